Background: an optimization exercise with open tools, aiming at small area. Do not read the settings as production practice. RTL that was checked went through simulation tests only; none was proved equivalent to the original. Order is by start time. A run may have started before the one above it ended, and the first run may already hold edits. Not every run is shown, and edits may drop behaviour that the tests do not exercise. For runs 2 and 3, only the layout was checked, not whether the RTL still works. No activity file was given, so power comes from the tool's default toggle rates.

## design/flow/design.v

```verilog
module ALU(input [7:0] a, b, input [3:0] oper, input clk,
           output reg [7:0] msb, lsb);
    wire [7:0] quo = (b == 8'h00) ? 8'hFF : a / b;
    wire [7:0] rem = (b == 8'h00) ? a : a % b;
    always @(posedge clk) begin
        case(oper)
            4'h0: {msb, lsb} <= a + b;   
            4'h1: {msb, lsb} <= a - b;   
            4'h2: {msb, lsb} <= a * b;   
            4'h3: {msb, lsb} <= quo;     
            4'h4: {msb, lsb} <= rem;     
            4'h5: {msb, lsb} <= a & b;   
            4'h6: {msb, lsb} <= ~(a & b);  
            4'h7: {msb, lsb} <= a | b;   
            4'h8: {msb, lsb} <= ~(a | b);  
            4'h9: {msb, lsb} <= a ^ b;   
            4'hA: {msb, lsb} <= a ~^ b;  
            4'hB: {msb, lsb} <= ~a;      
            4'hC: {msb, lsb} <= a << 1;  
            4'hD: {msb, lsb} <= a >> 1;  
            4'hE: {msb, lsb} <= a > b;     
            4'hF: {msb, lsb} <= a < b;     
            default: {msb, lsb} <= 16'h0000;
        endcase
    end
endmodule
```

## design/flow/run.sh

```bash
#!/bin/bash
# synth_recipe.tcl (not shown) runs the flow's synth.tcl, then flattens the netlist and writes it again
# the make line also repeats each setting of config.mk as NAME=value (left out here)
make -C /OpenROAD-flow-scripts/flow DESIGN_CONFIG=/design/flow/config.mk WORK_HOME=/design/flow/orfs CLKGATE_MAP_FILE= SYNTH_SCRIPT=/design/flow/synth_recipe.tcl finish
```

## design/flow/config.mk

```make
export PLATFORM = sky130hd
export DESIGN_NAME = ALU
export DESIGN_NICKNAME = ALU
export VERILOG_FILES = /design/flow/design.v
export SDC_FILE = /design/flow/constraint.sdc
export NUM_CORES = 4
export LEC_CHECK = 0
export CAP_MARGIN = 20
export CORE_MARGIN = 2
export CORE_UTILIZATION = 40
export SLEW_MARGIN = 20
```

## design/flow/constraint.sdc

```tcl
create_clock -name core_clock -period 12.5 [get_ports {clk}]
set_input_delay 2.5000 -clock core_clock [delete_from_list [all_inputs] [get_ports {clk}]]
set_output_delay 2.5000 -clock core_clock [all_outputs]
set_load 0.01 [all_outputs]
```

==> results.yml, run 1 <==
run_status:
  run_status: "timing/DRC/antenna clean"
pwr:
  switching_share_pct: 47.1
  power_density_mw_per_mm2: 92.7
  p_leak_uw: 0.00369
  p_sw_uw: 359
  ir_worst_vdd_v: 0.0000570
  power_frac_seq_pct: 8.6
  comb_power_share_pct: 82.6
  internal_power_uw: 402
  clkPwrFrac_pct: 8.7
die:
  fp.dieW_microns: 129
  start_util_pct: 41.2
  die_height_microns: 129
  die_area_sq_mm: 0.0167
  ioPinCount: 37
  rows: 45
  core_area_sq_mm: 0.0153
yosys:
  synth_top_flop_cell: "dfxtp_1"
  synth_compound_gate_area_share_pct: 27.6
  syn_nets: 1002
  synth_seq_cells: 16
  synth-edff-count: 0
  netlist_area_sq_mm: 0.00629
  synth.largest_area_cell: "ha_1"
  ys_types: 80
  synth_top_family_by_area: "adder cells"
  synth-xor-area-share_pct: 3.76
  yosys.area.top_type_share_pct: 19.9
  synth.area.mux_share_pct: 2.21
  syn_avg_cell_area_sq_um: 7.47
  synthArstFlopShare_pct: 0
  ys_warn_count: 1
  synth_adder_area_share_pct: 32.3
  syn_inst: 842
  ys_seq_area_share_pct: 5.09
  synthSimpleGateAreaFrac_pct: 21.2
  synth_area_leaders: "ha_1 20%, fa_1 12%, inv_1 5.1%"
cts:
  cts_sinks: 16
  clkTransAtPathRegs_ns: 0.05
  cts_tree: "done"
  clockBufferDepth: 2
  cts_hold_repair.buffers: 0
  htreeDepth: 1
  cts-root-buf: "clkbuf_16"
  cts_buffers: 3
setup_path:
  crit_path_start_kind: "input pin"
  crit_required_ns: 12.64
  cpPeakStageDelay_ns: 0.52
  setup.worst_path.class: "input pin to flop"
  end_kind: "flop"
  critical-path-slowest-cell: "clkdlybuf4s50_1"
  critPathMostFrequentCell: "a21oi_2"
  crit_fanout: 6
  worstPathArrival_ns: 12.25
routing:
  top_layer_used: "met4"
  met1_length_microns: 9930
  wl_met3_microns: 1820
  wl_met2_microns: 10100
  drt.antenna.violating_nets: 0
  num_vias: 6916
  drt-pass1-iter-count: 5
  routed_via_density: 5.90
  drc: 0
  wl_microns: 22400
  drt_iter0_markers: 695
  wl_per_cell_microns: 19.1
min_path:
  holdCritPathClass: "input pin to flop"
cells_and_area:
  final_net_count: 1123
  syn_to_final_growth_pct: 30.6
  final_cell_area_sq_mm: 0.00821
  drive_above_1_share_pct: 21.4
  stdcell_count: 1172
  nFillCells: 1451
  n_antenna_cell: 0
placed_design:
  gp_congestion: 0.967
  dp_cells: 1160
  postPlaceCellArea_sq_mm: 0.00766
  port_buffers: 36
  dp_hpwl_microns: 16700
sta:
  period_minus_slack_ns: 12.12
  hold_viol: 0
  fin_crit_sh_pct: 97.0
  setup_tns_ns: 0
  worst_pin_slew_ns: 1.05
  slew_headroom_pct: 29.7
  holdWs_ns: 3.21
  fmax_ghz: 0.0825
  final_max_slew_viol_count: 0
  setup_viol: 0
grt:
  grt_util_all_layers_pct: 26.1
  overflow: 0
  grt_start_max_net_pins: 46
  antenna_found_initial: 0
  first_global_vias: 6409
  grt_pass1_wl_microns: 34400
job:
  drv_cap: 0
## area by class of cell
class                   instances  area, sq um  share of cell area, %
repair buffers                157         1310                   15.9
multi-input cells             697         5910                   72.0
flip-flops and latches         16          320                   3.90
inverters                      88          330                   4.02
well taps                     211          264                   3.21
clock buffers                   3         75.1                  0.914
## placed cells by master, fill, tap and decap left out, types with 15 or more instances in the layout
cell,instances
o21a_1,15
nor2_1,69
inv_1,85
nor3_1,31
o21ai_0,36
buf_4,117
dfxtp_1,16
nand2_1,65
fa_1,38
ha_1,89
a21oi_1,42
clkdlybuf4s50_1,30
## through the flow
step	power (uW)	worst slack, ns	util [%]
finish	761	0.381	53.8
global route	832	-0.0757	53.8
CTS	717	0.0255	50.7
detailed placement	646	-0.296	50.2
global placement	643	-0.160	50.2
floorplan	458	0.00608	-
## cells by family after synthesis
logic type | count (synthesis)
AND/OR/NAND/NOR | 269
AO/OA/AOI/OAI | 250
adder cells (fa/ha/maj) | 139
buffers and inverters | 129
XOR/XNOR | 27
flip-flops | 16
multiplexers | 12
## state kept, by name (all words and copies together), names as in the netlist
| signal | flops |
|---|---|
| msb | 8 |
| lsb | 8 |
## synth_stat cells (15+ instances only)
master / instances
dfxtp_1: 16
fa_1: 39
nor3_1: 37
o21a_1: 15
nand2_1: 66
inv_1: 86
clkbuf_1: 32
o21ai_0: 41
a21oi_1: 51
a31oi_1: 17
ha_1: 100
nor2b_1: 15
nor2_1: 70
## worst max-delay path: cells and delay by family
kind / cells / cell delay [ns]
compound gates: 26 / 4.45
fa+ha+maj: 8 / 2.26
buf+inv: 7 / 1.09
mux: 2 / 0.57
simple gates: 6 / 1.37
## path summary, 6_finish.rpt
check	startpoint	to	slack [ns]	cells past startpoint
worst max-delay path	a[7]	lsb[1]	0.38	49
worst min-delay path	oper[2]	lsb[0]	3.21	4
## power by group through the flow
stage                     combinational, uW  sequential (uW)  clock, uW
after detailed placement                579             66.9          0
after CTS                               584             65.9       66.8
after global placement                  577             66.9          0
after global routing                    697             66.2       69.4
final                                   629             65.6       66.6
after floorplan                         387             70.6          0
## metal layers
metal  up-vias  global-route usage [%]
met3        57                    3.26
met1      3277                    37.9
met5         -                       0
met4         0                    7.16
met2       316                    40.6
li1       3266                       -
## repair_timing
| action | 4_1_cts | 5_1_grt |
|---|---|---|
| cloned | 0 | 0 |
| pin swaps | 1 | 37 |
| setup buffers | 1 | 8 |
| setup endpoints to repair | 3 | 8 |
| resized for setup | 1 | 76 |
==> inputs of run 2 (changes only) <==
==> design/flow/design.v (replaced) <==
module ALU(input [7:0] a, b, input [3:0] oper, input clk,
           output reg [7:0] msb, lsb);
    wire       inv = (oper == 4'h1) | (oper == 4'hE) | (oper == 4'hF);
    wire       cin = (oper == 4'h1) | (oper == 4'hF);
    wire [8:0] sum = {1'b0, a} + {1'b0, b ^ {8{inv}}} + {8'h00, cin};
    wire       co  = sum[8];
    wire [7:0] np [0:7];
    genvar i, j;
    generate
        for (i = 0; i < 8; i = i + 1) begin : pp
            assign np[i] = ~(a & {8{b[i]}});
        end
    endgenerate
    wire [7:0] ns [0:7];    
    wire [6:0] nc [0:7];    
    wire [15:0] nprod;
    assign ns[0] = np[0];
    assign nc[0] = 7'h7F;
    generate
        for (i = 1; i < 8; i = i + 1) begin : mrow
            for (j = 0; j < 7; j = j + 1) begin : cl
                wire x, y, z;
                assign x = np[i][j];
                assign y = ns[i-1][j+1];
                assign z = nc[i-1][j];
                assign ns[i][j] = x ^ y ^ z;
                assign nc[i][j] = (x & y) | (x & z) | (y & z);
            end
            assign ns[i][7] = np[i][7];
        end
        for (i = 0; i < 8; i = i + 1) begin : lowp
            assign nprod[i] = ns[i][0];
        end
    endgenerate
    wire [7:0] fc;    
    assign fc[0] = 1'b1;
    generate
        for (j = 0; j < 7; j = j + 1) begin : fadd
            wire x, y, z;
                assign x = ns[7][j+1];
                assign y = nc[7][j];
                assign z = fc[j];
            assign nprod[8+j] = x ^ y ^ z;
            assign fc[j+1] = (x & y) | (x & z) | (y & z);
        end
    endgenerate
    assign nprod[15] = fc[7];
    wire [15:0] prod = ~nprod;
    wire [7:0] q;
    wire [7:0] nb = ~b;
    genvar k;
    generate
        for (k = 7; k >= 0; k = k - 1) begin : row
            localparam integer W = 8 - k;
            wire [W-1:0] x;
            wire [W-1:0] r;
            wire [W-1:0] d;
            wire [W:0]   c;
            wire         hz;
            if (k == 7) begin : first
                assign x = a[7];
            end else begin : next
                assign x = {row[k+1].r, a[k]};
            end
            if (W < 8) begin : hzw
                assign hz = ~|b[7:W];
            end else begin : hzf
                assign hz = 1'b1;
            end
            assign c[0] = 1'b1;
            for (j = 0; j < W; j = j + 1) begin : sub
                assign d[j] = x[j] ^ nb[j] ^ c[j];
                assign c[j+1] = (x[j] & nb[j]) | (x[j] & c[j]) | (nb[j] & c[j]);
            end
            assign q[k] = hz & c[W];
            assign r = q[k] ? d : x;
        end
    endgenerate
    wire [7:0] r0 = row[0].r;
    always @(posedge clk) begin
        case (oper)
            4'h0: {msb, lsb} <= {7'h00, co, sum[7:0]};
            4'h1: {msb, lsb} <= {{8{~co}}, sum[7:0]};
            4'h2: {msb, lsb} <= prod;
            4'h3: {msb, lsb} <= {8'h00, q};
            4'h4: {msb, lsb} <= {8'h00, r0};
            4'h5: {msb, lsb} <= {8'h00, a & b};
            4'h6: {msb, lsb} <= {8'hFF, ~(a & b)};
            4'h7: {msb, lsb} <= {8'h00, a | b};
            4'h8: {msb, lsb} <= {8'hFF, ~(a | b)};
            4'h9: {msb, lsb} <= {8'h00, a ^ b};
            4'hA: {msb, lsb} <= {8'hFF, a ~^ b};
            4'hB: {msb, lsb} <= {8'hFF, ~a};
            4'hC: {msb, lsb} <= {7'h00, a, 1'b0};
            4'hD: {msb, lsb} <= {9'h000, a[7:1]};
            4'hE: {msb, lsb} <= {15'h0000, co};
            default: {msb, lsb} <= {15'h0000, ~co};
        endcase
    end
endmodule
==> run 2 against run 1 <==
The layout now fails its checks (negative setup slack). Synthesized area is 20% lower. Global-route usage is 0.095 points higher. Flip-flop and latch count stayed put. Sequential share of layout area is 0.96 points higher. Hold slack worse by 0.099 ns. Critical path type unchanged. Largest power group unchanged.
==> results.yml, run 2 <==
routing:
  wl_per_cell_microns: 18.9
  wl_microns: 16700
  drc: 0
  routed_via_density: 5.66
  drt.antenna.violating_nets: 0
  num_vias: 4978
  drt_iter0_markers: 409
  drt-pass1-iter-count: 5
die:
  die_height_microns: 116
  fp.dieW_microns: 116
  die_area_sq_mm: 0.0135
  ioPinCount: 37
  rows: 40
  start_util_pct: 41.4
  core_area_sq_mm: 0.0121
placed_design:
  gp_congestion: 0.903
  dp_hpwl_microns: 13000
  port_buffers: 36
  dp_cells: 857
  place_ws_ns: -5.06
cells_and_area:
  drive_above_1_share_pct: 27.1
  syn_to_final_growth_pct: 31.3
  mostFrequentLayoutCells: "94 x buf_4, 68 x inv_1, 67 x nor2_1"
  n_antenna_cell: 0
  final_net_count: 859
  nFillCells: 1193
  stdcell_count: 880
  multi_input_area_sq_mm: 0.00458
  seq_area_sq_um: 320
  final_common_cell: "buf_4"
pwr:
  comb_power_share_pct: 76.9
  internal_power_uw: 310
  power_frac_seq_pct: 11.2
  power_density_mw_per_mm2: 86.2
  switching_share_pct: 45.4
  p_sw_uw: 258
  clkPwrFrac_pct: 11.9
  p_leak_uw: 0.00295
  ir_worst_vdd_v: 0.0000434
grt:
  grt_util_all_layers_pct: 26.2
  grt_pass1_wl_microns: 26700
  overflow: 0
  first_global_vias: 5012
  antenna_found_initial: 0
  grt_start_max_net_pins: 47
yosys:
  synth_top_flop_cell: "dfxtp_1"
  synth_seq_cells: 16
  yosys.area.top_type_share_pct: 29.9
  ys_types: 71
  syn_avg_cell_area_sq_um: 8.41
  synthArstFlopShare_pct: 0
  synth-edff-count: 0
  ys_warn_count: 1
  synth_commonest_cells: "75 x fa_1, 75 x nor2_1, 70 x inv_1"
  ys_seq_area_share_pct: 6.38
  syn_inst: 597
  synth_area_leaders: "fa_1 30%, ha_1 12%, dfxtp_1 6.4%"
  netlist_area_sq_mm: 0.00502
  synth.largest_area_cell: "fa_1"
  syn_nets: 742
sta:
  setup_tns_ns: -30.60
  setup_slack_ns: -4.13
  fmax_ghz: 0.0601
  fin_crit_sh_pct: 133
  hold_viol: 0
  period_minus_slack_ns: 16.63
  setup_viol: 8
  rsz0062_at_grt: "true"
  worst_pin_slew_ns: 0.841
  final_max_slew_viol_count: 0
  slew_headroom_pct: 43.8
min_path:
  holdPathStages: 5
  holdCritPathClass: "input pin to flop"
cts:
  cts_buffers: 3
  cts_tree: "done"
  cts_sinks: 16
  clockBufferDepth: 2
  htreeDepth: 1
  cts_hold_repair.buffers: 0
  cts-root-buf: "clkbuf_16"
  clkTransAtPathRegs_ns: 0.06
setup_path:
  crit_fanout: 3
  critPathMostFrequentCell: "fa_2"
  worstPathArrival_ns: 16.76
  setup.worst_path.class: "input pin to flop"
  crit_required_ns: 12.64
  crit_path_start_kind: "input pin"
  critical-path-slowest-cell: "or4_4"
  cpPeakStageDelay_ns: 0.57
  end_kind: "flop"
run_status:
  so.violations: "negative setup slack"
  run_status: "failed layout checks"
job:
  drv_cap: 0
## run 2: final timing paths
kind | endpoint | slack, ns | start
worst max-delay path | lsb[7] | -4.13 | b[6]
worst min-delay path | lsb[1] | 3.11 | b[7]
## run 2: cells by family after synthesis
group	share of synthesized area, %
flip-flops	6.38
XOR/XNOR	2.97
AO/OA/AOI/OAI	17.9
buffers and inverters	7.63
AND/OR/NAND/NOR	18.9
adder cells (fa/ha/maj)	42.1
multiplexers	4.09
## run 2: stage by stage
stage	hold slack, ns	total power [uW]	cell area (sq um)	util, %
after global placement	3.24	469	6210	51.3
after global routing	3.14	628	6590	54.4
after detailed placement	3.23	478	6210	51.3
after CTS	3.10	557	6480	53.5
final	3.11	569	6590	54.4
after floorplan	2.75	336	5170	-
## run 2: what timing repair did
action / 4_1_cts / 5_1_grt
buffers inserted: 18 / 3
setup endpoints to repair: 8 / 8
resized for setup: 35 / 21
pin swaps: 52 / 14
## run 2: per-layer routing
layer / wire, microns / global-route usage [%]
met5: 0 / 0
met4: 726 / 12.8
met3: 981 / 2.82
met2: 7890 / 42.6
met1: 7070 / 34.9
## run 2: area by class of cell
type                            count  area share, %
Clock buffer                        3           1.14
Multi-Input combinational cell    484           69.5
Tap cell                          168           3.19
Inverter                           72           4.10
Timing Repair Buffer              137           17.3
Sequential cell                    16           4.86
## run 2: power by group through the flow
stage	sequential, uW	combinational [uW]	clock, uW
floorplan	69.5	267	0
global placement	64.8	405	0
detailed placement	64.9	413	0
finish	63.7	437	67.6
global route	64.3	493	70.9
CTS	63.8	425	68.7
## run 2: worst max-delay path: cells and delay by family
family,cells,cell delay (ns)
adder cells (fa/ha/maj),27,9.36
AND/OR/NAND/NOR,14,3.02
AO/OA/AOI/OAI,14,1.62
buffers and inverters,3,0.23
==> inputs of run 3 (changes only) <==
--- a/design/flow/config.mk
+++ b/design/flow/config.mk
@@ -5,6 +5,7 @@
 export SDC_FILE = /design/flow/constraint.sdc
 export NUM_CORES = 4
 export LEC_CHECK = 0
+export ABC_AREA = 1
 export CAP_MARGIN = 20
 export CORE_MARGIN = 2
 export CORE_UTILIZATION = 40
==> run 3 against run 2 <==
The layout still fails its checks (negative setup slack). Total power down 8.0%. Via count down 8.3%. Clock power down 3%. Count of clock-buffer cells in the layout unchanged. Sequential share of layout area up 0.21 points. Setup slack better by 1.7 ns. Wire length down 14%.
==> results.yml, run 3 <==
die:
  start_util_pct: 40.8
  die_area_sq_mm: 0.0131
  core_area_sq_mm: 0.0120
  rows: 40
  ioPinCount: 37
  die_height_microns: 114
  fp.dieW_microns: 114
pwr:
  ir_worst_vdd_v: 0.0000405
  switching_share_pct: 45.7
  p_leak_uw: 0.00337
  power_frac_seq_pct: 12.2
  power_density_mw_per_mm2: 82.8
  clkPwrFrac_pct: 12.6
  comb_power_share_pct: 75.2
  internal_power_uw: 284
  p_sw_uw: 239
yosys:
  synth.largest_area_cell: "fa_1"
  synth_area_leaders: "fa_1 31%, ha_1 13%, nand2_1 11%"
  synth.most_common_cell: "nand2_1"
  syn_nets: 779
  yosys.area.top_type_share_pct: 30.8
  ys_warn_count: 1
  synthArstFlopShare_pct: 0
  netlist_area_sq_mm: 0.00488
  synth_commonest_cells: "141 x nand2_1, 130 x inv_1, 75 x fa_1"
  syn_inst: 634
  ys_seq_area_share_pct: 6.56
  synth-edff-count: 0
  synth_seq_cells: 16
  syn_avg_cell_area_sq_um: 7.70
  ys_types: 49
  synth_top_flop_cell: "dfxtp_1"
cts:
  clockBufferDepth: 2
  cts_tree: "done"
  cts-root-buf: "clkbuf_16"
  cts_sinks: 16
  clkTransAtPathRegs_ns: 0.05
  htreeDepth: 1
  cts_buffers: 3
sta:
  fmax_ghz: 0.0671
  setup_slack_ns: -2.41
  final_max_slew_viol_count: 0
  worst_pin_slew_ns: 0.669
  holdWs_ns: 2.75
  setup_tns_ns: -18.39
  period_minus_slack_ns: 14.91
  slew_headroom_pct: 54.2
  hold_viol: 0
  setup_viol: 8
  fin_crit_sh_pct: 119
  rsz0062_at_grt: "true"
job:
  drv_cap: 0
routing:
  drt_iter0_markers: 318
  wl_per_cell_microns: 16.0
  drc: 0
  drt-pass1-iter-count: 5
  num_vias: 4564
  drt.antenna.violating_nets: 0
  routed_via_density: 5.08
  wl_microns: 14400
cells_and_area:
  final_common_cell: "nand2_1"
  mostFrequentLayoutCells: "137 x nand2_1, 126 x inv_1, 91 x buf_4"
  n_antenna_cell: 0
  final_net_count: 899
  drive_above_1_share_pct: 25.8
  syn_to_final_growth_pct: 29.5
  nFillCells: 1152
setup_path:
  critical-path-slowest-cell: "fa_2"
  crit_path_start_kind: "input pin"
  critPathMostFrequentCell: "fa_2"
  end_kind: "flop"
  worstPathArrival_ns: 15.04
  cpPeakStageDelay_ns: 0.46
  crit_required_ns: 12.63
  crit_fanout: 6
  setup.worst_path.class: "input pin to flop"
placed_design:
  gp_congestion: 0.970
  port_buffers: 36
  dp_hpwl_microns: 11900
grt:
  grt_util_all_layers_pct: 22.8
  antenna_found_initial: 0
  overflow: 0
  grt_pass1_wl_microns: 23200
  grt_start_max_net_pins: 17
  first_global_vias: 4491
min_path:
  holdCritPathClass: "input pin to flop"
run_status:
  run_status: "failed layout checks"
  so.violations: "negative setup slack"
## run 3: cells by family after synthesis
kind of cell | count (synthesis) | synth area share (%)
DFF | 16 | 6.56
xor gates and xnor gates | 11 | 1.97
AOI/OAI and AO/OA | 91 | 12.5
and+or+nand+nor | 238 | 22.9
buffers and inverters | 154 | 12.8
adders and majority gates | 124 | 43.3
## run 3: cell type report
class	count	area (sq um)	share of cell area, %
clock buffer	3	75.1	1.19
inverter	138	536	8.47
multi-input combinational	464	4120	65.1
sequential	16	320	5.07
tap	147	184	2.91
timing repair buffer	131	1090	17.2
## run 3: worst paths after layout
path / start / endpoint / cells past startpoint
max: b[1] / lsb[1] / 63
min: a[7] / msb[0] / 4
## run 3: stage by stage
step           setup slack (ns)  util [%]  total power [uW]  area [sq um]  std cells
3_5_place_dp              -3.61      51.2               455          6120        885
4_1_cts                   -2.66      52.1               525          6230        892
3_3_place_gp              -3.32      51.2               448          6120        885
2_1_floorplan             -2.96         -               321          5070        634
5_1_grt                   -2.86      52.8               586          6320        899
6_report                  -2.41      52.8               523          6320        899
## run 3: repair_timing
| action | 4_1_cts | 5_1_grt |
|---|---|---|
| endpoints found under the setup margin | 8 | 8 |
| hold buffers | 0 | 0 |
| gates resized for setup | 12 | 37 |
| pin swaps | 32 | 22 |
| buffers inserted | 4 | 7 |
| gates cloned | 0 | 0 |
## run 3: power groups by stage
| stage | clock [uW] | sequential, uW | combinational, uW |
|---|---|---|---|
| 2_1_floorplan | 0 | 69.7 | 251 |
| 3_3_place_gp | 0 | 64.6 | 383 |
| 6_report | 65.9 | 63.6 | 394 |
| 4_1_cts | 67.4 | 63.8 | 394 |
| 3_5_place_dp | 0 | 64.6 | 391 |
| 5_1_grt | 67.9 | 64.6 | 454 |
## run 3: metal layers
metal | share of wire (%) | vias to the layer above | GRT usage, %
li1 | - | 2213 | -
met3 | 4.6 | 29 | 1.59
met2 | 45 | 146 | 35.9
met5 | 0 | - | 0
met1 | 48 | 2176 | 33.4
met4 | 2.4 | 0 | 7.64
## run 3: critical path: cells and delay by family
family	cells	cell delay (ns)
buf+inv	8	0.92
simple gates	18	1.80
compound gates	10	1.25
fa+ha+maj	27	8.53
==> inputs of run 4 (changes only) <==
==> design/flow/design.v (replaced) <==
module ALU(input [7:0] a, b, input [3:0] oper, input clk,
           output reg [7:0] msb, lsb);
    wire [7:0] pp [0:7];
    wire [7:0] s  [0:7];    
    wire [6:0] c  [0:7];    
    wire [15:0] prod;
    genvar i, j, k;
    generate
        for (i = 0; i < 8; i = i + 1) begin : ppg
            assign pp[i] = a & {8{b[i]}};
        end
        assign s[0] = pp[0];
        assign c[0] = 7'h00;
        for (i = 1; i < 8; i = i + 1) begin : mrow
            for (j = 0; j < 7; j = j + 1) begin : mcl
                wire x = pp[i][j];
                wire y = s[i-1][j+1];
                wire z = c[i-1][j];
                assign s[i][j] = x ^ y ^ z;
                assign c[i][j] = (x & y) | (x & z) | (y & z);
            end
            assign s[i][7] = pp[i][7];
        end
        for (i = 0; i < 8; i = i + 1) begin : plo
            assign prod[i] = s[i][0];
        end
    endgenerate
    wire [7:0] fc;
    assign fc[0] = 1'b0;
    generate
        for (j = 0; j < 7; j = j + 1) begin : fadd
            wire x = s[7][j+1];
            wire y = c[7][j];
            assign prod[8+j] = x ^ y ^ fc[j];
            assign fc[j+1] = (x & y) | (x & fc[j]) | (y & fc[j]);
        end
    endgenerate
    assign prod[15] = fc[7];
    wire isdiv = (oper == 4'h3) | (oper == 4'h4);
    wire add   = (oper == 4'h0);
    wire gt    = (oper == 4'hE);
    wire [7:0] q;
    wire co;
    generate
        for (k = 7; k >= 0; k = k - 1) begin : row
            localparam integer W = 8 - k;
            wire [W-1:0] x;
            wire [W-1:0] bb;
            wire [W:0]   cc;
            wire [W-1:0] r;
            wire         qq;
            if (k == 7) begin : first
                assign x = a[7];
            end else begin : next
                assign x = {row[k+1].r, a[k]};
            end
            if (k == 0) begin : r0
                assign bb = b ^ {8{add}};
                assign cc[0] = ~(add | gt);
                assign qq = ~isdiv | cc[W];
                assign co = cc[W];
            end else begin : rk
                assign bb = b[W-1:0];
                assign cc[0] = 1'b1;
                assign qq = isdiv & ~|b[7:W] & cc[W];
            end
            for (j = 0; j < W; j = j + 1) begin : bt
                assign cc[j+1] = (x[j] & ~bb[j]) | (x[j] & cc[j]) | (~bb[j] & cc[j]);
                assign r[j] = x[j] ^ (qq & (~bb[j] ^ cc[j]));
            end
            assign q[k] = (k == 0) ? cc[W] : qq;
        end
    endgenerate
    wire [7:0] rem = row[0].r;
    always @(posedge clk) begin
        case (oper)
            4'h0: {msb, lsb} <= {7'h00, co, rem};
            4'h1: {msb, lsb} <= {{8{~co}}, rem};
            4'h2: {msb, lsb} <= prod;
            4'h3: {msb, lsb} <= {8'h00, q};
            4'h4: {msb, lsb} <= {8'h00, rem};
            4'h5: {msb, lsb} <= {8'h00, a & b};
            4'h6: {msb, lsb} <= {8'hFF, ~(a & b)};
            4'h7: {msb, lsb} <= {8'h00, a | b};
            4'h8: {msb, lsb} <= {8'hFF, ~(a | b)};
            4'h9: {msb, lsb} <= {8'h00, a ^ b};
            4'hA: {msb, lsb} <= {8'hFF, a ~^ b};
            4'hB: {msb, lsb} <= {8'hFF, ~a};
            4'hC: {msb, lsb} <= {7'h00, a, 1'b0};
            4'hD: {msb, lsb} <= {9'h000, a[7:1]};
            4'hE: {msb, lsb} <= {15'h0000, co};
            default: {msb, lsb} <= {15'h0000, ~co};
        endcase
    end
endmodule
==> design/flow/flow/run.sh (new file) <==
#!/bin/bash
# Own flow: the standard synthesis (kept for reference), then the
# hand-built netlist in flow/net.v (same registers, same names) in its place,
# then the standard layout from floorplan to finish. Port buffers are
# buf_1 cells.
set -euo pipefail
R=orfs/results/$FLOW_PLATFORM/ALU/base
bash standard.sh synth > std_synth.log 2>&1
cp $R/1_2_yosys.v std_1_2_yosys.v
cp flow/net.v $R/1_2_yosys.v
touch $R/1_2_yosys.v
bash standard.sh finish > layout.log 2>&1
==> design/flow/flow/net.v (new file) <==
module ALU(a, b, oper, clk, msb, lsb);
input [7:0] a; input [7:0] b; input [3:0] oper; input clk;
output [7:0] msb; output [7:0] lsb;
wire n0,n2,n3,n4,n5,n6,n7,n8,n9,n10,n11,n12,n13,n14,n15,n16,n17,n18,n19,n20;
wire n21,n22,n23,n24,n25,n26,n27,n28,n29,n30,n31,n32,n33,n34,n35,n36,n37,n38,n39,n40;
wire n41,n42,n43,n44,n45,n46,n47,n48,n49,n50,n51,n52,n53,n54,n55,n56,n57,n58,n59,n60;
wire n61,n62,n63,n64,n65,n66,n67,n68,n69,n70,n71,n72,n73,n74,n75,n76,n77,n78,n79,n80;
wire n81,n82,n83,n84,n85,n86,n87,n88,n89,n90,n91,n92,n93,n94,n95,n96,n97,n98,n99,n100;
wire n101,n102,n103,n104,n105,n106,n107,n108,n109,n110,n111,n112,n113,n114,n115,n116,n117,n118,n119,n120;
wire n121,n122,n123,n124,n125,n126,n127,n128,n129,n130,n131,n132,n133,n134,n135,n136,n137,n138,n139,n140;
wire n141,n142,n143,n144,n145,n146,n147,n148,n149,n150,n151,n152,n153,n154,n155,n156,n157,n158,n159,n160;
wire n161,n162,n163,n164,n165,n166,n167,n168,n169,n170,n171,n172,n173,n174,n175,n176,n177,n178,n179,n180;
wire n181,n182,n183,n184,n185,n186,n187,n188,n189,n190,n191,n192,n193,n194,n195,n196,n197,n198,n199,n200;
wire n201,n202,n203,n204,n205,n206,n207,n208,n209,n210,n211,n212,n213,n214,n215,n216,n217,n218,n219,n220;
wire n221,n222,n223,n224,n225,n226,n227,n228,n229,n230,n231,n232,n233,n234,n235,n236,n237,n238,n239,n240;
wire n241,n242,n243,n244,n245,n246,n247,n248,n249,n250,n251,n252,n253,n254,n255,n256,n257,n258,n259,n260;
wire n261,n262,n263,n264,n265,n266,n267,n268,n269,n270,n271,n272,n273,n274,n275,n276,n277,n278,n279,n280;
wire n281,n282,n283,n284,n285,n286,n287,n288,n289,n290,n291,n292,n293,n294,n295,n296,n297,n298,n299,n300;
wire n301,n302,n303,n304,n305,n306,n307,n308,n309,n310,n311,n312,n313,n314,n315,n316,n317,n318,n319,n320;
wire n321,n322,n323,n324,n325,n326,n327,n328,n329,n330,n331,n332,n333,n334,n335,n336,n337,n338,n339,n340;
wire n341,n342,n343,n344,n345,n346,n347,n348,n349,n350,n351,n352,n353,n354,n355,n356,n357,n358,n359,n360;
wire n361,n362,n363,n364,n365,n366,n367,n368,n369,n370,n371,n372,n373,n374,n375,n376,n377,n378,n379,n380;
wire n381,n382,n383,n384,n385,n386,n387,n388,n389,n390,n391,n392,n393,n394,n395,n396,n397,n398,n399,n400;
wire n401,n402,n403,n404,n405,n406,n407,n408,n409,n410,n411,n412,n413,n414,n415,n416,n417,n418,n419,n420;
wire n421,n422,n423,n424,n425,n426,n427,n428,n429,n430,n431,n432,n433,n434,n435,n436,n437,n438,n439,n440;
wire n441,n442,n443,n444,n445,n446,n447,n448,n449,n450,n451,n452,n453,n454,n455,n456,n457,n458,n459,n460;
wire n461,n462,n463,n464,n465,n466,n467,n468,n469,n470,n471,n472,n473,n474,n475,n476,n477,n478,n479,n480;
wire n481,n482,n483,n484,n485,n486,n487,n488,n489,n490,n491,n492,n493,n494,n495,n496,n497,n498,n499,n500;
wire n501,n502,n503,n504,n505,n506,n507,n508,n509,n510,n511,n512,n513,n514,n515,n516,n517,n518,n519,n520;
wire n521,n522,n523,n524,n525,n526,n527,n528,n529,n530,n531,n532,n533,n534,n535,n536,n537,n538,n539,n540;
wire n541,n542,n543,n544,n545,n546,n547,n548,n549,n550,n551,n552,n553,n554,n555,n556,n557,n558,n559,n560;
wire n561,n562,n563,n564,n565,n566,n567,n568,n569,n570,n571,n572,n573,n574;
sky130_fd_sc_hd__clkinv_1 g0(.A(b[5]),.Y(n2));
sky130_fd_sc_hd__clkinv_1 g1(.A(b[3]),.Y(n3));
sky130_fd_sc_hd__clkinv_1 g2(.A(b[1]),.Y(n4));
sky130_fd_sc_hd__clkinv_1 g3(.A(b[0]),.Y(n0));
sky130_fd_sc_hd__nor2_1 g4(.A(n0),.B(a[1]),.Y(n5));
sky130_fd_sc_hd__nor2_1 g5(.A(n0),.B(a[2]),.Y(n6));
sky130_fd_sc_hd__nor2_1 g6(.A(n0),.B(a[3]),.Y(n7));
sky130_fd_sc_hd__nor2_1 g7(.A(n0),.B(a[4]),.Y(n8));
sky130_fd_sc_hd__nor2_1 g8(.A(n0),.B(a[5]),.Y(n9));
sky130_fd_sc_hd__nor2_1 g9(.A(n0),.B(a[6]),.Y(n10));
sky130_fd_sc_hd__nor2_1 g10(.A(n0),.B(a[7]),.Y(n11));
sky130_fd_sc_hd__nor2_1 g11(.A(oper[1]),.B(oper[0]),.Y(n12));
sky130_fd_sc_hd__and3b_1 g12(.A_N(oper[2]),.B(oper[0]),.C(oper[1]),.X(n13));
sky130_fd_sc_hd__a21oi_1 g13(.A1(oper[2]),.A2(n12),.B1(n13),.Y(n14));
sky130_fd_sc_hd__clkbuf_1 g14(.A(n14),.X(n15));
sky130_fd_sc_hd__or2_2 g15(.A(oper[3]),.B(n15),.X(n16));
sky130_fd_sc_hd__or3_1 g16(.A(oper[3]),.B(b[7]),.C(n15),.X(n17));
sky130_fd_sc_hd__or2_2 g17(.A(b[7]),.B(b[6]),.X(n18));
sky130_fd_sc_hd__nor3_1 g18(.A(oper[3]),.B(n15),.C(n18),.Y(n19));
sky130_fd_sc_hd__or4_1 g19(.A(oper[3]),.B(b[5]),.C(n14),.D(n18),.X(n20));
sky130_fd_sc_hd__or4_1 g20(.A(b[7]),.B(b[6]),.C(b[5]),.D(b[4]),.X(n21));
sky130_fd_sc_hd__buf_2 g21(.A(n21),.X(n22));
sky130_fd_sc_hd__nor3_1 g22(.A(oper[3]),.B(n15),.C(n22),.Y(n23));
sky130_fd_sc_hd__or4_1 g23(.A(oper[3]),.B(b[3]),.C(n14),.D(n22),.X(n24));
sky130_fd_sc_hd__nor4_1 g24(.A(oper[3]),.B(b[3]),.C(b[2]),.D(n22),.Y(n25));
sky130_fd_sc_hd__nor2b_1 g25(.A(n15),.B_N(n25),.Y(n26));
sky130_fd_sc_hd__nor4_1 g26(.A(oper[3]),.B(b[3]),.C(b[2]),.D(b[1]),.Y(n27));
sky130_fd_sc_hd__or3b_1 g27(.A(n14),.B(n22),.C_N(n27),.X(n28));
sky130_fd_sc_hd__clkinv_1 g28(.A(oper[1]),.Y(n29));
sky130_fd_sc_hd__nor2_1 g29(.A(oper[0]),.B(n29),.Y(n30));
sky130_fd_sc_hd__clkinv_1 g30(.A(n30),.Y(n31));
sky130_fd_sc_hd__nor2_1 g31(.A(oper[2]),.B(n31),.Y(n32));
sky130_fd_sc_hd__clkinv_1 g32(.A(n33),.Y(n34));
sky130_fd_sc_hd__clkinv_1 g33(.A(oper[2]),.Y(n35));
sky130_fd_sc_hd__nand2_1 g34(.A(n35),.B(oper[3]),.Y(n36));
sky130_fd_sc_hd__clkinv_1 g35(.A(oper[0]),.Y(n37));
sky130_fd_sc_hd__nor2_1 g36(.A(oper[1]),.B(n37),.Y(n38));
sky130_fd_sc_hd__clkinv_1 g37(.A(oper[3]),.Y(n39));
sky130_fd_sc_hd__nand2_1 g38(.A(n39),.B(oper[2]),.Y(n40));
sky130_fd_sc_hd__o22ai_1 g39(.A1(n36),.A2(n38),.B1(n40),.B2(n31),.Y(n41));
sky130_fd_sc_hd__a21oi_1 g40(.A1(n32),.A2(n34),.B1(n41),.Y(n42));
sky130_fd_sc_hd__clkinv_1 g41(.A(n43),.Y(n44));
sky130_fd_sc_hd__a21oi_1 g42(.A1(n32),.A2(n44),.B1(n41),.Y(n45));
sky130_fd_sc_hd__clkinv_1 g43(.A(n46),.Y(n47));
sky130_fd_sc_hd__a21oi_1 g44(.A1(n32),.A2(n47),.B1(n41),.Y(n48));
sky130_fd_sc_hd__nand3_1 g45(.A(n30),.B(oper[3]),.C(n35),.Y(n49));
sky130_fd_sc_hd__o21ai_0 g46(.A1(n37),.A2(n40),.B1(n49),.Y(n50));
sky130_fd_sc_hd__clkinv_1 g47(.A(n50),.Y(n51));
sky130_fd_sc_hd__nand3_1 g48(.A(n39),.B(oper[1]),.C(oper[2]),.Y(n52));
sky130_fd_sc_hd__o21ai_0 g49(.A1(n37),.A2(n36),.B1(n52),.Y(n53));
sky130_fd_sc_hd__o21ai_0 g50(.A1(a[0]),.A2(n53),.B1(b[0]),.Y(n54));
sky130_fd_sc_hd__a21oi_1 g51(.A1(n51),.A2(a[0]),.B1(n54),.Y(n55));
sky130_fd_sc_hd__nor2_1 g52(.A(oper[3]),.B(oper[2]),.Y(n56));
sky130_fd_sc_hd__nand2_1 g53(.A(n30),.B(n56),.Y(n57));
sky130_fd_sc_hd__clkinv_1 g54(.A(a[1]),.Y(n58));
sky130_fd_sc_hd__nor2_1 g55(.A(n39),.B(n35),.Y(n59));
sky130_fd_sc_hd__nand2_1 g56(.A(n59),.B(n38),.Y(n60));
sky130_fd_sc_hd__o22ai_1 g57(.A1(n61),.A2(n57),.B1(n58),.B2(n60),.Y(n62));
sky130_fd_sc_hd__clkinv_1 g58(.A(b[0]),.Y(n63));
sky130_fd_sc_hd__o21ai_0 g59(.A1(a[0]),.A2(n41),.B1(n63),.Y(n64));
sky130_fd_sc_hd__clkinv_1 g60(.A(a[0]),.Y(n65));
sky130_fd_sc_hd__nor2_1 g61(.A(n36),.B(n38),.Y(n66));
sky130_fd_sc_hd__clkinv_1 g62(.A(n53),.Y(n67));
sky130_fd_sc_hd__nor2_1 g63(.A(n66),.B(n67),.Y(n68));
sky130_fd_sc_hd__nor2_1 g64(.A(n65),.B(n68),.Y(n69));
sky130_fd_sc_hd__nor2_1 g65(.A(n64),.B(n69),.Y(n70));
sky130_fd_sc_hd__nor3_1 g66(.A(n55),.B(n62),.C(n70),.Y(n71));
sky130_fd_sc_hd__clkinv_1 g67(.A(n72),.Y(n73));
sky130_fd_sc_hd__a21oi_1 g68(.A1(n32),.A2(n73),.B1(n41),.Y(n74));
sky130_fd_sc_hd__clkinv_1 g69(.A(n75),.Y(n76));
sky130_fd_sc_hd__a21oi_1 g70(.A1(n32),.A2(n76),.B1(n41),.Y(n77));
sky130_fd_sc_hd__clkinv_1 g71(.A(n78),.Y(n79));
sky130_fd_sc_hd__a21oi_1 g72(.A1(n32),.A2(n79),.B1(n41),.Y(n80));
sky130_fd_sc_hd__clkinv_1 g73(.A(a[7]),.Y(n81));
sky130_fd_sc_hd__nor2_1 g74(.A(oper[0]),.B(oper[1]),.Y(n82));
sky130_fd_sc_hd__nand2_1 g75(.A(n59),.B(n82),.Y(n83));
sky130_fd_sc_hd__nor2_1 g76(.A(n81),.B(n83),.Y(n84));
sky130_fd_sc_hd__nor3_1 g77(.A(oper[2]),.B(n85),.C(n31),.Y(n86));
sky130_fd_sc_hd__nor3_1 g78(.A(n84),.B(n41),.C(n86),.Y(n87));
sky130_fd_sc_hd__nand2_1 g79(.A(n50),.B(a[6]),.Y(n88));
sky130_fd_sc_hd__o21ai_0 g80(.A1(a[6]),.A2(n67),.B1(n88),.Y(n89));
sky130_fd_sc_hd__nor2_1 g81(.A(n90),.B(n57),.Y(n91));
sky130_fd_sc_hd__clkinv_1 g82(.A(a[5]),.Y(n92));
sky130_fd_sc_hd__o22ai_1 g83(.A1(n81),.A2(n60),.B1(n92),.B2(n83),.Y(n93));
sky130_fd_sc_hd__clkinv_1 g84(.A(b[6]),.Y(n94));
sky130_fd_sc_hd__o21ai_0 g85(.A1(a[6]),.A2(n41),.B1(n94),.Y(n95));
sky130_fd_sc_hd__clkinv_1 g86(.A(a[6]),.Y(n96));
sky130_fd_sc_hd__nor2_1 g87(.A(n96),.B(n68),.Y(n97));
sky130_fd_sc_hd__nor2_1 g88(.A(n95),.B(n97),.Y(n98));
sky130_fd_sc_hd__a2111oi_0 g89(.A1(b[6]),.A2(n89),.B1(n91),.C1(n93),.D1(n98),.Y(n99));
sky130_fd_sc_hd__nand2_1 g90(.A(n50),.B(a[5]),.Y(n100));
sky130_fd_sc_hd__o21ai_0 g91(.A1(a[5]),.A2(n67),.B1(n100),.Y(n101));
sky130_fd_sc_hd__nor2_1 g92(.A(n102),.B(n57),.Y(n103));
sky130_fd_sc_hd__clkinv_1 g93(.A(a[4]),.Y(n104));
sky130_fd_sc_hd__o22ai_1 g94(.A1(n96),.A2(n60),.B1(n104),.B2(n83),.Y(n105));
sky130_fd_sc_hd__clkinv_1 g95(.A(b[5]),.Y(n106));
sky130_fd_sc_hd__o21ai_0 g96(.A1(a[5]),.A2(n41),.B1(n106),.Y(n107));
sky130_fd_sc_hd__nor2_1 g97(.A(n92),.B(n68),.Y(n108));
sky130_fd_sc_hd__nor2_1 g98(.A(n107),.B(n108),.Y(n109));
sky130_fd_sc_hd__a2111oi_0 g99(.A1(b[5]),.A2(n101),.B1(n103),.C1(n105),.D1(n109),.Y(n110));
sky130_fd_sc_hd__nand2_1 g100(.A(n50),.B(a[3]),.Y(n111));
sky130_fd_sc_hd__o21ai_0 g101(.A1(a[3]),.A2(n67),.B1(n111),.Y(n112));
sky130_fd_sc_hd__nor2_1 g102(.A(n113),.B(n57),.Y(n114));
sky130_fd_sc_hd__clkinv_1 g103(.A(a[2]),.Y(n115));
sky130_fd_sc_hd__o22ai_1 g104(.A1(n104),.A2(n60),.B1(n115),.B2(n83),.Y(n116));
sky130_fd_sc_hd__clkinv_1 g105(.A(b[3]),.Y(n117));
sky130_fd_sc_hd__o21ai_0 g106(.A1(a[3]),.A2(n41),.B1(n117),.Y(n118));
sky130_fd_sc_hd__clkinv_1 g107(.A(a[3]),.Y(n119));
sky130_fd_sc_hd__nor2_1 g108(.A(n119),.B(n68),.Y(n120));
sky130_fd_sc_hd__nor2_1 g109(.A(n118),.B(n120),.Y(n121));
sky130_fd_sc_hd__a2111oi_0 g110(.A1(b[3]),.A2(n112),.B1(n114),.C1(n116),.D1(n121),.Y(n122));
sky130_fd_sc_hd__nand2_1 g111(.A(n50),.B(a[4]),.Y(n123));
sky130_fd_sc_hd__o21ai_0 g112(.A1(a[4]),.A2(n67),.B1(n123),.Y(n124));
sky130_fd_sc_hd__nor2_1 g113(.A(n125),.B(n57),.Y(n126));
sky130_fd_sc_hd__o22ai_1 g114(.A1(n92),.A2(n60),.B1(n119),.B2(n83),.Y(n127));
sky130_fd_sc_hd__clkinv_1 g115(.A(b[4]),.Y(n128));
sky130_fd_sc_hd__o21ai_0 g116(.A1(a[4]),.A2(n41),.B1(n128),.Y(n129));
sky130_fd_sc_hd__nor2_1 g117(.A(n104),.B(n68),.Y(n130));
sky130_fd_sc_hd__nor2_1 g118(.A(n129),.B(n130),.Y(n131));
sky130_fd_sc_hd__a2111oi_0 g119(.A1(b[4]),.A2(n124),.B1(n126),.C1(n127),.D1(n131),.Y(n132));
sky130_fd_sc_hd__nand2_1 g120(.A(n50),.B(a[2]),.Y(n133));
sky130_fd_sc_hd__o21ai_0 g121(.A1(a[2]),.A2(n67),.B1(n133),.Y(n134));
sky130_fd_sc_hd__nor2_1 g122(.A(n135),.B(n57),.Y(n136));
sky130_fd_sc_hd__o22ai_1 g123(.A1(n58),.A2(n83),.B1(n119),.B2(n60),.Y(n137));
sky130_fd_sc_hd__clkinv_1 g124(.A(b[2]),.Y(n138));
sky130_fd_sc_hd__o21ai_0 g125(.A1(a[2]),.A2(n41),.B1(n138),.Y(n139));
sky130_fd_sc_hd__nor2_1 g126(.A(n115),.B(n68),.Y(n140));
sky130_fd_sc_hd__nor2_1 g127(.A(n139),.B(n140),.Y(n141));
sky130_fd_sc_hd__a2111oi_0 g128(.A1(b[2]),.A2(n134),.B1(n136),.C1(n137),.D1(n141),.Y(n142));
sky130_fd_sc_hd__nand2_1 g129(.A(n56),.B(n82),.Y(n143));
sky130_fd_sc_hd__clkinv_1 g130(.A(n143),.Y(n144));
sky130_fd_sc_hd__xor2_1 g131(.A(n94),.B(n143),.X(n145));
sky130_fd_sc_hd__xor2_1 g132(.A(n106),.B(n143),.X(n146));
sky130_fd_sc_hd__clkinv_1 g133(.A(n146),.Y(n147));
sky130_fd_sc_hd__xor2_1 g134(.A(n128),.B(n143),.X(n148));
sky130_fd_sc_hd__xor2_1 g135(.A(n117),.B(n143),.X(n149));
sky130_fd_sc_hd__clkinv_1 g136(.A(n149),.Y(n150));
sky130_fd_sc_hd__xor2_1 g137(.A(n138),.B(n143),.X(n151));
sky130_fd_sc_hd__clkinv_1 g138(.A(b[1]),.Y(n152));
sky130_fd_sc_hd__xor2_1 g139(.A(n152),.B(n143),.X(n153));
sky130_fd_sc_hd__clkinv_1 g140(.A(n153),.Y(n154));
sky130_fd_sc_hd__nor2_1 g141(.A(b[0]),.B(n144),.Y(n155));
sky130_fd_sc_hd__nand2_1 g142(.A(n50),.B(a[1]),.Y(n156));
sky130_fd_sc_hd__o21ai_0 g143(.A1(a[1]),.A2(n67),.B1(n156),.Y(n157));
sky130_fd_sc_hd__nor2_1 g144(.A(n158),.B(n57),.Y(n159));
sky130_fd_sc_hd__o22ai_1 g145(.A1(n65),.A2(n83),.B1(n115),.B2(n60),.Y(n160));
sky130_fd_sc_hd__o21ai_0 g146(.A1(a[1]),.A2(n41),.B1(n152),.Y(n161));
sky130_fd_sc_hd__nor2_1 g147(.A(n58),.B(n68),.Y(n162));
sky130_fd_sc_hd__nor2_1 g148(.A(n161),.B(n162),.Y(n163));
sky130_fd_sc_hd__a2111oi_0 g149(.A1(b[1]),.A2(n157),.B1(n159),.C1(n160),.D1(n163),.Y(n164));
sky130_fd_sc_hd__clkinv_1 g150(.A(n56),.Y(n165));
sky130_fd_sc_hd__nor3_1 g151(.A(n37),.B(n29),.C(n165),.Y(n166));
sky130_fd_sc_hd__clkinv_1 g152(.A(n166),.Y(n167));
sky130_fd_sc_hd__nand2_1 g153(.A(n38),.B(n56),.Y(n168));
sky130_fd_sc_hd__clkinv_1 g154(.A(n168),.Y(n169));
sky130_fd_sc_hd__clkinv_1 g155(.A(n170),.Y(n171));
sky130_fd_sc_hd__a21oi_1 g156(.A1(n32),.A2(n171),.B1(n41),.Y(n172));
sky130_fd_sc_hd__o21ai_0 g157(.A1(a[7]),.A2(n53),.B1(b[7]),.Y(n173));
sky130_fd_sc_hd__a21oi_1 g158(.A1(n51),.A2(a[7]),.B1(n173),.Y(n174));
sky130_fd_sc_hd__o22ai_1 g159(.A1(n175),.A2(n57),.B1(n96),.B2(n83),.Y(n176));
sky130_fd_sc_hd__clkinv_1 g160(.A(b[7]),.Y(n177));
sky130_fd_sc_hd__o21ai_0 g161(.A1(a[7]),.A2(n41),.B1(n177),.Y(n178));
sky130_fd_sc_hd__nor2_1 g162(.A(n81),.B(n68),.Y(n179));
sky130_fd_sc_hd__nor2_1 g163(.A(n178),.B(n179),.Y(n180));
sky130_fd_sc_hd__nor3_1 g164(.A(n174),.B(n176),.C(n180),.Y(n181));
sky130_fd_sc_hd__clkinv_1 g165(.A(n59),.Y(n182));
sky130_fd_sc_hd__nor2_1 g166(.A(n31),.B(n182),.Y(n183));
sky130_fd_sc_hd__nor2_1 g167(.A(b[0]),.B(n183),.Y(n184));
sky130_fd_sc_hd__clkinv_1 g168(.A(n183),.Y(n185));
sky130_fd_sc_hd__a21oi_1 g169(.A1(n185),.A2(b[0]),.B1(n155),.Y(n186));
sky130_fd_sc_hd__nor2_1 g170(.A(n184),.B(n186),.Y(n187));
sky130_fd_sc_hd__clkinv_1 g171(.A(n187),.Y(n188));
sky130_fd_sc_hd__o21bai_1 g172(.A1(a[0]),.A2(n184),.B1_N(n186),.Y(n189));
sky130_fd_sc_hd__xor2_1 g173(.A(n177),.B(n143),.X(n190));
sky130_fd_sc_hd__clkinv_1 g174(.A(n190),.Y(n191));
sky130_fd_sc_hd__nor3_1 g175(.A(n37),.B(n29),.C(n182),.Y(n192));
sky130_fd_sc_hd__nand2_1 g176(.A(n185),.B(n167),.Y(n193));
sky130_fd_sc_hd__nor3_1 g177(.A(oper[1]),.B(oper[3]),.C(n50),.Y(n194));
sky130_fd_sc_hd__clkinv_1 g178(.A(n194),.Y(n195));
sky130_fd_sc_hd__a21oi_1 g179(.A1(n196),.A2(n197),.B1(n198),.Y(n199));
sky130_fd_sc_hd__a21oi_1 g180(.A1(n200),.A2(n201),.B1(n202),.Y(n203));
sky130_fd_sc_hd__a21oi_1 g181(.A1(n204),.A2(n205),.B1(n206),.Y(n207));
sky130_fd_sc_hd__a21oi_1 g182(.A1(n208),.A2(n209),.B1(n210),.Y(n211));
sky130_fd_sc_hd__a21oi_1 g183(.A1(n212),.A2(n213),.B1(n214),.Y(n215));
sky130_fd_sc_hd__a21oi_1 g184(.A1(n216),.A2(n217),.B1(n218),.Y(n219));
sky130_fd_sc_hd__a21oi_1 g185(.A1(n220),.A2(n221),.B1(n222),.Y(n223));
sky130_fd_sc_hd__a21oi_1 g186(.A1(n224),.A2(n225),.B1(n226),.Y(n227));
sky130_fd_sc_hd__a21oi_1 g187(.A1(n228),.A2(n229),.B1(n230),.Y(n231));
sky130_fd_sc_hd__a21oi_1 g188(.A1(n232),.A2(n233),.B1(n234),.Y(n235));
sky130_fd_sc_hd__a21oi_1 g189(.A1(n236),.A2(n237),.B1(n238),.Y(n239));
sky130_fd_sc_hd__a21oi_1 g190(.A1(n240),.A2(n241),.B1(n242),.Y(n243));
sky130_fd_sc_hd__buf_2 g191(.A(n244),.X(n245));
sky130_fd_sc_hd__fa_1 g192(.A(n246),.B(n247),.CIN(n248),.COUT(n249),.SUM(n135));
sky130_fd_sc_hd__fa_1 g193(.A(n250),.B(n251),.CIN(n252),.COUT(n253),.SUM(n254));
sky130_fd_sc_hd__fa_1 g194(.A(n255),.B(n256),.CIN(n257),.COUT(n258),.SUM(n259));
sky130_fd_sc_hd__fa_1 g195(.A(n260),.B(n261),.CIN(n262),.COUT(n263),.SUM(n264));
sky130_fd_sc_hd__fa_1 g196(.A(n265),.B(n266),.CIN(n267),.COUT(n268),.SUM(n269));
sky130_fd_sc_hd__fa_1 g197(.A(n270),.B(n271),.CIN(n272),.COUT(n273),.SUM(n274));
sky130_fd_sc_hd__fa_1 g198(.A(n275),.B(n276),.CIN(n277),.COUT(n278),.SUM(n125));
sky130_fd_sc_hd__fa_1 g199(.A(n279),.B(n280),.CIN(n281),.COUT(n282),.SUM(n283));
sky130_fd_sc_hd__fa_1 g200(.A(n284),.B(n259),.CIN(n285),.COUT(n286),.SUM(n287));
sky130_fd_sc_hd__fa_1 g201(.A(n288),.B(n264),.CIN(n258),.COUT(n289),.SUM(n290));
sky130_fd_sc_hd__fa_1 g202(.A(n291),.B(n269),.CIN(n263),.COUT(n292),.SUM(n293));
sky130_fd_sc_hd__fa_1 g203(.A(n294),.B(n274),.CIN(n268),.COUT(n295),.SUM(n296));
sky130_fd_sc_hd__fa_1 g204(.A(n297),.B(n298),.CIN(n299),.COUT(n300),.SUM(n301));
sky130_fd_sc_hd__fa_1 g205(.A(n302),.B(n303),.CIN(n273),.COUT(n304),.SUM(n305));
sky130_fd_sc_hd__fa_1 g206(.A(n306),.B(n283),.CIN(n278),.COUT(n307),.SUM(n102));
sky130_fd_sc_hd__fa_1 g207(.A(n308),.B(n287),.CIN(n282),.COUT(n309),.SUM(n310));
sky130_fd_sc_hd__fa_1 g208(.A(n311),.B(n290),.CIN(n286),.COUT(n312),.SUM(n313));
sky130_fd_sc_hd__fa_1 g209(.A(n314),.B(n293),.CIN(n289),.COUT(n315),.SUM(n316));
sky130_fd_sc_hd__fa_1 g210(.A(n317),.B(n296),.CIN(n292),.COUT(n318),.SUM(n319));
sky130_fd_sc_hd__fa_1 g211(.A(n320),.B(n305),.CIN(n295),.COUT(n321),.SUM(n322));
sky130_fd_sc_hd__fa_1 g212(.A(n323),.B(n324),.CIN(n304),.COUT(n325),.SUM(n326));
sky130_fd_sc_hd__fa_1 g213(.A(n327),.B(n310),.CIN(n307),.COUT(n328),.SUM(n90));
sky130_fd_sc_hd__fa_1 g214(.A(n329),.B(n313),.CIN(n309),.COUT(n330),.SUM(n331));
sky130_fd_sc_hd__fa_1 g215(.A(n332),.B(n333),.CIN(n334),.COUT(n257),.SUM(n335));
sky130_fd_sc_hd__fa_1 g216(.A(n336),.B(n316),.CIN(n312),.COUT(n337),.SUM(n338));
sky130_fd_sc_hd__fa_1 g217(.A(n339),.B(n319),.CIN(n315),.COUT(n340),.SUM(n341));
sky130_fd_sc_hd__fa_1 g218(.A(n342),.B(n322),.CIN(n318),.COUT(n343),.SUM(n344));
sky130_fd_sc_hd__fa_1 g219(.A(n345),.B(n326),.CIN(n321),.COUT(n346),.SUM(n347));
sky130_fd_sc_hd__fa_1 g220(.A(n348),.B(n349),.CIN(n325),.COUT(n350),.SUM(n351));
sky130_fd_sc_hd__fa_1 g221(.A(n352),.B(n331),.CIN(n328),.COUT(n353),.SUM(n175));
sky130_fd_sc_hd__fa_1 g222(.A(n354),.B(n338),.CIN(n330),.COUT(n355),.SUM(n356));
sky130_fd_sc_hd__fa_1 g223(.A(n357),.B(n341),.CIN(n337),.COUT(n358),.SUM(n359));
sky130_fd_sc_hd__fa_1 g224(.A(n360),.B(n344),.CIN(n340),.COUT(n361),.SUM(n362));
sky130_fd_sc_hd__fa_1 g225(.A(n363),.B(n347),.CIN(n343),.COUT(n364),.SUM(n365));
sky130_fd_sc_hd__fa_1 g226(.A(n366),.B(n367),.CIN(n368),.COUT(n262),.SUM(n256));
sky130_fd_sc_hd__fa_1 g227(.A(n369),.B(n351),.CIN(n346),.COUT(n370),.SUM(n371));
sky130_fd_sc_hd__fa_1 g228(.A(n372),.B(n373),.CIN(n350),.COUT(n374),.SUM(n375));
sky130_fd_sc_hd__fa_1 g229(.A(n359),.B(n355),.CIN(n376),.COUT(n377),.SUM(n78));
sky130_fd_sc_hd__fa_1 g230(.A(n362),.B(n358),.CIN(n377),.COUT(n378),.SUM(n75));
sky130_fd_sc_hd__fa_1 g231(.A(n365),.B(n361),.CIN(n378),.COUT(n379),.SUM(n72));
sky130_fd_sc_hd__fa_1 g232(.A(n371),.B(n364),.CIN(n379),.COUT(n380),.SUM(n43));
sky130_fd_sc_hd__fa_1 g233(.A(n375),.B(n370),.CIN(n380),.COUT(n381),.SUM(n33));
sky130_fd_sc_hd__fa_1 g234(.A(n382),.B(n374),.CIN(n381),.COUT(n170),.SUM(n46));
sky130_fd_sc_hd__fa_1 g235(.A(n383),.B(n384),.CIN(n385),.COUT(n267),.SUM(n261));
sky130_fd_sc_hd__fa_1 g236(.A(n386),.B(n387),.CIN(n388),.COUT(n272),.SUM(n266));
sky130_fd_sc_hd__fa_1 g237(.A(n389),.B(n254),.CIN(n249),.COUT(n277),.SUM(n113));
sky130_fd_sc_hd__fa_1 g238(.A(n390),.B(n301),.CIN(n253),.COUT(n281),.SUM(n276));
sky130_fd_sc_hd__fa_1 g239(.A(n391),.B(n335),.CIN(n300),.COUT(n285),.SUM(n280));
sky130_fd_sc_hd__mux2i_1 g240(.A0(n192),.A1(n193),.S(n245),.Y(n392));
sky130_fd_sc_hd__mux2i_1 g241(.A0(n169),.A1(n144),.S(n245),.Y(n393));
sky130_fd_sc_hd__nand2_1 g242(.A(a[0]),.B(b[0]),.Y(n61));
sky130_fd_sc_hd__nand2_1 g243(.A(a[1]),.B(b[0]),.Y(n394));
sky130_fd_sc_hd__nand2_1 g244(.A(a[2]),.B(b[1]),.Y(n395));
sky130_fd_sc_hd__nand2_1 g245(.A(n396),.B(n397),.Y(n398));
sky130_fd_sc_hd__nand2_1 g246(.A(n396),.B(n399),.Y(n400));
sky130_fd_sc_hd__nand2_1 g247(.A(n401),.B(n154),.Y(n402));
sky130_fd_sc_hd__nand2_1 g248(.A(n403),.B(n151),.Y(n240));
sky130_fd_sc_hd__nand2_1 g249(.A(n404),.B(n150),.Y(n405));
sky130_fd_sc_hd__nand2_1 g250(.A(n406),.B(n148),.Y(n204));
sky130_fd_sc_hd__nand2_1 g251(.A(n407),.B(n147),.Y(n408));
sky130_fd_sc_hd__nand2_1 g252(.A(n409),.B(n145),.Y(n208));
sky130_fd_sc_hd__nand2_1 g253(.A(n410),.B(n191),.Y(n411));
sky130_fd_sc_hd__nand2_1 g254(.A(n166),.B(n396),.Y(n412));
sky130_fd_sc_hd__nand2_1 g255(.A(a[3]),.B(b[1]),.Y(n413));
sky130_fd_sc_hd__nand2_1 g256(.A(n194),.B(n414),.Y(n415));
sky130_fd_sc_hd__nand2_1 g257(.A(n166),.B(n416),.Y(n417));
sky130_fd_sc_hd__nand2_1 g258(.A(n194),.B(n418),.Y(n419));
sky130_fd_sc_hd__nand2_1 g259(.A(n166),.B(n420),.Y(n421));
sky130_fd_sc_hd__nand2_1 g260(.A(n194),.B(n422),.Y(n423));
sky130_fd_sc_hd__nand2_1 g261(.A(n166),.B(n424),.Y(n425));
sky130_fd_sc_hd__nand2_1 g262(.A(n194),.B(n426),.Y(n427));
sky130_fd_sc_hd__nand2_1 g263(.A(n393),.B(n87),.Y(n428));
sky130_fd_sc_hd__nand2_1 g264(.A(a[4]),.B(b[1]),.Y(n429));
sky130_fd_sc_hd__nand2_1 g265(.A(a[5]),.B(b[1]),.Y(n430));
sky130_fd_sc_hd__nand2_1 g266(.A(a[6]),.B(b[1]),.Y(n431));
sky130_fd_sc_hd__nand2_1 g267(.A(a[7]),.B(b[1]),.Y(n387));
sky130_fd_sc_hd__nand2_1 g268(.A(a[0]),.B(b[2]),.Y(n246));
sky130_fd_sc_hd__nand2_1 g269(.A(a[1]),.B(b[2]),.Y(n250));
sky130_fd_sc_hd__nand2_1 g270(.A(a[2]),.B(b[2]),.Y(n297));
sky130_fd_sc_hd__nand2_1 g271(.A(a[3]),.B(b[2]),.Y(n332));
sky130_fd_sc_hd__nand2_1 g272(.A(a[2]),.B(b[0]),.Y(n432));
sky130_fd_sc_hd__nand2_1 g273(.A(a[4]),.B(b[2]),.Y(n366));
sky130_fd_sc_hd__nand2_1 g274(.A(a[5]),.B(b[2]),.Y(n383));
sky130_fd_sc_hd__nand2_1 g275(.A(a[6]),.B(b[2]),.Y(n386));
sky130_fd_sc_hd__nand2_1 g276(.A(a[7]),.B(b[2]),.Y(n271));
sky130_fd_sc_hd__nand2_1 g277(.A(a[0]),.B(b[3]),.Y(n389));
sky130_fd_sc_hd__nand2_1 g278(.A(a[1]),.B(b[3]),.Y(n390));
sky130_fd_sc_hd__nand2_1 g279(.A(a[2]),.B(b[3]),.Y(n391));
sky130_fd_sc_hd__nand2_1 g280(.A(a[3]),.B(b[3]),.Y(n255));
sky130_fd_sc_hd__nand2_1 g281(.A(a[4]),.B(b[3]),.Y(n260));
sky130_fd_sc_hd__nand2_1 g282(.A(a[5]),.B(b[3]),.Y(n265));
sky130_fd_sc_hd__nand2_1 g283(.A(a[3]),.B(b[0]),.Y(n433));
sky130_fd_sc_hd__nand2_1 g284(.A(a[6]),.B(b[3]),.Y(n270));
sky130_fd_sc_hd__nand2_1 g285(.A(a[7]),.B(b[3]),.Y(n303));
sky130_fd_sc_hd__nand2_1 g286(.A(a[0]),.B(b[4]),.Y(n275));
sky130_fd_sc_hd__nand2_1 g287(.A(a[1]),.B(b[4]),.Y(n279));
sky130_fd_sc_hd__nand2_1 g288(.A(a[2]),.B(b[4]),.Y(n284));
sky130_fd_sc_hd__nand2_1 g289(.A(a[3]),.B(b[4]),.Y(n288));
sky130_fd_sc_hd__nand2_1 g290(.A(a[4]),.B(b[4]),.Y(n291));
sky130_fd_sc_hd__nand2_1 g291(.A(a[5]),.B(b[4]),.Y(n294));
sky130_fd_sc_hd__nand2_1 g292(.A(a[6]),.B(b[4]),.Y(n302));
sky130_fd_sc_hd__nand2_1 g293(.A(a[7]),.B(b[4]),.Y(n324));
sky130_fd_sc_hd__nand2_1 g294(.A(a[4]),.B(b[0]),.Y(n434));
sky130_fd_sc_hd__nand2_1 g295(.A(a[0]),.B(b[5]),.Y(n306));
sky130_fd_sc_hd__nand2_1 g296(.A(a[1]),.B(b[5]),.Y(n308));
sky130_fd_sc_hd__nand2_1 g297(.A(a[2]),.B(b[5]),.Y(n311));
sky130_fd_sc_hd__nand2_1 g298(.A(a[3]),.B(b[5]),.Y(n314));
sky130_fd_sc_hd__nand2_1 g299(.A(a[4]),.B(b[5]),.Y(n317));
sky130_fd_sc_hd__nand2_1 g300(.A(a[5]),.B(b[5]),.Y(n320));
sky130_fd_sc_hd__nand2_1 g301(.A(a[6]),.B(b[5]),.Y(n323));
sky130_fd_sc_hd__nand2_1 g302(.A(a[7]),.B(b[5]),.Y(n349));
sky130_fd_sc_hd__nand2_1 g303(.A(a[0]),.B(b[6]),.Y(n327));
sky130_fd_sc_hd__nand2_1 g304(.A(a[1]),.B(b[6]),.Y(n329));
sky130_fd_sc_hd__nand2_1 g305(.A(a[5]),.B(b[0]),.Y(n435));
sky130_fd_sc_hd__nand2_1 g306(.A(a[2]),.B(b[6]),.Y(n336));
sky130_fd_sc_hd__nand2_1 g307(.A(a[3]),.B(b[6]),.Y(n339));
sky130_fd_sc_hd__nand2_1 g308(.A(a[4]),.B(b[6]),.Y(n342));
sky130_fd_sc_hd__nand2_1 g309(.A(a[5]),.B(b[6]),.Y(n345));
sky130_fd_sc_hd__nand2_1 g310(.A(a[6]),.B(b[6]),.Y(n348));
sky130_fd_sc_hd__nand2_1 g311(.A(a[7]),.B(b[6]),.Y(n373));
sky130_fd_sc_hd__nand2_1 g312(.A(a[0]),.B(b[7]),.Y(n352));
sky130_fd_sc_hd__nand2_1 g313(.A(a[1]),.B(b[7]),.Y(n354));
sky130_fd_sc_hd__nand2_1 g314(.A(a[2]),.B(b[7]),.Y(n357));
sky130_fd_sc_hd__nand2_1 g315(.A(a[3]),.B(b[7]),.Y(n360));
sky130_fd_sc_hd__nand2_1 g316(.A(a[6]),.B(b[0]),.Y(n436));
sky130_fd_sc_hd__nand2_1 g317(.A(a[4]),.B(b[7]),.Y(n363));
sky130_fd_sc_hd__nand2_1 g318(.A(a[5]),.B(b[7]),.Y(n369));
sky130_fd_sc_hd__nand2_1 g319(.A(a[6]),.B(b[7]),.Y(n372));
sky130_fd_sc_hd__nand2_1 g320(.A(a[7]),.B(b[7]),.Y(n382));
sky130_fd_sc_hd__nand2_1 g321(.A(n424),.B(b[0]),.Y(n437));
sky130_fd_sc_hd__nand2_1 g322(.A(n438),.B(n4),.Y(n439));
sky130_fd_sc_hd__nand2_1 g323(.A(n26),.B(n440),.Y(n441));
sky130_fd_sc_hd__nand2_1 g324(.A(n442),.B(n4),.Y(n443));
sky130_fd_sc_hd__nand2_1 g325(.A(n444),.B(b[2]),.Y(n196));
sky130_fd_sc_hd__nand2_1 g326(.A(n420),.B(b[0]),.Y(n445));
sky130_fd_sc_hd__nand2_1 g327(.A(a[7]),.B(b[0]),.Y(n446));
sky130_fd_sc_hd__nand2_1 g328(.A(n420),.B(n447),.Y(n448));
sky130_fd_sc_hd__nand2_1 g329(.A(n420),.B(n449),.Y(n450));
sky130_fd_sc_hd__nand2_1 g330(.A(n451),.B(n4),.Y(n452));
sky130_fd_sc_hd__nand2_1 g331(.A(n453),.B(b[2]),.Y(n200));
sky130_fd_sc_hd__nand2_1 g332(.A(n454),.B(n3),.Y(n455));
sky130_fd_sc_hd__nand2_1 g333(.A(n456),.B(n4),.Y(n457));
sky130_fd_sc_hd__nand2_1 g334(.A(n458),.B(b[2]),.Y(n212));
sky130_fd_sc_hd__nand2_1 g335(.A(n459),.B(n3),.Y(n460));
sky130_fd_sc_hd__nand2_1 g336(.A(n461),.B(b[4]),.Y(n216));
sky130_fd_sc_hd__nand2_1 g337(.A(n416),.B(b[0]),.Y(n462));
sky130_fd_sc_hd__nand2_1 g338(.A(a[0]),.B(b[1]),.Y(n463));
sky130_fd_sc_hd__nand2_1 g339(.A(n416),.B(n464),.Y(n465));
sky130_fd_sc_hd__nand2_1 g340(.A(n416),.B(n466),.Y(n467));
sky130_fd_sc_hd__nand2_1 g341(.A(n416),.B(n468),.Y(n469));
sky130_fd_sc_hd__nand2_1 g342(.A(n416),.B(n470),.Y(n471));
sky130_fd_sc_hd__nand2_1 g343(.A(n472),.B(n4),.Y(n473));
sky130_fd_sc_hd__nand2_1 g344(.A(n474),.B(b[2]),.Y(n220));
sky130_fd_sc_hd__nand2_1 g345(.A(n475),.B(n3),.Y(n476));
sky130_fd_sc_hd__nand2_1 g346(.A(n477),.B(b[4]),.Y(n224));
sky130_fd_sc_hd__nand2_1 g347(.A(n478),.B(n2),.Y(n479));
sky130_fd_sc_hd__nand2_1 g348(.A(n480),.B(n4),.Y(n481));
sky130_fd_sc_hd__nand2_1 g349(.A(a[1]),.B(b[1]),.Y(n482));
sky130_fd_sc_hd__nand2_1 g350(.A(n483),.B(b[2]),.Y(n228));
sky130_fd_sc_hd__nand2_1 g351(.A(n484),.B(n3),.Y(n485));
sky130_fd_sc_hd__nand2_1 g352(.A(n486),.B(b[4]),.Y(n232));
sky130_fd_sc_hd__nand2_1 g353(.A(n487),.B(n2),.Y(n488));
sky130_fd_sc_hd__nand2_1 g354(.A(n489),.B(b[6]),.Y(n236));
sky130_fd_sc_hd__nand2_1 g355(.A(n396),.B(b[0]),.Y(n490));
sky130_fd_sc_hd__nand2_1 g356(.A(n396),.B(n491),.Y(n492));
sky130_fd_sc_hd__nand2_1 g357(.A(n396),.B(n493),.Y(n494));
sky130_fd_sc_hd__nand2_1 g358(.A(n396),.B(n495),.Y(n496));
sky130_fd_sc_hd__nand2_1 g359(.A(n396),.B(n497),.Y(n498));
sky130_fd_sc_hd__nand2_2 g360(.A(n23),.B(n499),.Y(n500));
sky130_fd_sc_hd__nand2_2 g361(.A(n19),.B(n501),.Y(n502));
sky130_fd_sc_hd__nand3_1 g362(.A(n427),.B(n392),.C(n71),.Y(n503));
sky130_fd_sc_hd__nor2_1 g363(.A(n28),.B(n11),.Y(n424));
sky130_fd_sc_hd__nor2_1 g364(.A(n438),.B(n4),.Y(n504));
sky130_fd_sc_hd__nor2_1 g365(.A(n500),.B(n0),.Y(n505));
sky130_fd_sc_hd__nor2_1 g366(.A(n500),.B(n506),.Y(n507));
sky130_fd_sc_hd__nor2_1 g367(.A(n500),.B(n508),.Y(n509));
sky130_fd_sc_hd__nor2_1 g368(.A(n500),.B(n510),.Y(n511));
sky130_fd_sc_hd__nor2_1 g369(.A(n456),.B(n4),.Y(n512));
sky130_fd_sc_hd__nor2_1 g370(.A(n458),.B(b[2]),.Y(n214));
sky130_fd_sc_hd__nor2_1 g371(.A(n459),.B(n3),.Y(n513));
sky130_fd_sc_hd__nor2_1 g372(.A(n461),.B(b[4]),.Y(n218));
sky130_fd_sc_hd__nor2_1 g373(.A(n472),.B(n4),.Y(n514));
sky130_fd_sc_hd__nor2_1 g374(.A(n474),.B(b[2]),.Y(n222));
sky130_fd_sc_hd__nor2_1 g375(.A(n441),.B(n0),.Y(n515));
sky130_fd_sc_hd__nor2_1 g376(.A(n475),.B(n3),.Y(n516));
sky130_fd_sc_hd__nor2_1 g377(.A(n477),.B(b[4]),.Y(n226));
sky130_fd_sc_hd__nor2_1 g378(.A(n478),.B(n2),.Y(n517));
sky130_fd_sc_hd__nor2_1 g379(.A(n502),.B(n0),.Y(n518));
sky130_fd_sc_hd__nor2_1 g380(.A(n502),.B(n519),.Y(n520));
sky130_fd_sc_hd__nor2_1 g381(.A(n502),.B(n521),.Y(n522));
sky130_fd_sc_hd__nor2_1 g382(.A(n502),.B(n523),.Y(n524));
sky130_fd_sc_hd__nor2_1 g383(.A(n502),.B(n525),.Y(n526));
sky130_fd_sc_hd__nor2_1 g384(.A(n502),.B(n527),.Y(n528));
sky130_fd_sc_hd__nor2_1 g385(.A(n480),.B(n4),.Y(n529));
sky130_fd_sc_hd__nor2_1 g386(.A(n441),.B(n530),.Y(n531));
sky130_fd_sc_hd__nor2_1 g387(.A(n483),.B(b[2]),.Y(n230));
sky130_fd_sc_hd__nor2_1 g388(.A(n484),.B(n3),.Y(n532));
sky130_fd_sc_hd__nor2_1 g389(.A(n486),.B(b[4]),.Y(n234));
sky130_fd_sc_hd__nor2_1 g390(.A(n487),.B(n2),.Y(n533));
sky130_fd_sc_hd__nor2_1 g391(.A(n489),.B(b[6]),.Y(n238));
sky130_fd_sc_hd__nor2_1 g392(.A(n401),.B(n154),.Y(n534));
sky130_fd_sc_hd__nor2_1 g393(.A(n403),.B(n151),.Y(n242));
sky130_fd_sc_hd__nor2_1 g394(.A(n404),.B(n150),.Y(n535));
sky130_fd_sc_hd__nor2_1 g395(.A(n406),.B(n148),.Y(n206));
sky130_fd_sc_hd__nor2_1 g396(.A(n407),.B(n147),.Y(n536));
sky130_fd_sc_hd__nor2_1 g397(.A(n442),.B(n4),.Y(n537));
sky130_fd_sc_hd__nor2_1 g398(.A(n409),.B(n145),.Y(n210));
sky130_fd_sc_hd__nor2_1 g399(.A(n410),.B(n191),.Y(n538));
sky130_fd_sc_hd__nor2_1 g400(.A(n539),.B(n188),.Y(n540));
sky130_fd_sc_hd__nor2_1 g401(.A(n539),.B(n541),.Y(n542));
sky130_fd_sc_hd__nor2_1 g402(.A(n539),.B(n543),.Y(n544));
sky130_fd_sc_hd__nor2_1 g403(.A(n539),.B(n545),.Y(n546));
sky130_fd_sc_hd__nor2_1 g404(.A(n539),.B(n547),.Y(n548));
sky130_fd_sc_hd__nor2_1 g405(.A(n539),.B(n549),.Y(n550));
sky130_fd_sc_hd__nor2_1 g406(.A(n539),.B(n551),.Y(n552));
sky130_fd_sc_hd__nor2_1 g407(.A(n539),.B(n553),.Y(n554));
sky130_fd_sc_hd__nor2_1 g408(.A(n444),.B(b[2]),.Y(n198));
sky130_fd_sc_hd__nor2_1 g409(.A(n24),.B(n199),.Y(n420));
sky130_fd_sc_hd__nor2_1 g410(.A(n451),.B(n4),.Y(n555));
sky130_fd_sc_hd__nor2_1 g411(.A(n453),.B(b[2]),.Y(n202));
sky130_fd_sc_hd__nor2_1 g412(.A(n454),.B(n3),.Y(n556));
sky130_fd_sc_hd__nor2_2 g413(.A(n20),.B(n219),.Y(n416));
sky130_fd_sc_hd__nor2_2 g414(.A(n17),.B(n239),.Y(n396));
sky130_fd_sc_hd__nor2_2 g415(.A(n16),.B(n244),.Y(n539));
sky130_fd_sc_hd__o211ai_1 g416(.A1(n195),.A2(n557),.B1(n412),.C1(n164),.Y(n558));
sky130_fd_sc_hd__o211ai_1 g417(.A1(n167),.A2(n502),.B1(n415),.C1(n142),.Y(n559));
sky130_fd_sc_hd__o211ai_1 g418(.A1(n195),.A2(n560),.B1(n417),.C1(n122),.Y(n561));
sky130_fd_sc_hd__o211ai_1 g419(.A1(n167),.A2(n500),.B1(n419),.C1(n132),.Y(n562));
sky130_fd_sc_hd__o211ai_1 g420(.A1(n195),.A2(n563),.B1(n421),.C1(n110),.Y(n564));
sky130_fd_sc_hd__o211ai_1 g421(.A1(n167),.A2(n441),.B1(n423),.C1(n99),.Y(n565));
sky130_fd_sc_hd__o211ai_1 g422(.A1(n195),.A2(n566),.B1(n425),.C1(n181),.Y(n567));
sky130_fd_sc_hd__o21ai_1 g423(.A1(n504),.A2(n10),.B1(n439),.Y(n440));
sky130_fd_sc_hd__o21ai_1 g424(.A1(n537),.A2(n9),.B1(n443),.Y(n197));
sky130_fd_sc_hd__o21ai_1 g425(.A1(n532),.A2(n231),.B1(n485),.Y(n233));
sky130_fd_sc_hd__o21ai_1 g426(.A1(n533),.A2(n235),.B1(n488),.Y(n237));
sky130_fd_sc_hd__o21ai_1 g427(.A1(n534),.A2(n189),.B1(n402),.Y(n241));
sky130_fd_sc_hd__o21ai_1 g428(.A1(n535),.A2(n243),.B1(n405),.Y(n205));
sky130_fd_sc_hd__o21ai_1 g429(.A1(n536),.A2(n207),.B1(n408),.Y(n209));
sky130_fd_sc_hd__o21ai_1 g430(.A1(n538),.A2(n211),.B1(n411),.Y(n244));
sky130_fd_sc_hd__o21ai_1 g431(.A1(n168),.A2(n245),.B1(n80),.Y(n568));
sky130_fd_sc_hd__o21ai_1 g432(.A1(n168),.A2(n245),.B1(n77),.Y(n569));
sky130_fd_sc_hd__o21ai_1 g433(.A1(n168),.A2(n245),.B1(n74),.Y(n570));
sky130_fd_sc_hd__o21ai_1 g434(.A1(n168),.A2(n245),.B1(n45),.Y(n571));
sky130_fd_sc_hd__o21ai_1 g435(.A1(n555),.A2(n8),.B1(n452),.Y(n201));
sky130_fd_sc_hd__o21ai_1 g436(.A1(n168),.A2(n245),.B1(n42),.Y(n572));
sky130_fd_sc_hd__o21ai_1 g437(.A1(n168),.A2(n245),.B1(n48),.Y(n573));
sky130_fd_sc_hd__o21ai_1 g438(.A1(n168),.A2(n245),.B1(n172),.Y(n574));
sky130_fd_sc_hd__o21ai_1 g439(.A1(n556),.A2(n203),.B1(n455),.Y(n499));
sky130_fd_sc_hd__o21ai_1 g440(.A1(n512),.A2(n7),.B1(n457),.Y(n213));
sky130_fd_sc_hd__o21ai_1 g441(.A1(n513),.A2(n215),.B1(n460),.Y(n217));
sky130_fd_sc_hd__o21ai_1 g442(.A1(n514),.A2(n6),.B1(n473),.Y(n221));
sky130_fd_sc_hd__o21ai_1 g443(.A1(n516),.A2(n223),.B1(n476),.Y(n225));
sky130_fd_sc_hd__o21ai_1 g444(.A1(n517),.A2(n227),.B1(n479),.Y(n501));
sky130_fd_sc_hd__o21ai_1 g445(.A1(n529),.A2(n5),.B1(n481),.Y(n229));
sky130_fd_sc_hd__or2_1 g446(.A(n463),.B(n394),.X(n248));
sky130_fd_sc_hd__or2_1 g447(.A(n482),.B(n432),.X(n252));
sky130_fd_sc_hd__or2_1 g448(.A(n395),.B(n433),.X(n299));
sky130_fd_sc_hd__or2_1 g449(.A(n413),.B(n434),.X(n334));
sky130_fd_sc_hd__or2_1 g450(.A(n429),.B(n435),.X(n368));
sky130_fd_sc_hd__or2_1 g451(.A(n430),.B(n436),.X(n385));
sky130_fd_sc_hd__or2_1 g452(.A(n431),.B(n446),.X(n388));
sky130_fd_sc_hd__or2_1 g453(.A(n356),.B(n353),.X(n376));
sky130_fd_sc_hd__xnor2_1 g454(.A(n463),.B(n394),.Y(n158));
sky130_fd_sc_hd__xnor2_1 g455(.A(n482),.B(n432),.Y(n247));
sky130_fd_sc_hd__xnor2_1 g456(.A(n438),.B(n531),.Y(n444));
sky130_fd_sc_hd__xnor2_1 g457(.A(a[5]),.B(n445),.Y(n451));
sky130_fd_sc_hd__xnor2_1 g458(.A(b[2]),.B(n197),.Y(n449));
sky130_fd_sc_hd__xnor2_1 g459(.A(b[1]),.B(n8),.Y(n506));
sky130_fd_sc_hd__xnor2_1 g460(.A(n451),.B(n507),.Y(n458));
sky130_fd_sc_hd__xnor2_1 g461(.A(n453),.B(n509),.Y(n459));
sky130_fd_sc_hd__xnor2_1 g462(.A(b[3]),.B(n203),.Y(n510));
sky130_fd_sc_hd__xnor2_1 g463(.A(n454),.B(n511),.Y(n461));
sky130_fd_sc_hd__xnor2_1 g464(.A(a[3]),.B(n462),.Y(n472));
sky130_fd_sc_hd__xnor2_1 g465(.A(b[2]),.B(n213),.Y(n466));
sky130_fd_sc_hd__xnor2_1 g466(.A(n395),.B(n433),.Y(n251));
sky130_fd_sc_hd__xnor2_1 g467(.A(b[4]),.B(n217),.Y(n470));
sky130_fd_sc_hd__xnor2_1 g468(.A(b[1]),.B(n6),.Y(n519));
sky130_fd_sc_hd__xnor2_1 g469(.A(n472),.B(n520),.Y(n483));
sky130_fd_sc_hd__xnor2_1 g470(.A(n474),.B(n522),.Y(n484));
sky130_fd_sc_hd__xnor2_1 g471(.A(b[3]),.B(n223),.Y(n523));
sky130_fd_sc_hd__xnor2_1 g472(.A(n475),.B(n524),.Y(n486));
sky130_fd_sc_hd__xnor2_1 g473(.A(n477),.B(n526),.Y(n487));
sky130_fd_sc_hd__xnor2_1 g474(.A(b[5]),.B(n227),.Y(n527));
sky130_fd_sc_hd__xnor2_1 g475(.A(n478),.B(n528),.Y(n489));
sky130_fd_sc_hd__xnor2_1 g476(.A(a[1]),.B(n490),.Y(n401));
sky130_fd_sc_hd__xnor2_1 g477(.A(n413),.B(n434),.Y(n298));
sky130_fd_sc_hd__xnor2_1 g478(.A(b[2]),.B(n229),.Y(n493));
sky130_fd_sc_hd__xnor2_1 g479(.A(b[4]),.B(n233),.Y(n497));
sky130_fd_sc_hd__xnor2_1 g480(.A(b[6]),.B(n237),.Y(n399));
sky130_fd_sc_hd__xnor2_1 g481(.A(n153),.B(n189),.Y(n541));
sky130_fd_sc_hd__xnor2_1 g482(.A(n401),.B(n542),.Y(n557));
sky130_fd_sc_hd__xnor2_1 g483(.A(n403),.B(n544),.Y(n414));
sky130_fd_sc_hd__xnor2_1 g484(.A(n149),.B(n243),.Y(n545));
sky130_fd_sc_hd__xnor2_1 g485(.A(n404),.B(n546),.Y(n560));
sky130_fd_sc_hd__xnor2_1 g486(.A(n406),.B(n548),.Y(n418));
sky130_fd_sc_hd__xnor2_1 g487(.A(n146),.B(n207),.Y(n549));
sky130_fd_sc_hd__xnor2_1 g488(.A(n429),.B(n435),.Y(n333));
sky130_fd_sc_hd__xnor2_1 g489(.A(n407),.B(n550),.Y(n563));
sky130_fd_sc_hd__xnor2_1 g490(.A(n409),.B(n552),.Y(n422));
sky130_fd_sc_hd__xnor2_1 g491(.A(n190),.B(n211),.Y(n553));
sky130_fd_sc_hd__xnor2_1 g492(.A(n410),.B(n554),.Y(n566));
sky130_fd_sc_hd__xnor2_1 g493(.A(n430),.B(n436),.Y(n367));
sky130_fd_sc_hd__xnor2_1 g494(.A(n431),.B(n446),.Y(n384));
sky130_fd_sc_hd__xnor2_1 g495(.A(n356),.B(n353),.Y(n85));
sky130_fd_sc_hd__xnor2_1 g496(.A(a[7]),.B(n437),.Y(n438));
sky130_fd_sc_hd__xnor2_1 g497(.A(b[1]),.B(n10),.Y(n530));
sky130_fd_sc_hd__xor2_1 g498(.A(a[6]),.B(n515),.X(n442));
sky130_fd_sc_hd__xor2_1 g499(.A(b[1]),.B(n9),.X(n447));
sky130_fd_sc_hd__xor2_1 g500(.A(n459),.B(n469),.X(n477));
sky130_fd_sc_hd__xor2_1 g501(.A(n461),.B(n471),.X(n478));
sky130_fd_sc_hd__xor2_1 g502(.A(a[2]),.B(n518),.X(n480));
sky130_fd_sc_hd__xor2_1 g503(.A(b[2]),.B(n221),.X(n521));
sky130_fd_sc_hd__xor2_1 g504(.A(b[4]),.B(n225),.X(n525));
sky130_fd_sc_hd__xor2_1 g505(.A(b[1]),.B(n5),.X(n491));
sky130_fd_sc_hd__xor2_1 g506(.A(n480),.B(n492),.X(n403));
sky130_fd_sc_hd__xor2_1 g507(.A(n483),.B(n494),.X(n404));
sky130_fd_sc_hd__xor2_1 g508(.A(b[3]),.B(n231),.X(n495));
sky130_fd_sc_hd__xor2_1 g509(.A(n484),.B(n496),.X(n406));
sky130_fd_sc_hd__xor2_1 g510(.A(n442),.B(n448),.X(n453));
sky130_fd_sc_hd__xor2_1 g511(.A(n486),.B(n498),.X(n407));
sky130_fd_sc_hd__xor2_1 g512(.A(b[5]),.B(n235),.X(n397));
sky130_fd_sc_hd__xor2_1 g513(.A(n487),.B(n398),.X(n409));
sky130_fd_sc_hd__xor2_1 g514(.A(n489),.B(n400),.X(n410));
sky130_fd_sc_hd__xor2_1 g515(.A(a[0]),.B(n540),.X(n426));
sky130_fd_sc_hd__xor2_1 g516(.A(n151),.B(n241),.X(n543));
sky130_fd_sc_hd__xor2_1 g517(.A(n148),.B(n205),.X(n547));
sky130_fd_sc_hd__xor2_1 g518(.A(n145),.B(n209),.X(n551));
sky130_fd_sc_hd__xor2_1 g519(.A(n444),.B(n450),.X(n454));
sky130_fd_sc_hd__xor2_1 g520(.A(a[4]),.B(n505),.X(n456));
sky130_fd_sc_hd__xor2_1 g521(.A(b[2]),.B(n201),.X(n508));
sky130_fd_sc_hd__xor2_1 g522(.A(b[1]),.B(n7),.X(n464));
sky130_fd_sc_hd__xor2_1 g523(.A(n456),.B(n465),.X(n474));
sky130_fd_sc_hd__xor2_1 g524(.A(n458),.B(n467),.X(n475));
sky130_fd_sc_hd__xor2_1 g525(.A(b[3]),.B(n215),.X(n468));
sky130_fd_sc_hd__dfxtp_1 \lsb[0]$_DFF_P_ (.CLK(clk),.D(n503),.Q(lsb[0]));
sky130_fd_sc_hd__dfxtp_1 \lsb[1]$_DFF_P_ (.CLK(clk),.D(n558),.Q(lsb[1]));
sky130_fd_sc_hd__dfxtp_1 \lsb[2]$_DFF_P_ (.CLK(clk),.D(n559),.Q(lsb[2]));
sky130_fd_sc_hd__dfxtp_1 \lsb[3]$_DFF_P_ (.CLK(clk),.D(n561),.Q(lsb[3]));
sky130_fd_sc_hd__dfxtp_1 \lsb[4]$_DFF_P_ (.CLK(clk),.D(n562),.Q(lsb[4]));
sky130_fd_sc_hd__dfxtp_1 \lsb[5]$_DFF_P_ (.CLK(clk),.D(n564),.Q(lsb[5]));
sky130_fd_sc_hd__dfxtp_1 \lsb[6]$_DFF_P_ (.CLK(clk),.D(n565),.Q(lsb[6]));
sky130_fd_sc_hd__dfxtp_1 \lsb[7]$_DFF_P_ (.CLK(clk),.D(n567),.Q(lsb[7]));
sky130_fd_sc_hd__dfxtp_1 \msb[0]$_DFF_P_ (.CLK(clk),.D(n428),.Q(msb[0]));
sky130_fd_sc_hd__dfxtp_1 \msb[1]$_DFF_P_ (.CLK(clk),.D(n568),.Q(msb[1]));
sky130_fd_sc_hd__dfxtp_1 \msb[2]$_DFF_P_ (.CLK(clk),.D(n569),.Q(msb[2]));
sky130_fd_sc_hd__dfxtp_1 \msb[3]$_DFF_P_ (.CLK(clk),.D(n570),.Q(msb[3]));
sky130_fd_sc_hd__dfxtp_1 \msb[4]$_DFF_P_ (.CLK(clk),.D(n571),.Q(msb[4]));
sky130_fd_sc_hd__dfxtp_1 \msb[5]$_DFF_P_ (.CLK(clk),.D(n572),.Q(msb[5]));
sky130_fd_sc_hd__dfxtp_1 \msb[6]$_DFF_P_ (.CLK(clk),.D(n573),.Q(msb[6]));
sky130_fd_sc_hd__dfxtp_1 \msb[7]$_DFF_P_ (.CLK(clk),.D(n574),.Q(msb[7]));
endmodule
==> design/flow/standard.sh (new file) <==
#!/bin/bash
# synth_recipe.tcl (not shown) runs the flow's synth.tcl, then flattens the netlist and writes it again
# the make line also repeats each setting of config.mk as NAME=value (left out here)
make -C /OpenROAD-flow-scripts/flow DESIGN_CONFIG=/design/flow/config.mk WORK_HOME=/design/flow/orfs CLKGATE_MAP_FILE= SYNTH_SCRIPT=/design/flow/synth_recipe.tcl "${@:-finish}"
--- a/design/flow/config.mk
+++ b/design/flow/config.mk
@@ -5,7 +5,6 @@
 export SDC_FILE = /design/flow/constraint.sdc
 export NUM_CORES = 4
 export LEC_CHECK = 0
-export ABC_AREA = 1
 export CAP_MARGIN = 20
 export CORE_MARGIN = 2
 export CORE_UTILIZATION = 40
removed: design/flow/run.sh
==> run 4 against run 3 <==
Now clean on timing, DRC and antenna. Maximum frequency is 24% higher. Wire length fell by 20%. Critical path depth up 1. Via count down 14%. Non-clock buffer count is 48 lower. Clock power is 46% lower. Utilization grew 0.18 points. Flip-flop and latch count is the same. Total power shrank 18%. Global-route usage up 0.25 points. Setup slack gained 2.9 ns. Cell count shrank 18%. Highest routed layer unchanged.
==> results.yml, run 4 <==
placed_design:
  dp_hpwl_microns: 8890
  port_buffers: 36
  dp_cells: 719
  postPlaceCellArea_sq_mm: 0.00447
  place_ws_ns: -0.495
  gp_congestion: 0.857
routing:
  routed_via_density: 5.31
  num_vias: 3910
  wl_per_cell_microns: 15.7
  drt-pass1-iter-count: 4
  drt.antenna.violating_nets: 0
  drt_iter0_markers: 196
  drc: 0
  wl_microns: 11600
pwr:
  ir_worst_vdd_v: 0.0000534
  power_density_mw_per_mm2: 88.1
  p_sw_uw: 191
  internal_power_uw: 237
  p_leak_uw: 0.00174
  power_frac_seq_pct: 15.1
  switching_share_pct: 44.6
  clkPwrFrac_pct: 8.4
  comb_power_share_pct: 76.5
die:
  core_area_sq_mm: 0.00915
  die_height_microns: 101
  fp.dieW_microns: 101
  start_util_pct: 40.8
  ioPinCount: 37
  die_area_sq_mm: 0.0101
  rows: 35
cells_and_area:
  mostFrequentLayoutCells: "130 x nand2_1, 85 x nor2_1, 48 x fa_1"
  final_net_count: 696
  syn_to_final_growth_pct: 30.0
  seq_area_sq_um: 320
  nFillCells: 875
  n_antenna_cell: 0
  drive_above_1_share_pct: 16.6
  stdcell_count: 736
  multi_input_area_sq_mm: 0.00346
  final_cell_area_sq_mm: 0.00485
  final_util_pct: 53.0
  final_common_cell: "nand2_1"
setup_path:
  critPathMostFrequentCell: "o21ai_2"
  crit_fanout: 8
  setup.worst_path.class: "input pin to flop"
  cpPeakStageDelay_ns: 0.52
  crit_path_start_kind: "input pin"
  worstPathArrival_ns: 12.20
  critical-path-slowest-cell: "clkdlybuf4s50_1"
  crit_required_ns: 12.64
  end_kind: "flop"
grt:
  overflow: 0
  met1_usage_pct: 30.6
  busiest_layer: "met2"
  grt_start_max_net_pins: 27
  grt_util_met3_pct: 1.25
  antenna_found_initial: 0
  grt_util_all_layers_pct: 23.1
  grtUsageMet2_pct: 41.4
  grt_pass1_wl_microns: 18300
  first_global_vias: 3707
sta:
  holdWs_ns: 3.01
  worst_pin_slew_ns: 1.01
  setup_slack_ns: 0.440
  final_max_slew_viol_count: 0
  fin_crit_sh_pct: 96.5
  setup_viol: 0
  hold_viol: 0
  slew_headroom_pct: 31.9
  period_minus_slack_ns: 12.06
  fmax_ghz: 0.0829
yosys:
  syn_avg_cell_area_sq_um: 6.89
  syn_inst: 542
  netlist_area_sq_mm: 0.00373
  syn_nets: 611
  ys_warn_count: 1
cts:
  cts_sinks: 16
  cts_hold_repair.buffers: 0
  htreeDepth: 1
  cts_buffers: 3
  clockBufferDepth: 2
  cts_tree: "done"
  clkTransAtPathRegs_ns: 0.05
  cts-root-buf: "clkbuf_8"
job:
  drv_cap: 0
min_path:
  holdPathStages: 4
  holdCritPathClass: "input pin to flop"
run_status:
  run_status: "timing/DRC/antenna clean"
==> run 4: cell count changes in the layout (fill, tap and decap cells not counted), sizes merged, moves of 18 or more <==
cell / change
nand3: -21
xor2: +24
nor2: +52
buf: -52
nand2: -18
ha: -49
inv: -136
fa: -27
xnor2: +44
clkinv: +44
==> run 4: area by class of cell <==
cell class | instances | share of cell area, %
Multi-Input combinational cell | 477 | 71.3
Sequential cell | 16 | 6.60
Inverter | 46 | 3.56
Clock buffer | 3 | 0.851
Tap cell | 111 | 2.86
Timing Repair Buffer | 83 | 14.8
==> run 4: critical path, delay by kind of cell <==
family	cells	cell delay, ns
buf+inv	2	0.69
simple gates	26	3.63
compound gates	28	3.76
xor+xnor	8	1.59
==> run 4: timing repair <==
item / CTS / global route
pin swaps: 0 / 34
cloned: 0 / 0
setup endpoints to repair: 9 / 16
buffers inserted: 1 / 13
gates resized for setup: 8 / 43
==> run 4: path summary, 6_finish.rpt <==
kind,startpoint,to,slack [ns]
worst max-delay path,oper[3],lsb[4],0.44
worst min-delay path,b[6],lsb[6],3.01
==> run 4: stage by stage <==
stage / setup TNS, ns / power [uW]
2_1_floorplan: 0 / 279
3_3_place_gp: -0.416 / 372
3_5_place_dp: -4.05 / 380
4_1_cts: 0 / 419
5_1_grt: -1.35 / 473
6_report: 0 / 428
==> run 4: per-layer routing <==
metal / wire length, microns / vias up
li1: - / 1896
met1: 5030 / 1886
met2: 5880 / 113
met3: 495 / 15
met4: 171 / 0
met5: 0 / -
==> run 4: power groups by stage <==
| stage | logic [uW] | registers [uW] | clock network, uW |
|---|---|---|---|
| after floorplan | 206 | 72.2 | 0 |
| after global placement | 307 | 65.6 | 0 |
| after detailed placement | 314 | 66.0 | 0 |
| after CTS | 318 | 64.9 | 36.9 |
| after global routing | 370 | 65.4 | 37.7 |
| final | 327 | 64.7 | 35.7 |
==> inputs of run 5 (changes only) <==
--- a/design/flow/flow/run.sh
+++ b/design/flow/flow/run.sh
@@ -9,4 +9,4 @@
 cp $R/1_2_yosys.v std_1_2_yosys.v
 cp flow/net.v $R/1_2_yosys.v
 touch $R/1_2_yosys.v
-bash standard.sh finish > layout.log 2>&1
+bash standard.sh "BUFFER_PORTS_ARGS=-buffer_cell sky130_fd_sc_hd__buf_1" finish > layout.log 2>&1
==> run 5 against run 4 <==
Sequential power about the same. Flip-flop and latch count stayed put. Count of clock-buffer cells in the layout stayed put. Synthesized area stayed put. Synthesized cell count is the same. Maximum frequency is 1.9% higher. Die area unchanged. Critical path type unchanged. Highest routed layer unchanged.
==> results.yml, run 5 <==
sta:
  worst_pin_slew_ns: 0.996
  setup_viol: 0
  fin_crit_sh_pct: 94.7
  final_max_slew_viol_count: 0
  fmax_ghz: 0.0845
  period_minus_slack_ns: 11.83
  setup_slack_ns: 0.668
  setup_tns_ns: 0
  slew_headroom_pct: 32.9
  hold_viol: 0
job:
  drv_cap: 0
placed_design:
  port_buffers: 36
  gp_congestion: 0.975
  postPlaceCellArea_sq_mm: 0.00417
  dp_hpwl_microns: 8480
  dp_cells: 709
  place_ws_ns: -0.465
grt:
  busiest_layer: "met2"
  first_global_vias: 3609
  grt_util_all_layers_pct: 22.6
  met1_usage_pct: 32.0
  antenna_found_initial: 0
  grt_pass1_wl_microns: 18100
  overflow: 0
  grt_util_met3_pct: 1.04
  grtUsageMet2_pct: 37.8
  grt_start_max_net_pins: 27
cells_and_area:
  nFillCells: 934
  final_common_cell: "nand2_1"
  syn_to_final_growth_pct: 19.1
  n_antenna_cell: 0
  drive_above_1_share_pct: 12.6
  mostFrequentLayoutCells: "132 x nand2_1, 89 x nor2_1, 48 x fa_1"
  stdcell_count: 721
  final_net_count: 681
  final_cell_area_sq_mm: 0.00445
routing:
  drt.antenna.violating_nets: 0
  drt-pass1-iter-count: 5
  num_vias: 3776
  wl_microns: 11000
  drc: 0
  drt_iter0_markers: 215
  wl_per_cell_microns: 15.2
  routed_via_density: 5.24
setup_path:
  crit_fanout: 8
  cpPeakStageDelay_ns: 0.55
  critPathMostFrequentCell: "o21ai_2"
  end_kind: "flop"
  crit_path_start_kind: "input pin"
  critical-path-slowest-cell: "or4_1"
  crit_required_ns: 12.65
  worstPathArrival_ns: 11.98
  setup.worst_path.class: "input pin to flop"
cts:
  htreeDepth: 1
  cts_hold_repair.buffers: 0
  cts_tree: "done"
  cts-root-buf: "clkbuf_8"
  cts_buffers: 3
  clockBufferDepth: 2
  clkTransAtPathRegs_ns: 0.05
  cts_sinks: 16
run_status:
  run_status: "timing/DRC/antenna clean"
yosys:
  ys_warn_count: 1
  syn_nets: 611
  syn_inst: 542
  netlist_area_sq_mm: 0.00373
  syn_avg_cell_area_sq_um: 6.89
pwr:
  power_density_mw_per_mm2: 89.8
  ir_worst_vdd_v: 0.0000409
  p_leak_uw: 0.00154
  total_power_uw: 399
die:
  fp.dieW_microns: 101
  ioPinCount: 37
  die_area_sq_mm: 0.0101
  rows: 35
  core_area_sq_mm: 0.00915
  die_height_microns: 101
  start_util_pct: 40.8
min_path:
  holdCritPathClass: "input pin to flop"
-- run 5: changes by cell type in the layout (fill, tap and decap cells not counted), sizes merged --
cell           delta
buf              +21
clkdlybuf4s50    -34
dlymetal6s2s      -2
-- run 5: area by class of cell --
class                      instances  area [sq um]  area share, %
tap                              111           139           3.12
clock buffer                       3          41.3          0.929
multi-input combinational        477          3400           76.4
timing repair buffer              68           375           8.44
sequential                        16           320           7.21
inverter                          46           173           3.88
-- run 5: worst paths after layout --
| path | slack [ns] | depth (start not counted) | start | endpoint |
|---|---|---|---|---|
| setup / recovery | 0.67 | 65 | b[7] | lsb[2] |
| hold / removal | 2.80 | 4 | oper[2] | msb[0] |
-- run 5: where the power goes --
part	internal [uW]	total, uW	switching, uW
Sequential	62.3	64.5	2.21
Combinational	129	299	169
Clock	21.3	36.3	15.0
-- run 5: worst max-delay path, delay by kind of cell --
family / cells / cell delay (ns)
AOI/OAI and AO/OA: 27 / 3.81
buffers and inverters: 4 / 0.60
and+or+nand+nor: 26 / 3.48
xor gates and xnor gates: 8 / 1.56
-- run 5: what timing repair did --
item | in CTS | in global routing
buffers inserted | 3 | 6
setup endpoints to repair | 9 | 16
pin swaps | 2 | 12
gates cloned | 0 | 0
resized for setup | 2 | 33
-- run 5: per-stage QoR --
stage / hold slack, ns / utilization, %
3_5_place_dp: 2.88 / 45.5
2_1_floorplan: 2.66 / -
6_report: 2.80 / 48.6
5_1_grt: 2.85 / 48.6
3_3_place_gp: 2.89 / 45.5
4_1_cts: 2.79 / 46.4
-- run 5: per-layer routing --
metal	vias up	part of all wire (%)
met5	-	0
met4	0	2.1
met3	21	5.0
met2	121	48
met1	1761	45
li1	1873	-
==> inputs of run 6 (changes only) <==
==> design/flow/config.mk (replaced) <==
export PLATFORM = sky130hd
export DESIGN_NAME = ALU
export DESIGN_NICKNAME = ALU
export VERILOG_FILES = /design/flow/design.v
export SDC_FILE = /design/flow/constraint.sdc
export NUM_CORES = 4
export LEC_CHECK = 0
export CAP_MARGIN = 0
export CORE_MARGIN = 2
export CORE_UTILIZATION = 40
export SLEW_MARGIN = 0
==> run 6 against run 5 <==
Highest routed layer unchanged. Combinational power about the same. Global-route usage unchanged. Largest cell class unchanged. Via count increased by 0.13%. Critical endpoint unchanged. Final area down 0.14%.
==> results.yml, run 6 <==
run_status:
  run_status: "timing/DRC/antenna clean"
cells_and_area:
  mostFrequentLayoutCells: "132 x nand2_1, 89 x nor2_1, 48 x fa_1"
  final_common_cell: "nand2_1"
  final_net_count: 681
  stdcell_count: 721
  final_util_pct: 48.5
  n_antenna_cell: 0
  drive_above_1_share_pct: 12.5
  syn_to_final_growth_pct: 18.9
pwr:
  ir_worst_vdd_v: 0.0000410
  power_density_mw_per_mm2: 89.8
  p_leak_uw: 0.00154
yosys:
  syn_inst: 542
  netlist_area_sq_mm: 0.00373
  syn_avg_cell_area_sq_um: 6.89
  ys_warn_count: 1
  syn_nets: 611
routing:
  routed_via_density: 5.24
  wl_per_cell_microns: 15.3
  drc: 0
  drt-pass1-iter-count: 5
  drt_iter0_markers: 212
  drt.antenna.violating_nets: 0
  num_vias: 3781
  wl_microns: 11000
job:
  drv_cap: 0
grt:
  overflow: 0
  first_global_vias: 3609
  grt_start_max_net_pins: 27
  grt_pass1_wl_microns: 18100
  antenna_found_initial: 0
  grt_util_all_layers_pct: 22.6
die:
  core_area_sq_mm: 0.00915
  rows: 35
  start_util_pct: 40.8
  ioPinCount: 37
  die_area_sq_mm: 0.0101
  fp.dieW_microns: 101
  die_height_microns: 101
setup_path:
  setup.worst_path.class: "input pin to flop"
  critPathMostFrequentCell: "o21ai_2"
  crit_path_start_kind: "input pin"
  worstPathArrival_ns: 11.98
  cpPeakStageDelay_ns: 0.55
  critical-path-slowest-cell: "or4_1"
  crit_fanout: 8
  endpoint: "lsb[2]"
  end_kind: "flop"
  crit_path_start: "b[7]"
  crit_required_ns: 12.64
sta:
  worst_pin_slew_ns: 1.12
  fin_crit_sh_pct: 94.7
  slew_headroom_pct: 25.3
  setup_viol: 0
  hold_viol: 0
  fmax_ghz: 0.0845
  final_max_slew_viol_count: 0
  period_minus_slack_ns: 11.84
placed_design:
  dp_hpwl_microns: 8480
  port_buffers: 36
  dp_cells: 709
  gp_congestion: 0.975
cts:
  cts_buffers: 3
  htreeDepth: 1
  cts-root-buf: "clkbuf_8"
  clockBufferDepth: 2
  cts_hold_repair.buffers: 0
  clkTransAtPathRegs_ns: 0.05
  cts_sinks: 16
  cts_tree: "done"
min_path:
  holdCritPathClass: "input pin to flop"
run 6: report_power, final:
part | switching [uW] | internal, uW | total (uW)
Sequential | 2.21 | 62.3 | 64.5
Clock | 14.7 | 21.3 | 36.0
Combinational | 169 | 129 | 298
run 6: worst max-delay path, delay by kind of cell:
family	cells	cell delay, ns
buf+inv	4	0.60
compound gates	27	3.81
xor+xnor	8	1.56
simple gates	26	3.48
run 6: worst min-delay path by stage:
stage,from,end,slack (ns),cells after the start
after floorplan,b[1],lsb[1],2.66,2
after global placement,lsb[7],lsb[7],2.89,1
after detailed placement,lsb[4],lsb[4],2.88,1
after CTS,oper[2],msb[0],2.79,4
after global routing,oper[2],msb[0],2.85,4
final,oper[2],msb[0],2.80,4
run 6: what timing repair did:
item,in CTS,in global routing
setup buffers,3,6
gates resized for setup,2,33
hold endpoints to repair,0,0
setup endpoints to repair,9,16
pin swaps,2,12
run 6: routing by layer:
metal | vias up | wire length (microns) | global-route usage, %
met3 | 21 | 576 | 1.04
met5 | - | 0 | 0
li1 | 1873 | - | -
met4 | 0 | 227 | 5.90
met2 | 128 | 5290 | 37.8
met1 | 1759 | 4910 | 32.0
run 6: cell type report:
| class | instances | area [sq um] |
|---|---|---|
| clock buffer | 3 | 41.3 |
| fill | 933 | 4710 |
| inverter | 46 | 173 |
| multi-input combinational | 477 | 3390 |
| sequential | 16 | 320 |
| tap | 111 | 139 |
| timing repair buffer | 68 | 375 |
run 6: per-stage QoR:
stage	cell area, sq um	worst slack (ns)	setup TNS, ns	hold WS [ns]	power, uW
floorplan	3730	0.443	0	2.66	279
global route	4440	-0.174	-1.07	2.85	444
CTS	4240	0.0277	0	2.79	392
detailed placement	4170	-0.465	-4.00	2.88	354
finish	4440	0.661	0	2.80	399
global placement	4170	-0.0302	-0.0511	2.89	349
## Run 7: large edit since run 6, in outline
changed, not shown: design/flow/flow/net.v
==> run 7 against run 6 <==
Via count fell by 0.37%. Count of clock-buffer cells in the layout did not move. Setup slack improved by 0.37 ns. Critical endpoint is now lsb[4]. Highest routed layer unchanged.
==> results.yml, run 7 <==
cells_and_area:
  drive_above_1_share_pct: 5.71
  final_util_pct: 45.9
  final_common_cell: "nand2_1"
  mostFrequentLayoutCells: "130 x nand2_1, 84 x nor2_1, 48 x fa_1"
  multi_input_area_sq_mm: 0.00330
  n_antenna_cell: 0
  final_cell_area_sq_mm: 0.00424
  stdcell_count: 724
  seq_area_sq_um: 320
  syn_to_final_growth_pct: 11.3
  final_net_count: 666
  nFillCells: 992
yosys:
  syn_inst: 546
  syn_nets: 615
  ys_warn_count: 1
  netlist_area_sq_mm: 0.00381
  syn_avg_cell_area_sq_um: 6.98
routing:
  wl_per_cell_microns: 14.7
  drt-pass1-iter-count: 5
  wl_microns: 10700
  drc: 0
  drt.antenna.violating_nets: 0
  routed_via_density: 5.20
  num_vias: 3767
  drt_iter0_markers: 275
pwr:
  p_sw_uw: 185
  power_frac_seq_pct: 16.7
  p_leak_uw: 0.00147
  switching_share_pct: 47.2
  comb_power_share_pct: 73.7
  power_density_mw_per_mm2: 92.5
  clkPwrFrac_pct: 9.6
  internal_power_uw: 207
  ir_worst_vdd_v: 0.0000497
grt:
  grt_pass1_wl_microns: 18100
  first_global_vias: 3611
  grt_util_met3_pct: 1.73
  met1_usage_pct: 31.5
  antenna_found_initial: 0
  busiest_layer: "met2"
  grt_util_all_layers_pct: 22.0
  grt_start_max_net_pins: 24
  overflow: 0
  grtUsageMet2_pct: 36.5
placed_design:
  postPlaceCellArea_sq_mm: 0.00418
  gp_congestion: 0.918
  dp_cells: 721
  port_buffers: 36
  dp_hpwl_microns: 8490
cts:
  cts_tree: "done"
  htreeDepth: 1
  cts_sinks: 16
  cts_hold_repair.buffers: 0
  clkTransAtPathRegs_ns: 0.07
  clockBufferDepth: 2
  cts_setup_buffers: 0
  cts_buffers: 3
  cts-root-buf: "clkbuf_8"
die:
  core_area_sq_mm: 0.00924
  die_area_sq_mm: 0.0103
  fp.dieW_microns: 102
  rows: 35
  die_height_microns: 102
  start_util_pct: 41.2
  ioPinCount: 37
sta:
  rsz0062_at_grt: "false"
  setup_viol: 0
  worst_pin_slew_ns: 1.13
  final_max_slew_viol_count: 0
  period_minus_slack_ns: 11.47
  fmax_ghz: 0.0872
  fin_crit_sh_pct: 91.7
  hold_viol: 0
  setup_tns_ns: 0
  slew_headroom_pct: 24.4
setup_path:
  critical-path-slowest-cell: "buf_1"
  worstPathArrival_ns: 11.56
  end_kind: "flop"
  crit_path_start_kind: "input pin"
  crit_required_ns: 12.59
  crit_path_start: "oper[3]"
  cpPeakStageDelay_ns: 0.45
  critPathMostFrequentCell: "o21ai_1"
  crit_fanout: 10
  setup.worst_path.class: "input pin to flop"
  worstPathBufferInverterCount: 2
  cp_top_family: "compound AO/OA/AOI/OAI gates"
min_path:
  holdCritPathClass: "input pin to flop"
  worstHoldStart: "oper[2]"
run_status:
  run_status: "timing/DRC/antenna clean"
job:
  drv_cap: 0
## run 7: power groups by stage
stage	sequential [uW]	combinational, uW	clock (uW)
CTS	65.5	291	38.6
detailed placement	66.6	290	0
finish	65.4	289	37.8
global route	66.5	332	40.0
floorplan	72.3	207	0
global placement	66.5	285	0
## run 7: final timing paths
path	to	slack [ns]	depth (start not counted)
worst max-delay path	lsb[4]	1.03	54
worst min-delay path	msb[0]	2.81	4
## run 7: routing by layer
metal,up-vias,wire (microns)
met5,-,0
met4,0,167
met3,13,582
met2,103,4910
met1,1785,4990
li1,1866,-
## run 7: what timing repair did
item | in CTS | in global routing
hold endpoints to repair | 0 | 0
resized for setup | 0 | 8
endpoints found under the setup margin | 0 | 8
## run 7: per-stage QoR
step,setup WS (ns),hold slack [ns],total power [uW]
finish,1.03,2.81,392
global route,0.0407,2.88,438
CTS,1.01,2.85,395
detailed placement,0.772,2.89,356
global placement,1.12,2.89,352
floorplan,2.47,2.66,279
## run 7: cell type report
cell class	instances	share of cell area [%]
multi-input cells	477	77.8
flip-flops and latches	16	7.56
repair buffers	47	5.28
inverters	52	4.61
well taps	129	3.81
clock buffers	3	0.974
==> inputs of run 8 (changes only) <==
--- a/design/flow/flow/run.sh
+++ b/design/flow/flow/run.sh
@@ -9,4 +9,4 @@
 cp $R/1_2_yosys.v std_1_2_yosys.v
 cp flow/net.v $R/1_2_yosys.v
 touch $R/1_2_yosys.v
-bash standard.sh "BUFFER_PORTS_ARGS=-buffer_cell sky130_fd_sc_hd__buf_1" finish > layout.log 2>&1
+bash standard.sh "BUFFER_PORTS_ARGS=-buffer_cell sky130_fd_sc_hd__buf_2" finish > layout.log 2>&1
==> run 8 against run 7 <==
Wire length decreased by 2.6%. Largest cell class unchanged. Cell count decreased by 1.4%. Setup slack gained 0.23 ns. Largest power group unchanged. Highest routed layer unchanged. Via count shrank 1.8%. Die area unchanged. Still clean on timing, DRC and antenna. Final area decreased by 0.97%. Flip-flop and latch count stayed put. Global-route usage down 0.58 points. Utilization fell by 0.45 points. Sequential power fell by 0.8%.
==> results.yml, run 8 <==
setup_path:
  setup.worst_path.class: "input pin to flop"
  worstPathBufferInverterCount: 2
  worstPathArrival_ns: 11.32
  cpPeakStageDelay_ns: 0.40
  critPathMostFrequentCell: "o21ai_1"
  crit_path_start_kind: "input pin"
  crit_required_ns: 12.58
  critical-path-slowest-cell: "buf_2"
  cp_top_family: "compound AO/OA/AOI/OAI gates"
  end_kind: "flop"
  crit_fanout: 23
  cp.depth: 53
cts:
  cts_sinks: 16
  htreeDepth: 1
  cts-root-buf: "clkbuf_8"
  clockBufferDepth: 2
  cts_tree: "done"
  clkTransAtPathRegs_ns: 0.07
  cts_buffers: 3
yosys:
  netlist_area_sq_mm: 0.00381
  syn_inst: 546
  syn_avg_cell_area_sq_um: 6.98
  syn_nets: 615
  ys_warn_count: 1
sta:
  fin_crit_sh_pct: 89.9
  hold_viol: 0
  setup_tns_ns: 0
  slew_headroom_pct: 22.5
  setup_slack_ns: 1.26
  final_max_slew_viol_count: 0
  period_minus_slack_ns: 11.24
  rsz0062_at_grt: "false"
  setup_viol: 0
  worst_pin_slew_ns: 1.15
  holdWs_ns: 2.77
  fmax_ghz: 0.0890
placed_design:
  place_ws_ns: 0.922
  postPlaceCellArea_sq_mm: 0.00415
  dp_hpwl_microns: 8230
  gp_congestion: 0.888
  port_buffers: 36
routing:
  routed_via_density: 5.18
  num_vias: 3698
  drc: 0
  wl_microns: 10400
  drt_iter0_markers: 245
  drt-pass1-iter-count: 5
  drt.antenna.violating_nets: 0
  wl_per_cell_microns: 14.5
cells_and_area:
  final_common_cell: "nand2_1"
  syn_to_final_growth_pct: 10.2
  final_cell_area_sq_mm: 0.00420
  drive_above_1_share_pct: 9.23
  nFillCells: 955
  final_net_count: 656
  seq_area_sq_um: 320
  multi_input_area_sq_mm: 0.00329
  mostFrequentLayoutCells: "130 x nand2_1, 84 x nor2_1, 48 x fa_1"
  n_antenna_cell: 0
grt:
  grt_start_max_net_pins: 29
  antenna_found_initial: 0
  overflow: 0
  grt_util_all_layers_pct: 21.4
  grt_pass1_wl_microns: 17500
  first_global_vias: 3680
die:
  ioPinCount: 37
  rows: 35
  die_height_microns: 102
  core_area_sq_mm: 0.00924
  fp.dieW_microns: 102
  die_area_sq_mm: 0.0103
  start_util_pct: 41.2
pwr:
  total_power_uw: 393
  p_leak_uw: 0.00150
  ir_worst_vdd_v: 0.0000474
  power_density_mw_per_mm2: 93.7
min_path:
  holdPathStages: 4
  holdCritPathClass: "input pin to flop"
run_status:
  run_status: "timing/DRC/antenna clean"
job:
  drv_cap: 0
==> run 8: tightest hold or removal path: stages <==
cell     delay [ns]
buf_2          0.17
nor3_1         0.20
nor3_1         0.06
nand2_1        0.06
==> run 8: final timing paths <==
kind	from	end	slack, ns
min	oper[2]	msb[0]	2.77
max	b[1]	lsb[1]	1.26
==> run 8: through the flow <==
step                instances  util [%]
floorplan                 546         -
global placement          711      44.9
detailed placement        711      44.9
CTS                       714      45.4
global route              714      45.4
finish                    714      45.4
==> run 8: power by group <==
| group | internal (uW) | switching [uW] | total [uW] |
|---|---|---|---|
| registers | 62.3 | 2.67 | 64.9 |
| clock network | 21.3 | 16.6 | 37.9 |
| logic | 125 | 165 | 290 |
| total | 209 | 185 | 393 |
==> run 8: layout make-up <==
cell class | count | area share, %
Clock buffer | 3 | 0.984
Inverter | 52 | 4.65
Multi-Input combinational cell | 477 | 78.4
Sequential cell | 16 | 7.63
Tap cell | 129 | 3.85
Timing Repair Buffer | 37 | 4.53
==> run 8: repair_timing <==
action | 4_1_cts | 5_1_grt
gates resized for setup | 0 | 1
setup buffers | 0 | 0
endpoints found under the hold margin | 0 | 0
hold buffers | 0 | 0
endpoints found under the setup margin | 0 | 5
==> run 8: per-layer routing <==
layer | vias up | global-route usage [%] | part of all wire (%)
met2 | 114 | 37.3 | 46
met3 | 25 | 1.24 | 5.5
met1 | 1714 | 29.5 | 47
li1 | 1845 | - | -
met4 | 0 | 4.16 | 1.5
met5 | - | 0 | 0
--- run 9: outline of the changes from run 8 ---
changed, not shown: design/flow/flow/net.v
==> run 9 against run 8 <==
Combinational power about the same. Count of clock-buffer cells in the layout unchanged. Die area down 4.4%. Setup slack worse by 0.25 ns. Maximum frequency down 2.2%. Via count down 3.9%. Utilization up 1.9 points. Critical endpoint is now lsb[4]. Wire length down 2.7%. Critical path depth up 7.
==> results.yml, run 9 <==
run_status:
  run_status: "timing/DRC/antenna clean"
placed_design:
  port_buffers: 36
  gp_congestion: 0.902
  dp_hpwl_microns: 7950
  postPlaceCellArea_sq_mm: 0.00399
cells_and_area:
  n_antenna_cell: 0
  final_net_count: 646
  mostFrequentLayoutCells: "129 x nand2_1, 86 x nor2_1, 52 x clkinv_1"
  drive_above_1_share_pct: 12.0
  final_cell_area_sq_mm: 0.00415
  final_common_cell: "nand2_1"
  syn_to_final_growth_pct: 14.1
  nFillCells: 939
pwr:
  p_leak_uw: 0.00149
  total_power_uw: 389
  power_density_mw_per_mm2: 93.8
  ir_worst_vdd_v: 0.0000430
sta:
  final_max_slew_viol_count: 0
  setup_viol: 0
  fmax_ghz: 0.0871
  holdWs_ns: 2.70
  slew_headroom_pct: 30.1
  worst_pin_slew_ns: 1.05
  hold_viol: 0
  setup_tns_ns: 0
  fin_crit_sh_pct: 91.9
  period_minus_slack_ns: 11.49
yosys:
  syn_avg_cell_area_sq_um: 6.89
  syn_nets: 597
  ys_warn_count: 1
  syn_inst: 528
  netlist_area_sq_mm: 0.00364
setup_path:
  crit_required_ns: 12.64
  setup.worst_path.class: "input pin to flop"
  end_kind: "flop"
  cp_top_family: "compound AO/OA/AOI/OAI gates"
  worstPathArrival_ns: 11.63
  crit_fanout: 8
  crit_path_start_kind: "input pin"
  worstPathBufferInverterCount: 1
  critPathMostFrequentCell: "o21ai_1"
  critical-path-slowest-cell: "nor4_2"
  cpPeakStageDelay_ns: 0.34
grt:
  antenna_found_initial: 0
  first_global_vias: 3448
  overflow: 0
  grt_util_all_layers_pct: 21.0
  grt_start_max_net_pins: 29
  grt_pass1_wl_microns: 16900
die:
  core_area_sq_mm: 0.00876
  fp.dieW_microns: 99.3
  die_height_microns: 99.3
  start_util_pct: 41.5
  die_area_sq_mm: 0.00987
  ioPinCount: 37
  rows: 34
cts:
  cts_tree: "done"
  clockBufferDepth: 2
  clkTransAtPathRegs_ns: 0.06
  cts_sinks: 16
  cts-root-buf: "clkbuf_8"
  cts_buffers: 3
  htreeDepth: 1
  cts_hold_repair.buffers: 0
min_path:
  holdCritPathClass: "input pin to flop"
routing:
  wl_microns: 10100
  wl_per_cell_microns: 14.8
  drt-pass1-iter-count: 4
  drt.antenna.violating_nets: 0
  num_vias: 3555
  drt_iter0_markers: 191
  routed_via_density: 5.20
  drc: 0
job:
  drv_cap: 0
[run 9: repair_timing]
action,in CTS,in global routing
gates resized for setup,0,17
setup buffers,0,3
setup endpoints to repair,0,16
[run 9: per-layer routing]
metal,global-route usage (%),wire length [microns],vias to the layer above
met5,0,0,-
met4,4.95,44,0
met3,1.62,453,7
li1,-,-,1783
met2,34.8,4890,99
met1,30.0,4710,1666
[run 9: worst paths after layout]
check / start / endpoint / depth (start not counted)
min: oper[1] / msb[0] / 4
max: oper[2] / lsb[4] / 60
[run 9: stage by stage]
step	util (%)	setup WS (ns)	cells
after floorplan	-	1.67	528
after global placement	45.5	0.348	677
after detailed placement	45.5	-0.0326	677
after CTS	46.0	0.202	680
after global routing	47.3	-0.0666	683
final	47.3	1.01	683
[run 9: cell type report]
class	count	area, sq um	share of cell area (%)
sequential	16	320	7.72
multi-input combinational	459	3210	77.4
inverter	52	195	4.70
tap	108	135	3.26
timing repair buffer	45	248	5.97
clock buffer	3	41.3	0.995
[run 9: power by group]
group          internal [uW]  total (uW)  switching [uW]
combinational            125         288             163
sequential              62.9        65.1            2.23
clock                   21.3        36.1            14.8
==> run 10: too many edits to list; what changed since run 9 <==
changed, not shown: design/flow/flow/net.v
--- a/design/flow/config.mk
+++ b/design/flow/config.mk
@@ -8,4 +8,5 @@
 export CAP_MARGIN = 0
 export CORE_MARGIN = 2
 export CORE_UTILIZATION = 40
+export SETUP_SLACK_MARGIN = -0.5
 export SLEW_MARGIN = 0
==> run 10 against run 9 <==
Clock power decreased by 1%. Total power decreased by 5.1%. Final area decreased by 1.0%. Via count decreased by 6.8%. Maximum frequency decreased by 2.5%. Highest routed layer unchanged. Cell count decreased by 7.0%. Largest cell class unchanged. Synthesized cell count decreased by 9.1%. Still clean on timing, DRC and antenna. First-iteration DRC count increased by 3.7%. Setup slack got worse by 0.29 ns. Count of clock-buffer cells in the layout unchanged.
==> results.yml, run 10 <==
yosys:
  syn_nets: 549
  syn_inst: 480
  syn_avg_cell_area_sq_um: 7.56
  ys_warn_count: 1
  netlist_area_sq_mm: 0.00363
grt:
  antenna_found_initial: 0
  grt_pass1_wl_microns: 15400
  grt_util_all_layers_pct: 19.2
  busiest_layer: "met2"
  met1_usage_pct: 27.2
  grt_start_max_net_pins: 26
  grt_util_met3_pct: 0.843
  grtUsageMet2_pct: 31.7
  overflow: 0
  first_global_vias: 3154
cells_and_area:
  nFillCells: 873
  drive_above_1_share_pct: 11.4
  syn_to_final_growth_pct: 13.1
  n_antenna_cell: 0
  seq_area_sq_um: 320
  final_common_cell: "nand2_1"
  multi_input_area_sq_mm: 0.00324
  mostFrequentLayoutCells: "126 x nand2_1, 68 x nor2_1, 48 x fa_1"
  final_net_count: 598
  final_cell_area_sq_mm: 0.00411
pwr:
  power_density_mw_per_mm2: 89.9
  p_leak_uw: 0.00153
  ir_worst_vdd_v: 0.0000465
cts:
  cts_sinks: 16
  htreeDepth: 1
  clkTransAtPathRegs_ns: 0.05
  clockBufferDepth: 2
  cts_buffers: 3
  cts_tree: "done"
  cts_hold_repair.buffers: 0
  cts-root-buf: "clkbuf_8"
sta:
  fin_crit_sh_pct: 94.2
  setup_viol: 0
  setup_slack_ns: 0.722
  fmax_ghz: 0.0849
  worst_pin_slew_ns: 1.06
  final_max_slew_viol_count: 0
  setup_tns_ns: 0
  slew_headroom_pct: 28.4
  period_minus_slack_ns: 11.78
  hold_viol: 0
die:
  rows: 34
  start_util_pct: 41.4
  ioPinCount: 37
  die_area_sq_mm: 0.00986
  core_area_sq_mm: 0.00876
  fp.dieW_microns: 99.3
  die_height_microns: 99.3
job:
  drv_cap: 0
setup_path:
  worstPathBufferInverterCount: 1
  worstPathArrival_ns: 11.89
  crit_required_ns: 12.61
  end_kind: "flop"
  critical-path-slowest-cell: "nor4_4"
  setup.worst_path.class: "input pin to flop"
  cpPeakStageDelay_ns: 0.36
  critPathMostFrequentCell: "o21ai_1"
  crit_path_start_kind: "input pin"
  cp_top_family: "compound AO/OA/AOI/OAI gates"
  crit_fanout: 8
routing:
  wl_microns: 9080
  wl_per_cell_microns: 14.3
  num_vias: 3313
  routed_via_density: 5.22
  drt.antenna.violating_nets: 0
  drt_iter0_markers: 198
  drt-pass1-iter-count: 5
  drc: 0
placed_design:
  postPlaceCellArea_sq_mm: 0.00400
  dp_hpwl_microns: 7240
  port_buffers: 36
  place_ws_ns: -0.369
  gp_congestion: 0.847
min_path:
  min_to: "msb[0]"
  worstHoldStart: "oper[3]"
  holdPathStages: 4
  holdCritPathClass: "input pin to flop"
run_status:
  run_status: "timing/DRC/antenna clean"
## run 10: cell count changes in the layout (fill, tap and decap cells not counted), moves of 7 or more
cell and change:
clkinv_1 -18, o21a_1 +7, or2_1 +8, mux4_1 +8
o21ai_0 -12, xor2_1 +10, nor2_1 -18
## run 10: worst max-delay path by stage
stage	cells after the start	slack (ns)	end	start
after global placement	59	-0.09	lsb[5]	oper[2]
after CTS	59	-0.13	lsb[5]	oper[2]
final	59	0.72	lsb[7]	oper[2]
after floorplan	59	1.68	lsb[2]	oper[2]
after detailed placement	59	-0.37	lsb[5]	oper[2]
after global routing	59	-0.49	lsb[7]	oper[2]
## run 10: layer usage
layer | wire length (microns) | part of all wire (%)
met5 | 0 | 0
met4 | 273 | 3.0
met3 | 334 | 3.7
met2 | 4190 | 46
met1 | 4290 | 47
## run 10: tightest hold or removal path: stages
cell	delay, ns
buf_2	0.14
nor3_1	0.09
mux2i_1	0.12
nand2_1	0.06
## run 10: area by class of cell
| type | count | share of cell area [%] |
|---|---|---|
| Clock buffer | 3 | 1.01 |
| Tap cell | 108 | 3.29 |
| Multi-Input combinational cell | 429 | 78.8 |
| Sequential cell | 16 | 7.80 |
| Timing Repair Buffer | 45 | 6.03 |
| Inverter | 34 | 3.11 |
## run 10: metrics by stage
| stage | utilization [%] | cells | total power [uW] | hold slack (ns) |
|---|---|---|---|---|
| final | 46.9 | 635 | 369 | 2.71 |
| after global routing | 46.9 | 635 | 407 | 2.74 |
| after CTS | 46.1 | 634 | 371 | 2.69 |
| after detailed placement | 45.7 | 631 | 335 | 2.89 |
| after global placement | 45.7 | 631 | 329 | 2.90 |
| after floorplan | - | 480 | 264 | 2.63 |
## run 10: where the power goes
part	total (uW)	internal [uW]	switching, uW
sequential	62.5	60.9	1.64
clock	35.7	21.3	14.4
combinational	271	122	149
total	369	204	165
## run 10: what timing repair did
| item | 4_1_cts | 5_1_grt |
|---|---|---|
| setup endpoints to repair | 0 | 16 |
| buffers inserted | 0 | 1 |
| gates resized for setup | 0 | 9 |
==> inputs of run 11 (changes only) <==
--- a/design/flow/config.mk
+++ b/design/flow/config.mk
@@ -8,5 +8,6 @@
 export CAP_MARGIN = 0
 export CORE_MARGIN = 2
 export CORE_UTILIZATION = 40
-export SETUP_SLACK_MARGIN = -0.5
+export GPL_TIMING_DRIVEN = 0
+export SETUP_SLACK_MARGIN = -1.0
 export SLEW_MARGIN = 0
==> run 11 against run 10 <==
Still clean. Setup slack got worse by 0.36 ns. Synthesized area did not move. Sequential share of layout area rose by 0.12 points. Clock power fell by 2%. Non-clock buffer count fell by 6. Die area did not move.
==> results.yml, run 11 <==
cts:
  cts_sinks: 16
  clockBufferDepth: 2
  clkTransAtPathRegs_ns: 0.05
  cts_hold_repair.buffers: 0
  htreeDepth: 1
  cts_tree: "done"
  cts-root-buf: "clkbuf_8"
  cts_buffers: 3
grt:
  antenna_found_initial: 0
  grt_start_max_net_pins: 26
  overflow: 0
  grt_pass1_wl_microns: 15100
  grt_util_all_layers_pct: 18.6
  first_global_vias: 3071
routing:
  met1_length_microns: 4170
  wl_microns: 8740
  num_vias: 3245
  wl_met2_microns: 4160
  drc: 0
  drt-pass1-iter-count: 4
  wl_per_cell_microns: 13.9
  top_layer_used: "met4"
  drt.antenna.violating_nets: 0
  drt_iter0_markers: 162
  wl_met3_microns: 351
  routed_via_density: 5.16
die:
  die_area_sq_mm: 0.00986
  ioPinCount: 37
  fp.dieW_microns: 99.3
  die_height_microns: 99.3
  start_util_pct: 41.4
  rows: 34
  core_area_sq_mm: 0.00876
cells_and_area:
  n_antenna_cell: 0
  final_net_count: 592
  multi_input_area_sq_mm: 0.00322
  nFillCells: 912
  drive_above_1_share_pct: 9.79
  mostFrequentLayoutCells: "126 x nand2_1, 68 x nor2_1, 48 x fa_1"
  syn_to_final_growth_pct: 11.4
  final_common_cell: "nand2_1"
  seq_area_sq_um: 320
sta:
  setup_slack_ns: 0.359
  worst_pin_slew_ns: 1.15
  final_max_slew_viol_count: 0
  fmax_ghz: 0.0824
  setup_viol: 0
  period_minus_slack_ns: 12.14
  fin_crit_sh_pct: 97.1
  setup_tns_ns: 0
  hold_viol: 0
  slew_headroom_pct: 22.9
setup_path:
  setup.worst_path.class: "input pin to flop"
  cp_top_family: "compound AO/OA/AOI/OAI gates"
  crit_required_ns: 12.62
  end_kind: "flop"
  worstPathArrival_ns: 12.26
  crit_path_start_kind: "input pin"
  worstPathBufferInverterCount: 2
  critPathMostFrequentCell: "o21ai_1"
  cpPeakStageDelay_ns: 0.32
  crit_fanout: 9
  critical-path-slowest-cell: "nor4_4"
pwr:
  comb_power_share_pct: 73.5
  switching_share_pct: 44.8
  power_density_mw_per_mm2: 91.2
  internal_power_uw: 204
  clkPwrFrac_pct: 9.5
  ir_worst_vdd_v: 0.0000371
  power_frac_seq_pct: 17.0
  p_leak_uw: 0.00149
  p_sw_uw: 165
yosys:
  syn_avg_cell_area_sq_um: 7.56
  syn_nets: 549
  syn_inst: 480
  netlist_area_sq_mm: 0.00363
  ys_warn_count: 1
placed_design:
  gp_congestion: 0.765
  place_ws_ns: -0.319
  port_buffers: 36
  dp_hpwl_microns: 7000
min_path:
  holdCritPathClass: "input pin to flop"
run_status:
  run_status: "timing/DRC/antenna clean"
job:
  drv_cap: 0
-- run 11: per-layer routing --
layer / up-vias / GRT usage [%]
li1: 1645 / -
met1: 1511 / 26.8
met2: 83 / 31.6
met3: 6 / 0.562
met4: 0 / 3.79
met5: - / 0
-- run 11: area by class of cell --
type | count | area share (%)
Sequential cell | 16 | 7.92
Inverter | 34 | 3.15
Clock buffer | 3 | 1.02
Multi-Input combinational cell | 429 | 79.6
Buffer | 1 | 0.124
Timing Repair Buffer | 38 | 4.83
Tap cell | 108 | 3.34
-- run 11: timing repair --
| item | CTS | global route |
|---|---|---|
| endpoints found under the setup margin | 0 | 16 |
| resized for setup | 0 | 6 |
| buffers inserted | 0 | 2 |
-- run 11: path summary, 6_finish.rpt --
| path | start | endpoint | slack [ns] | cells past startpoint |
|---|---|---|---|---|
| worst min-delay path | oper[3] | msb[0] | 2.72 | 4 |
| worst max-delay path | oper[2] | lsb[0] | 0.36 | 58 |
-- run 11: through the flow --
| step | std cells | hold slack, ns | power, uW | utilization (%) | instance area (sq um) |
|---|---|---|---|---|---|
| after detailed placement | 624 | 2.89 | 336 | 45.0 | 3950 |
| after CTS | 627 | 2.69 | 373 | 45.5 | 3990 |
| after global placement | 624 | 2.90 | 329 | 45.0 | 3950 |
| after global routing | 629 | 2.77 | 412 | 46.2 | 4050 |
| final | 629 | 2.72 | 369 | 46.2 | 4050 |
| after floorplan | 480 | 2.63 | 264 | - | 3630 |
-- run 11: power groups by stage --
| stage | Clock (uW) | Combinational, uW | Sequential, uW |
|---|---|---|---|
| after floorplan | 0 | 194 | 69.9 |
| after global placement | 0 | 266 | 63.8 |
| after detailed placement | 0 | 272 | 63.8 |
| after CTS | 36.7 | 273 | 62.7 |
| after global routing | 38.1 | 310 | 63.4 |
| final | 35.1 | 271 | 62.6 |
-- run 11: tightest hold or removal path: stages --
cell and delay (ns):
buf_2 0.14, nor3_1 0.08, mux2i_1 0.12, nand2_1 0.07
--- run 12: outline of the changes from run 11 ---
changed, not shown: design/flow/flow/net.v
--- a/design/flow/config.mk
+++ b/design/flow/config.mk
@@ -8,6 +8,5 @@
 export CAP_MARGIN = 0
 export CORE_MARGIN = 2
 export CORE_UTILIZATION = 40
-export GPL_TIMING_DRIVEN = 0
-export SETUP_SLACK_MARGIN = -1.0
+export SETUP_SLACK_MARGIN = -0.5
 export SLEW_MARGIN = 0
==> run 12 against run 11 <==
Clock power up 31%. Cell count rose by 0.79%. Sequential power hardly changed. Count of clock-buffer cells in the layout up 1. Synthesized cell count fell by 1.0%. Non-clock buffer count up 9. Maximum frequency grew 1.8%. Final area grew 1.9%. Still clean. Wire length increased by 6.3%. Global-route usage rose by 1.4 points. Sequential share of layout area shrank 0.15 points.
==> results.yml, run 12 <==
grt:
  antenna_found_initial: 0
  grt_start_max_net_pins: 26
  grt_pass1_wl_microns: 15900
  first_global_vias: 3302
  overflow: 0
  grt_util_all_layers_pct: 20.0
die:
  rows: 34
  ioPinCount: 37
  die_area_sq_mm: 0.00981
  die_height_microns: 99.0
  fp.dieW_microns: 99.0
  core_area_sq_mm: 0.00872
  start_util_pct: 41.4
setup_path:
  worstPathArrival_ns: 12.05
  critical-path-slowest-cell: "o21ai_1"
  endpoint: "lsb[6]"
  cp.depth: 61
  crit_path_start_kind: "input pin"
  cpPeakStageDelay_ns: 0.25
  crit_required_ns: 12.62
  cp_top_family: "compound AO/OA/AOI/OAI gates"
  setup.worst_path.class: "input pin to flop"
  worstPathBufferInverterCount: 2
  end_kind: "flop"
  crit_fanout: 8
  crit_path_start: "oper[2]"
  critPathMostFrequentCell: "o21ai_1"
pwr:
  clkPwrFrac_pct: 12.1
  comb_power_share_pct: 71.4
  switching_share_pct: 44.0
  p_sw_uw: 167
  power_density_mw_per_mm2: 91.9
  p_leak_uw: 0.00155
  internal_power_uw: 212
  power_frac_seq_pct: 16.5
  ir_worst_vdd_v: 0.0000386
cells_and_area:
  syn_to_final_growth_pct: 14.1
  drive_above_1_share_pct: 13.3
  final_common_cell: "nand2_1"
  final_net_count: 596
  mostFrequentLayoutCells: "125 x nand2_1, 68 x nor2_1, 48 x fa_1"
  n_antenna_cell: 0
  final_cell_area_sq_mm: 0.00412
sta:
  fin_crit_sh_pct: 95.4
  setup_slack_ns: 0.572
  worst_pin_slew_ns: 0.826
  setup_viol: 0
  holdWs_ns: 2.67
  final_max_slew_viol_count: 0
  slew_headroom_pct: 44.5
  hold_viol: 0
  fmax_ghz: 0.0838
  period_minus_slack_ns: 11.93
placed_design:
  place_ws_ns: -0.0565
  dp_hpwl_microns: 7450
  port_buffers: 36
  postPlaceCellArea_sq_mm: 0.00401
  gp_congestion: 0.819
cts:
  htreeDepth: 1
  cts_tree: "done"
  clkTransAtPathRegs_ns: 0.06
  clockBufferDepth: 2
  cts_sinks: 16
  cts_buffers: 3
  cts-root-buf: "clkbuf_8"
yosys:
  netlist_area_sq_mm: 0.00361
  syn_avg_cell_area_sq_um: 7.61
  syn_inst: 475
  ys_warn_count: 1
  syn_nets: 544
routing:
  wl_microns: 9290
  drt.antenna.violating_nets: 0
  drt_iter0_markers: 195
  num_vias: 3303
  wl_per_cell_microns: 14.7
  drt-pass1-iter-count: 4
  routed_via_density: 5.21
  drc: 0
min_path:
  holdCritPathClass: "input pin to flop"
run_status:
  run_status: "timing/DRC/antenna clean"
job:
  drv_cap: 0
## run 12: tightest hold or removal path, delay by kind of cell
family                 cells  cell delay (ns)
buffers and inverters      1             0.13
and+or+nand+nor            2             0.13
muxes                      1             0.12
## run 12: worst min path at each step
stage	start	endpoint	cells past startpoint
after floorplan	a[1]	lsb[0]	2
after global placement	msb[1]	msb[1]	1
after detailed placement	msb[7]	msb[7]	1
after CTS	oper[3]	msb[0]	4
after global routing	oper[3]	msb[1]	4
final	oper[3]	msb[0]	4
## run 12: routing by layer
metal	track usage, %	part of all wire (%)	vias to the layer above
met1	26.2	45	1553
li1	-	-	1649
met2	34.8	48	80
met3	1.49	4.4	21
met5	0	0	-
met4	6.95	2.7	0
## run 12: area by class of cell
cell class              instances  area [sq um]
fillers                       871          4600
clock buffers                   4          55.1
inverters                      29           109
flip-flops and latches         16           320
well taps                     108           135
repair buffers                 48           270
multi-input cells             429          3230
## run 12: power by group through the flow
stage | registers (uW) | clock network (uW) | logic (uW)
6_report | 62.6 | 45.9 | 270
5_1_grt | 63.5 | 49.8 | 312
4_1_cts | 62.7 | 47.3 | 273
3_5_place_dp | 63.9 | 0 | 272
3_3_place_gp | 63.6 | 0 | 267
2_1_floorplan | 69.8 | 0 | 194
## run 12: what timing repair did
item	in CTS	in global routing
setup endpoints to repair	0	16
hold buffers	0	0
buffers inserted	0	0
gates resized for setup	0	10
## run 12: stage by stage
| step | cells | util, % | TNS (ns) | total power, uW |
|---|---|---|---|---|
| 5_1_grt | 634 | 47.3 | -4.95 | 425 |
| 6_report | 634 | 47.3 | 0 | 379 |
| 2_1_floorplan | 475 | - | 0 | 264 |
| 4_1_cts | 634 | 46.7 | 0 | 383 |
| 3_5_place_dp | 630 | 46.0 | -0.165 | 336 |
| 3_3_place_gp | 630 | 46.0 | 0 | 330 |
==> inputs of run 13 (changes only) <==
--- a/design/flow/config.mk
+++ b/design/flow/config.mk
@@ -8,5 +8,6 @@
 export CAP_MARGIN = 0
 export CORE_MARGIN = 2
 export CORE_UTILIZATION = 40
+export CTS_BUF_LIST = sky130_fd_sc_hd__clkbuf_4
 export SETUP_SLACK_MARGIN = -0.5
 export SLEW_MARGIN = 0
==> run 13 against run 12 <==
Combinational power is essentially flat. Total power is 4.6% lower. Largest cell class unchanged. Critical path type unchanged. Highest routed layer unchanged. Wire length is 0.38% higher. Clock power shrank 37%. First-iteration DRC count shrank 4.1%. Non-clock buffer count unchanged. Maximum frequency decreased by 0.11%. Global-route usage is 0.089 points higher. Utilization down 0.37 points. Synthesized cell count is the same.
==> results.yml, run 13 <==
grt:
  overflow: 0
  met1_usage_pct: 26.3
  grt_util_all_layers_pct: 20.1
  busiest_layer: "met2"
  antenna_found_initial: 0
  grtUsageMet2_pct: 34.9
  grt_util_met3_pct: 1.70
  grt_start_max_net_pins: 26
  grt_pass1_wl_microns: 16000
  first_global_vias: 3306
pwr:
  power_density_mw_per_mm2: 88.4
  p_leak_uw: 0.00153
  ir_worst_vdd_v: 0.0000385
  total_power_uw: 362
cts:
  cts_sinks: 16
  cts-root-buf: "clkbuf_4"
  clockBufferDepth: 2
  cts_tree: "done"
  cts_buffers: 3
  clkTransAtPathRegs_ns: 0.09
  htreeDepth: 1
die:
  ioPinCount: 37
  rows: 34
  die_height_microns: 99.0
  die_area_sq_mm: 0.00981
  start_util_pct: 41.4
  fp.dieW_microns: 99.0
  core_area_sq_mm: 0.00872
cells_and_area:
  drive_above_1_share_pct: 12.9
  mostFrequentLayoutCells: "125 x nand2_1, 68 x nor2_1, 48 x fa_1"
  final_common_cell: "nand2_1"
  final_net_count: 596
  final_util_pct: 46.9
  n_antenna_cell: 0
  syn_to_final_growth_pct: 13.2
sta:
  final_max_slew_viol_count: 0
  fmax_ghz: 0.0837
  setup_slack_ns: 0.558
  period_minus_slack_ns: 11.94
  worst_pin_slew_ns: 0.844
  setup_tns_ns: 0
  setup_viol: 0
  hold_viol: 0
  fin_crit_sh_pct: 95.5
  slew_headroom_pct: 43.3
routing:
  drt-pass1-iter-count: 4
  num_vias: 3317
  wl_per_cell_microns: 14.7
  wl_microns: 9330
  drc: 0
  drt.antenna.violating_nets: 0
  routed_via_density: 5.23
  drt_iter0_markers: 187
yosys:
  syn_avg_cell_area_sq_um: 7.61
  netlist_area_sq_mm: 0.00361
  syn_nets: 544
  syn_inst: 475
  ys_warn_count: 1
run_status:
  run_status: "timing/DRC/antenna clean"
setup_path:
  crit_required_ns: 12.67
  crit_fanout: 8
  cpPeakStageDelay_ns: 0.28
  crit_path_start: "oper[2]"
  critPathMostFrequentCell: "o21ai_1"
  end_kind: "flop"
  worstPathArrival_ns: 12.11
  setup.worst_path.class: "input pin to flop"
  crit_path_start_kind: "input pin"
  critical-path-slowest-cell: "a21oi_1"
placed_design:
  gp_congestion: 0.819
  port_buffers: 36
  dp_hpwl_microns: 7450
  place_ws_ns: -0.0565
job:
  drv_cap: 0
min_path:
  holdCritPathClass: "input pin to flop"
  worstHoldStart: "oper[3]"
run 13: metal layers:
metal | share of wire (%) | vias up | wire, microns
li1 | - | 1648 | -
met1 | 45 | 1570 | 4230
met2 | 48 | 79 | 4430
met3 | 4.4 | 20 | 409
met4 | 2.7 | 0 | 256
met5 | 0 | - | 0
run 13: worst paths after layout:
check | endpoint | slack, ns | cells past startpoint
min | msb[0] | 2.62 | 4
max | lsb[6] | 0.56 | 61
run 13: report_power, final:
| part | internal, uW | total, uW | switching (uW) |
|---|---|---|---|
| clock network | 11.7 | 28.7 | 17.1 |
| registers | 60.8 | 62.5 | 1.72 |
| logic | 123 | 270 | 147 |
| total | 196 | 362 | 166 |
run 13: layout make-up:
type | count | area [sq um]
clock buffer | 3 | 22.5
clock inverter | 1 | 3.75
fill | 879 | 4630
inverter | 29 | 109
multi-input combinational | 429 | 3230
sequential | 16 | 320
tap | 108 | 135
timing repair buffer | 48 | 270
run 13: critical path: cells and delay by family:
kind            cells  cell delay [ns]
compound gates     31             5.23
simple gates       23             3.06
xor+xnor            5             0.93
buf+inv             2             0.31
run 13: timing repair:
| action | CTS | global route |
|---|---|---|
| setup endpoints to repair | 0 | 16 |
| setup buffers | 0 | 0 |
| resized for setup | 0 | 9 |
| hold buffers | 0 | 0 |
run 13: metrics by stage:
stage / area, sq um / hold WS (ns) / std cells
after floorplan: 3610 / 2.63 / 475
after global placement: 4010 / 2.89 / 630
after detailed placement: 4010 / 2.89 / 630
after CTS: 4040 / 2.61 / 634
after global routing: 4090 / 2.67 / 634
final: 4090 / 2.62 / 634
==> inputs of run 14 (changes only) <==
--- a/design/flow/config.mk
+++ b/design/flow/config.mk
@@ -7,7 +7,8 @@
 export LEC_CHECK = 0
 export CAP_MARGIN = 0
 export CORE_MARGIN = 2
-export CORE_UTILIZATION = 40
+export CORE_UTILIZATION = 65
 export CTS_BUF_LIST = sky130_fd_sc_hd__clkbuf_4
+export GPL_TIMING_DRIVEN = 0
 export SETUP_SLACK_MARGIN = -0.5
 export SLEW_MARGIN = 0
==> run 14 against run 13 <==
Synthesized cell count stayed put. First-iteration DRC count down 22%. Maximum frequency grew 1.4%. Cell count down 7.3%. Combinational power up 3%. Sequential power about the same. Global-route usage increased by 7.9 points. Critical path depth fell by 2. Final area shrank 2.8%. Synthesized area is the same. Hold slack better by 0.036 ns. Utilization is 26 points higher. Critical path type unchanged. Critical endpoint is now lsb[7]. Largest power group unchanged. Highest routed layer unchanged.
==> results.yml, run 14 <==
pwr:
  ir_worst_vdd_v: 0.0000704
  p_leak_uw: 0.00149
  power_density_mw_per_mm2: 91.4
sta:
  period_minus_slack_ns: 11.77
  fmax_ghz: 0.0849
  holdWs_ns: 2.65
  slew_headroom_pct: 28.2
  final_max_slew_viol_count: 0
  worst_pin_slew_ns: 1.07
  setup_viol: 0
  hold_viol: 0
  fin_crit_sh_pct: 94.2
yosys:
  syn_nets: 544
  ys_warn_count: 1
  syn_avg_cell_area_sq_um: 7.61
  syn_inst: 475
  netlist_area_sq_mm: 0.00361
routing:
  routed_via_density: 5.57
  drt-pass1-iter-count: 4
  drc: 0
  wl_met3_microns: 285
  wl_met2_microns: 3960
  drt.antenna.violating_nets: 0
  top_layer_used: "met4"
  wl_microns: 8090
  num_vias: 3277
  drt_iter0_markers: 146
  met1_length_microns: 3710
  wl_per_cell_microns: 13.8
run_status:
  run_status: "timing/DRC/antenna clean"
setup_path:
  cpPeakStageDelay_ns: 0.26
  crit_path_start_kind: "input pin"
  setup.worst_path.class: "input pin to flop"
  worstPathArrival_ns: 11.91
  crit_fanout: 8
  crit_required_ns: 12.64
  end_kind: "flop"
  critical-path-slowest-cell: "xor2_1"
cts:
  cts-root-buf: "clkbuf_4"
  clockBufferDepth: 2
  htreeDepth: 1
  cts_buffers: 3
  cts_hold_repair.buffers: 0
  clkTransAtPathRegs_ns: 0.07
  cts_sinks: 16
  cts_tree: "done"
grt:
  grt_pass1_wl_microns: 13900
  first_global_vias: 3020
  overflow: 0
  grt_util_all_layers_pct: 28.0
  antenna_found_initial: 0
  grt_start_max_net_pins: 27
die:
  start_util_pct: 66.4
  rows: 27
  die_height_microns: 78.6
  fp.dieW_microns: 78.6
  ioPinCount: 37
  core_area_sq_mm: 0.00544
  die_area_sq_mm: 0.00617
cells_and_area:
  syn_to_final_growth_pct: 10.0
  drive_above_1_share_pct: 11.6
  final_common_cell: "nand2_1"
  mostFrequentLayoutCells: "125 x nand2_1, 67 x nor2_1, 48 x fa_1"
  n_antenna_cell: 0
  final_util_pct: 73.1
  final_net_count: 587
job:
  drv_cap: 0
min_path:
  holdCritPathClass: "input pin to flop"
  worstHoldStart: "oper[3]"
  min_to: "msb[0]"
  holdPathStages: 4
placed_design:
  dp_hpwl_microns: 6460
  port_buffers: 36
  gp_congestion: 0.950
==> run 14: final cells by class <==
| class | count | area [sq um] |
|---|---|---|
| Inverter | 29 | 109 |
| Multi-Input combinational cell | 429 | 3230 |
| Buffer | 1 | 5.00 |
| Sequential cell | 16 | 320 |
| Timing Repair Buffer | 38 | 195 |
| Fill cell | 456 | 1460 |
| Clock buffer | 3 | 22.5 |
| Tap cell | 72 | 90.1 |
==> run 14: worst max path at each step <==
stage	from	endpoint	slack, ns	cells after the start
3_5_place_dp	oper[2]	lsb[4]	-0.09	60
5_1_grt	oper[2]	lsb[7]	-0.50	59
4_1_cts	oper[2]	lsb[7]	0.17	59
3_3_place_gp	oper[2]	lsb[4]	0.17	60
2_1_floorplan	oper[2]	lsb[2]	1.80	59
6_report	oper[2]	lsb[7]	0.73	59
==> run 14: repair_timing <==
action | 4_1_cts | 5_1_grt
gates resized for setup | 0 | 11
setup buffers | 0 | 2
setup endpoints to repair | 0 | 16
==> run 14: metal layers <==
layer,vias to the layer above,GRT usage [%]
met2,72,47.2
met1,1560,40.2
met5,-,0
li1,1635,-
met4,0,6.84
met3,10,0.690
==> run 14: worst max-delay path: cells and delay by family <==
| family | cells | cell delay (ns) |
|---|---|---|
| buf+inv | 1 | 0.14 |
| simple gates | 21 | 2.96 |
| compound gates | 32 | 5.29 |
| xor+xnor | 5 | 1.05 |
==> run 14: report_power, final <==
| part | internal [uW] | switching [uW] | total, uW |
|---|---|---|---|
| sequential | 60.8 | 1.81 | 62.6 |
| clock | 11.1 | 12.3 | 23.5 |
| combinational | 125 | 153 | 277 |
| total | 197 | 167 | 364 |
==> run 14: stage by stage <==
step	TNS (ns)	setup slack, ns	power [uW]	cells	area (sq um)
after floorplan	0	1.80	264	475	3610
after global placement	0	0.166	329	583	3880
after detailed placement	-0.475	-0.0871	338	583	3880
after CTS	0	0.166	362	586	3910
after global routing	-5.66	-0.495	401	588	3980
final	0	0.728	364	588	3980
==> inputs of run 15 (changes only) <==
--- a/design/flow/config.mk
+++ b/design/flow/config.mk
@@ -7,7 +7,7 @@
 export LEC_CHECK = 0
 export CAP_MARGIN = 0
 export CORE_MARGIN = 2
-export CORE_UTILIZATION = 65
+export CORE_UTILIZATION = 40
 export CTS_BUF_LIST = sky130_fd_sc_hd__clkbuf_4
 export GPL_TIMING_DRIVEN = 0
 export SETUP_SLACK_MARGIN = -0.5
==> run 15 against run 14 <==
Still clean on timing, DRC and antenna. Combinational power fell by 3%. First-iteration DRC count fell by 16%. Count of clock-buffer cells in the layout did not move. Wire length rose by 7.9%. Setup slack got worse by 0.052 ns. Total power fell by 0.98%. Sequential power barely moved. Sequential share of layout area barely moved. Hold slack improved by 0.0027 ns. Cell count rose by 6.0%. Die area rose by 59%. Synthesized area did not move.
==> results.yml, run 15 <==
cells_and_area:
  n_antenna_cell: 0
  syn_to_final_growth_pct: 10.7
  nFillCells: 899
  mostFrequentLayoutCells: "125 x nand2_1, 68 x nor2_1, 48 x fa_1"
  final_net_count: 585
  final_common_cell: "nand2_1"
  final_util_pct: 45.9
  drive_above_1_share_pct: 10.5
sta:
  fmax_ghz: 0.0846
  fin_crit_sh_pct: 94.6
  period_minus_slack_ns: 11.82
  setup_tns_ns: 0
  final_max_slew_viol_count: 0
  worst_pin_slew_ns: 1.11
  hold_viol: 0
  setup_viol: 0
  slew_headroom_pct: 25.0
yosys:
  ys_warn_count: 1
  syn_avg_cell_area_sq_um: 7.61
  netlist_area_sq_mm: 0.00361
  syn_inst: 475
  syn_nets: 544
routing:
  routed_via_density: 5.16
  num_vias: 3216
  drt-pass1-iter-count: 5
  wl_microns: 8730
  drc: 0
  drt.antenna.violating_nets: 0
  drt_iter0_markers: 123
  wl_per_cell_microns: 14.0
die:
  start_util_pct: 41.4
  fp.dieW_microns: 99.0
  ioPinCount: 37
  die_area_sq_mm: 0.00981
  rows: 34
  core_area_sq_mm: 0.00872
  die_height_microns: 99.0
setup_path:
  crit_path_start_kind: "input pin"
  end_kind: "flop"
  crit_required_ns: 12.66
  critical-path-slowest-cell: "xnor2_1"
  cpPeakStageDelay_ns: 0.28
  worstPathArrival_ns: 11.98
  crit_fanout: 8
  setup.worst_path.class: "input pin to flop"
pwr:
  power_density_mw_per_mm2: 90.0
  ir_worst_vdd_v: 0.0000370
  p_leak_uw: 0.00146
  total_power_uw: 360
placed_design:
  gp_congestion: 0.805
  dp_hpwl_microns: 6920
  port_buffers: 36
cts:
  cts_sinks: 16
  clockBufferDepth: 2
  cts_hold_repair.buffers: 0
  clkTransAtPathRegs_ns: 0.08
  htreeDepth: 1
  cts-root-buf: "clkbuf_4"
  cts_buffers: 3
  cts_tree: "done"
grt:
  grt_start_max_net_pins: 27
  overflow: 0
  grt_util_all_layers_pct: 19.0
  grt_pass1_wl_microns: 15200
  first_global_vias: 3151
  antenna_found_initial: 0
job:
  drv_cap: 0
run_status:
  run_status: "timing/DRC/antenna clean"
min_path:
  holdCritPathClass: "input pin to flop"
[run 15: per-layer routing]
layer | up-vias | wire length (microns) | track usage (%)
li1 | 1628 | - | -
met1 | 1515 | 4240 | 26.5
met2 | 63 | 4090 | 32.3
met3 | 10 | 250 | 0.922
met4 | 0 | 151 | 5.16
met5 | - | 0 | 0
[run 15: final timing paths]
path	from	endpoint	slack, ns	cells past startpoint
setup / recovery	oper[2]	lsb[6]	0.68	60
hold / removal	oper[3]	msb[0]	2.66	4
[run 15: metrics by stage]
step	cell area (sq um)	hold slack [ns]	setup WS, ns	cells
2_1_floorplan	3610	2.63	1.80	475
3_3_place_gp	3930	2.89	0.109	619
3_5_place_dp	3930	2.89	-0.0928	619
4_1_cts	3960	2.63	0.209	623
5_1_grt	4000	2.67	-0.458	623
6_report	4000	2.66	0.676	623
[run 15: timing repair]
item,in CTS,in global routing
hold endpoints to repair,0,0
gates resized for setup,0,9
setup buffers,0,0
setup endpoints to repair,0,16
[run 15: area by class of cell]
cell class,count,area [sq um],area share (%)
timing repair buffer,36,180,4.50
multi-input combinational,429,3220,80.5
clock inverter,1,3.75,0.0938
buffer,1,7.51,0.188
inverter,29,109,2.72
clock buffer,3,22.5,0.563
sequential,16,320,8.01
tap,108,135,3.38
[run 15: critical path, delay by kind of cell]
| kind | cells | cell delay, ns |
|---|---|---|
| AO/OA/AOI/OAI | 31 | 5.30 |
| buffers and inverters | 1 | 0.14 |
| AND/OR/NAND/NOR | 23 | 3.03 |
| XOR/XNOR | 5 | 1.00 |
[run 15: power by group]
part / total (uW) / switching, uW / leakage, uW / internal, uW
Sequential: 62.5 / 1.72 / 0.000134 / 60.8
Clock: 27.3 / 15.7 / 0.0000154 / 11.6
Combinational: 270 / 148 / 0.00132 / 122
==> inputs of run 16 (changes only) <==
--- a/design/flow/flow/run.sh
+++ b/design/flow/flow/run.sh
@@ -9,4 +9,4 @@
 cp $R/1_2_yosys.v std_1_2_yosys.v
 cp flow/net.v $R/1_2_yosys.v
 touch $R/1_2_yosys.v
-bash standard.sh "BUFFER_PORTS_ARGS=-buffer_cell sky130_fd_sc_hd__buf_2" finish > layout.log 2>&1
+bash standard.sh "BUFFER_PORTS_ARGS=-buffer_cell sky130_fd_sc_hd__buf_1" finish > layout.log 2>&1
==> run 16 against run 15 <==
Clock power is essentially flat. Wire length grew 0.65%. Still clean on timing, DRC and antenna. Critical path type unchanged. Highest routed layer unchanged. Sequential power grew 0.8%. Via count grew 1.4%.
==> results.yml, run 16 <==
sta:
  period_minus_slack_ns: 11.82
  worst_pin_slew_ns: 1.13
  hold_viol: 0
  fin_crit_sh_pct: 94.6
  final_max_slew_viol_count: 0
  setup_tns_ns: 0
  setup_slack_ns: 0.676
  setup_viol: 0
  fmax_ghz: 0.0846
  slew_headroom_pct: 24.1
setup_path:
  setup.worst_path.class: "input pin to flop"
  critPathMostFrequentCell: "o21ai_1"
  critical-path-slowest-cell: "xnor2_1"
  crit_fanout: 9
  crit_path_start_kind: "input pin"
  worstPathArrival_ns: 12.00
  end_kind: "flop"
  crit_required_ns: 12.68
  cpPeakStageDelay_ns: 0.27
pwr:
  p_leak_uw: 0.00139
  power_frac_seq_pct: 17.7
  internal_power_uw: 191
  ir_worst_vdd_v: 0.0000353
  p_sw_uw: 165
  comb_power_share_pct: 74.7
  power_density_mw_per_mm2: 89.3
  total_power_uw: 357
  clkPwrFrac_pct: 7.6
  switching_share_pct: 46.4
cts:
  cts_tree: "done"
  cts-root-buf: "clkbuf_4"
  clkTransAtPathRegs_ns: 0.09
  htreeDepth: 1
  cts_hold_repair.buffers: 0
  cts_buffers: 3
  clockBufferDepth: 2
  cts_sinks: 16
cells_and_area:
  final_cell_area_sq_mm: 0.00400
  syn_to_final_growth_pct: 10.6
  final_common_cell: "nand2_1"
  n_antenna_cell: 0
  drive_above_1_share_pct: 5.42
  final_net_count: 587
  mostFrequentLayoutCells: "125 x nand2_1, 68 x nor2_1, 48 x fa_1"
  nFillCells: 897
grt:
  grt_pass1_wl_microns: 15100
  grt_start_max_net_pins: 27
  first_global_vias: 3078
  met1_usage_pct: 26.9
  grt_util_all_layers_pct: 18.7
  grt_util_met3_pct: 1.28
  overflow: 0
  grtUsageMet2_pct: 31.0
  antenna_found_initial: 0
  busiest_layer: "met2"
routing:
  drt.antenna.violating_nets: 0
  routed_via_density: 5.22
  wl_microns: 8790
  drc: 0
  drt_iter0_markers: 141
  drt-pass1-iter-count: 4
  num_vias: 3261
  wl_per_cell_microns: 14.1
yosys:
  netlist_area_sq_mm: 0.00361
  syn_nets: 544
  ys_warn_count: 1
  syn_inst: 475
  syn_avg_cell_area_sq_um: 7.61
run_status:
  run_status: "timing/DRC/antenna clean"
placed_design:
  dp_hpwl_microns: 6940
  gp_congestion: 0.821
  port_buffers: 36
  postPlaceCellArea_sq_mm: 0.00388
  place_ws_ns: -0.465
die:
  rows: 34
  start_util_pct: 41.4
  core_area_sq_mm: 0.00872
  die_area_sq_mm: 0.00981
  die_height_microns: 99.0
  fp.dieW_microns: 99.0
  ioPinCount: 37
min_path:
  holdCritPathClass: "input pin to flop"
job:
  drv_cap: 0
[run 16: metrics by stage]
stage	util (%)	hold WS (ns)	std cells
detailed placement	44.5	2.89	619
finish	45.8	2.76	625
CTS	44.8	2.72	623
global route	45.8	2.79	625
global placement	44.5	2.89	619
floorplan	-	2.63	475
[run 16: final cells by class]
class	count	area [sq um]	area share, %
multi-input combinational	429	3230	80.9
sequential	16	320	8.02
timing repair buffer	38	164	4.10
tap	108	135	3.38
inverter	29	109	2.72
clock buffer	3	22.5	0.564
buffer	1	7.51	0.188
clock inverter	1	3.75	0.0940
[run 16: worst paths after layout]
path / endpoint / start / cells after the start / slack, ns
setup / recovery: lsb[0] / oper[2] / 58 / 0.68
hold / removal: msb[0] / oper[3] / 4 / 2.76
[run 16: repair_timing]
item	CTS	global route
resized for setup	0	23
setup buffers	0	2
endpoints found under the setup margin	0	16
[run 16: power groups by stage]
stage / Combinational [uW] / Clock (uW) / Sequential (uW)
6_report: 267 / 27.2 / 63.0
5_1_grt: 307 / 30.6 / 63.8
4_1_cts: 267 / 28.5 / 63.0
3_5_place_dp: 266 / 0 / 64.2
3_3_place_gp: 261 / 0 / 64.0
2_1_floorplan: 194 / 0 / 69.8
[run 16: worst max-delay path, delay by kind of cell]
kind | cells | cell delay (ns)
xor gates and xnor gates | 4 | 0.91
and+or+nand+nor | 20 | 2.62
muxes | 1 | 0.20
AOI/OAI and AO/OA | 31 | 5.35
buffers and inverters | 2 | 0.41
[run 16: per-layer routing]
| metal | wire (microns) | up-vias |
|---|---|---|
| met5 | 0 | - |
| met4 | 80 | 0 |
| met3 | 260 | 8 |
| met2 | 4160 | 66 |
| met1 | 4290 | 1547 |
| li1 | - | 1640 |
==> run 17: too many edits to list; what changed since run 16 <==
changed, not shown: design/flow/flow/net.v
--- a/design/flow/flow/run.sh
+++ b/design/flow/flow/run.sh
@@ -9,4 +9,4 @@
 cp $R/1_2_yosys.v std_1_2_yosys.v
 cp flow/net.v $R/1_2_yosys.v
 touch $R/1_2_yosys.v
-bash standard.sh "BUFFER_PORTS_ARGS=-buffer_cell sky130_fd_sc_hd__buf_1" finish > layout.log 2>&1
+bash standard.sh "BUFFER_PORTS_ARGS=-buffer_cell sky130_fd_sc_hd__buf_2" finish > layout.log 2>&1
==> run 17 against run 16 <==
Setup slack worse by 0.019 ns. Via count grew 1.7%. Count of clock-buffer cells in the layout did not move. Non-clock buffer count is 3 higher. Cell count is 0.96% lower. Maximum frequency decreased by 0.16%. Largest cell class unchanged. First-iteration DRC count rose by 110%. Wire length is 3.4% higher. Global-route usage up 0.67 points. Total power rose by 1.9%. Combinational power increased by 2%.
==> results.yml, run 17 <==
routing:
  routed_via_density: 5.36
  wl_microns: 9080
  drc: 0
  wl_per_cell_microns: 14.7
  num_vias: 3317
  drt.antenna.violating_nets: 0
  drt_iter0_markers: 293
  drt-pass1-iter-count: 4
die:
  core_area_sq_mm: 0.00868
  fp.dieW_microns: 98.5
  ioPinCount: 37
  die_height_microns: 98.5
  die_area_sq_mm: 0.00970
  start_util_pct: 41.2
  rows: 34
sta:
  setup_viol: 0
  hold_viol: 0
  slew_headroom_pct: 25.0
  final_max_slew_viol_count: 0
  period_minus_slack_ns: 11.84
  holdWs_ns: 2.70
  worst_pin_slew_ns: 1.12
  fmax_ghz: 0.0844
  fin_crit_sh_pct: 94.7
cts:
  cts_tree: "done"
  cts_buffers: 3
  cts-root-buf: "clkbuf_4"
  clkTransAtPathRegs_ns: 0.10
  htreeDepth: 1
  cts_sinks: 16
  clockBufferDepth: 2
setup_path:
  end_kind: "flop"
  crit_required_ns: 12.67
  critical-path-slowest-cell: "xor2_1"
  worstPathBufferInverterCount: 1
  crit_fanout: 8
  worstPathArrival_ns: 12.01
  setup.worst_path.class: "input pin to flop"
  critPathMostFrequentCell: "o21ai_1"
  cpPeakStageDelay_ns: 0.27
  crit_path_start_kind: "input pin"
  cp_top_family: "compound AO/OA/AOI/OAI gates"
grt:
  grt_pass1_wl_microns: 15500
  overflow: 0
  grt_util_all_layers_pct: 19.4
  first_global_vias: 3318
  antenna_found_initial: 0
  grt_start_max_net_pins: 28
yosys:
  netlist_area_sq_mm: 0.00357
  syn_inst: 466
  syn_avg_cell_area_sq_um: 7.67
  syn_nets: 535
  ys_warn_count: 1
job:
  drv_cap: 0
placed_design:
  dp_hpwl_microns: 7090
  gp_congestion: 0.871
  port_buffers: 36
  postPlaceCellArea_sq_mm: 0.00389
cells_and_area:
  final_common_cell: "nand2_1"
  drive_above_1_share_pct: 11.9
  mostFrequentLayoutCells: "120 x nand2_1, 62 x nor2_1, 48 x fa_1"
  final_util_pct: 46.2
  syn_to_final_growth_pct: 12.2
  final_cell_area_sq_mm: 0.00401
  n_antenna_cell: 0
  final_net_count: 581
pwr:
  ir_worst_vdd_v: 0.0000523
  power_frac_seq_pct: 17.3
  switching_share_pct: 46.1
  power_density_mw_per_mm2: 90.8
  comb_power_share_pct: 74.7
  p_leak_uw: 0.00148
  internal_power_uw: 196
  clkPwrFrac_pct: 8.0
  p_sw_uw: 168
min_path:
  holdCritPathClass: "input pin to flop"
run_status:
  run_status: "timing/DRC/antenna clean"
-- run 17: path summary, 6_finish.rpt --
check,startpoint,cells after the start,endpoint
worst max-delay path,oper[2],59,lsb[5]
worst min-delay path,a[7],3,lsb[6]
-- run 17: power groups by stage --
| stage | Clock [uW] | Sequential (uW) | Combinational, uW |
|---|---|---|---|
| floorplan | 0 | 69.9 | 196 |
| global placement | 0 | 63.9 | 267 |
| detailed placement | 0 | 64.1 | 277 |
| CTS | 31.0 | 63.0 | 277 |
| global route | 33.6 | 63.8 | 312 |
| finish | 29.2 | 62.8 | 272 |
-- run 17: area by class of cell --
cell class / instances / area, sq um
well taps: 108 / 135
multi-input cells: 420 / 3190
repair buffers: 41 / 218
clock buffers: 3 / 22.5
fillers: 918 / 4670
plain buffers: 1 / 5.00
clock inverters: 1 / 3.75
inverters: 29 / 109
flip-flops and latches: 16 / 320
-- run 17: what timing repair did --
item                                    CTS  global route
resized for setup                         0            12
hold buffers                              0             0
endpoints found under the setup margin    0            16
hold endpoints to repair                  0             0
setup buffers                             0             5
-- run 17: per-stage QoR --
stage | power, uW | instances | setup TNS (ns) | setup WS (ns)
after floorplan | 265 | 466 | 0 | 1.82
after global placement | 331 | 610 | 0 | 0.146
after detailed placement | 341 | 610 | -0.621 | -0.112
after CTS | 371 | 614 | 0 | 0.164
after global routing | 410 | 619 | -5.75 | -0.501
final | 364 | 619 | 0 | 0.657
-- run 17: per-layer routing --
layer	routed length (microns)	up-vias	GRT usage, %
li1	-	1645	-
met1	4030	1603	25.6
met2	4710	63	35.6
met3	290	6	1.91
met4	49	0	1.90
met5	0	-	0
==> inputs of run 18 (changes only) <==
--- a/design/flow/config.mk
+++ b/design/flow/config.mk
@@ -10,5 +10,5 @@
 export CORE_UTILIZATION = 40
 export CTS_BUF_LIST = sky130_fd_sc_hd__clkbuf_4
 export GPL_TIMING_DRIVEN = 0
-export SETUP_SLACK_MARGIN = -0.5
+export SETUP_SLACK_MARGIN = -0.8
 export SLEW_MARGIN = 0
==> run 18 against run 17 <==
Still clean on timing, DRC and antenna. Hold slack lost 0.0088 ns. Setup slack worse by 0.15 ns. Non-clock buffer count down 3. Sequential share of layout area is 0.088 points higher. Die area stayed put. Maximum frequency is 1.3% lower. Critical endpoint unchanged. Largest power group unchanged.
==> results.yml, run 18 <==
pwr:
  p_leak_uw: 0.00146
  power_density_mw_per_mm2: 91.5
  ir_worst_vdd_v: 0.0000523
  total_power_uw: 363
cells_and_area:
  drive_above_1_share_pct: 10.4
  syn_to_final_growth_pct: 10.9
  final_common_cell: "nand2_1"
  final_cell_area_sq_mm: 0.00396
  final_net_count: 578
  mostFrequentLayoutCells: "120 x nand2_1, 63 x nor2_1, 48 x fa_1"
  final_util_pct: 45.7
  n_antenna_cell: 0
setup_path:
  crit_path_start_kind: "input pin"
  crit_required_ns: 12.67
  setup.worst_path.class: "input pin to flop"
  end_kind: "flop"
  crit_fanout: 8
  critical-path-slowest-cell: "xor2_1"
  crit_path_start: "oper[2]"
  cpPeakStageDelay_ns: 0.27
  critPathMostFrequentCell: "o21ai_1"
  worstPathArrival_ns: 12.17
die:
  die_height_microns: 98.5
  start_util_pct: 41.2
  fp.dieW_microns: 98.5
  ioPinCount: 37
  core_area_sq_mm: 0.00868
  die_area_sq_mm: 0.00970
  rows: 34
sta:
  worst_pin_slew_ns: 1.13
  fin_crit_sh_pct: 96.0
  final_max_slew_viol_count: 0
  holdWs_ns: 2.69
  slew_headroom_pct: 24.0
  setup_viol: 0
  hold_viol: 0
  period_minus_slack_ns: 12.00
  setup_slack_ns: 0.505
  fmax_ghz: 0.0834
cts:
  clkTransAtPathRegs_ns: 0.10
  cts_tree: "done"
  cts_buffers: 3
  clockBufferDepth: 2
  cts-root-buf: "clkbuf_4"
  cts_sinks: 16
  cts_hold_repair.buffers: 0
  htreeDepth: 1
yosys:
  ys_warn_count: 1
  syn_nets: 535
  syn_inst: 466
  netlist_area_sq_mm: 0.00357
  syn_avg_cell_area_sq_um: 7.67
placed_design:
  gp_congestion: 0.871
  place_ws_ns: -0.112
  dp_hpwl_microns: 7090
  port_buffers: 36
  postPlaceCellArea_sq_mm: 0.00389
routing:
  drt_iter0_markers: 297
  drt-pass1-iter-count: 4
  drt.antenna.violating_nets: 0
  drc: 0
  num_vias: 3292
  wl_microns: 9050
  routed_via_density: 5.34
  wl_per_cell_microns: 14.7
grt:
  grt_start_max_net_pins: 28
  antenna_found_initial: 0
  overflow: 0
  grt_util_all_layers_pct: 19.4
  grt_pass1_wl_microns: 15500
  first_global_vias: 3318
min_path:
  holdCritPathClass: "input pin to flop"
  worstHoldStart: "a[7]"
  holdPathStages: 3
  min_to: "lsb[6]"
job:
  drv_cap: 0
run_status:
  run_status: "timing/DRC/antenna clean"
[run 18: worst max-delay path, delay by kind of cell]
kind | cells | cell delay [ns]
buf+inv | 1 | 0.15
compound gates | 32 | 5.44
simple gates | 21 | 2.90
xor+xnor | 5 | 1.14
[run 18: report_power, final]
part	internal, uW	total, uW	switching [uW]
sequential	60.8	62.8	1.97
clock	11.6	29.8	18.1
combinational	123	270	147
[run 18: layer usage]
| layer | up-vias | track usage [%] | share of wire [%] |
|---|---|---|---|
| li1 | 1638 | - | - |
| met1 | 1591 | 25.6 | 43 |
| met2 | 57 | 35.6 | 52 |
| met3 | 6 | 1.91 | 3.8 |
| met4 | 0 | 1.90 | 0.50 |
| met5 | - | 0 | 0 |
[run 18: metrics by stage]
step / TNS [ns] / instances
2_1_floorplan: 0 / 466
3_3_place_gp: 0 / 610
3_5_place_dp: -0.621 / 610
4_1_cts: 0 / 614
5_1_grt: -10.40 / 616
6_report: 0 / 616
[run 18: timing repair]
item / 4_1_cts / 5_1_grt
endpoints found under the setup margin: 0 / 9
setup buffers: 0 / 2
resized for setup: 0 / 7
endpoints found under the hold margin: 0 / 0
[run 18: worst max-delay path by stage]
| stage | to | slack [ns] | cells after the start |
|---|---|---|---|
| after global routing | lsb[3] | -0.82 | 59 |
| after detailed placement | lsb[3] | -0.11 | 59 |
| after global placement | lsb[5] | 0.15 | 59 |
| after floorplan | lsb[0] | 1.82 | 57 |
| after CTS | lsb[3] | 0.16 | 59 |
| final | lsb[5] | 0.50 | 59 |
[run 18: layout make-up]
class	instances	area [sq um]
fill	924	4720
multi-input combinational	420	3170
sequential	16	320
timing repair buffer	38	195
tap	108	135
inverter	29	109
clock buffer	3	22.5
buffer	1	5.00
clock inverter	1	3.75
==> inputs of run 19 (changes only) <==
==> design/flow/flow/net.v (replaced) <==
module ALU(a, b, oper, clk, msb, lsb);
input [7:0] a; input [7:0] b; input [3:0] oper; input clk;
output [7:0] msb; output [7:0] lsb;
wire n0,n2,n3,n4,n5,n6,n7,n8,n9,n10,n11,n12,n13,n14,n15,n16,n17,n18,n19,n20;
wire n21,n22,n23,n24,n25,n26,n27,n28,n29,n30,n31,n32,n33,n34,n35,n36,n37,n38,n39,n40;
wire n41,n42,n43,n44,n45,n46,n47,n48,n49,n50,n51,n52,n53,n54,n55,n56,n57,n58,n59,n60;
wire n61,n62,n63,n64,n65,n66,n67,n68,n69,n70,n71,n72,n73,n74,n75,n76,n77,n78,n79,n80;
wire n81,n82,n83,n84,n85,n86,n87,n88,n89,n90,n91,n92,n93,n94,n95,n96,n97,n98,n99,n100;
wire n101,n102,n103,n104,n105,n106,n107,n108,n109,n110,n111,n112,n113,n114,n115,n116,n117,n118,n119,n120;
wire n121,n122,n123,n124,n125,n126,n127,n128,n129,n130,n131,n132,n133,n134,n135,n136,n137,n138,n139,n140;
wire n141,n142,n143,n144,n145,n146,n147,n148,n149,n150,n151,n152,n153,n154,n155,n156,n157,n158,n159,n160;
wire n161,n162,n163,n164,n165,n166,n167,n168,n169,n170,n171,n172,n173,n174,n175,n176,n177,n178,n179,n180;
wire n181,n182,n183,n184,n185,n186,n187,n188,n189,n190,n191,n192,n193,n194,n195,n196,n197,n198,n199,n200;
wire n201,n202,n203,n204,n205,n206,n207,n208,n209,n210,n211,n212,n213,n214,n215,n216,n217,n218,n219,n220;
wire n221,n222,n223,n224,n225,n226,n227,n228,n229,n230,n231,n232,n233,n234,n235,n236,n237,n238,n239,n240;
wire n241,n242,n243,n244,n245,n246,n247,n248,n249,n250,n251,n252,n253,n254,n255,n256,n257,n258,n259,n260;
wire n261,n262,n263,n264,n265,n266,n267,n268,n269,n270,n271,n272,n273,n274,n275,n276,n277,n278,n279,n280;
wire n281,n282,n283,n284,n285,n286,n287,n288,n289,n290,n291,n292,n293,n294,n295,n296,n297,n298,n299,n300;
wire n301,n302,n303,n304,n305,n306,n307,n308,n309,n310,n311,n312,n313,n314,n315,n316,n317,n318,n319,n320;
wire n321,n322,n323,n324,n325,n326,n327,n328,n329,n330,n331,n332,n333,n334,n335,n336,n337,n338,n339,n340;
wire n341,n342,n343,n344,n345,n346,n347,n348,n349,n350,n351,n352,n353,n354,n355,n356,n357,n358,n359,n360;
wire n361,n362,n363,n364,n365,n366,n367,n368,n369,n370,n371,n372,n373,n374,n375,n376,n377,n378,n379,n380;
wire n381,n382,n383,n384,n385,n386,n387,n388,n389,n390,n391,n392,n393,n394,n395,n396,n397,n398,n399,n400;
wire n401,n402,n403,n404,n405,n406,n407,n408,n409,n410,n411,n412,n413,n414,n415,n416,n417,n418,n419,n420;
wire n421,n422,n423,n424,n425,n426,n427,n428,n429,n430,n431,n432,n433,n434,n435,n436,n437,n438,n439,n440;
wire n441,n442,n443,n444,n445,n446,n447,n448,n449,n450,n451,n452,n453,n454,n455,n456,n457,n458,n459,n460;
wire n461,n462,n463,n464,n465,n466,n467,n468,n469,n470,n471,n472,n473,n474,n475,n476,n477,n478,n479,n480;
wire n481,n482,n483,n484,n485,n486,n487,n488,n489,n490,n491,n492,n493,n494,n495,n496,n497,n498,n499;
sky130_fd_sc_hd__clkinv_1 g0(.A(b[3]),.Y(n2));
sky130_fd_sc_hd__clkinv_1 g1(.A(b[1]),.Y(n3));
sky130_fd_sc_hd__clkinv_1 g2(.A(b[0]),.Y(n0));
sky130_fd_sc_hd__clkinv_1 g3(.A(b[5]),.Y(n4));
sky130_fd_sc_hd__nor3_1 g4(.A(b[6]),.B(b[5]),.C(b[7]),.Y(n5));
sky130_fd_sc_hd__nor2_1 g5(.A(b[3]),.B(b[4]),.Y(n6));
sky130_fd_sc_hd__nand2_1 g6(.A(n5),.B(n6),.Y(n7));
sky130_fd_sc_hd__nor3_1 g7(.A(b[1]),.B(b[2]),.C(n7),.Y(n8));
sky130_fd_sc_hd__clkinv_1 g8(.A(a[7]),.Y(n9));
sky130_fd_sc_hd__a21oi_1 g9(.A1(n8),.A2(b[0]),.B1(n9),.Y(n10));
sky130_fd_sc_hd__clkinv_1 g10(.A(b[0]),.Y(n11));
sky130_fd_sc_hd__nor2_1 g11(.A(a[6]),.B(n11),.Y(n12));
sky130_fd_sc_hd__nor3_1 g12(.A(b[2]),.B(n12),.C(n7),.Y(n13));
sky130_fd_sc_hd__clkinv_1 g13(.A(n13),.Y(n14));
sky130_fd_sc_hd__a21oi_1 g14(.A1(b[1]),.A2(n9),.B1(n14),.Y(n15));
sky130_fd_sc_hd__nand2_1 g15(.A(n15),.B(b[0]),.Y(n16));
sky130_fd_sc_hd__nand2_1 g16(.A(n16),.B(a[6]),.Y(n17));
sky130_fd_sc_hd__clkinv_1 g17(.A(b[1]),.Y(n18));
sky130_fd_sc_hd__o21ai_0 g18(.A1(n18),.A2(n14),.B1(n10),.Y(n19));
sky130_fd_sc_hd__nor3_1 g19(.A(a[5]),.B(n18),.C(n11),.Y(n20));
sky130_fd_sc_hd__nor2_1 g20(.A(a[5]),.B(n11),.Y(n21));
sky130_fd_sc_hd__nor2_1 g21(.A(b[1]),.B(n21),.Y(n22));
sky130_fd_sc_hd__nor2_1 g22(.A(n20),.B(n22),.Y(n23));
sky130_fd_sc_hd__a21o_2 g23(.A1(n17),.A2(n23),.B1(n20),.X(n24));
sky130_fd_sc_hd__a21oi_1 g24(.A1(n24),.A2(b[2]),.B1(n7),.Y(n25));
sky130_fd_sc_hd__o21ai_0 g25(.A1(b[2]),.A2(n24),.B1(n19),.Y(n26));
sky130_fd_sc_hd__and2_2 g26(.A(n25),.B(n26),.X(n27));
sky130_fd_sc_hd__o21a_1 g27(.A1(n11),.A2(a[7]),.B1(n8),.X(n28));
sky130_fd_sc_hd__mux2_2 g28(.A0(oper[2]),.A1(oper[0]),.S(oper[1]),.X(n29));
sky130_fd_sc_hd__a21oi_1 g29(.A1(oper[0]),.A2(oper[2]),.B1(oper[3]),.Y(n30));
sky130_fd_sc_hd__nand2_1 g30(.A(n29),.B(n30),.Y(n31));
sky130_fd_sc_hd__nor3_1 g31(.A(b[1]),.B(b[2]),.C(b[0]),.Y(n32));
sky130_fd_sc_hd__nor2_1 g32(.A(n32),.B(n31),.Y(n33));
sky130_fd_sc_hd__a21oi_1 g33(.A1(n25),.A2(n33),.B1(n9),.Y(n34));
sky130_fd_sc_hd__nor2_1 g34(.A(a[1]),.B(n11),.Y(n35));
sky130_fd_sc_hd__nor2_1 g35(.A(a[2]),.B(n11),.Y(n36));
sky130_fd_sc_hd__nor2_1 g36(.A(a[3]),.B(n11),.Y(n37));
sky130_fd_sc_hd__nor2_1 g37(.A(a[4]),.B(n11),.Y(n38));
sky130_fd_sc_hd__clkinv_1 g38(.A(n31),.Y(n39));
sky130_fd_sc_hd__nand2_1 g39(.A(n27),.B(n39),.Y(n40));
sky130_fd_sc_hd__nor2_1 g40(.A(n11),.B(n40),.Y(n41));
sky130_fd_sc_hd__xor2_1 g41(.A(a[5]),.B(n41),.X(n42));
sky130_fd_sc_hd__or2_2 g42(.A(b[7]),.B(n31),.X(n43));
sky130_fd_sc_hd__nand2_1 g43(.A(n39),.B(n5),.Y(n44));
sky130_fd_sc_hd__nor2_1 g44(.A(b[6]),.B(n43),.Y(n45));
sky130_fd_sc_hd__nor2_1 g45(.A(b[4]),.B(n44),.Y(n46));
sky130_fd_sc_hd__nor3_1 g46(.A(n20),.B(n22),.C(n40),.Y(n47));
sky130_fd_sc_hd__o21ai_0 g47(.A1(n31),.A2(n16),.B1(a[6]),.Y(n48));
sky130_fd_sc_hd__nor2_1 g48(.A(n48),.B(n47),.Y(n49));
sky130_fd_sc_hd__a21oi_1 g49(.A1(n17),.A2(n47),.B1(n49),.Y(n50));
sky130_fd_sc_hd__nor2_1 g50(.A(oper[0]),.B(oper[2]),.Y(n51));
sky130_fd_sc_hd__clkinv_1 g51(.A(n51),.Y(n52));
sky130_fd_sc_hd__clkinv_1 g52(.A(oper[1]),.Y(n53));
sky130_fd_sc_hd__clkinv_1 g53(.A(oper[3]),.Y(n54));
sky130_fd_sc_hd__nand2_1 g54(.A(n53),.B(n54),.Y(n55));
sky130_fd_sc_hd__nor2_1 g55(.A(n52),.B(n55),.Y(n56));
sky130_fd_sc_hd__clkinv_1 g56(.A(n56),.Y(n57));
sky130_fd_sc_hd__nor2_1 g57(.A(b[3]),.B(n57),.Y(n58));
sky130_fd_sc_hd__a21oi_1 g58(.A1(b[3]),.A2(n57),.B1(n58),.Y(n59));
sky130_fd_sc_hd__nor2_1 g59(.A(b[1]),.B(n57),.Y(n60));
sky130_fd_sc_hd__a21oi_1 g60(.A1(b[1]),.A2(n57),.B1(n60),.Y(n61));
sky130_fd_sc_hd__clkinv_1 g61(.A(oper[2]),.Y(n62));
sky130_fd_sc_hd__nor2_1 g62(.A(n53),.B(oper[3]),.Y(n63));
sky130_fd_sc_hd__nand3_1 g63(.A(oper[0]),.B(n62),.C(n63),.Y(n64));
sky130_fd_sc_hd__clkinv_1 g64(.A(n64),.Y(n65));
sky130_fd_sc_hd__nand2_1 g65(.A(b[6]),.B(n57),.Y(n66));
sky130_fd_sc_hd__o21ai_0 g66(.A1(b[6]),.A2(n57),.B1(n66),.Y(n67));
sky130_fd_sc_hd__nand2_1 g67(.A(b[4]),.B(n57),.Y(n68));
sky130_fd_sc_hd__o21ai_0 g68(.A1(b[4]),.A2(n57),.B1(n68),.Y(n69));
sky130_fd_sc_hd__nand2_1 g69(.A(b[2]),.B(n57),.Y(n70));
sky130_fd_sc_hd__o21ai_0 g70(.A1(b[2]),.A2(n57),.B1(n70),.Y(n71));
sky130_fd_sc_hd__clkinv_1 g71(.A(oper[0]),.Y(n72));
sky130_fd_sc_hd__nor3_1 g72(.A(n72),.B(oper[2]),.C(n55),.Y(n73));
sky130_fd_sc_hd__clkinv_1 g73(.A(n73),.Y(n74));
sky130_fd_sc_hd__nand2_1 g74(.A(n51),.B(n63),.Y(n75));
sky130_fd_sc_hd__nor2_1 g75(.A(n72),.B(n62),.Y(n76));
sky130_fd_sc_hd__clkinv_1 g76(.A(n76),.Y(n77));
sky130_fd_sc_hd__nor3_1 g77(.A(oper[1]),.B(n54),.C(n77),.Y(n78));
sky130_fd_sc_hd__nor4_1 g78(.A(oper[1]),.B(n54),.C(oper[0]),.D(n62),.Y(n79));
sky130_fd_sc_hd__nor2_1 g79(.A(b[5]),.B(n57),.Y(n80));
sky130_fd_sc_hd__a21oi_1 g80(.A1(b[5]),.A2(n57),.B1(n80),.Y(n81));
sky130_fd_sc_hd__nor2_1 g81(.A(n53),.B(n54),.Y(n82));
sky130_fd_sc_hd__clkinv_1 g82(.A(n82),.Y(n83));
sky130_fd_sc_hd__o22ai_1 g83(.A1(oper[2]),.A2(oper[3]),.B1(n62),.B2(n63),.Y(n84));
sky130_fd_sc_hd__a21oi_1 g84(.A1(oper[0]),.A2(n83),.B1(n84),.Y(n85));
sky130_fd_sc_hd__clkinv_1 g85(.A(n85),.Y(n86));
sky130_fd_sc_hd__a22oi_1 g86(.A1(n77),.A2(n83),.B1(oper[3]),.B2(n52),.Y(n87));
sky130_fd_sc_hd__nor3_1 g87(.A(n51),.B(n84),.C(n82),.Y(n88));
sky130_fd_sc_hd__nor2_1 g88(.A(n51),.B(n84),.Y(n89));
sky130_fd_sc_hd__clkinv_1 g89(.A(b[0]),.Y(n90));
sky130_fd_sc_hd__nand3_1 g90(.A(n72),.B(oper[2]),.C(n82),.Y(n91));
sky130_fd_sc_hd__nand2_1 g91(.A(n90),.B(n91),.Y(n92));
sky130_fd_sc_hd__o21ai_0 g92(.A1(n90),.A2(n91),.B1(n92),.Y(n93));
sky130_fd_sc_hd__nand2b_1 g93(.A_N(a[0]),.B(n92),.Y(n94));
sky130_fd_sc_hd__o221ai_1 g94(.A1(n90),.A2(n91),.B1(b[0]),.B2(n57),.C1(n94),.Y(n95));
sky130_fd_sc_hd__nor2_1 g95(.A(b[7]),.B(n57),.Y(n96));
sky130_fd_sc_hd__a21oi_1 g96(.A1(b[7]),.A2(n57),.B1(n96),.Y(n97));
sky130_fd_sc_hd__nor2_1 g97(.A(n77),.B(n83),.Y(n98));
sky130_fd_sc_hd__nand2_1 g98(.A(n64),.B(n91),.Y(n99));
sky130_fd_sc_hd__nor2_1 g99(.A(n55),.B(n76),.Y(n100));
sky130_fd_sc_hd__clkinv_1 g100(.A(n100),.Y(n101));
sky130_fd_sc_hd__a21oi_1 g101(.A1(n102),.A2(n103),.B1(n104),.Y(n105));
sky130_fd_sc_hd__a21oi_1 g102(.A1(n106),.A2(n107),.B1(n108),.Y(n109));
sky130_fd_sc_hd__a21oi_1 g103(.A1(n110),.A2(n111),.B1(n112),.Y(n113));
sky130_fd_sc_hd__a21oi_1 g104(.A1(n78),.A2(a[1]),.B1(n114),.Y(n115));
sky130_fd_sc_hd__a21oi_1 g105(.A1(n79),.A2(a[6]),.B1(n116),.Y(n117));
sky130_fd_sc_hd__a21oi_1 g106(.A1(n118),.A2(n119),.B1(n120),.Y(n121));
sky130_fd_sc_hd__a21oi_1 g107(.A1(n122),.A2(n123),.B1(n124),.Y(n125));
sky130_fd_sc_hd__a21oi_1 g108(.A1(n126),.A2(n127),.B1(n128),.Y(n129));
sky130_fd_sc_hd__a21oi_1 g109(.A1(n130),.A2(n131),.B1(n132),.Y(n133));
sky130_fd_sc_hd__a21oi_1 g110(.A1(n134),.A2(n135),.B1(n136),.Y(n137));
sky130_fd_sc_hd__a21oi_1 g111(.A1(n138),.A2(n139),.B1(n140),.Y(n141));
sky130_fd_sc_hd__a21oi_1 g112(.A1(n142),.A2(n143),.B1(n144),.Y(n145));
sky130_fd_sc_hd__a21oi_1 g113(.A1(n146),.A2(n147),.B1(n148),.Y(n149));
sky130_fd_sc_hd__a221oi_1 g114(.A1(n79),.A2(a[0]),.B1(n78),.B2(a[2]),.C1(n150),.Y(n151));
sky130_fd_sc_hd__a221oi_1 g115(.A1(n79),.A2(a[1]),.B1(n78),.B2(a[3]),.C1(n152),.Y(n153));
sky130_fd_sc_hd__a221oi_1 g116(.A1(n79),.A2(a[2]),.B1(n78),.B2(a[4]),.C1(n154),.Y(n155));
sky130_fd_sc_hd__a221oi_1 g117(.A1(n79),.A2(a[3]),.B1(n78),.B2(a[5]),.C1(n156),.Y(n157));
sky130_fd_sc_hd__a221oi_1 g118(.A1(n79),.A2(a[4]),.B1(n78),.B2(a[6]),.C1(n158),.Y(n159));
sky130_fd_sc_hd__a221oi_1 g119(.A1(n79),.A2(a[5]),.B1(n78),.B2(a[7]),.C1(n160),.Y(n161));
sky130_fd_sc_hd__a2bb2oi_1 g120(.A1_N(n75),.A2_N(n162),.B1(n65),.B2(n163),.Y(n164));
sky130_fd_sc_hd__a2bb2oi_1 g121(.A1_N(n75),.A2_N(n165),.B1(n65),.B2(n166),.Y(n167));
sky130_fd_sc_hd__a2bb2oi_1 g122(.A1_N(n75),.A2_N(n168),.B1(n65),.B2(n27),.Y(n169));
sky130_fd_sc_hd__a2bb2oi_1 g123(.A1_N(n75),.A2_N(n170),.B1(n65),.B2(n15),.Y(n171));
sky130_fd_sc_hd__a2bb2oi_1 g124(.A1_N(n75),.A2_N(n172),.B1(n65),.B2(n28),.Y(n173));
sky130_fd_sc_hd__buf_2 g125(.A(n174),.X(n175));
sky130_fd_sc_hd__fa_1 g126(.A(n176),.B(n177),.CIN(n178),.COUT(n179),.SUM(n180));
sky130_fd_sc_hd__fa_1 g127(.A(n181),.B(n182),.CIN(n183),.COUT(n184),.SUM(n185));
sky130_fd_sc_hd__fa_1 g128(.A(n186),.B(n187),.CIN(n188),.COUT(n189),.SUM(n190));
sky130_fd_sc_hd__fa_1 g129(.A(n191),.B(n192),.CIN(n193),.COUT(n194),.SUM(n195));
sky130_fd_sc_hd__fa_1 g130(.A(n196),.B(n197),.CIN(n198),.COUT(n199),.SUM(n200));
sky130_fd_sc_hd__fa_1 g131(.A(n201),.B(n202),.CIN(n203),.COUT(n204),.SUM(n205));
sky130_fd_sc_hd__fa_1 g132(.A(n206),.B(n207),.CIN(n208),.COUT(n209),.SUM(n210));
sky130_fd_sc_hd__fa_1 g133(.A(n211),.B(n212),.CIN(n213),.COUT(n214),.SUM(n215));
sky130_fd_sc_hd__fa_1 g134(.A(n216),.B(n190),.CIN(n217),.COUT(n218),.SUM(n219));
sky130_fd_sc_hd__fa_1 g135(.A(n220),.B(n195),.CIN(n189),.COUT(n221),.SUM(n222));
sky130_fd_sc_hd__fa_1 g136(.A(n223),.B(n200),.CIN(n194),.COUT(n224),.SUM(n225));
sky130_fd_sc_hd__fa_1 g137(.A(n226),.B(n205),.CIN(n199),.COUT(n227),.SUM(n228));
sky130_fd_sc_hd__fa_1 g138(.A(n229),.B(n230),.CIN(n231),.COUT(n232),.SUM(n233));
sky130_fd_sc_hd__fa_1 g139(.A(n234),.B(n235),.CIN(n204),.COUT(n236),.SUM(n237));
sky130_fd_sc_hd__fa_1 g140(.A(n238),.B(n215),.CIN(n209),.COUT(n239),.SUM(n168));
sky130_fd_sc_hd__fa_1 g141(.A(n240),.B(n219),.CIN(n214),.COUT(n241),.SUM(n242));
sky130_fd_sc_hd__fa_1 g142(.A(n243),.B(n222),.CIN(n218),.COUT(n244),.SUM(n245));
sky130_fd_sc_hd__fa_1 g143(.A(n246),.B(n225),.CIN(n221),.COUT(n247),.SUM(n248));
sky130_fd_sc_hd__fa_1 g144(.A(n249),.B(n228),.CIN(n224),.COUT(n250),.SUM(n251));
sky130_fd_sc_hd__fa_1 g145(.A(n252),.B(n237),.CIN(n227),.COUT(n253),.SUM(n254));
sky130_fd_sc_hd__fa_1 g146(.A(n255),.B(n256),.CIN(n236),.COUT(n257),.SUM(n258));
sky130_fd_sc_hd__fa_1 g147(.A(n259),.B(n242),.CIN(n239),.COUT(n260),.SUM(n170));
sky130_fd_sc_hd__fa_1 g148(.A(n261),.B(n245),.CIN(n241),.COUT(n262),.SUM(n263));
sky130_fd_sc_hd__fa_1 g149(.A(n264),.B(n265),.CIN(n266),.COUT(n188),.SUM(n267));
sky130_fd_sc_hd__fa_1 g150(.A(n268),.B(n248),.CIN(n244),.COUT(n269),.SUM(n270));
sky130_fd_sc_hd__fa_1 g151(.A(n271),.B(n251),.CIN(n247),.COUT(n272),.SUM(n273));
sky130_fd_sc_hd__fa_1 g152(.A(n274),.B(n254),.CIN(n250),.COUT(n275),.SUM(n276));
sky130_fd_sc_hd__fa_1 g153(.A(n277),.B(n258),.CIN(n253),.COUT(n278),.SUM(n279));
sky130_fd_sc_hd__fa_1 g154(.A(n280),.B(n281),.CIN(n257),.COUT(n282),.SUM(n283));
sky130_fd_sc_hd__fa_1 g155(.A(n284),.B(n263),.CIN(n260),.COUT(n285),.SUM(n172));
sky130_fd_sc_hd__fa_1 g156(.A(n286),.B(n270),.CIN(n262),.COUT(n287),.SUM(n288));
sky130_fd_sc_hd__fa_1 g157(.A(n289),.B(n273),.CIN(n269),.COUT(n290),.SUM(n291));
sky130_fd_sc_hd__fa_1 g158(.A(n292),.B(n276),.CIN(n272),.COUT(n293),.SUM(n294));
sky130_fd_sc_hd__fa_1 g159(.A(n295),.B(n279),.CIN(n275),.COUT(n296),.SUM(n297));
sky130_fd_sc_hd__fa_1 g160(.A(n298),.B(n299),.CIN(n300),.COUT(n193),.SUM(n187));
sky130_fd_sc_hd__fa_1 g161(.A(n301),.B(n283),.CIN(n278),.COUT(n302),.SUM(n303));
sky130_fd_sc_hd__fa_1 g162(.A(n304),.B(n305),.CIN(n282),.COUT(n306),.SUM(n307));
sky130_fd_sc_hd__fa_1 g163(.A(n291),.B(n287),.CIN(n308),.COUT(n309),.SUM(n310));
sky130_fd_sc_hd__fa_1 g164(.A(n294),.B(n290),.CIN(n309),.COUT(n311),.SUM(n312));
sky130_fd_sc_hd__fa_1 g165(.A(n297),.B(n293),.CIN(n311),.COUT(n313),.SUM(n314));
sky130_fd_sc_hd__fa_1 g166(.A(n303),.B(n296),.CIN(n313),.COUT(n315),.SUM(n316));
sky130_fd_sc_hd__fa_1 g167(.A(n307),.B(n302),.CIN(n315),.COUT(n317),.SUM(n318));
sky130_fd_sc_hd__fa_1 g168(.A(n319),.B(n306),.CIN(n317),.COUT(n320),.SUM(n321));
sky130_fd_sc_hd__fa_1 g169(.A(n322),.B(n323),.CIN(n324),.COUT(n198),.SUM(n192));
sky130_fd_sc_hd__fa_1 g170(.A(n325),.B(n326),.CIN(n327),.COUT(n203),.SUM(n197));
sky130_fd_sc_hd__fa_1 g171(.A(n328),.B(n185),.CIN(n179),.COUT(n208),.SUM(n165));
sky130_fd_sc_hd__fa_1 g172(.A(n329),.B(n233),.CIN(n184),.COUT(n213),.SUM(n207));
sky130_fd_sc_hd__fa_1 g173(.A(n330),.B(n267),.CIN(n232),.COUT(n217),.SUM(n212));
sky130_fd_sc_hd__mux2i_1 g174(.A0(n98),.A1(n99),.S(n175),.Y(n331));
sky130_fd_sc_hd__mux2i_1 g175(.A0(n73),.A1(n56),.S(n175),.Y(n332));
sky130_fd_sc_hd__mux4_1 g176(.A0(n85),.A1(n89),.A2(n88),.A3(n87),.S0(b[0]),.S1(a[0]),.X(n333));
sky130_fd_sc_hd__mux4_1 g177(.A0(n85),.A1(n89),.A2(n88),.A3(n87),.S0(b[1]),.S1(a[1]),.X(n150));
sky130_fd_sc_hd__mux4_1 g178(.A0(n85),.A1(n89),.A2(n88),.A3(n87),.S0(b[2]),.S1(a[2]),.X(n152));
sky130_fd_sc_hd__mux4_1 g179(.A0(n85),.A1(n89),.A2(n88),.A3(n87),.S0(b[3]),.S1(a[3]),.X(n154));
sky130_fd_sc_hd__mux4_1 g180(.A0(n85),.A1(n89),.A2(n88),.A3(n87),.S0(b[4]),.S1(a[4]),.X(n156));
sky130_fd_sc_hd__mux4_1 g181(.A0(n85),.A1(n89),.A2(n88),.A3(n87),.S0(b[5]),.S1(a[5]),.X(n158));
sky130_fd_sc_hd__mux4_1 g182(.A0(n85),.A1(n89),.A2(n88),.A3(n87),.S0(b[6]),.S1(a[6]),.X(n160));
sky130_fd_sc_hd__mux4_1 g183(.A0(n85),.A1(n89),.A2(n88),.A3(n87),.S0(b[7]),.S1(a[7]),.X(n116));
sky130_fd_sc_hd__nand2_1 g184(.A(a[0]),.B(b[0]),.Y(n334));
sky130_fd_sc_hd__nand2_1 g185(.A(a[1]),.B(b[0]),.Y(n335));
sky130_fd_sc_hd__nand2_1 g186(.A(a[2]),.B(b[1]),.Y(n336));
sky130_fd_sc_hd__nand2_1 g187(.A(n337),.B(n97),.Y(n338));
sky130_fd_sc_hd__nand2_1 g188(.A(n79),.B(a[7]),.Y(n339));
sky130_fd_sc_hd__nand2_1 g189(.A(n100),.B(n340),.Y(n341));
sky130_fd_sc_hd__nand2_1 g190(.A(n100),.B(n342),.Y(n343));
sky130_fd_sc_hd__nand2_1 g191(.A(n100),.B(n344),.Y(n345));
sky130_fd_sc_hd__nand2_1 g192(.A(n100),.B(n346),.Y(n347));
sky130_fd_sc_hd__nand2_1 g193(.A(n332),.B(n348),.Y(n349));
sky130_fd_sc_hd__nand2_1 g194(.A(a[3]),.B(b[1]),.Y(n350));
sky130_fd_sc_hd__nand2_1 g195(.A(a[4]),.B(b[1]),.Y(n351));
sky130_fd_sc_hd__nand2_1 g196(.A(a[5]),.B(b[1]),.Y(n352));
sky130_fd_sc_hd__nand2_1 g197(.A(a[6]),.B(b[1]),.Y(n353));
sky130_fd_sc_hd__nand2_1 g198(.A(a[7]),.B(b[1]),.Y(n326));
sky130_fd_sc_hd__nand2_1 g199(.A(a[0]),.B(b[2]),.Y(n176));
sky130_fd_sc_hd__nand2_1 g200(.A(a[1]),.B(b[2]),.Y(n181));
sky130_fd_sc_hd__nand2_1 g201(.A(a[2]),.B(b[2]),.Y(n229));
sky130_fd_sc_hd__nand2_1 g202(.A(a[3]),.B(b[2]),.Y(n264));
sky130_fd_sc_hd__nand2_1 g203(.A(a[2]),.B(b[0]),.Y(n354));
sky130_fd_sc_hd__nand2_1 g204(.A(a[4]),.B(b[2]),.Y(n298));
sky130_fd_sc_hd__nand2_1 g205(.A(a[5]),.B(b[2]),.Y(n322));
sky130_fd_sc_hd__nand2_1 g206(.A(a[6]),.B(b[2]),.Y(n325));
sky130_fd_sc_hd__nand2_1 g207(.A(a[7]),.B(b[2]),.Y(n202));
sky130_fd_sc_hd__nand2_1 g208(.A(a[0]),.B(b[3]),.Y(n328));
sky130_fd_sc_hd__nand2_1 g209(.A(a[1]),.B(b[3]),.Y(n329));
sky130_fd_sc_hd__nand2_1 g210(.A(a[2]),.B(b[3]),.Y(n330));
sky130_fd_sc_hd__nand2_1 g211(.A(a[3]),.B(b[3]),.Y(n186));
sky130_fd_sc_hd__nand2_1 g212(.A(a[4]),.B(b[3]),.Y(n191));
sky130_fd_sc_hd__nand2_1 g213(.A(a[5]),.B(b[3]),.Y(n196));
sky130_fd_sc_hd__nand2_1 g214(.A(a[3]),.B(b[0]),.Y(n355));
sky130_fd_sc_hd__nand2_1 g215(.A(a[6]),.B(b[3]),.Y(n201));
sky130_fd_sc_hd__nand2_1 g216(.A(a[7]),.B(b[3]),.Y(n235));
sky130_fd_sc_hd__nand2_1 g217(.A(a[0]),.B(b[4]),.Y(n206));
sky130_fd_sc_hd__nand2_1 g218(.A(a[1]),.B(b[4]),.Y(n211));
sky130_fd_sc_hd__nand2_1 g219(.A(a[2]),.B(b[4]),.Y(n216));
sky130_fd_sc_hd__nand2_1 g220(.A(a[3]),.B(b[4]),.Y(n220));
sky130_fd_sc_hd__nand2_1 g221(.A(a[4]),.B(b[4]),.Y(n223));
sky130_fd_sc_hd__nand2_1 g222(.A(a[5]),.B(b[4]),.Y(n226));
sky130_fd_sc_hd__nand2_1 g223(.A(a[6]),.B(b[4]),.Y(n234));
sky130_fd_sc_hd__nand2_1 g224(.A(a[7]),.B(b[4]),.Y(n256));
sky130_fd_sc_hd__nand2_1 g225(.A(a[4]),.B(b[0]),.Y(n356));
sky130_fd_sc_hd__nand2_1 g226(.A(a[0]),.B(b[5]),.Y(n238));
sky130_fd_sc_hd__nand2_1 g227(.A(a[1]),.B(b[5]),.Y(n240));
sky130_fd_sc_hd__nand2_1 g228(.A(a[2]),.B(b[5]),.Y(n243));
sky130_fd_sc_hd__nand2_1 g229(.A(a[3]),.B(b[5]),.Y(n246));
sky130_fd_sc_hd__nand2_1 g230(.A(a[4]),.B(b[5]),.Y(n249));
sky130_fd_sc_hd__nand2_1 g231(.A(a[5]),.B(b[5]),.Y(n252));
sky130_fd_sc_hd__nand2_1 g232(.A(a[6]),.B(b[5]),.Y(n255));
sky130_fd_sc_hd__nand2_1 g233(.A(a[7]),.B(b[5]),.Y(n281));
sky130_fd_sc_hd__nand2_1 g234(.A(a[0]),.B(b[6]),.Y(n259));
sky130_fd_sc_hd__nand2_1 g235(.A(a[1]),.B(b[6]),.Y(n261));
sky130_fd_sc_hd__nand2_1 g236(.A(a[5]),.B(b[0]),.Y(n357));
sky130_fd_sc_hd__nand2_1 g237(.A(a[2]),.B(b[6]),.Y(n268));
sky130_fd_sc_hd__nand2_1 g238(.A(a[3]),.B(b[6]),.Y(n271));
sky130_fd_sc_hd__nand2_1 g239(.A(a[4]),.B(b[6]),.Y(n274));
sky130_fd_sc_hd__nand2_1 g240(.A(a[5]),.B(b[6]),.Y(n277));
sky130_fd_sc_hd__nand2_1 g241(.A(a[6]),.B(b[6]),.Y(n280));
sky130_fd_sc_hd__nand2_1 g242(.A(a[7]),.B(b[6]),.Y(n305));
sky130_fd_sc_hd__nand2_1 g243(.A(a[0]),.B(b[7]),.Y(n284));
sky130_fd_sc_hd__nand2_1 g244(.A(a[1]),.B(b[7]),.Y(n286));
sky130_fd_sc_hd__nand2_1 g245(.A(a[2]),.B(b[7]),.Y(n289));
sky130_fd_sc_hd__nand2_1 g246(.A(a[3]),.B(b[7]),.Y(n292));
sky130_fd_sc_hd__nand2_1 g247(.A(a[6]),.B(b[0]),.Y(n358));
sky130_fd_sc_hd__nand2_1 g248(.A(a[4]),.B(b[7]),.Y(n295));
sky130_fd_sc_hd__nand2_1 g249(.A(a[5]),.B(b[7]),.Y(n301));
sky130_fd_sc_hd__nand2_1 g250(.A(a[6]),.B(b[7]),.Y(n304));
sky130_fd_sc_hd__nand2_1 g251(.A(a[7]),.B(b[7]),.Y(n319));
sky130_fd_sc_hd__nand2_1 g252(.A(n42),.B(n3),.Y(n359));
sky130_fd_sc_hd__nand2_1 g253(.A(n50),.B(b[2]),.Y(n102));
sky130_fd_sc_hd__nand2_1 g254(.A(n34),.B(n2),.Y(n360));
sky130_fd_sc_hd__nand2_1 g255(.A(n361),.B(n3),.Y(n362));
sky130_fd_sc_hd__nand2_1 g256(.A(n363),.B(b[2]),.Y(n106));
sky130_fd_sc_hd__nand2_1 g257(.A(n364),.B(n2),.Y(n365));
sky130_fd_sc_hd__nand2_1 g258(.A(a[7]),.B(b[0]),.Y(n366));
sky130_fd_sc_hd__nand2_1 g259(.A(n367),.B(b[4]),.Y(n118));
sky130_fd_sc_hd__nand2_1 g260(.A(n166),.B(b[0]),.Y(n368));
sky130_fd_sc_hd__nand2_1 g261(.A(n166),.B(n369),.Y(n370));
sky130_fd_sc_hd__nand2_1 g262(.A(n166),.B(n371),.Y(n372));
sky130_fd_sc_hd__nand2_1 g263(.A(n166),.B(n373),.Y(n374));
sky130_fd_sc_hd__nand2_1 g264(.A(n166),.B(n375),.Y(n376));
sky130_fd_sc_hd__nand2_1 g265(.A(n377),.B(n3),.Y(n378));
sky130_fd_sc_hd__nand2_1 g266(.A(n379),.B(b[2]),.Y(n122));
sky130_fd_sc_hd__nand2_1 g267(.A(n380),.B(n2),.Y(n381));
sky130_fd_sc_hd__nand2_1 g268(.A(n382),.B(b[4]),.Y(n126));
sky130_fd_sc_hd__nand2_1 g269(.A(a[0]),.B(b[1]),.Y(n383));
sky130_fd_sc_hd__nand2_1 g270(.A(n384),.B(n4),.Y(n385));
sky130_fd_sc_hd__nand2_1 g271(.A(n386),.B(n3),.Y(n387));
sky130_fd_sc_hd__nand2_1 g272(.A(n388),.B(b[2]),.Y(n130));
sky130_fd_sc_hd__nand2_1 g273(.A(n389),.B(n2),.Y(n390));
sky130_fd_sc_hd__nand2_1 g274(.A(n391),.B(b[4]),.Y(n134));
sky130_fd_sc_hd__nand2_1 g275(.A(n392),.B(n4),.Y(n393));
sky130_fd_sc_hd__nand2_1 g276(.A(n394),.B(b[6]),.Y(n138));
sky130_fd_sc_hd__nand2_1 g277(.A(n163),.B(b[0]),.Y(n395));
sky130_fd_sc_hd__nand2_1 g278(.A(n163),.B(n396),.Y(n397));
sky130_fd_sc_hd__nand2_1 g279(.A(n163),.B(n398),.Y(n399));
sky130_fd_sc_hd__nand2_1 g280(.A(a[1]),.B(b[1]),.Y(n400));
sky130_fd_sc_hd__nand2_1 g281(.A(n163),.B(n401),.Y(n402));
sky130_fd_sc_hd__nand2_1 g282(.A(n163),.B(n403),.Y(n404));
sky130_fd_sc_hd__nand2_1 g283(.A(n163),.B(n405),.Y(n406));
sky130_fd_sc_hd__nand2_1 g284(.A(n163),.B(n407),.Y(n408));
sky130_fd_sc_hd__nand2_1 g285(.A(n409),.B(n61),.Y(n410));
sky130_fd_sc_hd__nand2_1 g286(.A(n411),.B(n71),.Y(n142));
sky130_fd_sc_hd__nand2_1 g287(.A(n412),.B(n59),.Y(n413));
sky130_fd_sc_hd__nand2_1 g288(.A(n414),.B(n69),.Y(n146));
sky130_fd_sc_hd__nand2_1 g289(.A(n415),.B(n81),.Y(n416));
sky130_fd_sc_hd__nand2_1 g290(.A(n417),.B(n67),.Y(n110));
sky130_fd_sc_hd__nand2_2 g291(.A(n46),.B(n418),.Y(n419));
sky130_fd_sc_hd__nand2_2 g292(.A(n45),.B(n420),.Y(n421));
sky130_fd_sc_hd__nand3_1 g293(.A(n341),.B(n422),.C(n153),.Y(n423));
sky130_fd_sc_hd__nand3_1 g294(.A(n343),.B(n424),.C(n157),.Y(n425));
sky130_fd_sc_hd__nand3_1 g295(.A(n345),.B(n171),.C(n161),.Y(n426));
sky130_fd_sc_hd__nand3_1 g296(.A(n347),.B(n331),.C(n115),.Y(n427));
sky130_fd_sc_hd__nor2_1 g297(.A(n42),.B(n3),.Y(n428));
sky130_fd_sc_hd__nor2_1 g298(.A(n50),.B(b[2]),.Y(n104));
sky130_fd_sc_hd__nor2_1 g299(.A(n367),.B(b[4]),.Y(n120));
sky130_fd_sc_hd__nor2_1 g300(.A(n377),.B(n3),.Y(n429));
sky130_fd_sc_hd__nor2_1 g301(.A(n379),.B(b[2]),.Y(n124));
sky130_fd_sc_hd__nor2_1 g302(.A(n380),.B(n2),.Y(n430));
sky130_fd_sc_hd__nor2_1 g303(.A(n382),.B(b[4]),.Y(n128));
sky130_fd_sc_hd__nor2_1 g304(.A(n384),.B(n4),.Y(n431));
sky130_fd_sc_hd__nor2_1 g305(.A(n421),.B(n0),.Y(n432));
sky130_fd_sc_hd__nor2_1 g306(.A(n421),.B(n433),.Y(n434));
sky130_fd_sc_hd__nor2_1 g307(.A(n421),.B(n435),.Y(n436));
sky130_fd_sc_hd__nor2_1 g308(.A(n421),.B(n437),.Y(n438));
sky130_fd_sc_hd__nor2_1 g309(.A(n34),.B(n2),.Y(n439));
sky130_fd_sc_hd__nor2_1 g310(.A(n421),.B(n440),.Y(n441));
sky130_fd_sc_hd__nor2_1 g311(.A(n421),.B(n442),.Y(n443));
sky130_fd_sc_hd__nor2_1 g312(.A(n386),.B(n3),.Y(n444));
sky130_fd_sc_hd__nor2_1 g313(.A(n388),.B(b[2]),.Y(n132));
sky130_fd_sc_hd__nor2_1 g314(.A(n389),.B(n2),.Y(n445));
sky130_fd_sc_hd__nor2_1 g315(.A(n391),.B(b[4]),.Y(n136));
sky130_fd_sc_hd__nor2_1 g316(.A(n392),.B(n4),.Y(n446));
sky130_fd_sc_hd__nor2_1 g317(.A(n394),.B(b[6]),.Y(n140));
sky130_fd_sc_hd__nor2_1 g318(.A(n409),.B(n61),.Y(n447));
sky130_fd_sc_hd__nor2_1 g319(.A(n411),.B(n71),.Y(n144));
sky130_fd_sc_hd__nor2_1 g320(.A(n419),.B(n0),.Y(n448));
sky130_fd_sc_hd__nor2_1 g321(.A(n412),.B(n59),.Y(n449));
sky130_fd_sc_hd__nor2_1 g322(.A(n414),.B(n69),.Y(n148));
sky130_fd_sc_hd__nor2_1 g323(.A(n415),.B(n81),.Y(n450));
sky130_fd_sc_hd__nor2_1 g324(.A(n417),.B(n67),.Y(n112));
sky130_fd_sc_hd__nor2_1 g325(.A(n337),.B(n97),.Y(n451));
sky130_fd_sc_hd__nor2_1 g326(.A(n452),.B(n93),.Y(n453));
sky130_fd_sc_hd__nor2_1 g327(.A(n452),.B(n454),.Y(n455));
sky130_fd_sc_hd__nor2_1 g328(.A(n452),.B(n456),.Y(n457));
sky130_fd_sc_hd__nor2_1 g329(.A(n452),.B(n458),.Y(n459));
sky130_fd_sc_hd__nor2_1 g330(.A(n452),.B(n460),.Y(n461));
sky130_fd_sc_hd__nor2_1 g331(.A(n419),.B(n462),.Y(n463));
sky130_fd_sc_hd__nor2_1 g332(.A(n452),.B(n464),.Y(n465));
sky130_fd_sc_hd__nor2_1 g333(.A(n452),.B(n466),.Y(n467));
sky130_fd_sc_hd__nor2_1 g334(.A(n452),.B(n468),.Y(n469));
sky130_fd_sc_hd__nor2_1 g335(.A(n75),.B(n334),.Y(n470));
sky130_fd_sc_hd__nor2_1 g336(.A(n419),.B(n471),.Y(n472));
sky130_fd_sc_hd__nor2_1 g337(.A(n419),.B(n473),.Y(n474));
sky130_fd_sc_hd__nor2_1 g338(.A(n361),.B(n3),.Y(n475));
sky130_fd_sc_hd__nor2_1 g339(.A(n363),.B(b[2]),.Y(n108));
sky130_fd_sc_hd__nor2_1 g340(.A(n364),.B(n2),.Y(n476));
sky130_fd_sc_hd__nor2_2 g341(.A(n44),.B(n121),.Y(n166));
sky130_fd_sc_hd__nor2_2 g342(.A(n43),.B(n141),.Y(n163));
sky130_fd_sc_hd__nor2_2 g343(.A(n31),.B(n174),.Y(n452));
sky130_fd_sc_hd__o211a_1 g344(.A1(n75),.A2(n477),.B1(n86),.C1(n339),.X(n348));
sky130_fd_sc_hd__o211ai_1 g345(.A1(n101),.A2(n478),.B1(n164),.C1(n151),.Y(n479));
sky130_fd_sc_hd__o211ai_1 g346(.A1(n101),.A2(n480),.B1(n167),.C1(n155),.Y(n481));
sky130_fd_sc_hd__o211ai_1 g347(.A1(n101),.A2(n482),.B1(n169),.C1(n159),.Y(n483));
sky130_fd_sc_hd__o211ai_1 g348(.A1(n101),.A2(n484),.B1(n173),.C1(n117),.Y(n485));
sky130_fd_sc_hd__o21a_1 g349(.A1(n75),.A2(n310),.B1(n86),.X(n486));
sky130_fd_sc_hd__o21a_1 g350(.A1(n75),.A2(n312),.B1(n86),.X(n487));
sky130_fd_sc_hd__o21a_1 g351(.A1(n75),.A2(n314),.B1(n86),.X(n488));
sky130_fd_sc_hd__o21a_1 g352(.A1(n75),.A2(n316),.B1(n86),.X(n489));
sky130_fd_sc_hd__o21a_1 g353(.A1(n75),.A2(n318),.B1(n86),.X(n490));
sky130_fd_sc_hd__o21a_1 g354(.A1(n75),.A2(n321),.B1(n86),.X(n491));
sky130_fd_sc_hd__o21a_1 g355(.A1(n75),.A2(n320),.B1(n86),.X(n492));
sky130_fd_sc_hd__o21ai_1 g356(.A1(n428),.A2(n38),.B1(n359),.Y(n103));
sky130_fd_sc_hd__o21ai_1 g357(.A1(n439),.A2(n105),.B1(n360),.Y(n418));
sky130_fd_sc_hd__o21ai_1 g358(.A1(n447),.A2(n95),.B1(n410),.Y(n143));
sky130_fd_sc_hd__o21ai_1 g359(.A1(n449),.A2(n145),.B1(n413),.Y(n147));
sky130_fd_sc_hd__o21ai_1 g360(.A1(n450),.A2(n149),.B1(n416),.Y(n111));
sky130_fd_sc_hd__o21ai_1 g361(.A1(n451),.A2(n113),.B1(n338),.Y(n174));
sky130_fd_sc_hd__o21ai_1 g362(.A1(n74),.A2(n175),.B1(n486),.Y(n493));
sky130_fd_sc_hd__o21ai_1 g363(.A1(n74),.A2(n175),.B1(n487),.Y(n494));
sky130_fd_sc_hd__o21ai_1 g364(.A1(n74),.A2(n175),.B1(n488),.Y(n495));
sky130_fd_sc_hd__o21ai_1 g365(.A1(n74),.A2(n175),.B1(n489),.Y(n496));
sky130_fd_sc_hd__o21ai_1 g366(.A1(n74),.A2(n175),.B1(n490),.Y(n497));
sky130_fd_sc_hd__o21ai_1 g367(.A1(n74),.A2(n175),.B1(n491),.Y(n498));
sky130_fd_sc_hd__o21ai_1 g368(.A1(n475),.A2(n37),.B1(n362),.Y(n107));
sky130_fd_sc_hd__o21ai_1 g369(.A1(n74),.A2(n175),.B1(n492),.Y(n499));
sky130_fd_sc_hd__o21ai_1 g370(.A1(n476),.A2(n109),.B1(n365),.Y(n119));
sky130_fd_sc_hd__o21ai_1 g371(.A1(n429),.A2(n36),.B1(n378),.Y(n123));
sky130_fd_sc_hd__o21ai_1 g372(.A1(n430),.A2(n125),.B1(n381),.Y(n127));
sky130_fd_sc_hd__o21ai_1 g373(.A1(n431),.A2(n129),.B1(n385),.Y(n420));
sky130_fd_sc_hd__o21ai_1 g374(.A1(n444),.A2(n35),.B1(n387),.Y(n131));
sky130_fd_sc_hd__o21ai_1 g375(.A1(n445),.A2(n133),.B1(n390),.Y(n135));
sky130_fd_sc_hd__o21ai_1 g376(.A1(n446),.A2(n137),.B1(n393),.Y(n139));
sky130_fd_sc_hd__o22a_1 g377(.A1(n64),.A2(n421),.B1(n75),.B2(n180),.X(n422));
sky130_fd_sc_hd__o22a_1 g378(.A1(n64),.A2(n419),.B1(n75),.B2(n210),.X(n424));
sky130_fd_sc_hd__or2_1 g379(.A(n383),.B(n335),.X(n178));
sky130_fd_sc_hd__or2_1 g380(.A(n400),.B(n354),.X(n183));
sky130_fd_sc_hd__or2_1 g381(.A(n336),.B(n355),.X(n231));
sky130_fd_sc_hd__or2_1 g382(.A(n350),.B(n356),.X(n266));
sky130_fd_sc_hd__or2_1 g383(.A(n351),.B(n357),.X(n300));
sky130_fd_sc_hd__or2_1 g384(.A(n352),.B(n358),.X(n324));
sky130_fd_sc_hd__or2_1 g385(.A(n353),.B(n366),.X(n327));
sky130_fd_sc_hd__or2_1 g386(.A(n288),.B(n285),.X(n308));
sky130_fd_sc_hd__or2_1 g387(.A(n333),.B(n470),.X(n114));
sky130_fd_sc_hd__xnor2_1 g388(.A(n383),.B(n335),.Y(n162));
sky130_fd_sc_hd__xnor2_1 g389(.A(n400),.B(n354),.Y(n177));
sky130_fd_sc_hd__xnor2_1 g390(.A(n50),.B(n472),.Y(n364));
sky130_fd_sc_hd__xnor2_1 g391(.A(b[3]),.B(n105),.Y(n473));
sky130_fd_sc_hd__xnor2_1 g392(.A(n34),.B(n474),.Y(n367));
sky130_fd_sc_hd__xnor2_1 g393(.A(a[3]),.B(n368),.Y(n377));
sky130_fd_sc_hd__xnor2_1 g394(.A(b[2]),.B(n107),.Y(n371));
sky130_fd_sc_hd__xnor2_1 g395(.A(b[4]),.B(n119),.Y(n375));
sky130_fd_sc_hd__xnor2_1 g396(.A(b[1]),.B(n36),.Y(n433));
sky130_fd_sc_hd__xnor2_1 g397(.A(n377),.B(n434),.Y(n388));
sky130_fd_sc_hd__xnor2_1 g398(.A(n379),.B(n436),.Y(n389));
sky130_fd_sc_hd__xnor2_1 g399(.A(b[3]),.B(n125),.Y(n437));
sky130_fd_sc_hd__xnor2_1 g400(.A(n336),.B(n355),.Y(n182));
sky130_fd_sc_hd__xnor2_1 g401(.A(n380),.B(n438),.Y(n391));
sky130_fd_sc_hd__xnor2_1 g402(.A(n382),.B(n441),.Y(n392));
sky130_fd_sc_hd__xnor2_1 g403(.A(b[5]),.B(n129),.Y(n442));
sky130_fd_sc_hd__xnor2_1 g404(.A(n384),.B(n443),.Y(n394));
sky130_fd_sc_hd__xnor2_1 g405(.A(a[1]),.B(n395),.Y(n409));
sky130_fd_sc_hd__xnor2_1 g406(.A(b[2]),.B(n131),.Y(n398));
sky130_fd_sc_hd__xnor2_1 g407(.A(b[4]),.B(n135),.Y(n403));
sky130_fd_sc_hd__xnor2_1 g408(.A(b[6]),.B(n139),.Y(n407));
sky130_fd_sc_hd__xnor2_1 g409(.A(n409),.B(n455),.Y(n478));
sky130_fd_sc_hd__xnor2_1 g410(.A(n411),.B(n457),.Y(n340));
sky130_fd_sc_hd__xnor2_1 g411(.A(n350),.B(n356),.Y(n230));
sky130_fd_sc_hd__xnor2_1 g412(.A(n412),.B(n459),.Y(n480));
sky130_fd_sc_hd__xnor2_1 g413(.A(n414),.B(n461),.Y(n342));
sky130_fd_sc_hd__xnor2_1 g414(.A(n415),.B(n465),.Y(n482));
sky130_fd_sc_hd__xnor2_1 g415(.A(n417),.B(n467),.Y(n344));
sky130_fd_sc_hd__xnor2_1 g416(.A(n337),.B(n469),.Y(n484));
sky130_fd_sc_hd__xnor2_1 g417(.A(n351),.B(n357),.Y(n265));
sky130_fd_sc_hd__xnor2_1 g418(.A(n352),.B(n358),.Y(n299));
sky130_fd_sc_hd__xnor2_1 g419(.A(n353),.B(n366),.Y(n323));
sky130_fd_sc_hd__xnor2_1 g420(.A(n288),.B(n285),.Y(n477));
sky130_fd_sc_hd__xnor2_1 g421(.A(b[1]),.B(n38),.Y(n462));
sky130_fd_sc_hd__xnor2_1 g422(.A(n42),.B(n463),.Y(n363));
sky130_fd_sc_hd__xor2_1 g423(.A(a[4]),.B(n448),.X(n361));
sky130_fd_sc_hd__xor2_1 g424(.A(b[2]),.B(n103),.X(n471));
sky130_fd_sc_hd__xor2_1 g425(.A(b[4]),.B(n127),.X(n440));
sky130_fd_sc_hd__xor2_1 g426(.A(b[1]),.B(n35),.X(n396));
sky130_fd_sc_hd__xor2_1 g427(.A(n386),.B(n397),.X(n411));
sky130_fd_sc_hd__xor2_1 g428(.A(n388),.B(n399),.X(n412));
sky130_fd_sc_hd__xor2_1 g429(.A(b[3]),.B(n133),.X(n401));
sky130_fd_sc_hd__xor2_1 g430(.A(n389),.B(n402),.X(n414));
sky130_fd_sc_hd__xor2_1 g431(.A(n391),.B(n404),.X(n415));
sky130_fd_sc_hd__xor2_1 g432(.A(b[5]),.B(n137),.X(n405));
sky130_fd_sc_hd__xor2_1 g433(.A(n392),.B(n406),.X(n417));
sky130_fd_sc_hd__xor2_1 g434(.A(n394),.B(n408),.X(n337));
sky130_fd_sc_hd__xor2_1 g435(.A(b[1]),.B(n37),.X(n369));
sky130_fd_sc_hd__xor2_1 g436(.A(a[0]),.B(n453),.X(n346));
sky130_fd_sc_hd__xor2_1 g437(.A(n61),.B(n95),.X(n454));
sky130_fd_sc_hd__xor2_1 g438(.A(n71),.B(n143),.X(n456));
sky130_fd_sc_hd__xor2_1 g439(.A(n59),.B(n145),.X(n458));
sky130_fd_sc_hd__xor2_1 g440(.A(n69),.B(n147),.X(n460));
sky130_fd_sc_hd__xor2_1 g441(.A(n81),.B(n149),.X(n464));
sky130_fd_sc_hd__xor2_1 g442(.A(n67),.B(n111),.X(n466));
sky130_fd_sc_hd__xor2_1 g443(.A(n97),.B(n113),.X(n468));
sky130_fd_sc_hd__xor2_1 g444(.A(n361),.B(n370),.X(n379));
sky130_fd_sc_hd__xor2_1 g445(.A(n363),.B(n372),.X(n380));
sky130_fd_sc_hd__xor2_1 g446(.A(b[3]),.B(n109),.X(n373));
sky130_fd_sc_hd__xor2_1 g447(.A(n364),.B(n374),.X(n382));
sky130_fd_sc_hd__xor2_1 g448(.A(n367),.B(n376),.X(n384));
sky130_fd_sc_hd__xor2_1 g449(.A(a[2]),.B(n432),.X(n386));
sky130_fd_sc_hd__xor2_1 g450(.A(b[2]),.B(n123),.X(n435));
sky130_fd_sc_hd__dfxtp_1 \lsb[0]$_DFF_P_ (.CLK(clk),.D(n427),.Q(lsb[0]));
sky130_fd_sc_hd__dfxtp_1 \lsb[1]$_DFF_P_ (.CLK(clk),.D(n479),.Q(lsb[1]));
sky130_fd_sc_hd__dfxtp_1 \lsb[2]$_DFF_P_ (.CLK(clk),.D(n423),.Q(lsb[2]));
sky130_fd_sc_hd__dfxtp_1 \lsb[3]$_DFF_P_ (.CLK(clk),.D(n481),.Q(lsb[3]));
sky130_fd_sc_hd__dfxtp_1 \lsb[4]$_DFF_P_ (.CLK(clk),.D(n425),.Q(lsb[4]));
sky130_fd_sc_hd__dfxtp_1 \lsb[5]$_DFF_P_ (.CLK(clk),.D(n483),.Q(lsb[5]));
sky130_fd_sc_hd__dfxtp_1 \lsb[6]$_DFF_P_ (.CLK(clk),.D(n426),.Q(lsb[6]));
sky130_fd_sc_hd__dfxtp_1 \lsb[7]$_DFF_P_ (.CLK(clk),.D(n485),.Q(lsb[7]));
sky130_fd_sc_hd__dfxtp_1 \msb[0]$_DFF_P_ (.CLK(clk),.D(n349),.Q(msb[0]));
sky130_fd_sc_hd__dfxtp_1 \msb[1]$_DFF_P_ (.CLK(clk),.D(n493),.Q(msb[1]));
sky130_fd_sc_hd__dfxtp_1 \msb[2]$_DFF_P_ (.CLK(clk),.D(n494),.Q(msb[2]));
sky130_fd_sc_hd__dfxtp_1 \msb[3]$_DFF_P_ (.CLK(clk),.D(n495),.Q(msb[3]));
sky130_fd_sc_hd__dfxtp_1 \msb[4]$_DFF_P_ (.CLK(clk),.D(n496),.Q(msb[4]));
sky130_fd_sc_hd__dfxtp_1 \msb[5]$_DFF_P_ (.CLK(clk),.D(n497),.Q(msb[5]));
sky130_fd_sc_hd__dfxtp_1 \msb[6]$_DFF_P_ (.CLK(clk),.D(n498),.Q(msb[6]));
sky130_fd_sc_hd__dfxtp_1 \msb[7]$_DFF_P_ (.CLK(clk),.D(n499),.Q(msb[7]));
endmodule
==> run 19 against run 18 <==
Final area is 0.54% lower. First-iteration DRC count is 32% lower. Non-clock buffer count is 2 lower. Die area is 0.17% higher. Combinational power is 1% lower. Critical path type unchanged. Largest power group unchanged.
==> results.yml, run 19 <==
run_status:
  run_status: "timing/DRC/antenna clean"
cts:
  cts-root-buf: "clkbuf_4"
  cts_buffers: 3
  cts_setup_buffers: 0
  htreeDepth: 1
  cts_hold_repair.buffers: 0
  cts_sinks: 16
  cts_tree: "done"
  clkTransAtPathRegs_ns: 0.09
  clockBufferDepth: 2
  ctsResizeCount: 0
cells_and_area:
  nFillCells: 917
  final_common_cell: "nand2_1"
  final_util_pct: 45.4
  drive_above_1_share_pct: 10.1
  final_net_count: 577
  syn_to_final_growth_pct: 10.1
  mostFrequentLayoutCells: "120 x nand2_1, 70 x nor2_1, 48 x fa_1"
  n_antenna_cell: 0
  stdcell_count: 615
setup_path:
  critPathMostFrequentCell: "o21ai_1"
  crit_required_ns: 12.68
  critical-path-slowest-cell: "xnor2_1"
  cpPeakStageDelay_ns: 0.29
  crit_fanout: 16
  crit_path_start_kind: "input pin"
  worstPathArrival_ns: 12.16
  setup.worst_path.class: "input pin to flop"
  end_kind: "flop"
routing:
  drt.antenna.violating_nets: 0
  drt-pass1-iter-count: 5
  met1_length_microns: 3820
  drc: 0
  wl_per_cell_microns: 14.5
  wl_met2_microns: 4550
  top_layer_used: "met4"
  wl_met3_microns: 460
  routed_via_density: 5.41
  wl_microns: 8910
  num_vias: 3327
  drt_iter0_markers: 202
placed_design:
  gp_congestion: 0.948
  dp_hpwl_microns: 6850
  port_buffers: 36
  dp_cells: 611
yosys:
  syn_avg_cell_area_sq_um: 7.66
  ys_warn_count: 1
  syn_inst: 467
  netlist_area_sq_mm: 0.00358
  syn_nets: 536
sta:
  hold_viol: 0
  fmax_ghz: 0.0835
  worst_pin_slew_ns: 1.08
  fin_crit_sh_pct: 95.8
  holdWs_ns: 2.67
  setup_tns_ns: 0
  period_minus_slack_ns: 11.98
  setup_viol: 0
  slew_headroom_pct: 27.6
  final_max_slew_viol_count: 0
grt:
  overflow: 0
  grt_pass1_wl_microns: 15000
  grt_util_all_layers_pct: 18.9
  antenna_found_initial: 0
  grt_start_max_net_pins: 29
  first_global_vias: 3182
min_path:
  holdCritPathClass: "input pin to flop"
  holdPathStages: 4
  worstHoldStart: "oper[2]"
  min_to: "msb[0]"
die:
  die_area_sq_mm: 0.00972
  ioPinCount: 37
  rows: 34
  fp.dieW_microns: 98.6
  die_height_microns: 98.6
  core_area_sq_mm: 0.00868
  start_util_pct: 41.2
pwr:
  ir_worst_vdd_v: 0.0000547
  p_leak_uw: 0.00145
  power_density_mw_per_mm2: 90.5
  total_power_uw: 357
job:
  drv_cap: 0
==> run 19: worst max-delay path: cells and delay by family <==
family / cells / cell delay [ns]
compound gates: 28 / 4.68
mux: 1 / 0.21
xor+xnor: 5 / 1.34
simple gates: 22 / 2.74
buf+inv: 3 / 0.63
==> run 19: report_power, final <==
part / switching [uW] / internal, uW
sequential: 1.99 / 60.8
clock: 16.4 / 11.6
combinational: 145 / 121
total: 163 / 193
==> run 19: worst max-delay path by stage <==
stage,start,end,depth (start not counted)
2_1_floorplan,b[6],lsb[0],58
3_3_place_gp,b[0],lsb[5],60
4_1_cts,b[0],lsb[5],60
6_report,b[6],lsb[0],59
3_5_place_dp,b[0],lsb[4],61
5_1_grt,b[6],lsb[0],59
==> run 19: final cells by class <==
cell class	count	area [sq um]	share of cell area, %
clock inverters	1	3.75	0.0952
flip-flops and latches	16	320	8.13
clock buffers	3	22.5	0.571
well taps	108	135	3.43
inverters	22	86.3	2.19
plain buffers	1	5.00	0.127
repair buffers	36	183	4.63
multi-input cells	428	3190	80.8
==> run 19: per-stage QoR <==
step                setup WS (ns)  cell area, sq um
floorplan                    1.86              3580
CTS                         0.303              3920
detailed placement         0.0640              3890
global placement            0.204              3890
finish                      0.519              3940
global route               -0.705              3940
==> run 19: metal layers <==
| layer | vias up | track usage, % |
|---|---|---|
| li1 | 1635 | - |
| met1 | 1607 | 24.8 |
| met2 | 77 | 34.4 |
| met3 | 8 | 2.27 |
| met4 | 0 | 2.53 |
| met5 | - | 0 |
==> inputs of run 20 (changes only) <==
--- a/design/flow/config.mk
+++ b/design/flow/config.mk
@@ -9,6 +9,8 @@
 export CORE_MARGIN = 2
 export CORE_UTILIZATION = 40
 export CTS_BUF_LIST = sky130_fd_sc_hd__clkbuf_4
+export CTS_CLUSTER_DIAMETER = 150
+export CTS_CLUSTER_SIZE = 20
 export GPL_TIMING_DRIVEN = 0
 export SETUP_SLACK_MARGIN = -0.8
 export SLEW_MARGIN = 0
==> run 20 against run 19 <==
Global-route usage is the same. Sequential share of layout area is the same. Final area is the same. Combinational power is essentially flat. Synthesized cell count is the same. Setup slack is the same. Via count is the same. Cell count is the same. Clock power is essentially flat. Hold slack is the same.
==> results.yml, run 20 <==
run_status:
  run_status: "timing/DRC/antenna clean"
pwr:
  power_density_mw_per_mm2: 90.5
  switching_share_pct: 45.8
  internal_power_uw: 193
  ir_worst_vdd_v: 0.0000547
  p_leak_uw: 0.00145
  p_sw_uw: 163
  clkPwrFrac_pct: 7.8
  comb_power_share_pct: 74.5
  power_frac_seq_pct: 17.6
cells_and_area:
  final_common_cell: "nand2_1"
  final_net_count: 577
  drive_above_1_share_pct: 10.1
  final_util_pct: 45.4
  n_antenna_cell: 0
  syn_to_final_growth_pct: 10.1
  mostFrequentLayoutCells: "120 x nand2_1, 70 x nor2_1, 48 x fa_1"
  nFillCells: 917
  final_cell_area_sq_mm: 0.00394
sta:
  hold_viol: 0
  fin_crit_sh_pct: 95.8
  final_max_slew_viol_count: 0
  period_minus_slack_ns: 11.98
  setup_viol: 0
  worst_pin_slew_ns: 1.08
  slew_headroom_pct: 27.6
  fmax_ghz: 0.0835
grt:
  grt_pass1_wl_microns: 15000
  grt_util_all_layers_pct: 18.9
  first_global_vias: 3182
  antenna_found_initial: 0
  grt_start_max_net_pins: 29
  overflow: 0
routing:
  num_vias: 3327
  wl_microns: 8910
  routed_via_density: 5.41
  drt.antenna.violating_nets: 0
  drc: 0
  wl_per_cell_microns: 14.5
  drt-pass1-iter-count: 5
  drt_iter0_markers: 202
die:
  die_area_sq_mm: 0.00972
  rows: 34
  fp.dieW_microns: 98.6
  ioPinCount: 37
  core_area_sq_mm: 0.00868
  start_util_pct: 41.2
  die_height_microns: 98.6
placed_design:
  gp_congestion: 0.948
  postPlaceCellArea_sq_mm: 0.00389
  port_buffers: 36
  dp_hpwl_microns: 6850
min_path:
  holdCritPathClass: "input pin to flop"
yosys:
  ys_warn_count: 1
  syn_avg_cell_area_sq_um: 7.66
  syn_inst: 467
  netlist_area_sq_mm: 0.00358
  syn_nets: 536
cts:
  cts-root-buf: "clkbuf_4"
  cts_tree: "done"
  cts_hold_repair.buffers: 0
  clkTransAtPathRegs_ns: 0.09
  cts_buffers: 3
  cts_setup_buffers: 0
  htreeDepth: 1
  cts_sinks: 16
  ctsResizeCount: 0
  clockBufferDepth: 2
setup_path:
  crit_required_ns: 12.68
  crit_fanout: 16
  cpPeakStageDelay_ns: 0.29
  crit_path_start_kind: "input pin"
  worstPathArrival_ns: 12.16
  critPathMostFrequentCell: "o21ai_1"
  setup.worst_path.class: "input pin to flop"
  critical-path-slowest-cell: "xnor2_1"
  end_kind: "flop"
job:
  drv_cap: 0
[run 20: critical path: cells and delay by family]
kind	cells	cell delay [ns]
xor+xnor	5	1.34
buf+inv	3	0.63
mux	1	0.21
compound gates	28	4.68
simple gates	22	2.74
[run 20: power groups by stage]
| stage | Clock [uW] | Sequential [uW] | Combinational, uW |
|---|---|---|---|
| floorplan | 0 | 69.8 | 195 |
| global placement | 0 | 63.8 | 268 |
| detailed placement | 0 | 63.9 | 272 |
| CTS | 29.6 | 62.9 | 273 |
| global route | 32.0 | 63.6 | 306 |
| finish | 28.0 | 62.8 | 266 |
[run 20: final cells by class]
class / instances / area (sq um) / area share [%]
plain buffers: 1 / 5.00 / 0.127
clock buffers: 3 / 22.5 / 0.571
clock inverters: 1 / 3.75 / 0.0952
inverters: 22 / 86.3 / 2.19
multi-input cells: 428 / 3190 / 80.8
flip-flops and latches: 16 / 320 / 8.13
well taps: 108 / 135 / 3.43
repair buffers: 36 / 183 / 4.63
[run 20: routing by layer]
layer	GRT usage [%]	up-vias	share of wire (%)
met5	0	-	0
met4	2.53	0	0.84
met3	2.27	8	5.2
met2	34.4	77	51
met1	24.8	1607	43
li1	-	1635	-
[run 20: final timing paths]
check / cells after the start / to / start / slack (ns)
worst max-delay path: 59 / lsb[0] / b[6] / 0.52
worst min-delay path: 4 / msb[0] / oper[2] / 2.67
[run 20: per-stage QoR]
stage / instances / total power, uW / setup TNS [ns] / hold WS [ns] / worst slack (ns)
2_1_floorplan: 467 / 264 / 0 / 2.63 / 1.86
3_3_place_gp: 611 / 332 / 0 / 2.89 / 0.204
3_5_place_dp: 611 / 336 / 0 / 2.89 / 0.0640
4_1_cts: 615 / 365 / 0 / 2.65 / 0.303
5_1_grt: 615 / 401 / -8.79 / 2.68 / -0.705
6_report: 615 / 357 / 0 / 2.67 / 0.519
==> inputs of run 21 (changes only) <==
==> design/flow/flow/net.v (replaced) <==
module ALU(a, b, oper, clk, msb, lsb);
input [7:0] a; input [7:0] b; input [3:0] oper; input clk;
output [7:0] msb; output [7:0] lsb;
wire n0,n2,n3,n4,n5,n6,n7,n8,n9,n10,n11,n12,n13,n14,n15,n16,n17,n18,n19,n20;
wire n21,n22,n23,n24,n25,n26,n27,n28,n29,n30,n31,n32,n33,n34,n35,n36,n37,n38,n39,n40;
wire n41,n42,n43,n44,n45,n46,n47,n48,n49,n50,n51,n52,n53,n54,n55,n56,n57,n58,n59,n60;
wire n61,n62,n63,n64,n65,n66,n67,n68,n69,n70,n71,n72,n73,n74,n75,n76,n77,n78,n79,n80;
wire n81,n82,n83,n84,n85,n86,n87,n88,n89,n90,n91,n92,n93,n94,n95,n96,n97,n98,n99,n100;
wire n101,n102,n103,n104,n105,n106,n107,n108,n109,n110,n111,n112,n113,n114,n115,n116,n117,n118,n119,n120;
wire n121,n122,n123,n124,n125,n126,n127,n128,n129,n130,n131,n132,n133,n134,n135,n136,n137,n138,n139,n140;
wire n141,n142,n143,n144,n145,n146,n147,n148,n149,n150,n151,n152,n153,n154,n155,n156,n157,n158,n159,n160;
wire n161,n162,n163,n164,n165,n166,n167,n168,n169,n170,n171,n172,n173,n174,n175,n176,n177,n178,n179,n180;
wire n181,n182,n183,n184,n185,n186,n187,n188,n189,n190,n191,n192,n193,n194,n195,n196,n197,n198,n199,n200;
wire n201,n202,n203,n204,n205,n206,n207,n208,n209,n210,n211,n212,n213,n214,n215,n216,n217,n218,n219,n220;
wire n221,n222,n223,n224,n225,n226,n227,n228,n229,n230,n231,n232,n233,n234,n235,n236,n237,n238,n239,n240;
wire n241,n242,n243,n244,n245,n246,n247,n248,n249,n250,n251,n252,n253,n254,n255,n256,n257,n258,n259,n260;
wire n261,n262,n263,n264,n265,n266,n267,n268,n269,n270,n271,n272,n273,n274,n275,n276,n277,n278,n279,n280;
wire n281,n282,n283,n284,n285,n286,n287,n288,n289,n290,n291,n292,n293,n294,n295,n296,n297,n298,n299,n300;
wire n301,n302,n303,n304,n305,n306,n307,n308,n309,n310,n311,n312,n313,n314,n315,n316,n317,n318,n319,n320;
wire n321,n322,n323,n324,n325,n326,n327,n328,n329,n330,n331,n332,n333,n334,n335,n336,n337,n338,n339,n340;
wire n341,n342,n343,n344,n345,n346,n347,n348,n349,n350,n351,n352,n353,n354,n355,n356,n357,n358,n359,n360;
wire n361,n362,n363,n364,n365,n366,n367,n368,n369,n370,n371,n372,n373,n374,n375,n376,n377,n378,n379,n380;
wire n381,n382,n383,n384,n385,n386,n387,n388,n389,n390,n391,n392,n393,n394,n395,n396,n397,n398,n399,n400;
wire n401,n402,n403,n404,n405,n406,n407,n408,n409,n410,n411,n412,n413,n414,n415,n416,n417,n418,n419,n420;
wire n421,n422,n423,n424,n425,n426,n427,n428,n429,n430,n431,n432,n433,n434,n435,n436,n437,n438,n439,n440;
wire n441,n442,n443,n444,n445,n446,n447,n448,n449,n450,n451,n452,n453,n454,n455,n456,n457,n458,n459,n460;
wire n461,n462,n463,n464,n465,n466,n467,n468,n469,n470,n471,n472,n473,n474,n475,n476,n477,n478,n479,n480;
wire n481,n482,n483,n484,n485,n486,n487,n488,n489,n490,n491;
sky130_fd_sc_hd__clkinv_1 g0(.A(b[3]),.Y(n2));
sky130_fd_sc_hd__clkinv_1 g1(.A(b[1]),.Y(n3));
sky130_fd_sc_hd__clkinv_1 g2(.A(b[0]),.Y(n0));
sky130_fd_sc_hd__clkinv_1 g3(.A(b[5]),.Y(n4));
sky130_fd_sc_hd__nor3_1 g4(.A(b[6]),.B(b[5]),.C(b[7]),.Y(n5));
sky130_fd_sc_hd__nor2_1 g5(.A(b[3]),.B(b[4]),.Y(n6));
sky130_fd_sc_hd__nand2_1 g6(.A(n5),.B(n6),.Y(n7));
sky130_fd_sc_hd__nor3_1 g7(.A(b[1]),.B(b[2]),.C(n7),.Y(n8));
sky130_fd_sc_hd__clkinv_1 g8(.A(a[7]),.Y(n9));
sky130_fd_sc_hd__a21oi_1 g9(.A1(n8),.A2(b[0]),.B1(n9),.Y(n10));
sky130_fd_sc_hd__clkinv_1 g10(.A(b[0]),.Y(n11));
sky130_fd_sc_hd__nor2_1 g11(.A(a[6]),.B(n11),.Y(n12));
sky130_fd_sc_hd__nor3_1 g12(.A(b[2]),.B(n12),.C(n7),.Y(n13));
sky130_fd_sc_hd__clkinv_1 g13(.A(n13),.Y(n14));
sky130_fd_sc_hd__a21oi_1 g14(.A1(b[1]),.A2(n9),.B1(n14),.Y(n15));
sky130_fd_sc_hd__nand2_1 g15(.A(n15),.B(b[0]),.Y(n16));
sky130_fd_sc_hd__nand2_1 g16(.A(n16),.B(a[6]),.Y(n17));
sky130_fd_sc_hd__clkinv_1 g17(.A(b[1]),.Y(n18));
sky130_fd_sc_hd__o21ai_0 g18(.A1(n18),.A2(n14),.B1(n10),.Y(n19));
sky130_fd_sc_hd__nor3_1 g19(.A(a[5]),.B(n18),.C(n11),.Y(n20));
sky130_fd_sc_hd__nor2_1 g20(.A(a[5]),.B(n11),.Y(n21));
sky130_fd_sc_hd__nor2_1 g21(.A(b[1]),.B(n21),.Y(n22));
sky130_fd_sc_hd__nor2_1 g22(.A(n20),.B(n22),.Y(n23));
sky130_fd_sc_hd__a21o_2 g23(.A1(n17),.A2(n23),.B1(n20),.X(n24));
sky130_fd_sc_hd__a21oi_1 g24(.A1(n24),.A2(b[2]),.B1(n7),.Y(n25));
sky130_fd_sc_hd__o21ai_0 g25(.A1(b[2]),.A2(n24),.B1(n19),.Y(n26));
sky130_fd_sc_hd__and2_2 g26(.A(n25),.B(n26),.X(n27));
sky130_fd_sc_hd__o21a_1 g27(.A1(n11),.A2(a[7]),.B1(n8),.X(n28));
sky130_fd_sc_hd__mux2_2 g28(.A0(oper[2]),.A1(oper[0]),.S(oper[1]),.X(n29));
sky130_fd_sc_hd__a21oi_1 g29(.A1(oper[0]),.A2(oper[2]),.B1(oper[3]),.Y(n30));
sky130_fd_sc_hd__nand2_1 g30(.A(n29),.B(n30),.Y(n31));
sky130_fd_sc_hd__nor3_1 g31(.A(b[1]),.B(b[2]),.C(b[0]),.Y(n32));
sky130_fd_sc_hd__nor2_1 g32(.A(n32),.B(n31),.Y(n33));
sky130_fd_sc_hd__a21oi_1 g33(.A1(n25),.A2(n33),.B1(n9),.Y(n34));
sky130_fd_sc_hd__nor2_1 g34(.A(a[1]),.B(n11),.Y(n35));
sky130_fd_sc_hd__nor2_1 g35(.A(a[2]),.B(n11),.Y(n36));
sky130_fd_sc_hd__nor2_1 g36(.A(a[3]),.B(n11),.Y(n37));
sky130_fd_sc_hd__nor2_1 g37(.A(a[4]),.B(n11),.Y(n38));
sky130_fd_sc_hd__clkinv_1 g38(.A(n31),.Y(n39));
sky130_fd_sc_hd__nand2_1 g39(.A(n27),.B(n39),.Y(n40));
sky130_fd_sc_hd__nor2_1 g40(.A(n11),.B(n40),.Y(n41));
sky130_fd_sc_hd__xor2_1 g41(.A(a[5]),.B(n41),.X(n42));
sky130_fd_sc_hd__or2_2 g42(.A(b[7]),.B(n31),.X(n43));
sky130_fd_sc_hd__nand2_1 g43(.A(n39),.B(n5),.Y(n44));
sky130_fd_sc_hd__nor2_1 g44(.A(b[6]),.B(n43),.Y(n45));
sky130_fd_sc_hd__nor2_1 g45(.A(b[4]),.B(n44),.Y(n46));
sky130_fd_sc_hd__nor3_1 g46(.A(n20),.B(n22),.C(n40),.Y(n47));
sky130_fd_sc_hd__o21ai_0 g47(.A1(n31),.A2(n16),.B1(a[6]),.Y(n48));
sky130_fd_sc_hd__nor2_1 g48(.A(n48),.B(n47),.Y(n49));
sky130_fd_sc_hd__a21oi_1 g49(.A1(n17),.A2(n47),.B1(n49),.Y(n50));
sky130_fd_sc_hd__nor2_1 g50(.A(oper[0]),.B(oper[2]),.Y(n51));
sky130_fd_sc_hd__clkinv_1 g51(.A(n51),.Y(n52));
sky130_fd_sc_hd__clkinv_1 g52(.A(oper[1]),.Y(n53));
sky130_fd_sc_hd__clkinv_1 g53(.A(oper[3]),.Y(n54));
sky130_fd_sc_hd__nand2_1 g54(.A(n53),.B(n54),.Y(n55));
sky130_fd_sc_hd__nor2_1 g55(.A(n52),.B(n55),.Y(n56));
sky130_fd_sc_hd__clkinv_1 g56(.A(n56),.Y(n57));
sky130_fd_sc_hd__nor2_1 g57(.A(b[3]),.B(n57),.Y(n58));
sky130_fd_sc_hd__a21oi_1 g58(.A1(b[3]),.A2(n57),.B1(n58),.Y(n59));
sky130_fd_sc_hd__nor2_1 g59(.A(b[1]),.B(n57),.Y(n60));
sky130_fd_sc_hd__a21oi_1 g60(.A1(b[1]),.A2(n57),.B1(n60),.Y(n61));
sky130_fd_sc_hd__clkinv_1 g61(.A(oper[2]),.Y(n62));
sky130_fd_sc_hd__nor2_1 g62(.A(n53),.B(oper[3]),.Y(n63));
sky130_fd_sc_hd__nand3_1 g63(.A(oper[0]),.B(n62),.C(n63),.Y(n64));
sky130_fd_sc_hd__clkinv_1 g64(.A(n64),.Y(n65));
sky130_fd_sc_hd__nand2_1 g65(.A(b[6]),.B(n57),.Y(n66));
sky130_fd_sc_hd__o21ai_0 g66(.A1(b[6]),.A2(n57),.B1(n66),.Y(n67));
sky130_fd_sc_hd__nand2_1 g67(.A(b[4]),.B(n57),.Y(n68));
sky130_fd_sc_hd__o21ai_0 g68(.A1(b[4]),.A2(n57),.B1(n68),.Y(n69));
sky130_fd_sc_hd__nand2_1 g69(.A(b[2]),.B(n57),.Y(n70));
sky130_fd_sc_hd__o21ai_0 g70(.A1(b[2]),.A2(n57),.B1(n70),.Y(n71));
sky130_fd_sc_hd__clkinv_1 g71(.A(oper[0]),.Y(n72));
sky130_fd_sc_hd__nor3_1 g72(.A(n72),.B(oper[2]),.C(n55),.Y(n73));
sky130_fd_sc_hd__clkinv_1 g73(.A(n73),.Y(n74));
sky130_fd_sc_hd__nand2_1 g74(.A(n51),.B(n63),.Y(n75));
sky130_fd_sc_hd__nor2_1 g75(.A(n72),.B(n62),.Y(n76));
sky130_fd_sc_hd__clkinv_1 g76(.A(n76),.Y(n77));
sky130_fd_sc_hd__nor3_1 g77(.A(oper[1]),.B(n54),.C(n77),.Y(n78));
sky130_fd_sc_hd__nor4_1 g78(.A(oper[1]),.B(n54),.C(oper[0]),.D(n62),.Y(n79));
sky130_fd_sc_hd__nor2_1 g79(.A(b[5]),.B(n57),.Y(n80));
sky130_fd_sc_hd__a21oi_1 g80(.A1(b[5]),.A2(n57),.B1(n80),.Y(n81));
sky130_fd_sc_hd__nor2_1 g81(.A(n53),.B(n54),.Y(n82));
sky130_fd_sc_hd__clkinv_1 g82(.A(n82),.Y(n83));
sky130_fd_sc_hd__o22ai_1 g83(.A1(oper[2]),.A2(oper[3]),.B1(n62),.B2(n63),.Y(n84));
sky130_fd_sc_hd__a21oi_1 g84(.A1(oper[0]),.A2(n83),.B1(n84),.Y(n85));
sky130_fd_sc_hd__clkinv_1 g85(.A(n85),.Y(n86));
sky130_fd_sc_hd__a22oi_1 g86(.A1(n77),.A2(n83),.B1(oper[3]),.B2(n52),.Y(n87));
sky130_fd_sc_hd__nor3_1 g87(.A(n51),.B(n84),.C(n82),.Y(n88));
sky130_fd_sc_hd__nor2_1 g88(.A(n51),.B(n84),.Y(n89));
sky130_fd_sc_hd__clkinv_1 g89(.A(b[0]),.Y(n90));
sky130_fd_sc_hd__nand3_1 g90(.A(n72),.B(oper[2]),.C(n82),.Y(n91));
sky130_fd_sc_hd__nand2_1 g91(.A(n90),.B(n91),.Y(n92));
sky130_fd_sc_hd__o21ai_0 g92(.A1(n90),.A2(n91),.B1(n92),.Y(n93));
sky130_fd_sc_hd__nand2b_1 g93(.A_N(a[0]),.B(n92),.Y(n94));
sky130_fd_sc_hd__o221ai_1 g94(.A1(n90),.A2(n91),.B1(b[0]),.B2(n57),.C1(n94),.Y(n95));
sky130_fd_sc_hd__nor2_1 g95(.A(b[7]),.B(n57),.Y(n96));
sky130_fd_sc_hd__a21oi_1 g96(.A1(b[7]),.A2(n57),.B1(n96),.Y(n97));
sky130_fd_sc_hd__nor2_1 g97(.A(n77),.B(n83),.Y(n98));
sky130_fd_sc_hd__nand2_1 g98(.A(n64),.B(n91),.Y(n99));
sky130_fd_sc_hd__nor2_1 g99(.A(n55),.B(n76),.Y(n100));
sky130_fd_sc_hd__clkinv_1 g100(.A(n100),.Y(n101));
sky130_fd_sc_hd__a211oi_1 g101(.A1(n78),.A2(a[1]),.B1(n102),.C1(n103),.Y(n104));
sky130_fd_sc_hd__a21oi_1 g102(.A1(n105),.A2(n106),.B1(n107),.Y(n108));
sky130_fd_sc_hd__a21oi_1 g103(.A1(n109),.A2(n110),.B1(n111),.Y(n112));
sky130_fd_sc_hd__a21oi_1 g104(.A1(n113),.A2(n114),.B1(n115),.Y(n116));
sky130_fd_sc_hd__a21oi_1 g105(.A1(n79),.A2(a[6]),.B1(n117),.Y(n118));
sky130_fd_sc_hd__a21oi_1 g106(.A1(n119),.A2(n120),.B1(n121),.Y(n122));
sky130_fd_sc_hd__a21oi_1 g107(.A1(n123),.A2(n124),.B1(n125),.Y(n126));
sky130_fd_sc_hd__a21oi_1 g108(.A1(n127),.A2(n128),.B1(n129),.Y(n130));
sky130_fd_sc_hd__a21oi_1 g109(.A1(n131),.A2(n132),.B1(n133),.Y(n134));
sky130_fd_sc_hd__a21oi_1 g110(.A1(n135),.A2(n136),.B1(n137),.Y(n138));
sky130_fd_sc_hd__a21oi_1 g111(.A1(n139),.A2(n140),.B1(n141),.Y(n142));
sky130_fd_sc_hd__a21oi_1 g112(.A1(n143),.A2(n144),.B1(n145),.Y(n146));
sky130_fd_sc_hd__a21oi_1 g113(.A1(n147),.A2(n148),.B1(n149),.Y(n150));
sky130_fd_sc_hd__a221oi_1 g114(.A1(n79),.A2(a[0]),.B1(n78),.B2(a[2]),.C1(n151),.Y(n152));
sky130_fd_sc_hd__a221oi_1 g115(.A1(n79),.A2(a[1]),.B1(n78),.B2(a[3]),.C1(n153),.Y(n154));
sky130_fd_sc_hd__a221oi_1 g116(.A1(n79),.A2(a[2]),.B1(n78),.B2(a[4]),.C1(n155),.Y(n156));
sky130_fd_sc_hd__a221oi_1 g117(.A1(n79),.A2(a[3]),.B1(n78),.B2(a[5]),.C1(n157),.Y(n158));
sky130_fd_sc_hd__a221oi_1 g118(.A1(n79),.A2(a[4]),.B1(n78),.B2(a[6]),.C1(n159),.Y(n160));
sky130_fd_sc_hd__a221oi_1 g119(.A1(n79),.A2(a[5]),.B1(n78),.B2(a[7]),.C1(n161),.Y(n162));
sky130_fd_sc_hd__a2bb2oi_1 g120(.A1_N(n75),.A2_N(n163),.B1(n65),.B2(n164),.Y(n165));
sky130_fd_sc_hd__a2bb2oi_1 g121(.A1_N(n75),.A2_N(n166),.B1(n65),.B2(n167),.Y(n168));
sky130_fd_sc_hd__a2bb2oi_1 g122(.A1_N(n75),.A2_N(n169),.B1(n65),.B2(n27),.Y(n170));
sky130_fd_sc_hd__a2bb2oi_1 g123(.A1_N(n75),.A2_N(n171),.B1(n65),.B2(n15),.Y(n172));
sky130_fd_sc_hd__a2bb2oi_1 g124(.A1_N(n75),.A2_N(n173),.B1(n65),.B2(n28),.Y(n174));
sky130_fd_sc_hd__buf_2 g125(.A(n175),.X(n176));
sky130_fd_sc_hd__fa_1 g126(.A(n177),.B(n178),.CIN(n179),.COUT(n180),.SUM(n181));
sky130_fd_sc_hd__fa_1 g127(.A(n182),.B(n183),.CIN(n184),.COUT(n185),.SUM(n186));
sky130_fd_sc_hd__fa_1 g128(.A(n187),.B(n188),.CIN(n189),.COUT(n190),.SUM(n191));
sky130_fd_sc_hd__fa_1 g129(.A(n192),.B(n193),.CIN(n194),.COUT(n195),.SUM(n196));
sky130_fd_sc_hd__fa_1 g130(.A(n197),.B(n198),.CIN(n199),.COUT(n200),.SUM(n201));
sky130_fd_sc_hd__fa_1 g131(.A(n202),.B(n203),.CIN(n204),.COUT(n205),.SUM(n206));
sky130_fd_sc_hd__fa_1 g132(.A(n207),.B(n208),.CIN(n209),.COUT(n210),.SUM(n211));
sky130_fd_sc_hd__fa_1 g133(.A(n212),.B(n213),.CIN(n214),.COUT(n215),.SUM(n216));
sky130_fd_sc_hd__fa_1 g134(.A(n217),.B(n191),.CIN(n218),.COUT(n219),.SUM(n220));
sky130_fd_sc_hd__fa_1 g135(.A(n221),.B(n196),.CIN(n190),.COUT(n222),.SUM(n223));
sky130_fd_sc_hd__fa_1 g136(.A(n224),.B(n201),.CIN(n195),.COUT(n225),.SUM(n226));
sky130_fd_sc_hd__fa_1 g137(.A(n227),.B(n206),.CIN(n200),.COUT(n228),.SUM(n229));
sky130_fd_sc_hd__fa_1 g138(.A(n230),.B(n231),.CIN(n232),.COUT(n233),.SUM(n234));
sky130_fd_sc_hd__fa_1 g139(.A(n235),.B(n236),.CIN(n205),.COUT(n237),.SUM(n238));
sky130_fd_sc_hd__fa_1 g140(.A(n239),.B(n216),.CIN(n210),.COUT(n240),.SUM(n169));
sky130_fd_sc_hd__fa_1 g141(.A(n241),.B(n220),.CIN(n215),.COUT(n242),.SUM(n243));
sky130_fd_sc_hd__fa_1 g142(.A(n244),.B(n223),.CIN(n219),.COUT(n245),.SUM(n246));
sky130_fd_sc_hd__fa_1 g143(.A(n247),.B(n226),.CIN(n222),.COUT(n248),.SUM(n249));
sky130_fd_sc_hd__fa_1 g144(.A(n250),.B(n229),.CIN(n225),.COUT(n251),.SUM(n252));
sky130_fd_sc_hd__fa_1 g145(.A(n253),.B(n238),.CIN(n228),.COUT(n254),.SUM(n255));
sky130_fd_sc_hd__fa_1 g146(.A(n256),.B(n257),.CIN(n237),.COUT(n258),.SUM(n259));
sky130_fd_sc_hd__fa_1 g147(.A(n260),.B(n243),.CIN(n240),.COUT(n261),.SUM(n171));
sky130_fd_sc_hd__fa_1 g148(.A(n262),.B(n246),.CIN(n242),.COUT(n263),.SUM(n264));
sky130_fd_sc_hd__fa_1 g149(.A(n265),.B(n266),.CIN(n267),.COUT(n189),.SUM(n268));
sky130_fd_sc_hd__fa_1 g150(.A(n269),.B(n249),.CIN(n245),.COUT(n270),.SUM(n271));
sky130_fd_sc_hd__fa_1 g151(.A(n272),.B(n252),.CIN(n248),.COUT(n273),.SUM(n274));
sky130_fd_sc_hd__fa_1 g152(.A(n275),.B(n255),.CIN(n251),.COUT(n276),.SUM(n277));
sky130_fd_sc_hd__fa_1 g153(.A(n278),.B(n259),.CIN(n254),.COUT(n279),.SUM(n280));
sky130_fd_sc_hd__fa_1 g154(.A(n281),.B(n282),.CIN(n258),.COUT(n283),.SUM(n284));
sky130_fd_sc_hd__fa_1 g155(.A(n285),.B(n264),.CIN(n261),.COUT(n286),.SUM(n173));
sky130_fd_sc_hd__fa_1 g156(.A(n287),.B(n271),.CIN(n263),.COUT(n288),.SUM(n289));
sky130_fd_sc_hd__fa_1 g157(.A(n290),.B(n274),.CIN(n270),.COUT(n291),.SUM(n292));
sky130_fd_sc_hd__fa_1 g158(.A(n293),.B(n277),.CIN(n273),.COUT(n294),.SUM(n295));
sky130_fd_sc_hd__fa_1 g159(.A(n296),.B(n280),.CIN(n276),.COUT(n297),.SUM(n298));
sky130_fd_sc_hd__fa_1 g160(.A(n299),.B(n300),.CIN(n301),.COUT(n194),.SUM(n188));
sky130_fd_sc_hd__fa_1 g161(.A(n302),.B(n284),.CIN(n279),.COUT(n303),.SUM(n304));
sky130_fd_sc_hd__fa_1 g162(.A(n305),.B(n306),.CIN(n283),.COUT(n307),.SUM(n308));
sky130_fd_sc_hd__fa_1 g163(.A(n292),.B(n288),.CIN(n309),.COUT(n310),.SUM(n311));
sky130_fd_sc_hd__fa_1 g164(.A(n295),.B(n291),.CIN(n310),.COUT(n312),.SUM(n313));
sky130_fd_sc_hd__fa_1 g165(.A(n298),.B(n294),.CIN(n312),.COUT(n314),.SUM(n315));
sky130_fd_sc_hd__fa_1 g166(.A(n304),.B(n297),.CIN(n314),.COUT(n316),.SUM(n317));
sky130_fd_sc_hd__fa_1 g167(.A(n308),.B(n303),.CIN(n316),.COUT(n318),.SUM(n319));
sky130_fd_sc_hd__fa_1 g168(.A(n320),.B(n307),.CIN(n318),.COUT(n321),.SUM(n322));
sky130_fd_sc_hd__fa_1 g169(.A(n323),.B(n324),.CIN(n325),.COUT(n199),.SUM(n193));
sky130_fd_sc_hd__fa_1 g170(.A(n326),.B(n327),.CIN(n328),.COUT(n204),.SUM(n198));
sky130_fd_sc_hd__fa_1 g171(.A(n329),.B(n186),.CIN(n180),.COUT(n209),.SUM(n166));
sky130_fd_sc_hd__fa_1 g172(.A(n330),.B(n234),.CIN(n185),.COUT(n214),.SUM(n208));
sky130_fd_sc_hd__fa_1 g173(.A(n331),.B(n268),.CIN(n233),.COUT(n218),.SUM(n213));
sky130_fd_sc_hd__mux2i_1 g174(.A0(n98),.A1(n99),.S(n176),.Y(n332));
sky130_fd_sc_hd__mux2i_1 g175(.A0(n73),.A1(n56),.S(n176),.Y(n333));
sky130_fd_sc_hd__mux4_1 g176(.A0(n85),.A1(n89),.A2(n88),.A3(n87),.S0(b[0]),.S1(a[0]),.X(n102));
sky130_fd_sc_hd__mux4_1 g177(.A0(n85),.A1(n89),.A2(n88),.A3(n87),.S0(b[1]),.S1(a[1]),.X(n151));
sky130_fd_sc_hd__mux4_1 g178(.A0(n85),.A1(n89),.A2(n88),.A3(n87),.S0(b[2]),.S1(a[2]),.X(n153));
sky130_fd_sc_hd__mux4_1 g179(.A0(n85),.A1(n89),.A2(n88),.A3(n87),.S0(b[3]),.S1(a[3]),.X(n155));
sky130_fd_sc_hd__mux4_1 g180(.A0(n85),.A1(n89),.A2(n88),.A3(n87),.S0(b[4]),.S1(a[4]),.X(n157));
sky130_fd_sc_hd__mux4_1 g181(.A0(n85),.A1(n89),.A2(n88),.A3(n87),.S0(b[5]),.S1(a[5]),.X(n159));
sky130_fd_sc_hd__mux4_1 g182(.A0(n85),.A1(n89),.A2(n88),.A3(n87),.S0(b[6]),.S1(a[6]),.X(n161));
sky130_fd_sc_hd__mux4_1 g183(.A0(n85),.A1(n89),.A2(n88),.A3(n87),.S0(b[7]),.S1(a[7]),.X(n117));
sky130_fd_sc_hd__nand2_1 g184(.A(a[0]),.B(b[0]),.Y(n334));
sky130_fd_sc_hd__nand2_1 g185(.A(a[1]),.B(b[0]),.Y(n335));
sky130_fd_sc_hd__nand2_1 g186(.A(a[2]),.B(b[1]),.Y(n336));
sky130_fd_sc_hd__nand2_1 g187(.A(n337),.B(n97),.Y(n338));
sky130_fd_sc_hd__nand2_1 g188(.A(n79),.B(a[7]),.Y(n339));
sky130_fd_sc_hd__nand2_1 g189(.A(n100),.B(n340),.Y(n341));
sky130_fd_sc_hd__nand2_1 g190(.A(n100),.B(n342),.Y(n343));
sky130_fd_sc_hd__nand2_1 g191(.A(n100),.B(n344),.Y(n345));
sky130_fd_sc_hd__nand2_1 g192(.A(n100),.B(n346),.Y(n347));
sky130_fd_sc_hd__nand2_1 g193(.A(n333),.B(n348),.Y(n349));
sky130_fd_sc_hd__nand2_1 g194(.A(a[3]),.B(b[1]),.Y(n350));
sky130_fd_sc_hd__nand2_1 g195(.A(a[4]),.B(b[1]),.Y(n351));
sky130_fd_sc_hd__nand2_1 g196(.A(a[5]),.B(b[1]),.Y(n352));
sky130_fd_sc_hd__nand2_1 g197(.A(a[6]),.B(b[1]),.Y(n353));
sky130_fd_sc_hd__nand2_1 g198(.A(a[7]),.B(b[1]),.Y(n327));
sky130_fd_sc_hd__nand2_1 g199(.A(a[0]),.B(b[2]),.Y(n177));
sky130_fd_sc_hd__nand2_1 g200(.A(a[1]),.B(b[2]),.Y(n182));
sky130_fd_sc_hd__nand2_1 g201(.A(a[2]),.B(b[2]),.Y(n230));
sky130_fd_sc_hd__nand2_1 g202(.A(a[3]),.B(b[2]),.Y(n265));
sky130_fd_sc_hd__nand2_1 g203(.A(a[2]),.B(b[0]),.Y(n354));
sky130_fd_sc_hd__nand2_1 g204(.A(a[4]),.B(b[2]),.Y(n299));
sky130_fd_sc_hd__nand2_1 g205(.A(a[5]),.B(b[2]),.Y(n323));
sky130_fd_sc_hd__nand2_1 g206(.A(a[6]),.B(b[2]),.Y(n326));
sky130_fd_sc_hd__nand2_1 g207(.A(a[7]),.B(b[2]),.Y(n203));
sky130_fd_sc_hd__nand2_1 g208(.A(a[0]),.B(b[3]),.Y(n329));
sky130_fd_sc_hd__nand2_1 g209(.A(a[1]),.B(b[3]),.Y(n330));
sky130_fd_sc_hd__nand2_1 g210(.A(a[2]),.B(b[3]),.Y(n331));
sky130_fd_sc_hd__nand2_1 g211(.A(a[3]),.B(b[3]),.Y(n187));
sky130_fd_sc_hd__nand2_1 g212(.A(a[4]),.B(b[3]),.Y(n192));
sky130_fd_sc_hd__nand2_1 g213(.A(a[5]),.B(b[3]),.Y(n197));
sky130_fd_sc_hd__nand2_1 g214(.A(a[3]),.B(b[0]),.Y(n355));
sky130_fd_sc_hd__nand2_1 g215(.A(a[6]),.B(b[3]),.Y(n202));
sky130_fd_sc_hd__nand2_1 g216(.A(a[7]),.B(b[3]),.Y(n236));
sky130_fd_sc_hd__nand2_1 g217(.A(a[0]),.B(b[4]),.Y(n207));
sky130_fd_sc_hd__nand2_1 g218(.A(a[1]),.B(b[4]),.Y(n212));
sky130_fd_sc_hd__nand2_1 g219(.A(a[2]),.B(b[4]),.Y(n217));
sky130_fd_sc_hd__nand2_1 g220(.A(a[3]),.B(b[4]),.Y(n221));
sky130_fd_sc_hd__nand2_1 g221(.A(a[4]),.B(b[4]),.Y(n224));
sky130_fd_sc_hd__nand2_1 g222(.A(a[5]),.B(b[4]),.Y(n227));
sky130_fd_sc_hd__nand2_1 g223(.A(a[6]),.B(b[4]),.Y(n235));
sky130_fd_sc_hd__nand2_1 g224(.A(a[7]),.B(b[4]),.Y(n257));
sky130_fd_sc_hd__nand2_1 g225(.A(a[4]),.B(b[0]),.Y(n356));
sky130_fd_sc_hd__nand2_1 g226(.A(a[0]),.B(b[5]),.Y(n239));
sky130_fd_sc_hd__nand2_1 g227(.A(a[1]),.B(b[5]),.Y(n241));
sky130_fd_sc_hd__nand2_1 g228(.A(a[2]),.B(b[5]),.Y(n244));
sky130_fd_sc_hd__nand2_1 g229(.A(a[3]),.B(b[5]),.Y(n247));
sky130_fd_sc_hd__nand2_1 g230(.A(a[4]),.B(b[5]),.Y(n250));
sky130_fd_sc_hd__nand2_1 g231(.A(a[5]),.B(b[5]),.Y(n253));
sky130_fd_sc_hd__nand2_1 g232(.A(a[6]),.B(b[5]),.Y(n256));
sky130_fd_sc_hd__nand2_1 g233(.A(a[7]),.B(b[5]),.Y(n282));
sky130_fd_sc_hd__nand2_1 g234(.A(a[0]),.B(b[6]),.Y(n260));
sky130_fd_sc_hd__nand2_1 g235(.A(a[1]),.B(b[6]),.Y(n262));
sky130_fd_sc_hd__nand2_1 g236(.A(a[5]),.B(b[0]),.Y(n357));
sky130_fd_sc_hd__nand2_1 g237(.A(a[2]),.B(b[6]),.Y(n269));
sky130_fd_sc_hd__nand2_1 g238(.A(a[3]),.B(b[6]),.Y(n272));
sky130_fd_sc_hd__nand2_1 g239(.A(a[4]),.B(b[6]),.Y(n275));
sky130_fd_sc_hd__nand2_1 g240(.A(a[5]),.B(b[6]),.Y(n278));
sky130_fd_sc_hd__nand2_1 g241(.A(a[6]),.B(b[6]),.Y(n281));
sky130_fd_sc_hd__nand2_1 g242(.A(a[7]),.B(b[6]),.Y(n306));
sky130_fd_sc_hd__nand2_1 g243(.A(a[0]),.B(b[7]),.Y(n285));
sky130_fd_sc_hd__nand2_1 g244(.A(a[1]),.B(b[7]),.Y(n287));
sky130_fd_sc_hd__nand2_1 g245(.A(a[2]),.B(b[7]),.Y(n290));
sky130_fd_sc_hd__nand2_1 g246(.A(a[3]),.B(b[7]),.Y(n293));
sky130_fd_sc_hd__nand2_1 g247(.A(a[6]),.B(b[0]),.Y(n358));
sky130_fd_sc_hd__nand2_1 g248(.A(a[4]),.B(b[7]),.Y(n296));
sky130_fd_sc_hd__nand2_1 g249(.A(a[5]),.B(b[7]),.Y(n302));
sky130_fd_sc_hd__nand2_1 g250(.A(a[6]),.B(b[7]),.Y(n305));
sky130_fd_sc_hd__nand2_1 g251(.A(a[7]),.B(b[7]),.Y(n320));
sky130_fd_sc_hd__nand2_1 g252(.A(n42),.B(n3),.Y(n359));
sky130_fd_sc_hd__nand2_1 g253(.A(n50),.B(b[2]),.Y(n105));
sky130_fd_sc_hd__nand2_1 g254(.A(n34),.B(n2),.Y(n360));
sky130_fd_sc_hd__nand2_1 g255(.A(n361),.B(n3),.Y(n362));
sky130_fd_sc_hd__nand2_1 g256(.A(n363),.B(b[2]),.Y(n109));
sky130_fd_sc_hd__nand2_1 g257(.A(n364),.B(n2),.Y(n365));
sky130_fd_sc_hd__nand2_1 g258(.A(a[7]),.B(b[0]),.Y(n366));
sky130_fd_sc_hd__nand2_1 g259(.A(n367),.B(b[4]),.Y(n119));
sky130_fd_sc_hd__nand2_1 g260(.A(n167),.B(b[0]),.Y(n368));
sky130_fd_sc_hd__nand2_1 g261(.A(n167),.B(n369),.Y(n370));
sky130_fd_sc_hd__nand2_1 g262(.A(n167),.B(n371),.Y(n372));
sky130_fd_sc_hd__nand2_1 g263(.A(n167),.B(n373),.Y(n374));
sky130_fd_sc_hd__nand2_1 g264(.A(n167),.B(n375),.Y(n376));
sky130_fd_sc_hd__nand2_1 g265(.A(n377),.B(n3),.Y(n378));
sky130_fd_sc_hd__nand2_1 g266(.A(n379),.B(b[2]),.Y(n123));
sky130_fd_sc_hd__nand2_1 g267(.A(n380),.B(n2),.Y(n381));
sky130_fd_sc_hd__nand2_1 g268(.A(n382),.B(b[4]),.Y(n127));
sky130_fd_sc_hd__nand2_1 g269(.A(a[0]),.B(b[1]),.Y(n383));
sky130_fd_sc_hd__nand2_1 g270(.A(n384),.B(n4),.Y(n385));
sky130_fd_sc_hd__nand2_1 g271(.A(n386),.B(n3),.Y(n387));
sky130_fd_sc_hd__nand2_1 g272(.A(n388),.B(b[2]),.Y(n131));
sky130_fd_sc_hd__nand2_1 g273(.A(n389),.B(n2),.Y(n390));
sky130_fd_sc_hd__nand2_1 g274(.A(n391),.B(b[4]),.Y(n135));
sky130_fd_sc_hd__nand2_1 g275(.A(n392),.B(n4),.Y(n393));
sky130_fd_sc_hd__nand2_1 g276(.A(n394),.B(b[6]),.Y(n139));
sky130_fd_sc_hd__nand2_1 g277(.A(n164),.B(b[0]),.Y(n395));
sky130_fd_sc_hd__nand2_1 g278(.A(n164),.B(n396),.Y(n397));
sky130_fd_sc_hd__nand2_1 g279(.A(n164),.B(n398),.Y(n399));
sky130_fd_sc_hd__nand2_1 g280(.A(a[1]),.B(b[1]),.Y(n400));
sky130_fd_sc_hd__nand2_1 g281(.A(n164),.B(n401),.Y(n402));
sky130_fd_sc_hd__nand2_1 g282(.A(n164),.B(n403),.Y(n404));
sky130_fd_sc_hd__nand2_1 g283(.A(n164),.B(n405),.Y(n406));
sky130_fd_sc_hd__nand2_1 g284(.A(n164),.B(n407),.Y(n408));
sky130_fd_sc_hd__nand2_1 g285(.A(n409),.B(n61),.Y(n410));
sky130_fd_sc_hd__nand2_1 g286(.A(n411),.B(n71),.Y(n143));
sky130_fd_sc_hd__nand2_1 g287(.A(n412),.B(n59),.Y(n413));
sky130_fd_sc_hd__nand2_1 g288(.A(n414),.B(n69),.Y(n147));
sky130_fd_sc_hd__nand2_1 g289(.A(n415),.B(n81),.Y(n416));
sky130_fd_sc_hd__nand2_1 g290(.A(n417),.B(n67),.Y(n113));
sky130_fd_sc_hd__nand2_2 g291(.A(n46),.B(n418),.Y(n419));
sky130_fd_sc_hd__nand2_2 g292(.A(n45),.B(n420),.Y(n421));
sky130_fd_sc_hd__nand3_1 g293(.A(n341),.B(n422),.C(n154),.Y(n423));
sky130_fd_sc_hd__nand3_1 g294(.A(n343),.B(n424),.C(n158),.Y(n425));
sky130_fd_sc_hd__nand3_1 g295(.A(n345),.B(n172),.C(n162),.Y(n426));
sky130_fd_sc_hd__nand3_1 g296(.A(n347),.B(n332),.C(n104),.Y(n427));
sky130_fd_sc_hd__nor2_1 g297(.A(n42),.B(n3),.Y(n428));
sky130_fd_sc_hd__nor2_1 g298(.A(n50),.B(b[2]),.Y(n107));
sky130_fd_sc_hd__nor2_1 g299(.A(n367),.B(b[4]),.Y(n121));
sky130_fd_sc_hd__nor2_1 g300(.A(n377),.B(n3),.Y(n429));
sky130_fd_sc_hd__nor2_1 g301(.A(n379),.B(b[2]),.Y(n125));
sky130_fd_sc_hd__nor2_1 g302(.A(n380),.B(n2),.Y(n430));
sky130_fd_sc_hd__nor2_1 g303(.A(n382),.B(b[4]),.Y(n129));
sky130_fd_sc_hd__nor2_1 g304(.A(n384),.B(n4),.Y(n431));
sky130_fd_sc_hd__nor2_1 g305(.A(n421),.B(n0),.Y(n432));
sky130_fd_sc_hd__nor2_1 g306(.A(n421),.B(n433),.Y(n434));
sky130_fd_sc_hd__nor2_1 g307(.A(n421),.B(n435),.Y(n436));
sky130_fd_sc_hd__nor2_1 g308(.A(n421),.B(n437),.Y(n438));
sky130_fd_sc_hd__nor2_1 g309(.A(n34),.B(n2),.Y(n439));
sky130_fd_sc_hd__nor2_1 g310(.A(n421),.B(n440),.Y(n441));
sky130_fd_sc_hd__nor2_1 g311(.A(n421),.B(n442),.Y(n443));
sky130_fd_sc_hd__nor2_1 g312(.A(n386),.B(n3),.Y(n444));
sky130_fd_sc_hd__nor2_1 g313(.A(n388),.B(b[2]),.Y(n133));
sky130_fd_sc_hd__nor2_1 g314(.A(n389),.B(n2),.Y(n445));
sky130_fd_sc_hd__nor2_1 g315(.A(n391),.B(b[4]),.Y(n137));
sky130_fd_sc_hd__nor2_1 g316(.A(n392),.B(n4),.Y(n446));
sky130_fd_sc_hd__nor2_1 g317(.A(n394),.B(b[6]),.Y(n141));
sky130_fd_sc_hd__nor2_1 g318(.A(n409),.B(n61),.Y(n447));
sky130_fd_sc_hd__nor2_1 g319(.A(n411),.B(n71),.Y(n145));
sky130_fd_sc_hd__nor2_1 g320(.A(n419),.B(n0),.Y(n448));
sky130_fd_sc_hd__nor2_1 g321(.A(n412),.B(n59),.Y(n449));
sky130_fd_sc_hd__nor2_1 g322(.A(n414),.B(n69),.Y(n149));
sky130_fd_sc_hd__nor2_1 g323(.A(n415),.B(n81),.Y(n450));
sky130_fd_sc_hd__nor2_1 g324(.A(n417),.B(n67),.Y(n115));
sky130_fd_sc_hd__nor2_1 g325(.A(n337),.B(n97),.Y(n451));
sky130_fd_sc_hd__nor2_1 g326(.A(n452),.B(n93),.Y(n453));
sky130_fd_sc_hd__nor2_1 g327(.A(n452),.B(n454),.Y(n455));
sky130_fd_sc_hd__nor2_1 g328(.A(n452),.B(n456),.Y(n457));
sky130_fd_sc_hd__nor2_1 g329(.A(n452),.B(n458),.Y(n459));
sky130_fd_sc_hd__nor2_1 g330(.A(n452),.B(n460),.Y(n461));
sky130_fd_sc_hd__nor2_1 g331(.A(n419),.B(n462),.Y(n463));
sky130_fd_sc_hd__nor2_1 g332(.A(n452),.B(n464),.Y(n465));
sky130_fd_sc_hd__nor2_1 g333(.A(n452),.B(n466),.Y(n467));
sky130_fd_sc_hd__nor2_1 g334(.A(n452),.B(n468),.Y(n469));
sky130_fd_sc_hd__nor2_1 g335(.A(n75),.B(n334),.Y(n103));
sky130_fd_sc_hd__nor2_1 g336(.A(n419),.B(n470),.Y(n471));
sky130_fd_sc_hd__nor2_1 g337(.A(n419),.B(n472),.Y(n473));
sky130_fd_sc_hd__nor2_1 g338(.A(n361),.B(n3),.Y(n474));
sky130_fd_sc_hd__nor2_1 g339(.A(n363),.B(b[2]),.Y(n111));
sky130_fd_sc_hd__nor2_1 g340(.A(n364),.B(n2),.Y(n475));
sky130_fd_sc_hd__nor2_2 g341(.A(n44),.B(n122),.Y(n167));
sky130_fd_sc_hd__nor2_2 g342(.A(n43),.B(n142),.Y(n164));
sky130_fd_sc_hd__nor2_2 g343(.A(n31),.B(n175),.Y(n452));
sky130_fd_sc_hd__o211a_1 g344(.A1(n75),.A2(n476),.B1(n86),.C1(n339),.X(n348));
sky130_fd_sc_hd__o211ai_1 g345(.A1(n101),.A2(n477),.B1(n165),.C1(n152),.Y(n478));
sky130_fd_sc_hd__o211ai_1 g346(.A1(n101),.A2(n479),.B1(n168),.C1(n156),.Y(n480));
sky130_fd_sc_hd__o211ai_1 g347(.A1(n101),.A2(n481),.B1(n170),.C1(n160),.Y(n482));
sky130_fd_sc_hd__o211ai_1 g348(.A1(n101),.A2(n483),.B1(n174),.C1(n118),.Y(n484));
sky130_fd_sc_hd__o21ai_1 g349(.A1(n428),.A2(n38),.B1(n359),.Y(n106));
sky130_fd_sc_hd__o21ai_1 g350(.A1(n439),.A2(n108),.B1(n360),.Y(n418));
sky130_fd_sc_hd__o21ai_1 g351(.A1(n447),.A2(n95),.B1(n410),.Y(n144));
sky130_fd_sc_hd__o21ai_1 g352(.A1(n449),.A2(n146),.B1(n413),.Y(n148));
sky130_fd_sc_hd__o21ai_1 g353(.A1(n450),.A2(n150),.B1(n416),.Y(n114));
sky130_fd_sc_hd__o21ai_1 g354(.A1(n451),.A2(n116),.B1(n338),.Y(n175));
sky130_fd_sc_hd__o21ai_1 g355(.A1(n474),.A2(n37),.B1(n362),.Y(n110));
sky130_fd_sc_hd__o21ai_1 g356(.A1(n475),.A2(n112),.B1(n365),.Y(n120));
sky130_fd_sc_hd__o21ai_1 g357(.A1(n429),.A2(n36),.B1(n378),.Y(n124));
sky130_fd_sc_hd__o21ai_1 g358(.A1(n430),.A2(n126),.B1(n381),.Y(n128));
sky130_fd_sc_hd__o21ai_1 g359(.A1(n431),.A2(n130),.B1(n385),.Y(n420));
sky130_fd_sc_hd__o21ai_1 g360(.A1(n444),.A2(n35),.B1(n387),.Y(n132));
sky130_fd_sc_hd__o21ai_1 g361(.A1(n445),.A2(n134),.B1(n390),.Y(n136));
sky130_fd_sc_hd__o21ai_1 g362(.A1(n446),.A2(n138),.B1(n393),.Y(n140));
sky130_fd_sc_hd__o221ai_1 g363(.A1(n74),.A2(n176),.B1(n75),.B2(n311),.C1(n86),.Y(n485));
sky130_fd_sc_hd__o221ai_1 g364(.A1(n74),.A2(n176),.B1(n75),.B2(n313),.C1(n86),.Y(n486));
sky130_fd_sc_hd__o221ai_1 g365(.A1(n74),.A2(n176),.B1(n75),.B2(n315),.C1(n86),.Y(n487));
sky130_fd_sc_hd__o221ai_1 g366(.A1(n74),.A2(n176),.B1(n75),.B2(n317),.C1(n86),.Y(n488));
sky130_fd_sc_hd__o221ai_1 g367(.A1(n74),.A2(n176),.B1(n75),.B2(n319),.C1(n86),.Y(n489));
sky130_fd_sc_hd__o221ai_1 g368(.A1(n74),.A2(n176),.B1(n75),.B2(n322),.C1(n86),.Y(n490));
sky130_fd_sc_hd__o221ai_1 g369(.A1(n74),.A2(n176),.B1(n75),.B2(n321),.C1(n86),.Y(n491));
sky130_fd_sc_hd__o22a_1 g370(.A1(n64),.A2(n421),.B1(n75),.B2(n181),.X(n422));
sky130_fd_sc_hd__o22a_1 g371(.A1(n64),.A2(n419),.B1(n75),.B2(n211),.X(n424));
sky130_fd_sc_hd__or2_1 g372(.A(n383),.B(n335),.X(n179));
sky130_fd_sc_hd__or2_1 g373(.A(n400),.B(n354),.X(n184));
sky130_fd_sc_hd__or2_1 g374(.A(n336),.B(n355),.X(n232));
sky130_fd_sc_hd__or2_1 g375(.A(n350),.B(n356),.X(n267));
sky130_fd_sc_hd__or2_1 g376(.A(n351),.B(n357),.X(n301));
sky130_fd_sc_hd__or2_1 g377(.A(n352),.B(n358),.X(n325));
sky130_fd_sc_hd__or2_1 g378(.A(n353),.B(n366),.X(n328));
sky130_fd_sc_hd__or2_1 g379(.A(n289),.B(n286),.X(n309));
sky130_fd_sc_hd__xnor2_1 g380(.A(n383),.B(n335),.Y(n163));
sky130_fd_sc_hd__xnor2_1 g381(.A(n400),.B(n354),.Y(n178));
sky130_fd_sc_hd__xnor2_1 g382(.A(n50),.B(n471),.Y(n364));
sky130_fd_sc_hd__xnor2_1 g383(.A(b[3]),.B(n108),.Y(n472));
sky130_fd_sc_hd__xnor2_1 g384(.A(n34),.B(n473),.Y(n367));
sky130_fd_sc_hd__xnor2_1 g385(.A(a[3]),.B(n368),.Y(n377));
sky130_fd_sc_hd__xnor2_1 g386(.A(b[2]),.B(n110),.Y(n371));
sky130_fd_sc_hd__xnor2_1 g387(.A(b[4]),.B(n120),.Y(n375));
sky130_fd_sc_hd__xnor2_1 g388(.A(b[1]),.B(n36),.Y(n433));
sky130_fd_sc_hd__xnor2_1 g389(.A(n377),.B(n434),.Y(n388));
sky130_fd_sc_hd__xnor2_1 g390(.A(n379),.B(n436),.Y(n389));
sky130_fd_sc_hd__xnor2_1 g391(.A(b[3]),.B(n126),.Y(n437));
sky130_fd_sc_hd__xnor2_1 g392(.A(n336),.B(n355),.Y(n183));
sky130_fd_sc_hd__xnor2_1 g393(.A(n380),.B(n438),.Y(n391));
sky130_fd_sc_hd__xnor2_1 g394(.A(n382),.B(n441),.Y(n392));
sky130_fd_sc_hd__xnor2_1 g395(.A(b[5]),.B(n130),.Y(n442));
sky130_fd_sc_hd__xnor2_1 g396(.A(n384),.B(n443),.Y(n394));
sky130_fd_sc_hd__xnor2_1 g397(.A(a[1]),.B(n395),.Y(n409));
sky130_fd_sc_hd__xnor2_1 g398(.A(b[2]),.B(n132),.Y(n398));
sky130_fd_sc_hd__xnor2_1 g399(.A(b[4]),.B(n136),.Y(n403));
sky130_fd_sc_hd__xnor2_1 g400(.A(b[6]),.B(n140),.Y(n407));
sky130_fd_sc_hd__xnor2_1 g401(.A(n409),.B(n455),.Y(n477));
sky130_fd_sc_hd__xnor2_1 g402(.A(n411),.B(n457),.Y(n340));
sky130_fd_sc_hd__xnor2_1 g403(.A(n350),.B(n356),.Y(n231));
sky130_fd_sc_hd__xnor2_1 g404(.A(n412),.B(n459),.Y(n479));
sky130_fd_sc_hd__xnor2_1 g405(.A(n414),.B(n461),.Y(n342));
sky130_fd_sc_hd__xnor2_1 g406(.A(n415),.B(n465),.Y(n481));
sky130_fd_sc_hd__xnor2_1 g407(.A(n417),.B(n467),.Y(n344));
sky130_fd_sc_hd__xnor2_1 g408(.A(n337),.B(n469),.Y(n483));
sky130_fd_sc_hd__xnor2_1 g409(.A(n351),.B(n357),.Y(n266));
sky130_fd_sc_hd__xnor2_1 g410(.A(n352),.B(n358),.Y(n300));
sky130_fd_sc_hd__xnor2_1 g411(.A(n353),.B(n366),.Y(n324));
sky130_fd_sc_hd__xnor2_1 g412(.A(n289),.B(n286),.Y(n476));
sky130_fd_sc_hd__xnor2_1 g413(.A(b[1]),.B(n38),.Y(n462));
sky130_fd_sc_hd__xnor2_1 g414(.A(n42),.B(n463),.Y(n363));
sky130_fd_sc_hd__xor2_1 g415(.A(a[4]),.B(n448),.X(n361));
sky130_fd_sc_hd__xor2_1 g416(.A(b[2]),.B(n106),.X(n470));
sky130_fd_sc_hd__xor2_1 g417(.A(b[4]),.B(n128),.X(n440));
sky130_fd_sc_hd__xor2_1 g418(.A(b[1]),.B(n35),.X(n396));
sky130_fd_sc_hd__xor2_1 g419(.A(n386),.B(n397),.X(n411));
sky130_fd_sc_hd__xor2_1 g420(.A(n388),.B(n399),.X(n412));
sky130_fd_sc_hd__xor2_1 g421(.A(b[3]),.B(n134),.X(n401));
sky130_fd_sc_hd__xor2_1 g422(.A(n389),.B(n402),.X(n414));
sky130_fd_sc_hd__xor2_1 g423(.A(n391),.B(n404),.X(n415));
sky130_fd_sc_hd__xor2_1 g424(.A(b[5]),.B(n138),.X(n405));
sky130_fd_sc_hd__xor2_1 g425(.A(n392),.B(n406),.X(n417));
sky130_fd_sc_hd__xor2_1 g426(.A(n394),.B(n408),.X(n337));
sky130_fd_sc_hd__xor2_1 g427(.A(b[1]),.B(n37),.X(n369));
sky130_fd_sc_hd__xor2_1 g428(.A(a[0]),.B(n453),.X(n346));
sky130_fd_sc_hd__xor2_1 g429(.A(n61),.B(n95),.X(n454));
sky130_fd_sc_hd__xor2_1 g430(.A(n71),.B(n144),.X(n456));
sky130_fd_sc_hd__xor2_1 g431(.A(n59),.B(n146),.X(n458));
sky130_fd_sc_hd__xor2_1 g432(.A(n69),.B(n148),.X(n460));
sky130_fd_sc_hd__xor2_1 g433(.A(n81),.B(n150),.X(n464));
sky130_fd_sc_hd__xor2_1 g434(.A(n67),.B(n114),.X(n466));
sky130_fd_sc_hd__xor2_1 g435(.A(n97),.B(n116),.X(n468));
sky130_fd_sc_hd__xor2_1 g436(.A(n361),.B(n370),.X(n379));
sky130_fd_sc_hd__xor2_1 g437(.A(n363),.B(n372),.X(n380));
sky130_fd_sc_hd__xor2_1 g438(.A(b[3]),.B(n112),.X(n373));
sky130_fd_sc_hd__xor2_1 g439(.A(n364),.B(n374),.X(n382));
sky130_fd_sc_hd__xor2_1 g440(.A(n367),.B(n376),.X(n384));
sky130_fd_sc_hd__xor2_1 g441(.A(a[2]),.B(n432),.X(n386));
sky130_fd_sc_hd__xor2_1 g442(.A(b[2]),.B(n124),.X(n435));
sky130_fd_sc_hd__dfxtp_1 \lsb[0]$_DFF_P_ (.CLK(clk),.D(n427),.Q(lsb[0]));
sky130_fd_sc_hd__dfxtp_1 \lsb[1]$_DFF_P_ (.CLK(clk),.D(n478),.Q(lsb[1]));
sky130_fd_sc_hd__dfxtp_1 \lsb[2]$_DFF_P_ (.CLK(clk),.D(n423),.Q(lsb[2]));
sky130_fd_sc_hd__dfxtp_1 \lsb[3]$_DFF_P_ (.CLK(clk),.D(n480),.Q(lsb[3]));
sky130_fd_sc_hd__dfxtp_1 \lsb[4]$_DFF_P_ (.CLK(clk),.D(n425),.Q(lsb[4]));
sky130_fd_sc_hd__dfxtp_1 \lsb[5]$_DFF_P_ (.CLK(clk),.D(n482),.Q(lsb[5]));
sky130_fd_sc_hd__dfxtp_1 \lsb[6]$_DFF_P_ (.CLK(clk),.D(n426),.Q(lsb[6]));
sky130_fd_sc_hd__dfxtp_1 \lsb[7]$_DFF_P_ (.CLK(clk),.D(n484),.Q(lsb[7]));
sky130_fd_sc_hd__dfxtp_1 \msb[0]$_DFF_P_ (.CLK(clk),.D(n349),.Q(msb[0]));
sky130_fd_sc_hd__dfxtp_1 \msb[1]$_DFF_P_ (.CLK(clk),.D(n485),.Q(msb[1]));
sky130_fd_sc_hd__dfxtp_1 \msb[2]$_DFF_P_ (.CLK(clk),.D(n486),.Q(msb[2]));
sky130_fd_sc_hd__dfxtp_1 \msb[3]$_DFF_P_ (.CLK(clk),.D(n487),.Q(msb[3]));
sky130_fd_sc_hd__dfxtp_1 \msb[4]$_DFF_P_ (.CLK(clk),.D(n488),.Q(msb[4]));
sky130_fd_sc_hd__dfxtp_1 \msb[5]$_DFF_P_ (.CLK(clk),.D(n489),.Q(msb[5]));
sky130_fd_sc_hd__dfxtp_1 \msb[6]$_DFF_P_ (.CLK(clk),.D(n490),.Q(msb[6]));
sky130_fd_sc_hd__dfxtp_1 \msb[7]$_DFF_P_ (.CLK(clk),.D(n491),.Q(msb[7]));
endmodule
--- a/design/flow/config.mk
+++ b/design/flow/config.mk
@@ -9,8 +9,6 @@
 export CORE_MARGIN = 2
 export CORE_UTILIZATION = 40
 export CTS_BUF_LIST = sky130_fd_sc_hd__clkbuf_4
-export CTS_CLUSTER_DIAMETER = 150
-export CTS_CLUSTER_SIZE = 20
 export GPL_TIMING_DRIVEN = 0
 export SETUP_SLACK_MARGIN = -0.8
 export SLEW_MARGIN = 0
==> run 21 against run 20 <==
Still clean. Die area is 0.81% lower. Flip-flop and latch count stayed put. Sequential share of layout area is 0.052 points higher. Combinational power is 3% lower. Total power is 2.3% lower. Synthesized area is 0.84% lower. Final area is 0.63% lower. Setup slack worse by 0.098 ns. Critical path depth stayed put. Critical path type unchanged. Critical endpoint unchanged.
==> results.yml, run 21 <==
pwr:
  p_leak_uw: 0.00144
  ir_worst_vdd_v: 0.0000363
  power_density_mw_per_mm2: 88.9
grt:
  grt_util_met3_pct: 1.15
  grt_util_all_layers_pct: 18.3
  antenna_found_initial: 0
  grtUsageMet2_pct: 31.3
  grt_start_max_net_pins: 29
  busiest_layer: "met2"
  first_global_vias: 3074
  met1_usage_pct: 24.8
  overflow: 0
  grt_pass1_wl_microns: 14500
sta:
  worst_pin_slew_ns: 1.27
  period_minus_slack_ns: 12.08
  hold_viol: 0
  setup_slack_ns: 0.422
  fmax_ghz: 0.0828
  slew_headroom_pct: 14.6
  fin_crit_sh_pct: 96.6
  final_max_slew_viol_count: 0
  setup_viol: 0
die:
  fp.dieW_microns: 98.2
  die_area_sq_mm: 0.00964
  die_height_microns: 98.2
  start_util_pct: 40.9
  core_area_sq_mm: 0.00868
  rows: 34
  ioPinCount: 37
setup_path:
  setup.worst_path.class: "input pin to flop"
  critPathMostFrequentCell: "o21ai_1"
  critical-path-slowest-cell: "a21oi_1"
  crit_path_start_kind: "input pin"
  worstPathArrival_ns: 12.26
  crit_required_ns: 12.68
  end_kind: "flop"
  cpPeakStageDelay_ns: 0.29
  crit_fanout: 16
cells_and_area:
  mostFrequentLayoutCells: "120 x nand2_1, 70 x nor2_1, 48 x fa_1"
  n_antenna_cell: 0
  final_net_count: 569
  nFillCells: 918
  final_util_pct: 45.1
  stdcell_count: 606
  syn_to_final_growth_pct: 10.4
  drive_above_1_share_pct: 10.4
  final_common_cell: "nand2_1"
cts:
  cts-root-buf: "clkbuf_4"
  cts_sinks: 16
  cts_tree: "done"
  htreeDepth: 1
  clockBufferDepth: 2
  clkTransAtPathRegs_ns: 0.09
  cts_hold_repair.buffers: 0
  cts_buffers: 3
placed_design:
  place_ws_ns: -0.213
  gp_congestion: 0.872
  dp_cells: 603
  port_buffers: 36
  dp_hpwl_microns: 6760
routing:
  drc: 0
  wl_per_cell_microns: 14.2
  num_vias: 3196
  drt-pass1-iter-count: 5
  wl_microns: 8580
  drt.antenna.violating_nets: 0
  drt_iter0_markers: 154
  routed_via_density: 5.27
run_status:
  run_status: "timing/DRC/antenna clean"
job:
  drv_cap: 0
yosys:
  ys_warn_count: 1
  netlist_area_sq_mm: 0.00355
  syn_avg_cell_area_sq_um: 7.73
  syn_inst: 459
  syn_nets: 528
min_path:
  holdCritPathClass: "input pin to flop"
==> run 21: worst paths after layout <==
kind	end	startpoint	cells past startpoint	slack [ns]
min	msb[0]	oper[2]	4	2.66
max	lsb[0]	b[6]	59	0.42
==> run 21: worst max-delay path, delay by kind of cell <==
kind	cells	cell delay (ns)
AND/OR/NAND/NOR	22	2.80
multiplexers	1	0.22
buffers and inverters	3	0.62
AO/OA/AOI/OAI	28	4.80
XOR/XNOR	5	1.29
==> run 21: through the flow <==
step | area, sq um | power, uW | hold slack [ns] | setup TNS, ns
2_1_floorplan | 3550 | 262 | 2.64 | 0
3_3_place_gp | 3860 | 323 | 2.89 | -0.107
3_5_place_dp | 3860 | 327 | 2.89 | -1.68
4_1_cts | 3890 | 354 | 2.65 | 0
5_1_grt | 3920 | 390 | 2.72 | -10.90
6_report | 3920 | 348 | 2.66 | 0
==> run 21: power by group <==
part | internal, uW | switching, uW
Clock | 11.2 | 15.3
Combinational | 118 | 141
Sequential | 60.8 | 1.80
Total | 190 | 158
==> run 21: repair_timing <==
action,CTS,global route
setup buffers,0,0
setup endpoints to repair,0,16
gates resized for setup,0,6
==> run 21: layout make-up <==
cell class | count | area, sq um | area share (%)
plain buffers | 1 | 5.00 | 0.128
inverters | 22 | 86.3 | 2.20
flip-flops and latches | 16 | 320 | 8.18
well taps | 108 | 135 | 3.45
repair buffers | 36 | 180 | 4.60
clock buffers | 3 | 22.5 | 0.575
multi-input cells | 420 | 3170 | 80.9
==> run 21: layer usage <==
metal	vias to the layer above	share of wire, %
met1	1503	45
met5	-	0
li1	1614	-
met2	65	47
met3	14	4.4
met4	0	2.8
==> inputs of run 22 (changes only) <==
==> design/flow/flow/net.v (replaced) <==
module ALU(a, b, oper, clk, msb, lsb);
input [7:0] a; input [7:0] b; input [3:0] oper; input clk;
output [7:0] msb; output [7:0] lsb;
wire n0,n2,n3,n4,n5,n6,n7,n8,n9,n10,n11,n12,n13,n14,n15,n16,n17,n18,n19,n20;
wire n21,n22,n23,n24,n25,n26,n27,n28,n29,n30,n31,n32,n33,n34,n35,n36,n37,n38,n39,n40;
wire n41,n42,n43,n44,n45,n46,n47,n48,n49,n50,n51,n52,n53,n54,n55,n56,n57,n58,n59,n60;
wire n61,n62,n63,n64,n65,n66,n67,n68,n69,n70,n71,n72,n73,n74,n75,n76,n77,n78,n79,n80;
wire n81,n82,n83,n84,n85,n86,n87,n88,n89,n90,n91,n92,n93,n94,n95,n96,n97,n98,n99,n100;
wire n101,n102,n103,n104,n105,n106,n107,n108,n109,n110,n111,n112,n113,n114,n115,n116,n117,n118,n119,n120;
wire n121,n122,n123,n124,n125,n126,n127,n128,n129,n130,n131,n132,n133,n134,n135,n136,n137,n138,n139,n140;
wire n141,n142,n143,n144,n145,n146,n147,n148,n149,n150,n151,n152,n153,n154,n155,n156,n157,n158,n159,n160;
wire n161,n162,n163,n164,n165,n166,n167,n168,n169,n170,n171,n172,n173,n174,n175,n176,n177,n178,n179,n180;
wire n181,n182,n183,n184,n185,n186,n187,n188,n189,n190,n191,n192,n193,n194,n195,n196,n197,n198,n199,n200;
wire n201,n202,n203,n204,n205,n206,n207,n208,n209,n210,n211,n212,n213,n214,n215,n216,n217,n218,n219,n220;
wire n221,n222,n223,n224,n225,n226,n227,n228,n229,n230,n231,n232,n233,n234,n235,n236,n237,n238,n239,n240;
wire n241,n242,n243,n244,n245,n246,n247,n248,n249,n250,n251,n252,n253,n254,n255,n256,n257,n258,n259,n260;
wire n261,n262,n263,n264,n265,n266,n267,n268,n269,n270,n271,n272,n273,n274,n275,n276,n277,n278,n279,n280;
wire n281,n282,n283,n284,n285,n286,n287,n288,n289,n290,n291,n292,n293,n294,n295,n296,n297,n298,n299,n300;
wire n301,n302,n303,n304,n305,n306,n307,n308,n309,n310,n311,n312,n313,n314,n315,n316,n317,n318,n319,n320;
wire n321,n322,n323,n324,n325,n326,n327,n328,n329,n330,n331,n332,n333,n334,n335,n336,n337,n338,n339,n340;
wire n341,n342,n343,n344,n345,n346,n347,n348,n349,n350,n351,n352,n353,n354,n355,n356,n357,n358,n359,n360;
wire n361,n362,n363,n364,n365,n366,n367,n368,n369,n370,n371,n372,n373,n374,n375,n376,n377,n378,n379,n380;
wire n381,n382,n383,n384,n385,n386,n387,n388,n389,n390,n391,n392,n393,n394,n395,n396,n397,n398,n399,n400;
wire n401,n402,n403,n404,n405,n406,n407,n408,n409,n410,n411,n412,n413,n414,n415,n416,n417,n418,n419,n420;
wire n421,n422,n423,n424,n425,n426,n427,n428,n429,n430,n431,n432,n433,n434,n435,n436,n437,n438,n439,n440;
wire n441,n442,n443,n444,n445,n446,n447,n448,n449,n450,n451,n452,n453,n454,n455,n456,n457,n458,n459,n460;
wire n461,n462,n463,n464,n465,n466,n467,n468,n469,n470,n471,n472,n473,n474,n475,n476,n477,n478,n479,n480;
wire n481,n482,n483,n484,n485,n486,n487,n488,n489,n490,n491,n492,n493;
sky130_fd_sc_hd__clkinv_1 g0(.A(b[3]),.Y(n2));
sky130_fd_sc_hd__clkinv_1 g1(.A(b[1]),.Y(n3));
sky130_fd_sc_hd__clkinv_1 g2(.A(b[0]),.Y(n0));
sky130_fd_sc_hd__clkinv_1 g3(.A(b[5]),.Y(n4));
sky130_fd_sc_hd__nor3_1 g4(.A(b[6]),.B(b[5]),.C(b[7]),.Y(n5));
sky130_fd_sc_hd__nor2_1 g5(.A(b[3]),.B(b[4]),.Y(n6));
sky130_fd_sc_hd__nand2_1 g6(.A(n5),.B(n6),.Y(n7));
sky130_fd_sc_hd__nor3_1 g7(.A(b[1]),.B(b[2]),.C(n7),.Y(n8));
sky130_fd_sc_hd__clkinv_1 g8(.A(a[7]),.Y(n9));
sky130_fd_sc_hd__a21oi_1 g9(.A1(n8),.A2(b[0]),.B1(n9),.Y(n10));
sky130_fd_sc_hd__clkinv_1 g10(.A(b[1]),.Y(n11));
sky130_fd_sc_hd__nor2_1 g11(.A(a[7]),.B(n11),.Y(n12));
sky130_fd_sc_hd__clkinv_1 g12(.A(b[0]),.Y(n13));
sky130_fd_sc_hd__clkinv_1 g13(.A(b[2]),.Y(n14));
sky130_fd_sc_hd__o2111ai_1 g14(.A1(a[6]),.A2(n13),.B1(n14),.C1(n6),.D1(n5),.Y(n15));
sky130_fd_sc_hd__nor2_1 g15(.A(n12),.B(n15),.Y(n16));
sky130_fd_sc_hd__o31ai_1 g16(.A1(n13),.A2(n12),.A3(n15),.B1(a[6]),.Y(n17));
sky130_fd_sc_hd__o21ai_0 g17(.A1(n11),.A2(n15),.B1(n10),.Y(n18));
sky130_fd_sc_hd__nor2_1 g18(.A(a[5]),.B(n13),.Y(n19));
sky130_fd_sc_hd__xor2_1 g19(.A(b[1]),.B(n19),.X(n20));
sky130_fd_sc_hd__nand2_1 g20(.A(n17),.B(n20),.Y(n21));
sky130_fd_sc_hd__nand2_1 g21(.A(n19),.B(b[1]),.Y(n22));
sky130_fd_sc_hd__nand2_1 g22(.A(n21),.B(n22),.Y(n23));
sky130_fd_sc_hd__a21oi_1 g23(.A1(n23),.A2(b[2]),.B1(n7),.Y(n24));
sky130_fd_sc_hd__o21ai_0 g24(.A1(b[2]),.A2(n23),.B1(n18),.Y(n25));
sky130_fd_sc_hd__and2_2 g25(.A(n24),.B(n25),.X(n26));
sky130_fd_sc_hd__o21a_1 g26(.A1(n13),.A2(a[7]),.B1(n8),.X(n27));
sky130_fd_sc_hd__clkinv_1 g27(.A(oper[1]),.Y(n28));
sky130_fd_sc_hd__nand2_1 g28(.A(n28),.B(oper[2]),.Y(n29));
sky130_fd_sc_hd__nand2_1 g29(.A(oper[1]),.B(oper[0]),.Y(n30));
sky130_fd_sc_hd__a21oi_1 g30(.A1(oper[0]),.A2(oper[2]),.B1(oper[3]),.Y(n31));
sky130_fd_sc_hd__a21boi_0 g31(.A1(n29),.A2(n30),.B1_N(n31),.Y(n32));
sky130_fd_sc_hd__clkinv_1 g32(.A(n32),.Y(n33));
sky130_fd_sc_hd__a31oi_1 g33(.A1(n11),.A2(n14),.A3(n13),.B1(n33),.Y(n34));
sky130_fd_sc_hd__a21oi_1 g34(.A1(n24),.A2(n34),.B1(n9),.Y(n35));
sky130_fd_sc_hd__nor2_1 g35(.A(a[1]),.B(n13),.Y(n36));
sky130_fd_sc_hd__nor2_1 g36(.A(a[2]),.B(n13),.Y(n37));
sky130_fd_sc_hd__nor2_1 g37(.A(a[3]),.B(n13),.Y(n38));
sky130_fd_sc_hd__nor2_1 g38(.A(a[4]),.B(n13),.Y(n39));
sky130_fd_sc_hd__nand3_1 g39(.A(n24),.B(n25),.C(n32),.Y(n40));
sky130_fd_sc_hd__o21ai_0 g40(.A1(n13),.A2(n40),.B1(a[5]),.Y(n41));
sky130_fd_sc_hd__nand4_1 g41(.A(n24),.B(n25),.C(n19),.D(n32),.Y(n42));
sky130_fd_sc_hd__nand2_1 g42(.A(n41),.B(n42),.Y(n43));
sky130_fd_sc_hd__or2_2 g43(.A(b[7]),.B(n33),.X(n44));
sky130_fd_sc_hd__nand2_1 g44(.A(n32),.B(n5),.Y(n45));
sky130_fd_sc_hd__nor2_1 g45(.A(b[6]),.B(n44),.Y(n46));
sky130_fd_sc_hd__nor2_1 g46(.A(b[4]),.B(n45),.Y(n47));
sky130_fd_sc_hd__nand4_1 g47(.A(n24),.B(n25),.C(n20),.D(n32),.Y(n48));
sky130_fd_sc_hd__clkinv_1 g48(.A(a[6]),.Y(n49));
sky130_fd_sc_hd__a31oi_1 g49(.A1(n16),.A2(b[0]),.A3(n32),.B1(n49),.Y(n50));
sky130_fd_sc_hd__nor2_1 g50(.A(n21),.B(n40),.Y(n51));
sky130_fd_sc_hd__a21oi_1 g51(.A1(n48),.A2(n50),.B1(n51),.Y(n52));
sky130_fd_sc_hd__clkinv_1 g52(.A(n53),.Y(n54));
sky130_fd_sc_hd__nor2_1 g53(.A(oper[0]),.B(oper[2]),.Y(n55));
sky130_fd_sc_hd__clkinv_1 g54(.A(n55),.Y(n56));
sky130_fd_sc_hd__clkinv_1 g55(.A(oper[1]),.Y(n57));
sky130_fd_sc_hd__clkinv_1 g56(.A(oper[3]),.Y(n58));
sky130_fd_sc_hd__nand2_1 g57(.A(n57),.B(n58),.Y(n59));
sky130_fd_sc_hd__nor2_1 g58(.A(n56),.B(n59),.Y(n60));
sky130_fd_sc_hd__clkinv_1 g59(.A(n60),.Y(n61));
sky130_fd_sc_hd__nor2_1 g60(.A(b[3]),.B(n61),.Y(n62));
sky130_fd_sc_hd__a21oi_1 g61(.A1(b[3]),.A2(n61),.B1(n62),.Y(n63));
sky130_fd_sc_hd__nor2_1 g62(.A(b[1]),.B(n61),.Y(n64));
sky130_fd_sc_hd__a21oi_1 g63(.A1(b[1]),.A2(n61),.B1(n64),.Y(n65));
sky130_fd_sc_hd__clkinv_1 g64(.A(oper[2]),.Y(n66));
sky130_fd_sc_hd__nor2_1 g65(.A(n57),.B(oper[3]),.Y(n67));
sky130_fd_sc_hd__nand3_1 g66(.A(oper[0]),.B(n66),.C(n67),.Y(n68));
sky130_fd_sc_hd__clkinv_1 g67(.A(n68),.Y(n69));
sky130_fd_sc_hd__nand2_1 g68(.A(b[6]),.B(n61),.Y(n70));
sky130_fd_sc_hd__o21ai_0 g69(.A1(b[6]),.A2(n61),.B1(n70),.Y(n71));
sky130_fd_sc_hd__nand2_1 g70(.A(b[4]),.B(n61),.Y(n72));
sky130_fd_sc_hd__o21ai_0 g71(.A1(b[4]),.A2(n61),.B1(n72),.Y(n73));
sky130_fd_sc_hd__nand2_1 g72(.A(b[2]),.B(n61),.Y(n74));
sky130_fd_sc_hd__o21ai_0 g73(.A1(b[2]),.A2(n61),.B1(n74),.Y(n75));
sky130_fd_sc_hd__clkinv_1 g74(.A(oper[0]),.Y(n76));
sky130_fd_sc_hd__nor3_1 g75(.A(n76),.B(oper[2]),.C(n59),.Y(n77));
sky130_fd_sc_hd__clkinv_1 g76(.A(n77),.Y(n78));
sky130_fd_sc_hd__nand2_1 g77(.A(n55),.B(n67),.Y(n79));
sky130_fd_sc_hd__nor2_1 g78(.A(n76),.B(n66),.Y(n80));
sky130_fd_sc_hd__clkinv_1 g79(.A(n80),.Y(n81));
sky130_fd_sc_hd__nor3_1 g80(.A(oper[1]),.B(n58),.C(n81),.Y(n82));
sky130_fd_sc_hd__nor4_1 g81(.A(oper[1]),.B(n58),.C(oper[0]),.D(n66),.Y(n83));
sky130_fd_sc_hd__nor2_1 g82(.A(b[5]),.B(n61),.Y(n84));
sky130_fd_sc_hd__a21oi_1 g83(.A1(b[5]),.A2(n61),.B1(n84),.Y(n85));
sky130_fd_sc_hd__nor2_1 g84(.A(n57),.B(n58),.Y(n86));
sky130_fd_sc_hd__clkinv_1 g85(.A(n86),.Y(n87));
sky130_fd_sc_hd__o22ai_1 g86(.A1(oper[2]),.A2(oper[3]),.B1(n66),.B2(n67),.Y(n88));
sky130_fd_sc_hd__a21oi_1 g87(.A1(oper[0]),.A2(n87),.B1(n88),.Y(n89));
sky130_fd_sc_hd__clkinv_1 g88(.A(n89),.Y(n90));
sky130_fd_sc_hd__a22oi_1 g89(.A1(n81),.A2(n87),.B1(oper[3]),.B2(n56),.Y(n91));
sky130_fd_sc_hd__nor3_1 g90(.A(n55),.B(n88),.C(n86),.Y(n92));
sky130_fd_sc_hd__nor2_1 g91(.A(n55),.B(n88),.Y(n93));
sky130_fd_sc_hd__clkinv_1 g92(.A(b[0]),.Y(n94));
sky130_fd_sc_hd__nand3_1 g93(.A(n76),.B(oper[2]),.C(n86),.Y(n95));
sky130_fd_sc_hd__nand2_1 g94(.A(n94),.B(n95),.Y(n96));
sky130_fd_sc_hd__o21ai_0 g95(.A1(n94),.A2(n95),.B1(n96),.Y(n97));
sky130_fd_sc_hd__nand2b_1 g96(.A_N(a[0]),.B(n96),.Y(n98));
sky130_fd_sc_hd__o221ai_1 g97(.A1(n94),.A2(n95),.B1(b[0]),.B2(n61),.C1(n98),.Y(n99));
sky130_fd_sc_hd__nor2_1 g98(.A(b[7]),.B(n61),.Y(n100));
sky130_fd_sc_hd__a21oi_1 g99(.A1(b[7]),.A2(n61),.B1(n100),.Y(n101));
sky130_fd_sc_hd__nor2_1 g100(.A(n81),.B(n87),.Y(n102));
sky130_fd_sc_hd__nand2_1 g101(.A(n68),.B(n95),.Y(n103));
sky130_fd_sc_hd__nor2_1 g102(.A(n59),.B(n80),.Y(n53));
sky130_fd_sc_hd__a211oi_1 g103(.A1(n82),.A2(a[1]),.B1(n104),.C1(n105),.Y(n106));
sky130_fd_sc_hd__a21oi_1 g104(.A1(n107),.A2(n108),.B1(n109),.Y(n110));
sky130_fd_sc_hd__a21oi_1 g105(.A1(n111),.A2(n112),.B1(n113),.Y(n114));
sky130_fd_sc_hd__a21oi_1 g106(.A1(n115),.A2(n116),.B1(n117),.Y(n118));
sky130_fd_sc_hd__a21oi_1 g107(.A1(n83),.A2(a[6]),.B1(n119),.Y(n120));
sky130_fd_sc_hd__a21oi_1 g108(.A1(n121),.A2(n122),.B1(n123),.Y(n124));
sky130_fd_sc_hd__a21oi_1 g109(.A1(n125),.A2(n126),.B1(n127),.Y(n128));
sky130_fd_sc_hd__a21oi_1 g110(.A1(n129),.A2(n130),.B1(n131),.Y(n132));
sky130_fd_sc_hd__a21oi_1 g111(.A1(n133),.A2(n134),.B1(n135),.Y(n136));
sky130_fd_sc_hd__a21oi_1 g112(.A1(n137),.A2(n138),.B1(n139),.Y(n140));
sky130_fd_sc_hd__a21oi_1 g113(.A1(n141),.A2(n142),.B1(n143),.Y(n144));
sky130_fd_sc_hd__a21oi_1 g114(.A1(n145),.A2(n146),.B1(n147),.Y(n148));
sky130_fd_sc_hd__a21oi_1 g115(.A1(n149),.A2(n150),.B1(n151),.Y(n152));
sky130_fd_sc_hd__a221oi_1 g116(.A1(n83),.A2(a[0]),.B1(n82),.B2(a[2]),.C1(n153),.Y(n154));
sky130_fd_sc_hd__a221oi_1 g117(.A1(n83),.A2(a[1]),.B1(n82),.B2(a[3]),.C1(n155),.Y(n156));
sky130_fd_sc_hd__a221oi_1 g118(.A1(n83),.A2(a[2]),.B1(n82),.B2(a[4]),.C1(n157),.Y(n158));
sky130_fd_sc_hd__a221oi_1 g119(.A1(n83),.A2(a[3]),.B1(n82),.B2(a[5]),.C1(n159),.Y(n160));
sky130_fd_sc_hd__a221oi_1 g120(.A1(n83),.A2(a[4]),.B1(n82),.B2(a[6]),.C1(n161),.Y(n162));
sky130_fd_sc_hd__a221oi_1 g121(.A1(n83),.A2(a[5]),.B1(n82),.B2(a[7]),.C1(n163),.Y(n164));
sky130_fd_sc_hd__a2bb2oi_1 g122(.A1_N(n79),.A2_N(n165),.B1(n69),.B2(n166),.Y(n167));
sky130_fd_sc_hd__a2bb2oi_1 g123(.A1_N(n79),.A2_N(n168),.B1(n69),.B2(n169),.Y(n170));
sky130_fd_sc_hd__a2bb2oi_1 g124(.A1_N(n79),.A2_N(n171),.B1(n69),.B2(n26),.Y(n172));
sky130_fd_sc_hd__a2bb2oi_1 g125(.A1_N(n79),.A2_N(n173),.B1(n69),.B2(n16),.Y(n174));
sky130_fd_sc_hd__a2bb2oi_1 g126(.A1_N(n79),.A2_N(n175),.B1(n69),.B2(n27),.Y(n176));
sky130_fd_sc_hd__buf_2 g127(.A(n177),.X(n178));
sky130_fd_sc_hd__fa_1 g128(.A(n179),.B(n180),.CIN(n181),.COUT(n182),.SUM(n183));
sky130_fd_sc_hd__fa_1 g129(.A(n184),.B(n185),.CIN(n186),.COUT(n187),.SUM(n188));
sky130_fd_sc_hd__fa_1 g130(.A(n189),.B(n190),.CIN(n191),.COUT(n192),.SUM(n193));
sky130_fd_sc_hd__fa_1 g131(.A(n194),.B(n195),.CIN(n196),.COUT(n197),.SUM(n198));
sky130_fd_sc_hd__fa_1 g132(.A(n199),.B(n200),.CIN(n201),.COUT(n202),.SUM(n203));
sky130_fd_sc_hd__fa_1 g133(.A(n204),.B(n205),.CIN(n206),.COUT(n207),.SUM(n208));
sky130_fd_sc_hd__fa_1 g134(.A(n209),.B(n210),.CIN(n211),.COUT(n212),.SUM(n213));
sky130_fd_sc_hd__fa_1 g135(.A(n214),.B(n215),.CIN(n216),.COUT(n217),.SUM(n218));
sky130_fd_sc_hd__fa_1 g136(.A(n219),.B(n193),.CIN(n220),.COUT(n221),.SUM(n222));
sky130_fd_sc_hd__fa_1 g137(.A(n223),.B(n198),.CIN(n192),.COUT(n224),.SUM(n225));
sky130_fd_sc_hd__fa_1 g138(.A(n226),.B(n203),.CIN(n197),.COUT(n227),.SUM(n228));
sky130_fd_sc_hd__fa_1 g139(.A(n229),.B(n208),.CIN(n202),.COUT(n230),.SUM(n231));
sky130_fd_sc_hd__fa_1 g140(.A(n232),.B(n233),.CIN(n234),.COUT(n235),.SUM(n236));
sky130_fd_sc_hd__fa_1 g141(.A(n237),.B(n238),.CIN(n207),.COUT(n239),.SUM(n240));
sky130_fd_sc_hd__fa_1 g142(.A(n241),.B(n218),.CIN(n212),.COUT(n242),.SUM(n171));
sky130_fd_sc_hd__fa_1 g143(.A(n243),.B(n222),.CIN(n217),.COUT(n244),.SUM(n245));
sky130_fd_sc_hd__fa_1 g144(.A(n246),.B(n225),.CIN(n221),.COUT(n247),.SUM(n248));
sky130_fd_sc_hd__fa_1 g145(.A(n249),.B(n228),.CIN(n224),.COUT(n250),.SUM(n251));
sky130_fd_sc_hd__fa_1 g146(.A(n252),.B(n231),.CIN(n227),.COUT(n253),.SUM(n254));
sky130_fd_sc_hd__fa_1 g147(.A(n255),.B(n240),.CIN(n230),.COUT(n256),.SUM(n257));
sky130_fd_sc_hd__fa_1 g148(.A(n258),.B(n259),.CIN(n239),.COUT(n260),.SUM(n261));
sky130_fd_sc_hd__fa_1 g149(.A(n262),.B(n245),.CIN(n242),.COUT(n263),.SUM(n173));
sky130_fd_sc_hd__fa_1 g150(.A(n264),.B(n248),.CIN(n244),.COUT(n265),.SUM(n266));
sky130_fd_sc_hd__fa_1 g151(.A(n267),.B(n268),.CIN(n269),.COUT(n191),.SUM(n270));
sky130_fd_sc_hd__fa_1 g152(.A(n271),.B(n251),.CIN(n247),.COUT(n272),.SUM(n273));
sky130_fd_sc_hd__fa_1 g153(.A(n274),.B(n254),.CIN(n250),.COUT(n275),.SUM(n276));
sky130_fd_sc_hd__fa_1 g154(.A(n277),.B(n257),.CIN(n253),.COUT(n278),.SUM(n279));
sky130_fd_sc_hd__fa_1 g155(.A(n280),.B(n261),.CIN(n256),.COUT(n281),.SUM(n282));
sky130_fd_sc_hd__fa_1 g156(.A(n283),.B(n284),.CIN(n260),.COUT(n285),.SUM(n286));
sky130_fd_sc_hd__fa_1 g157(.A(n287),.B(n266),.CIN(n263),.COUT(n288),.SUM(n175));
sky130_fd_sc_hd__fa_1 g158(.A(n289),.B(n273),.CIN(n265),.COUT(n290),.SUM(n291));
sky130_fd_sc_hd__fa_1 g159(.A(n292),.B(n276),.CIN(n272),.COUT(n293),.SUM(n294));
sky130_fd_sc_hd__fa_1 g160(.A(n295),.B(n279),.CIN(n275),.COUT(n296),.SUM(n297));
sky130_fd_sc_hd__fa_1 g161(.A(n298),.B(n282),.CIN(n278),.COUT(n299),.SUM(n300));
sky130_fd_sc_hd__fa_1 g162(.A(n301),.B(n302),.CIN(n303),.COUT(n196),.SUM(n190));
sky130_fd_sc_hd__fa_1 g163(.A(n304),.B(n286),.CIN(n281),.COUT(n305),.SUM(n306));
sky130_fd_sc_hd__fa_1 g164(.A(n307),.B(n308),.CIN(n285),.COUT(n309),.SUM(n310));
sky130_fd_sc_hd__fa_1 g165(.A(n294),.B(n290),.CIN(n311),.COUT(n312),.SUM(n313));
sky130_fd_sc_hd__fa_1 g166(.A(n297),.B(n293),.CIN(n312),.COUT(n314),.SUM(n315));
sky130_fd_sc_hd__fa_1 g167(.A(n300),.B(n296),.CIN(n314),.COUT(n316),.SUM(n317));
sky130_fd_sc_hd__fa_1 g168(.A(n306),.B(n299),.CIN(n316),.COUT(n318),.SUM(n319));
sky130_fd_sc_hd__fa_1 g169(.A(n310),.B(n305),.CIN(n318),.COUT(n320),.SUM(n321));
sky130_fd_sc_hd__fa_1 g170(.A(n322),.B(n309),.CIN(n320),.COUT(n323),.SUM(n324));
sky130_fd_sc_hd__fa_1 g171(.A(n325),.B(n326),.CIN(n327),.COUT(n201),.SUM(n195));
sky130_fd_sc_hd__fa_1 g172(.A(n328),.B(n329),.CIN(n330),.COUT(n206),.SUM(n200));
sky130_fd_sc_hd__fa_1 g173(.A(n331),.B(n188),.CIN(n182),.COUT(n211),.SUM(n168));
sky130_fd_sc_hd__fa_1 g174(.A(n332),.B(n236),.CIN(n187),.COUT(n216),.SUM(n210));
sky130_fd_sc_hd__fa_1 g175(.A(n333),.B(n270),.CIN(n235),.COUT(n220),.SUM(n215));
sky130_fd_sc_hd__mux2i_1 g176(.A0(n102),.A1(n103),.S(n178),.Y(n334));
sky130_fd_sc_hd__mux2i_1 g177(.A0(n77),.A1(n60),.S(n178),.Y(n335));
sky130_fd_sc_hd__mux4_1 g178(.A0(n89),.A1(n93),.A2(n92),.A3(n91),.S0(b[0]),.S1(a[0]),.X(n104));
sky130_fd_sc_hd__mux4_1 g179(.A0(n89),.A1(n93),.A2(n92),.A3(n91),.S0(b[1]),.S1(a[1]),.X(n153));
sky130_fd_sc_hd__mux4_1 g180(.A0(n89),.A1(n93),.A2(n92),.A3(n91),.S0(b[2]),.S1(a[2]),.X(n155));
sky130_fd_sc_hd__mux4_1 g181(.A0(n89),.A1(n93),.A2(n92),.A3(n91),.S0(b[3]),.S1(a[3]),.X(n157));
sky130_fd_sc_hd__mux4_1 g182(.A0(n89),.A1(n93),.A2(n92),.A3(n91),.S0(b[4]),.S1(a[4]),.X(n159));
sky130_fd_sc_hd__mux4_1 g183(.A0(n89),.A1(n93),.A2(n92),.A3(n91),.S0(b[5]),.S1(a[5]),.X(n161));
sky130_fd_sc_hd__mux4_1 g184(.A0(n89),.A1(n93),.A2(n92),.A3(n91),.S0(b[6]),.S1(a[6]),.X(n163));
sky130_fd_sc_hd__mux4_1 g185(.A0(n89),.A1(n93),.A2(n92),.A3(n91),.S0(b[7]),.S1(a[7]),.X(n119));
sky130_fd_sc_hd__nand2_1 g186(.A(a[0]),.B(b[0]),.Y(n336));
sky130_fd_sc_hd__nand2_1 g187(.A(a[1]),.B(b[0]),.Y(n337));
sky130_fd_sc_hd__nand2_1 g188(.A(a[2]),.B(b[1]),.Y(n338));
sky130_fd_sc_hd__nand2_1 g189(.A(n339),.B(n101),.Y(n340));
sky130_fd_sc_hd__nand2_1 g190(.A(n83),.B(a[7]),.Y(n341));
sky130_fd_sc_hd__nand2_1 g191(.A(n53),.B(n342),.Y(n343));
sky130_fd_sc_hd__nand2_1 g192(.A(n53),.B(n344),.Y(n345));
sky130_fd_sc_hd__nand2_1 g193(.A(n53),.B(n346),.Y(n347));
sky130_fd_sc_hd__nand2_1 g194(.A(n53),.B(n348),.Y(n349));
sky130_fd_sc_hd__nand2_1 g195(.A(n335),.B(n350),.Y(n351));
sky130_fd_sc_hd__nand2_1 g196(.A(a[3]),.B(b[1]),.Y(n352));
sky130_fd_sc_hd__nand2_1 g197(.A(a[4]),.B(b[1]),.Y(n353));
sky130_fd_sc_hd__nand2_1 g198(.A(a[5]),.B(b[1]),.Y(n354));
sky130_fd_sc_hd__nand2_1 g199(.A(a[6]),.B(b[1]),.Y(n355));
sky130_fd_sc_hd__nand2_1 g200(.A(a[7]),.B(b[1]),.Y(n329));
sky130_fd_sc_hd__nand2_1 g201(.A(a[0]),.B(b[2]),.Y(n179));
sky130_fd_sc_hd__nand2_1 g202(.A(a[1]),.B(b[2]),.Y(n184));
sky130_fd_sc_hd__nand2_1 g203(.A(a[2]),.B(b[2]),.Y(n232));
sky130_fd_sc_hd__nand2_1 g204(.A(a[3]),.B(b[2]),.Y(n267));
sky130_fd_sc_hd__nand2_1 g205(.A(a[2]),.B(b[0]),.Y(n356));
sky130_fd_sc_hd__nand2_1 g206(.A(a[4]),.B(b[2]),.Y(n301));
sky130_fd_sc_hd__nand2_1 g207(.A(a[5]),.B(b[2]),.Y(n325));
sky130_fd_sc_hd__nand2_1 g208(.A(a[6]),.B(b[2]),.Y(n328));
sky130_fd_sc_hd__nand2_1 g209(.A(a[7]),.B(b[2]),.Y(n205));
sky130_fd_sc_hd__nand2_1 g210(.A(a[0]),.B(b[3]),.Y(n331));
sky130_fd_sc_hd__nand2_1 g211(.A(a[1]),.B(b[3]),.Y(n332));
sky130_fd_sc_hd__nand2_1 g212(.A(a[2]),.B(b[3]),.Y(n333));
sky130_fd_sc_hd__nand2_1 g213(.A(a[3]),.B(b[3]),.Y(n189));
sky130_fd_sc_hd__nand2_1 g214(.A(a[4]),.B(b[3]),.Y(n194));
sky130_fd_sc_hd__nand2_1 g215(.A(a[5]),.B(b[3]),.Y(n199));
sky130_fd_sc_hd__nand2_1 g216(.A(a[3]),.B(b[0]),.Y(n357));
sky130_fd_sc_hd__nand2_1 g217(.A(a[6]),.B(b[3]),.Y(n204));
sky130_fd_sc_hd__nand2_1 g218(.A(a[7]),.B(b[3]),.Y(n238));
sky130_fd_sc_hd__nand2_1 g219(.A(a[0]),.B(b[4]),.Y(n209));
sky130_fd_sc_hd__nand2_1 g220(.A(a[1]),.B(b[4]),.Y(n214));
sky130_fd_sc_hd__nand2_1 g221(.A(a[2]),.B(b[4]),.Y(n219));
sky130_fd_sc_hd__nand2_1 g222(.A(a[3]),.B(b[4]),.Y(n223));
sky130_fd_sc_hd__nand2_1 g223(.A(a[4]),.B(b[4]),.Y(n226));
sky130_fd_sc_hd__nand2_1 g224(.A(a[5]),.B(b[4]),.Y(n229));
sky130_fd_sc_hd__nand2_1 g225(.A(a[6]),.B(b[4]),.Y(n237));
sky130_fd_sc_hd__nand2_1 g226(.A(a[7]),.B(b[4]),.Y(n259));
sky130_fd_sc_hd__nand2_1 g227(.A(a[4]),.B(b[0]),.Y(n358));
sky130_fd_sc_hd__nand2_1 g228(.A(a[0]),.B(b[5]),.Y(n241));
sky130_fd_sc_hd__nand2_1 g229(.A(a[1]),.B(b[5]),.Y(n243));
sky130_fd_sc_hd__nand2_1 g230(.A(a[2]),.B(b[5]),.Y(n246));
sky130_fd_sc_hd__nand2_1 g231(.A(a[3]),.B(b[5]),.Y(n249));
sky130_fd_sc_hd__nand2_1 g232(.A(a[4]),.B(b[5]),.Y(n252));
sky130_fd_sc_hd__nand2_1 g233(.A(a[5]),.B(b[5]),.Y(n255));
sky130_fd_sc_hd__nand2_1 g234(.A(a[6]),.B(b[5]),.Y(n258));
sky130_fd_sc_hd__nand2_1 g235(.A(a[7]),.B(b[5]),.Y(n284));
sky130_fd_sc_hd__nand2_1 g236(.A(a[0]),.B(b[6]),.Y(n262));
sky130_fd_sc_hd__nand2_1 g237(.A(a[1]),.B(b[6]),.Y(n264));
sky130_fd_sc_hd__nand2_1 g238(.A(a[5]),.B(b[0]),.Y(n359));
sky130_fd_sc_hd__nand2_1 g239(.A(a[2]),.B(b[6]),.Y(n271));
sky130_fd_sc_hd__nand2_1 g240(.A(a[3]),.B(b[6]),.Y(n274));
sky130_fd_sc_hd__nand2_1 g241(.A(a[4]),.B(b[6]),.Y(n277));
sky130_fd_sc_hd__nand2_1 g242(.A(a[5]),.B(b[6]),.Y(n280));
sky130_fd_sc_hd__nand2_1 g243(.A(a[6]),.B(b[6]),.Y(n283));
sky130_fd_sc_hd__nand2_1 g244(.A(a[7]),.B(b[6]),.Y(n308));
sky130_fd_sc_hd__nand2_1 g245(.A(a[0]),.B(b[7]),.Y(n287));
sky130_fd_sc_hd__nand2_1 g246(.A(a[1]),.B(b[7]),.Y(n289));
sky130_fd_sc_hd__nand2_1 g247(.A(a[2]),.B(b[7]),.Y(n292));
sky130_fd_sc_hd__nand2_1 g248(.A(a[3]),.B(b[7]),.Y(n295));
sky130_fd_sc_hd__nand2_1 g249(.A(a[6]),.B(b[0]),.Y(n360));
sky130_fd_sc_hd__nand2_1 g250(.A(a[4]),.B(b[7]),.Y(n298));
sky130_fd_sc_hd__nand2_1 g251(.A(a[5]),.B(b[7]),.Y(n304));
sky130_fd_sc_hd__nand2_1 g252(.A(a[6]),.B(b[7]),.Y(n307));
sky130_fd_sc_hd__nand2_1 g253(.A(a[7]),.B(b[7]),.Y(n322));
sky130_fd_sc_hd__nand2_1 g254(.A(n43),.B(n3),.Y(n361));
sky130_fd_sc_hd__nand2_1 g255(.A(n52),.B(b[2]),.Y(n107));
sky130_fd_sc_hd__nand2_1 g256(.A(n35),.B(n2),.Y(n362));
sky130_fd_sc_hd__nand2_1 g257(.A(n363),.B(n3),.Y(n364));
sky130_fd_sc_hd__nand2_1 g258(.A(n365),.B(b[2]),.Y(n111));
sky130_fd_sc_hd__nand2_1 g259(.A(n366),.B(n2),.Y(n367));
sky130_fd_sc_hd__nand2_1 g260(.A(a[7]),.B(b[0]),.Y(n368));
sky130_fd_sc_hd__nand2_1 g261(.A(n369),.B(b[4]),.Y(n121));
sky130_fd_sc_hd__nand2_1 g262(.A(n169),.B(b[0]),.Y(n370));
sky130_fd_sc_hd__nand2_1 g263(.A(n169),.B(n371),.Y(n372));
sky130_fd_sc_hd__nand2_1 g264(.A(n169),.B(n373),.Y(n374));
sky130_fd_sc_hd__nand2_1 g265(.A(n169),.B(n375),.Y(n376));
sky130_fd_sc_hd__nand2_1 g266(.A(n169),.B(n377),.Y(n378));
sky130_fd_sc_hd__nand2_1 g267(.A(n379),.B(n3),.Y(n380));
sky130_fd_sc_hd__nand2_1 g268(.A(n381),.B(b[2]),.Y(n125));
sky130_fd_sc_hd__nand2_1 g269(.A(n382),.B(n2),.Y(n383));
sky130_fd_sc_hd__nand2_1 g270(.A(n384),.B(b[4]),.Y(n129));
sky130_fd_sc_hd__nand2_1 g271(.A(a[0]),.B(b[1]),.Y(n385));
sky130_fd_sc_hd__nand2_1 g272(.A(n386),.B(n4),.Y(n387));
sky130_fd_sc_hd__nand2_1 g273(.A(n388),.B(n3),.Y(n389));
sky130_fd_sc_hd__nand2_1 g274(.A(n390),.B(b[2]),.Y(n133));
sky130_fd_sc_hd__nand2_1 g275(.A(n391),.B(n2),.Y(n392));
sky130_fd_sc_hd__nand2_1 g276(.A(n393),.B(b[4]),.Y(n137));
sky130_fd_sc_hd__nand2_1 g277(.A(n394),.B(n4),.Y(n395));
sky130_fd_sc_hd__nand2_1 g278(.A(n396),.B(b[6]),.Y(n141));
sky130_fd_sc_hd__nand2_1 g279(.A(n166),.B(b[0]),.Y(n397));
sky130_fd_sc_hd__nand2_1 g280(.A(n166),.B(n398),.Y(n399));
sky130_fd_sc_hd__nand2_1 g281(.A(n166),.B(n400),.Y(n401));
sky130_fd_sc_hd__nand2_1 g282(.A(a[1]),.B(b[1]),.Y(n402));
sky130_fd_sc_hd__nand2_1 g283(.A(n166),.B(n403),.Y(n404));
sky130_fd_sc_hd__nand2_1 g284(.A(n166),.B(n405),.Y(n406));
sky130_fd_sc_hd__nand2_1 g285(.A(n166),.B(n407),.Y(n408));
sky130_fd_sc_hd__nand2_1 g286(.A(n166),.B(n409),.Y(n410));
sky130_fd_sc_hd__nand2_1 g287(.A(n411),.B(n65),.Y(n412));
sky130_fd_sc_hd__nand2_1 g288(.A(n413),.B(n75),.Y(n145));
sky130_fd_sc_hd__nand2_1 g289(.A(n414),.B(n63),.Y(n415));
sky130_fd_sc_hd__nand2_1 g290(.A(n416),.B(n73),.Y(n149));
sky130_fd_sc_hd__nand2_1 g291(.A(n417),.B(n85),.Y(n418));
sky130_fd_sc_hd__nand2_1 g292(.A(n419),.B(n71),.Y(n115));
sky130_fd_sc_hd__nand2_2 g293(.A(n47),.B(n420),.Y(n421));
sky130_fd_sc_hd__nand2_2 g294(.A(n46),.B(n422),.Y(n423));
sky130_fd_sc_hd__nand3_1 g295(.A(n343),.B(n424),.C(n156),.Y(n425));
sky130_fd_sc_hd__nand3_1 g296(.A(n345),.B(n426),.C(n160),.Y(n427));
sky130_fd_sc_hd__nand3_1 g297(.A(n347),.B(n174),.C(n164),.Y(n428));
sky130_fd_sc_hd__nand3_1 g298(.A(n349),.B(n334),.C(n106),.Y(n429));
sky130_fd_sc_hd__nor2_1 g299(.A(n43),.B(n3),.Y(n430));
sky130_fd_sc_hd__nor2_1 g300(.A(n52),.B(b[2]),.Y(n109));
sky130_fd_sc_hd__nor2_1 g301(.A(n369),.B(b[4]),.Y(n123));
sky130_fd_sc_hd__nor2_1 g302(.A(n379),.B(n3),.Y(n431));
sky130_fd_sc_hd__nor2_1 g303(.A(n381),.B(b[2]),.Y(n127));
sky130_fd_sc_hd__nor2_1 g304(.A(n382),.B(n2),.Y(n432));
sky130_fd_sc_hd__nor2_1 g305(.A(n384),.B(b[4]),.Y(n131));
sky130_fd_sc_hd__nor2_1 g306(.A(n386),.B(n4),.Y(n433));
sky130_fd_sc_hd__nor2_1 g307(.A(n423),.B(n0),.Y(n434));
sky130_fd_sc_hd__nor2_1 g308(.A(n423),.B(n435),.Y(n436));
sky130_fd_sc_hd__nor2_1 g309(.A(n423),.B(n437),.Y(n438));
sky130_fd_sc_hd__nor2_1 g310(.A(n423),.B(n439),.Y(n440));
sky130_fd_sc_hd__nor2_1 g311(.A(n35),.B(n2),.Y(n441));
sky130_fd_sc_hd__nor2_1 g312(.A(n423),.B(n442),.Y(n443));
sky130_fd_sc_hd__nor2_1 g313(.A(n423),.B(n444),.Y(n445));
sky130_fd_sc_hd__nor2_1 g314(.A(n388),.B(n3),.Y(n446));
sky130_fd_sc_hd__nor2_1 g315(.A(n390),.B(b[2]),.Y(n135));
sky130_fd_sc_hd__nor2_1 g316(.A(n391),.B(n2),.Y(n447));
sky130_fd_sc_hd__nor2_1 g317(.A(n393),.B(b[4]),.Y(n139));
sky130_fd_sc_hd__nor2_1 g318(.A(n394),.B(n4),.Y(n448));
sky130_fd_sc_hd__nor2_1 g319(.A(n396),.B(b[6]),.Y(n143));
sky130_fd_sc_hd__nor2_1 g320(.A(n411),.B(n65),.Y(n449));
sky130_fd_sc_hd__nor2_1 g321(.A(n413),.B(n75),.Y(n147));
sky130_fd_sc_hd__nor2_1 g322(.A(n421),.B(n0),.Y(n450));
sky130_fd_sc_hd__nor2_1 g323(.A(n414),.B(n63),.Y(n451));
sky130_fd_sc_hd__nor2_1 g324(.A(n416),.B(n73),.Y(n151));
sky130_fd_sc_hd__nor2_1 g325(.A(n417),.B(n85),.Y(n452));
sky130_fd_sc_hd__nor2_1 g326(.A(n419),.B(n71),.Y(n117));
sky130_fd_sc_hd__nor2_1 g327(.A(n339),.B(n101),.Y(n453));
sky130_fd_sc_hd__nor2_1 g328(.A(n454),.B(n97),.Y(n455));
sky130_fd_sc_hd__nor2_1 g329(.A(n454),.B(n456),.Y(n457));
sky130_fd_sc_hd__nor2_1 g330(.A(n454),.B(n458),.Y(n459));
sky130_fd_sc_hd__nor2_1 g331(.A(n454),.B(n460),.Y(n461));
sky130_fd_sc_hd__nor2_1 g332(.A(n454),.B(n462),.Y(n463));
sky130_fd_sc_hd__nor2_1 g333(.A(n421),.B(n464),.Y(n465));
sky130_fd_sc_hd__nor2_1 g334(.A(n454),.B(n466),.Y(n467));
sky130_fd_sc_hd__nor2_1 g335(.A(n454),.B(n468),.Y(n469));
sky130_fd_sc_hd__nor2_1 g336(.A(n454),.B(n470),.Y(n471));
sky130_fd_sc_hd__nor2_1 g337(.A(n79),.B(n336),.Y(n105));
sky130_fd_sc_hd__nor2_1 g338(.A(n421),.B(n472),.Y(n473));
sky130_fd_sc_hd__nor2_1 g339(.A(n421),.B(n474),.Y(n475));
sky130_fd_sc_hd__nor2_1 g340(.A(n363),.B(n3),.Y(n476));
sky130_fd_sc_hd__nor2_1 g341(.A(n365),.B(b[2]),.Y(n113));
sky130_fd_sc_hd__nor2_1 g342(.A(n366),.B(n2),.Y(n477));
sky130_fd_sc_hd__nor2_2 g343(.A(n45),.B(n124),.Y(n169));
sky130_fd_sc_hd__nor2_2 g344(.A(n44),.B(n144),.Y(n166));
sky130_fd_sc_hd__nor2_2 g345(.A(n33),.B(n177),.Y(n454));
sky130_fd_sc_hd__o211a_1 g346(.A1(n79),.A2(n478),.B1(n90),.C1(n341),.X(n350));
sky130_fd_sc_hd__o211ai_1 g347(.A1(n54),.A2(n479),.B1(n167),.C1(n154),.Y(n480));
sky130_fd_sc_hd__o211ai_1 g348(.A1(n54),.A2(n481),.B1(n170),.C1(n158),.Y(n482));
sky130_fd_sc_hd__o211ai_1 g349(.A1(n54),.A2(n483),.B1(n172),.C1(n162),.Y(n484));
sky130_fd_sc_hd__o211ai_1 g350(.A1(n54),.A2(n485),.B1(n176),.C1(n120),.Y(n486));
sky130_fd_sc_hd__o21ai_1 g351(.A1(n430),.A2(n39),.B1(n361),.Y(n108));
sky130_fd_sc_hd__o21ai_1 g352(.A1(n441),.A2(n110),.B1(n362),.Y(n420));
sky130_fd_sc_hd__o21ai_1 g353(.A1(n449),.A2(n99),.B1(n412),.Y(n146));
sky130_fd_sc_hd__o21ai_1 g354(.A1(n451),.A2(n148),.B1(n415),.Y(n150));
sky130_fd_sc_hd__o21ai_1 g355(.A1(n452),.A2(n152),.B1(n418),.Y(n116));
sky130_fd_sc_hd__o21ai_1 g356(.A1(n453),.A2(n118),.B1(n340),.Y(n177));
sky130_fd_sc_hd__o21ai_1 g357(.A1(n476),.A2(n38),.B1(n364),.Y(n112));
sky130_fd_sc_hd__o21ai_1 g358(.A1(n477),.A2(n114),.B1(n367),.Y(n122));
sky130_fd_sc_hd__o21ai_1 g359(.A1(n431),.A2(n37),.B1(n380),.Y(n126));
sky130_fd_sc_hd__o21ai_1 g360(.A1(n432),.A2(n128),.B1(n383),.Y(n130));
sky130_fd_sc_hd__o21ai_1 g361(.A1(n433),.A2(n132),.B1(n387),.Y(n422));
sky130_fd_sc_hd__o21ai_1 g362(.A1(n446),.A2(n36),.B1(n389),.Y(n134));
sky130_fd_sc_hd__o21ai_1 g363(.A1(n447),.A2(n136),.B1(n392),.Y(n138));
sky130_fd_sc_hd__o21ai_1 g364(.A1(n448),.A2(n140),.B1(n395),.Y(n142));
sky130_fd_sc_hd__o221ai_1 g365(.A1(n78),.A2(n178),.B1(n79),.B2(n313),.C1(n90),.Y(n487));
sky130_fd_sc_hd__o221ai_1 g366(.A1(n78),.A2(n178),.B1(n79),.B2(n315),.C1(n90),.Y(n488));
sky130_fd_sc_hd__o221ai_1 g367(.A1(n78),.A2(n178),.B1(n79),.B2(n317),.C1(n90),.Y(n489));
sky130_fd_sc_hd__o221ai_1 g368(.A1(n78),.A2(n178),.B1(n79),.B2(n319),.C1(n90),.Y(n490));
sky130_fd_sc_hd__o221ai_1 g369(.A1(n78),.A2(n178),.B1(n79),.B2(n321),.C1(n90),.Y(n491));
sky130_fd_sc_hd__o221ai_1 g370(.A1(n78),.A2(n178),.B1(n79),.B2(n324),.C1(n90),.Y(n492));
sky130_fd_sc_hd__o221ai_1 g371(.A1(n78),.A2(n178),.B1(n79),.B2(n323),.C1(n90),.Y(n493));
sky130_fd_sc_hd__o22a_1 g372(.A1(n68),.A2(n423),.B1(n79),.B2(n183),.X(n424));
sky130_fd_sc_hd__o22a_1 g373(.A1(n68),.A2(n421),.B1(n79),.B2(n213),.X(n426));
sky130_fd_sc_hd__or2_1 g374(.A(n385),.B(n337),.X(n181));
sky130_fd_sc_hd__or2_1 g375(.A(n402),.B(n356),.X(n186));
sky130_fd_sc_hd__or2_1 g376(.A(n338),.B(n357),.X(n234));
sky130_fd_sc_hd__or2_1 g377(.A(n352),.B(n358),.X(n269));
sky130_fd_sc_hd__or2_1 g378(.A(n353),.B(n359),.X(n303));
sky130_fd_sc_hd__or2_1 g379(.A(n354),.B(n360),.X(n327));
sky130_fd_sc_hd__or2_1 g380(.A(n355),.B(n368),.X(n330));
sky130_fd_sc_hd__or2_1 g381(.A(n291),.B(n288),.X(n311));
sky130_fd_sc_hd__xnor2_1 g382(.A(n385),.B(n337),.Y(n165));
sky130_fd_sc_hd__xnor2_1 g383(.A(n402),.B(n356),.Y(n180));
sky130_fd_sc_hd__xnor2_1 g384(.A(n52),.B(n473),.Y(n366));
sky130_fd_sc_hd__xnor2_1 g385(.A(b[3]),.B(n110),.Y(n474));
sky130_fd_sc_hd__xnor2_1 g386(.A(n35),.B(n475),.Y(n369));
sky130_fd_sc_hd__xnor2_1 g387(.A(a[3]),.B(n370),.Y(n379));
sky130_fd_sc_hd__xnor2_1 g388(.A(b[2]),.B(n112),.Y(n373));
sky130_fd_sc_hd__xnor2_1 g389(.A(b[4]),.B(n122),.Y(n377));
sky130_fd_sc_hd__xnor2_1 g390(.A(b[1]),.B(n37),.Y(n435));
sky130_fd_sc_hd__xnor2_1 g391(.A(n379),.B(n436),.Y(n390));
sky130_fd_sc_hd__xnor2_1 g392(.A(n381),.B(n438),.Y(n391));
sky130_fd_sc_hd__xnor2_1 g393(.A(b[3]),.B(n128),.Y(n439));
sky130_fd_sc_hd__xnor2_1 g394(.A(n338),.B(n357),.Y(n185));
sky130_fd_sc_hd__xnor2_1 g395(.A(n382),.B(n440),.Y(n393));
sky130_fd_sc_hd__xnor2_1 g396(.A(n384),.B(n443),.Y(n394));
sky130_fd_sc_hd__xnor2_1 g397(.A(b[5]),.B(n132),.Y(n444));
sky130_fd_sc_hd__xnor2_1 g398(.A(n386),.B(n445),.Y(n396));
sky130_fd_sc_hd__xnor2_1 g399(.A(a[1]),.B(n397),.Y(n411));
sky130_fd_sc_hd__xnor2_1 g400(.A(b[2]),.B(n134),.Y(n400));
sky130_fd_sc_hd__xnor2_1 g401(.A(b[4]),.B(n138),.Y(n405));
sky130_fd_sc_hd__xnor2_1 g402(.A(b[6]),.B(n142),.Y(n409));
sky130_fd_sc_hd__xnor2_1 g403(.A(n411),.B(n457),.Y(n479));
sky130_fd_sc_hd__xnor2_1 g404(.A(n413),.B(n459),.Y(n342));
sky130_fd_sc_hd__xnor2_1 g405(.A(n352),.B(n358),.Y(n233));
sky130_fd_sc_hd__xnor2_1 g406(.A(n414),.B(n461),.Y(n481));
sky130_fd_sc_hd__xnor2_1 g407(.A(n416),.B(n463),.Y(n344));
sky130_fd_sc_hd__xnor2_1 g408(.A(n417),.B(n467),.Y(n483));
sky130_fd_sc_hd__xnor2_1 g409(.A(n419),.B(n469),.Y(n346));
sky130_fd_sc_hd__xnor2_1 g410(.A(n339),.B(n471),.Y(n485));
sky130_fd_sc_hd__xnor2_1 g411(.A(n353),.B(n359),.Y(n268));
sky130_fd_sc_hd__xnor2_1 g412(.A(n354),.B(n360),.Y(n302));
sky130_fd_sc_hd__xnor2_1 g413(.A(n355),.B(n368),.Y(n326));
sky130_fd_sc_hd__xnor2_1 g414(.A(n291),.B(n288),.Y(n478));
sky130_fd_sc_hd__xnor2_1 g415(.A(b[1]),.B(n39),.Y(n464));
sky130_fd_sc_hd__xnor2_1 g416(.A(n43),.B(n465),.Y(n365));
sky130_fd_sc_hd__xor2_1 g417(.A(a[4]),.B(n450),.X(n363));
sky130_fd_sc_hd__xor2_1 g418(.A(b[2]),.B(n108),.X(n472));
sky130_fd_sc_hd__xor2_1 g419(.A(b[4]),.B(n130),.X(n442));
sky130_fd_sc_hd__xor2_1 g420(.A(b[1]),.B(n36),.X(n398));
sky130_fd_sc_hd__xor2_1 g421(.A(n388),.B(n399),.X(n413));
sky130_fd_sc_hd__xor2_1 g422(.A(n390),.B(n401),.X(n414));
sky130_fd_sc_hd__xor2_1 g423(.A(b[3]),.B(n136),.X(n403));
sky130_fd_sc_hd__xor2_1 g424(.A(n391),.B(n404),.X(n416));
sky130_fd_sc_hd__xor2_1 g425(.A(n393),.B(n406),.X(n417));
sky130_fd_sc_hd__xor2_1 g426(.A(b[5]),.B(n140),.X(n407));
sky130_fd_sc_hd__xor2_1 g427(.A(n394),.B(n408),.X(n419));
sky130_fd_sc_hd__xor2_1 g428(.A(n396),.B(n410),.X(n339));
sky130_fd_sc_hd__xor2_1 g429(.A(b[1]),.B(n38),.X(n371));
sky130_fd_sc_hd__xor2_1 g430(.A(a[0]),.B(n455),.X(n348));
sky130_fd_sc_hd__xor2_1 g431(.A(n65),.B(n99),.X(n456));
sky130_fd_sc_hd__xor2_1 g432(.A(n75),.B(n146),.X(n458));
sky130_fd_sc_hd__xor2_1 g433(.A(n63),.B(n148),.X(n460));
sky130_fd_sc_hd__xor2_1 g434(.A(n73),.B(n150),.X(n462));
sky130_fd_sc_hd__xor2_1 g435(.A(n85),.B(n152),.X(n466));
sky130_fd_sc_hd__xor2_1 g436(.A(n71),.B(n116),.X(n468));
sky130_fd_sc_hd__xor2_1 g437(.A(n101),.B(n118),.X(n470));
sky130_fd_sc_hd__xor2_1 g438(.A(n363),.B(n372),.X(n381));
sky130_fd_sc_hd__xor2_1 g439(.A(n365),.B(n374),.X(n382));
sky130_fd_sc_hd__xor2_1 g440(.A(b[3]),.B(n114),.X(n375));
sky130_fd_sc_hd__xor2_1 g441(.A(n366),.B(n376),.X(n384));
sky130_fd_sc_hd__xor2_1 g442(.A(n369),.B(n378),.X(n386));
sky130_fd_sc_hd__xor2_1 g443(.A(a[2]),.B(n434),.X(n388));
sky130_fd_sc_hd__xor2_1 g444(.A(b[2]),.B(n126),.X(n437));
sky130_fd_sc_hd__dfxtp_1 \lsb[0]$_DFF_P_ (.CLK(clk),.D(n429),.Q(lsb[0]));
sky130_fd_sc_hd__dfxtp_1 \lsb[1]$_DFF_P_ (.CLK(clk),.D(n480),.Q(lsb[1]));
sky130_fd_sc_hd__dfxtp_1 \lsb[2]$_DFF_P_ (.CLK(clk),.D(n425),.Q(lsb[2]));
sky130_fd_sc_hd__dfxtp_1 \lsb[3]$_DFF_P_ (.CLK(clk),.D(n482),.Q(lsb[3]));
sky130_fd_sc_hd__dfxtp_1 \lsb[4]$_DFF_P_ (.CLK(clk),.D(n427),.Q(lsb[4]));
sky130_fd_sc_hd__dfxtp_1 \lsb[5]$_DFF_P_ (.CLK(clk),.D(n484),.Q(lsb[5]));
sky130_fd_sc_hd__dfxtp_1 \lsb[6]$_DFF_P_ (.CLK(clk),.D(n428),.Q(lsb[6]));
sky130_fd_sc_hd__dfxtp_1 \lsb[7]$_DFF_P_ (.CLK(clk),.D(n486),.Q(lsb[7]));
sky130_fd_sc_hd__dfxtp_1 \msb[0]$_DFF_P_ (.CLK(clk),.D(n351),.Q(msb[0]));
sky130_fd_sc_hd__dfxtp_1 \msb[1]$_DFF_P_ (.CLK(clk),.D(n487),.Q(msb[1]));
sky130_fd_sc_hd__dfxtp_1 \msb[2]$_DFF_P_ (.CLK(clk),.D(n488),.Q(msb[2]));
sky130_fd_sc_hd__dfxtp_1 \msb[3]$_DFF_P_ (.CLK(clk),.D(n489),.Q(msb[3]));
sky130_fd_sc_hd__dfxtp_1 \msb[4]$_DFF_P_ (.CLK(clk),.D(n490),.Q(msb[4]));
sky130_fd_sc_hd__dfxtp_1 \msb[5]$_DFF_P_ (.CLK(clk),.D(n491),.Q(msb[5]));
sky130_fd_sc_hd__dfxtp_1 \msb[6]$_DFF_P_ (.CLK(clk),.D(n492),.Q(msb[6]));
sky130_fd_sc_hd__dfxtp_1 \msb[7]$_DFF_P_ (.CLK(clk),.D(n493),.Q(msb[7]));
endmodule
==> run 22 against run 21 <==
Total power increased by 1.4%. Global-route usage increased by 0.99 points. Wire length increased by 3.1%. Synthesized area increased by 0.35%. Maximum frequency increased by 2.6%. Largest cell class unchanged.
==> results.yml, run 22 <==
routing:
  drt_iter0_markers: 147
  wl_microns: 8840
  wl_per_cell_microns: 14.5
  routed_via_density: 5.36
  drc: 0
  drt.antenna.violating_nets: 0
  drt-pass1-iter-count: 4
  num_vias: 3262
die:
  die_height_microns: 98.4
  start_util_pct: 41.0
  core_area_sq_mm: 0.00868
  die_area_sq_mm: 0.00967
  ioPinCount: 37
  fp.dieW_microns: 98.4
  rows: 34
cts:
  cts_tree: "done"
  clkTransAtPathRegs_ns: 0.08
  htreeDepth: 1
  cts_buffers: 3
  clockBufferDepth: 2
  cts-root-buf: "clkbuf_4"
  cts_sinks: 16
pwr:
  p_leak_uw: 0.00143
  ir_worst_vdd_v: 0.0000349
  power_density_mw_per_mm2: 90.2
yosys:
  syn_avg_cell_area_sq_um: 7.72
  syn_inst: 461
  ys_warn_count: 1
  syn_nets: 530
  netlist_area_sq_mm: 0.00356
cells_and_area:
  drive_above_1_share_pct: 9.98
  stdcell_count: 609
  syn_to_final_growth_pct: 9.91
  final_cell_area_sq_mm: 0.00391
  final_net_count: 572
  final_common_cell: "nand2_1"
  n_antenna_cell: 0
  final_util_pct: 45.1
  mostFrequentLayoutCells: "122 x nand2_1, 67 x nor2_1, 48 x fa_1"
grt:
  overflow: 0
  grt_pass1_wl_microns: 15400
  antenna_found_initial: 0
  grt_start_max_net_pins: 28
  grt_util_all_layers_pct: 19.3
  first_global_vias: 3224
min_path:
  holdCritPathClass: "input pin to flop"
placed_design:
  postPlaceCellArea_sq_mm: 0.00388
  port_buffers: 36
  gp_congestion: 0.875
  dp_cells: 605
  dp_hpwl_microns: 7000
setup_path:
  end_kind: "flop"
  setup.worst_path.class: "input pin to flop"
  critical-path-slowest-cell: "buf_2"
  cpPeakStageDelay_ns: 0.32
  worstPathArrival_ns: 11.95
  critPathMostFrequentCell: "o21ai_1"
  crit_required_ns: 12.68
  crit_path_start_kind: "input pin"
  crit_fanout: 17
run_status:
  run_status: "timing/DRC/antenna clean"
sta:
  period_minus_slack_ns: 11.77
  slew_headroom_pct: 12.1
  setup_viol: 0
  fin_crit_sh_pct: 94.2
  final_max_slew_viol_count: 0
  worst_pin_slew_ns: 1.31
  fmax_ghz: 0.0849
  setup_tns_ns: 0
  hold_viol: 0
job:
  drv_cap: 0
[run 22: changes by cell type in the layout (fill, tap and decap cells not counted), sizes merged]
cell,previous run,this run
nand3,6,7
a21oi,23,22
nor3,9,5
o31ai,0,1
nand2,122,124
a21boi,0,1
o2111ai,0,1
nor2,73,70
a31oi,0,2
nand4,0,2
mux2,1,0
a21o,1,0
clkinv,21,23
buf,37,38
[run 22: power breakdown]
part           switching (uW)  total, uW  internal (uW)
combinational             144        264            120
sequential               2.02       62.8           60.8
clock                    14.8       26.0           11.2
[run 22: timing repair]
action                     in CTS  in global routing
hold buffers                    0                  0
setup buffers                   0                  1
resized for setup               0                  3
setup endpoints to repair       0                 16
[run 22: path summary, 6_finish.rpt]
kind              from      to  depth (start not counted)
setup / recovery  b[0]  lsb[0]                         55
hold / removal    a[1]  lsb[0]                          3
[run 22: worst max-delay path, delay by kind of cell]
family	cells	cell delay, ns
compound gates	29	5.03
mux	1	0.22
xor+xnor	4	1.08
buf+inv	3	0.86
simple gates	18	2.20
[run 22: layer usage]
layer	GRT usage (%)	vias to the layer above	share of wire (%)
met5	0	-	0
met4	5.27	0	1.3
met3	1.72	9	4.5
met2	33.1	69	49
met1	26.1	1555	45
li1	-	1629	-
[run 22: metrics by stage]
step	hold slack (ns)	total power, uW	setup WS, ns
after floorplan	2.64	261	2.19
after global placement	2.89	327	0.340
after detailed placement	2.90	332	0.163
after CTS	2.66	358	0.428
after global routing	2.72	398	-0.743
final	2.67	353	0.727
[run 22: final cells by class]
class / count / area (sq um)
Buffer: 1 / 5.00
Clock buffer: 3 / 22.5
Fill cell: 917 / 4760
Inverter: 24 / 93.8
Multi-Input combinational cell: 420 / 3150
Sequential cell: 16 / 320
Tap cell: 108 / 135
Timing Repair Buffer: 37 / 188
==> inputs of run 23 (changes only) <==
--- a/design/flow/config.mk
+++ b/design/flow/config.mk
@@ -10,5 +10,5 @@
 export CORE_UTILIZATION = 40
 export CTS_BUF_LIST = sky130_fd_sc_hd__clkbuf_4
 export GPL_TIMING_DRIVEN = 0
-export SETUP_SLACK_MARGIN = -0.8
+export SETUP_SLACK_MARGIN = -1.1
 export SLEW_MARGIN = 0
==> run 23 against run 22 <==
Still clean. Total power is essentially flat. Cell count decreased by 0.16%. Combinational power barely moved. Non-clock buffer count fell by 1. Highest routed layer unchanged.
==> results.yml, run 23 <==
routing:
  drt.antenna.violating_nets: 0
  routed_via_density: 5.45
  drt-pass1-iter-count: 5
  num_vias: 3311
  drt_iter0_markers: 137
  drc: 0
  wl_microns: 8900
  wl_per_cell_microns: 14.6
min_path:
  worstHoldStart: "a[1]"
  min_to: "lsb[0]"
  holdCritPathClass: "input pin to flop"
  holdPathStages: 3
die:
  rows: 34
  start_util_pct: 41.0
  fp.dieW_microns: 98.4
  die_height_microns: 98.4
  die_area_sq_mm: 0.00967
  core_area_sq_mm: 0.00868
  ioPinCount: 37
pwr:
  comb_power_share_pct: 74.7
  ir_worst_vdd_v: 0.0000351
  clkPwrFrac_pct: 7.5
  p_leak_uw: 0.00143
  total_power_uw: 353
  power_density_mw_per_mm2: 90.5
  p_sw_uw: 161
  internal_power_uw: 192
  power_frac_seq_pct: 17.8
  switching_share_pct: 45.6
cells_and_area:
  stdcell_count: 608
  final_common_cell: "nand2_1"
  mostFrequentLayoutCells: "122 x nand2_1, 67 x nor2_1, 48 x fa_1"
  final_net_count: 571
  final_util_pct: 45.0
  n_antenna_cell: 0
  drive_above_1_share_pct: 9.60
  syn_to_final_growth_pct: 9.59
setup_path:
  crit_fanout: 17
  critPathMostFrequentCell: "o21ai_1"
  crit_required_ns: 12.68
  crit_path_start_kind: "input pin"
  worstPathBufferInverterCount: 3
  cp_top_family: "compound AO/OA/AOI/OAI gates"
  critical-path-slowest-cell: "o21ai_0"
  end_kind: "flop"
  worstPathArrival_ns: 12.14
  cpPeakStageDelay_ns: 0.36
  setup.worst_path.class: "input pin to flop"
cts:
  htreeDepth: 1
  cts_buffers: 3
  clkTransAtPathRegs_ns: 0.09
  cts-root-buf: "clkbuf_4"
  cts_setup_buffers: 0
  clockBufferDepth: 2
  cts_hold_repair.buffers: 0
  cts_sinks: 16
  cts_tree: "done"
placed_design:
  port_buffers: 36
  gp_congestion: 0.875
  dp_cells: 605
  dp_hpwl_microns: 7000
sta:
  final_max_slew_viol_count: 0
  setup_viol: 0
  holdWs_ns: 2.68
  worst_pin_slew_ns: 1.27
  hold_viol: 0
  period_minus_slack_ns: 11.96
  slew_headroom_pct: 14.5
  fmax_ghz: 0.0836
  fin_crit_sh_pct: 95.7
yosys:
  syn_avg_cell_area_sq_um: 7.72
  syn_nets: 530
  netlist_area_sq_mm: 0.00356
  syn_inst: 461
  ys_warn_count: 1
grt:
  overflow: 0
  grt_util_all_layers_pct: 19.3
  antenna_found_initial: 0
  first_global_vias: 3224
  grt_start_max_net_pins: 28
  grt_pass1_wl_microns: 15400
job:
  drv_cap: 0
run_status:
  run_status: "timing/DRC/antenna clean"
-- run 23: cell types whose count changed in the layout (fill, tap and decap cells not counted) --
cell	change
a21oi_1	+1
a21oi_2	-1
buf_4	-1
o21ai_0	+1
o21ai_1	-1
-- run 23: repair_timing --
item                       4_1_cts  5_1_grt
hold endpoints to repair         0        0
resized for setup                0        1
setup endpoints to repair        0        1
-- run 23: how the worst max path moves through the flow --
stage | from | end | slack [ns] | cells after the start
floorplan | b[6] | lsb[0] | 2.19 | 56
global placement | b[0] | lsb[5] | 0.34 | 56
detailed placement | b[0] | lsb[0] | 0.16 | 57
CTS | b[0] | lsb[0] | 0.43 | 57
global route | b[0] | lsb[0] | -1.01 | 57
finish | b[0] | lsb[0] | 0.54 | 55
-- run 23: per-stage QoR --
step | worst slack [ns] | instance area [sq um] | TNS (ns)
after floorplan | 2.19 | 3560 | 0
after global placement | 0.340 | 3880 | 0
after detailed placement | 0.163 | 3880 | 0
after CTS | 0.428 | 3900 | 0
after global routing | -1.01 | 3900 | -13.98
final | 0.536 | 3900 | 0
-- run 23: layout make-up --
cell class | count | area, sq um
clock buffers | 3 | 22.5
repair buffers | 36 | 180
flip-flops and latches | 16 | 320
inverters | 24 | 93.8
multi-input cells | 420 | 3150
well taps | 108 | 135
fillers | 919 | 4780
plain buffers | 1 | 5.00
-- run 23: metal layers --
| metal | up-vias | GRT usage (%) | routed length, microns | part of all wire (%) |
|---|---|---|---|---|
| li1 | 1630 | - | - | - |
| met2 | 70 | 33.1 | 4280 | 48 |
| met1 | 1600 | 26.1 | 4150 | 47 |
| met5 | - | 0 | 0 | 0 |
| met3 | 11 | 1.72 | 334 | 3.8 |
| met4 | 0 | 5.27 | 133 | 1.5 |
-- run 23: power by group through the flow --
stage	Combinational (uW)	Clock (uW)	Sequential, uW
3_5_place_dp	268	0	64.2
2_1_floorplan	191	0	69.7
4_1_cts	268	27.0	63.0
5_1_grt	304	29.5	63.7
6_report	264	26.3	62.8
3_3_place_gp	263	0	64.0
==> inputs of run 24 (changes only) <==
--- a/design/flow/config.mk
+++ b/design/flow/config.mk
@@ -8,7 +8,7 @@
 export CAP_MARGIN = 0
 export CORE_MARGIN = 2
 export CORE_UTILIZATION = 40
-export CTS_BUF_LIST = sky130_fd_sc_hd__clkbuf_4
+export CTS_BUF_LIST = sky130_fd_sc_hd__clkbuf_8
 export GPL_TIMING_DRIVEN = 0
 export SETUP_SLACK_MARGIN = -1.1
 export SLEW_MARGIN = 0
==> run 24 against run 23 <==
Total power grew 3.1%. Still clean. Combinational power is essentially flat. Hold slack improved by 0.032 ns. Highest routed layer unchanged. Sequential power about the same. Wire length fell by 0.48%.
==> results.yml, run 24 <==
run_status:
  run_status: "timing/DRC/antenna clean"
placed_design:
  port_buffers: 36
  dp_hpwl_microns: 7000
  gp_congestion: 0.875
  place_ws_ns: 0.163
sta:
  setup_tns_ns: 0
  period_minus_slack_ns: 12.05
  fin_crit_sh_pct: 96.4
  final_max_slew_viol_count: 0
  fmax_ghz: 0.0830
  hold_viol: 0
  worst_pin_slew_ns: 1.31
  setup_slack_ns: 0.454
  setup_viol: 0
  slew_headroom_pct: 12.1
pwr:
  clkPwrFrac_pct: 10.2
  power_density_mw_per_mm2: 92.8
  power_frac_seq_pct: 17.3
  p_leak_uw: 0.00144
  switching_share_pct: 44.5
  ir_worst_vdd_v: 0.0000360
  comb_power_share_pct: 72.5
  internal_power_uw: 202
  p_sw_uw: 162
min_path:
  worstHoldStart: "a[1]"
  min_to: "lsb[0]"
  holdCritPathClass: "input pin to flop"
  holdPathStages: 3
cells_and_area:
  n_antenna_cell: 0
  final_net_count: 571
  mostFrequentLayoutCells: "122 x nand2_1, 67 x nor2_1, 48 x fa_1"
  drive_above_1_share_pct: 9.60
  final_common_cell: "nand2_1"
  syn_to_final_growth_pct: 10.1
setup_path:
  setup.worst_path.class: "input pin to flop"
  critPathMostFrequentCell: "o21ai_1"
  end_kind: "flop"
  crit_fanout: 17
  cpPeakStageDelay_ns: 0.36
  crit_required_ns: 12.63
  critical-path-slowest-cell: "o21ai_0"
  worstPathArrival_ns: 12.18
  crit_path_start_kind: "input pin"
cts:
  cts_tree: "done"
  cts_hold_repair.buffers: 0
  cts_sinks: 16
  clkTransAtPathRegs_ns: 0.06
  cts_setup_buffers: 0
  cts_buffers: 3
  ctsResizeCount: 0
  cts-root-buf: "clkbuf_8"
  clockBufferDepth: 2
  htreeDepth: 1
routing:
  wl_per_cell_microns: 14.6
  drt-pass1-iter-count: 4
  drc: 0
  routed_via_density: 5.44
  drt.antenna.violating_nets: 0
  wl_microns: 8860
  drt_iter0_markers: 140
  num_vias: 3308
yosys:
  syn_nets: 530
  syn_inst: 461
  ys_warn_count: 1
  netlist_area_sq_mm: 0.00356
  syn_avg_cell_area_sq_um: 7.72
grt:
  overflow: 0
  grt_pass1_wl_microns: 15400
  grt_util_all_layers_pct: 19.3
  first_global_vias: 3224
  grt_start_max_net_pins: 28
  antenna_found_initial: 0
die:
  rows: 34
  start_util_pct: 41.0
  die_height_microns: 98.4
  fp.dieW_microns: 98.4
  die_area_sq_mm: 0.00967
  core_area_sq_mm: 0.00868
  ioPinCount: 37
job:
  drv_cap: 0
==> run 24: worst max-delay path by stage <==
stage                     startpoint  endpoint  slack (ns)  depth (start not counted)
after floorplan                 b[6]    lsb[0]        2.19                         56
after global placement          b[0]    lsb[5]        0.34                         56
after detailed placement        b[0]    lsb[0]        0.16                         57
after CTS                       b[0]    lsb[0]        0.38                         57
after global routing            b[0]    lsb[0]       -1.06                         57
final                           b[0]    lsb[0]        0.45                         55
==> run 24: final cells by class <==
type | instances | area, sq um
fillers | 918 | 4760
multi-input cells | 420 | 3150
flip-flops and latches | 16 | 320
repair buffers | 36 | 180
well taps | 108 | 135
inverters | 24 | 93.8
clock buffers | 3 | 41.3
plain buffers | 1 | 5.00
==> run 24: power by group through the flow <==
stage / clock, uW / combinational (uW) / sequential (uW)
3_3_place_gp: 0 / 263 / 64.0
4_1_cts: 38.2 / 268 / 63.1
5_1_grt: 40.7 / 304 / 63.8
6_report: 37.2 / 264 / 63.0
3_5_place_dp: 0 / 268 / 64.2
2_1_floorplan: 0 / 191 / 69.7
==> run 24: routing by layer <==
layer  global-route usage (%)  up-vias  wire length (microns)
met5                        0        -                      0
met1                     26.1     1592                   4080
met3                     1.72       12                    352
met2                     33.1       74                   4280
li1                         -     1630                      -
met4                     5.27        0                    137
==> run 24: critical path: cells and delay by family <==
kind	cells	cell delay, ns
and+or+nand+nor	18	2.23
muxes	1	0.22
xor gates and xnor gates	4	1.11
AOI/OAI and AO/OA	29	5.13
buffers and inverters	3	0.94
==> run 24: stage by stage <==
stage / hold WS, ns / std cells / instance area [sq um] / total power (uW) / utilization, %
5_1_grt: 2.77 / 608 / 3920 / 409 / 45.2
4_1_cts: 2.71 / 608 / 3920 / 369 / 45.1
3_3_place_gp: 2.89 / 605 / 3880 / 327 / 44.7
3_5_place_dp: 2.90 / 605 / 3880 / 332 / 44.7
2_1_floorplan: 2.64 / 461 / 3560 / 261 / -
6_report: 2.71 / 608 / 3920 / 364 / 45.2
## Run 25: large edit since run 24, in outline
changed, not shown: design/flow/flow/net.v
--- a/design/flow/config.mk
+++ b/design/flow/config.mk
@@ -8,7 +8,7 @@
 export CAP_MARGIN = 0
 export CORE_MARGIN = 2
 export CORE_UTILIZATION = 40
-export CTS_BUF_LIST = sky130_fd_sc_hd__clkbuf_8
+export CTS_BUF_LIST = sky130_fd_sc_hd__clkbuf_4
 export GPL_TIMING_DRIVEN = 0
 export SETUP_SLACK_MARGIN = -1.1
 export SLEW_MARGIN = 0
==> run 25 against run 24 <==
Still clean. Total power down 4.3%. Wire length down 1.1%. Critical path depth up 1. Combinational power down 2%. Synthesized cell count down 0.22%. Non-clock buffer count unchanged. Flip-flop and latch count unchanged. Count of clock-buffer cells in the layout unchanged. Hold slack worse by 0.045 ns. Largest power group unchanged.
==> results.yml, run 25 <==
yosys:
  syn_nets: 529
  ys_warn_count: 1
  netlist_area_sq_mm: 0.00355
  syn_avg_cell_area_sq_um: 7.71
  syn_inst: 460
pwr:
  total_power_uw: 348
  p_leak_uw: 0.00143
  ir_worst_vdd_v: 0.0000402
  power_density_mw_per_mm2: 88.9
cells_and_area:
  final_net_count: 571
  syn_to_final_growth_pct: 10.4
  nFillCells: 889
  final_util_pct: 45.1
  seq_area_sq_um: 320
  multi_input_area_sq_mm: 0.00316
  final_common_cell: "nand2_1"
  n_antenna_cell: 0
  drive_above_1_share_pct: 9.40
  mostFrequentLayoutCells: "124 x nand2_1, 67 x nor2_1, 48 x fa_1"
setup_path:
  crit_path_start: "b[0]"
  critical-path-slowest-cell: "o21ai_0"
  crit_required_ns: 12.65
  end_kind: "flop"
  cpPeakStageDelay_ns: 0.36
  crit_fanout: 17
  critPathMostFrequentCell: "o21ai_1"
  worstPathArrival_ns: 12.29
  setup.worst_path.class: "input pin to flop"
  endpoint: "lsb[5]"
  crit_path_start_kind: "input pin"
job:
  drv_cap: 0
grt:
  antenna_found_initial: 0
  first_global_vias: 3170
  grt_util_all_layers_pct: 18.8
  grt_start_max_net_pins: 28
  grt_pass1_wl_microns: 14900
  overflow: 0
sta:
  setup_viol: 0
  hold_viol: 0
  setup_tns_ns: 0
  fmax_ghz: 0.0824
  period_minus_slack_ns: 12.14
  final_max_slew_viol_count: 0
  fin_crit_sh_pct: 97.1
  worst_pin_slew_ns: 1.26
  holdWs_ns: 2.66
  slew_headroom_pct: 15.5
min_path:
  holdPathStages: 4
  holdCritPathClass: "input pin to flop"
  worstHoldStart: "oper[2]"
routing:
  drc: 0
  drt_iter0_markers: 78
  num_vias: 3241
  drt-pass1-iter-count: 4
  drt.antenna.violating_nets: 0
  routed_via_density: 5.33
  wl_microns: 8760
  wl_per_cell_microns: 14.4
die:
  die_height_microns: 98.2
  core_area_sq_mm: 0.00868
  ioPinCount: 37
  rows: 34
  die_area_sq_mm: 0.00964
  start_util_pct: 40.9
  fp.dieW_microns: 98.2
cts:
  cts_sinks: 16
  clockBufferDepth: 2
  cts-root-buf: "clkbuf_4"
  htreeDepth: 1
  cts_buffers: 3
  cts_tree: "done"
  cts_hold_repair.buffers: 0
  clkTransAtPathRegs_ns: 0.09
run_status:
  run_status: "timing/DRC/antenna clean"
placed_design:
  port_buffers: 36
  gp_congestion: 0.840
  dp_hpwl_microns: 6850
## run 25: cell type report
| cell class | count | share of cell area, % |
|---|---|---|
| well taps | 108 | 3.45 |
| inverters | 24 | 2.40 |
| clock buffers | 3 | 0.575 |
| flip-flops and latches | 16 | 8.18 |
| multi-input cells | 420 | 80.6 |
| repair buffers | 37 | 4.79 |
## run 25: worst min-delay path by stage
stage | end
after floorplan | lsb[7]
after global placement | lsb[3]
after detailed placement | lsb[1]
after CTS | msb[0]
after global routing | msb[0]
final | msb[0]
## run 25: per-stage QoR
stage,instances,cell area [sq um],setup WS [ns]
3_5_place_dp,604,3860,-0.791
6_report,608,3920,0.364
2_1_floorplan,460,3550,1.73
3_3_place_gp,604,3860,-0.493
5_1_grt,608,3920,-1.00
4_1_cts,607,3890,-0.544
## run 25: per-layer routing
| metal | track usage (%) | up-vias | wire, microns |
|---|---|---|---|
| met3 | 1.29 | 10 | 287 |
| met5 | 0 | - | 0 |
| met2 | 33.4 | 63 | 4120 |
| met4 | 3.58 | 0 | 131 |
| li1 | - | 1629 | - |
| met1 | 25.6 | 1539 | 4230 |
## run 25: power breakdown
| part | switching (uW) | internal (uW) | leakage, uW |
|---|---|---|---|
| Sequential | 1.79 | 60.7 | 0.000135 |
| Clock | 14.5 | 11.2 | 0.0000138 |
| Combinational | 142 | 118 | 0.00128 |
| Total | 158 | 190 | 0.00143 |
## run 25: worst max-delay path: cells and delay by family
kind,cells,cell delay [ns]
compound gates,30,5.20
xor+xnor,5,1.22
simple gates,19,2.66
buf+inv,2,0.64
## run 25: repair_timing
item                                    in CTS  in global routing
buffers inserted                             0                  1
endpoints found under the setup margin       0                 16
gates resized for setup                      0                  5

static timing again, ports no longer ideal:
No port has a modelled driver above. Below, the same layouts with a new extraction and two added sets of constraints.
Step 1, drivers: a clkbuf_16 drives clk and a buf_2 each remaining input, both assumed.
Step 2, shift: input delay + t, output delay - t, t = (earliest + latest rising clock arrival at the registers) / 2. This alone moves slack from input paths to output paths.
a / b / c = no drivers / after step 1 / after step 2; a / b = the first two.
run | t, ns | slack for setup (ns) | worst setup path at the end
run 1 | 0.287 | 0.381 / 0.391 / 0.104 | input to register
run 2 | 0.296 | -4.127 / -4.120 / -4.416 | input to register
run 3 | 0.291 | -2.411 / -2.413 / -2.704 | input to register
run 4 | 0.265 | 0.440 / 0.443 / 0.178 | input to register
run 5 | 0.272 | 0.668 / 0.673 / 0.401 | input to register
run 6 | 0.271 | 0.661 / 0.665 / 0.395 | input to register
run 7 | 0.269 | 1.035 / 1.039 / 0.770 | input to register
run 8 | 0.272 | 1.265 / 1.268 / 0.996 | input to register
run 9 | 0.263 | 1.013 / 1.015 / 0.752 | input to register
run 10 | 0.260 | 0.722 / 0.725 / 0.465 | input to register
run 11 | 0.258 | 0.359 / 0.361 / 0.103 | input to register
run 12 | 0.279 | 0.572 / 0.577 / 0.298 | input to register
run 13 | 0.319 | 0.558 / 0.561 / 0.242 | input to register
run 14 | 0.285 | 0.728 / 0.729 / 0.444 | input to register
run 15 | 0.309 | 0.676 / 0.681 / 0.372 | input to register
run 16 | 0.305 | 0.676 / 0.681 / 0.376 | input to register
run 17 | 0.312 | 0.657 / 0.659 / 0.347 | input to register
run 18 | 0.319 | 0.505 / 0.506 / 0.188 | input to register
run 19 | 0.310 | 0.519 / 0.525 / 0.215 | input to register
run 20 | 0.310 | 0.519 / 0.525 / 0.215 | input to register
run 21 | 0.306 | 0.422 / 0.423 / 0.117 | input to register
run 22 | 0.305 | 0.727 / 0.730 / 0.425 | input to register
run 23 | 0.307 | 0.536 / 0.540 / 0.233 | input to register
run 24 | 0.271 | 0.454 / 0.460 / 0.189 | input to register
run 25 | 0.295 | 0.364 / 0.362 / 0.066 | input to register
For run 18, which loses most, drivers alone change the setup slack by +0.001 ns; drivers and shift together by -0.317 ns.
